Source: an optimization exercise on an open RTL-to-GDS flow (aim: small area, a short achievable clock period and few clock cycles). Production flows keep margins and buffers that such runs may drop.
RTL that was checked went through simulation tests only; none was proved equivalent to the original.
The runs stand in the order in which they began. Some may have run side by side, so a run need not build on the results above it, and the first need not be the original design.
Some runs may be left out. An edit can pass the tests and still lose a function that they never use.
The RTL of runs 1, 3 to 8, 10, 14, 15, 19, 24, 26, 27, 30, 33 and 34 was laid out without a check of its function.
Power figures rest on the tool's default switching activity, not on a simulated workload.

**design/flow/constraint.sdc**
```tcl
create_clock -name core_clock -period 10.0 [get_ports {clk}]
set_input_delay 2.0000 -clock core_clock [delete_from_list [all_inputs] [get_ports {clk}]]
set_output_delay 2.0000 -clock core_clock [all_outputs]
set_load 0.01 [all_outputs]
```
**design/flow/design.v**
```verilog
module encrpytion        
    # (parameter k = 32)(
    input clk,               
    input rst,               
    input en,                
    input [k-1:0]a,          
    input [2*k-1:0]n,        
    input [k:0]e,            
    output reg [k-1:0]cipher,        
    output reg ready_flag            
    );
reg [2*k-1:0]   a1;          
reg [2*k-1:0]   n1;          
reg [2*k-1:0]   c;           
reg [2*k-1:0]   b;           
reg [2*k-1:0]   x;           
reg [2*k-1:0]   y;           
reg [k:0]       i;
reg [3:0]       p_state, n_state;
reg [1:0]       counter;
reg             update_flag;      
always @(posedge clk or posedge rst)	
begin
    if(rst) begin            
        ready_flag = 1'b0;
        c = 0;
        a1 = 0;
        n1 = 0;
        x = 0;
        y = 0;
        b = 0;
        i = 0;
        n_state <= 3'b000;
    end
    else if(en) begin
        if(update_flag) begin
            case(p_state)
                3'b000: begin			     
                        a1 = a;
                        n1 = n;
                        y = a1;	 
                        b = a1;
                        i = ((e-1)/2);
                        n_state <= 3'b001;
                        end
                3'b001: begin                
                            if(b > 0) begin
                                n_state <= 3'b011;
                            end
                            else begin   
                                if(i==0) begin
                                    n_state <= 3'b100;         
                                end
                                else begin
                                    i = i-1;
                                    n_state <= 3'b010;
                                end
                            end
                        end
                3'b010: begin	              
                        if(i==0) begin
                            a1=y;
                            b=c;
                            n_state <= 3'b001;
                        end
                        else begin
                            if(i == (((e-1)/2)-1)) begin
                                x=c;
                                a1=c;
                                b=c;
                                n_state <= 3'b001;
                            end
                            else begin
                                a1=x;
                                b=c;
                                n_state <= 3'b001;
                            end
                        end	
                        c = 0;
                        end
                3'b011: begin 			        
                        if((b & 1)!=0) begin				
                            c = c + a1;
                            if(c >= n1) begin
                                c = c - n1;
                            end 		
                        end
                        a1 = a1 << 1;
                        if(a1 >= n1) begin
                            a1 = a1 - n1;
                        end
                        b = b >> 1; 
                        n_state <= 3'b001;					
                        end	
                3'b100: begin                    
                        cipher = c;  
                        ready_flag = 1'b1;
                        end
                default: n_state <= 3'b000;
            endcase
        end
    end
    else begin           
        ready_flag = 1'b0;
        c = 0;
        a1 = 0;
        n1 = 0;
        x = 0;
        y = 0;
        b = 0;
        i = 0;
        n_state <= 3'b000;
    end
end
always @(posedge clk or posedge rst)
begin
	if(rst) begin
	   p_state <= 3'b000;
	   counter <= 0;
	   update_flag <= 1'b0;
	end
	else begin
        if(counter == 1) begin
            p_state <= n_state;
            counter <= 0;
            update_flag <= 1'b1;         
        end
        else begin
            counter <= counter + 1;
            update_flag <= 1'b0;         
        end
    end
end			
endmodule
```
**design/flow/config.mk**
```make
export PLATFORM = sky130hd
export DESIGN_NAME = encrpytion
export DESIGN_NICKNAME = encrpytion
export VERILOG_FILES = /design/flow/design.v
export SDC_FILE = /design/flow/constraint.sdc
export NUM_CORES = 4
export LEC_CHECK = 0
export CAP_MARGIN = 20
export CORE_MARGIN = 2
export CORE_UTILIZATION = 40
export PLACE_DENSITY = 0.6
export SLEW_MARGIN = 20
```
**design/flow/run.sh**
```bash
#!/bin/bash
# synth_recipe.tcl (not shown) runs the flow's synth.tcl, then flattens the netlist and writes it again
# the make line also repeats each setting of config.mk as NAME=value (left out here)
make -C /OpenROAD-flow-scripts/flow DESIGN_CONFIG=/design/flow/config.mk WORK_HOME=/design/flow/orfs CLKGATE_MAP_FILE= SYNTH_SCRIPT=/design/flow/synth_recipe.tcl finish
```
==> summary.txt, run 1 <==
----------------------------------------------------
[Place]
  Pre-CTS WS ... 1.417 ns
  Placed wire-length estimate after detailed placement ... 88300 microns
  Number of cells after detailed placement ... 5264
  Placer congestion estimate ... approximately 0.98
  Post-placement cell area ... 36730 sq um
  Total of buffers placed on input and output ports ... 164

[Min path]
  Worst-case hold path end point ... counter[0]
  Cell depth of the worst hold path ... 1
  Classification of the worst-slack hold path ... flip-flop to flip-flop
  Startpoint of the worst hold path ... counter[0]

[Die]
  Count of boundary I/O pins ... 165
  DIE WIDTH ... around 300 microns
  Total die area ... about 88000 sq um
  Total core area ... between 80000 and 90000 sq um
  Die Y-Extent ... 296.9 microns
  # rows ... 107
  Starting Density ... between 40% and 50%

[Final layout]
  Layout cell share with drive strength beyond 1 ... 4.813%
  Final std cells w/o fill ... 5363
  Net total in the final layout ... ~4500
  Post-synthesis to final-layout area growth ... 12.70%
  Cell area after layout ... 38660 sq um

[Worst setup path]
  Count of buffer and inverter cells on the critical path ... 4
  Data arrival time of the critical path ... 8.57 ns
  Source of the worst register-to-register timing path ... c[19]
  Cells along the critical path ... clkdlybuf4s50_1 -> inv_1 -> ha_1 -> nor4b_2 -> nand4_1 -> xnor2_1 -> or4_4 -> or3_1 -> or4_1 -> o21ai_1 -> o221a_2 -> o211a_1 -> buf_4 -> nand4_4 -> buf_12 -> mux2i_1 -> nor2_1
  Largest delay share family, worst path ... simple AND/OR/NAND/NOR gates
  Required time at the worst-slack endpoint ... around 10 ns
  CP max stage cell ... sky130_fd_sc_hd__nand4_4
  Reg2Reg Depth ... 23
  Capture point of the worst reg-to-reg path ... c[48]
  Crit Path Max Fanout ... 34
  R2R Setup Slk ... around 2.1 ns
  Longest individual stage delay on the worst path ... between 0.8 and 0.9 ns
  Type of the worst setup path ... input port to flip-flop
  Nature of the critical path startpoint ... input port
  Nature of the critical path endpoint ... flip-flop

[STA]
  Number of failing setup endpoints in the final timing report ... 0
  Count of final hold-check violations ... 0
  Post-route worst setup slack ... around 1.9 ns
  Setup TNS ... 0 ns
  Pin slew with the least headroom to its limit ... approximately 1.2 ns
  Final period util ... 80.93%
  Maximum clock frequency ... 123.6 MHz
  Relative slew margins ... 16.57%
  Worst-case clock skew ... 0.04034 ns
  Unrepaired setup endpoints after global routing ... false
  Max-slew violation count ... 0
  Final min period ... 8.093 ns

[Pwr]
  Power Dens Cells ... 161.1 nW/um^2
  Peak supply drop ... 0.1519 mV
  Leakage power ... 0.01714 uW

[CTS]
  Worst-Skew Late Latency ... about 0.64 ns
  Clock transition at the register clock pins on the worst setup and hold paths after CTS ... 0.06 ns
  CTS tree ... built
  Post-CTS Setup Inserts ... 0
  Post-CTS sizing ... 0
  # H-tree levels ... 2
  Maximum root-to-sink buffer count ... 3
  Sinks on the clock net ... 427
  Root Buffer ... sky130_fd_sc_hd__clkbuf_16
  Number of buffers inserted during clock tree synthesis ... 54
  Hold-fix buffers, CTS ... 0

[Global route]
  Maximum number of pins on one net before global-route repair ... 159
  Number of global-route vias before repair ... 30370
  Total track usage ... 26.37%
  Wire length of the first global-routing pass ... 185000 microns
  Antenna violations before repair ... 3
  Sum of overflow across all layers after global routing ... 0

[Yosys]
  Biggest area contributors in the synthesized netlist ... sky130_fd_sc_hd__dfrtp_1 29%, sky130_fd_sc_hd__ha_1 7.1%, sky130_fd_sc_hd__mux2i_1 6.7%
  Mean instance size in the synthesized netlist ... 8.229 sq um
  Warning count from the yosys run ... 1
  Dominant cell by count in the synthesized netlist ... sky130_fd_sc_hd__nand2_1
  Flop and latch count out of synthesis ... 427
  Post-synth EDFFs ... 32
  Post-synthesis sequential area ratio ... 31.61%
  Mapped Cells ... around 4200
  Area of the mapped netlist ... 34310 sq um
  Fraction of synthesized cell area taken by the top area cell type ... ~29%
  Distinct cell type count after synthesis ... 89
  Ranking of synthesized cells by instance count ... 480 x sky130_fd_sc_hd__nand2_1, 424 x sky130_fd_sc_hd__a21oi_1, 395 x sky130_fd_sc_hd__dfrtp_1
  Synthesized netlist net count ... about 4500
  Biggest area consumer among synthesized cells ... sky130_fd_sc_hd__dfrtp_1
  Synth Flop Type ... sky130_fd_sc_hd__dfrtp_1
  Asr flop ratio synth ... 92.51%

[Detailed routing]
  Iteration-0 DRC Markers ... around 2700
  DR DRC count ... 0
  Vias per cell ... 5.984
  Routed length per placed instance ... roughly 22 microns
  Residual antenna-violating net count after detailed routing ... 0
  First-pass iteration count of the detailed router ... 7
  Final wirelength ... 120000 microns
  Via count ... 32090

[Job]
  Max-Cap Viols ... 0

[Run status]
  Outcome ... finished clean

----------------------------------------------------
through the flow:
| stage | util [%] | hold WS, ns | power, uW |
|---|---|---|---|
| 2_1_floorplan | - | 0.4024 | 3451 |
| 3_3_place_gp | 43.20 | 0.4093 | 4076 |
| 3_5_place_dp | 43.21 | 0.4176 | 4075 |
| 4_1_cts | 45.48 | 0.4331 | 6227 |
| 5_1_grt | 45.48 | 0.4671 | 6544 |
| 6_report | 45.48 | 0.4340 | 6230 |
cell families after synthesis:
kind of cell	Yosys count	synth area share, %
AO/OA/AOI/OAI	1359	24.88
XOR/XNOR	248	6.419
adder cells (fa/ha/maj)	197	7.251
buffers and inverters	397	4.873
flip-flops	427	31.61
multiplexers	242	7.105
AND/OR/NAND/NOR	1299	17.86
worst max path at each step:
stage               slack, ns  cells after the start  endpoint  startpoint
finish                   1.91                     17     x[50]        e[0]
global route             1.59                     17     x[59]        e[0]
CTS                      2.05                     17     x[50]        e[0]
detailed placement       1.42                     17     x[28]        e[0]
global placement         1.53                     17     x[27]        e[0]
floorplan                2.68                      1     a1[0]         rst
sequential cells by signal, summed over array words and instances, names as in the netlist:
name         flops
n_state          3
y               32
x               64
n1              64
update_flag      1
ready_flag       1
b               64
i               33
c               64
a1              64
p_state          3
cipher          32
counter          2
report_power, final:
group          internal, uW  switching, uW  total (uW)
sequential             1820            112        1930
combinational           830           1340        2170
clock                  1290            847        2130
cell type report:
cell class | instances | area (sq um)
Clock buffer | 78 | 1593
Antenna cell | 1 | 2.502
Fill cell | 8541 | 46350
Clock inverter | 20 | 335.3
Tap cell | 1144 | 1431
Multi-Input combinational cell | 3345 | 21900
Timing Repair Buffer | 210 | 2019
Sequential cell | 427 | 10850
Inverter | 138 | 526.8
cell usage in the layout, fill, tap and decap left out, drive strengths merged, types with 21 or more instances in the layout:
| cell type | n |
|---|---|
| a211oi | 25 |
| a21o | 127 |
| a21oi | 424 |
| a22o | 60 |
| a31oi | 50 |
| and2 | 21 |
| and3 | 24 |
| buf | 47 |
| clkbuf | 78 |
| clkdlybuf4s50 | 163 |
| dfrtp | 395 |
| edfxtp | 32 |
| ha | 194 |
| inv | 137 |
| mux2i | 230 |
| nand2 | 481 |
| nand2b | 36 |
| nand3 | 78 |
| nand4 | 83 |
| nor2 | 329 |
| nor2b | 47 |
| nor3 | 72 |
| nor4 | 42 |
| o211ai | 26 |
| o21a | 34 |
| o21ai | 351 |
| o21bai | 29 |
| o31ai | 70 |
| or3 | 24 |
| xnor2 | 151 |
| xor2 | 95 |
layer usage:
| layer | wire length (microns) | vias up | track usage (%) |
|---|---|---|---|
| met3 | 7628 | 167 | 4.001 |
| met1 | 55160 | 15660 | 37.12 |
| met5 | 0 | - | 0 |
| met2 | 54250 | 1019 | 42.31 |
| met4 | 2972 | 0 | 6.614 |
| li1 | - | 15240 | - |
==> inputs of run 2 (changes only) <==
==> design/flow/design.v (replaced) <==
module encrpytion        
    # (parameter k = 32)(
    input clk,               
    input rst,               
    input en,                
    input [k-1:0]a,          
    input [2*k-1:0]n,        
    input [k:0]e,            
    output [k-1:0]cipher,    
    output reg ready_flag    
    );
reg  [k-1:0] R;          
reg  [k-1:0] P;          
reg  [k-1:0] Ni;         
reg          bq;         
reg  [4:0]   cnt;        
reg  [4:0]   idx;        
reg          ebit;       
reg          sq;         
reg          run;        
assign cipher = R;
reg  [4:0] idx0;
integer i;
always @(*) begin
    idx0 = 5'd0;
    for (i = 1; i <= k; i = i + 1)
        if (e[i]) idx0 = i - 1;
end
wire [k+2:0] x  = {2'b00, P, 1'b0};
wire [k+2:0] y  = {3'b000, bq ? R : {k{1'b0}}};
wire [k+2:0] z1 = {3'b111, Ni};           
wire [k+2:0] z2 = {2'b11, Ni, 1'b1};      
wire [k+2:0] s1 = x ^ y ^ z1;
wire [k+2:0] c1 = (x & y) | (x & z1) | (y & z1);
wire [k+2:0] s2 = x ^ y ^ z2;
wire [k+2:0] c2 = (x & y) | (x & z2) | (y & z2);
wire [k+2:0] t0 = x + y;
wire [k+2:0] t1 = s1 + {c1[k+1:0], 1'b1};    
wire [k+2:0] t2 = s2 + {c2[k+1:0], 1'b1};    
wire [k-1:0] res = !t2[k+2] ? t2[k-1:0] : !t1[k+2] ? t1[k-1:0] : t0[k-1:0];
wire last   = (cnt == 5'd31);
wire domul  = sq & ebit;
wire finish = last & ~domul & (idx == 5'd0);
wire load   = en & ~run & ~ready_flag;
always @(posedge clk or posedge rst) begin
    if (rst) begin
        run <= 1'b0;
        ready_flag <= 1'b0;
    end else if (!en) begin
        run <= 1'b0;
        ready_flag <= 1'b0;
    end else if (load) begin
        run <= 1'b1;
    end else if (run && finish) begin
        run <= 1'b0;
        ready_flag <= 1'b1;
    end
end
always @(posedge clk) begin
    ebit <= e[idx];
    if (load) begin
        R   <= a;
        Ni  <= ~n[k-1:0];
        P   <= {k{1'b0}};
        bq  <= a[k-1];
        cnt <= 5'd30;
        idx <= idx0;
        sq  <= 1'b1;
    end else if (run) begin
        cnt <= cnt - 5'd1;
        if (last) begin
            R <= res;
            P <= {k{1'b0}};
            if (domul) begin
                sq <= 1'b0;
                bq <= a[k-1];
            end else begin
                sq  <= 1'b1;
                bq  <= res[k-1];
                idx <= idx - 5'd1;
            end
        end else begin
            P  <= res;
            bq <= sq ? R[cnt] : a[cnt];
        end
    end
end
endmodule
==> run 2 against run 1 <==
Net effect: synthesized cell count shrank 69%; global-route usage shrank 2.5 points; highest routed layer unchanged; critical path depth shrank 3; final cell count shrank 67%; sequential share of layout area shrank 7.2 points.
==> summary.txt, run 2 <==
----------------------------------------------------
[Run status]
  Outcome ... finished clean

[Yosys]
  Mean instance size in the synthesized netlist ... 9.387 sq um (+14%)
  Complex-gate fraction of the synthesized area ... 21.85% (-3.0 points)
  Warning count from the yosys run ... 1 (unchanged)
  Asr flop ratio synth ... 1.802% (-91 points)
  Flop and latch count out of synthesis ... 111 (-74%)
  Area share of and/or/nand/nor cells after synthesis ... 13.81% (-4.0 points)
  Area of the mapped netlist ... 12020 sq um (-65%)
  Synth Flop Type ... sky130_fd_sc_hd__edfxtp_1
  Biggest area contributors in the synthesized netlist ... sky130_fd_sc_hd__edfxtp_1 17%, sky130_fd_sc_hd__fa_1 11%, sky130_fd_sc_hd__ha_1 10%
  Distinct cell type count after synthesis ... 93 (+4.5%)
  Dominant cell by count in the synthesized netlist ... sky130_fd_sc_hd__a21oi_1
  Combinational family with the most area after synthesis ... compound AO/OA/AOI/OAI gates
  Biggest area consumer among synthesized cells ... sky130_fd_sc_hd__edfxtp_1
  Post-synthesis sequential area ratio ... 24.41% (-7.2 points)
  Fraction of the mapped netlist area in adder cells ... 21.24% (+14 points)
  Synthesized netlist net count ... 1577 (-65%)
  Share of cell area taken by muxes after synthesis ... 8.435% (+1.3 points)
  Synth Area in XOR/XNOR ... 6.123% (-0.30 points)
  Fraction of synthesized cell area taken by the top area cell type ... 17.49% (-11 points)
  Mapped Cells ... 1280 (-69%)
  Ranking of synthesized cells by instance count ... 111 x sky130_fd_sc_hd__a21oi_1, 101 x sky130_fd_sc_hd__nand2_1, 100 x sky130_fd_sc_hd__ha_1
  Post-synth EDFFs ... 70 (+120%)

[Die]
  DIE WIDTH ... 177.3 microns (-40%)
  Count of boundary I/O pins ... 165 (unchanged)
  Total die area ... 31440 sq um (-64%)
  Total core area ... 29640 sq um (-65%)
  # rows ... 63 (-41%)
  Die Y-Extent ... 177.3 microns (-40%)
  Starting Density ... 40.54% (+0.19 points)

[Worst setup path]
  CP Launch Point ... bq
  Capture point of the critical path ... R[20]
  Cell depth of the worst setup path ... 14 (-3)
  Count of buffer and inverter cells on the critical path ... 2 (-2)
  Type of the worst setup path ... flip-flop to flip-flop
  Nature of the critical path startpoint ... flip-flop
  Cells along the critical path ... buf_4 -> and2_1 -> fa_1 -> ha_1 -> and3_2 -> a21boi_0 -> o22ai_1 -> o21ai_1 -> or3_1 -> nand2_1 -> o31ai_4 -> buf_4 -> o21ai_0 -> mux2_2
  Longest individual stage delay on the worst path ... 0.92 ns (+0.08 ns)
  Crit Path Max Fanout ... 43 (+26%)
  Capture point of the worst reg-to-reg path ... R[20]
  Largest delay share family, worst path ... compound AO/OA/AOI/OAI gates
  Reg2Reg Depth ... 14 (-39%)
  Cell repeated most along the worst path ... sky130_fd_sc_hd__buf_4
  R2R Setup Slk ... 3.70 ns (+1.63 ns)
  Data arrival time of the critical path ... 6.43 ns (-2.14 ns)
  Required time at the worst-slack endpoint ... 10.13 ns (-0.34 ns)
  Source of the worst register-to-register timing path ... bq
  CP max stage cell ... sky130_fd_sc_hd__o31ai_4
  Nature of the critical path endpoint ... flip-flop

[Final layout]
  Registers with the most flip-flops ... Ni (32), P (32), R (32)
  Most common cell after layout, fill and taps aside ... sky130_fd_sc_hd__clkdlybuf4s50_1
  Fill count ... 2869 (-66%)
  Most used cells in the layout excluding fill and tap cells ... 132 x sky130_fd_sc_hd__clkdlybuf4s50_1, 111 x sky130_fd_sc_hd__a21oi_1, 101 x sky130_fd_sc_hd__nand2_1, 100 x sky130_fd_sc_hd__ha_1, 88 x sky130_fd_sc_hd__o21ai_0
  Layout cell share with drive strength beyond 1 ... 7.897% (+3.1 points)
  Post-synthesis to final-layout area growth ... 17.06%
  Net total in the final layout ... 1685 (-63%)

[Detailed routing]
  First-pass iteration count of the detailed router ... 5 (-2)
  Iteration-0 DRC Markers ... 746 (-72%)
  Residual antenna-violating net count after detailed routing ... 0 (unchanged)
  Routed length per placed instance ... 20.68 microns (-7.6%)
  DR DRC count ... 0 (unchanged)
  Via count ... 10350 (-68%)
  Final wirelength ... 36910 microns (-69%)
  Vias per cell ... 5.798 (-3.1%)

[CTS]
  # H-tree levels ... 3 (+1)
  Post-CTS sizing ... 0 (unchanged)
  Post-CTS Setup Inserts ... 0 (unchanged)
  Number of buffers inserted during clock tree synthesis ... 9 (-83%)
  Hold-fix buffers, CTS ... 0 (unchanged)
  Root Buffer ... sky130_fd_sc_hd__clkbuf_16
  Sinks on the clock net ... 111 (-74%)
  Worst-Skew Late Latency ... 0.38 ns (-0.26 ns)
  Maximum root-to-sink buffer count ... 2 (-1)
  Clock transition at the register clock pins on the worst setup and hold paths after CTS ... 0.08 ns (+0.02 ns)
  CTS tree ... built

[STA]
  Setup TNS ... 0 ns (unchanged)
  Worst-case clock skew ... 0.01191 ns (-0.02842 ns)
  Pin slew with the least headroom to its limit ... 1.037 ns (-0.2060 ns)
  Final period util ... 62.99% (-18 points)
  Max-slew violation count ... 0 (unchanged)
  Relative slew margins ... 30.86% (+14 points)
  Maximum clock frequency ... 158.8 MHz (+28%)
  Unrepaired setup endpoints after global routing ... false
  Final min period ... 6.299 ns (-1.794 ns)
  Number of failing setup endpoints in the final timing report ... 0 (unchanged)
  Post-route worst setup slack ... 3.701 ns (+1.794 ns)
  Count of final hold-check violations ... 0 (unchanged)

[Place]
  Placer congestion estimate ... 0.8838 (-10%)
  Pre-CTS WS ... 3.769 ns (+2.352 ns)
  Placed wire-length estimate after detailed placement ... 29190 microns (-67%)
  Total of buffers placed on input and output ports ... 132 (-20%)

[Min path]
  Classification of the worst-slack hold path ... flip-flop to flip-flop
  Startpoint of the worst hold path ... ready_flag

[Global route]
  Number of global-route vias before repair ... 10210 (-66%)
  Total track usage ... 23.88% (-2.5 points)
  Sum of overflow across all layers after global routing ... 0 (unchanged)
  Maximum number of pins on one net before global-route repair ... 47 (-70%)
  Wire length of the first global-routing pass ... 57750 microns (-69%)
  Antenna violations before repair ... 2 (-1)

[Job]
  Max-Cap Viols ... 0 (unchanged)

----------------------------------------------------
## run 2: cell types whose count changed after synthesis, sizes merged, moves of 224 or more
cell / delta
dfrtp: -393
nand2: -379
a21oi: -313
o21ai: -258
nor2: -250
mux2i: -224
## run 2: stage by stage
step / cell area, sq um / std cells / hold WS [ns] / util (%)
after floorplan: 12020 / 1280 / 0.4795 / -
after global placement: 13730 / 1766 / 0.4943 / 46.31
after detailed placement: 13750 / 1767 / 0.5011 / 46.40
after CTS: 14060 / 1783 / 0.5184 / 47.44
after global routing: 14060 / 1785 / 0.5506 / 47.45
final: 14060 / 1785 / 0.5132 / 47.45
## run 2: worst min-delay path by stage
stage                       to  slack, ns  depth (start not counted)
finish              ready_flag       0.51                          1
floorplan                P[30]       0.48                          1
detailed placement  ready_flag       0.50                          1
CTS                 ready_flag       0.52                          1
global route        ready_flag       0.55                          1
global placement    ready_flag       0.49                          1
## run 2: worst register-to-register path, cell delays in order, from the launching register on
cell and delay (ns):
sky130_fd_sc_hd__edfxtp_1 0.63, sky130_fd_sc_hd__buf_4 0.35, sky130_fd_sc_hd__and2_1 0.27, sky130_fd_sc_hd__fa_1 0.45, sky130_fd_sc_hd__ha_1 0.36, sky130_fd_sc_hd__and3_2 0.24, sky130_fd_sc_hd__a21boi_0 0.32, sky130_fd_sc_hd__o22ai_1 0.26
sky130_fd_sc_hd__o21ai_1 0.55, sky130_fd_sc_hd__or3_1 0.30, sky130_fd_sc_hd__nand2_1 0.14, sky130_fd_sc_hd__o31ai_4 0.92, sky130_fd_sc_hd__buf_4 0.58, sky130_fd_sc_hd__o21ai_0 0.35, sky130_fd_sc_hd__mux2_2 0.34
## run 2: cell families (layout without fill, tap and decap cells)
logic type	Yosys count	count (layout)
AO/OA/AOI/OAI	398	398
AND/OR/NAND/NOR	335	335
adder cells (fa/ha/maj)	165	165
buffers and inverters	128	241
flip-flops	111	111
XOR/XNOR	84	84
multiplexers	59	59
other	0	2
## run 2: area by class of cell
type / count / area (sq um) / area share (%)
inverters: 83 / 311.5 / 2.215
flip-flops and latches: 111 / 2933 / 20.85
well taps: 390 / 488.0 / 3.469
multi-input cells: 1041 / 8605 / 61.18
diodes: 2 / 5.005 / 0.03558
repair buffers: 142 / 1416 / 10.07
clock inverters: 4 / 70.07 / 0.4982
clock buffers: 12 / 236.5 / 1.681
## run 2: per-layer routing
layer | share of wire, % | track usage, % | wire length (microns) | vias to the layer above
li1 | - | - | - | 4963
met5 | 0 | 0 | 0 | -
met1 | 46 | 33.78 | 17040 | 5033
met4 | 2.5 | 8.128 | 935 | 0
met3 | 5.2 | 3.192 | 1906 | 50
met2 | 46 | 37.61 | 17030 | 304
Testbench counts for the RTL of run 2, summed over its fixed seeds: cycles 6,240.
Power of run 2 is not shown: the default activity estimate is doubtful for this run.
==> inputs of run 3 (changes only) <==
--- a/design/flow/design.v
+++ b/design/flow/design.v
@@ -41,24 +41,19 @@
 wire last   = (cnt == 5'd31);
 wire domul  = sq & ebit;
 wire finish = last & ~domul & (idx == 5'd0);
-wire load   = en & ~run & ~ready_flag;
+wire idle   = ~run & ~ready_flag;
 always @(posedge clk or posedge rst) begin
     if (rst) begin
         run <= 1'b0;
         ready_flag <= 1'b0;
-    end else if (!en) begin
-        run <= 1'b0;
-        ready_flag <= 1'b0;
-    end else if (load) begin
-        run <= 1'b1;
-    end else if (run && finish) begin
-        run <= 1'b0;
-        ready_flag <= 1'b1;
+    end else begin
+        run <= en & (idle | (run & ~finish));
+        ready_flag <= en & (ready_flag | (run & finish));
     end
 end
 always @(posedge clk) begin
     ebit <= e[idx];
-    if (load) begin
+    if (idle) begin
         R   <= a;
         Ni  <= ~n[k-1:0];
         P   <= {k{1'b0}};
--- a/design/flow/config.mk
+++ b/design/flow/config.mk
@@ -7,6 +7,7 @@
 export LEC_CHECK = 0
 export CAP_MARGIN = 20
 export CORE_MARGIN = 2
-export CORE_UTILIZATION = 40
-export PLACE_DENSITY = 0.6
+export CORE_UTILIZATION = 55
+export PLACE_DENSITY = 0.7
+export SETUP_SLACK_MARGIN = 5
 export SLEW_MARGIN = 20
==> run 3 against run 2 <==
Net effect: still clean on timing, DRC and antenna; global-route usage increased by 8.6 points; synthesized cell count increased by 9.4%; clock-buffer cell count is 3 lower; die area shrank 24%; register-to-register slack improved by 1.4 ns; critical path type unchanged; critical endpoint is now R[31].
==> summary.txt, run 3 <==
----------------------------------------------------
[Yosys]
  Mean instance size in the synthesized netlist ... 8.950 sq um (-4.7%)
  Dominant cell by count in the synthesized netlist ... sky130_fd_sc_hd__a21oi_1
  Mapped Cells ... 1400 (+9.4%)
  Area share of and/or/nand/nor cells after synthesis ... 16.12% (+2.3 points)
  Asr flop ratio synth ... 1.802% (unchanged)
  Distinct cell type count after synthesis ... 84 (-9.7%)
  Synth Area in XOR/XNOR ... 5.033% (-1.1 points)
  Fraction of the mapped netlist area in adder cells ... 20.37% (-0.87 points)
  Synth Flop Type ... sky130_fd_sc_hd__edfxtp_1
  Area of the mapped netlist ... 12530 sq um (+4.3%)
  Warning count from the yosys run ... 1 (unchanged)
  Fraction of synthesized cell area taken by the top area cell type ... 16.78% (-0.72 points)
  Biggest area consumer among synthesized cells ... sky130_fd_sc_hd__edfxtp_1
  Synthesized netlist net count ... 1697 (+7.6%)
  Post-synthesis sequential area ratio ... 23.41% (-1.0 points)
  Biggest area contributors in the synthesized netlist ... sky130_fd_sc_hd__edfxtp_1 17%, sky130_fd_sc_hd__fa_1 10%, sky130_fd_sc_hd__ha_1 10%
  Ranking of synthesized cells by instance count ... 114 x sky130_fd_sc_hd__a21oi_1, 102 x sky130_fd_sc_hd__nand2_1, 100 x sky130_fd_sc_hd__ha_1
  Flop and latch count out of synthesis ... 111 (unchanged)
  Complex-gate fraction of the synthesized area ... 24.04% (+2.2 points)
  Share of cell area taken by muxes after synthesis ... 6.161% (-2.3 points)
  Combinational family with the most area after synthesis ... compound AO/OA/AOI/OAI gates
  Post-synth EDFFs ... 70 (unchanged)

[Detailed routing]
  DR DRC count ... 0 (unchanged)
  Residual antenna-violating net count after detailed routing ... 0 (unchanged)
  Final wirelength ... 38970 microns (+5.6%)
  Via count ... 11610 (+12%)
  Iteration-0 DRC Markers ... 1135 (+52%)
  First-pass iteration count of the detailed router ... 5 (unchanged)
  Routed length per placed instance ... 21.89 microns (+5.9%)
  Vias per cell ... 6.520 (+12%)

[CTS]
  Maximum root-to-sink buffer count ... 2 (unchanged)
  Worst-Skew Late Latency ... 0.37 ns (about the same)
  Sinks on the clock net ... 111 (unchanged)
  Root Buffer ... sky130_fd_sc_hd__clkbuf_16
  Hold-fix buffers, CTS ... 0 (unchanged)
  Number of buffers inserted during clock tree synthesis ... 9 (unchanged)
  # H-tree levels ... 3 (unchanged)
  Clock transition at the register clock pins on the worst setup and hold paths after CTS ... 0.08 ns (about the same)
  CTS tree ... built

[Final layout]
  Most common cell after layout, fill and taps aside ... sky130_fd_sc_hd__clkdlybuf4s50_1
  Post-synthesis to final-layout area growth ... 15.36%
  Combined area of the multi-input logic cells ... 9020 sq um (+4.8%)
  Storage cell area ... 2933 sq um (unchanged)
  Diodes inserted ... 0 (-2)
  Net total in the final layout ... 1787 (+6.1%)
  Most used cells in the layout excluding fill and tap cells ... 132 x sky130_fd_sc_hd__clkdlybuf4s50_1, 112 x sky130_fd_sc_hd__a21oi_1, 102 x sky130_fd_sc_hd__nand2_1, 100 x sky130_fd_sc_hd__ha_1, 93 x sky130_fd_sc_hd__nor2_1
  Layout cell share with drive strength beyond 1 ... 6.087% (-1.8 points)
  Fill count ... 1923 (-33%)
  Registers with the most flip-flops ... Ni (32), P (32), R (32)
  Final core occ ... 64.23% (+17 points)

[Place]
  Pre-CTS WS ... 4.317 ns (+0.5486 ns)
  Placer congestion estimate ... 1.019 (+15%)
  Total of buffers placed on input and output ports ... 132 (unchanged)
  Placed wire-length estimate after detailed placement ... 29350 microns (+0.56%)

[Min path]
  Classification of the worst-slack hold path ... flip-flop to flip-flop
  Startpoint of the worst hold path ... P[30]
  Worst-case hold path end point ... P[30]
  Cell depth of the worst hold path ... 2 (+1)

[Global route]
  Number of global-route vias before repair ... 11120 (+8.9%)
  Sum of overflow across all layers after global routing ... 0 (unchanged)
  Maximum number of pins on one net before global-route repair ... 65 (+38%)
  Wire length of the first global-routing pass ... 60910 microns (+5.5%)
  Total track usage ... 32.46% (+8.6 points)
  Antenna violations before repair ... 0 (-2)

[STA]
  Count of final hold-check violations ... 0 (unchanged)
  Relative slew margins ... 24.50% (-6.4 points)
  Maximum clock frequency ... 205.1 MHz (+29%)
  Unrepaired setup endpoints after global routing ... true
  Number of failing setup endpoints in the final timing report ... 0 (unchanged)
  Setup TNS ... 0 ns (unchanged)
  Final period util ... 48.76% (-14 points)
  Post-route worst setup slack ... 5.124 ns (+1.422 ns)
  Worst-case clock skew ... 0.01119 ns (-0.0007282 ns)
  Pin slew with the least headroom to its limit ... 1.132 ns (+0.09540 ns)
  Final min period ... 4.876 ns (-1.422 ns)
  Max-slew violation count ... 0 (unchanged)

[Worst setup path]
  Required time at the worst-slack endpoint ... 10.23 ns (+0.10 ns)
  Type of the worst setup path ... flip-flop to flip-flop
  Largest delay share family, worst path ... compound AO/OA/AOI/OAI gates
  Cells along the critical path ... buf_4 -> buf_6 -> and2_1 -> fa_1 -> ha_1 -> a21o_1 -> a21o_1 -> a21oi_1 -> nor2_1 -> nor2_1 -> buf_4 -> nand2_1 -> a311oi_1 -> mux2_2
  Capture point of the worst reg-to-reg path ... R[31]
  Crit Path Max Fanout ... 18 (-58%)
  Reg2Reg Depth ... 14 (unchanged)
  Longest individual stage delay on the worst path ... 0.73 ns (-0.19 ns)
  Count of buffer and inverter cells on the critical path ... 3 (+1)
  Nature of the critical path startpoint ... flip-flop
  Source of the worst register-to-register timing path ... bq
  Data arrival time of the critical path ... 5.11 ns (-1.32 ns)
  CP max stage cell ... sky130_fd_sc_hd__a311oi_1
  R2R Setup Slk ... 5.12 ns (+1.42 ns)
  Nature of the critical path endpoint ... flip-flop

[Die]
  Die Y-Extent ... 154.9 microns (-13%)
  DIE WIDTH ... 154.9 microns (-13%)
  Total core area ... 22500 sq um (-24%)
  Count of boundary I/O pins ... 165 (unchanged)
  # rows ... 55 (-13%)
  Total die area ... 24000 sq um (-24%)
  Starting Density ... 55.68% (+15 points)

[Run status]
  Outcome ... finished clean

[Job]
  Max-Cap Viols ... 0 (unchanged)

----------------------------------------------------
run 3: layout make-up:
type	count	area share [%]
Timing Repair Buffer	147	10.11
Multi-Input combinational cell	1131	62.40
Sequential cell	111	20.29
Clock buffer	9	1.558
Tap cell	285	2.467
Clock inverter	7	0.8310
Inverter	90	2.337
run 3: per-layer routing:
layer  wire length (microns)  up-vias  track usage (%)
met5                       0        -                0
met4                    1325        0            11.16
met3                    3739       83            5.265
met2                   17270      603            51.51
met1                   16640     5522            45.35
li1                        -     5398                -
run 3: kinds of logic after synthesis:
group	count (synthesis)
AO/OA/AOI/OAI	447
multiplexers	39
buffers and inverters	158
flip-flops	111
AND/OR/NAND/NOR	408
XOR/XNOR	72
adder cells (fa/ha/maj)	165
run 3: through the flow:
stage	hold WS (ns)	area (sq um)	instances
detailed placement	0.5047	14010	1758
CTS	0.5247	14410	1778
floorplan	0.4646	12530	1400
finish	0.5288	14450	1780
global route	0.5503	14450	1780
global placement	0.4883	14010	1758
run 3: how the worst max path moves through the flow:
stage               slack [ns]   from    end  cells after the start
floorplan                 6.05  a[30]     bq                      7
global placement          4.38     bq  R[31]                     12
detailed placement        4.32     bq  R[31]                     12
CTS                       5.11     bq  R[17]                     13
global route              4.97     bq     bq                     14
finish                    5.12     bq  R[31]                     14
run 3: tightest hold or removal path: stages (launching register included):
cell                      delay, ns
sky130_fd_sc_hd__dfxtp_1       0.37
sky130_fd_sc_hd__a32oi_1       0.07
sky130_fd_sc_hd__o31ai_1       0.06
run 3: timing repair:
item	in CTS	in global routing
resized for setup	3	3
setup buffers	4	1
setup endpoints to repair	65	13
pin swaps	0	1
Power of run 3 is not shown: the default activity estimate is doubtful for this run.
==> inputs of run 4 (changes only) <==
==> design/flow/design.v (replaced) <==
module encrpytion        
    # (parameter k = 32)(
    input clk,               
    input rst,               
    input en,                
    input [k-1:0]a,          
    input [2*k-1:0]n,        
    input [k:0]e,            
    output [k-1:0]cipher,    
    output reg ready_flag    
    );
localparam KS = 2;                   
localparam W  = 35;                  
localparam NW = (33 + KS - 1) / KS;  
localparam D  = NW * KS;             
localparam JW = 5;                   
localparam ST_MUL  = 3'd0;           
localparam ST_CONV = 3'd1;           
localparam ST_NORM = 3'd2;           
localparam ST_FIX  = 3'd3;           
localparam ST_UNA  = 3'd4;           
localparam ST_UNB  = 3'd5;           
reg  [W-1:0]  S, C;       
reg  [32:0]   R;          
reg  [31:0]   N;          
reg  [4:0]    sh;         
reg  [KS-1:0] dq;         
reg           first;      
reg           lastc;      
reg  [JW-1:0] j;          
reg  [4:0]    idx;        
reg           ebit;       
reg           sq;         
reg  [2:0]    st;
reg           run;
assign cipher = R[31:0];
reg  [4:0] idx0;
integer i;
always @(*) begin
    idx0 = 5'd0;
    for (i = 1; i <= k; i = i + 1)
        if (e[i]) idx0 = i - 1;
end
wire [W-1:0] Y  = {{(W-33){R[32]}}, R};
wire [W-1:0] Nx = {{(W-32){1'b0}}, N};
wire [W-1:0] N2 = {{(W-33){1'b0}}, N, 1'b0};
wire [7:0] H1 = {4'd0, N[31:28]};
wire [7:0] H3 = {4'd0, N[31:28]} + {3'd0, N[31:27]};
reg [W-1:0] vs [0:KS];
reg [W-1:0] vc [0:KS];
reg [W-1:0] z, s1, c1, z2;
reg [7:0]   u2;
reg         neg, nz, qp, qn, q2;
integer     t;
always @(*) begin
    vs[0] = S;
    vc[0] = C;
    for (t = 0; t < KS; t = t + 1) begin
        nz  = dq[KS-1-t];
        neg = first & (t == 0) & nz;        
        z   = nz ? (Y ^ {W{neg}}) : {W{1'b0}};
        s1  = {vs[t][W-2:0], 1'b0} ^ {vc[t][W-2:0], 1'b0} ^ z;
        c1  = {(({vs[t][W-3:0], 1'b0} & {vc[t][W-3:0], 1'b0}) |
                ({vs[t][W-3:0], 1'b0} & z[W-2:0]) |
                ({vc[t][W-3:0], 1'b0} & z[W-2:0])), neg};
        u2  = {s1[W-1:28] + c1[W-1:28], 1'b0} + 8'd2;
        qp  = !u2[7] && (u2 >= H1);
        q2  = (!u2[7] && (u2 >= H3)) || (u2[7] && ((-u2) > H3));
        qn  = u2[7] && ((-u2) > H1);
        z2  = (qp | qn) ? ((q2 ? N2 : Nx) ^ {W{qp}}) : {W{1'b0}};
        vs[t+1] = s1 ^ c1 ^ z2;
        vc[t+1] = {((s1[W-2:0] & c1[W-2:0]) | (s1[W-2:0] & z2[W-2:0]) |
                    (c1[W-2:0] & z2[W-2:0])), qp};
    end
end
wire        cpa_conv = (st == ST_CONV);
wire [32:0] opA = cpa_conv ? S[32:0] : R;
wire [32:0] opB = cpa_conv ? C[32:0] : ((st == ST_FIX) ? {1'b0, N} : ~{1'b0, N});
wire [32:0] sum = opA + opB + {32'd0, st == ST_UNB};
wire [D-1:0] Xs = {{(D-33){R[32]}}, R};
wire [D-1:0] Xn = {{(D-33){sum[32]}}, sum};
wire [D-1:0] Xa = {{(D-32){1'b0}}, a};
wire [KS-1:0] wsq  = Xs[KS*j +: KS];
wire [KS-1:0] wmul = Xa[KS*j +: KS];
wire idle   = ~run & ~ready_flag;
wire domul  = sq & ebit;
wire conv_done = ~domul & (idx == 5'd0);
wire fin    = ((st == ST_FIX) | (st == ST_UNB)) & (sh == 5'd0);
always @(posedge clk or posedge rst) begin
    if (rst) begin
        run <= 1'b0;
        ready_flag <= 1'b0;
    end else begin
        run <= en & (idle | (run & ~fin));
        ready_flag <= en & (ready_flag | (run & fin));
    end
end
always @(posedge clk) begin
    ebit <= e[idx];
    if (idle) begin
        R     <= {1'b0, a};
        N     <= n[31:0];
        sh    <= 5'd0;
        idx   <= idx0;
        sq    <= 1'b1;
        S     <= {W{1'b0}};
        C     <= {W{1'b0}};
        dq    <= Xa[D-1 -: KS];
        first <= 1'b1;
        lastc <= 1'b0;
        j     <= NW - 2;
        st    <= n[31] ? ST_MUL : ST_NORM;
    end else if (run) begin
        case (st)
        ST_NORM: begin
            N  <= {N[30:0], 1'b0};
            sh <= sh + 5'd1;
            if (N[30]) st <= ST_MUL;
        end
        ST_MUL: begin
            S     <= vs[KS];
            C     <= vc[KS];
            first <= 1'b0;
            dq    <= sq ? wsq : wmul;
            lastc <= (j == 0);
            j     <= j - 1'b1;
            if (lastc) st <= ST_CONV;
        end
        ST_CONV: begin
            R     <= sum;
            S     <= {W{1'b0}};
            C     <= {W{1'b0}};
            first <= 1'b1;
            lastc <= 1'b0;
            j     <= NW - 2;
            if (domul) begin
                sq <= 1'b0;
                dq <= Xa[D-1 -: KS];
                st <= ST_MUL;
            end else if (idx == 5'd0) begin
                st <= ST_FIX;
            end else begin
                sq  <= 1'b1;
                idx <= idx - 5'd1;
                dq  <= Xn[D-1 -: KS];
                st  <= ST_MUL;
            end
        end
        ST_FIX: begin
            if (R[32]) R <= sum;
            st <= ST_UNA;
        end
        ST_UNA: begin
            N  <= {1'b0, N[31:1]};
            sh <= sh - 5'd1;
            st <= ST_UNB;
        end
        ST_UNB: begin
            if (!sum[32]) R <= sum;
            st <= ST_UNA;
        end
        default: st <= ST_MUL;
        endcase
    end
end
endmodule
==> run 4 against run 3 <==
Net effect: clock-buffer cell count rose by 11; via count rose by 47%; fmax fell by 50%; final cell count rose by 53%; register-to-register slack got worse by 5.0 ns; final area rose by 58%; still clean; die area rose by 48%; utilization rose by 3.9 points.
==> summary.txt, run 4 <==
----------------------------------------------------
[Run status]
  Outcome ... finished clean

[Global route]
  Maximum number of pins on one net before global-route repair ... 97 (+49%)
  Antenna violations before repair ... 0 (unchanged)
  Sum of overflow across all layers after global routing ... 0 (unchanged)
  Wire length of the first global-routing pass ... 89160 microns (+46%)
  Total track usage ... 31.61% (-0.85 points)
  Number of global-route vias before repair ... 16530 (+49%)

[Place]
  Placed wire-length estimate after detailed placement ... 39610 microns (+35%)
  Total of buffers placed on input and output ports ... 132 (unchanged)
  Placer congestion estimate ... 0.8996 (-12%)

[STA]
  Count of final hold-check violations ... 0 (unchanged)
  Maximum clock frequency ... 101.8 MHz (-50%)
  Unrepaired setup endpoints after global routing ... true
  Final min period ... 9.827 ns (+4.951 ns)
  Number of failing setup endpoints in the final timing report ... 0 (unchanged)
  Relative slew margins ... 29.23% (+4.7 points)
  Max-slew violation count ... 0 (unchanged)
  Hold Worst Slack ... 0.4638 ns (-0.06506 ns)
  Pin slew with the least headroom to its limit ... 1.062 ns (-0.07096 ns)
  Final period util ... 98.27% (+50 points)
  Worst-case clock skew ... 0.01250 ns (+0.001312 ns)

[CTS]
  Worst-Skew Late Latency ... 0.46 ns (+0.09 ns)
  Clock transition at the register clock pins on the worst setup and hold paths after CTS ... 0.07 ns (about the same)
  CTS tree ... built
  # H-tree levels ... 4 (+1)
  Sinks on the clock net ... 159 (+43%)
  Number of buffers inserted during clock tree synthesis ... 17 (+8)
  Hold-fix buffers, CTS ... 0 (unchanged)
  Root Buffer ... sky130_fd_sc_hd__clkbuf_16
  Maximum root-to-sink buffer count ... 2 (unchanged)

[Worst setup path]
  Required time at the worst-slack endpoint ... 10.31 ns (+0.08 ns)
  CP Launch Point ... R[28]
  Nature of the critical path endpoint ... flip-flop
  Data arrival time of the critical path ... 10.14 ns (+5.03 ns)
  Nature of the critical path startpoint ... flip-flop
  Crit Path Max Fanout ... 8 (-10)
  Source of the worst register-to-register timing path ... R[28]
  Cell repeated most along the worst path ... sky130_fd_sc_hd__inv_2
  Type of the worst setup path ... flip-flop to flip-flop
  Longest individual stage delay on the worst path ... 0.57 ns (-0.16 ns)
  CP max stage cell ... sky130_fd_sc_hd__fa_2

[Die]
  Starting Density ... 55.92% (+0.24 points)
  Count of boundary I/O pins ... 165 (unchanged)
  # rows ... 67 (+22%)
  Die Y-Extent ... 188.6 microns (+22%)
  Total core area ... 33530 sq um (+49%)
  DIE WIDTH ... 188.6 microns (+22%)
  Total die area ... 35590 sq um (+48%)

[Final layout]
  Diodes inserted ... 0 (unchanged)
  Net total in the final layout ... 2627 (+47%)
  Post-synthesis to final-layout area growth ... 21.88%
  Layout cell share with drive strength beyond 1 ... 19.41% (+13 points)
  Registers with the most flip-flops ... C (34), S (34), R (33)
  Most common cell after layout, fill and taps aside ... sky130_fd_sc_hd__inv_1
  Most used cells in the layout excluding fill and tap cells ... 221 x sky130_fd_sc_hd__inv_1, 158 x sky130_fd_sc_hd__a21oi_1, 132 x sky130_fd_sc_hd__nor2_1, 132 x sky130_fd_sc_hd__clkdlybuf4s50_1, 128 x sky130_fd_sc_hd__nand2_1
  Fill count ... 2641 (+37%)

[Yosys]
  Fraction of synthesized cell area taken by the top area cell type ... 14.31% (-2.5 points)
  Synth Flop Type ... sky130_fd_sc_hd__dfxtp_1
  Mean instance size in the synthesized netlist ... 8.551 sq um (-4.5%)
  Asr flop ratio synth ... 1.258% (-0.54 points)
  Post-synth EDFFs ... 72 (+2.9%)
  Warning count from the yosys run ... 3 (+2)
  Synthesized netlist net count ... 2551 (+50%)
  Dominant cell by count in the synthesized netlist ... sky130_fd_sc_hd__inv_1
  Biggest area contributors in the synthesized netlist ... sky130_fd_sc_hd__fa_1 14%, sky130_fd_sc_hd__edfxtp_1 12%, sky130_fd_sc_hd__dfxtp_1 9.1%
  Flop and latch count out of synthesis ... 159 (+43%)
  Biggest area consumer among synthesized cells ... sky130_fd_sc_hd__fa_1
  Post-synthesis sequential area ratio ... 20.87% (-2.5 points)
  Area of the mapped netlist ... 18750 sq um (+50%)
  Distinct cell type count after synthesis ... 88 (+4.8%)
  Ranking of synthesized cells by instance count ... 226 x sky130_fd_sc_hd__inv_1, 171 x sky130_fd_sc_hd__a21oi_1, 162 x sky130_fd_sc_hd__nor2_1
  Mapped Cells ... 2193 (+57%)

[Job]
  Max-Cap Viols ... 0 (unchanged)

[Detailed routing]
  Routed length per placed instance ... 21.54 microns (-1.6%)
  Final wirelength ... 58790 microns (+51%)
  Residual antenna-violating net count after detailed routing ... 0 (unchanged)
  Iteration-0 DRC Markers ... 1408 (+24%)
  Via count ... 17060 (+47%)
  DR DRC count ... 0 (unchanged)
  Vias per cell ... 6.250 (-4.1%)
  First-pass iteration count of the detailed router ... 12 (+7)

[Min path]
  Startpoint of the worst hold path ... C[0]
  Classification of the worst-slack hold path ... flip-flop to flip-flop

----------------------------------------------------
-- run 4: worst paths after layout --
check,to,slack [ns],cells after the start
worst max-delay path,S[2],0.17,45
worst min-delay path,C[0],0.46,2
worst max register to register,S[2],0.17,45
worst min register to register,C[0],0.46,2
max in group asynchronous,ready_flag,8.18,2
min in group asynchronous,run,1.70,2
-- run 4: cell type report --
| cell class | count | area, sq um | area share (%) |
|---|---|---|---|
| Clock buffer | 20 | 456.7 | 1.998 |
| Sequential cell | 159 | 3918 | 17.14 |
| Multi-Input combinational cell | 1640 | 14500 | 63.44 |
| Timing Repair Buffer | 224 | 2385 | 10.43 |
| Clock inverter | 12 | 183.9 | 0.8048 |
| Tap cell | 448 | 560.5 | 2.453 |
| Inverter | 227 | 852.1 | 3.728 |
-- run 4: what timing repair did --
item / CTS / global route
gates resized for setup: 24 / 230
pin swaps: 13 / 110
setup endpoints to repair: 121 / 126
cloned: 2 / 9
setup buffers: 12 / 19
-- run 4: per-layer routing --
layer / vias up / global-route usage [%] / wire (microns)
met4: 0 / 10.37 / 1760
met3: 121 / 5.960 / 5180
met1: 8355 / 42.27 / 24450
met2: 812 / 51.74 / 27400
met5: - / 0 / 0
li1: 7775 / - / -
-- run 4: kinds of logic (layout without fill, tap and decap cells) --
group,count (synthesis),in the layout,synth area share [%]
buffers and inverters,394,483,8.861
flip-flops,159,159,20.87
adder cells (fa/ha/maj),226,226,20.44
AND/OR/NAND/NOR,592,592,15.63
multiplexers,164,164,10.62
XOR/XNOR,93,93,4.344
AO/OA/AOI/OAI,565,565,19.23
-- run 4: critical path, delay by kind of cell, from the launching register on --
family / cells / cell delay (ns)
buffers and inverters: 10 / 1.11
adder cells (fa/ha/maj): 11 / 4.24
flip-flops: 1 / 0.47
XOR/XNOR: 4 / 0.55
AND/OR/NAND/NOR: 11 / 1.61
multiplexers: 3 / 0.75
AO/OA/AOI/OAI: 6 / 0.94
-- run 4: metrics by stage --
stage               TNS [ns]  worst slack [ns]  area (sq um)  util [%]  cells
floorplan                  0            0.7980         18980         -   2193
global placement           0           0.05793         20520     61.20   2655
detailed placement  -0.03200          -0.02514         20520     61.20   2655
CTS                        0            0.2376         21430     63.90   2701
global route          -3.738           -0.2025         22850     68.16   2730
finish                     0            0.1727         22850     68.16   2730
Power of run 4 is not shown: default switching activity piles up to over one toggle a cycle in this logic, so the estimate is an artifact.
==> inputs of run 5 (changes only) <==
--- a/design/flow/design.v
+++ b/design/flow/design.v
@@ -9,7 +9,7 @@
     output [k-1:0]cipher,    
     output reg ready_flag    
     );
-localparam KS = 2;                   
+localparam KS = 1;                   
 localparam W  = 35;                  
 localparam NW = (33 + KS - 1) / KS;  
 localparam D  = NW * KS;             
==> run 5 against run 4 <==
Net effect: still clean on timing, DRC and antenna; final cell count is 24% lower; setup slack better by 4.2 ns; worst hold slack got worse by 0.0022 ns; global-route usage decreased by 0.79 points; die area is 22% lower; first-iteration DRC count is 13% lower; critical endpoint is now S[32].
==> summary.txt, run 5 <==
----------------------------------------------------
[Place]
  Placer congestion estimate ... 0.8859 (-1.5%)
  Placed wire-length estimate after detailed placement ... 28740 microns (-27%)
  Total of buffers placed on input and output ports ... 132 (unchanged)

[Worst setup path]
  CP max stage cell ... sky130_fd_sc_hd__fa_2
  Nature of the critical path endpoint ... flip-flop
  Type of the worst setup path ... flip-flop to flip-flop
  Required time at the worst-slack endpoint ... 10.38 ns (+0.07 ns)
  R2R Setup Slk ... 4.35 ns (+4.17 ns)
  Capture point of the worst reg-to-reg path ... S[32]
  Nature of the critical path startpoint ... flip-flop
  Longest individual stage delay on the worst path ... 0.57 ns (about the same)
  Source of the worst register-to-register timing path ... R[28]
  Cell repeated most along the worst path ... sky130_fd_sc_hd__o21a_1
  Reg2Reg Depth ... 27 (-40%)
  Data arrival time of the critical path ... 6.03 ns (-4.11 ns)
  Crit Path Max Fanout ... 6 (-2)

[Yosys]
  Biggest area consumer among synthesized cells ... sky130_fd_sc_hd__edfxtp_1
  Area of the mapped netlist ... 14520 sq um (-23%)
  Share of cell area taken by muxes after synthesis ... 14.00% (+3.4 points)
  Post-synthesis sequential area ratio ... 26.82% (+5.9 points)
  Mean instance size in the synthesized netlist ... 8.886 sq um (+3.9%)
  Flop and latch count out of synthesis ... 158 (-0.63%)
  Warning count from the yosys run ... 3 (unchanged)
  Area share of and/or/nand/nor cells after synthesis ... 14.39% (-1.2 points)
  Synth Area in XOR/XNOR ... 4.998% (+0.65 points)
  Biggest area contributors in the synthesized netlist ... sky130_fd_sc_hd__edfxtp_1 15%, sky130_fd_sc_hd__dfxtp_1 12%, sky130_fd_sc_hd__fa_1 9.5%
  Fraction of synthesized cell area taken by the top area cell type ... 14.89% (+0.59 points)
  Fraction of the mapped netlist area in adder cells ... 15.37% (-5.1 points)
  Mapped Cells ... 1634 (-25%)
  Asr flop ratio synth ... 1.266% (+0.0080 points)
  Post-synth EDFFs ... 72 (unchanged)
  Distinct cell type count after synthesis ... 83 (-5.7%)
  Combinational family with the most area after synthesis ... compound AO/OA/AOI/OAI gates
  Dominant cell by count in the synthesized netlist ... sky130_fd_sc_hd__nand2_1
  Synthesized netlist net count ... 1903 (-25%)
  Complex-gate fraction of the synthesized area ... 17.27% (-2.0 points)
  Synth Flop Type ... sky130_fd_sc_hd__dfxtp_1
  Ranking of synthesized cells by instance count ... 163 x sky130_fd_sc_hd__nand2_1, 140 x sky130_fd_sc_hd__a21oi_1, 118 x sky130_fd_sc_hd__nor2_1

[Detailed routing]
  Via count ... 13050 (-23%)
  Routed length per placed instance ... 21.27 microns (-1.3%)
  Vias per cell ... 6.279 (+0.46%)
  First-pass iteration count of the detailed router ... 5 (-7)
  DR DRC count ... 0 (unchanged)
  Iteration-0 DRC Markers ... 1225 (-13%)
  Final wirelength ... 44210 microns (-25%)
  Residual antenna-violating net count after detailed routing ... 0 (unchanged)

[STA]
  Final period util ... 56.53% (-42 points)
  Worst-case clock skew ... 0.01681 ns (+0.004311 ns)
  Final min period ... 5.653 ns (-4.174 ns)
  Relative slew margins ... 17.94% (-11 points)
  Setup TNS ... 0 ns (unchanged)
  Max-slew violation count ... 0 (unchanged)
  Maximum clock frequency ... 176.9 MHz (+74%)
  Unrepaired setup endpoints after global routing ... true
  Count of final hold-check violations ... 0 (unchanged)
  Pin slew with the least headroom to its limit ... 1.229 ns (+0.1676 ns)
  Number of failing setup endpoints in the final timing report ... 0 (unchanged)

[Min path]
  Cell depth of the worst hold path ... 2 (unchanged)
  Classification of the worst-slack hold path ... flip-flop to flip-flop
  Worst-case hold path end point ... lastc
  Startpoint of the worst hold path ... lastc

[Final layout]
  Net total in the final layout ... 2000 (-24%)
  Layout cell share with drive strength beyond 1 ... 17.14% (-2.3 points)
  Registers with the most flip-flops ... C (34), S (34), R (33)
  Most common cell after layout, fill and taps aside ... sky130_fd_sc_hd__nand2_1
  Most used cells in the layout excluding fill and tap cells ... 161 x sky130_fd_sc_hd__nand2_1, 137 x sky130_fd_sc_hd__a21oi_1, 132 x sky130_fd_sc_hd__clkdlybuf4s50_1, 112 x sky130_fd_sc_hd__nor2_1, 98 x sky130_fd_sc_hd__inv_1
  Post-synthesis to final-layout area growth ... 21.09%
  Final core occ ... 67.66% (-0.50 points)
  Diodes inserted ... 0 (unchanged)

[CTS]
  Root Buffer ... sky130_fd_sc_hd__clkbuf_16
  # H-tree levels ... 4 (unchanged)
  Worst-Skew Late Latency ... 0.45 ns (about the same)
  Maximum root-to-sink buffer count ... 2 (unchanged)
  Clock transition at the register clock pins on the worst setup and hold paths after CTS ... 0.07 ns (about the same)
  Sinks on the clock net ... 158 (-0.63%)
  Hold-fix buffers, CTS ... 0 (unchanged)
  CTS tree ... built
  Number of buffers inserted during clock tree synthesis ... 17 (unchanged)

[Die]
  DIE WIDTH ... 166.5 microns (-12%)
  Total die area ... 27710 sq um (-22%)
  Count of boundary I/O pins ... 165 (unchanged)
  Total core area ... 25980 sq um (-23%)
  Die Y-Extent ... 166.5 microns (-12%)
  Starting Density ... 55.87% (about the same)
  # rows ... 59 (-12%)

[Global route]
  Number of global-route vias before repair ... 12690 (-23%)
  Total track usage ... 30.82% (-0.79 points)
  Wire length of the first global-routing pass ... 67950 microns (-24%)
  Antenna violations before repair ... 0 (unchanged)
  Sum of overflow across all layers after global routing ... 0 (unchanged)
  Maximum number of pins on one net before global-route repair ... 98 (+1.0%)

[Run status]
  Outcome ... finished clean

[Job]
  Max-Cap Viols ... 0 (unchanged)

----------------------------------------------------
==> run 5: area by class of cell <==
class	instances	area [sq um]
Clock buffer	17	425.4
Clock inverter	15	131.4
Fill cell	2140	8404
Inverter	107	410.4
Multi-Input combinational cell	1237	10150
Sequential cell	158	3899
Tap cell	335	419.2
Timing Repair Buffer	210	2145
==> run 5: cell families (layout without fill, tap and decap cells) <==
logic type               after synthesis  count (layout)
AND/OR/NAND/NOR                      463             464
AO/OA/AOI/OAI                        393             393
buffers and inverters                240             349
multiplexers                         161             161
flip-flops                           158             158
adder cells (fa/ha/maj)              137             137
XOR/XNOR                              82              82
==> run 5: worst max path at each step <==
stage / startpoint / endpoint / slack, ns
after floorplan: dq / S[31] / 4.68
after global placement: first / S[31] / 3.39
after detailed placement: first / S[31] / 3.30
after CTS: R[28] / S[31] / 4.53
after global routing: R[28] / S[6] / 4.15
final: R[28] / S[32] / 4.35
==> run 5: metrics by stage <==
step	hold WS [ns]	instance area [sq um]	setup slack, ns	cells
after global placement	0.4481	15890	3.387	1988
final	0.4616	17580	4.347	2079
after detailed placement	0.4550	15890	3.302	1988
after global routing	0.4845	17580	4.151	2079
after floorplan	0.4323	14670	4.683	1634
after CTS	0.4625	17100	4.530	2062
==> run 5: metal layers <==
| layer | routed length [microns] | GRT usage (%) | share of wire [%] | up-vias |
|---|---|---|---|---|
| li1 | - | - | - | 5999 |
| met1 | 17850 | 40.03 | 40 | 6408 |
| met2 | 21860 | 53.00 | 49 | 540 |
| met3 | 3115 | 4.325 | 7.0 | 107 |
| met4 | 1386 | 10.57 | 3.1 | 0 |
| met5 | 0 | 0 | 0 | - |
==> run 5: timing repair <==
action | in CTS | in global routing
gates resized for setup | 64 | 70
gates cloned | 4 | 3
endpoints found under the setup margin | 116 | 99
buffers inserted | 38 | 14
hold endpoints to repair | 0 | 0
pin swaps | 77 | 33
==> run 5: critical path, delay by kind of cell, from the launching register on <==
family / cells / cell delay, ns
and+or+nand+nor: 4 / 0.47
AOI/OAI and AO/OA: 6 / 0.88
DFF: 1 / 0.47
muxes: 1 / 0.23
xor gates and xnor gates: 2 / 0.36
adders and majority gates: 6 / 2.24
buffers and inverters: 8 / 0.91
Power of run 5 is left out for the same reason.
==> inputs of run 6 (changes only) <==
--- a/design/flow/design.v
+++ b/design/flow/design.v
@@ -9,10 +9,9 @@
     output [k-1:0]cipher,    
     output reg ready_flag    
     );
-localparam KS = 1;                   
+localparam KS = 2;                   
 localparam W  = 35;                  
-localparam NW = (33 + KS - 1) / KS;  
-localparam D  = NW * KS;             
+localparam NW = 32 / KS;             
 localparam JW = 5;                   
 localparam ST_MUL  = 3'd0;           
 localparam ST_CONV = 3'd1;           
@@ -25,7 +24,6 @@
 reg  [31:0]   N;          
 reg  [4:0]    sh;         
 reg  [KS-1:0] dq;         
-reg           first;      
 reg           lastc;      
 reg  [JW-1:0] j;          
 reg  [4:0]    idx;        
@@ -44,29 +42,58 @@
 wire [W-1:0] Y  = {{(W-33){R[32]}}, R};
 wire [W-1:0] Nx = {{(W-32){1'b0}}, N};
 wire [W-1:0] N2 = {{(W-33){1'b0}}, N, 1'b0};
-wire [7:0] H1 = {4'd0, N[31:28]};
-wire [7:0] H3 = {4'd0, N[31:28]} + {3'd0, N[31:27]};
+reg [27:0] thr;
+always @(*) begin
+    case (N[30:27])
+        4'd0: thr = {7'd125, 7'd117, 7'd5, 7'd13};
+        4'd1: thr = {7'd125, 7'd116, 7'd5, 7'd13};
+        4'd2: thr = {7'd124, 7'd115, 7'd5, 7'd14};
+        4'd3: thr = {7'd124, 7'd115, 7'd5, 7'd15};
+        4'd4: thr = {7'd124, 7'd114, 7'd6, 7'd16};
+        4'd5: thr = {7'd124, 7'd113, 7'd6, 7'd16};
+        4'd6: thr = {7'd123, 7'd112, 7'd6, 7'd17};
+        4'd7: thr = {7'd123, 7'd112, 7'd6, 7'd18};
+        4'd8: thr = {7'd123, 7'd111, 7'd7, 7'd19};
+        4'd9: thr = {7'd123, 7'd110, 7'd7, 7'd19};
+        4'd10: thr = {7'd122, 7'd109, 7'd7, 7'd20};
+        4'd11: thr = {7'd122, 7'd109, 7'd7, 7'd21};
+        4'd12: thr = {7'd122, 7'd108, 7'd8, 7'd22};
+        4'd13: thr = {7'd122, 7'd107, 7'd8, 7'd22};
+        4'd14: thr = {7'd121, 7'd106, 7'd8, 7'd23};
+        4'd15: thr = {7'd121, 7'd106, 7'd8, 7'd24};
+        default: thr = 28'd0;
+    endcase
+end
+wire [6:0] nA1 = thr[27:21], nA3 = thr[20:14], nB1 = thr[13:7], nB3 = thr[6:0];
+function ge7;    
+    input [6:0] x, y, nt;
+    reg [6:0] ps, pc;
+    reg [6:0] r;
+    begin
+        ps = x ^ y ^ nt;
+        pc = {((x[5:0] & y[5:0]) | (x[5:0] & nt[5:0]) | (y[5:0] & nt[5:0])), 1'b0};
+        r  = ps + pc;
+        ge7 = ~r[6];
+    end
+endfunction
 reg [W-1:0] vs [0:KS];
 reg [W-1:0] vc [0:KS];
 reg [W-1:0] z, s1, c1, z2;
-reg [7:0]   u2;
-reg         neg, nz, qp, qn, q2;
+reg         nz, qp, qn, q2;
 integer     t;
 always @(*) begin
     vs[0] = S;
     vc[0] = C;
     for (t = 0; t < KS; t = t + 1) begin
         nz  = dq[KS-1-t];
-        neg = first & (t == 0) & nz;        
-        z   = nz ? (Y ^ {W{neg}}) : {W{1'b0}};
+        z   = nz ? Y : {W{1'b0}};
         s1  = {vs[t][W-2:0], 1'b0} ^ {vc[t][W-2:0], 1'b0} ^ z;
         c1  = {(({vs[t][W-3:0], 1'b0} & {vc[t][W-3:0], 1'b0}) |
                 ({vs[t][W-3:0], 1'b0} & z[W-2:0]) |
-                ({vc[t][W-3:0], 1'b0} & z[W-2:0])), neg};
-        u2  = {s1[W-1:28] + c1[W-1:28], 1'b0} + 8'd2;
-        qp  = !u2[7] && (u2 >= H1);
-        q2  = (!u2[7] && (u2 >= H3)) || (u2[7] && ((-u2) > H3));
-        qn  = u2[7] && ((-u2) > H1);
+                ({vc[t][W-3:0], 1'b0} & z[W-2:0])), 1'b0};
+        qp  = ge7(s1[34:28], c1[34:28], nA1);
+        q2  = ge7(s1[34:28], c1[34:28], nA3) | ~ge7(s1[34:28], c1[34:28], nB3);
+        qn  = ~ge7(s1[34:28], c1[34:28], nB1);
         z2  = (qp | qn) ? ((q2 ? N2 : Nx) ^ {W{qp}}) : {W{1'b0}};
         vs[t+1] = s1 ^ c1 ^ z2;
         vc[t+1] = {((s1[W-2:0] & c1[W-2:0]) | (s1[W-2:0] & z2[W-2:0]) |
@@ -77,11 +104,8 @@
 wire [32:0] opA = cpa_conv ? S[32:0] : R;
 wire [32:0] opB = cpa_conv ? C[32:0] : ((st == ST_FIX) ? {1'b0, N} : ~{1'b0, N});
 wire [32:0] sum = opA + opB + {32'd0, st == ST_UNB};
-wire [D-1:0] Xs = {{(D-33){R[32]}}, R};
-wire [D-1:0] Xn = {{(D-33){sum[32]}}, sum};
-wire [D-1:0] Xa = {{(D-32){1'b0}}, a};
-wire [KS-1:0] wsq  = Xs[KS*j +: KS];
-wire [KS-1:0] wmul = Xa[KS*j +: KS];
+wire [KS-1:0] wsq  = R[KS*j +: KS];
+wire [KS-1:0] wmul = a[KS*j +: KS];
 wire idle   = ~run & ~ready_flag;
 wire domul  = sq & ebit;
 wire conv_done = ~domul & (idx == 5'd0);
@@ -105,8 +129,7 @@
         sq    <= 1'b1;
         S     <= {W{1'b0}};
         C     <= {W{1'b0}};
-        dq    <= Xa[D-1 -: KS];
-        first <= 1'b1;
+        dq    <= a[31 -: KS];
         lastc <= 1'b0;
         j     <= NW - 2;
         st    <= n[31] ? ST_MUL : ST_NORM;
@@ -120,7 +143,6 @@
         ST_MUL: begin
             S     <= vs[KS];
             C     <= vc[KS];
-            first <= 1'b0;
             dq    <= sq ? wsq : wmul;
             lastc <= (j == 0);
             j     <= j - 1'b1;
@@ -130,19 +152,20 @@
             R     <= sum;
             S     <= {W{1'b0}};
             C     <= {W{1'b0}};
-            first <= 1'b1;
             lastc <= 1'b0;
             j     <= NW - 2;
             if (domul) begin
                 sq <= 1'b0;
-                dq <= Xa[D-1 -: KS];
+                dq <= a[31 -: KS];
                 st <= ST_MUL;
             end else if (idx == 5'd0) begin
                 st <= ST_FIX;
             end else begin
                 sq  <= 1'b1;
                 idx <= idx - 5'd1;
-                dq  <= Xn[D-1 -: KS];
+                dq  <= sum[31 -: KS];
+                S   <= {{(W-33){~sum[32]}}, ~sum} & {W{sum[32]}};
+                C   <= {{(W-1){1'b0}}, sum[32]};
                 st  <= ST_MUL;
             end
         end
==> run 6 against run 5 <==
Net effect: still clean on timing, DRC and antenna; setup slack worse by 3.1 ns; critical path depth increased by 11; die area rose by 27%; synthesized cell count rose by 20%; final cell count grew 20%; first-iteration DRC count increased by 24%; wire length rose by 30%; utilization down 1.9 points; clock-buffer cell count grew 4; fmax is 35% lower; global-route usage grew 2.5 points; non-clock buffer count is 20 higher.
==> summary.txt, run 6 <==
----------------------------------------------------
[Run status]
  Outcome ... finished clean

[Detailed routing]
  Vias per cell ... 6.215 (-1.0%)
  First-pass iteration count of the detailed router ... 5 (unchanged)
  DR DRC count ... 0 (unchanged)
  Via count ... 15540 (+19%)
  Iteration-0 DRC Markers ... 1525 (+24%)
  Final wirelength ... 57420 microns (+30%)
  Routed length per placed instance ... 22.97 microns (+8.0%)
  Residual antenna-violating net count after detailed routing ... 0 (unchanged)

[Global route]
  Sum of overflow across all layers after global routing ... 0 (unchanged)
  Antenna violations before repair ... 0 (unchanged)
  Total track usage ... 33.29% (+2.5 points)
  Maximum number of pins on one net before global-route repair ... 77 (-21%)
  Number of global-route vias before repair ... 15860 (+25%)
  Wire length of the first global-routing pass ... 90450 microns (+33%)

[Yosys]
  Mapped Cells ... 1954 (+20%)
  Post-synthesis sequential area ratio ... 23.03% (-3.8 points)
  Warning count from the yosys run ... 3 (unchanged)
  Synth Flop Type ... sky130_fd_sc_hd__dfxtp_1
  Dominant cell by count in the synthesized netlist ... sky130_fd_sc_hd__inv_1
  Biggest area consumer among synthesized cells ... sky130_fd_sc_hd__fa_1
  Area of the mapped netlist ... 18470 sq um (+27%)
  Fraction of synthesized cell area taken by the top area cell type ... 17.01% (+2.1 points)
  Asr flop ratio synth ... 1.143% (-0.12 points)
  Post-synth EDFFs ... 74 (+2.8%)
  Mean instance size in the synthesized netlist ... 9.454 sq um (+6.4%)
  Ranking of synthesized cells by instance count ... 218 x sky130_fd_sc_hd__inv_1, 158 x sky130_fd_sc_hd__mux2i_1, 157 x sky130_fd_sc_hd__fa_1
  Distinct cell type count after synthesis ... 76 (-8.4%)
  Synthesized netlist net count ... 2335 (+23%)
  Flop and latch count out of synthesis ... 175 (+11%)
  Biggest area contributors in the synthesized netlist ... sky130_fd_sc_hd__fa_1 17%, sky130_fd_sc_hd__edfxtp_1 12%, sky130_fd_sc_hd__dfxtp_1 11%

[Die]
  Total core area ... 33280 sq um (+28%)
  Total die area ... 35070 sq um (+27%)
  Count of boundary I/O pins ... 165 (unchanged)
  DIE WIDTH ... 187.3 microns (+12%)
  # rows ... 67 (+14%)
  Starting Density ... 55.51% (-0.37 points)
  Die Y-Extent ... 187.3 microns (+12%)

[Place]
  Placer congestion estimate ... 0.8705 (-1.7%)
  Number of cells after detailed placement ... 2395 (+20%)
  Post-placement cell area ... 20070 sq um (+26%)
  Placed wire-length estimate after detailed placement ... 37270 microns (+30%)
  Total of buffers placed on input and output ports ... 132 (unchanged)

[Worst setup path]
  Crit Path Max Fanout ... 7 (+1)
  Type of the worst setup path ... flip-flop to flip-flop
  Longest individual stage delay on the worst path ... 0.50 ns (-0.07 ns)
  Required time at the worst-slack endpoint ... 10.31 ns (-0.07 ns)
  Count of buffer and inverter cells on the critical path ... 11 (+3)
  Largest delay share family, worst path ... adder cells
  CP max stage cell ... sky130_fd_sc_hd__fa_2
  Nature of the critical path startpoint ... flip-flop
  Data arrival time of the critical path ... 9.08 ns (+3.05 ns)
  Nature of the critical path endpoint ... flip-flop

[Final layout]
  Registers with the most flip-flops ... C (34), S (34), R (33)
  Fill count ... 2716 (+27%)
  Layout cell share with drive strength beyond 1 ... 15.59% (-1.5 points)
  Diodes inserted ... 0 (unchanged)
  Most used cells in the layout excluding fill and tap cells ... 210 x sky130_fd_sc_hd__inv_1, 145 x sky130_fd_sc_hd__a21oi_1, 141 x sky130_fd_sc_hd__mux2i_1, 132 x sky130_fd_sc_hd__clkdlybuf4s50_1, 115 x sky130_fd_sc_hd__fa_1
  Final std cells w/o fill ... 2500 (+20%)
  Net total in the final layout ... 2420 (+21%)
  Most common cell after layout, fill and taps aside ... sky130_fd_sc_hd__inv_1
  Combined area of the multi-input logic cells ... 13240 sq um (+30%)
  Storage cell area ... 4258 sq um (+9.2%)
  Cell area after layout ... 21890 sq um (+25%)
  Post-synthesis to final-layout area growth ... 18.50%

[STA]
  Maximum clock frequency ... 114.1 MHz (-35%)
  Unrepaired setup endpoints after global routing ... true
  Worst-case clock skew ... 0.01267 ns (-0.004139 ns)
  Pin slew with the least headroom to its limit ... 1.162 ns (-0.06736 ns)
  Final period util ... 87.64% (+31 points)
  Relative slew margins ... 22.44% (+4.5 points)
  Hold Worst Slack ... 0.4759 ns (+0.01430 ns)
  Max-slew violation count ... 0 (unchanged)
  Number of failing setup endpoints in the final timing report ... 0 (unchanged)
  Count of final hold-check violations ... 0 (unchanged)
  Final min period ... 8.764 ns (+3.111 ns)
  Setup TNS ... 0 ns (unchanged)

[Job]
  Max-Cap Viols ... 0 (unchanged)

[CTS]
  Sinks on the clock net ... 175 (+11%)
  Root Buffer ... sky130_fd_sc_hd__clkbuf_16
  Maximum root-to-sink buffer count ... 2 (unchanged)
  Worst-Skew Late Latency ... 0.46 ns (about the same)
  Number of buffers inserted during clock tree synthesis ... 17 (unchanged)
  CTS tree ... built
  # H-tree levels ... 4 (unchanged)
  Clock transition at the register clock pins on the worst setup and hold paths after CTS ... 0.07 ns (about the same)

[Min path]
  Classification of the worst-slack hold path ... flip-flop to flip-flop

----------------------------------------------------
-- run 6: logic make-up (layout without fill, tap and decap cells) --
kind of cell,count (synthesis),after routing,synth area share [%]
adder cells (fa/ha/maj),249,249,23.25
AO/OA/AOI/OAI,427,427,15.00
buffers and inverters,387,482,8.697
flip-flops,175,175,23.03
XOR/XNOR,57,57,3.089
AND/OR/NAND/NOR,431,434,12.23
multiplexers,228,228,14.72
-- run 6: worst paths after layout --
| check | from | end | slack [ns] | cells past startpoint |
|---|---|---|---|---|
| hold / removal | S[33] | S[33] | 0.48 | 2 |
| min in group asynchronous | rst | ready_flag | 1.70 | 2 |
| setup / recovery | dq[1] | S[1] | 1.24 | 38 |
| max in group asynchronous | rst | run | 8.18 | 2 |
| setup reg to reg | dq[1] | S[1] | 1.24 | 38 |
| hold reg to reg | S[33] | S[33] | 0.48 | 2 |
-- run 6: cell type report --
cell class | count | share of cell area, %
multi-input combinational | 1395 | 60.49
clock inverter | 11 | 0.2286
tap | 448 | 2.561
inverter | 220 | 3.807
sequential | 175 | 19.45
timing repair buffer | 230 | 11.45
clock buffer | 21 | 2.012
-- run 6: worst min-delay path, delay by kind of cell (launching register included) --
kind             cells  cell delay [ns]
AO/OA/AOI/OAI        1             0.06
AND/OR/NAND/NOR      1             0.05
flip-flops           1             0.32
-- run 6: per-layer routing --
layer	vias to the layer above	global-route usage (%)	part of all wire, %
met3	158	5.947	8.5
met5	-	0	0
met1	7664	42.88	39
met4	0	15.45	5.0
li1	6907	-	-
met2	809	54.70	47
-- run 6: timing repair --
item | 4_1_cts | 5_1_grt
pin swaps | 43 | 24
setup endpoints to repair | 105 | 100
setup buffers | 51 | 10
gates resized for setup | 91 | 33
hold buffers | 0 | 0
cloned | 12 | 0
-- run 6: metrics by stage --
step | worst slack (ns) | util (%)
6_report | 1.236 | 65.77
5_1_grt | 0.9158 | 65.77
4_1_cts | 1.276 | 65.02
3_5_place_dp | 0.6233 | 60.30
3_3_place_gp | 0.7531 | 60.30
2_1_floorplan | 1.722 | -
Power of run 6 is left out for the same reason.
==> inputs of run 7 (changes only) <==
--- a/design/flow/design.v
+++ b/design/flow/design.v
@@ -9,7 +9,7 @@
     output [k-1:0]cipher,    
     output reg ready_flag    
     );
-localparam KS = 2;                   
+localparam KS = 1;                   
 localparam W  = 35;                  
 localparam NW = 32 / KS;             
 localparam JW = 5;                   
==> run 7 against run 6 <==
Net effect: sequential share of layout area rose by 5.1 points; first-iteration DRC count is 21% lower; worst hold slack lost 0.014 ns; global-route usage decreased by 2.3 points; setup slack improved by 3.8 ns; flip-flop and latch count fell by 1; wire length decreased by 24%; largest cell class unchanged; fmax increased by 75%; still clean; clock-buffer cell count decreased by 2; via count fell by 19%; highest routed layer is now met5; final area decreased by 22%.
==> summary.txt, run 7 <==
----------------------------------------------------
[Run status]
  Outcome ... finished clean

[Min path]
  Cell depth of the worst hold path ... 2 (unchanged)
  Classification of the worst-slack hold path ... flip-flop to flip-flop
  Worst-case hold path end point ... S[33]
  Startpoint of the worst hold path ... S[33]

[CTS]
  Maximum root-to-sink buffer count ... 2 (unchanged)
  Clock transition at the register clock pins on the worst setup and hold paths after CTS ... 0.07 ns (about the same)
  # H-tree levels ... 4 (unchanged)
  Number of buffers inserted during clock tree synthesis ... 17 (unchanged)
  Hold-fix buffers, CTS ... 0 (unchanged)
  Root Buffer ... sky130_fd_sc_hd__clkbuf_16
  Worst-Skew Late Latency ... 0.45 ns (about the same)
  CTS tree ... built
  Sinks on the clock net ... 174 (-0.57%)

[Place]
  Placed wire-length estimate after detailed placement ... 29250 microns (-22%)
  Placer congestion estimate ... 0.8948 (+2.8%)
  Total of buffers placed on input and output ports ... 132 (unchanged)
  Pre-CTS WS ... 4.218 ns (+3.595 ns)

[Die]
  Starting Density ... 55.47% (about the same)
  Die Y-Extent ... 167.9 microns (-10%)
  Total core area ... 26650 sq um (-20%)
  DIE WIDTH ... 167.9 microns (-10%)
  Count of boundary I/O pins ... 165 (unchanged)
  # rows ... 60 (-10%)
  Total die area ... 28210 sq um (-20%)

[Global route]
  Wire length of the first global-routing pass ... 68760 microns (-24%)
  Maximum number of pins on one net before global-route repair ... 75 (-2.6%)
  Antenna violations before repair ... 1 (+1)
  Total track usage ... 30.98% (-2.3 points)
  Number of global-route vias before repair ... 12430 (-22%)
  Sum of overflow across all layers after global routing ... 0 (unchanged)

[Detailed routing]
  DR DRC count ... 0 (unchanged)
  Via count ... 12560 (-19%)
  Routed length per placed instance ... 22.49 microns (-2.1%)
  Residual antenna-violating net count after detailed routing ... 0 (unchanged)
  First-pass iteration count of the detailed router ... 7 (+2)
  Met1 wire length ... 18120 microns (-20%)
  Met3 wirelength from detailed routing ... 3558 microns (-27%)
  Iteration-0 DRC Markers ... 1212 (-21%)
  Final wirelength ... 43740 microns (-24%)
  Met2 wire len ... 20630 microns (-24%)
  Vias per cell ... 6.460 (+3.9%)
  Highest metal used ... met5

[STA]
  Unrepaired setup endpoints after global routing ... true
  Maximum clock frequency ... 199.8 MHz (+75%)
  Relative slew margins ... 25.13% (+2.7 points)
  Max-slew violation count ... 0 (unchanged)
  Count of final hold-check violations ... 0 (unchanged)
  Final min period ... 5.006 ns (-3.758 ns)
  Number of failing setup endpoints in the final timing report ... 0 (unchanged)
  Final period util ... 50.06% (-38 points)
  Post-route worst setup slack ... 4.994 ns (+3.758 ns)
  Pin slew with the least headroom to its limit ... 1.117 ns (-0.04480 ns)
  Setup TNS ... 0 ns (unchanged)
  Worst-case clock skew ... 0.01773 ns (+0.005065 ns)

[Yosys]
  Warning count from the yosys run ... 3 (unchanged)
  Ranking of synthesized cells by instance count ... 102 x sky130_fd_sc_hd__nand2_1, 102 x sky130_fd_sc_hd__o21ai_0, 101 x sky130_fd_sc_hd__a21oi_1
  Post-synth EDFFs ... 73 (-1.4%)
  Synthesized netlist net count ... 1806 (-23%)
  Mapped Cells ... 1527 (-22%)
  Biggest area consumer among synthesized cells ... sky130_fd_sc_hd__edfxtp_1
  Synth Flop Type ... sky130_fd_sc_hd__dfxtp_1
  Distinct cell type count after synthesis ... 74 (-2.6%)
  Post-synthesis sequential area ratio ... 28.57% (+5.5 points)
  Area of the mapped netlist ... 14780 sq um (-20%)
  Mean instance size in the synthesized netlist ... 9.681 sq um (+2.4%)
  Flop and latch count out of synthesis ... 174 (-0.57%)
  Asr flop ratio synth ... 1.149% (+0.0066 points)
  Biggest area contributors in the synthesized netlist ... sky130_fd_sc_hd__edfxtp_1 15%, sky130_fd_sc_hd__dfxtp_1 13%, sky130_fd_sc_hd__fa_1 11%
  Fraction of synthesized cell area taken by the top area cell type ... 14.83% (-2.2 points)

[Worst setup path]
  Nature of the critical path endpoint ... flip-flop
  CP max stage cell ... sky130_fd_sc_hd__fa_2
  Count of buffer and inverter cells on the critical path ... 3 (-8)
  Longest individual stage delay on the worst path ... 0.63 ns (+0.13 ns)
  Nature of the critical path startpoint ... flip-flop
  Data arrival time of the critical path ... 5.34 ns (-3.74 ns)
  Cells along the critical path ... buf_4 -> and2_1 -> fa_2 -> fa_1 -> ha_1 -> o21a_1 -> o211a_1 -> or3_4 -> nand2_4 -> o21a_4 -> buf_12 -> buf_4 -> mux2i_1 -> mux2_2 -> fa_1 -> o21ai_0 -> a21oi_1 -> nor2_1
  Crit Path Max Fanout ... 7 (unchanged)
  Required time at the worst-slack endpoint ... 10.33 ns (+0.02 ns)
  Capture point of the worst reg-to-reg path ... S[30]
  Largest delay share family, worst path ... adder cells
  Type of the worst setup path ... flip-flop to flip-flop
  Reg2Reg Depth ... 18 (-53%)
  Source of the worst register-to-register timing path ... dq
  R2R Setup Slk ... 4.99 ns (+3.76 ns)

[Final layout]
  Net total in the final layout ... 1870 (-23%)
  Fill count ... 2189 (-19%)
  Registers with the most flip-flops ... C (34), S (34), R (33)
  Most used cells in the layout excluding fill and tap cells ... 132 x sky130_fd_sc_hd__clkdlybuf4s50_1, 100 x sky130_fd_sc_hd__nand2_1, 100 x sky130_fd_sc_hd__o21ai_0, 99 x sky130_fd_sc_hd__dfxtp_1, 97 x sky130_fd_sc_hd__a21oi_1
  Most common cell after layout, fill and taps aside ... sky130_fd_sc_hd__clkdlybuf4s50_1
  Diodes inserted ... 0 (unchanged)
  Layout cell share with drive strength beyond 1 ... 12.78% (-2.8 points)
  Post-synthesis to final-layout area growth ... 16.17%

[Job]
  Max-Cap Viols ... 0 (unchanged)

----------------------------------------------------
==> run 7: changes by cell type in the layout (fill, tap and decap cells not counted), moves of 29 or more <==
cell and change:
sky130_fd_sc_hd__a21oi_1 -48, sky130_fd_sc_hd__nor3b_1 -30, sky130_fd_sc_hd__o21ai_0 +32, sky130_fd_sc_hd__fa_1 -41
sky130_fd_sc_hd__nor3_1 +29, sky130_fd_sc_hd__fa_2 -36, sky130_fd_sc_hd__mux2i_1 -60, sky130_fd_sc_hd__buf_4 -33
sky130_fd_sc_hd__inv_1 -164
==> run 7: worst reg2reg max path: stages, from the launching register on <==
cell and delay, ns:
sky130_fd_sc_hd__edfxtp_1 0.46, sky130_fd_sc_hd__buf_4 0.21, sky130_fd_sc_hd__and2_1 0.16, sky130_fd_sc_hd__fa_2 0.63, sky130_fd_sc_hd__fa_1 0.45, sky130_fd_sc_hd__ha_1 0.30
sky130_fd_sc_hd__o21a_1 0.14, sky130_fd_sc_hd__o211a_1 0.26, sky130_fd_sc_hd__or3_4 0.39, sky130_fd_sc_hd__nand2_4 0.07, sky130_fd_sc_hd__o21a_4 0.15, sky130_fd_sc_hd__buf_12 0.14
sky130_fd_sc_hd__buf_4 0.14, sky130_fd_sc_hd__mux2i_1 0.22, sky130_fd_sc_hd__mux2_2 0.38, sky130_fd_sc_hd__fa_1 0.53, sky130_fd_sc_hd__o21ai_0 0.08, sky130_fd_sc_hd__a21oi_1 0.14
sky130_fd_sc_hd__nor2_1 0.06
==> run 7: how the worst max path moves through the flow <==
stage               start    end  slack [ns]  cells past startpoint
finish                 dq  S[30]        4.99                     18
global route           dq  S[30]        4.85                     20
CTS                    dq  S[29]        4.98                     20
detailed placement     dq  S[29]        4.22                     18
global placement       dq  S[29]        4.31                     18
floorplan              dq  S[31]        5.14                     20
==> run 7: area by class of cell <==
type                    instances  area (sq um)  share of cell area, %
clock buffers                  19         432.9                  2.521
clock inverters                13         155.1                 0.9035
inverters                      53         200.2                  1.166
multi-input cells            1172          9977                  58.10
flip-flops and latches        174          4224                  24.60
well taps                     341         426.7                  2.485
repair buffers                173          1757                  10.23
==> run 7: layer usage <==
metal | track usage, % | up-vias
li1 | - | 5745
met1 | 41.27 | 6136
met2 | 50.90 | 577
met3 | 6.135 | 104
met4 | 10.28 | 2
met5 | 0 | -
==> run 7: cell families (layout without fill, tap and decap cells) <==
logic type	count (synthesis)	in the layout	synth area share, %
AOI/OAI and AO/OA	454	454	20.57
and+or+nand+nor	361	362	11.76
buffers and inverters	182	258	5.696
DFF	174	174	28.57
muxes	165	165	14.14
adders and majority gates	147	147	16.50
xor gates and xnor gates	44	44	2.759
==> run 7: repair_timing <==
action	4_1_cts	5_1_grt
setup buffers	11	7
gates resized for setup	16	51
gates cloned	2	2
pin swaps	2	38
endpoints found under the setup margin	93	64
==> run 7: through the flow <==
| step | cell area, sq um | hold slack [ns] | instances | utilization [%] |
|---|---|---|---|---|
| global route | 17170 | 0.4810 | 1945 | 64.44 |
| global placement | 16100 | 0.4445 | 1891 | 60.40 |
| CTS | 16870 | 0.4598 | 1936 | 63.32 |
| floorplan | 14790 | 0.4380 | 1527 | - |
| detailed placement | 16100 | 0.4500 | 1891 | 60.40 |
| finish | 17170 | 0.4615 | 1945 | 64.44 |
Power of run 7 is left out for the same reason.
==> inputs of run 8 (changes only) <==
==> design/flow/design.v (replaced) <==
module encrpytion        
    # (parameter k = 32)(
    input clk,               
    input rst,               
    input en,                
    input [k-1:0]a,          
    input [2*k-1:0]n,        
    input [k:0]e,            
    output [k-1:0]cipher,    
    output reg ready_flag    
    );
reg  [k-1:0] R;          
reg  [k-1:0] P;          
reg  [k-1:0] Ni;         
reg          bq;         
reg  [4:0]   cnt;        
reg  [4:0]   idx;        
reg          ebit;       
reg          sq;         
reg          run;        
assign cipher = R;
reg  [4:0] idx0;
integer i;
always @(*) begin
    idx0 = 5'd0;
    for (i = 1; i <= k; i = i + 1)
        if (e[i]) idx0 = i - 1;
end
wire [k+2:0] x  = {2'b00, P, 1'b0};
wire [k+2:0] y  = {3'b000, bq ? R : {k{1'b0}}};
wire [k+2:0] z1 = {3'b111, Ni};           
wire [k+2:0] z2 = {2'b11, Ni, 1'b1};      
wire [k+2:0] s1 = x ^ y ^ z1;
wire [k+2:0] c1 = (x & y) | (x & z1) | (y & z1);
wire [k+2:0] s2 = x ^ y ^ z2;
wire [k+2:0] c2 = (x & y) | (x & z2) | (y & z2);
wire [34:0] ad0_p0 = x ^ y;
wire [34:0] ad0_g0 = x & y;
wire [34:0] ad0_G0 = {ad0_g0[34:1], ad0_g0[0] | (ad0_p0[0] & 1'b0)};
wire [34:0] ad0_P0 = ad0_p0;
wire ad0_g1_1 = ad0_G0[1] | (ad0_P0[1] & ad0_G0[0]);
wire ad0_p1_1 = ad0_P0[1] & ad0_P0[0];
wire ad0_g1_2 = ad0_G0[2] | (ad0_P0[2] & ad0_G0[1]);
wire ad0_p1_2 = ad0_P0[2] & ad0_P0[1];
wire ad0_g1_3 = ad0_G0[3] | (ad0_P0[3] & ad0_G0[2]);
wire ad0_p1_3 = ad0_P0[3] & ad0_P0[2];
wire ad0_g1_4 = ad0_G0[4] | (ad0_P0[4] & ad0_G0[3]);
wire ad0_p1_4 = ad0_P0[4] & ad0_P0[3];
wire ad0_g1_5 = ad0_G0[5] | (ad0_P0[5] & ad0_G0[4]);
wire ad0_p1_5 = ad0_P0[5] & ad0_P0[4];
wire ad0_g1_6 = ad0_G0[6] | (ad0_P0[6] & ad0_G0[5]);
wire ad0_p1_6 = ad0_P0[6] & ad0_P0[5];
wire ad0_g1_7 = ad0_G0[7] | (ad0_P0[7] & ad0_G0[6]);
wire ad0_p1_7 = ad0_P0[7] & ad0_P0[6];
wire ad0_g1_8 = ad0_G0[8] | (ad0_P0[8] & ad0_G0[7]);
wire ad0_p1_8 = ad0_P0[8] & ad0_P0[7];
wire ad0_g1_9 = ad0_G0[9] | (ad0_P0[9] & ad0_G0[8]);
wire ad0_p1_9 = ad0_P0[9] & ad0_P0[8];
wire ad0_g1_10 = ad0_G0[10] | (ad0_P0[10] & ad0_G0[9]);
wire ad0_p1_10 = ad0_P0[10] & ad0_P0[9];
wire ad0_g1_11 = ad0_G0[11] | (ad0_P0[11] & ad0_G0[10]);
wire ad0_p1_11 = ad0_P0[11] & ad0_P0[10];
wire ad0_g1_12 = ad0_G0[12] | (ad0_P0[12] & ad0_G0[11]);
wire ad0_p1_12 = ad0_P0[12] & ad0_P0[11];
wire ad0_g1_13 = ad0_G0[13] | (ad0_P0[13] & ad0_G0[12]);
wire ad0_p1_13 = ad0_P0[13] & ad0_P0[12];
wire ad0_g1_14 = ad0_G0[14] | (ad0_P0[14] & ad0_G0[13]);
wire ad0_p1_14 = ad0_P0[14] & ad0_P0[13];
wire ad0_g1_15 = ad0_G0[15] | (ad0_P0[15] & ad0_G0[14]);
wire ad0_p1_15 = ad0_P0[15] & ad0_P0[14];
wire ad0_g1_16 = ad0_G0[16] | (ad0_P0[16] & ad0_G0[15]);
wire ad0_p1_16 = ad0_P0[16] & ad0_P0[15];
wire ad0_g1_17 = ad0_G0[17] | (ad0_P0[17] & ad0_G0[16]);
wire ad0_p1_17 = ad0_P0[17] & ad0_P0[16];
wire ad0_g1_18 = ad0_G0[18] | (ad0_P0[18] & ad0_G0[17]);
wire ad0_p1_18 = ad0_P0[18] & ad0_P0[17];
wire ad0_g1_19 = ad0_G0[19] | (ad0_P0[19] & ad0_G0[18]);
wire ad0_p1_19 = ad0_P0[19] & ad0_P0[18];
wire ad0_g1_20 = ad0_G0[20] | (ad0_P0[20] & ad0_G0[19]);
wire ad0_p1_20 = ad0_P0[20] & ad0_P0[19];
wire ad0_g1_21 = ad0_G0[21] | (ad0_P0[21] & ad0_G0[20]);
wire ad0_p1_21 = ad0_P0[21] & ad0_P0[20];
wire ad0_g1_22 = ad0_G0[22] | (ad0_P0[22] & ad0_G0[21]);
wire ad0_p1_22 = ad0_P0[22] & ad0_P0[21];
wire ad0_g1_23 = ad0_G0[23] | (ad0_P0[23] & ad0_G0[22]);
wire ad0_p1_23 = ad0_P0[23] & ad0_P0[22];
wire ad0_g1_24 = ad0_G0[24] | (ad0_P0[24] & ad0_G0[23]);
wire ad0_p1_24 = ad0_P0[24] & ad0_P0[23];
wire ad0_g1_25 = ad0_G0[25] | (ad0_P0[25] & ad0_G0[24]);
wire ad0_p1_25 = ad0_P0[25] & ad0_P0[24];
wire ad0_g1_26 = ad0_G0[26] | (ad0_P0[26] & ad0_G0[25]);
wire ad0_p1_26 = ad0_P0[26] & ad0_P0[25];
wire ad0_g1_27 = ad0_G0[27] | (ad0_P0[27] & ad0_G0[26]);
wire ad0_p1_27 = ad0_P0[27] & ad0_P0[26];
wire ad0_g1_28 = ad0_G0[28] | (ad0_P0[28] & ad0_G0[27]);
wire ad0_p1_28 = ad0_P0[28] & ad0_P0[27];
wire ad0_g1_29 = ad0_G0[29] | (ad0_P0[29] & ad0_G0[28]);
wire ad0_p1_29 = ad0_P0[29] & ad0_P0[28];
wire ad0_g1_30 = ad0_G0[30] | (ad0_P0[30] & ad0_G0[29]);
wire ad0_p1_30 = ad0_P0[30] & ad0_P0[29];
wire ad0_g1_31 = ad0_G0[31] | (ad0_P0[31] & ad0_G0[30]);
wire ad0_p1_31 = ad0_P0[31] & ad0_P0[30];
wire ad0_g1_32 = ad0_G0[32] | (ad0_P0[32] & ad0_G0[31]);
wire ad0_p1_32 = ad0_P0[32] & ad0_P0[31];
wire ad0_g1_33 = ad0_G0[33] | (ad0_P0[33] & ad0_G0[32]);
wire ad0_p1_33 = ad0_P0[33] & ad0_P0[32];
wire ad0_g1_34 = ad0_G0[34] | (ad0_P0[34] & ad0_G0[33]);
wire ad0_p1_34 = ad0_P0[34] & ad0_P0[33];
wire ad0_g2_2 = ad0_g1_2 | (ad0_p1_2 & ad0_G0[0]);
wire ad0_p2_2 = ad0_p1_2 & ad0_P0[0];
wire ad0_g2_3 = ad0_g1_3 | (ad0_p1_3 & ad0_g1_1);
wire ad0_p2_3 = ad0_p1_3 & ad0_p1_1;
wire ad0_g2_4 = ad0_g1_4 | (ad0_p1_4 & ad0_g1_2);
wire ad0_p2_4 = ad0_p1_4 & ad0_p1_2;
wire ad0_g2_5 = ad0_g1_5 | (ad0_p1_5 & ad0_g1_3);
wire ad0_p2_5 = ad0_p1_5 & ad0_p1_3;
wire ad0_g2_6 = ad0_g1_6 | (ad0_p1_6 & ad0_g1_4);
wire ad0_p2_6 = ad0_p1_6 & ad0_p1_4;
wire ad0_g2_7 = ad0_g1_7 | (ad0_p1_7 & ad0_g1_5);
wire ad0_p2_7 = ad0_p1_7 & ad0_p1_5;
wire ad0_g2_8 = ad0_g1_8 | (ad0_p1_8 & ad0_g1_6);
wire ad0_p2_8 = ad0_p1_8 & ad0_p1_6;
wire ad0_g2_9 = ad0_g1_9 | (ad0_p1_9 & ad0_g1_7);
wire ad0_p2_9 = ad0_p1_9 & ad0_p1_7;
wire ad0_g2_10 = ad0_g1_10 | (ad0_p1_10 & ad0_g1_8);
wire ad0_p2_10 = ad0_p1_10 & ad0_p1_8;
wire ad0_g2_11 = ad0_g1_11 | (ad0_p1_11 & ad0_g1_9);
wire ad0_p2_11 = ad0_p1_11 & ad0_p1_9;
wire ad0_g2_12 = ad0_g1_12 | (ad0_p1_12 & ad0_g1_10);
wire ad0_p2_12 = ad0_p1_12 & ad0_p1_10;
wire ad0_g2_13 = ad0_g1_13 | (ad0_p1_13 & ad0_g1_11);
wire ad0_p2_13 = ad0_p1_13 & ad0_p1_11;
wire ad0_g2_14 = ad0_g1_14 | (ad0_p1_14 & ad0_g1_12);
wire ad0_p2_14 = ad0_p1_14 & ad0_p1_12;
wire ad0_g2_15 = ad0_g1_15 | (ad0_p1_15 & ad0_g1_13);
wire ad0_p2_15 = ad0_p1_15 & ad0_p1_13;
wire ad0_g2_16 = ad0_g1_16 | (ad0_p1_16 & ad0_g1_14);
wire ad0_p2_16 = ad0_p1_16 & ad0_p1_14;
wire ad0_g2_17 = ad0_g1_17 | (ad0_p1_17 & ad0_g1_15);
wire ad0_p2_17 = ad0_p1_17 & ad0_p1_15;
wire ad0_g2_18 = ad0_g1_18 | (ad0_p1_18 & ad0_g1_16);
wire ad0_p2_18 = ad0_p1_18 & ad0_p1_16;
wire ad0_g2_19 = ad0_g1_19 | (ad0_p1_19 & ad0_g1_17);
wire ad0_p2_19 = ad0_p1_19 & ad0_p1_17;
wire ad0_g2_20 = ad0_g1_20 | (ad0_p1_20 & ad0_g1_18);
wire ad0_p2_20 = ad0_p1_20 & ad0_p1_18;
wire ad0_g2_21 = ad0_g1_21 | (ad0_p1_21 & ad0_g1_19);
wire ad0_p2_21 = ad0_p1_21 & ad0_p1_19;
wire ad0_g2_22 = ad0_g1_22 | (ad0_p1_22 & ad0_g1_20);
wire ad0_p2_22 = ad0_p1_22 & ad0_p1_20;
wire ad0_g2_23 = ad0_g1_23 | (ad0_p1_23 & ad0_g1_21);
wire ad0_p2_23 = ad0_p1_23 & ad0_p1_21;
wire ad0_g2_24 = ad0_g1_24 | (ad0_p1_24 & ad0_g1_22);
wire ad0_p2_24 = ad0_p1_24 & ad0_p1_22;
wire ad0_g2_25 = ad0_g1_25 | (ad0_p1_25 & ad0_g1_23);
wire ad0_p2_25 = ad0_p1_25 & ad0_p1_23;
wire ad0_g2_26 = ad0_g1_26 | (ad0_p1_26 & ad0_g1_24);
wire ad0_p2_26 = ad0_p1_26 & ad0_p1_24;
wire ad0_g2_27 = ad0_g1_27 | (ad0_p1_27 & ad0_g1_25);
wire ad0_p2_27 = ad0_p1_27 & ad0_p1_25;
wire ad0_g2_28 = ad0_g1_28 | (ad0_p1_28 & ad0_g1_26);
wire ad0_p2_28 = ad0_p1_28 & ad0_p1_26;
wire ad0_g2_29 = ad0_g1_29 | (ad0_p1_29 & ad0_g1_27);
wire ad0_p2_29 = ad0_p1_29 & ad0_p1_27;
wire ad0_g2_30 = ad0_g1_30 | (ad0_p1_30 & ad0_g1_28);
wire ad0_p2_30 = ad0_p1_30 & ad0_p1_28;
wire ad0_g2_31 = ad0_g1_31 | (ad0_p1_31 & ad0_g1_29);
wire ad0_p2_31 = ad0_p1_31 & ad0_p1_29;
wire ad0_g2_32 = ad0_g1_32 | (ad0_p1_32 & ad0_g1_30);
wire ad0_p2_32 = ad0_p1_32 & ad0_p1_30;
wire ad0_g2_33 = ad0_g1_33 | (ad0_p1_33 & ad0_g1_31);
wire ad0_p2_33 = ad0_p1_33 & ad0_p1_31;
wire ad0_g2_34 = ad0_g1_34 | (ad0_p1_34 & ad0_g1_32);
wire ad0_p2_34 = ad0_p1_34 & ad0_p1_32;
wire ad0_g3_4 = ad0_g2_4 | (ad0_p2_4 & ad0_G0[0]);
wire ad0_p3_4 = ad0_p2_4 & ad0_P0[0];
wire ad0_g3_5 = ad0_g2_5 | (ad0_p2_5 & ad0_g1_1);
wire ad0_p3_5 = ad0_p2_5 & ad0_p1_1;
wire ad0_g3_6 = ad0_g2_6 | (ad0_p2_6 & ad0_g2_2);
wire ad0_p3_6 = ad0_p2_6 & ad0_p2_2;
wire ad0_g3_7 = ad0_g2_7 | (ad0_p2_7 & ad0_g2_3);
wire ad0_p3_7 = ad0_p2_7 & ad0_p2_3;
wire ad0_g3_8 = ad0_g2_8 | (ad0_p2_8 & ad0_g2_4);
wire ad0_p3_8 = ad0_p2_8 & ad0_p2_4;
wire ad0_g3_9 = ad0_g2_9 | (ad0_p2_9 & ad0_g2_5);
wire ad0_p3_9 = ad0_p2_9 & ad0_p2_5;
wire ad0_g3_10 = ad0_g2_10 | (ad0_p2_10 & ad0_g2_6);
wire ad0_p3_10 = ad0_p2_10 & ad0_p2_6;
wire ad0_g3_11 = ad0_g2_11 | (ad0_p2_11 & ad0_g2_7);
wire ad0_p3_11 = ad0_p2_11 & ad0_p2_7;
wire ad0_g3_12 = ad0_g2_12 | (ad0_p2_12 & ad0_g2_8);
wire ad0_p3_12 = ad0_p2_12 & ad0_p2_8;
wire ad0_g3_13 = ad0_g2_13 | (ad0_p2_13 & ad0_g2_9);
wire ad0_p3_13 = ad0_p2_13 & ad0_p2_9;
wire ad0_g3_14 = ad0_g2_14 | (ad0_p2_14 & ad0_g2_10);
wire ad0_p3_14 = ad0_p2_14 & ad0_p2_10;
wire ad0_g3_15 = ad0_g2_15 | (ad0_p2_15 & ad0_g2_11);
wire ad0_p3_15 = ad0_p2_15 & ad0_p2_11;
wire ad0_g3_16 = ad0_g2_16 | (ad0_p2_16 & ad0_g2_12);
wire ad0_p3_16 = ad0_p2_16 & ad0_p2_12;
wire ad0_g3_17 = ad0_g2_17 | (ad0_p2_17 & ad0_g2_13);
wire ad0_p3_17 = ad0_p2_17 & ad0_p2_13;
wire ad0_g3_18 = ad0_g2_18 | (ad0_p2_18 & ad0_g2_14);
wire ad0_p3_18 = ad0_p2_18 & ad0_p2_14;
wire ad0_g3_19 = ad0_g2_19 | (ad0_p2_19 & ad0_g2_15);
wire ad0_p3_19 = ad0_p2_19 & ad0_p2_15;
wire ad0_g3_20 = ad0_g2_20 | (ad0_p2_20 & ad0_g2_16);
wire ad0_p3_20 = ad0_p2_20 & ad0_p2_16;
wire ad0_g3_21 = ad0_g2_21 | (ad0_p2_21 & ad0_g2_17);
wire ad0_p3_21 = ad0_p2_21 & ad0_p2_17;
wire ad0_g3_22 = ad0_g2_22 | (ad0_p2_22 & ad0_g2_18);
wire ad0_p3_22 = ad0_p2_22 & ad0_p2_18;
wire ad0_g3_23 = ad0_g2_23 | (ad0_p2_23 & ad0_g2_19);
wire ad0_p3_23 = ad0_p2_23 & ad0_p2_19;
wire ad0_g3_24 = ad0_g2_24 | (ad0_p2_24 & ad0_g2_20);
wire ad0_p3_24 = ad0_p2_24 & ad0_p2_20;
wire ad0_g3_25 = ad0_g2_25 | (ad0_p2_25 & ad0_g2_21);
wire ad0_p3_25 = ad0_p2_25 & ad0_p2_21;
wire ad0_g3_26 = ad0_g2_26 | (ad0_p2_26 & ad0_g2_22);
wire ad0_p3_26 = ad0_p2_26 & ad0_p2_22;
wire ad0_g3_27 = ad0_g2_27 | (ad0_p2_27 & ad0_g2_23);
wire ad0_p3_27 = ad0_p2_27 & ad0_p2_23;
wire ad0_g3_28 = ad0_g2_28 | (ad0_p2_28 & ad0_g2_24);
wire ad0_p3_28 = ad0_p2_28 & ad0_p2_24;
wire ad0_g3_29 = ad0_g2_29 | (ad0_p2_29 & ad0_g2_25);
wire ad0_p3_29 = ad0_p2_29 & ad0_p2_25;
wire ad0_g3_30 = ad0_g2_30 | (ad0_p2_30 & ad0_g2_26);
wire ad0_p3_30 = ad0_p2_30 & ad0_p2_26;
wire ad0_g3_31 = ad0_g2_31 | (ad0_p2_31 & ad0_g2_27);
wire ad0_p3_31 = ad0_p2_31 & ad0_p2_27;
wire ad0_g3_32 = ad0_g2_32 | (ad0_p2_32 & ad0_g2_28);
wire ad0_p3_32 = ad0_p2_32 & ad0_p2_28;
wire ad0_g3_33 = ad0_g2_33 | (ad0_p2_33 & ad0_g2_29);
wire ad0_p3_33 = ad0_p2_33 & ad0_p2_29;
wire ad0_g3_34 = ad0_g2_34 | (ad0_p2_34 & ad0_g2_30);
wire ad0_p3_34 = ad0_p2_34 & ad0_p2_30;
wire ad0_g4_8 = ad0_g3_8 | (ad0_p3_8 & ad0_G0[0]);
wire ad0_p4_8 = ad0_p3_8 & ad0_P0[0];
wire ad0_g4_9 = ad0_g3_9 | (ad0_p3_9 & ad0_g1_1);
wire ad0_p4_9 = ad0_p3_9 & ad0_p1_1;
wire ad0_g4_10 = ad0_g3_10 | (ad0_p3_10 & ad0_g2_2);
wire ad0_p4_10 = ad0_p3_10 & ad0_p2_2;
wire ad0_g4_11 = ad0_g3_11 | (ad0_p3_11 & ad0_g2_3);
wire ad0_p4_11 = ad0_p3_11 & ad0_p2_3;
wire ad0_g4_12 = ad0_g3_12 | (ad0_p3_12 & ad0_g3_4);
wire ad0_p4_12 = ad0_p3_12 & ad0_p3_4;
wire ad0_g4_13 = ad0_g3_13 | (ad0_p3_13 & ad0_g3_5);
wire ad0_p4_13 = ad0_p3_13 & ad0_p3_5;
wire ad0_g4_14 = ad0_g3_14 | (ad0_p3_14 & ad0_g3_6);
wire ad0_p4_14 = ad0_p3_14 & ad0_p3_6;
wire ad0_g4_15 = ad0_g3_15 | (ad0_p3_15 & ad0_g3_7);
wire ad0_p4_15 = ad0_p3_15 & ad0_p3_7;
wire ad0_g4_16 = ad0_g3_16 | (ad0_p3_16 & ad0_g3_8);
wire ad0_p4_16 = ad0_p3_16 & ad0_p3_8;
wire ad0_g4_17 = ad0_g3_17 | (ad0_p3_17 & ad0_g3_9);
wire ad0_p4_17 = ad0_p3_17 & ad0_p3_9;
wire ad0_g4_18 = ad0_g3_18 | (ad0_p3_18 & ad0_g3_10);
wire ad0_p4_18 = ad0_p3_18 & ad0_p3_10;
wire ad0_g4_19 = ad0_g3_19 | (ad0_p3_19 & ad0_g3_11);
wire ad0_p4_19 = ad0_p3_19 & ad0_p3_11;
wire ad0_g4_20 = ad0_g3_20 | (ad0_p3_20 & ad0_g3_12);
wire ad0_p4_20 = ad0_p3_20 & ad0_p3_12;
wire ad0_g4_21 = ad0_g3_21 | (ad0_p3_21 & ad0_g3_13);
wire ad0_p4_21 = ad0_p3_21 & ad0_p3_13;
wire ad0_g4_22 = ad0_g3_22 | (ad0_p3_22 & ad0_g3_14);
wire ad0_p4_22 = ad0_p3_22 & ad0_p3_14;
wire ad0_g4_23 = ad0_g3_23 | (ad0_p3_23 & ad0_g3_15);
wire ad0_p4_23 = ad0_p3_23 & ad0_p3_15;
wire ad0_g4_24 = ad0_g3_24 | (ad0_p3_24 & ad0_g3_16);
wire ad0_p4_24 = ad0_p3_24 & ad0_p3_16;
wire ad0_g4_25 = ad0_g3_25 | (ad0_p3_25 & ad0_g3_17);
wire ad0_p4_25 = ad0_p3_25 & ad0_p3_17;
wire ad0_g4_26 = ad0_g3_26 | (ad0_p3_26 & ad0_g3_18);
wire ad0_p4_26 = ad0_p3_26 & ad0_p3_18;
wire ad0_g4_27 = ad0_g3_27 | (ad0_p3_27 & ad0_g3_19);
wire ad0_p4_27 = ad0_p3_27 & ad0_p3_19;
wire ad0_g4_28 = ad0_g3_28 | (ad0_p3_28 & ad0_g3_20);
wire ad0_p4_28 = ad0_p3_28 & ad0_p3_20;
wire ad0_g4_29 = ad0_g3_29 | (ad0_p3_29 & ad0_g3_21);
wire ad0_p4_29 = ad0_p3_29 & ad0_p3_21;
wire ad0_g4_30 = ad0_g3_30 | (ad0_p3_30 & ad0_g3_22);
wire ad0_p4_30 = ad0_p3_30 & ad0_p3_22;
wire ad0_g4_31 = ad0_g3_31 | (ad0_p3_31 & ad0_g3_23);
wire ad0_p4_31 = ad0_p3_31 & ad0_p3_23;
wire ad0_g4_32 = ad0_g3_32 | (ad0_p3_32 & ad0_g3_24);
wire ad0_p4_32 = ad0_p3_32 & ad0_p3_24;
wire ad0_g4_33 = ad0_g3_33 | (ad0_p3_33 & ad0_g3_25);
wire ad0_p4_33 = ad0_p3_33 & ad0_p3_25;
wire ad0_g4_34 = ad0_g3_34 | (ad0_p3_34 & ad0_g3_26);
wire ad0_p4_34 = ad0_p3_34 & ad0_p3_26;
wire ad0_g5_16 = ad0_g4_16 | (ad0_p4_16 & ad0_G0[0]);
wire ad0_p5_16 = ad0_p4_16 & ad0_P0[0];
wire ad0_g5_17 = ad0_g4_17 | (ad0_p4_17 & ad0_g1_1);
wire ad0_p5_17 = ad0_p4_17 & ad0_p1_1;
wire ad0_g5_18 = ad0_g4_18 | (ad0_p4_18 & ad0_g2_2);
wire ad0_p5_18 = ad0_p4_18 & ad0_p2_2;
wire ad0_g5_19 = ad0_g4_19 | (ad0_p4_19 & ad0_g2_3);
wire ad0_p5_19 = ad0_p4_19 & ad0_p2_3;
wire ad0_g5_20 = ad0_g4_20 | (ad0_p4_20 & ad0_g3_4);
wire ad0_p5_20 = ad0_p4_20 & ad0_p3_4;
wire ad0_g5_21 = ad0_g4_21 | (ad0_p4_21 & ad0_g3_5);
wire ad0_p5_21 = ad0_p4_21 & ad0_p3_5;
wire ad0_g5_22 = ad0_g4_22 | (ad0_p4_22 & ad0_g3_6);
wire ad0_p5_22 = ad0_p4_22 & ad0_p3_6;
wire ad0_g5_23 = ad0_g4_23 | (ad0_p4_23 & ad0_g3_7);
wire ad0_p5_23 = ad0_p4_23 & ad0_p3_7;
wire ad0_g5_24 = ad0_g4_24 | (ad0_p4_24 & ad0_g4_8);
wire ad0_p5_24 = ad0_p4_24 & ad0_p4_8;
wire ad0_g5_25 = ad0_g4_25 | (ad0_p4_25 & ad0_g4_9);
wire ad0_p5_25 = ad0_p4_25 & ad0_p4_9;
wire ad0_g5_26 = ad0_g4_26 | (ad0_p4_26 & ad0_g4_10);
wire ad0_p5_26 = ad0_p4_26 & ad0_p4_10;
wire ad0_g5_27 = ad0_g4_27 | (ad0_p4_27 & ad0_g4_11);
wire ad0_p5_27 = ad0_p4_27 & ad0_p4_11;
wire ad0_g5_28 = ad0_g4_28 | (ad0_p4_28 & ad0_g4_12);
wire ad0_p5_28 = ad0_p4_28 & ad0_p4_12;
wire ad0_g5_29 = ad0_g4_29 | (ad0_p4_29 & ad0_g4_13);
wire ad0_p5_29 = ad0_p4_29 & ad0_p4_13;
wire ad0_g5_30 = ad0_g4_30 | (ad0_p4_30 & ad0_g4_14);
wire ad0_p5_30 = ad0_p4_30 & ad0_p4_14;
wire ad0_g5_31 = ad0_g4_31 | (ad0_p4_31 & ad0_g4_15);
wire ad0_p5_31 = ad0_p4_31 & ad0_p4_15;
wire ad0_g5_32 = ad0_g4_32 | (ad0_p4_32 & ad0_g4_16);
wire ad0_p5_32 = ad0_p4_32 & ad0_p4_16;
wire ad0_g5_33 = ad0_g4_33 | (ad0_p4_33 & ad0_g4_17);
wire ad0_p5_33 = ad0_p4_33 & ad0_p4_17;
wire ad0_g5_34 = ad0_g4_34 | (ad0_p4_34 & ad0_g4_18);
wire ad0_p5_34 = ad0_p4_34 & ad0_p4_18;
wire ad0_g6_32 = ad0_g5_32 | (ad0_p5_32 & ad0_G0[0]);
wire ad0_p6_32 = ad0_p5_32 & ad0_P0[0];
wire ad0_g6_33 = ad0_g5_33 | (ad0_p5_33 & ad0_g1_1);
wire ad0_p6_33 = ad0_p5_33 & ad0_p1_1;
wire ad0_g6_34 = ad0_g5_34 | (ad0_p5_34 & ad0_g2_2);
wire ad0_p6_34 = ad0_p5_34 & ad0_p2_2;
wire [34:0] t0 = ad0_p0 ^ {ad0_g6_33, ad0_g6_32, ad0_g5_31, ad0_g5_30, ad0_g5_29, ad0_g5_28, ad0_g5_27, ad0_g5_26, ad0_g5_25, ad0_g5_24, ad0_g5_23, ad0_g5_22, ad0_g5_21, ad0_g5_20, ad0_g5_19, ad0_g5_18, ad0_g5_17, ad0_g5_16, ad0_g4_15, ad0_g4_14, ad0_g4_13, ad0_g4_12, ad0_g4_11, ad0_g4_10, ad0_g4_9, ad0_g4_8, ad0_g3_7, ad0_g3_6, ad0_g3_5, ad0_g3_4, ad0_g2_3, ad0_g2_2, ad0_g1_1, ad0_G0[0], 1'b0};
wire [34:0] ad1_p0 = s1 ^ {c1[k+1:0], 1'b0};
wire [34:0] ad1_g0 = s1 & {c1[k+1:0], 1'b0};
wire [34:0] ad1_G0 = {ad1_g0[34:1], ad1_g0[0] | (ad1_p0[0] & 1'b1)};
wire [34:0] ad1_P0 = ad1_p0;
wire ad1_g1_1 = ad1_G0[1] | (ad1_P0[1] & ad1_G0[0]);
wire ad1_p1_1 = ad1_P0[1] & ad1_P0[0];
wire ad1_g1_2 = ad1_G0[2] | (ad1_P0[2] & ad1_G0[1]);
wire ad1_p1_2 = ad1_P0[2] & ad1_P0[1];
wire ad1_g1_3 = ad1_G0[3] | (ad1_P0[3] & ad1_G0[2]);
wire ad1_p1_3 = ad1_P0[3] & ad1_P0[2];
wire ad1_g1_4 = ad1_G0[4] | (ad1_P0[4] & ad1_G0[3]);
wire ad1_p1_4 = ad1_P0[4] & ad1_P0[3];
wire ad1_g1_5 = ad1_G0[5] | (ad1_P0[5] & ad1_G0[4]);
wire ad1_p1_5 = ad1_P0[5] & ad1_P0[4];
wire ad1_g1_6 = ad1_G0[6] | (ad1_P0[6] & ad1_G0[5]);
wire ad1_p1_6 = ad1_P0[6] & ad1_P0[5];
wire ad1_g1_7 = ad1_G0[7] | (ad1_P0[7] & ad1_G0[6]);
wire ad1_p1_7 = ad1_P0[7] & ad1_P0[6];
wire ad1_g1_8 = ad1_G0[8] | (ad1_P0[8] & ad1_G0[7]);
wire ad1_p1_8 = ad1_P0[8] & ad1_P0[7];
wire ad1_g1_9 = ad1_G0[9] | (ad1_P0[9] & ad1_G0[8]);
wire ad1_p1_9 = ad1_P0[9] & ad1_P0[8];
wire ad1_g1_10 = ad1_G0[10] | (ad1_P0[10] & ad1_G0[9]);
wire ad1_p1_10 = ad1_P0[10] & ad1_P0[9];
wire ad1_g1_11 = ad1_G0[11] | (ad1_P0[11] & ad1_G0[10]);
wire ad1_p1_11 = ad1_P0[11] & ad1_P0[10];
wire ad1_g1_12 = ad1_G0[12] | (ad1_P0[12] & ad1_G0[11]);
wire ad1_p1_12 = ad1_P0[12] & ad1_P0[11];
wire ad1_g1_13 = ad1_G0[13] | (ad1_P0[13] & ad1_G0[12]);
wire ad1_p1_13 = ad1_P0[13] & ad1_P0[12];
wire ad1_g1_14 = ad1_G0[14] | (ad1_P0[14] & ad1_G0[13]);
wire ad1_p1_14 = ad1_P0[14] & ad1_P0[13];
wire ad1_g1_15 = ad1_G0[15] | (ad1_P0[15] & ad1_G0[14]);
wire ad1_p1_15 = ad1_P0[15] & ad1_P0[14];
wire ad1_g1_16 = ad1_G0[16] | (ad1_P0[16] & ad1_G0[15]);
wire ad1_p1_16 = ad1_P0[16] & ad1_P0[15];
wire ad1_g1_17 = ad1_G0[17] | (ad1_P0[17] & ad1_G0[16]);
wire ad1_p1_17 = ad1_P0[17] & ad1_P0[16];
wire ad1_g1_18 = ad1_G0[18] | (ad1_P0[18] & ad1_G0[17]);
wire ad1_p1_18 = ad1_P0[18] & ad1_P0[17];
wire ad1_g1_19 = ad1_G0[19] | (ad1_P0[19] & ad1_G0[18]);
wire ad1_p1_19 = ad1_P0[19] & ad1_P0[18];
wire ad1_g1_20 = ad1_G0[20] | (ad1_P0[20] & ad1_G0[19]);
wire ad1_p1_20 = ad1_P0[20] & ad1_P0[19];
wire ad1_g1_21 = ad1_G0[21] | (ad1_P0[21] & ad1_G0[20]);
wire ad1_p1_21 = ad1_P0[21] & ad1_P0[20];
wire ad1_g1_22 = ad1_G0[22] | (ad1_P0[22] & ad1_G0[21]);
wire ad1_p1_22 = ad1_P0[22] & ad1_P0[21];
wire ad1_g1_23 = ad1_G0[23] | (ad1_P0[23] & ad1_G0[22]);
wire ad1_p1_23 = ad1_P0[23] & ad1_P0[22];
wire ad1_g1_24 = ad1_G0[24] | (ad1_P0[24] & ad1_G0[23]);
wire ad1_p1_24 = ad1_P0[24] & ad1_P0[23];
wire ad1_g1_25 = ad1_G0[25] | (ad1_P0[25] & ad1_G0[24]);
wire ad1_p1_25 = ad1_P0[25] & ad1_P0[24];
wire ad1_g1_26 = ad1_G0[26] | (ad1_P0[26] & ad1_G0[25]);
wire ad1_p1_26 = ad1_P0[26] & ad1_P0[25];
wire ad1_g1_27 = ad1_G0[27] | (ad1_P0[27] & ad1_G0[26]);
wire ad1_p1_27 = ad1_P0[27] & ad1_P0[26];
wire ad1_g1_28 = ad1_G0[28] | (ad1_P0[28] & ad1_G0[27]);
wire ad1_p1_28 = ad1_P0[28] & ad1_P0[27];
wire ad1_g1_29 = ad1_G0[29] | (ad1_P0[29] & ad1_G0[28]);
wire ad1_p1_29 = ad1_P0[29] & ad1_P0[28];
wire ad1_g1_30 = ad1_G0[30] | (ad1_P0[30] & ad1_G0[29]);
wire ad1_p1_30 = ad1_P0[30] & ad1_P0[29];
wire ad1_g1_31 = ad1_G0[31] | (ad1_P0[31] & ad1_G0[30]);
wire ad1_p1_31 = ad1_P0[31] & ad1_P0[30];
wire ad1_g1_32 = ad1_G0[32] | (ad1_P0[32] & ad1_G0[31]);
wire ad1_p1_32 = ad1_P0[32] & ad1_P0[31];
wire ad1_g1_33 = ad1_G0[33] | (ad1_P0[33] & ad1_G0[32]);
wire ad1_p1_33 = ad1_P0[33] & ad1_P0[32];
wire ad1_g1_34 = ad1_G0[34] | (ad1_P0[34] & ad1_G0[33]);
wire ad1_p1_34 = ad1_P0[34] & ad1_P0[33];
wire ad1_g2_2 = ad1_g1_2 | (ad1_p1_2 & ad1_G0[0]);
wire ad1_p2_2 = ad1_p1_2 & ad1_P0[0];
wire ad1_g2_3 = ad1_g1_3 | (ad1_p1_3 & ad1_g1_1);
wire ad1_p2_3 = ad1_p1_3 & ad1_p1_1;
wire ad1_g2_4 = ad1_g1_4 | (ad1_p1_4 & ad1_g1_2);
wire ad1_p2_4 = ad1_p1_4 & ad1_p1_2;
wire ad1_g2_5 = ad1_g1_5 | (ad1_p1_5 & ad1_g1_3);
wire ad1_p2_5 = ad1_p1_5 & ad1_p1_3;
wire ad1_g2_6 = ad1_g1_6 | (ad1_p1_6 & ad1_g1_4);
wire ad1_p2_6 = ad1_p1_6 & ad1_p1_4;
wire ad1_g2_7 = ad1_g1_7 | (ad1_p1_7 & ad1_g1_5);
wire ad1_p2_7 = ad1_p1_7 & ad1_p1_5;
wire ad1_g2_8 = ad1_g1_8 | (ad1_p1_8 & ad1_g1_6);
wire ad1_p2_8 = ad1_p1_8 & ad1_p1_6;
wire ad1_g2_9 = ad1_g1_9 | (ad1_p1_9 & ad1_g1_7);
wire ad1_p2_9 = ad1_p1_9 & ad1_p1_7;
wire ad1_g2_10 = ad1_g1_10 | (ad1_p1_10 & ad1_g1_8);
wire ad1_p2_10 = ad1_p1_10 & ad1_p1_8;
wire ad1_g2_11 = ad1_g1_11 | (ad1_p1_11 & ad1_g1_9);
wire ad1_p2_11 = ad1_p1_11 & ad1_p1_9;
wire ad1_g2_12 = ad1_g1_12 | (ad1_p1_12 & ad1_g1_10);
wire ad1_p2_12 = ad1_p1_12 & ad1_p1_10;
wire ad1_g2_13 = ad1_g1_13 | (ad1_p1_13 & ad1_g1_11);
wire ad1_p2_13 = ad1_p1_13 & ad1_p1_11;
wire ad1_g2_14 = ad1_g1_14 | (ad1_p1_14 & ad1_g1_12);
wire ad1_p2_14 = ad1_p1_14 & ad1_p1_12;
wire ad1_g2_15 = ad1_g1_15 | (ad1_p1_15 & ad1_g1_13);
wire ad1_p2_15 = ad1_p1_15 & ad1_p1_13;
wire ad1_g2_16 = ad1_g1_16 | (ad1_p1_16 & ad1_g1_14);
wire ad1_p2_16 = ad1_p1_16 & ad1_p1_14;
wire ad1_g2_17 = ad1_g1_17 | (ad1_p1_17 & ad1_g1_15);
wire ad1_p2_17 = ad1_p1_17 & ad1_p1_15;
wire ad1_g2_18 = ad1_g1_18 | (ad1_p1_18 & ad1_g1_16);
wire ad1_p2_18 = ad1_p1_18 & ad1_p1_16;
wire ad1_g2_19 = ad1_g1_19 | (ad1_p1_19 & ad1_g1_17);
wire ad1_p2_19 = ad1_p1_19 & ad1_p1_17;
wire ad1_g2_20 = ad1_g1_20 | (ad1_p1_20 & ad1_g1_18);
wire ad1_p2_20 = ad1_p1_20 & ad1_p1_18;
wire ad1_g2_21 = ad1_g1_21 | (ad1_p1_21 & ad1_g1_19);
wire ad1_p2_21 = ad1_p1_21 & ad1_p1_19;
wire ad1_g2_22 = ad1_g1_22 | (ad1_p1_22 & ad1_g1_20);
wire ad1_p2_22 = ad1_p1_22 & ad1_p1_20;
wire ad1_g2_23 = ad1_g1_23 | (ad1_p1_23 & ad1_g1_21);
wire ad1_p2_23 = ad1_p1_23 & ad1_p1_21;
wire ad1_g2_24 = ad1_g1_24 | (ad1_p1_24 & ad1_g1_22);
wire ad1_p2_24 = ad1_p1_24 & ad1_p1_22;
wire ad1_g2_25 = ad1_g1_25 | (ad1_p1_25 & ad1_g1_23);
wire ad1_p2_25 = ad1_p1_25 & ad1_p1_23;
wire ad1_g2_26 = ad1_g1_26 | (ad1_p1_26 & ad1_g1_24);
wire ad1_p2_26 = ad1_p1_26 & ad1_p1_24;
wire ad1_g2_27 = ad1_g1_27 | (ad1_p1_27 & ad1_g1_25);
wire ad1_p2_27 = ad1_p1_27 & ad1_p1_25;
wire ad1_g2_28 = ad1_g1_28 | (ad1_p1_28 & ad1_g1_26);
wire ad1_p2_28 = ad1_p1_28 & ad1_p1_26;
wire ad1_g2_29 = ad1_g1_29 | (ad1_p1_29 & ad1_g1_27);
wire ad1_p2_29 = ad1_p1_29 & ad1_p1_27;
wire ad1_g2_30 = ad1_g1_30 | (ad1_p1_30 & ad1_g1_28);
wire ad1_p2_30 = ad1_p1_30 & ad1_p1_28;
wire ad1_g2_31 = ad1_g1_31 | (ad1_p1_31 & ad1_g1_29);
wire ad1_p2_31 = ad1_p1_31 & ad1_p1_29;
wire ad1_g2_32 = ad1_g1_32 | (ad1_p1_32 & ad1_g1_30);
wire ad1_p2_32 = ad1_p1_32 & ad1_p1_30;
wire ad1_g2_33 = ad1_g1_33 | (ad1_p1_33 & ad1_g1_31);
wire ad1_p2_33 = ad1_p1_33 & ad1_p1_31;
wire ad1_g2_34 = ad1_g1_34 | (ad1_p1_34 & ad1_g1_32);
wire ad1_p2_34 = ad1_p1_34 & ad1_p1_32;
wire ad1_g3_4 = ad1_g2_4 | (ad1_p2_4 & ad1_G0[0]);
wire ad1_p3_4 = ad1_p2_4 & ad1_P0[0];
wire ad1_g3_5 = ad1_g2_5 | (ad1_p2_5 & ad1_g1_1);
wire ad1_p3_5 = ad1_p2_5 & ad1_p1_1;
wire ad1_g3_6 = ad1_g2_6 | (ad1_p2_6 & ad1_g2_2);
wire ad1_p3_6 = ad1_p2_6 & ad1_p2_2;
wire ad1_g3_7 = ad1_g2_7 | (ad1_p2_7 & ad1_g2_3);
wire ad1_p3_7 = ad1_p2_7 & ad1_p2_3;
wire ad1_g3_8 = ad1_g2_8 | (ad1_p2_8 & ad1_g2_4);
wire ad1_p3_8 = ad1_p2_8 & ad1_p2_4;
wire ad1_g3_9 = ad1_g2_9 | (ad1_p2_9 & ad1_g2_5);
wire ad1_p3_9 = ad1_p2_9 & ad1_p2_5;
wire ad1_g3_10 = ad1_g2_10 | (ad1_p2_10 & ad1_g2_6);
wire ad1_p3_10 = ad1_p2_10 & ad1_p2_6;
wire ad1_g3_11 = ad1_g2_11 | (ad1_p2_11 & ad1_g2_7);
wire ad1_p3_11 = ad1_p2_11 & ad1_p2_7;
wire ad1_g3_12 = ad1_g2_12 | (ad1_p2_12 & ad1_g2_8);
wire ad1_p3_12 = ad1_p2_12 & ad1_p2_8;
wire ad1_g3_13 = ad1_g2_13 | (ad1_p2_13 & ad1_g2_9);
wire ad1_p3_13 = ad1_p2_13 & ad1_p2_9;
wire ad1_g3_14 = ad1_g2_14 | (ad1_p2_14 & ad1_g2_10);
wire ad1_p3_14 = ad1_p2_14 & ad1_p2_10;
wire ad1_g3_15 = ad1_g2_15 | (ad1_p2_15 & ad1_g2_11);
wire ad1_p3_15 = ad1_p2_15 & ad1_p2_11;
wire ad1_g3_16 = ad1_g2_16 | (ad1_p2_16 & ad1_g2_12);
wire ad1_p3_16 = ad1_p2_16 & ad1_p2_12;
wire ad1_g3_17 = ad1_g2_17 | (ad1_p2_17 & ad1_g2_13);
wire ad1_p3_17 = ad1_p2_17 & ad1_p2_13;
wire ad1_g3_18 = ad1_g2_18 | (ad1_p2_18 & ad1_g2_14);
wire ad1_p3_18 = ad1_p2_18 & ad1_p2_14;
wire ad1_g3_19 = ad1_g2_19 | (ad1_p2_19 & ad1_g2_15);
wire ad1_p3_19 = ad1_p2_19 & ad1_p2_15;
wire ad1_g3_20 = ad1_g2_20 | (ad1_p2_20 & ad1_g2_16);
wire ad1_p3_20 = ad1_p2_20 & ad1_p2_16;
wire ad1_g3_21 = ad1_g2_21 | (ad1_p2_21 & ad1_g2_17);
wire ad1_p3_21 = ad1_p2_21 & ad1_p2_17;
wire ad1_g3_22 = ad1_g2_22 | (ad1_p2_22 & ad1_g2_18);
wire ad1_p3_22 = ad1_p2_22 & ad1_p2_18;
wire ad1_g3_23 = ad1_g2_23 | (ad1_p2_23 & ad1_g2_19);
wire ad1_p3_23 = ad1_p2_23 & ad1_p2_19;
wire ad1_g3_24 = ad1_g2_24 | (ad1_p2_24 & ad1_g2_20);
wire ad1_p3_24 = ad1_p2_24 & ad1_p2_20;
wire ad1_g3_25 = ad1_g2_25 | (ad1_p2_25 & ad1_g2_21);
wire ad1_p3_25 = ad1_p2_25 & ad1_p2_21;
wire ad1_g3_26 = ad1_g2_26 | (ad1_p2_26 & ad1_g2_22);
wire ad1_p3_26 = ad1_p2_26 & ad1_p2_22;
wire ad1_g3_27 = ad1_g2_27 | (ad1_p2_27 & ad1_g2_23);
wire ad1_p3_27 = ad1_p2_27 & ad1_p2_23;
wire ad1_g3_28 = ad1_g2_28 | (ad1_p2_28 & ad1_g2_24);
wire ad1_p3_28 = ad1_p2_28 & ad1_p2_24;
wire ad1_g3_29 = ad1_g2_29 | (ad1_p2_29 & ad1_g2_25);
wire ad1_p3_29 = ad1_p2_29 & ad1_p2_25;
wire ad1_g3_30 = ad1_g2_30 | (ad1_p2_30 & ad1_g2_26);
wire ad1_p3_30 = ad1_p2_30 & ad1_p2_26;
wire ad1_g3_31 = ad1_g2_31 | (ad1_p2_31 & ad1_g2_27);
wire ad1_p3_31 = ad1_p2_31 & ad1_p2_27;
wire ad1_g3_32 = ad1_g2_32 | (ad1_p2_32 & ad1_g2_28);
wire ad1_p3_32 = ad1_p2_32 & ad1_p2_28;
wire ad1_g3_33 = ad1_g2_33 | (ad1_p2_33 & ad1_g2_29);
wire ad1_p3_33 = ad1_p2_33 & ad1_p2_29;
wire ad1_g3_34 = ad1_g2_34 | (ad1_p2_34 & ad1_g2_30);
wire ad1_p3_34 = ad1_p2_34 & ad1_p2_30;
wire ad1_g4_8 = ad1_g3_8 | (ad1_p3_8 & ad1_G0[0]);
wire ad1_p4_8 = ad1_p3_8 & ad1_P0[0];
wire ad1_g4_9 = ad1_g3_9 | (ad1_p3_9 & ad1_g1_1);
wire ad1_p4_9 = ad1_p3_9 & ad1_p1_1;
wire ad1_g4_10 = ad1_g3_10 | (ad1_p3_10 & ad1_g2_2);
wire ad1_p4_10 = ad1_p3_10 & ad1_p2_2;
wire ad1_g4_11 = ad1_g3_11 | (ad1_p3_11 & ad1_g2_3);
wire ad1_p4_11 = ad1_p3_11 & ad1_p2_3;
wire ad1_g4_12 = ad1_g3_12 | (ad1_p3_12 & ad1_g3_4);
wire ad1_p4_12 = ad1_p3_12 & ad1_p3_4;
wire ad1_g4_13 = ad1_g3_13 | (ad1_p3_13 & ad1_g3_5);
wire ad1_p4_13 = ad1_p3_13 & ad1_p3_5;
wire ad1_g4_14 = ad1_g3_14 | (ad1_p3_14 & ad1_g3_6);
wire ad1_p4_14 = ad1_p3_14 & ad1_p3_6;
wire ad1_g4_15 = ad1_g3_15 | (ad1_p3_15 & ad1_g3_7);
wire ad1_p4_15 = ad1_p3_15 & ad1_p3_7;
wire ad1_g4_16 = ad1_g3_16 | (ad1_p3_16 & ad1_g3_8);
wire ad1_p4_16 = ad1_p3_16 & ad1_p3_8;
wire ad1_g4_17 = ad1_g3_17 | (ad1_p3_17 & ad1_g3_9);
wire ad1_p4_17 = ad1_p3_17 & ad1_p3_9;
wire ad1_g4_18 = ad1_g3_18 | (ad1_p3_18 & ad1_g3_10);
wire ad1_p4_18 = ad1_p3_18 & ad1_p3_10;
wire ad1_g4_19 = ad1_g3_19 | (ad1_p3_19 & ad1_g3_11);
wire ad1_p4_19 = ad1_p3_19 & ad1_p3_11;
wire ad1_g4_20 = ad1_g3_20 | (ad1_p3_20 & ad1_g3_12);
wire ad1_p4_20 = ad1_p3_20 & ad1_p3_12;
wire ad1_g4_21 = ad1_g3_21 | (ad1_p3_21 & ad1_g3_13);
wire ad1_p4_21 = ad1_p3_21 & ad1_p3_13;
wire ad1_g4_22 = ad1_g3_22 | (ad1_p3_22 & ad1_g3_14);
wire ad1_p4_22 = ad1_p3_22 & ad1_p3_14;
wire ad1_g4_23 = ad1_g3_23 | (ad1_p3_23 & ad1_g3_15);
wire ad1_p4_23 = ad1_p3_23 & ad1_p3_15;
wire ad1_g4_24 = ad1_g3_24 | (ad1_p3_24 & ad1_g3_16);
wire ad1_p4_24 = ad1_p3_24 & ad1_p3_16;
wire ad1_g4_25 = ad1_g3_25 | (ad1_p3_25 & ad1_g3_17);
wire ad1_p4_25 = ad1_p3_25 & ad1_p3_17;
wire ad1_g4_26 = ad1_g3_26 | (ad1_p3_26 & ad1_g3_18);
wire ad1_p4_26 = ad1_p3_26 & ad1_p3_18;
wire ad1_g4_27 = ad1_g3_27 | (ad1_p3_27 & ad1_g3_19);
wire ad1_p4_27 = ad1_p3_27 & ad1_p3_19;
wire ad1_g4_28 = ad1_g3_28 | (ad1_p3_28 & ad1_g3_20);
wire ad1_p4_28 = ad1_p3_28 & ad1_p3_20;
wire ad1_g4_29 = ad1_g3_29 | (ad1_p3_29 & ad1_g3_21);
wire ad1_p4_29 = ad1_p3_29 & ad1_p3_21;
wire ad1_g4_30 = ad1_g3_30 | (ad1_p3_30 & ad1_g3_22);
wire ad1_p4_30 = ad1_p3_30 & ad1_p3_22;
wire ad1_g4_31 = ad1_g3_31 | (ad1_p3_31 & ad1_g3_23);
wire ad1_p4_31 = ad1_p3_31 & ad1_p3_23;
wire ad1_g4_32 = ad1_g3_32 | (ad1_p3_32 & ad1_g3_24);
wire ad1_p4_32 = ad1_p3_32 & ad1_p3_24;
wire ad1_g4_33 = ad1_g3_33 | (ad1_p3_33 & ad1_g3_25);
wire ad1_p4_33 = ad1_p3_33 & ad1_p3_25;
wire ad1_g4_34 = ad1_g3_34 | (ad1_p3_34 & ad1_g3_26);
wire ad1_p4_34 = ad1_p3_34 & ad1_p3_26;
wire ad1_g5_16 = ad1_g4_16 | (ad1_p4_16 & ad1_G0[0]);
wire ad1_p5_16 = ad1_p4_16 & ad1_P0[0];
wire ad1_g5_17 = ad1_g4_17 | (ad1_p4_17 & ad1_g1_1);
wire ad1_p5_17 = ad1_p4_17 & ad1_p1_1;
wire ad1_g5_18 = ad1_g4_18 | (ad1_p4_18 & ad1_g2_2);
wire ad1_p5_18 = ad1_p4_18 & ad1_p2_2;
wire ad1_g5_19 = ad1_g4_19 | (ad1_p4_19 & ad1_g2_3);
wire ad1_p5_19 = ad1_p4_19 & ad1_p2_3;
wire ad1_g5_20 = ad1_g4_20 | (ad1_p4_20 & ad1_g3_4);
wire ad1_p5_20 = ad1_p4_20 & ad1_p3_4;
wire ad1_g5_21 = ad1_g4_21 | (ad1_p4_21 & ad1_g3_5);
wire ad1_p5_21 = ad1_p4_21 & ad1_p3_5;
wire ad1_g5_22 = ad1_g4_22 | (ad1_p4_22 & ad1_g3_6);
wire ad1_p5_22 = ad1_p4_22 & ad1_p3_6;
wire ad1_g5_23 = ad1_g4_23 | (ad1_p4_23 & ad1_g3_7);
wire ad1_p5_23 = ad1_p4_23 & ad1_p3_7;
wire ad1_g5_24 = ad1_g4_24 | (ad1_p4_24 & ad1_g4_8);
wire ad1_p5_24 = ad1_p4_24 & ad1_p4_8;
wire ad1_g5_25 = ad1_g4_25 | (ad1_p4_25 & ad1_g4_9);
wire ad1_p5_25 = ad1_p4_25 & ad1_p4_9;
wire ad1_g5_26 = ad1_g4_26 | (ad1_p4_26 & ad1_g4_10);
wire ad1_p5_26 = ad1_p4_26 & ad1_p4_10;
wire ad1_g5_27 = ad1_g4_27 | (ad1_p4_27 & ad1_g4_11);
wire ad1_p5_27 = ad1_p4_27 & ad1_p4_11;
wire ad1_g5_28 = ad1_g4_28 | (ad1_p4_28 & ad1_g4_12);
wire ad1_p5_28 = ad1_p4_28 & ad1_p4_12;
wire ad1_g5_29 = ad1_g4_29 | (ad1_p4_29 & ad1_g4_13);
wire ad1_p5_29 = ad1_p4_29 & ad1_p4_13;
wire ad1_g5_30 = ad1_g4_30 | (ad1_p4_30 & ad1_g4_14);
wire ad1_p5_30 = ad1_p4_30 & ad1_p4_14;
wire ad1_g5_31 = ad1_g4_31 | (ad1_p4_31 & ad1_g4_15);
wire ad1_p5_31 = ad1_p4_31 & ad1_p4_15;
wire ad1_g5_32 = ad1_g4_32 | (ad1_p4_32 & ad1_g4_16);
wire ad1_p5_32 = ad1_p4_32 & ad1_p4_16;
wire ad1_g5_33 = ad1_g4_33 | (ad1_p4_33 & ad1_g4_17);
wire ad1_p5_33 = ad1_p4_33 & ad1_p4_17;
wire ad1_g5_34 = ad1_g4_34 | (ad1_p4_34 & ad1_g4_18);
wire ad1_p5_34 = ad1_p4_34 & ad1_p4_18;
wire ad1_g6_32 = ad1_g5_32 | (ad1_p5_32 & ad1_G0[0]);
wire ad1_p6_32 = ad1_p5_32 & ad1_P0[0];
wire ad1_g6_33 = ad1_g5_33 | (ad1_p5_33 & ad1_g1_1);
wire ad1_p6_33 = ad1_p5_33 & ad1_p1_1;
wire ad1_g6_34 = ad1_g5_34 | (ad1_p5_34 & ad1_g2_2);
wire ad1_p6_34 = ad1_p5_34 & ad1_p2_2;
wire [34:0] t1 = ad1_p0 ^ {ad1_g6_33, ad1_g6_32, ad1_g5_31, ad1_g5_30, ad1_g5_29, ad1_g5_28, ad1_g5_27, ad1_g5_26, ad1_g5_25, ad1_g5_24, ad1_g5_23, ad1_g5_22, ad1_g5_21, ad1_g5_20, ad1_g5_19, ad1_g5_18, ad1_g5_17, ad1_g5_16, ad1_g4_15, ad1_g4_14, ad1_g4_13, ad1_g4_12, ad1_g4_11, ad1_g4_10, ad1_g4_9, ad1_g4_8, ad1_g3_7, ad1_g3_6, ad1_g3_5, ad1_g3_4, ad1_g2_3, ad1_g2_2, ad1_g1_1, ad1_G0[0], 1'b1};
wire [34:0] ad2_p0 = s2 ^ {c2[k+1:0], 1'b0};
wire [34:0] ad2_g0 = s2 & {c2[k+1:0], 1'b0};
wire [34:0] ad2_G0 = {ad2_g0[34:1], ad2_g0[0] | (ad2_p0[0] & 1'b1)};
wire [34:0] ad2_P0 = ad2_p0;
wire ad2_g1_1 = ad2_G0[1] | (ad2_P0[1] & ad2_G0[0]);
wire ad2_p1_1 = ad2_P0[1] & ad2_P0[0];
wire ad2_g1_2 = ad2_G0[2] | (ad2_P0[2] & ad2_G0[1]);
wire ad2_p1_2 = ad2_P0[2] & ad2_P0[1];
wire ad2_g1_3 = ad2_G0[3] | (ad2_P0[3] & ad2_G0[2]);
wire ad2_p1_3 = ad2_P0[3] & ad2_P0[2];
wire ad2_g1_4 = ad2_G0[4] | (ad2_P0[4] & ad2_G0[3]);
wire ad2_p1_4 = ad2_P0[4] & ad2_P0[3];
wire ad2_g1_5 = ad2_G0[5] | (ad2_P0[5] & ad2_G0[4]);
wire ad2_p1_5 = ad2_P0[5] & ad2_P0[4];
wire ad2_g1_6 = ad2_G0[6] | (ad2_P0[6] & ad2_G0[5]);
wire ad2_p1_6 = ad2_P0[6] & ad2_P0[5];
wire ad2_g1_7 = ad2_G0[7] | (ad2_P0[7] & ad2_G0[6]);
wire ad2_p1_7 = ad2_P0[7] & ad2_P0[6];
wire ad2_g1_8 = ad2_G0[8] | (ad2_P0[8] & ad2_G0[7]);
wire ad2_p1_8 = ad2_P0[8] & ad2_P0[7];
wire ad2_g1_9 = ad2_G0[9] | (ad2_P0[9] & ad2_G0[8]);
wire ad2_p1_9 = ad2_P0[9] & ad2_P0[8];
wire ad2_g1_10 = ad2_G0[10] | (ad2_P0[10] & ad2_G0[9]);
wire ad2_p1_10 = ad2_P0[10] & ad2_P0[9];
wire ad2_g1_11 = ad2_G0[11] | (ad2_P0[11] & ad2_G0[10]);
wire ad2_p1_11 = ad2_P0[11] & ad2_P0[10];
wire ad2_g1_12 = ad2_G0[12] | (ad2_P0[12] & ad2_G0[11]);
wire ad2_p1_12 = ad2_P0[12] & ad2_P0[11];
wire ad2_g1_13 = ad2_G0[13] | (ad2_P0[13] & ad2_G0[12]);
wire ad2_p1_13 = ad2_P0[13] & ad2_P0[12];
wire ad2_g1_14 = ad2_G0[14] | (ad2_P0[14] & ad2_G0[13]);
wire ad2_p1_14 = ad2_P0[14] & ad2_P0[13];
wire ad2_g1_15 = ad2_G0[15] | (ad2_P0[15] & ad2_G0[14]);
wire ad2_p1_15 = ad2_P0[15] & ad2_P0[14];
wire ad2_g1_16 = ad2_G0[16] | (ad2_P0[16] & ad2_G0[15]);
wire ad2_p1_16 = ad2_P0[16] & ad2_P0[15];
wire ad2_g1_17 = ad2_G0[17] | (ad2_P0[17] & ad2_G0[16]);
wire ad2_p1_17 = ad2_P0[17] & ad2_P0[16];
wire ad2_g1_18 = ad2_G0[18] | (ad2_P0[18] & ad2_G0[17]);
wire ad2_p1_18 = ad2_P0[18] & ad2_P0[17];
wire ad2_g1_19 = ad2_G0[19] | (ad2_P0[19] & ad2_G0[18]);
wire ad2_p1_19 = ad2_P0[19] & ad2_P0[18];
wire ad2_g1_20 = ad2_G0[20] | (ad2_P0[20] & ad2_G0[19]);
wire ad2_p1_20 = ad2_P0[20] & ad2_P0[19];
wire ad2_g1_21 = ad2_G0[21] | (ad2_P0[21] & ad2_G0[20]);
wire ad2_p1_21 = ad2_P0[21] & ad2_P0[20];
wire ad2_g1_22 = ad2_G0[22] | (ad2_P0[22] & ad2_G0[21]);
wire ad2_p1_22 = ad2_P0[22] & ad2_P0[21];
wire ad2_g1_23 = ad2_G0[23] | (ad2_P0[23] & ad2_G0[22]);
wire ad2_p1_23 = ad2_P0[23] & ad2_P0[22];
wire ad2_g1_24 = ad2_G0[24] | (ad2_P0[24] & ad2_G0[23]);
wire ad2_p1_24 = ad2_P0[24] & ad2_P0[23];
wire ad2_g1_25 = ad2_G0[25] | (ad2_P0[25] & ad2_G0[24]);
wire ad2_p1_25 = ad2_P0[25] & ad2_P0[24];
wire ad2_g1_26 = ad2_G0[26] | (ad2_P0[26] & ad2_G0[25]);
wire ad2_p1_26 = ad2_P0[26] & ad2_P0[25];
wire ad2_g1_27 = ad2_G0[27] | (ad2_P0[27] & ad2_G0[26]);
wire ad2_p1_27 = ad2_P0[27] & ad2_P0[26];
wire ad2_g1_28 = ad2_G0[28] | (ad2_P0[28] & ad2_G0[27]);
wire ad2_p1_28 = ad2_P0[28] & ad2_P0[27];
wire ad2_g1_29 = ad2_G0[29] | (ad2_P0[29] & ad2_G0[28]);
wire ad2_p1_29 = ad2_P0[29] & ad2_P0[28];
wire ad2_g1_30 = ad2_G0[30] | (ad2_P0[30] & ad2_G0[29]);
wire ad2_p1_30 = ad2_P0[30] & ad2_P0[29];
wire ad2_g1_31 = ad2_G0[31] | (ad2_P0[31] & ad2_G0[30]);
wire ad2_p1_31 = ad2_P0[31] & ad2_P0[30];
wire ad2_g1_32 = ad2_G0[32] | (ad2_P0[32] & ad2_G0[31]);
wire ad2_p1_32 = ad2_P0[32] & ad2_P0[31];
wire ad2_g1_33 = ad2_G0[33] | (ad2_P0[33] & ad2_G0[32]);
wire ad2_p1_33 = ad2_P0[33] & ad2_P0[32];
wire ad2_g1_34 = ad2_G0[34] | (ad2_P0[34] & ad2_G0[33]);
wire ad2_p1_34 = ad2_P0[34] & ad2_P0[33];
wire ad2_g2_2 = ad2_g1_2 | (ad2_p1_2 & ad2_G0[0]);
wire ad2_p2_2 = ad2_p1_2 & ad2_P0[0];
wire ad2_g2_3 = ad2_g1_3 | (ad2_p1_3 & ad2_g1_1);
wire ad2_p2_3 = ad2_p1_3 & ad2_p1_1;
wire ad2_g2_4 = ad2_g1_4 | (ad2_p1_4 & ad2_g1_2);
wire ad2_p2_4 = ad2_p1_4 & ad2_p1_2;
wire ad2_g2_5 = ad2_g1_5 | (ad2_p1_5 & ad2_g1_3);
wire ad2_p2_5 = ad2_p1_5 & ad2_p1_3;
wire ad2_g2_6 = ad2_g1_6 | (ad2_p1_6 & ad2_g1_4);
wire ad2_p2_6 = ad2_p1_6 & ad2_p1_4;
wire ad2_g2_7 = ad2_g1_7 | (ad2_p1_7 & ad2_g1_5);
wire ad2_p2_7 = ad2_p1_7 & ad2_p1_5;
wire ad2_g2_8 = ad2_g1_8 | (ad2_p1_8 & ad2_g1_6);
wire ad2_p2_8 = ad2_p1_8 & ad2_p1_6;
wire ad2_g2_9 = ad2_g1_9 | (ad2_p1_9 & ad2_g1_7);
wire ad2_p2_9 = ad2_p1_9 & ad2_p1_7;
wire ad2_g2_10 = ad2_g1_10 | (ad2_p1_10 & ad2_g1_8);
wire ad2_p2_10 = ad2_p1_10 & ad2_p1_8;
wire ad2_g2_11 = ad2_g1_11 | (ad2_p1_11 & ad2_g1_9);
wire ad2_p2_11 = ad2_p1_11 & ad2_p1_9;
wire ad2_g2_12 = ad2_g1_12 | (ad2_p1_12 & ad2_g1_10);
wire ad2_p2_12 = ad2_p1_12 & ad2_p1_10;
wire ad2_g2_13 = ad2_g1_13 | (ad2_p1_13 & ad2_g1_11);
wire ad2_p2_13 = ad2_p1_13 & ad2_p1_11;
wire ad2_g2_14 = ad2_g1_14 | (ad2_p1_14 & ad2_g1_12);
wire ad2_p2_14 = ad2_p1_14 & ad2_p1_12;
wire ad2_g2_15 = ad2_g1_15 | (ad2_p1_15 & ad2_g1_13);
wire ad2_p2_15 = ad2_p1_15 & ad2_p1_13;
wire ad2_g2_16 = ad2_g1_16 | (ad2_p1_16 & ad2_g1_14);
wire ad2_p2_16 = ad2_p1_16 & ad2_p1_14;
wire ad2_g2_17 = ad2_g1_17 | (ad2_p1_17 & ad2_g1_15);
wire ad2_p2_17 = ad2_p1_17 & ad2_p1_15;
wire ad2_g2_18 = ad2_g1_18 | (ad2_p1_18 & ad2_g1_16);
wire ad2_p2_18 = ad2_p1_18 & ad2_p1_16;
wire ad2_g2_19 = ad2_g1_19 | (ad2_p1_19 & ad2_g1_17);
wire ad2_p2_19 = ad2_p1_19 & ad2_p1_17;
wire ad2_g2_20 = ad2_g1_20 | (ad2_p1_20 & ad2_g1_18);
wire ad2_p2_20 = ad2_p1_20 & ad2_p1_18;
wire ad2_g2_21 = ad2_g1_21 | (ad2_p1_21 & ad2_g1_19);
wire ad2_p2_21 = ad2_p1_21 & ad2_p1_19;
wire ad2_g2_22 = ad2_g1_22 | (ad2_p1_22 & ad2_g1_20);
wire ad2_p2_22 = ad2_p1_22 & ad2_p1_20;
wire ad2_g2_23 = ad2_g1_23 | (ad2_p1_23 & ad2_g1_21);
wire ad2_p2_23 = ad2_p1_23 & ad2_p1_21;
wire ad2_g2_24 = ad2_g1_24 | (ad2_p1_24 & ad2_g1_22);
wire ad2_p2_24 = ad2_p1_24 & ad2_p1_22;
wire ad2_g2_25 = ad2_g1_25 | (ad2_p1_25 & ad2_g1_23);
wire ad2_p2_25 = ad2_p1_25 & ad2_p1_23;
wire ad2_g2_26 = ad2_g1_26 | (ad2_p1_26 & ad2_g1_24);
wire ad2_p2_26 = ad2_p1_26 & ad2_p1_24;
wire ad2_g2_27 = ad2_g1_27 | (ad2_p1_27 & ad2_g1_25);
wire ad2_p2_27 = ad2_p1_27 & ad2_p1_25;
wire ad2_g2_28 = ad2_g1_28 | (ad2_p1_28 & ad2_g1_26);
wire ad2_p2_28 = ad2_p1_28 & ad2_p1_26;
wire ad2_g2_29 = ad2_g1_29 | (ad2_p1_29 & ad2_g1_27);
wire ad2_p2_29 = ad2_p1_29 & ad2_p1_27;
wire ad2_g2_30 = ad2_g1_30 | (ad2_p1_30 & ad2_g1_28);
wire ad2_p2_30 = ad2_p1_30 & ad2_p1_28;
wire ad2_g2_31 = ad2_g1_31 | (ad2_p1_31 & ad2_g1_29);
wire ad2_p2_31 = ad2_p1_31 & ad2_p1_29;
wire ad2_g2_32 = ad2_g1_32 | (ad2_p1_32 & ad2_g1_30);
wire ad2_p2_32 = ad2_p1_32 & ad2_p1_30;
wire ad2_g2_33 = ad2_g1_33 | (ad2_p1_33 & ad2_g1_31);
wire ad2_p2_33 = ad2_p1_33 & ad2_p1_31;
wire ad2_g2_34 = ad2_g1_34 | (ad2_p1_34 & ad2_g1_32);
wire ad2_p2_34 = ad2_p1_34 & ad2_p1_32;
wire ad2_g3_4 = ad2_g2_4 | (ad2_p2_4 & ad2_G0[0]);
wire ad2_p3_4 = ad2_p2_4 & ad2_P0[0];
wire ad2_g3_5 = ad2_g2_5 | (ad2_p2_5 & ad2_g1_1);
wire ad2_p3_5 = ad2_p2_5 & ad2_p1_1;
wire ad2_g3_6 = ad2_g2_6 | (ad2_p2_6 & ad2_g2_2);
wire ad2_p3_6 = ad2_p2_6 & ad2_p2_2;
wire ad2_g3_7 = ad2_g2_7 | (ad2_p2_7 & ad2_g2_3);
wire ad2_p3_7 = ad2_p2_7 & ad2_p2_3;
wire ad2_g3_8 = ad2_g2_8 | (ad2_p2_8 & ad2_g2_4);
wire ad2_p3_8 = ad2_p2_8 & ad2_p2_4;
wire ad2_g3_9 = ad2_g2_9 | (ad2_p2_9 & ad2_g2_5);
wire ad2_p3_9 = ad2_p2_9 & ad2_p2_5;
wire ad2_g3_10 = ad2_g2_10 | (ad2_p2_10 & ad2_g2_6);
wire ad2_p3_10 = ad2_p2_10 & ad2_p2_6;
wire ad2_g3_11 = ad2_g2_11 | (ad2_p2_11 & ad2_g2_7);
wire ad2_p3_11 = ad2_p2_11 & ad2_p2_7;
wire ad2_g3_12 = ad2_g2_12 | (ad2_p2_12 & ad2_g2_8);
wire ad2_p3_12 = ad2_p2_12 & ad2_p2_8;
wire ad2_g3_13 = ad2_g2_13 | (ad2_p2_13 & ad2_g2_9);
wire ad2_p3_13 = ad2_p2_13 & ad2_p2_9;
wire ad2_g3_14 = ad2_g2_14 | (ad2_p2_14 & ad2_g2_10);
wire ad2_p3_14 = ad2_p2_14 & ad2_p2_10;
wire ad2_g3_15 = ad2_g2_15 | (ad2_p2_15 & ad2_g2_11);
wire ad2_p3_15 = ad2_p2_15 & ad2_p2_11;
wire ad2_g3_16 = ad2_g2_16 | (ad2_p2_16 & ad2_g2_12);
wire ad2_p3_16 = ad2_p2_16 & ad2_p2_12;
wire ad2_g3_17 = ad2_g2_17 | (ad2_p2_17 & ad2_g2_13);
wire ad2_p3_17 = ad2_p2_17 & ad2_p2_13;
wire ad2_g3_18 = ad2_g2_18 | (ad2_p2_18 & ad2_g2_14);
wire ad2_p3_18 = ad2_p2_18 & ad2_p2_14;
wire ad2_g3_19 = ad2_g2_19 | (ad2_p2_19 & ad2_g2_15);
wire ad2_p3_19 = ad2_p2_19 & ad2_p2_15;
wire ad2_g3_20 = ad2_g2_20 | (ad2_p2_20 & ad2_g2_16);
wire ad2_p3_20 = ad2_p2_20 & ad2_p2_16;
wire ad2_g3_21 = ad2_g2_21 | (ad2_p2_21 & ad2_g2_17);
wire ad2_p3_21 = ad2_p2_21 & ad2_p2_17;
wire ad2_g3_22 = ad2_g2_22 | (ad2_p2_22 & ad2_g2_18);
wire ad2_p3_22 = ad2_p2_22 & ad2_p2_18;
wire ad2_g3_23 = ad2_g2_23 | (ad2_p2_23 & ad2_g2_19);
wire ad2_p3_23 = ad2_p2_23 & ad2_p2_19;
wire ad2_g3_24 = ad2_g2_24 | (ad2_p2_24 & ad2_g2_20);
wire ad2_p3_24 = ad2_p2_24 & ad2_p2_20;
wire ad2_g3_25 = ad2_g2_25 | (ad2_p2_25 & ad2_g2_21);
wire ad2_p3_25 = ad2_p2_25 & ad2_p2_21;
wire ad2_g3_26 = ad2_g2_26 | (ad2_p2_26 & ad2_g2_22);
wire ad2_p3_26 = ad2_p2_26 & ad2_p2_22;
wire ad2_g3_27 = ad2_g2_27 | (ad2_p2_27 & ad2_g2_23);
wire ad2_p3_27 = ad2_p2_27 & ad2_p2_23;
wire ad2_g3_28 = ad2_g2_28 | (ad2_p2_28 & ad2_g2_24);
wire ad2_p3_28 = ad2_p2_28 & ad2_p2_24;
wire ad2_g3_29 = ad2_g2_29 | (ad2_p2_29 & ad2_g2_25);
wire ad2_p3_29 = ad2_p2_29 & ad2_p2_25;
wire ad2_g3_30 = ad2_g2_30 | (ad2_p2_30 & ad2_g2_26);
wire ad2_p3_30 = ad2_p2_30 & ad2_p2_26;
wire ad2_g3_31 = ad2_g2_31 | (ad2_p2_31 & ad2_g2_27);
wire ad2_p3_31 = ad2_p2_31 & ad2_p2_27;
wire ad2_g3_32 = ad2_g2_32 | (ad2_p2_32 & ad2_g2_28);
wire ad2_p3_32 = ad2_p2_32 & ad2_p2_28;
wire ad2_g3_33 = ad2_g2_33 | (ad2_p2_33 & ad2_g2_29);
wire ad2_p3_33 = ad2_p2_33 & ad2_p2_29;
wire ad2_g3_34 = ad2_g2_34 | (ad2_p2_34 & ad2_g2_30);
wire ad2_p3_34 = ad2_p2_34 & ad2_p2_30;
wire ad2_g4_8 = ad2_g3_8 | (ad2_p3_8 & ad2_G0[0]);
wire ad2_p4_8 = ad2_p3_8 & ad2_P0[0];
wire ad2_g4_9 = ad2_g3_9 | (ad2_p3_9 & ad2_g1_1);
wire ad2_p4_9 = ad2_p3_9 & ad2_p1_1;
wire ad2_g4_10 = ad2_g3_10 | (ad2_p3_10 & ad2_g2_2);
wire ad2_p4_10 = ad2_p3_10 & ad2_p2_2;
wire ad2_g4_11 = ad2_g3_11 | (ad2_p3_11 & ad2_g2_3);
wire ad2_p4_11 = ad2_p3_11 & ad2_p2_3;
wire ad2_g4_12 = ad2_g3_12 | (ad2_p3_12 & ad2_g3_4);
wire ad2_p4_12 = ad2_p3_12 & ad2_p3_4;
wire ad2_g4_13 = ad2_g3_13 | (ad2_p3_13 & ad2_g3_5);
wire ad2_p4_13 = ad2_p3_13 & ad2_p3_5;
wire ad2_g4_14 = ad2_g3_14 | (ad2_p3_14 & ad2_g3_6);
wire ad2_p4_14 = ad2_p3_14 & ad2_p3_6;
wire ad2_g4_15 = ad2_g3_15 | (ad2_p3_15 & ad2_g3_7);
wire ad2_p4_15 = ad2_p3_15 & ad2_p3_7;
wire ad2_g4_16 = ad2_g3_16 | (ad2_p3_16 & ad2_g3_8);
wire ad2_p4_16 = ad2_p3_16 & ad2_p3_8;
wire ad2_g4_17 = ad2_g3_17 | (ad2_p3_17 & ad2_g3_9);
wire ad2_p4_17 = ad2_p3_17 & ad2_p3_9;
wire ad2_g4_18 = ad2_g3_18 | (ad2_p3_18 & ad2_g3_10);
wire ad2_p4_18 = ad2_p3_18 & ad2_p3_10;
wire ad2_g4_19 = ad2_g3_19 | (ad2_p3_19 & ad2_g3_11);
wire ad2_p4_19 = ad2_p3_19 & ad2_p3_11;
wire ad2_g4_20 = ad2_g3_20 | (ad2_p3_20 & ad2_g3_12);
wire ad2_p4_20 = ad2_p3_20 & ad2_p3_12;
wire ad2_g4_21 = ad2_g3_21 | (ad2_p3_21 & ad2_g3_13);
wire ad2_p4_21 = ad2_p3_21 & ad2_p3_13;
wire ad2_g4_22 = ad2_g3_22 | (ad2_p3_22 & ad2_g3_14);
wire ad2_p4_22 = ad2_p3_22 & ad2_p3_14;
wire ad2_g4_23 = ad2_g3_23 | (ad2_p3_23 & ad2_g3_15);
wire ad2_p4_23 = ad2_p3_23 & ad2_p3_15;
wire ad2_g4_24 = ad2_g3_24 | (ad2_p3_24 & ad2_g3_16);
wire ad2_p4_24 = ad2_p3_24 & ad2_p3_16;
wire ad2_g4_25 = ad2_g3_25 | (ad2_p3_25 & ad2_g3_17);
wire ad2_p4_25 = ad2_p3_25 & ad2_p3_17;
wire ad2_g4_26 = ad2_g3_26 | (ad2_p3_26 & ad2_g3_18);
wire ad2_p4_26 = ad2_p3_26 & ad2_p3_18;
wire ad2_g4_27 = ad2_g3_27 | (ad2_p3_27 & ad2_g3_19);
wire ad2_p4_27 = ad2_p3_27 & ad2_p3_19;
wire ad2_g4_28 = ad2_g3_28 | (ad2_p3_28 & ad2_g3_20);
wire ad2_p4_28 = ad2_p3_28 & ad2_p3_20;
wire ad2_g4_29 = ad2_g3_29 | (ad2_p3_29 & ad2_g3_21);
wire ad2_p4_29 = ad2_p3_29 & ad2_p3_21;
wire ad2_g4_30 = ad2_g3_30 | (ad2_p3_30 & ad2_g3_22);
wire ad2_p4_30 = ad2_p3_30 & ad2_p3_22;
wire ad2_g4_31 = ad2_g3_31 | (ad2_p3_31 & ad2_g3_23);
wire ad2_p4_31 = ad2_p3_31 & ad2_p3_23;
wire ad2_g4_32 = ad2_g3_32 | (ad2_p3_32 & ad2_g3_24);
wire ad2_p4_32 = ad2_p3_32 & ad2_p3_24;
wire ad2_g4_33 = ad2_g3_33 | (ad2_p3_33 & ad2_g3_25);
wire ad2_p4_33 = ad2_p3_33 & ad2_p3_25;
wire ad2_g4_34 = ad2_g3_34 | (ad2_p3_34 & ad2_g3_26);
wire ad2_p4_34 = ad2_p3_34 & ad2_p3_26;
wire ad2_g5_16 = ad2_g4_16 | (ad2_p4_16 & ad2_G0[0]);
wire ad2_p5_16 = ad2_p4_16 & ad2_P0[0];
wire ad2_g5_17 = ad2_g4_17 | (ad2_p4_17 & ad2_g1_1);
wire ad2_p5_17 = ad2_p4_17 & ad2_p1_1;
wire ad2_g5_18 = ad2_g4_18 | (ad2_p4_18 & ad2_g2_2);
wire ad2_p5_18 = ad2_p4_18 & ad2_p2_2;
wire ad2_g5_19 = ad2_g4_19 | (ad2_p4_19 & ad2_g2_3);
wire ad2_p5_19 = ad2_p4_19 & ad2_p2_3;
wire ad2_g5_20 = ad2_g4_20 | (ad2_p4_20 & ad2_g3_4);
wire ad2_p5_20 = ad2_p4_20 & ad2_p3_4;
wire ad2_g5_21 = ad2_g4_21 | (ad2_p4_21 & ad2_g3_5);
wire ad2_p5_21 = ad2_p4_21 & ad2_p3_5;
wire ad2_g5_22 = ad2_g4_22 | (ad2_p4_22 & ad2_g3_6);
wire ad2_p5_22 = ad2_p4_22 & ad2_p3_6;
wire ad2_g5_23 = ad2_g4_23 | (ad2_p4_23 & ad2_g3_7);
wire ad2_p5_23 = ad2_p4_23 & ad2_p3_7;
wire ad2_g5_24 = ad2_g4_24 | (ad2_p4_24 & ad2_g4_8);
wire ad2_p5_24 = ad2_p4_24 & ad2_p4_8;
wire ad2_g5_25 = ad2_g4_25 | (ad2_p4_25 & ad2_g4_9);
wire ad2_p5_25 = ad2_p4_25 & ad2_p4_9;
wire ad2_g5_26 = ad2_g4_26 | (ad2_p4_26 & ad2_g4_10);
wire ad2_p5_26 = ad2_p4_26 & ad2_p4_10;
wire ad2_g5_27 = ad2_g4_27 | (ad2_p4_27 & ad2_g4_11);
wire ad2_p5_27 = ad2_p4_27 & ad2_p4_11;
wire ad2_g5_28 = ad2_g4_28 | (ad2_p4_28 & ad2_g4_12);
wire ad2_p5_28 = ad2_p4_28 & ad2_p4_12;
wire ad2_g5_29 = ad2_g4_29 | (ad2_p4_29 & ad2_g4_13);
wire ad2_p5_29 = ad2_p4_29 & ad2_p4_13;
wire ad2_g5_30 = ad2_g4_30 | (ad2_p4_30 & ad2_g4_14);
wire ad2_p5_30 = ad2_p4_30 & ad2_p4_14;
wire ad2_g5_31 = ad2_g4_31 | (ad2_p4_31 & ad2_g4_15);
wire ad2_p5_31 = ad2_p4_31 & ad2_p4_15;
wire ad2_g5_32 = ad2_g4_32 | (ad2_p4_32 & ad2_g4_16);
wire ad2_p5_32 = ad2_p4_32 & ad2_p4_16;
wire ad2_g5_33 = ad2_g4_33 | (ad2_p4_33 & ad2_g4_17);
wire ad2_p5_33 = ad2_p4_33 & ad2_p4_17;
wire ad2_g5_34 = ad2_g4_34 | (ad2_p4_34 & ad2_g4_18);
wire ad2_p5_34 = ad2_p4_34 & ad2_p4_18;
wire ad2_g6_32 = ad2_g5_32 | (ad2_p5_32 & ad2_G0[0]);
wire ad2_p6_32 = ad2_p5_32 & ad2_P0[0];
wire ad2_g6_33 = ad2_g5_33 | (ad2_p5_33 & ad2_g1_1);
wire ad2_p6_33 = ad2_p5_33 & ad2_p1_1;
wire ad2_g6_34 = ad2_g5_34 | (ad2_p5_34 & ad2_g2_2);
wire ad2_p6_34 = ad2_p5_34 & ad2_p2_2;
wire [34:0] t2 = ad2_p0 ^ {ad2_g6_33, ad2_g6_32, ad2_g5_31, ad2_g5_30, ad2_g5_29, ad2_g5_28, ad2_g5_27, ad2_g5_26, ad2_g5_25, ad2_g5_24, ad2_g5_23, ad2_g5_22, ad2_g5_21, ad2_g5_20, ad2_g5_19, ad2_g5_18, ad2_g5_17, ad2_g5_16, ad2_g4_15, ad2_g4_14, ad2_g4_13, ad2_g4_12, ad2_g4_11, ad2_g4_10, ad2_g4_9, ad2_g4_8, ad2_g3_7, ad2_g3_6, ad2_g3_5, ad2_g3_4, ad2_g2_3, ad2_g2_2, ad2_g1_1, ad2_G0[0], 1'b1};
wire [k-1:0] res = !t2[k+2] ? t2[k-1:0] : !t1[k+2] ? t1[k-1:0] : t0[k-1:0];
wire last   = (cnt == 5'd31);
wire domul  = sq & ebit;
wire finish = last & ~domul & (idx == 5'd0);
wire idle   = ~run & ~ready_flag;
always @(posedge clk or posedge rst) begin
    if (rst) begin
        run <= 1'b0;
        ready_flag <= 1'b0;
    end else begin
        run <= en & (idle | (run & ~finish));
        ready_flag <= en & (ready_flag | (run & finish));
    end
end
always @(posedge clk) begin
    ebit <= e[idx];
    if (idle) begin
        R   <= a;
        Ni  <= ~n[k-1:0];
        P   <= {k{1'b0}};
        bq  <= a[k-1];
        cnt <= 5'd30;
        idx <= idx0;
        sq  <= 1'b1;
    end else if (run) begin
        cnt <= cnt - 5'd1;
        if (last) begin
            R <= res;
            P <= {k{1'b0}};
            if (domul) begin
                sq <= 1'b0;
                bq <= a[k-1];
            end else begin
                sq  <= 1'b1;
                bq  <= res[k-1];
                idx <= idx - 5'd1;
            end
        end else begin
            P  <= res;
            bq <= sq ? R[cnt] : a[cnt];
        end
    end
end
endmodule
==> run 8 against run 7 <==
Net effect: flip-flop and latch count shrank 63; sequential share of layout area down 3.4 points; fmax rose by 3.1%; still clean; setup slack better by 0.15 ns; worst hold slack better by 0.081 ns; die area is 19% lower; area after synthesis is 20% lower; non-clock buffer count is 25 lower; first-iteration DRC count shrank 33%; clock-buffer cell count down 10; wire length shrank 17%.
==> summary.txt, run 8 <==
----------------------------------------------------
[Run status]
  Outcome ... finished clean

[STA]
  Maximum clock frequency ... 206.0 MHz (+3.1%)
  Setup TNS ... 0 ns (unchanged)
  Max-slew violation count ... 0 (unchanged)
  Relative slew margins ... 36.44% (+11 points)
  Count of final hold-check violations ... 0 (unchanged)
  Final min period ... 4.855 ns (-0.1510 ns)
  Final period util ... 48.55% (-1.5 points)
  Unrepaired setup endpoints after global routing ... true
  Worst-case clock skew ... 0.009199 ns (-0.008536 ns)
  Pin slew with the least headroom to its limit ... 0.9435 ns (-0.1735 ns)
  Number of failing setup endpoints in the final timing report ... 0 (unchanged)

[Yosys]
  Biggest area contributors in the synthesized netlist ... sky130_fd_sc_hd__edfxtp_1 18%, sky130_fd_sc_hd__fa_1 11%, sky130_fd_sc_hd__ha_1 10%
  Dominant cell by count in the synthesized netlist ... sky130_fd_sc_hd__nand2_1
  Ranking of synthesized cells by instance count ... 122 x sky130_fd_sc_hd__nand2_1, 118 x sky130_fd_sc_hd__a21oi_1, 99 x sky130_fd_sc_hd__ha_1
  Fraction of synthesized cell area taken by the top area cell type ... 17.72% (+2.9 points)
  Mean instance size in the synthesized netlist ... 9.166 sq um (-5.3%)
  Flop and latch count out of synthesis ... 111 (-36%)
  Asr flop ratio synth ... 1.802% (+0.65 points)
  Area of the mapped netlist ... 11860 sq um (-20%)
  Warning count from the yosys run ... 1 (-2)
  Distinct cell type count after synthesis ... 77 (+4.1%)
  Mapped Cells ... 1294 (-15%)
  Post-synthesis sequential area ratio ... 24.73% (-3.8 points)
  Synth Flop Type ... sky130_fd_sc_hd__edfxtp_1
  Biggest area consumer among synthesized cells ... sky130_fd_sc_hd__edfxtp_1
  Post-synth EDFFs ... 70 (-4.1%)
  Synthesized netlist net count ... 1590 (-12%)

[CTS]
  Root Buffer ... sky130_fd_sc_hd__clkbuf_16
  Maximum root-to-sink buffer count ... 2 (unchanged)
  CTS tree ... built
  Clock transition at the register clock pins on the worst setup and hold paths after CTS ... 0.08 ns (about the same)
  Number of buffers inserted during clock tree synthesis ... 9 (-8)
  Worst-Skew Late Latency ... 0.37 ns (-0.08 ns)
  # H-tree levels ... 3 (-1)
  Sinks on the clock net ... 111 (-36%)

[Detailed routing]
  DR DRC count ... 0 (unchanged)
  Via count ... 10710 (-15%)
  Routed length per placed instance ... 21.50 microns (-4.4%)
  Vias per cell ... 6.335 (-1.9%)
  Residual antenna-violating net count after detailed routing ... 0 (unchanged)
  Iteration-0 DRC Markers ... 812 (-33%)
  Final wirelength ... 36360 microns (-17%)
  First-pass iteration count of the detailed router ... 5 (-2)

[Worst setup path]
  Required time at the worst-slack endpoint ... 10.24 ns (-0.09 ns)
  Cell repeated most along the worst path ... sky130_fd_sc_hd__buf_4
  Cells along the critical path ... buf_4 -> and2_1 -> fa_1 -> ha_1 -> a21o_1 -> a21oi_1 -> a2111oi_4 -> nor4_4 -> buf_4 -> o41ai_4 -> o211ai_1 -> a22o_4 -> buf_8 -> nand2_1 -> o221ai_2 -> a41o_1
  Crit Path Max Fanout ... 32 (+25)
  R2R Setup Slk ... 5.14 ns (+0.15 ns)
  Longest individual stage delay on the worst path ... 0.51 ns (-0.12 ns)
  Capture point of the worst reg-to-reg path ... bq
  CP max stage cell ... sky130_fd_sc_hd__edfxtp_1
  Source of the worst register-to-register timing path ... bq
  Data arrival time of the critical path ... 5.09 ns (-0.25 ns)
  Type of the worst setup path ... flip-flop to flip-flop
  Nature of the critical path endpoint ... flip-flop
  Reg2Reg Depth ... 16 (-2)
  Nature of the critical path startpoint ... flip-flop

[Global route]
  Maximum number of pins on one net before global-route repair ... 43 (-43%)
  Sum of overflow across all layers after global routing ... 0 (unchanged)
  Antenna violations before repair ... 0 (-1)
  Wire length of the first global-routing pass ... 57430 microns (-16%)
  Number of global-route vias before repair ... 10660 (-14%)
  Total track usage ... 33.00% (+2.0 points)

[Final layout]
  Registers with the most flip-flops ... Ni (32), P (32), R (32)
  Most used cells in the layout excluding fill and tap cells ... 132 x sky130_fd_sc_hd__clkdlybuf4s50_1, 121 x sky130_fd_sc_hd__nand2_1, 118 x sky130_fd_sc_hd__a21oi_1, 99 x sky130_fd_sc_hd__ha_1, 83 x sky130_fd_sc_hd__nor2_1
  Combined area of the multi-input logic cells ... 8526 sq um (-15%)
  Diodes inserted ... 0 (unchanged)
  Layout cell share with drive strength beyond 1 ... 6.003% (-6.8 points)
  Storage cell area ... 2933 sq um (-31%)
  Post-synthesis to final-layout area growth ... 16.84%
  Fill count ... 1778 (-19%)
  Final std cells w/o fill ... 1691 (-13%)
  Most common cell after layout, fill and taps aside ... sky130_fd_sc_hd__clkdlybuf4s50_1
  Net total in the final layout ... 1707 (-8.7%)

[Min path]
  Worst-case hold path end point ... P[21]
  Cell depth of the worst hold path ... 2 (unchanged)
  Classification of the worst-slack hold path ... flip-flop to flip-flop
  Startpoint of the worst hold path ... P[21]

[Job]
  Max-Cap Viols ... 0 (unchanged)

[Die]
  Count of boundary I/O pins ... 165 (unchanged)
  DIE WIDTH ... 150.9 microns (-10%)
  Die Y-Extent ... 150.9 microns (-10%)
  Total die area ... 22760 sq um (-19%)
  Total core area ... 21090 sq um (-21%)
  Starting Density ... 56.25% (+0.78 points)
  # rows ... 53 (-12%)

[Place]
  Placer congestion estimate ... 0.9003 (+0.61%)
  Number of cells after detailed placement ... 1669 (-12%)
  Placed wire-length estimate after detailed placement ... 28140 microns (-3.8%)
  Total of buffers placed on input and output ports ... 132 (unchanged)

----------------------------------------------------
run 8: cell types whose count changed after synthesis, sizes merged, moves of 23 or more:
cell / delta
clkbuf: -43
a211oi: -28
dfxtp: -60
mux2i: -80
nor2b: -23
mux2: -32
inv: +24
buf: -44
a22o: -45
ha: +32
run 8: how the worst max path moves through the flow:
stage	from	to	slack, ns	cells past startpoint
after global placement	bq	bq	4.17	14
after floorplan	bq	R[31]	5.99	15
after CTS	bq	R[24]	5.02	14
after global routing	bq	R[24]	4.96	14
final	bq	bq	5.14	16
after detailed placement	bq	bq	4.08	14
run 8: kinds of logic after synthesis:
family	share of synthesized area [%]
AND/OR/NAND/NOR	14.62
AO/OA/AOI/OAI	22.43
XOR/XNOR	5.316
flip-flops	24.73
adder cells (fa/ha/maj)	21.41
buffers and inverters	3.850
multiplexers	7.648
run 8: layout make-up:
class | instances | share of cell area, %
multi-input combinational | 1067 | 61.52
sequential | 111 | 21.16
timing repair buffer | 148 | 10.48
tap | 275 | 2.483
inverter | 74 | 2.004
clock buffer | 9 | 1.625
clock inverter | 7 | 0.7223
run 8: worst max-delay path: cells and delay by family (launching register included):
family	cells	cell delay, ns
AO/OA/AOI/OAI	8	2.09
adder cells (fa/ha/maj)	2	0.79
buffers and inverters	3	0.70
AND/OR/NAND/NOR	3	0.62
flip-flops	1	0.51
run 8: layer usage:
| layer | wire length (microns) | global-route usage [%] | up-vias | part of all wire (%) |
|---|---|---|---|---|
| met5 | 0 | 0 | - | 0 |
| met4 | 1262 | 11.73 | 0 | 3.5 |
| met3 | 2789 | 5.361 | 70 | 7.7 |
| met2 | 16640 | 53.73 | 470 | 46 |
| met1 | 15660 | 44.77 | 5134 | 43 |
| li1 | - | - | 5038 | - |
run 8: per-stage QoR:
stage | utilization (%) | worst slack [ns] | hold slack [ns] | cell area (sq um)
final | 65.72 | 5.145 | 0.5421 | 13860
after CTS | 65.63 | 5.021 | 0.5407 | 13840
after global routing | 65.72 | 4.955 | 0.5718 | 13860
after floorplan | - | 5.990 | 0.5033 | 11860
after global placement | 63.71 | 4.174 | 0.5215 | 13440
after detailed placement | 63.71 | 4.077 | 0.5299 | 13440
run 8: timing repair:
item / 4_1_cts / 5_1_grt
buffers inserted: 6 / 0
pin swaps: 4 / 3
gates resized for setup: 9 / 4
endpoints found under the setup margin: 59 / 14
hold buffers: 0 / 0
Power of run 8 is not shown: the default activity estimate is doubtful for this run.
## Run 9: large edit since run 8, in outline
design/flow/design.v: 977 -> 605 lines; modules unchanged: 0
  encrpytion: edited, 977 -> 605 lines, shown in part
==> module encrpytion as of run 9, first 53 of 605 lines <==
module encrpytion        
    # (parameter k = 32)(
    input clk,               
    input rst,               
    input en,                
    input [k-1:0]a,          
    input [2*k-1:0]n,        
    input [k:0]e,            
    output [k-1:0]cipher,    
    output reg ready_flag    
    );
reg  [k-1:0] R;          
reg  [k-1:0] P;          
reg  [k-1:0] Ni;         
reg          bq;         
reg  [4:0]   cnt;        
reg  [4:0]   idx;        
reg          ebit;       
reg          sq;         
reg          run;        
assign cipher = R;
reg  [4:0] idx0;
integer i;
always @(*) begin
    idx0 = 5'd0;
    for (i = 1; i <= k; i = i + 1)
        if (e[i]) idx0 = i - 1;
end
wire [k+2:0] x  = {2'b00, P, 1'b0};
wire [k+2:0] y  = {3'b000, bq ? R : {k{1'b0}}};
wire [k+2:0] z1 = {3'b111, Ni};           
wire [k+2:0] z2 = {2'b11, Ni, 1'b1};      
wire [k+2:0] s1 = x ^ y ^ z1;
wire [k+2:0] c1 = (x & y) | (x & z1) | (y & z1);
wire [k+2:0] s2 = x ^ y ^ z2;
wire [k+2:0] c2 = (x & y) | (x & z2) | (y & z2);
wire [34:0] ad0_p0 = x ^ y;
wire [34:0] ad0_g0 = x & y;
wire [34:0] ad0_G0 = {ad0_g0[34:1], ad0_g0[0] | (ad0_p0[0] & 1'b0)};
wire [34:0] ad0_P0 = ad0_p0;
wire ad0_g1_1 = ad0_G0[1] | (ad0_P0[1] & ad0_G0[0]);
wire ad0_p1_1 = ad0_P0[1] & ad0_P0[0];
wire ad0_g1_3 = ad0_G0[3] | (ad0_P0[3] & ad0_G0[2]);
wire ad0_p1_3 = ad0_P0[3] & ad0_P0[2];
wire ad0_g1_5 = ad0_G0[5] | (ad0_P0[5] & ad0_G0[4]);
wire ad0_p1_5 = ad0_P0[5] & ad0_P0[4];
wire ad0_g1_7 = ad0_G0[7] | (ad0_P0[7] & ad0_G0[6]);
wire ad0_p1_7 = ad0_P0[7] & ad0_P0[6];
wire ad0_g1_9 = ad0_G0[9] | (ad0_P0[9] & ad0_G0[8]);
wire ad0_p1_9 = ad0_P0[9] & ad0_P0[8];
wire ad0_g1_11 = ad0_G0[11] | (ad0_P0[11] & ad0_G0[10]);
wire ad0_p1_11 = ad0_P0[11] & ad0_P0[10];
wire ad0_g1_13 = ad0_G0[13] | (ad0_P0[13] & ad0_G0[12]);
==> run 9 against run 8 <==
Net effect: sequential share of layout area increased by 1.0 points; area after synthesis decreased by 5.0%; highest routed layer unchanged; still clean on timing, DRC and antenna; wire length decreased by 13%; fmax increased by 2.3%; first-iteration DRC count decreased by 23%; critical path depth increased by 1; flip-flop and latch count unchanged.
==> summary.txt, run 9 <==
----------------------------------------------------
[Yosys]
  Distinct cell type count after synthesis ... 72 (-6.5%)
  Flop and latch count out of synthesis ... 111 (unchanged)
  Fraction of the mapped netlist area in adder cells ... 24.27% (+2.9 points)
  Complex-gate fraction of the synthesized area ... 17.03% (-5.4 points)
  Biggest area contributors in the synthesized netlist ... sky130_fd_sc_hd__edfxtp_1 19%, sky130_fd_sc_hd__fa_1 13%, sky130_fd_sc_hd__ha_1 11%
  Synth Flop Type ... sky130_fd_sc_hd__edfxtp_1
  Area share of and/or/nand/nor cells after synthesis ... 11.98% (-2.6 points)
  Post-synthesis sequential area ratio ... 26.02% (+1.3 points)
  Dominant cell by count in the synthesized netlist ... sky130_fd_sc_hd__ha_1
  Synthesized netlist net count ... 1440 (-9.4%)
  Combinational family with the most area after synthesis ... adder cells
  Mean instance size in the synthesized netlist ... 9.930 sq um (+8.3%)
  Asr flop ratio synth ... 1.802% (unchanged)
  Post-synth EDFFs ... 70 (unchanged)
  Mapped Cells ... 1135 (-12%)
  Area of the mapped netlist ... 11270 sq um (-5.0%)
  Share of cell area taken by muxes after synthesis ... 10.37% (+2.7 points)
  Fraction of synthesized cell area taken by the top area cell type ... 18.65% (+0.93 points)
  Ranking of synthesized cells by instance count ... 97 x sky130_fd_sc_hd__ha_1, 89 x sky130_fd_sc_hd__inv_1, 87 x sky130_fd_sc_hd__a21oi_1
  Warning count from the yosys run ... 1 (unchanged)
  Synth Area in XOR/XNOR ... 5.906% (+0.59 points)
  Biggest area consumer among synthesized cells ... sky130_fd_sc_hd__edfxtp_1

[Place]
  Pre-CTS WS ... 4.002 ns (-0.07423 ns)
  Placer congestion estimate ... 0.9069 (+0.73%)
  Placed wire-length estimate after detailed placement ... 24180 microns (-14%)
  Total of buffers placed on input and output ports ... 132 (unchanged)

[CTS]
  Maximum root-to-sink buffer count ... 2 (unchanged)
  Sinks on the clock net ... 111 (unchanged)
  # H-tree levels ... 3 (unchanged)
  Worst-Skew Late Latency ... 0.37 ns (about the same)
  CTS tree ... built
  Root Buffer ... sky130_fd_sc_hd__clkbuf_16
  Hold-fix buffers, CTS ... 0 (unchanged)
  Clock transition at the register clock pins on the worst setup and hold paths after CTS ... 0.08 ns (about the same)
  Number of buffers inserted during clock tree synthesis ... 9 (unchanged)

[Die]
  Total die area ... 21650 sq um (-4.9%)
  Total core area ... 20170 sq um (-4.4%)
  # rows ... 52 (-1.9%)
  Count of boundary I/O pins ... 165 (unchanged)
  Starting Density ... 55.88% (-0.37 points)
  Die Y-Extent ... 147.2 microns (-2.5%)
  DIE WIDTH ... 147.2 microns (-2.5%)

[STA]
  Max-slew violation count ... 0 (unchanged)
  Relative slew margins ... 43.63% (+7.2 points)
  Setup TNS ... 0 ns (unchanged)
  Number of failing setup endpoints in the final timing report ... 0 (unchanged)
  Worst-case clock skew ... 0.01264 ns (+0.003442 ns)
  Final min period ... 4.745 ns (-0.1098 ns)
  Maximum clock frequency ... 210.7 MHz (+2.3%)
  Final period util ... 47.45% (-1.1 points)
  Pin slew with the least headroom to its limit ... 0.8404 ns (-0.1031 ns)
  Count of final hold-check violations ... 0 (unchanged)
  Post-route worst setup slack ... 5.255 ns (+0.1098 ns)
  Unrepaired setup endpoints after global routing ... false

[Global route]
  Sum of overflow across all layers after global routing ... 0 (unchanged)
  Antenna violations before repair ... 0 (unchanged)
  Maximum number of pins on one net before global-route repair ... 46 (+7.0%)
  Total track usage ... 29.78% (-3.2 points)
  Wire length of the first global-routing pass ... 50510 microns (-12%)
  Number of global-route vias before repair ... 9527 (-11%)

[Detailed routing]
  Iteration-0 DRC Markers ... 626 (-23%)
  DR DRC count ... 0 (unchanged)
  Residual antenna-violating net count after detailed routing ... 0 (unchanged)
  Via count ... 9381 (-12%)
  Vias per cell ... 6.107 (-3.6%)
  Routed length per placed instance ... 20.51 microns (-4.6%)
  Final wirelength ... 31510 microns (-13%)
  First-pass iteration count of the detailed router ... 8 (+3)

[Worst setup path]
  CP max stage cell ... sky130_fd_sc_hd__fa_1
  Count of buffer and inverter cells on the critical path ... 5 (+2)
  Data arrival time of the critical path ... 4.84 ns (-0.25 ns)
  Reg2Reg Depth ... 17 (+1)
  R2R Setup Slk ... 5.25 ns (+0.11 ns)
  CP Launch Point ... bq
  Source of the worst register-to-register timing path ... bq
  Capture point of the worst reg-to-reg path ... R[16]
  Largest delay share family, worst path ... compound AO/OA/AOI/OAI gates
  Crit Path Max Fanout ... 16 (-50%)
  Longest individual stage delay on the worst path ... 0.47 ns (-0.04 ns)
  Required time at the worst-slack endpoint ... 10.09 ns (-0.15 ns)
  Cell repeated most along the worst path ... sky130_fd_sc_hd__buf_4
  Nature of the critical path endpoint ... flip-flop
  Type of the worst setup path ... flip-flop to flip-flop
  Nature of the critical path startpoint ... flip-flop
  Cells along the critical path ... buf_4 -> nand2_1 -> inv_1 -> fa_1 -> inv_1 -> fa_1 -> nand2b_1 -> a211oi_2 -> o211ai_1 -> buf_4 -> o211ai_4 -> a31oi_2 -> o21ai_4 -> buf_4 -> mux2_2 -> mux2i_1 -> o21ai_0

[Final layout]
  Storage cell area ... 2933 sq um (unchanged)
  Net total in the final layout ... 1566 (-8.3%)
  Post-synthesis to final-layout area growth ... 17.20%
  Combined area of the multi-input logic cells ... 7878 sq um (-7.6%)
  Most used cells in the layout excluding fill and tap cells ... 132 x sky130_fd_sc_hd__clkdlybuf4s50_1, 97 x sky130_fd_sc_hd__ha_1, 88 x sky130_fd_sc_hd__inv_1, 87 x sky130_fd_sc_hd__a21oi_1, 78 x sky130_fd_sc_hd__nand2_1
  Most common cell after layout, fill and taps aside ... sky130_fd_sc_hd__clkdlybuf4s50_1
  Fill count ... 1712 (-3.7%)
  Diodes inserted ... 0 (unchanged)
  Registers with the most flip-flops ... Ni (32), P (32), R (32)
  Layout cell share with drive strength beyond 1 ... 7.267% (+1.3 points)

[Min path]
  Startpoint of the worst hold path ... P[16]
  Classification of the worst-slack hold path ... flip-flop to flip-flop
  Cell depth of the worst hold path ... 2 (unchanged)
  Worst-case hold path end point ... P[16]

[Pwr]
  Power Dens Cells ... between 300 and 400 nW/um^2
  Leakage power ... 0.005477 uW
  Peak supply drop ... 0.1493 mV

[Run status]
  Outcome ... finished clean

[Job]
  Max-Cap Viols ... 0 (unchanged)

----------------------------------------------------
run 9: layer usage:
layer	vias up	GRT usage, %	part of all wire [%]
li1	4397	-	-
met1	4569	40.69	43
met2	365	49.04	47
met3	50	4.907	7.0
met4	0	9.038	2.6
met5	-	0	0
run 9: report_power, final:
group	switching, uW	leakage (uW)	internal, uW
Clock	185	0.000130	168
Combinational	1900	0.00431	1520
Sequential	151	0.00104	658
run 9: kinds of logic after synthesis:
group                    Yosys count
AO/OA/AOI/OAI                    295
XOR/XNOR                          76
adder cells (fa/ha/maj)          173
buffers and inverters            125
flip-flops                       111
multiplexers                      77
AND/OR/NAND/NOR                  278
run 9: timing repair:
| item | in CTS | in global routing |
|---|---|---|
| endpoints found under the hold margin | 0 | 0 |
| gates resized for setup | 2 | 4 |
| setup buffers | 3 | 4 |
| setup endpoints to repair | 65 | 35 |
| pin swaps | 1 | 2 |
run 9: per-stage QoR:
stage               instance area, sq um  util (%)  cells  hold WS (ns)  power [uW]
floorplan                          11270         -   1135        0.5065        3227
global placement                   12860     63.78   1513        0.5278        4065
detailed placement                 12860     63.78   1513        0.5377        4122
CTS                                13160     65.24   1532        0.5495        4514
global route                       13210     65.49   1536        0.5859        4961
finish                             13210     65.49   1536        0.5533        4575
run 9: final cells by class:
cell class              count  area share [%]
clock buffers               9           1.705
inverters                  89           2.529
clock inverters             7          0.2842
multi-input cells         899           59.64
repair buffers            151           11.08
flip-flops and latches    111           22.20
well taps                 270           2.558
run 9: worst max-delay path by stage:
| stage | depth (start not counted) | end |
|---|---|---|
| CTS | 14 | R[19] |
| floorplan | 16 | R[2] |
| finish | 17 | R[16] |
| global placement | 16 | R[16] |
| global route | 17 | R[16] |
| detailed placement | 16 | R[16] |
run 9: worst min-delay path, cell delays in order (launching register included):
cell and delay (ns):
sky130_fd_sc_hd__dfxtp_1 0.38, sky130_fd_sc_hd__nand2_1 0.08, sky130_fd_sc_hd__o21ai_1 0.05
Testbench counts for the RTL of run 9, summed over its fixed seeds: cycles 6,240.
==> inputs of run 10 (changes only) <==
==> design/flow/design.v (replaced) <==
module encrpytion        
    # (parameter k = 32)(
    input clk,               
    input rst,               
    input en,                
    input [k-1:0]a,          
    input [2*k-1:0]n,        
    input [k:0]e,            
    output [k-1:0]cipher,    
    output reg ready_flag    
    );
reg  [32:0]  P;          
reg  [31:0]  R;          
reg  [31:0]  Ni;         
reg          bq;         
reg  [4:0]   cnt;        
reg  [4:0]   idx;        
reg          ebit;       
reg          sq;         
reg          conv;       
reg          run;        
assign cipher = R;
reg  [4:0] idx0;
integer i;
always @(*) begin
    idx0 = 5'd0;
    for (i = 1; i <= k; i = i + 1)
        if (e[i]) idx0 = i - 1;
end
wire        f    = P[32];
wire [34:0] x2   = {P[32], P, 1'b0};                           
wire [34:0] y    = conv ? ~{P[32], P[32], P} : {3'b000, bq ? R : 32'd0};
wire [34:0] cAv  = f ? {3'b000, ~Ni} : (conv ? 35'd0 : {3'b111, Ni});
wire        cinA = ~f & ~conv;
wire [34:0] cBv  = f ? 35'd0 : {2'b11, Ni, 1'b1};
wire        cinB = ~f;
wire [34:0] sA   = x2 ^ y ^ cAv;
wire [34:0] cA   = (x2 & y) | (x2 & cAv) | (y & cAv);
wire [34:0] sB   = x2 ^ y ^ cBv;
wire [34:0] cB   = (x2 & y) | (x2 & cBv) | (y & cBv);
wire [34:0] adA_p0 = sA ^ {cA[33:0], conv};
wire [34:0] adA_g0 = sA & {cA[33:0], conv};
wire [34:0] adA_G0 = {adA_g0[34:1], adA_g0[0] | (adA_p0[0] & cinA)};
wire [34:0] adA_P0 = adA_p0;
wire adA_g1_1 = adA_G0[1] | (adA_P0[1] & adA_G0[0]);
wire adA_p1_1 = adA_P0[1] & adA_P0[0];
wire adA_g1_3 = adA_G0[3] | (adA_P0[3] & adA_G0[2]);
wire adA_p1_3 = adA_P0[3] & adA_P0[2];
wire adA_g1_5 = adA_G0[5] | (adA_P0[5] & adA_G0[4]);
wire adA_p1_5 = adA_P0[5] & adA_P0[4];
wire adA_g1_7 = adA_G0[7] | (adA_P0[7] & adA_G0[6]);
wire adA_p1_7 = adA_P0[7] & adA_P0[6];
wire adA_g1_9 = adA_G0[9] | (adA_P0[9] & adA_G0[8]);
wire adA_p1_9 = adA_P0[9] & adA_P0[8];
wire adA_g1_11 = adA_G0[11] | (adA_P0[11] & adA_G0[10]);
wire adA_p1_11 = adA_P0[11] & adA_P0[10];
wire adA_g1_13 = adA_G0[13] | (adA_P0[13] & adA_G0[12]);
wire adA_p1_13 = adA_P0[13] & adA_P0[12];
wire adA_g1_15 = adA_G0[15] | (adA_P0[15] & adA_G0[14]);
wire adA_p1_15 = adA_P0[15] & adA_P0[14];
wire adA_g1_17 = adA_G0[17] | (adA_P0[17] & adA_G0[16]);
wire adA_p1_17 = adA_P0[17] & adA_P0[16];
wire adA_g1_19 = adA_G0[19] | (adA_P0[19] & adA_G0[18]);
wire adA_p1_19 = adA_P0[19] & adA_P0[18];
wire adA_g1_21 = adA_G0[21] | (adA_P0[21] & adA_G0[20]);
wire adA_p1_21 = adA_P0[21] & adA_P0[20];
wire adA_g1_23 = adA_G0[23] | (adA_P0[23] & adA_G0[22]);
wire adA_p1_23 = adA_P0[23] & adA_P0[22];
wire adA_g1_25 = adA_G0[25] | (adA_P0[25] & adA_G0[24]);
wire adA_p1_25 = adA_P0[25] & adA_P0[24];
wire adA_g1_27 = adA_G0[27] | (adA_P0[27] & adA_G0[26]);
wire adA_p1_27 = adA_P0[27] & adA_P0[26];
wire adA_g1_29 = adA_G0[29] | (adA_P0[29] & adA_G0[28]);
wire adA_p1_29 = adA_P0[29] & adA_P0[28];
wire adA_g1_31 = adA_G0[31] | (adA_P0[31] & adA_G0[30]);
wire adA_p1_31 = adA_P0[31] & adA_P0[30];
wire adA_g1_33 = adA_G0[33] | (adA_P0[33] & adA_G0[32]);
wire adA_p1_33 = adA_P0[33] & adA_P0[32];
wire adA_g2_2 = adA_G0[2] | (adA_P0[2] & adA_g1_1);
wire adA_p2_2 = adA_P0[2] & adA_p1_1;
wire adA_g2_3 = adA_g1_3 | (adA_p1_3 & adA_g1_1);
wire adA_p2_3 = adA_p1_3 & adA_p1_1;
wire adA_g2_6 = adA_G0[6] | (adA_P0[6] & adA_g1_5);
wire adA_p2_6 = adA_P0[6] & adA_p1_5;
wire adA_g2_7 = adA_g1_7 | (adA_p1_7 & adA_g1_5);
wire adA_p2_7 = adA_p1_7 & adA_p1_5;
wire adA_g2_10 = adA_G0[10] | (adA_P0[10] & adA_g1_9);
wire adA_p2_10 = adA_P0[10] & adA_p1_9;
wire adA_g2_11 = adA_g1_11 | (adA_p1_11 & adA_g1_9);
wire adA_p2_11 = adA_p1_11 & adA_p1_9;
wire adA_g2_14 = adA_G0[14] | (adA_P0[14] & adA_g1_13);
wire adA_p2_14 = adA_P0[14] & adA_p1_13;
wire adA_g2_15 = adA_g1_15 | (adA_p1_15 & adA_g1_13);
wire adA_p2_15 = adA_p1_15 & adA_p1_13;
wire adA_g2_18 = adA_G0[18] | (adA_P0[18] & adA_g1_17);
wire adA_p2_18 = adA_P0[18] & adA_p1_17;
wire adA_g2_19 = adA_g1_19 | (adA_p1_19 & adA_g1_17);
wire adA_p2_19 = adA_p1_19 & adA_p1_17;
wire adA_g2_22 = adA_G0[22] | (adA_P0[22] & adA_g1_21);
wire adA_p2_22 = adA_P0[22] & adA_p1_21;
wire adA_g2_23 = adA_g1_23 | (adA_p1_23 & adA_g1_21);
wire adA_p2_23 = adA_p1_23 & adA_p1_21;
wire adA_g2_26 = adA_G0[26] | (adA_P0[26] & adA_g1_25);
wire adA_p2_26 = adA_P0[26] & adA_p1_25;
wire adA_g2_27 = adA_g1_27 | (adA_p1_27 & adA_g1_25);
wire adA_p2_27 = adA_p1_27 & adA_p1_25;
wire adA_g2_30 = adA_G0[30] | (adA_P0[30] & adA_g1_29);
wire adA_p2_30 = adA_P0[30] & adA_p1_29;
wire adA_g2_31 = adA_g1_31 | (adA_p1_31 & adA_g1_29);
wire adA_p2_31 = adA_p1_31 & adA_p1_29;
wire adA_g2_34 = adA_G0[34] | (adA_P0[34] & adA_g1_33);
wire adA_p2_34 = adA_P0[34] & adA_p1_33;
wire adA_g3_4 = adA_G0[4] | (adA_P0[4] & adA_g2_3);
wire adA_p3_4 = adA_P0[4] & adA_p2_3;
wire adA_g3_5 = adA_g1_5 | (adA_p1_5 & adA_g2_3);
wire adA_p3_5 = adA_p1_5 & adA_p2_3;
wire adA_g3_6 = adA_g2_6 | (adA_p2_6 & adA_g2_3);
wire adA_p3_6 = adA_p2_6 & adA_p2_3;
wire adA_g3_7 = adA_g2_7 | (adA_p2_7 & adA_g2_3);
wire adA_p3_7 = adA_p2_7 & adA_p2_3;
wire adA_g3_12 = adA_G0[12] | (adA_P0[12] & adA_g2_11);
wire adA_p3_12 = adA_P0[12] & adA_p2_11;
wire adA_g3_13 = adA_g1_13 | (adA_p1_13 & adA_g2_11);
wire adA_p3_13 = adA_p1_13 & adA_p2_11;
wire adA_g3_14 = adA_g2_14 | (adA_p2_14 & adA_g2_11);
wire adA_p3_14 = adA_p2_14 & adA_p2_11;
wire adA_g3_15 = adA_g2_15 | (adA_p2_15 & adA_g2_11);
wire adA_p3_15 = adA_p2_15 & adA_p2_11;
wire adA_g3_20 = adA_G0[20] | (adA_P0[20] & adA_g2_19);
wire adA_p3_20 = adA_P0[20] & adA_p2_19;
wire adA_g3_21 = adA_g1_21 | (adA_p1_21 & adA_g2_19);
wire adA_p3_21 = adA_p1_21 & adA_p2_19;
wire adA_g3_22 = adA_g2_22 | (adA_p2_22 & adA_g2_19);
wire adA_p3_22 = adA_p2_22 & adA_p2_19;
wire adA_g3_23 = adA_g2_23 | (adA_p2_23 & adA_g2_19);
wire adA_p3_23 = adA_p2_23 & adA_p2_19;
wire adA_g3_28 = adA_G0[28] | (adA_P0[28] & adA_g2_27);
wire adA_p3_28 = adA_P0[28] & adA_p2_27;
wire adA_g3_29 = adA_g1_29 | (adA_p1_29 & adA_g2_27);
wire adA_p3_29 = adA_p1_29 & adA_p2_27;
wire adA_g3_30 = adA_g2_30 | (adA_p2_30 & adA_g2_27);
wire adA_p3_30 = adA_p2_30 & adA_p2_27;
wire adA_g3_31 = adA_g2_31 | (adA_p2_31 & adA_g2_27);
wire adA_p3_31 = adA_p2_31 & adA_p2_27;
wire adA_g4_8 = adA_G0[8] | (adA_P0[8] & adA_g3_7);
wire adA_p4_8 = adA_P0[8] & adA_p3_7;
wire adA_g4_9 = adA_g1_9 | (adA_p1_9 & adA_g3_7);
wire adA_p4_9 = adA_p1_9 & adA_p3_7;
wire adA_g4_10 = adA_g2_10 | (adA_p2_10 & adA_g3_7);
wire adA_p4_10 = adA_p2_10 & adA_p3_7;
wire adA_g4_11 = adA_g2_11 | (adA_p2_11 & adA_g3_7);
wire adA_p4_11 = adA_p2_11 & adA_p3_7;
wire adA_g4_12 = adA_g3_12 | (adA_p3_12 & adA_g3_7);
wire adA_p4_12 = adA_p3_12 & adA_p3_7;
wire adA_g4_13 = adA_g3_13 | (adA_p3_13 & adA_g3_7);
wire adA_p4_13 = adA_p3_13 & adA_p3_7;
wire adA_g4_14 = adA_g3_14 | (adA_p3_14 & adA_g3_7);
wire adA_p4_14 = adA_p3_14 & adA_p3_7;
wire adA_g4_15 = adA_g3_15 | (adA_p3_15 & adA_g3_7);
wire adA_p4_15 = adA_p3_15 & adA_p3_7;
wire adA_g4_24 = adA_G0[24] | (adA_P0[24] & adA_g3_23);
wire adA_p4_24 = adA_P0[24] & adA_p3_23;
wire adA_g4_25 = adA_g1_25 | (adA_p1_25 & adA_g3_23);
wire adA_p4_25 = adA_p1_25 & adA_p3_23;
wire adA_g4_26 = adA_g2_26 | (adA_p2_26 & adA_g3_23);
wire adA_p4_26 = adA_p2_26 & adA_p3_23;
wire adA_g4_27 = adA_g2_27 | (adA_p2_27 & adA_g3_23);
wire adA_p4_27 = adA_p2_27 & adA_p3_23;
wire adA_g4_28 = adA_g3_28 | (adA_p3_28 & adA_g3_23);
wire adA_p4_28 = adA_p3_28 & adA_p3_23;
wire adA_g4_29 = adA_g3_29 | (adA_p3_29 & adA_g3_23);
wire adA_p4_29 = adA_p3_29 & adA_p3_23;
wire adA_g4_30 = adA_g3_30 | (adA_p3_30 & adA_g3_23);
wire adA_p4_30 = adA_p3_30 & adA_p3_23;
wire adA_g4_31 = adA_g3_31 | (adA_p3_31 & adA_g3_23);
wire adA_p4_31 = adA_p3_31 & adA_p3_23;
wire adA_g5_16 = adA_G0[16] | (adA_P0[16] & adA_g4_15);
wire adA_p5_16 = adA_P0[16] & adA_p4_15;
wire adA_g5_17 = adA_g1_17 | (adA_p1_17 & adA_g4_15);
wire adA_p5_17 = adA_p1_17 & adA_p4_15;
wire adA_g5_18 = adA_g2_18 | (adA_p2_18 & adA_g4_15);
wire adA_p5_18 = adA_p2_18 & adA_p4_15;
wire adA_g5_19 = adA_g2_19 | (adA_p2_19 & adA_g4_15);
wire adA_p5_19 = adA_p2_19 & adA_p4_15;
wire adA_g5_20 = adA_g3_20 | (adA_p3_20 & adA_g4_15);
wire adA_p5_20 = adA_p3_20 & adA_p4_15;
wire adA_g5_21 = adA_g3_21 | (adA_p3_21 & adA_g4_15);
wire adA_p5_21 = adA_p3_21 & adA_p4_15;
wire adA_g5_22 = adA_g3_22 | (adA_p3_22 & adA_g4_15);
wire adA_p5_22 = adA_p3_22 & adA_p4_15;
wire adA_g5_23 = adA_g3_23 | (adA_p3_23 & adA_g4_15);
wire adA_p5_23 = adA_p3_23 & adA_p4_15;
wire adA_g5_24 = adA_g4_24 | (adA_p4_24 & adA_g4_15);
wire adA_p5_24 = adA_p4_24 & adA_p4_15;
wire adA_g5_25 = adA_g4_25 | (adA_p4_25 & adA_g4_15);
wire adA_p5_25 = adA_p4_25 & adA_p4_15;
wire adA_g5_26 = adA_g4_26 | (adA_p4_26 & adA_g4_15);
wire adA_p5_26 = adA_p4_26 & adA_p4_15;
wire adA_g5_27 = adA_g4_27 | (adA_p4_27 & adA_g4_15);
wire adA_p5_27 = adA_p4_27 & adA_p4_15;
wire adA_g5_28 = adA_g4_28 | (adA_p4_28 & adA_g4_15);
wire adA_p5_28 = adA_p4_28 & adA_p4_15;
wire adA_g5_29 = adA_g4_29 | (adA_p4_29 & adA_g4_15);
wire adA_p5_29 = adA_p4_29 & adA_p4_15;
wire adA_g5_30 = adA_g4_30 | (adA_p4_30 & adA_g4_15);
wire adA_p5_30 = adA_p4_30 & adA_p4_15;
wire adA_g5_31 = adA_g4_31 | (adA_p4_31 & adA_g4_15);
wire adA_p5_31 = adA_p4_31 & adA_p4_15;
wire adA_g6_32 = adA_G0[32] | (adA_P0[32] & adA_g5_31);
wire adA_p6_32 = adA_P0[32] & adA_p5_31;
wire adA_g6_33 = adA_g1_33 | (adA_p1_33 & adA_g5_31);
wire adA_p6_33 = adA_p1_33 & adA_p5_31;
wire adA_g6_34 = adA_g2_34 | (adA_p2_34 & adA_g5_31);
wire adA_p6_34 = adA_p2_34 & adA_p5_31;
wire [34:0] tA = adA_p0 ^ {adA_g6_33, adA_g6_32, adA_g5_31, adA_g5_30, adA_g5_29, adA_g5_28, adA_g5_27, adA_g5_26, adA_g5_25, adA_g5_24, adA_g5_23, adA_g5_22, adA_g5_21, adA_g5_20, adA_g5_19, adA_g5_18, adA_g5_17, adA_g5_16, adA_g4_15, adA_g4_14, adA_g4_13, adA_g4_12, adA_g4_11, adA_g4_10, adA_g4_9, adA_g4_8, adA_g3_7, adA_g3_6, adA_g3_5, adA_g3_4, adA_g2_3, adA_g2_2, adA_g1_1, adA_G0[0], cinA};
wire [34:0] adB_p0 = sB ^ {cB[33:0], 1'b0};
wire [34:0] adB_g0 = sB & {cB[33:0], 1'b0};
wire [34:0] adB_G0 = {adB_g0[34:1], adB_g0[0] | (adB_p0[0] & cinB)};
wire [34:0] adB_P0 = adB_p0;
wire adB_g1_1 = adB_G0[1] | (adB_P0[1] & adB_G0[0]);
wire adB_p1_1 = adB_P0[1] & adB_P0[0];
wire adB_g1_3 = adB_G0[3] | (adB_P0[3] & adB_G0[2]);
wire adB_p1_3 = adB_P0[3] & adB_P0[2];
wire adB_g1_5 = adB_G0[5] | (adB_P0[5] & adB_G0[4]);
wire adB_p1_5 = adB_P0[5] & adB_P0[4];
wire adB_g1_7 = adB_G0[7] | (adB_P0[7] & adB_G0[6]);
wire adB_p1_7 = adB_P0[7] & adB_P0[6];
wire adB_g1_9 = adB_G0[9] | (adB_P0[9] & adB_G0[8]);
wire adB_p1_9 = adB_P0[9] & adB_P0[8];
wire adB_g1_11 = adB_G0[11] | (adB_P0[11] & adB_G0[10]);
wire adB_p1_11 = adB_P0[11] & adB_P0[10];
wire adB_g1_13 = adB_G0[13] | (adB_P0[13] & adB_G0[12]);
wire adB_p1_13 = adB_P0[13] & adB_P0[12];
wire adB_g1_15 = adB_G0[15] | (adB_P0[15] & adB_G0[14]);
wire adB_p1_15 = adB_P0[15] & adB_P0[14];
wire adB_g1_17 = adB_G0[17] | (adB_P0[17] & adB_G0[16]);
wire adB_p1_17 = adB_P0[17] & adB_P0[16];
wire adB_g1_19 = adB_G0[19] | (adB_P0[19] & adB_G0[18]);
wire adB_p1_19 = adB_P0[19] & adB_P0[18];
wire adB_g1_21 = adB_G0[21] | (adB_P0[21] & adB_G0[20]);
wire adB_p1_21 = adB_P0[21] & adB_P0[20];
wire adB_g1_23 = adB_G0[23] | (adB_P0[23] & adB_G0[22]);
wire adB_p1_23 = adB_P0[23] & adB_P0[22];
wire adB_g1_25 = adB_G0[25] | (adB_P0[25] & adB_G0[24]);
wire adB_p1_25 = adB_P0[25] & adB_P0[24];
wire adB_g1_27 = adB_G0[27] | (adB_P0[27] & adB_G0[26]);
wire adB_p1_27 = adB_P0[27] & adB_P0[26];
wire adB_g1_29 = adB_G0[29] | (adB_P0[29] & adB_G0[28]);
wire adB_p1_29 = adB_P0[29] & adB_P0[28];
wire adB_g1_31 = adB_G0[31] | (adB_P0[31] & adB_G0[30]);
wire adB_p1_31 = adB_P0[31] & adB_P0[30];
wire adB_g1_33 = adB_G0[33] | (adB_P0[33] & adB_G0[32]);
wire adB_p1_33 = adB_P0[33] & adB_P0[32];
wire adB_g2_2 = adB_G0[2] | (adB_P0[2] & adB_g1_1);
wire adB_p2_2 = adB_P0[2] & adB_p1_1;
wire adB_g2_3 = adB_g1_3 | (adB_p1_3 & adB_g1_1);
wire adB_p2_3 = adB_p1_3 & adB_p1_1;
wire adB_g2_6 = adB_G0[6] | (adB_P0[6] & adB_g1_5);
wire adB_p2_6 = adB_P0[6] & adB_p1_5;
wire adB_g2_7 = adB_g1_7 | (adB_p1_7 & adB_g1_5);
wire adB_p2_7 = adB_p1_7 & adB_p1_5;
wire adB_g2_10 = adB_G0[10] | (adB_P0[10] & adB_g1_9);
wire adB_p2_10 = adB_P0[10] & adB_p1_9;
wire adB_g2_11 = adB_g1_11 | (adB_p1_11 & adB_g1_9);
wire adB_p2_11 = adB_p1_11 & adB_p1_9;
wire adB_g2_14 = adB_G0[14] | (adB_P0[14] & adB_g1_13);
wire adB_p2_14 = adB_P0[14] & adB_p1_13;
wire adB_g2_15 = adB_g1_15 | (adB_p1_15 & adB_g1_13);
wire adB_p2_15 = adB_p1_15 & adB_p1_13;
wire adB_g2_18 = adB_G0[18] | (adB_P0[18] & adB_g1_17);
wire adB_p2_18 = adB_P0[18] & adB_p1_17;
wire adB_g2_19 = adB_g1_19 | (adB_p1_19 & adB_g1_17);
wire adB_p2_19 = adB_p1_19 & adB_p1_17;
wire adB_g2_22 = adB_G0[22] | (adB_P0[22] & adB_g1_21);
wire adB_p2_22 = adB_P0[22] & adB_p1_21;
wire adB_g2_23 = adB_g1_23 | (adB_p1_23 & adB_g1_21);
wire adB_p2_23 = adB_p1_23 & adB_p1_21;
wire adB_g2_26 = adB_G0[26] | (adB_P0[26] & adB_g1_25);
wire adB_p2_26 = adB_P0[26] & adB_p1_25;
wire adB_g2_27 = adB_g1_27 | (adB_p1_27 & adB_g1_25);
wire adB_p2_27 = adB_p1_27 & adB_p1_25;
wire adB_g2_30 = adB_G0[30] | (adB_P0[30] & adB_g1_29);
wire adB_p2_30 = adB_P0[30] & adB_p1_29;
wire adB_g2_31 = adB_g1_31 | (adB_p1_31 & adB_g1_29);
wire adB_p2_31 = adB_p1_31 & adB_p1_29;
wire adB_g2_34 = adB_G0[34] | (adB_P0[34] & adB_g1_33);
wire adB_p2_34 = adB_P0[34] & adB_p1_33;
wire adB_g3_4 = adB_G0[4] | (adB_P0[4] & adB_g2_3);
wire adB_p3_4 = adB_P0[4] & adB_p2_3;
wire adB_g3_5 = adB_g1_5 | (adB_p1_5 & adB_g2_3);
wire adB_p3_5 = adB_p1_5 & adB_p2_3;
wire adB_g3_6 = adB_g2_6 | (adB_p2_6 & adB_g2_3);
wire adB_p3_6 = adB_p2_6 & adB_p2_3;
wire adB_g3_7 = adB_g2_7 | (adB_p2_7 & adB_g2_3);
wire adB_p3_7 = adB_p2_7 & adB_p2_3;
wire adB_g3_12 = adB_G0[12] | (adB_P0[12] & adB_g2_11);
wire adB_p3_12 = adB_P0[12] & adB_p2_11;
wire adB_g3_13 = adB_g1_13 | (adB_p1_13 & adB_g2_11);
wire adB_p3_13 = adB_p1_13 & adB_p2_11;
wire adB_g3_14 = adB_g2_14 | (adB_p2_14 & adB_g2_11);
wire adB_p3_14 = adB_p2_14 & adB_p2_11;
wire adB_g3_15 = adB_g2_15 | (adB_p2_15 & adB_g2_11);
wire adB_p3_15 = adB_p2_15 & adB_p2_11;
wire adB_g3_20 = adB_G0[20] | (adB_P0[20] & adB_g2_19);
wire adB_p3_20 = adB_P0[20] & adB_p2_19;
wire adB_g3_21 = adB_g1_21 | (adB_p1_21 & adB_g2_19);
wire adB_p3_21 = adB_p1_21 & adB_p2_19;
wire adB_g3_22 = adB_g2_22 | (adB_p2_22 & adB_g2_19);
wire adB_p3_22 = adB_p2_22 & adB_p2_19;
wire adB_g3_23 = adB_g2_23 | (adB_p2_23 & adB_g2_19);
wire adB_p3_23 = adB_p2_23 & adB_p2_19;
wire adB_g3_28 = adB_G0[28] | (adB_P0[28] & adB_g2_27);
wire adB_p3_28 = adB_P0[28] & adB_p2_27;
wire adB_g3_29 = adB_g1_29 | (adB_p1_29 & adB_g2_27);
wire adB_p3_29 = adB_p1_29 & adB_p2_27;
wire adB_g3_30 = adB_g2_30 | (adB_p2_30 & adB_g2_27);
wire adB_p3_30 = adB_p2_30 & adB_p2_27;
wire adB_g3_31 = adB_g2_31 | (adB_p2_31 & adB_g2_27);
wire adB_p3_31 = adB_p2_31 & adB_p2_27;
wire adB_g4_8 = adB_G0[8] | (adB_P0[8] & adB_g3_7);
wire adB_p4_8 = adB_P0[8] & adB_p3_7;
wire adB_g4_9 = adB_g1_9 | (adB_p1_9 & adB_g3_7);
wire adB_p4_9 = adB_p1_9 & adB_p3_7;
wire adB_g4_10 = adB_g2_10 | (adB_p2_10 & adB_g3_7);
wire adB_p4_10 = adB_p2_10 & adB_p3_7;
wire adB_g4_11 = adB_g2_11 | (adB_p2_11 & adB_g3_7);
wire adB_p4_11 = adB_p2_11 & adB_p3_7;
wire adB_g4_12 = adB_g3_12 | (adB_p3_12 & adB_g3_7);
wire adB_p4_12 = adB_p3_12 & adB_p3_7;
wire adB_g4_13 = adB_g3_13 | (adB_p3_13 & adB_g3_7);
wire adB_p4_13 = adB_p3_13 & adB_p3_7;
wire adB_g4_14 = adB_g3_14 | (adB_p3_14 & adB_g3_7);
wire adB_p4_14 = adB_p3_14 & adB_p3_7;
wire adB_g4_15 = adB_g3_15 | (adB_p3_15 & adB_g3_7);
wire adB_p4_15 = adB_p3_15 & adB_p3_7;
wire adB_g4_24 = adB_G0[24] | (adB_P0[24] & adB_g3_23);
wire adB_p4_24 = adB_P0[24] & adB_p3_23;
wire adB_g4_25 = adB_g1_25 | (adB_p1_25 & adB_g3_23);
wire adB_p4_25 = adB_p1_25 & adB_p3_23;
wire adB_g4_26 = adB_g2_26 | (adB_p2_26 & adB_g3_23);
wire adB_p4_26 = adB_p2_26 & adB_p3_23;
wire adB_g4_27 = adB_g2_27 | (adB_p2_27 & adB_g3_23);
wire adB_p4_27 = adB_p2_27 & adB_p3_23;
wire adB_g4_28 = adB_g3_28 | (adB_p3_28 & adB_g3_23);
wire adB_p4_28 = adB_p3_28 & adB_p3_23;
wire adB_g4_29 = adB_g3_29 | (adB_p3_29 & adB_g3_23);
wire adB_p4_29 = adB_p3_29 & adB_p3_23;
wire adB_g4_30 = adB_g3_30 | (adB_p3_30 & adB_g3_23);
wire adB_p4_30 = adB_p3_30 & adB_p3_23;
wire adB_g4_31 = adB_g3_31 | (adB_p3_31 & adB_g3_23);
wire adB_p4_31 = adB_p3_31 & adB_p3_23;
wire adB_g5_16 = adB_G0[16] | (adB_P0[16] & adB_g4_15);
wire adB_p5_16 = adB_P0[16] & adB_p4_15;
wire adB_g5_17 = adB_g1_17 | (adB_p1_17 & adB_g4_15);
wire adB_p5_17 = adB_p1_17 & adB_p4_15;
wire adB_g5_18 = adB_g2_18 | (adB_p2_18 & adB_g4_15);
wire adB_p5_18 = adB_p2_18 & adB_p4_15;
wire adB_g5_19 = adB_g2_19 | (adB_p2_19 & adB_g4_15);
wire adB_p5_19 = adB_p2_19 & adB_p4_15;
wire adB_g5_20 = adB_g3_20 | (adB_p3_20 & adB_g4_15);
wire adB_p5_20 = adB_p3_20 & adB_p4_15;
wire adB_g5_21 = adB_g3_21 | (adB_p3_21 & adB_g4_15);
wire adB_p5_21 = adB_p3_21 & adB_p4_15;
wire adB_g5_22 = adB_g3_22 | (adB_p3_22 & adB_g4_15);
wire adB_p5_22 = adB_p3_22 & adB_p4_15;
wire adB_g5_23 = adB_g3_23 | (adB_p3_23 & adB_g4_15);
wire adB_p5_23 = adB_p3_23 & adB_p4_15;
wire adB_g5_24 = adB_g4_24 | (adB_p4_24 & adB_g4_15);
wire adB_p5_24 = adB_p4_24 & adB_p4_15;
wire adB_g5_25 = adB_g4_25 | (adB_p4_25 & adB_g4_15);
wire adB_p5_25 = adB_p4_25 & adB_p4_15;
wire adB_g5_26 = adB_g4_26 | (adB_p4_26 & adB_g4_15);
wire adB_p5_26 = adB_p4_26 & adB_p4_15;
wire adB_g5_27 = adB_g4_27 | (adB_p4_27 & adB_g4_15);
wire adB_p5_27 = adB_p4_27 & adB_p4_15;
wire adB_g5_28 = adB_g4_28 | (adB_p4_28 & adB_g4_15);
wire adB_p5_28 = adB_p4_28 & adB_p4_15;
wire adB_g5_29 = adB_g4_29 | (adB_p4_29 & adB_g4_15);
wire adB_p5_29 = adB_p4_29 & adB_p4_15;
wire adB_g5_30 = adB_g4_30 | (adB_p4_30 & adB_g4_15);
wire adB_p5_30 = adB_p4_30 & adB_p4_15;
wire adB_g5_31 = adB_g4_31 | (adB_p4_31 & adB_g4_15);
wire adB_p5_31 = adB_p4_31 & adB_p4_15;
wire adB_g6_32 = adB_G0[32] | (adB_P0[32] & adB_g5_31);
wire adB_p6_32 = adB_P0[32] & adB_p5_31;
wire adB_g6_33 = adB_g1_33 | (adB_p1_33 & adB_g5_31);
wire adB_p6_33 = adB_p1_33 & adB_p5_31;
wire adB_g6_34 = adB_g2_34 | (adB_p2_34 & adB_g5_31);
wire adB_p6_34 = adB_p2_34 & adB_p5_31;
wire [34:0] tB = adB_p0 ^ {adB_g6_33, adB_g6_32, adB_g5_31, adB_g5_30, adB_g5_29, adB_g5_28, adB_g5_27, adB_g5_26, adB_g5_25, adB_g5_24, adB_g5_23, adB_g5_22, adB_g5_21, adB_g5_20, adB_g5_19, adB_g5_18, adB_g5_17, adB_g5_16, adB_g4_15, adB_g4_14, adB_g4_13, adB_g4_12, adB_g4_11, adB_g4_10, adB_g4_9, adB_g4_8, adB_g3_7, adB_g3_6, adB_g3_5, adB_g3_4, adB_g2_3, adB_g2_2, adB_g1_1, adB_G0[0], cinB};
wire [32:0] pn   = tB[34] ? tA[32:0] : tB[32:0];
wire last   = (cnt == 5'd31) & ~conv;
wire domul  = sq & ebit;
wire finish = conv & ~domul & (idx == 5'd0);
wire idle   = ~run & ~ready_flag;
always @(posedge clk or posedge rst) begin
    if (rst) begin
        run <= 1'b0;
        ready_flag <= 1'b0;
    end else begin
        run <= en & (idle | (run & ~finish));
        ready_flag <= en & (ready_flag | (run & finish));
    end
end
always @(posedge clk) begin
    ebit <= e[idx];
    if (idle) begin
        R    <= a;
        Ni   <= ~n[k-1:0];
        P    <= 33'd0;
        bq   <= a[k-1];
        cnt  <= 5'd30;
        idx  <= idx0;
        sq   <= 1'b1;
        conv <= 1'b0;
    end else if (run) begin
        if (conv) begin
            R    <= tA[31:0];
            P    <= 33'd0;
            conv <= 1'b0;
            cnt  <= 5'd30;
            if (domul) begin
                sq <= 1'b0;
                bq <= a[k-1];
            end else begin
                sq  <= 1'b1;
                bq  <= tA[31];
                idx <= idx - 5'd1;
            end
        end else begin
            P    <= pn;
            cnt  <= cnt - 5'd1;
            bq   <= sq ? R[cnt] : a[cnt];
            conv <= last;
        end
    end
end
endmodule
==> run 10 against run 9 <==
Net effect: still clean on timing, DRC and antenna; worst hold slack got worse by 0.012 ns; flip-flop and latch count up 2; sequential share of layout area increased by 0.75 points; die area fell by 4.6%; critical endpoint is now P[24]; highest routed layer unchanged.
==> summary.txt, run 10 <==
----------------------------------------------------
[Yosys]
  Synth Flop Type ... sky130_fd_sc_hd__edfxtp_1
  Mean instance size in the synthesized netlist ... 9.397 sq um (-5.4%)
  Biggest area consumer among synthesized cells ... sky130_fd_sc_hd__edfxtp_1
  Synthesized netlist net count ... 1417 (-1.6%)
  Post-synthesis sequential area ratio ... 27.68% (+1.7 points)
  Fraction of synthesized cell area taken by the top area cell type ... 19.57% (+0.92 points)
  Dominant cell by count in the synthesized netlist ... sky130_fd_sc_hd__inv_1
  Distinct cell type count after synthesis ... 71 (-1.4%)
  Flop and latch count out of synthesis ... 113 (+1.8%)
  Biggest area contributors in the synthesized netlist ... sky130_fd_sc_hd__edfxtp_1 20%, sky130_fd_sc_hd__fa_1 14%, sky130_fd_sc_hd__ha_1 8.0%
  Warning count from the yosys run ... 1 (unchanged)
  Asr flop ratio synth ... 1.770% (-0.032 points)
  Area of the mapped netlist ... 10740 sq um (-4.7%)
  Post-synth EDFFs ... 70 (unchanged)
  Mapped Cells ... 1143 (+0.70%)
  Ranking of synthesized cells by instance count ... 189 x sky130_fd_sc_hd__inv_1, 107 x sky130_fd_sc_hd__nand2_1, 73 x sky130_fd_sc_hd__fa_1

[Die]
  Total core area ... 19330 sq um (-4.1%)
  DIE WIDTH ... 143.7 microns (-2.3%)
  # rows ... 51 (-1.9%)
  Count of boundary I/O pins ... 165 (unchanged)
  Total die area ... 20660 sq um (-4.6%)
  Die Y-Extent ... 143.7 microns (-2.3%)
  Starting Density ... 55.55% (-0.33 points)

[STA]
  Worst-case clock skew ... 0.01127 ns (-0.001372 ns)
  Relative slew margins ... 36.71% (-6.9 points)
  Max-slew violation count ... 0 (unchanged)
  Unrepaired setup endpoints after global routing ... true
  Final min period ... 4.737 ns (-0.008180 ns)
  Count of final hold-check violations ... 0 (unchanged)
  Final period util ... 47.37% (-0.082 points)
  Maximum clock frequency ... 211.1 MHz (+0.17%)
  Number of failing setup endpoints in the final timing report ... 0 (unchanged)
  Setup TNS ... 0 ns (unchanged)
  Pin slew with the least headroom to its limit ... 0.9493 ns (+0.1089 ns)

[Worst setup path]
  Reg2Reg Depth ... 17 (unchanged)
  Required time at the worst-slack endpoint ... 10.37 ns (+0.28 ns)
  Largest delay share family, worst path ... compound AO/OA/AOI/OAI gates
  Type of the worst setup path ... flip-flop to flip-flop
  Source of the worst register-to-register timing path ... conv
  Cells along the critical path ... buf_8 -> inv_1 -> and3_1 -> a21oi_1 -> inv_1 -> fa_1 -> ha_1 -> and3_1 -> a221oi_2 -> o2111a_1 -> o21ai_2 -> a32oi_2 -> o21ai_4 -> buf_4 -> o311ai_0 -> a21oi_1 -> a21o_1
  R2R Setup Slk ... 5.26 ns (about the same)
  Count of buffer and inverter cells on the critical path ... 4 (-1)
  Longest individual stage delay on the worst path ... 0.48 ns (about the same)
  CP max stage cell ... sky130_fd_sc_hd__buf_4
  Data arrival time of the critical path ... 5.10 ns (+0.26 ns)
  Capture point of the worst reg-to-reg path ... P[24]
  Nature of the critical path startpoint ... flip-flop
  CP Launch Point ... conv
  Cell depth of the worst setup path ... 17 (unchanged)
  Nature of the critical path endpoint ... flip-flop
  Capture point of the critical path ... P[24]
  Crit Path Max Fanout ... 37 (+21)

[Min path]
  Classification of the worst-slack hold path ... flip-flop to flip-flop

[Final layout]
  Layout cell share with drive strength beyond 1 ... 6.986% (-0.28 points)
  Most common cell after layout, fill and taps aside ... sky130_fd_sc_hd__inv_1
  Storage cell area ... 2974 sq um (+1.4%)
  Combined area of the multi-input logic cells ... 6920 sq um (-12%)
  Fill count ... 1605 (-6.3%)
  Largest reg by FF count ... P
  Diodes inserted ... 0 (unchanged)
  Most used cells in the layout excluding fill and tap cells ... 188 x sky130_fd_sc_hd__inv_1, 132 x sky130_fd_sc_hd__clkdlybuf4s50_1, 107 x sky130_fd_sc_hd__nand2_1, 73 x sky130_fd_sc_hd__fa_1, 70 x sky130_fd_sc_hd__edfxtp_1
  Net total in the final layout ... 1535 (-2.0%)
  Max FFs per register ... 33
  Cell area after layout ... 12960 sq um (-1.9%)
  Registers with the most flip-flops ... P (33), Ni (32), R (32)
  Post-synthesis to final-layout area growth ... 20.65%
  Final std cells w/o fill ... 1539 (+0.20%)

[Place]
  Placer congestion estimate ... 0.8797 (-3.0%)
  Number of cells after detailed placement ... 1506 (-0.46%)
  Placed wire-length estimate after detailed placement ... 21010 microns (-13%)
  Post-placement cell area ... 12310 sq um (-4.3%)
  Total of buffers placed on input and output ports ... 132 (unchanged)

[CTS]
  Hold-fix buffers, CTS ... 0 (unchanged)
  Root Buffer ... sky130_fd_sc_hd__clkbuf_16
  Maximum root-to-sink buffer count ... 2 (unchanged)
  Number of buffers inserted during clock tree synthesis ... 17 (+8)
  Worst-Skew Late Latency ... 0.42 ns (+0.05 ns)
  Sinks on the clock net ... 113 (+1.8%)
  CTS tree ... built
  Clock transition at the register clock pins on the worst setup and hold paths after CTS ... 0.06 ns (-0.02 ns)
  # H-tree levels ... 4 (+1)

[Global route]
  Wire length of the first global-routing pass ... 46370 microns (-8.2%)
  Antenna violations before repair ... 0 (unchanged)
  Number of global-route vias before repair ... 8921 (-6.4%)
  Maximum number of pins on one net before global-route repair ... 66 (+43%)
  Total track usage ... 29.24% (-0.54 points)
  Sum of overflow across all layers after global routing ... 0 (unchanged)

[Detailed routing]
  First-pass iteration count of the detailed router ... 5 (-3)
  Routed length per placed instance ... 18.89 microns (-7.9%)
  Via count ... 8815 (-6.0%)
  Final wirelength ... 29070 microns (-7.7%)
  DR DRC count ... 0 (unchanged)
  Iteration-0 DRC Markers ... 616 (-1.6%)
  Residual antenna-violating net count after detailed routing ... 0 (unchanged)
  Vias per cell ... 5.728 (-6.2%)

[Run status]
  Outcome ... finished clean

[Job]
  Max-Cap Viols ... 0 (unchanged)

----------------------------------------------------
[run 10: cell count changes in the layout (fill, tap and decap cells not counted), moves of 22 or more]
cell,previous run,this run
sky130_fd_sc_hd__inv_1,88,188
sky130_fd_sc_hd__nand2_1,78,107
sky130_fd_sc_hd__a22oi_1,3,32
sky130_fd_sc_hd__o21ai_0,62,30
sky130_fd_sc_hd__ha_1,97,69
sky130_fd_sc_hd__nor2b_1,6,38
sky130_fd_sc_hd__and2_1,41,1
sky130_fd_sc_hd__a21oi_1,87,65
[run 10: how the worst min path moves through the flow]
stage          cells past startpoint   start  slack [ns]     to
3_3_place_gp                       2   P[30]        0.52  P[30]
2_1_floorplan                      1   P[24]        0.49  P[24]
4_1_cts                            2  cnt[4]        0.54   conv
5_1_grt                            2  cnt[4]        0.57   conv
3_5_place_dp                       2   P[30]        0.52  P[30]
6_report                           2  cnt[4]        0.54   conv
[run 10: stage by stage]
step	worst slack, ns	hold slack, ns	util [%]
global route	4.995	0.5700	67.02
finish	5.263	0.5415	67.02
global placement	4.837	0.5191	63.66
CTS	4.959	0.5408	66.81
floorplan	5.822	0.4908	-
detailed placement	4.752	0.5230	63.66
[run 10: final cells by class]
cell class / instances / area share, %
Inverter: 189 / 5.475
Tap cell: 265 / 2.559
Clock buffer: 21 / 3.476
Sequential cell: 113 / 22.95
Clock inverter: 11 / 1.062
Multi-Input combinational cell: 796 / 53.40
Timing Repair Buffer: 144 / 11.07
[run 10: per-layer routing]
metal,GRT usage (%),part of all wire (%),wire length (microns),vias up
li1,-,-,-,4212
met1,40.16,45,13060,4270
met2,48.85,48,13950,301
met3,5.432,5.9,1702,32
met4,5.573,1.3,366,0
met5,0,0,0,-
[run 10: worst register-to-register path, cell delays in order (launching register included)]
cell and delay (ns):
sky130_fd_sc_hd__dfxtp_1 0.40, sky130_fd_sc_hd__buf_8 0.33, sky130_fd_sc_hd__inv_1 0.25, sky130_fd_sc_hd__and3_1 0.24, sky130_fd_sc_hd__a21oi_1 0.22, sky130_fd_sc_hd__inv_1 0.09
sky130_fd_sc_hd__fa_1 0.44, sky130_fd_sc_hd__ha_1 0.34, sky130_fd_sc_hd__and3_1 0.23, sky130_fd_sc_hd__a221oi_2 0.09, sky130_fd_sc_hd__o2111a_1 0.27, sky130_fd_sc_hd__o21ai_2 0.15
sky130_fd_sc_hd__a32oi_2 0.24, sky130_fd_sc_hd__o21ai_4 0.35, sky130_fd_sc_hd__buf_4 0.48, sky130_fd_sc_hd__o311ai_0 0.27, sky130_fd_sc_hd__a21oi_1 0.21, sky130_fd_sc_hd__a21o_1 0.10
[run 10: logic make-up after synthesis]
| family | synth area share (%) |
|---|---|
| buffers and inverters | 8.294 |
| and+or+nand+nor | 11.34 |
| adders and majority gates | 21.64 |
| muxes | 10.27 |
| xor gates and xnor gates | 4.485 |
| AOI/OAI and AO/OA | 16.29 |
| DFF | 27.68 |
[run 10: timing repair]
| item | 4_1_cts | 5_1_grt |
|---|---|---|
| endpoints found under the setup margin | 14 | 33 |
| gates resized for setup | 5 | 10 |
| setup buffers | 0 | 1 |
| pin swaps | 0 | 0 |
Power of run 10 is not shown: the default activity estimate is doubtful for this run.
==> run 11: too many edits to list; what changed since run 10 <==
design/flow/design.v: 438 -> 604 lines; modules unchanged: 0
  encrpytion: edited, 438 -> 604 lines, shown in part
==> module encrpytion as of run 11, first 53 of 604 lines <==
module encrpytion        
    # (parameter k = 32)(
    input clk,               
    input rst,               
    input en,                
    input [k-1:0]a,          
    input [2*k-1:0]n,        
    input [k:0]e,            
    output [k-1:0]cipher,    
    output reg ready_flag    
    );
reg  [k-1:0] R;          
reg  [k-1:0] P;          
reg  [k-1:0] Ni;         
reg          bq;         
reg  [4:0]   cnt;        
reg  [4:0]   idx;        
reg          ebit;       
reg          sq;         
reg          run;        
assign cipher = R;
reg  [4:0] idx0;
integer i;
always @(*) begin
    idx0 = 5'd0;
    for (i = 1; i <= k; i = i + 1)
        if (e[i]) idx0 = i - 1;
end
wire [k+2:0] x  = {2'b00, P, 1'b0};
wire [k+2:0] y  = {3'b000, bq ? R : {k{1'b0}}};
wire [k+2:0] z1 = {3'b111, Ni};           
wire [k+2:0] z2 = {2'b11, Ni, 1'b1};      
wire [k+2:0] s1 = x ^ y ^ z1;
wire [k+2:0] c1 = (x & y) | (x & z1) | (y & z1);
wire [k+2:0] s2 = x ^ y ^ z2;
wire [k+2:0] c2 = (x & y) | (x & z2) | (y & z2);
wire [34:0] ad0_p0 = x ^ y;
wire [34:0] ad0_g0 = x & y;
wire [34:0] ad0_G0 = {ad0_g0[34:1], ad0_g0[0] | (ad0_p0[0] & 1'b0)};
wire [34:0] ad0_P0 = ad0_p0;
wire ad0_g1_1 = ad0_G0[1] | (ad0_P0[1] & ad0_G0[0]);
wire ad0_p1_1 = ad0_P0[1] & ad0_P0[0];
wire ad0_g1_3 = ad0_G0[3] | (ad0_P0[3] & ad0_G0[2]);
wire ad0_p1_3 = ad0_P0[3] & ad0_P0[2];
wire ad0_g1_5 = ad0_G0[5] | (ad0_P0[5] & ad0_G0[4]);
wire ad0_p1_5 = ad0_P0[5] & ad0_P0[4];
wire ad0_g1_7 = ad0_G0[7] | (ad0_P0[7] & ad0_G0[6]);
wire ad0_p1_7 = ad0_P0[7] & ad0_P0[6];
wire ad0_g1_9 = ad0_G0[9] | (ad0_P0[9] & ad0_G0[8]);
wire ad0_p1_9 = ad0_P0[9] & ad0_P0[8];
wire ad0_g1_11 = ad0_G0[11] | (ad0_P0[11] & ad0_G0[10]);
wire ad0_p1_11 = ad0_P0[11] & ad0_P0[10];
wire ad0_g1_13 = ad0_G0[13] | (ad0_P0[13] & ad0_G0[12]);
--- a/design/flow/config.mk
+++ b/design/flow/config.mk
@@ -7,7 +7,7 @@
 export LEC_CHECK = 0
 export CAP_MARGIN = 20
 export CORE_MARGIN = 2
-export CORE_UTILIZATION = 55
-export PLACE_DENSITY = 0.7
+export CORE_UTILIZATION = 70
+export PLACE_DENSITY = 0.8
 export SETUP_SLACK_MARGIN = 5
 export SLEW_MARGIN = 20
==> run 11 against run 10 <==
Net effect: largest cell class unchanged; critical path depth fell by 2; final cell count down 9.7%; still clean; utilization rose by 17 points; clock-buffer cell count decreased by 12; first-iteration DRC count is 27% higher; setup slack got worse by 0.13 ns.
==> summary.txt, run 11 <==
----------------------------------------------------
[Die]
  Starting Density ... 72.14% (+17 points)
  Die Y-Extent ... 126.8 microns (-12%)
  Count of boundary I/O pins ... 165 (unchanged)
  DIE WIDTH ... 126.8 microns (-12%)
  # rows ... 44 (-14%)
  Total die area ... 16090 sq um (-22%)
  Total core area ... 14640 sq um (-24%)

[Global route]
  Number of global-route vias before repair ... 9194 (+3.1%)
  Wire length of the first global-routing pass ... 45650 microns (-1.6%)
  Antenna violations before repair ... 0 (unchanged)
  Maximum number of pins on one net before global-route repair ... 59 (-11%)
  Total track usage ... 36.22% (+7.0 points)
  Sum of overflow across all layers after global routing ... 0 (unchanged)

[Yosys]
  Fraction of synthesized cell area taken by the top area cell type ... 14.40% (-5.2 points)
  Mean instance size in the synthesized netlist ... 9.763 sq um (+3.9%)
  Area of the mapped netlist ... 10560 sq um (-1.6%)
  Post-synth EDFFs ... 38 (-46%)
  Synth Flop Type ... sky130_fd_sc_hd__dfxtp_1
  Post-synthesis sequential area ratio ... 24.73% (-2.9 points)
  Mapped Cells ... 1082 (-5.3%)
  Dominant cell by count in the synthesized netlist ... sky130_fd_sc_hd__ha_1
  Flop and latch count out of synthesis ... 111 (-1.8%)
  Biggest area consumer among synthesized cells ... sky130_fd_sc_hd__fa_1
  Distinct cell type count after synthesis ... 77 (+8.5%)
  Warning count from the yosys run ... 1 (unchanged)
  Biggest area contributors in the synthesized netlist ... sky130_fd_sc_hd__fa_1 14%, sky130_fd_sc_hd__dfxtp_1 13%, sky130_fd_sc_hd__ha_1 11%
  Ranking of synthesized cells by instance count ... 97 x sky130_fd_sc_hd__ha_1, 81 x sky130_fd_sc_hd__nor2_1, 79 x sky130_fd_sc_hd__nand2_1
  Asr flop ratio synth ... 1.802% (+0.032 points)
  Synthesized netlist net count ... 1387 (-2.1%)

[Final layout]
  Registers with the most flip-flops ... Ni (32), P (32), R (32)
  Most common cell after layout, fill and taps aside ... sky130_fd_sc_hd__clkdlybuf4s50_1
  Storage cell area ... 2613 sq um (-12%)
  Fill count ... 882 (-45%)
  Post-synthesis to final-layout area growth ... 16.78%
  Layout cell share with drive strength beyond 1 ... 7.137% (+0.15 points)
  Combined area of the multi-input logic cells ... 7503 sq um (+8.4%)
  Diodes inserted ... 0 (unchanged)
  Most used cells in the layout excluding fill and tap cells ... 132 x sky130_fd_sc_hd__clkdlybuf4s50_1, 97 x sky130_fd_sc_hd__ha_1, 80 x sky130_fd_sc_hd__nor2_1, 79 x sky130_fd_sc_hd__nand2_1, 78 x sky130_fd_sc_hd__inv_1
  Net total in the final layout ... 1505 (-2.0%)

[CTS]
  # H-tree levels ... 3 (-1)
  Hold-fix buffers, CTS ... 0 (unchanged)
  Worst-Skew Late Latency ... 0.37 ns (-0.05 ns)
  Number of buffers inserted during clock tree synthesis ... 9 (-8)
  CTS tree ... built
  Clock transition at the register clock pins on the worst setup and hold paths after CTS ... 0.08 ns (+0.02 ns)
  Maximum root-to-sink buffer count ... 2 (unchanged)
  Sinks on the clock net ... 111 (-1.8%)
  Root Buffer ... sky130_fd_sc_hd__clkbuf_16

[Detailed routing]
  Residual antenna-violating net count after detailed routing ... 0 (unchanged)
  Via count ... 9071 (+2.9%)
  Iteration-0 DRC Markers ... 785 (+27%)
  Vias per cell ... 6.531 (+14%)
  Final wirelength ... 28080 microns (-3.4%)
  First-pass iteration count of the detailed router ... 5 (unchanged)
  Routed length per placed instance ... 20.22 microns (+7.0%)
  DR DRC count ... 0 (unchanged)

[Worst setup path]
  CP max stage cell ... sky130_fd_sc_hd__fa_1
  Cells along the critical path ... buf_4 -> and2_1 -> fa_1 -> ha_1 -> a21oi_1 -> o21bai_1 -> a211o_1 -> o22ai_2 -> o21ai_2 -> a221oi_4 -> buf_4 -> o21ai_0 -> o211ai_1 -> o31ai_1 -> mux2_2
  Required time at the worst-slack endpoint ... 10.13 ns (-0.24 ns)
  CP Launch Point ... bq
  Type of the worst setup path ... flip-flop to flip-flop
  Data arrival time of the critical path ... 5.00 ns (-0.10 ns)
  Nature of the critical path endpoint ... flip-flop
  Cell repeated most along the worst path ... sky130_fd_sc_hd__buf_4
  Longest individual stage delay on the worst path ... 0.45 ns (-0.03 ns)
  Source of the worst register-to-register timing path ... bq
  Crit Path Max Fanout ... 33 (-11%)
  Nature of the critical path startpoint ... flip-flop

[STA]
  Worst-case clock skew ... 0.009541 ns (-0.001728 ns)
  Number of failing setup endpoints in the final timing report ... 0 (unchanged)
  Unrepaired setup endpoints after global routing ... false
  Final min period ... 4.870 ns (+0.1326 ns)
  Maximum clock frequency ... 205.3 MHz (-2.7%)
  Setup TNS ... 0 ns (unchanged)
  Pin slew with the least headroom to its limit ... 1.005 ns (+0.05553 ns)
  Count of final hold-check violations ... 0 (unchanged)
  Final period util ... 48.70% (+1.3 points)
  Max-slew violation count ... 0 (unchanged)
  Relative slew margins ... 33.01% (-3.7 points)

[Place]
  Placer congestion estimate ... 0.9338 (+6.1%)
  Total of buffers placed on input and output ports ... 132 (unchanged)
  Placed wire-length estimate after detailed placement ... 21450 microns (+2.1%)

[Min path]
  Classification of the worst-slack hold path ... flip-flop to flip-flop
  Startpoint of the worst hold path ... cnt[4]

[Job]
  Max-Cap Viols ... 0 (unchanged)

[Run status]
  Outcome ... finished clean

----------------------------------------------------
==> run 11: final timing paths <==
check	slack, ns	endpoint	depth (start not counted)
hold / removal	0.58	cnt[4]	2
setup / recovery	5.13	R[12]	15
hold reg to reg	0.58	cnt[4]	2
min in group asynchronous	1.77	run	2
setup reg to reg	5.13	R[12]	15
max in group asynchronous	8.12	ready_flag	2
==> run 11: metrics by stage <==
| step | std cells | worst slack [ns] | cell area (sq um) | hold WS [ns] | utilization (%) |
|---|---|---|---|---|---|
| finish | 1389 | 5.130 | 12340 | 0.5822 | 84.24 |
| global route | 1389 | 5.022 | 12340 | 0.6197 | 84.24 |
| CTS | 1389 | 5.214 | 12330 | 0.5829 | 84.18 |
| detailed placement | 1371 | 4.663 | 12000 | 0.5579 | 81.95 |
| global placement | 1371 | 4.749 | 12000 | 0.5270 | 81.95 |
| floorplan | 1082 | 6.059 | 10560 | 0.5117 | - |
==> run 11: routing by layer <==
layer | track usage (%) | routed length, microns | vias up
li1 | - | - | 4130
met1 | 46.96 | 11290 | 4349
met2 | 58.19 | 12950 | 500
met3 | 9.110 | 2709 | 92
met4 | 15.71 | 1127 | 0
met5 | 0 | 0 | -
==> run 11: what timing repair did <==
action	CTS	global route
setup buffers	2	0
gates resized for setup	2	1
endpoints found under the setup margin	50	2
pin swaps	0	0
==> run 11: critical path: cells and delay by family (launching register included) <==
| kind | cells | cell delay [ns] |
|---|---|---|
| fa+ha+maj | 2 | 0.82 |
| flops | 1 | 0.37 |
| compound gates | 9 | 2.17 |
| mux | 1 | 0.29 |
| buf+inv | 2 | 0.71 |
| simple gates | 1 | 0.25 |
==> run 11: cell type report <==
type | instances | share of cell area (%)
clock inverter | 7 | 0.6491
tap | 184 | 1.866
clock buffer | 9 | 1.826
multi-input combinational | 859 | 60.82
sequential | 111 | 21.18
timing repair buffer | 141 | 11.29
inverter | 78 | 2.373
==> run 11: cell families after synthesis <==
logic type | synth area share (%)
flip-flops | 24.73
AO/OA/AOI/OAI | 17.39
AND/OR/NAND/NOR | 13.54
adder cells (fa/ha/maj) | 25.89
buffers and inverters | 4.370
XOR/XNOR | 5.555
multiplexers | 8.528
Testbench counts for the RTL of run 11, summed over its fixed seeds: cycles 6,240.
Power of run 11 is not shown: the default activity estimate is doubtful for this run.
==> inputs of run 12 (changes only) <==
--- a/design/flow/config.mk
+++ b/design/flow/config.mk
@@ -7,7 +7,7 @@
 export LEC_CHECK = 0
 export CAP_MARGIN = 20
 export CORE_MARGIN = 2
-export CORE_UTILIZATION = 70
-export PLACE_DENSITY = 0.8
+export CORE_UTILIZATION = 55
+export PLACE_DENSITY = 0.7
 export SETUP_SLACK_MARGIN = 5
 export SLEW_MARGIN = 20
==> run 12 against run 11 <==
Net effect: clock-buffer cell count stayed put; utilization is 18 points lower; die area is 26% higher; via count is 4.8% lower; fmax is 1.7% higher; synthesized cell count stayed put; wire length is 3.3% lower; final cell count is 3.7% higher; sequential share of layout area is 0.15 points lower; setup slack better by 0.082 ns; register-to-register slack better by 0.08 ns; area after synthesis stayed put.
==> summary.txt, run 12 <==
----------------------------------------------------
[Detailed routing]
  Final wirelength ... 27150 microns (-3.3%)
  Via count ... 8632 (-4.8%)
  DR DRC count ... 0 (unchanged)
  Residual antenna-violating net count after detailed routing ... 0 (unchanged)
  Iteration-0 DRC Markers ... 553 (-30%)
  Routed length per placed instance ... 18.84 microns (-6.8%)
  First-pass iteration count of the detailed router ... 5 (unchanged)
  Vias per cell ... 5.990 (-8.3%)

[STA]
  Setup TNS ... 0 ns (unchanged)
  Final period util ... 47.87% (-0.82 points)
  Unrepaired setup endpoints after global routing ... false
  Relative slew margins ... 33.75% (+0.74 points)
  Maximum clock frequency ... 208.9 MHz (+1.7%)
  Count of final hold-check violations ... 0 (unchanged)
  Max-slew violation count ... 0 (unchanged)
  Number of failing setup endpoints in the final timing report ... 0 (unchanged)
  Pin slew with the least headroom to its limit ... 0.9937 ns (-0.01109 ns)
  Post-route worst setup slack ... 5.213 ns (+0.08244 ns)
  Final min period ... 4.787 ns (-0.08244 ns)
  Worst-case clock skew ... 0.009950 ns (+0.0004084 ns)

[Min path]
  Cell depth of the worst hold path ... 2 (unchanged)
  Worst-case hold path end point ... cnt[4]
  Classification of the worst-slack hold path ... flip-flop to flip-flop
  Startpoint of the worst hold path ... cnt[4]

[Final layout]
  Layout cell share with drive strength beyond 1 ... 7.125% (-0.012 points)
  Final std cells w/o fill ... 1441 (+3.7%)
  Post-synthesis to final-layout area growth ... 17.62%
  Cell area after layout ... 12430 sq um (+0.72%)
  Most used cells in the layout excluding fill and tap cells ... 132 x sky130_fd_sc_hd__clkdlybuf4s50_1, 97 x sky130_fd_sc_hd__ha_1, 80 x sky130_fd_sc_hd__nor2_1, 78 x sky130_fd_sc_hd__inv_1, 78 x sky130_fd_sc_hd__nand2_1
  Registers with the most flip-flops ... Ni (32), P (32), R (32)
  Fill count ... 1549 (+76%)
  Net total in the final layout ... 1507 (+0.13%)
  Diodes inserted ... 0 (unchanged)
  Most common cell after layout, fill and taps aside ... sky130_fd_sc_hd__clkdlybuf4s50_1

[Yosys]
  Post-synthesis sequential area ratio ... 24.73% (unchanged)
  Combinational family with the most area after synthesis ... adder cells
  Biggest area contributors in the synthesized netlist ... sky130_fd_sc_hd__fa_1 14%, sky130_fd_sc_hd__dfxtp_1 13%, sky130_fd_sc_hd__ha_1 11%
  Flop and latch count out of synthesis ... 111 (unchanged)
  Area of the mapped netlist ... 10560 sq um (unchanged)
  Area share of and/or/nand/nor cells after synthesis ... 13.54% (unchanged)
  Mean instance size in the synthesized netlist ... 9.763 sq um (unchanged)
  Ranking of synthesized cells by instance count ... 97 x sky130_fd_sc_hd__ha_1, 81 x sky130_fd_sc_hd__nor2_1, 79 x sky130_fd_sc_hd__nand2_1
  Synthesized netlist net count ... 1387 (unchanged)
  Dominant cell by count in the synthesized netlist ... sky130_fd_sc_hd__ha_1
  Complex-gate fraction of the synthesized area ... 17.39% (unchanged)
  Distinct cell type count after synthesis ... 77 (unchanged)
  Warning count from the yosys run ... 1 (unchanged)
  Synth Flop Type ... sky130_fd_sc_hd__dfxtp_1
  Mapped Cells ... 1082 (unchanged)
  Biggest area consumer among synthesized cells ... sky130_fd_sc_hd__fa_1
  Synth Area in XOR/XNOR ... 5.555% (unchanged)
  Share of cell area taken by muxes after synthesis ... 8.528% (unchanged)
  Fraction of synthesized cell area taken by the top area cell type ... 14.40% (unchanged)
  Fraction of the mapped netlist area in adder cells ... 25.89% (unchanged)
  Asr flop ratio synth ... 1.802% (unchanged)
  Post-synth EDFFs ... 38 (unchanged)

[Die]
  # rows ... 50 (+14%)
  Die Y-Extent ... 142.6 microns (+12%)
  Total die area ... 20330 sq um (+26%)
  DIE WIDTH ... 142.6 microns (+12%)
  Total core area ... 18770 sq um (+28%)
  Starting Density ... 56.29% (-16 points)
  Count of boundary I/O pins ... 165 (unchanged)

[Run status]
  Outcome ... finished clean

[CTS]
  Root Buffer ... sky130_fd_sc_hd__clkbuf_16
  # H-tree levels ... 3 (unchanged)
  Hold-fix buffers, CTS ... 0 (unchanged)
  Clock transition at the register clock pins on the worst setup and hold paths after CTS ... 0.08 ns (about the same)
  CTS tree ... built
  Number of buffers inserted during clock tree synthesis ... 9 (unchanged)
  Sinks on the clock net ... 111 (unchanged)
  Maximum root-to-sink buffer count ... 2 (unchanged)
  Worst-Skew Late Latency ... 0.36 ns (about the same)

[Worst setup path]
  Required time at the worst-slack endpoint ... 10.12 ns (about the same)
  Type of the worst setup path ... flip-flop to flip-flop
  Data arrival time of the critical path ... 4.91 ns (-0.09 ns)
  Crit Path Max Fanout ... 58 (+76%)
  Nature of the critical path endpoint ... flip-flop
  Longest individual stage delay on the worst path ... 0.55 ns (+0.10 ns)
  Reg2Reg Depth ... 14 (-1)
  Cells along the critical path ... buf_12 -> and2_1 -> fa_1 -> ha_1 -> o21ai_0 -> o21ai_2 -> a2111oi_4 -> or4_1 -> o21ai_2 -> a211o_4 -> a21oi_4 -> clkbuf_8 -> mux2_2 -> mux2_2
  Source of the worst register-to-register timing path ... bq
  Largest delay share family, worst path ... compound AO/OA/AOI/OAI gates
  Capture point of the worst reg-to-reg path ... R[14]
  Nature of the critical path startpoint ... flip-flop
  Count of buffer and inverter cells on the critical path ... 2 (unchanged)
  R2R Setup Slk ... 5.21 ns (+0.08 ns)
  CP max stage cell ... sky130_fd_sc_hd__a2111oi_4

[Place]
  Placed wire-length estimate after detailed placement ... 20890 microns (-2.6%)
  Placer congestion estimate ... 0.9099 (-2.6%)
  Number of cells after detailed placement ... 1421 (+3.6%)
  Pre-CTS WS ... 4.406 ns (-0.2573 ns)
  Total of buffers placed on input and output ports ... 132 (unchanged)
  Post-placement cell area ... 12060 sq um (+0.52%)

[Global route]
  Sum of overflow across all layers after global routing ... 0 (unchanged)
  Maximum number of pins on one net before global-route repair ... 59 (unchanged)
  Number of global-route vias before repair ... 8626 (-6.2%)
  Total track usage ... 28.07% (-8.2 points)
  Wire length of the first global-routing pass ... 44460 microns (-2.6%)
  Antenna violations before repair ... 0 (unchanged)

[Job]
  Max-Cap Viols ... 0 (unchanged)

----------------------------------------------------
-- run 12: kinds of logic after synthesis --
logic type      Yosys count
simple gates            296
flops                   111
mux                      50
buf+inv                 112
xor+xnor                 67
fa+ha+maj               173
compound gates          273
-- run 12: worst max-delay path by stage --
stage | startpoint | depth (start not counted) | to
2_1_floorplan | bq | 15 | R[22]
3_3_place_gp | bq | 13 | R[22]
3_5_place_dp | bq | 13 | R[22]
4_1_cts | bq | 16 | R[29]
5_1_grt | bq | 15 | R[14]
6_report | bq | 14 | R[14]
-- run 12: cell type report --
class / count / area (sq um) / area share, %
clock inverter: 7 / 62.56 / 0.5035
clock buffer: 9 / 225.2 / 1.813
sequential: 111 / 2613 / 21.03
tap: 234 / 292.8 / 2.356
timing repair buffer: 143 / 1426 / 11.48
multi-input combinational: 859 / 7513 / 60.47
inverter: 78 / 292.8 / 2.356
-- run 12: what timing repair did --
action / CTS / global route
setup endpoints to repair: 65 / 36
pin swaps: 0 / 1
endpoints found under the hold margin: 0 / 0
resized for setup: 1 / 4
setup buffers: 3 / 1
-- run 12: worst reg2reg max path, cell delays in order, from the launching register on --
cell and delay (ns):
sky130_fd_sc_hd__edfxtp_1 0.44, sky130_fd_sc_hd__buf_12 0.18, sky130_fd_sc_hd__and2_1 0.20, sky130_fd_sc_hd__fa_1 0.44, sky130_fd_sc_hd__ha_1 0.32, sky130_fd_sc_hd__o21ai_0 0.32, sky130_fd_sc_hd__o21ai_2 0.16, sky130_fd_sc_hd__a2111oi_4 0.55
sky130_fd_sc_hd__or4_1 0.21, sky130_fd_sc_hd__o21ai_2 0.08, sky130_fd_sc_hd__a211o_4 0.40, sky130_fd_sc_hd__a21oi_4 0.13, sky130_fd_sc_hd__clkbuf_8 0.40, sky130_fd_sc_hd__mux2_2 0.47, sky130_fd_sc_hd__mux2_2 0.26
-- run 12: layer usage --
metal / vias up / track usage [%] / part of all wire, % / wire [microns]
li1: 4134 / - / - / -
met1: 4190 / 38.66 / 46 / 12370
met2: 269 / 45.47 / 46 / 12360
met3: 39 / 5.485 / 6.6 / 1796
met4: 0 / 7.660 / 2.3 / 626
met5: - / 0 / 0 / 0
-- run 12: metrics by stage --
stage	utilization, %	hold WS [ns]
after global routing	66.21	0.6035
after floorplan	-	0.5117
after global placement	64.28	0.5237
after detailed placement	64.28	0.5399
final	66.21	0.5647
after CTS	66.03	0.5591
Power of run 12 is not shown: the default activity estimate is doubtful for this run.
==> inputs of run 13 (changes only) <==
--- a/design/flow/config.mk
+++ b/design/flow/config.mk
@@ -5,6 +5,7 @@
 export SDC_FILE = /design/flow/constraint.sdc
 export NUM_CORES = 4
 export LEC_CHECK = 0
+export ABC_AREA = 1
 export CAP_MARGIN = 20
 export CORE_MARGIN = 2
 export CORE_UTILIZATION = 55
==> run 13 against run 12 <==
Net effect: wire length increased by 8.6%; critical path type unchanged; clock skew fell by 0.00056 ns; critical endpoint is now R[19]; via count rose by 12%; register-to-register slack gained 0.10 ns; die area up 0.58%.
==> summary.txt, run 13 <==
----------------------------------------------------
[STA]
  Maximum clock frequency ... 213.5 MHz (+2.2%)
  Unrepaired setup endpoints after global routing ... false
  Worst-case clock skew ... 0.009390 ns (-0.0005594 ns)
  Setup TNS ... 0 ns (unchanged)
  Final min period ... 4.684 ns (-0.1037 ns)
  Pin slew with the least headroom to its limit ... 0.9686 ns (-0.02517 ns)
  Number of failing setup endpoints in the final timing report ... 0 (unchanged)
  Relative slew margins ... 35.03% (+1.3 points)
  Count of final hold-check violations ... 0 (unchanged)
  Final period util ... 46.84% (-1.0 points)
  Max-slew violation count ... 0 (unchanged)

[Pwr]
  Part of the total power dissipated in the clock network ... 9.0%
  Total internal power ... between 2000 and 2500 uW
  Switching pwr ... around 2200 uW
  Total power draw ... 4271 uW
  Relative contribution of sequential cells to total power ... 18.2%
  Comb pwr share ... 72.7%
  Power Dens Cells ... between 300 and 400 nW/um^2
  Peak supply drop ... roughly 0.17 mV
  Leakage power ... 0.006023 uW
  Switching power as a share of total power ... about half

[Detailed routing]
  Met3 wirelength from detailed routing ... 2240 microns (+25%)
  Residual antenna-violating net count after detailed routing ... 0 (unchanged)
  DR DRC count ... 0 (unchanged)
  Routed length per placed instance ... 16.81 microns (-11%)
  Final wirelength ... 29490 microns (+8.6%)
  Iteration-0 DRC Markers ... 768 (+39%)
  Met2 wire len ... 13490 microns (+9.2%)
  Highest metal used ... met4
  Met1 wire length ... 13020 microns (+5.3%)
  Via count ... 9695 (+12%)
  First-pass iteration count of the detailed router ... 5 (unchanged)
  Vias per cell ... 5.527 (-7.7%)

[CTS]
  Maximum root-to-sink buffer count ... 2 (unchanged)
  # H-tree levels ... 3 (unchanged)
  Clock transition at the register clock pins on the worst setup and hold paths after CTS ... 0.08 ns (about the same)
  Number of buffers inserted during clock tree synthesis ... 9 (unchanged)
  Worst-Skew Late Latency ... 0.37 ns (about the same)
  Sinks on the clock net ... 111 (unchanged)
  Hold-fix buffers, CTS ... 0 (unchanged)
  Root Buffer ... sky130_fd_sc_hd__clkbuf_16
  CTS tree ... built

[Die]
  # rows ... 50 (unchanged)
  Total die area ... 20450 sq um (+0.58%)
  Starting Density ... 56.43% (+0.15 points)
  Total core area ... 18830 sq um (+0.33%)
  Count of boundary I/O pins ... 165 (unchanged)
  DIE WIDTH ... 143 microns (+0.29%)
  Die Y-Extent ... 143 microns (+0.29%)

[Final layout]
  Registers with the most flip-flops ... Ni (32), P (32), R (32)
  Diodes inserted ... 0 (unchanged)
  Final std cells w/o fill ... 1754 (+22%)
  Net total in the final layout ... 1794 (+19%)
  Layout cell share with drive strength beyond 1 ... 5.355% (-1.8 points)
  Most common cell after layout, fill and taps aside ... sky130_fd_sc_hd__nand2_1
  Post-synthesis to final-layout area growth ... 17.23%
  Final core occ ... 66.15% (about the same)
  Most used cells in the layout excluding fill and tap cells ... 246 x sky130_fd_sc_hd__nand2_1, 198 x sky130_fd_sc_hd__inv_1, 154 x sky130_fd_sc_hd__nor2_1, 132 x sky130_fd_sc_hd__clkdlybuf4s50_1, 98 x sky130_fd_sc_hd__o21ai_0

[Run status]
  Outcome ... finished clean

[Yosys]
  Post-synthesis sequential area ratio ... 24.58% (-0.15 points)
  Mean instance size in the synthesized netlist ... 7.717 sq um (-21%)
  Mapped Cells ... 1377 (+27%)
  Biggest area consumer among synthesized cells ... sky130_fd_sc_hd__fa_1
  Post-synth EDFFs ... 38 (unchanged)
  Biggest area contributors in the synthesized netlist ... sky130_fd_sc_hd__fa_1 14%, sky130_fd_sc_hd__dfxtp_1 13%, sky130_fd_sc_hd__ha_1 11%
  Area of the mapped netlist ... 10630 sq um (+0.59%)
  Fraction of synthesized cell area taken by the top area cell type ... 14.32% (-0.085 points)
  Warning count from the yosys run ... 1 (unchanged)
  Synthesized netlist net count ... 1682 (+21%)
  Synth Flop Type ... sky130_fd_sc_hd__dfxtp_1
  Distinct cell type count after synthesis ... 55 (-29%)
  Ranking of synthesized cells by instance count ... 246 x sky130_fd_sc_hd__nand2_1, 198 x sky130_fd_sc_hd__inv_1, 155 x sky130_fd_sc_hd__nor2_1
  Dominant cell by count in the synthesized netlist ... sky130_fd_sc_hd__nand2_1
  Asr flop ratio synth ... 1.802% (unchanged)
  Flop and latch count out of synthesis ... 111 (unchanged)

[Place]
  Total of buffers placed on input and output ports ... 132 (unchanged)
  Placed wire-length estimate after detailed placement ... 22140 microns (+6.0%)
  Placer congestion estimate ... 0.8636 (-5.1%)
  Number of cells after detailed placement ... 1736 (+22%)

[Worst setup path]
  Required time at the worst-slack endpoint ... 10.10 ns (-0.02 ns)
  Type of the worst setup path ... flip-flop to flip-flop
  Data arrival time of the critical path ... 4.79 ns (-0.12 ns)
  Nature of the critical path startpoint ... flip-flop
  Crit Path Max Fanout ... 31 (-47%)
  Nature of the critical path endpoint ... flip-flop
  Reg2Reg Depth ... 26 (+12)

[Global route]
  Total track usage ... 29.76% (+1.7 points)
  Sum of overflow across all layers after global routing ... 0 (unchanged)
  Maximum number of pins on one net before global-route repair ... 35 (-41%)
  Antenna violations before repair ... 0 (unchanged)
  Number of global-route vias before repair ... 9380 (+8.7%)
  Wire length of the first global-routing pass ... 47290 microns (+6.4%)

[Min path]
  Classification of the worst-slack hold path ... flip-flop to flip-flop
  Cell depth of the worst hold path ... 2 (unchanged)

[Job]
  Max-Cap Viols ... 0 (unchanged)

----------------------------------------------------
==> run 13: final cells by class <==
cell class / count / area (sq um)
multi-input cells: 1023 / 7053
fillers: 1660 / 6374
flip-flops and latches: 111 / 2613
repair buffers: 140 / 1381
inverters: 204 / 780.7
well taps: 260 / 325.3
clock buffers: 9 / 225.2
clock inverters: 7 / 78.83
==> run 13: logic make-up (layout without fill, tap and decap cells) <==
group / after synthesis / in the layout / synth area share (%)
buf+inv: 244 / 360 / 9.290
xor+xnor: 50 / 50 / 4.121
fa+ha+maj: 173 / 173 / 25.74
compound gates: 286 / 286 / 15.95
flops: 111 / 111 / 24.58
simple gates: 513 / 514 / 20.31
==> run 13: final timing paths <==
kind	startpoint	to	slack, ns
worst max-delay path	bq	R[19]	5.32
worst max register to register	bq	R[19]	5.32
max in group asynchronous	rst	ready_flag	8.08
min in group asynchronous	rst	run	1.80
worst min register to register	idx[4]	ebit	0.56
worst min-delay path	idx[4]	ebit	0.56
==> run 13: critical path: stages (launching register included) <==
cell and delay, ns:
sky130_fd_sc_hd__edfxtp_1 0.41, sky130_fd_sc_hd__buf_4 0.23, sky130_fd_sc_hd__nand2_1 0.08, sky130_fd_sc_hd__inv_1 0.08
sky130_fd_sc_hd__fa_1 0.50, sky130_fd_sc_hd__inv_1 0.05, sky130_fd_sc_hd__fa_1 0.36, sky130_fd_sc_hd__inv_1 0.12
sky130_fd_sc_hd__nand3_1 0.08, sky130_fd_sc_hd__nand2_1 0.14, sky130_fd_sc_hd__nand2_1 0.09, sky130_fd_sc_hd__nand2_2 0.10
sky130_fd_sc_hd__nand3_2 0.09, sky130_fd_sc_hd__nand2_4 0.10, sky130_fd_sc_hd__a21oi_4 0.08, sky130_fd_sc_hd__inv_2 0.08
sky130_fd_sc_hd__nand2_1 0.06, sky130_fd_sc_hd__nand2_2 0.10, sky130_fd_sc_hd__inv_2 0.08, sky130_fd_sc_hd__o21ai_4 0.21
sky130_fd_sc_hd__nand2_4 0.10, sky130_fd_sc_hd__o21ai_4 0.17, sky130_fd_sc_hd__nand2_2 0.11, sky130_fd_sc_hd__nand3_4 0.24
sky130_fd_sc_hd__inv_4 0.24, sky130_fd_sc_hd__o21ai_0 0.38, sky130_fd_sc_hd__a31oi_1 0.14
==> run 13: power groups by stage <==
| stage | clock (uW) | combinational (uW) | sequential, uW |
|---|---|---|---|
| after global placement | 0 | 2940 | 795 |
| after CTS | 394 | 3050 | 780 |
| after global routing | 407 | 3490 | 801 |
| after detailed placement | 0 | 3010 | 797 |
| final | 386 | 3110 | 778 |
| after floorplan | 0 | 2280 | 779 |
==> run 13: metrics by stage <==
stage	hold slack [ns]	worst slack (ns)	instance area, sq um
3_3_place_gp	0.5045	4.518	12110
6_report	0.5589	5.316	12460
2_1_floorplan	0.4766	6.162	10630
4_1_cts	0.5527	5.109	12430
5_1_grt	0.5893	5.018	12460
3_5_place_dp	0.5314	4.514	12110
==> run 13: routing by layer <==
| metal | vias to the layer above | GRT usage [%] |
|---|---|---|
| met5 | - | 0 |
| met3 | 62 | 4.091 |
| met1 | 4541 | 41.28 |
| met4 | 0 | 8.911 |
| li1 | 4725 | - |
| met2 | 367 | 48.53 |
==> run 13: repair_timing <==
| action | 4_1_cts | 5_1_grt |
|---|---|---|
| setup buffers | 1 | 0 |
| endpoints found under the setup margin | 61 | 49 |
| gates cloned | 0 | 1 |
| resized for setup | 1 | 4 |
| pin swaps | 0 | 0 |
==> inputs of run 14 (changes only) <==
==> design/flow/design.v (replaced) <==
module encrpytion        
    # (parameter k = 32)(
    input clk,               
    input rst,               
    input en,                
    input [k-1:0]a,          
    input [2*k-1:0]n,        
    input [k:0]e,            
    output [k-1:0]cipher,    
    output reg ready_flag    
    );
reg  [k-1:0] R;          
reg  [k-1:0] P;          
reg  [k-1:0] Ni;         
reg          bq;         
reg  [4:0]   cnt;        
reg  [4:0]   idx;        
reg          ebit;       
reg          sq;         
reg          run;        
assign cipher = R;
reg  [4:0] idx0;
integer i;
always @(*) begin
    idx0 = 5'd0;
    for (i = 1; i <= k; i = i + 1)
        if (e[i]) idx0 = i - 1;
end
wire [k+2:0] x  = {2'b00, P, 1'b0};
wire [k+2:0] y  = {3'b000, bq ? R : {k{1'b0}}};
wire [k+2:0] z1 = {3'b111, Ni};           
wire [k+2:0] z2 = {2'b11, Ni, 1'b1};      
wire [k+2:0] s1 = x ^ y ^ z1;
wire [k+2:0] c1 = (x & y) | (x & z1) | (y & z1);
wire [k+2:0] s2 = x ^ y ^ z2;
wire [k+2:0] c2 = (x & y) | (x & z2) | (y & z2);
wire [34:0] ad0_p0 = x ^ y;
wire [34:0] ad0_g0 = x & y;
wire [34:0] ad0_G0 = {ad0_g0[34:1], ad0_g0[0] | (ad0_p0[0] & 1'b0)};
wire [34:0] ad0_P0 = ad0_p0;
wire ad0_g1_1 = ad0_G0[1] | (ad0_P0[1] & ad0_G0[0]);
wire ad0_p1_1 = ad0_P0[1] & ad0_P0[0];
wire ad0_g1_3 = ad0_G0[3] | (ad0_P0[3] & ad0_G0[2]);
wire ad0_p1_3 = ad0_P0[3] & ad0_P0[2];
wire ad0_g1_5 = ad0_G0[5] | (ad0_P0[5] & ad0_G0[4]);
wire ad0_p1_5 = ad0_P0[5] & ad0_P0[4];
wire ad0_g1_7 = ad0_G0[7] | (ad0_P0[7] & ad0_G0[6]);
wire ad0_p1_7 = ad0_P0[7] & ad0_P0[6];
wire ad0_g1_9 = ad0_G0[9] | (ad0_P0[9] & ad0_G0[8]);
wire ad0_p1_9 = ad0_P0[9] & ad0_P0[8];
wire ad0_g1_11 = ad0_G0[11] | (ad0_P0[11] & ad0_G0[10]);
wire ad0_p1_11 = ad0_P0[11] & ad0_P0[10];
wire ad0_g1_13 = ad0_G0[13] | (ad0_P0[13] & ad0_G0[12]);
wire ad0_p1_13 = ad0_P0[13] & ad0_P0[12];
wire ad0_g1_15 = ad0_G0[15] | (ad0_P0[15] & ad0_G0[14]);
wire ad0_p1_15 = ad0_P0[15] & ad0_P0[14];
wire ad0_g1_17 = ad0_G0[17] | (ad0_P0[17] & ad0_G0[16]);
wire ad0_p1_17 = ad0_P0[17] & ad0_P0[16];
wire ad0_g1_19 = ad0_G0[19] | (ad0_P0[19] & ad0_G0[18]);
wire ad0_p1_19 = ad0_P0[19] & ad0_P0[18];
wire ad0_g1_21 = ad0_G0[21] | (ad0_P0[21] & ad0_G0[20]);
wire ad0_p1_21 = ad0_P0[21] & ad0_P0[20];
wire ad0_g1_23 = ad0_G0[23] | (ad0_P0[23] & ad0_G0[22]);
wire ad0_p1_23 = ad0_P0[23] & ad0_P0[22];
wire ad0_g1_25 = ad0_G0[25] | (ad0_P0[25] & ad0_G0[24]);
wire ad0_p1_25 = ad0_P0[25] & ad0_P0[24];
wire ad0_g1_27 = ad0_G0[27] | (ad0_P0[27] & ad0_G0[26]);
wire ad0_p1_27 = ad0_P0[27] & ad0_P0[26];
wire ad0_g1_29 = ad0_G0[29] | (ad0_P0[29] & ad0_G0[28]);
wire ad0_p1_29 = ad0_P0[29] & ad0_P0[28];
wire ad0_g1_31 = ad0_G0[31] | (ad0_P0[31] & ad0_G0[30]);
wire ad0_p1_31 = ad0_P0[31] & ad0_P0[30];
wire ad0_g1_33 = ad0_G0[33] | (ad0_P0[33] & ad0_G0[32]);
wire ad0_p1_33 = ad0_P0[33] & ad0_P0[32];
wire ad0_g2_3 = ad0_g1_3 | (ad0_p1_3 & ad0_g1_1);
wire ad0_p2_3 = ad0_p1_3 & ad0_p1_1;
wire ad0_g2_7 = ad0_g1_7 | (ad0_p1_7 & ad0_g1_5);
wire ad0_p2_7 = ad0_p1_7 & ad0_p1_5;
wire ad0_g2_11 = ad0_g1_11 | (ad0_p1_11 & ad0_g1_9);
wire ad0_p2_11 = ad0_p1_11 & ad0_p1_9;
wire ad0_g2_15 = ad0_g1_15 | (ad0_p1_15 & ad0_g1_13);
wire ad0_p2_15 = ad0_p1_15 & ad0_p1_13;
wire ad0_g2_19 = ad0_g1_19 | (ad0_p1_19 & ad0_g1_17);
wire ad0_p2_19 = ad0_p1_19 & ad0_p1_17;
wire ad0_g2_23 = ad0_g1_23 | (ad0_p1_23 & ad0_g1_21);
wire ad0_p2_23 = ad0_p1_23 & ad0_p1_21;
wire ad0_g2_27 = ad0_g1_27 | (ad0_p1_27 & ad0_g1_25);
wire ad0_p2_27 = ad0_p1_27 & ad0_p1_25;
wire ad0_g2_31 = ad0_g1_31 | (ad0_p1_31 & ad0_g1_29);
wire ad0_p2_31 = ad0_p1_31 & ad0_p1_29;
wire ad0_g3_7 = ad0_g2_7 | (ad0_p2_7 & ad0_g2_3);
wire ad0_p3_7 = ad0_p2_7 & ad0_p2_3;
wire ad0_g3_15 = ad0_g2_15 | (ad0_p2_15 & ad0_g2_11);
wire ad0_p3_15 = ad0_p2_15 & ad0_p2_11;
wire ad0_g3_23 = ad0_g2_23 | (ad0_p2_23 & ad0_g2_19);
wire ad0_p3_23 = ad0_p2_23 & ad0_p2_19;
wire ad0_g3_31 = ad0_g2_31 | (ad0_p2_31 & ad0_g2_27);
wire ad0_p3_31 = ad0_p2_31 & ad0_p2_27;
wire ad0_g4_15 = ad0_g3_15 | (ad0_p3_15 & ad0_g3_7);
wire ad0_p4_15 = ad0_p3_15 & ad0_p3_7;
wire ad0_g4_31 = ad0_g3_31 | (ad0_p3_31 & ad0_g3_23);
wire ad0_p4_31 = ad0_p3_31 & ad0_p3_23;
wire ad0_g5_31 = ad0_g4_31 | (ad0_p4_31 & ad0_g4_15);
wire ad0_p5_31 = ad0_p4_31 & ad0_p4_15;
wire ad0_g9_23 = ad0_g3_23 | (ad0_p3_23 & ad0_g4_15);
wire ad0_p9_23 = ad0_p3_23 & ad0_p4_15;
wire ad0_g10_11 = ad0_g2_11 | (ad0_p2_11 & ad0_g3_7);
wire ad0_p10_11 = ad0_p2_11 & ad0_p3_7;
wire ad0_g10_19 = ad0_g2_19 | (ad0_p2_19 & ad0_g4_15);
wire ad0_p10_19 = ad0_p2_19 & ad0_p4_15;
wire ad0_g10_27 = ad0_g2_27 | (ad0_p2_27 & ad0_g9_23);
wire ad0_p10_27 = ad0_p2_27 & ad0_p9_23;
wire ad0_g11_5 = ad0_g1_5 | (ad0_p1_5 & ad0_g2_3);
wire ad0_p11_5 = ad0_p1_5 & ad0_p2_3;
wire ad0_g11_9 = ad0_g1_9 | (ad0_p1_9 & ad0_g3_7);
wire ad0_p11_9 = ad0_p1_9 & ad0_p3_7;
wire ad0_g11_13 = ad0_g1_13 | (ad0_p1_13 & ad0_g10_11);
wire ad0_p11_13 = ad0_p1_13 & ad0_p10_11;
wire ad0_g11_17 = ad0_g1_17 | (ad0_p1_17 & ad0_g4_15);
wire ad0_p11_17 = ad0_p1_17 & ad0_p4_15;
wire ad0_g11_21 = ad0_g1_21 | (ad0_p1_21 & ad0_g10_19);
wire ad0_p11_21 = ad0_p1_21 & ad0_p10_19;
wire ad0_g11_25 = ad0_g1_25 | (ad0_p1_25 & ad0_g9_23);
wire ad0_p11_25 = ad0_p1_25 & ad0_p9_23;
wire ad0_g11_29 = ad0_g1_29 | (ad0_p1_29 & ad0_g10_27);
wire ad0_p11_29 = ad0_p1_29 & ad0_p10_27;
wire ad0_g11_33 = ad0_g1_33 | (ad0_p1_33 & ad0_g5_31);
wire ad0_p11_33 = ad0_p1_33 & ad0_p5_31;
wire ad0_g12_2 = ad0_G0[2] | (ad0_P0[2] & ad0_g1_1);
wire ad0_p12_2 = ad0_P0[2] & ad0_p1_1;
wire ad0_g12_4 = ad0_G0[4] | (ad0_P0[4] & ad0_g2_3);
wire ad0_p12_4 = ad0_P0[4] & ad0_p2_3;
wire ad0_g12_6 = ad0_G0[6] | (ad0_P0[6] & ad0_g11_5);
wire ad0_p12_6 = ad0_P0[6] & ad0_p11_5;
wire ad0_g12_8 = ad0_G0[8] | (ad0_P0[8] & ad0_g3_7);
wire ad0_p12_8 = ad0_P0[8] & ad0_p3_7;
wire ad0_g12_10 = ad0_G0[10] | (ad0_P0[10] & ad0_g11_9);
wire ad0_p12_10 = ad0_P0[10] & ad0_p11_9;
wire ad0_g12_12 = ad0_G0[12] | (ad0_P0[12] & ad0_g10_11);
wire ad0_p12_12 = ad0_P0[12] & ad0_p10_11;
wire ad0_g12_14 = ad0_G0[14] | (ad0_P0[14] & ad0_g11_13);
wire ad0_p12_14 = ad0_P0[14] & ad0_p11_13;
wire ad0_g12_16 = ad0_G0[16] | (ad0_P0[16] & ad0_g4_15);
wire ad0_p12_16 = ad0_P0[16] & ad0_p4_15;
wire ad0_g12_18 = ad0_G0[18] | (ad0_P0[18] & ad0_g11_17);
wire ad0_p12_18 = ad0_P0[18] & ad0_p11_17;
wire ad0_g12_20 = ad0_G0[20] | (ad0_P0[20] & ad0_g10_19);
wire ad0_p12_20 = ad0_P0[20] & ad0_p10_19;
wire ad0_g12_22 = ad0_G0[22] | (ad0_P0[22] & ad0_g11_21);
wire ad0_p12_22 = ad0_P0[22] & ad0_p11_21;
wire ad0_g12_24 = ad0_G0[24] | (ad0_P0[24] & ad0_g9_23);
wire ad0_p12_24 = ad0_P0[24] & ad0_p9_23;
wire ad0_g12_26 = ad0_G0[26] | (ad0_P0[26] & ad0_g11_25);
wire ad0_p12_26 = ad0_P0[26] & ad0_p11_25;
wire ad0_g12_28 = ad0_G0[28] | (ad0_P0[28] & ad0_g10_27);
wire ad0_p12_28 = ad0_P0[28] & ad0_p10_27;
wire ad0_g12_30 = ad0_G0[30] | (ad0_P0[30] & ad0_g11_29);
wire ad0_p12_30 = ad0_P0[30] & ad0_p11_29;
wire ad0_g12_32 = ad0_G0[32] | (ad0_P0[32] & ad0_g5_31);
wire ad0_p12_32 = ad0_P0[32] & ad0_p5_31;
wire ad0_g12_34 = ad0_G0[34] | (ad0_P0[34] & ad0_g11_33);
wire ad0_p12_34 = ad0_P0[34] & ad0_p11_33;
wire [34:0] t0 = ad0_p0 ^ {ad0_g11_33, ad0_g12_32, ad0_g5_31, ad0_g12_30, ad0_g11_29, ad0_g12_28, ad0_g10_27, ad0_g12_26, ad0_g11_25, ad0_g12_24, ad0_g9_23, ad0_g12_22, ad0_g11_21, ad0_g12_20, ad0_g10_19, ad0_g12_18, ad0_g11_17, ad0_g12_16, ad0_g4_15, ad0_g12_14, ad0_g11_13, ad0_g12_12, ad0_g10_11, ad0_g12_10, ad0_g11_9, ad0_g12_8, ad0_g3_7, ad0_g12_6, ad0_g11_5, ad0_g12_4, ad0_g2_3, ad0_g12_2, ad0_g1_1, ad0_G0[0], 1'b0};
wire [34:0] ad1_p0 = s1 ^ {c1[k+1:0], 1'b0};
wire [34:0] ad1_g0 = s1 & {c1[k+1:0], 1'b0};
wire [34:0] ad1_G0 = {ad1_g0[34:1], ad1_g0[0] | (ad1_p0[0] & 1'b1)};
wire [34:0] ad1_P0 = ad1_p0;
wire ad1_g1_1 = ad1_G0[1] | (ad1_P0[1] & ad1_G0[0]);
wire ad1_p1_1 = ad1_P0[1] & ad1_P0[0];
wire ad1_g1_3 = ad1_G0[3] | (ad1_P0[3] & ad1_G0[2]);
wire ad1_p1_3 = ad1_P0[3] & ad1_P0[2];
wire ad1_g1_5 = ad1_G0[5] | (ad1_P0[5] & ad1_G0[4]);
wire ad1_p1_5 = ad1_P0[5] & ad1_P0[4];
wire ad1_g1_7 = ad1_G0[7] | (ad1_P0[7] & ad1_G0[6]);
wire ad1_p1_7 = ad1_P0[7] & ad1_P0[6];
wire ad1_g1_9 = ad1_G0[9] | (ad1_P0[9] & ad1_G0[8]);
wire ad1_p1_9 = ad1_P0[9] & ad1_P0[8];
wire ad1_g1_11 = ad1_G0[11] | (ad1_P0[11] & ad1_G0[10]);
wire ad1_p1_11 = ad1_P0[11] & ad1_P0[10];
wire ad1_g1_13 = ad1_G0[13] | (ad1_P0[13] & ad1_G0[12]);
wire ad1_p1_13 = ad1_P0[13] & ad1_P0[12];
wire ad1_g1_15 = ad1_G0[15] | (ad1_P0[15] & ad1_G0[14]);
wire ad1_p1_15 = ad1_P0[15] & ad1_P0[14];
wire ad1_g1_17 = ad1_G0[17] | (ad1_P0[17] & ad1_G0[16]);
wire ad1_p1_17 = ad1_P0[17] & ad1_P0[16];
wire ad1_g1_19 = ad1_G0[19] | (ad1_P0[19] & ad1_G0[18]);
wire ad1_p1_19 = ad1_P0[19] & ad1_P0[18];
wire ad1_g1_21 = ad1_G0[21] | (ad1_P0[21] & ad1_G0[20]);
wire ad1_p1_21 = ad1_P0[21] & ad1_P0[20];
wire ad1_g1_23 = ad1_G0[23] | (ad1_P0[23] & ad1_G0[22]);
wire ad1_p1_23 = ad1_P0[23] & ad1_P0[22];
wire ad1_g1_25 = ad1_G0[25] | (ad1_P0[25] & ad1_G0[24]);
wire ad1_p1_25 = ad1_P0[25] & ad1_P0[24];
wire ad1_g1_27 = ad1_G0[27] | (ad1_P0[27] & ad1_G0[26]);
wire ad1_p1_27 = ad1_P0[27] & ad1_P0[26];
wire ad1_g1_29 = ad1_G0[29] | (ad1_P0[29] & ad1_G0[28]);
wire ad1_p1_29 = ad1_P0[29] & ad1_P0[28];
wire ad1_g1_31 = ad1_G0[31] | (ad1_P0[31] & ad1_G0[30]);
wire ad1_p1_31 = ad1_P0[31] & ad1_P0[30];
wire ad1_g1_33 = ad1_G0[33] | (ad1_P0[33] & ad1_G0[32]);
wire ad1_p1_33 = ad1_P0[33] & ad1_P0[32];
wire ad1_g2_3 = ad1_g1_3 | (ad1_p1_3 & ad1_g1_1);
wire ad1_p2_3 = ad1_p1_3 & ad1_p1_1;
wire ad1_g2_7 = ad1_g1_7 | (ad1_p1_7 & ad1_g1_5);
wire ad1_p2_7 = ad1_p1_7 & ad1_p1_5;
wire ad1_g2_11 = ad1_g1_11 | (ad1_p1_11 & ad1_g1_9);
wire ad1_p2_11 = ad1_p1_11 & ad1_p1_9;
wire ad1_g2_15 = ad1_g1_15 | (ad1_p1_15 & ad1_g1_13);
wire ad1_p2_15 = ad1_p1_15 & ad1_p1_13;
wire ad1_g2_19 = ad1_g1_19 | (ad1_p1_19 & ad1_g1_17);
wire ad1_p2_19 = ad1_p1_19 & ad1_p1_17;
wire ad1_g2_23 = ad1_g1_23 | (ad1_p1_23 & ad1_g1_21);
wire ad1_p2_23 = ad1_p1_23 & ad1_p1_21;
wire ad1_g2_27 = ad1_g1_27 | (ad1_p1_27 & ad1_g1_25);
wire ad1_p2_27 = ad1_p1_27 & ad1_p1_25;
wire ad1_g2_31 = ad1_g1_31 | (ad1_p1_31 & ad1_g1_29);
wire ad1_p2_31 = ad1_p1_31 & ad1_p1_29;
wire ad1_g3_7 = ad1_g2_7 | (ad1_p2_7 & ad1_g2_3);
wire ad1_p3_7 = ad1_p2_7 & ad1_p2_3;
wire ad1_g3_15 = ad1_g2_15 | (ad1_p2_15 & ad1_g2_11);
wire ad1_p3_15 = ad1_p2_15 & ad1_p2_11;
wire ad1_g3_23 = ad1_g2_23 | (ad1_p2_23 & ad1_g2_19);
wire ad1_p3_23 = ad1_p2_23 & ad1_p2_19;
wire ad1_g3_31 = ad1_g2_31 | (ad1_p2_31 & ad1_g2_27);
wire ad1_p3_31 = ad1_p2_31 & ad1_p2_27;
wire ad1_g4_15 = ad1_g3_15 | (ad1_p3_15 & ad1_g3_7);
wire ad1_p4_15 = ad1_p3_15 & ad1_p3_7;
wire ad1_g4_31 = ad1_g3_31 | (ad1_p3_31 & ad1_g3_23);
wire ad1_p4_31 = ad1_p3_31 & ad1_p3_23;
wire ad1_g5_31 = ad1_g4_31 | (ad1_p4_31 & ad1_g4_15);
wire ad1_p5_31 = ad1_p4_31 & ad1_p4_15;
wire ad1_g9_23 = ad1_g3_23 | (ad1_p3_23 & ad1_g4_15);
wire ad1_p9_23 = ad1_p3_23 & ad1_p4_15;
wire ad1_g10_11 = ad1_g2_11 | (ad1_p2_11 & ad1_g3_7);
wire ad1_p10_11 = ad1_p2_11 & ad1_p3_7;
wire ad1_g10_19 = ad1_g2_19 | (ad1_p2_19 & ad1_g4_15);
wire ad1_p10_19 = ad1_p2_19 & ad1_p4_15;
wire ad1_g10_27 = ad1_g2_27 | (ad1_p2_27 & ad1_g9_23);
wire ad1_p10_27 = ad1_p2_27 & ad1_p9_23;
wire ad1_g11_5 = ad1_g1_5 | (ad1_p1_5 & ad1_g2_3);
wire ad1_p11_5 = ad1_p1_5 & ad1_p2_3;
wire ad1_g11_9 = ad1_g1_9 | (ad1_p1_9 & ad1_g3_7);
wire ad1_p11_9 = ad1_p1_9 & ad1_p3_7;
wire ad1_g11_13 = ad1_g1_13 | (ad1_p1_13 & ad1_g10_11);
wire ad1_p11_13 = ad1_p1_13 & ad1_p10_11;
wire ad1_g11_17 = ad1_g1_17 | (ad1_p1_17 & ad1_g4_15);
wire ad1_p11_17 = ad1_p1_17 & ad1_p4_15;
wire ad1_g11_21 = ad1_g1_21 | (ad1_p1_21 & ad1_g10_19);
wire ad1_p11_21 = ad1_p1_21 & ad1_p10_19;
wire ad1_g11_25 = ad1_g1_25 | (ad1_p1_25 & ad1_g9_23);
wire ad1_p11_25 = ad1_p1_25 & ad1_p9_23;
wire ad1_g11_29 = ad1_g1_29 | (ad1_p1_29 & ad1_g10_27);
wire ad1_p11_29 = ad1_p1_29 & ad1_p10_27;
wire ad1_g11_33 = ad1_g1_33 | (ad1_p1_33 & ad1_g5_31);
wire ad1_p11_33 = ad1_p1_33 & ad1_p5_31;
wire ad1_g12_2 = ad1_G0[2] | (ad1_P0[2] & ad1_g1_1);
wire ad1_p12_2 = ad1_P0[2] & ad1_p1_1;
wire ad1_g12_4 = ad1_G0[4] | (ad1_P0[4] & ad1_g2_3);
wire ad1_p12_4 = ad1_P0[4] & ad1_p2_3;
wire ad1_g12_6 = ad1_G0[6] | (ad1_P0[6] & ad1_g11_5);
wire ad1_p12_6 = ad1_P0[6] & ad1_p11_5;
wire ad1_g12_8 = ad1_G0[8] | (ad1_P0[8] & ad1_g3_7);
wire ad1_p12_8 = ad1_P0[8] & ad1_p3_7;
wire ad1_g12_10 = ad1_G0[10] | (ad1_P0[10] & ad1_g11_9);
wire ad1_p12_10 = ad1_P0[10] & ad1_p11_9;
wire ad1_g12_12 = ad1_G0[12] | (ad1_P0[12] & ad1_g10_11);
wire ad1_p12_12 = ad1_P0[12] & ad1_p10_11;
wire ad1_g12_14 = ad1_G0[14] | (ad1_P0[14] & ad1_g11_13);
wire ad1_p12_14 = ad1_P0[14] & ad1_p11_13;
wire ad1_g12_16 = ad1_G0[16] | (ad1_P0[16] & ad1_g4_15);
wire ad1_p12_16 = ad1_P0[16] & ad1_p4_15;
wire ad1_g12_18 = ad1_G0[18] | (ad1_P0[18] & ad1_g11_17);
wire ad1_p12_18 = ad1_P0[18] & ad1_p11_17;
wire ad1_g12_20 = ad1_G0[20] | (ad1_P0[20] & ad1_g10_19);
wire ad1_p12_20 = ad1_P0[20] & ad1_p10_19;
wire ad1_g12_22 = ad1_G0[22] | (ad1_P0[22] & ad1_g11_21);
wire ad1_p12_22 = ad1_P0[22] & ad1_p11_21;
wire ad1_g12_24 = ad1_G0[24] | (ad1_P0[24] & ad1_g9_23);
wire ad1_p12_24 = ad1_P0[24] & ad1_p9_23;
wire ad1_g12_26 = ad1_G0[26] | (ad1_P0[26] & ad1_g11_25);
wire ad1_p12_26 = ad1_P0[26] & ad1_p11_25;
wire ad1_g12_28 = ad1_G0[28] | (ad1_P0[28] & ad1_g10_27);
wire ad1_p12_28 = ad1_P0[28] & ad1_p10_27;
wire ad1_g12_30 = ad1_G0[30] | (ad1_P0[30] & ad1_g11_29);
wire ad1_p12_30 = ad1_P0[30] & ad1_p11_29;
wire ad1_g12_32 = ad1_G0[32] | (ad1_P0[32] & ad1_g5_31);
wire ad1_p12_32 = ad1_P0[32] & ad1_p5_31;
wire ad1_g12_34 = ad1_G0[34] | (ad1_P0[34] & ad1_g11_33);
wire ad1_p12_34 = ad1_P0[34] & ad1_p11_33;
wire [34:0] t1 = ad1_p0 ^ {ad1_g11_33, ad1_g12_32, ad1_g5_31, ad1_g12_30, ad1_g11_29, ad1_g12_28, ad1_g10_27, ad1_g12_26, ad1_g11_25, ad1_g12_24, ad1_g9_23, ad1_g12_22, ad1_g11_21, ad1_g12_20, ad1_g10_19, ad1_g12_18, ad1_g11_17, ad1_g12_16, ad1_g4_15, ad1_g12_14, ad1_g11_13, ad1_g12_12, ad1_g10_11, ad1_g12_10, ad1_g11_9, ad1_g12_8, ad1_g3_7, ad1_g12_6, ad1_g11_5, ad1_g12_4, ad1_g2_3, ad1_g12_2, ad1_g1_1, ad1_G0[0], 1'b1};
wire [34:0] ad2_p0 = s2 ^ {c2[k+1:0], 1'b0};
wire [34:0] ad2_g0 = s2 & {c2[k+1:0], 1'b0};
wire [34:0] ad2_G0 = {ad2_g0[34:1], ad2_g0[0] | (ad2_p0[0] & 1'b1)};
wire [34:0] ad2_P0 = ad2_p0;
wire ad2_g1_1 = ad2_G0[1] | (ad2_P0[1] & ad2_G0[0]);
wire ad2_p1_1 = ad2_P0[1] & ad2_P0[0];
wire ad2_g1_3 = ad2_G0[3] | (ad2_P0[3] & ad2_G0[2]);
wire ad2_p1_3 = ad2_P0[3] & ad2_P0[2];
wire ad2_g1_5 = ad2_G0[5] | (ad2_P0[5] & ad2_G0[4]);
wire ad2_p1_5 = ad2_P0[5] & ad2_P0[4];
wire ad2_g1_7 = ad2_G0[7] | (ad2_P0[7] & ad2_G0[6]);
wire ad2_p1_7 = ad2_P0[7] & ad2_P0[6];
wire ad2_g1_9 = ad2_G0[9] | (ad2_P0[9] & ad2_G0[8]);
wire ad2_p1_9 = ad2_P0[9] & ad2_P0[8];
wire ad2_g1_11 = ad2_G0[11] | (ad2_P0[11] & ad2_G0[10]);
wire ad2_p1_11 = ad2_P0[11] & ad2_P0[10];
wire ad2_g1_13 = ad2_G0[13] | (ad2_P0[13] & ad2_G0[12]);
wire ad2_p1_13 = ad2_P0[13] & ad2_P0[12];
wire ad2_g1_15 = ad2_G0[15] | (ad2_P0[15] & ad2_G0[14]);
wire ad2_p1_15 = ad2_P0[15] & ad2_P0[14];
wire ad2_g1_17 = ad2_G0[17] | (ad2_P0[17] & ad2_G0[16]);
wire ad2_p1_17 = ad2_P0[17] & ad2_P0[16];
wire ad2_g1_19 = ad2_G0[19] | (ad2_P0[19] & ad2_G0[18]);
wire ad2_p1_19 = ad2_P0[19] & ad2_P0[18];
wire ad2_g1_21 = ad2_G0[21] | (ad2_P0[21] & ad2_G0[20]);
wire ad2_p1_21 = ad2_P0[21] & ad2_P0[20];
wire ad2_g1_23 = ad2_G0[23] | (ad2_P0[23] & ad2_G0[22]);
wire ad2_p1_23 = ad2_P0[23] & ad2_P0[22];
wire ad2_g1_25 = ad2_G0[25] | (ad2_P0[25] & ad2_G0[24]);
wire ad2_p1_25 = ad2_P0[25] & ad2_P0[24];
wire ad2_g1_27 = ad2_G0[27] | (ad2_P0[27] & ad2_G0[26]);
wire ad2_p1_27 = ad2_P0[27] & ad2_P0[26];
wire ad2_g1_29 = ad2_G0[29] | (ad2_P0[29] & ad2_G0[28]);
wire ad2_p1_29 = ad2_P0[29] & ad2_P0[28];
wire ad2_g1_31 = ad2_G0[31] | (ad2_P0[31] & ad2_G0[30]);
wire ad2_p1_31 = ad2_P0[31] & ad2_P0[30];
wire ad2_g1_33 = ad2_G0[33] | (ad2_P0[33] & ad2_G0[32]);
wire ad2_p1_33 = ad2_P0[33] & ad2_P0[32];
wire ad2_g2_3 = ad2_g1_3 | (ad2_p1_3 & ad2_g1_1);
wire ad2_p2_3 = ad2_p1_3 & ad2_p1_1;
wire ad2_g2_7 = ad2_g1_7 | (ad2_p1_7 & ad2_g1_5);
wire ad2_p2_7 = ad2_p1_7 & ad2_p1_5;
wire ad2_g2_11 = ad2_g1_11 | (ad2_p1_11 & ad2_g1_9);
wire ad2_p2_11 = ad2_p1_11 & ad2_p1_9;
wire ad2_g2_15 = ad2_g1_15 | (ad2_p1_15 & ad2_g1_13);
wire ad2_p2_15 = ad2_p1_15 & ad2_p1_13;
wire ad2_g2_19 = ad2_g1_19 | (ad2_p1_19 & ad2_g1_17);
wire ad2_p2_19 = ad2_p1_19 & ad2_p1_17;
wire ad2_g2_23 = ad2_g1_23 | (ad2_p1_23 & ad2_g1_21);
wire ad2_p2_23 = ad2_p1_23 & ad2_p1_21;
wire ad2_g2_27 = ad2_g1_27 | (ad2_p1_27 & ad2_g1_25);
wire ad2_p2_27 = ad2_p1_27 & ad2_p1_25;
wire ad2_g2_31 = ad2_g1_31 | (ad2_p1_31 & ad2_g1_29);
wire ad2_p2_31 = ad2_p1_31 & ad2_p1_29;
wire ad2_g3_7 = ad2_g2_7 | (ad2_p2_7 & ad2_g2_3);
wire ad2_p3_7 = ad2_p2_7 & ad2_p2_3;
wire ad2_g3_15 = ad2_g2_15 | (ad2_p2_15 & ad2_g2_11);
wire ad2_p3_15 = ad2_p2_15 & ad2_p2_11;
wire ad2_g3_23 = ad2_g2_23 | (ad2_p2_23 & ad2_g2_19);
wire ad2_p3_23 = ad2_p2_23 & ad2_p2_19;
wire ad2_g3_31 = ad2_g2_31 | (ad2_p2_31 & ad2_g2_27);
wire ad2_p3_31 = ad2_p2_31 & ad2_p2_27;
wire ad2_g4_15 = ad2_g3_15 | (ad2_p3_15 & ad2_g3_7);
wire ad2_p4_15 = ad2_p3_15 & ad2_p3_7;
wire ad2_g4_31 = ad2_g3_31 | (ad2_p3_31 & ad2_g3_23);
wire ad2_p4_31 = ad2_p3_31 & ad2_p3_23;
wire ad2_g5_31 = ad2_g4_31 | (ad2_p4_31 & ad2_g4_15);
wire ad2_p5_31 = ad2_p4_31 & ad2_p4_15;
wire ad2_g9_23 = ad2_g3_23 | (ad2_p3_23 & ad2_g4_15);
wire ad2_p9_23 = ad2_p3_23 & ad2_p4_15;
wire ad2_g10_11 = ad2_g2_11 | (ad2_p2_11 & ad2_g3_7);
wire ad2_p10_11 = ad2_p2_11 & ad2_p3_7;
wire ad2_g10_19 = ad2_g2_19 | (ad2_p2_19 & ad2_g4_15);
wire ad2_p10_19 = ad2_p2_19 & ad2_p4_15;
wire ad2_g10_27 = ad2_g2_27 | (ad2_p2_27 & ad2_g9_23);
wire ad2_p10_27 = ad2_p2_27 & ad2_p9_23;
wire ad2_g11_5 = ad2_g1_5 | (ad2_p1_5 & ad2_g2_3);
wire ad2_p11_5 = ad2_p1_5 & ad2_p2_3;
wire ad2_g11_9 = ad2_g1_9 | (ad2_p1_9 & ad2_g3_7);
wire ad2_p11_9 = ad2_p1_9 & ad2_p3_7;
wire ad2_g11_13 = ad2_g1_13 | (ad2_p1_13 & ad2_g10_11);
wire ad2_p11_13 = ad2_p1_13 & ad2_p10_11;
wire ad2_g11_17 = ad2_g1_17 | (ad2_p1_17 & ad2_g4_15);
wire ad2_p11_17 = ad2_p1_17 & ad2_p4_15;
wire ad2_g11_21 = ad2_g1_21 | (ad2_p1_21 & ad2_g10_19);
wire ad2_p11_21 = ad2_p1_21 & ad2_p10_19;
wire ad2_g11_25 = ad2_g1_25 | (ad2_p1_25 & ad2_g9_23);
wire ad2_p11_25 = ad2_p1_25 & ad2_p9_23;
wire ad2_g11_29 = ad2_g1_29 | (ad2_p1_29 & ad2_g10_27);
wire ad2_p11_29 = ad2_p1_29 & ad2_p10_27;
wire ad2_g11_33 = ad2_g1_33 | (ad2_p1_33 & ad2_g5_31);
wire ad2_p11_33 = ad2_p1_33 & ad2_p5_31;
wire ad2_g12_2 = ad2_G0[2] | (ad2_P0[2] & ad2_g1_1);
wire ad2_p12_2 = ad2_P0[2] & ad2_p1_1;
wire ad2_g12_4 = ad2_G0[4] | (ad2_P0[4] & ad2_g2_3);
wire ad2_p12_4 = ad2_P0[4] & ad2_p2_3;
wire ad2_g12_6 = ad2_G0[6] | (ad2_P0[6] & ad2_g11_5);
wire ad2_p12_6 = ad2_P0[6] & ad2_p11_5;
wire ad2_g12_8 = ad2_G0[8] | (ad2_P0[8] & ad2_g3_7);
wire ad2_p12_8 = ad2_P0[8] & ad2_p3_7;
wire ad2_g12_10 = ad2_G0[10] | (ad2_P0[10] & ad2_g11_9);
wire ad2_p12_10 = ad2_P0[10] & ad2_p11_9;
wire ad2_g12_12 = ad2_G0[12] | (ad2_P0[12] & ad2_g10_11);
wire ad2_p12_12 = ad2_P0[12] & ad2_p10_11;
wire ad2_g12_14 = ad2_G0[14] | (ad2_P0[14] & ad2_g11_13);
wire ad2_p12_14 = ad2_P0[14] & ad2_p11_13;
wire ad2_g12_16 = ad2_G0[16] | (ad2_P0[16] & ad2_g4_15);
wire ad2_p12_16 = ad2_P0[16] & ad2_p4_15;
wire ad2_g12_18 = ad2_G0[18] | (ad2_P0[18] & ad2_g11_17);
wire ad2_p12_18 = ad2_P0[18] & ad2_p11_17;
wire ad2_g12_20 = ad2_G0[20] | (ad2_P0[20] & ad2_g10_19);
wire ad2_p12_20 = ad2_P0[20] & ad2_p10_19;
wire ad2_g12_22 = ad2_G0[22] | (ad2_P0[22] & ad2_g11_21);
wire ad2_p12_22 = ad2_P0[22] & ad2_p11_21;
wire ad2_g12_24 = ad2_G0[24] | (ad2_P0[24] & ad2_g9_23);
wire ad2_p12_24 = ad2_P0[24] & ad2_p9_23;
wire ad2_g12_26 = ad2_G0[26] | (ad2_P0[26] & ad2_g11_25);
wire ad2_p12_26 = ad2_P0[26] & ad2_p11_25;
wire ad2_g12_28 = ad2_G0[28] | (ad2_P0[28] & ad2_g10_27);
wire ad2_p12_28 = ad2_P0[28] & ad2_p10_27;
wire ad2_g12_30 = ad2_G0[30] | (ad2_P0[30] & ad2_g11_29);
wire ad2_p12_30 = ad2_P0[30] & ad2_p11_29;
wire ad2_g12_32 = ad2_G0[32] | (ad2_P0[32] & ad2_g5_31);
wire ad2_p12_32 = ad2_P0[32] & ad2_p5_31;
wire ad2_g12_34 = ad2_G0[34] | (ad2_P0[34] & ad2_g11_33);
wire ad2_p12_34 = ad2_P0[34] & ad2_p11_33;
wire [34:0] t2 = ad2_p0 ^ {ad2_g11_33, ad2_g12_32, ad2_g5_31, ad2_g12_30, ad2_g11_29, ad2_g12_28, ad2_g10_27, ad2_g12_26, ad2_g11_25, ad2_g12_24, ad2_g9_23, ad2_g12_22, ad2_g11_21, ad2_g12_20, ad2_g10_19, ad2_g12_18, ad2_g11_17, ad2_g12_16, ad2_g4_15, ad2_g12_14, ad2_g11_13, ad2_g12_12, ad2_g10_11, ad2_g12_10, ad2_g11_9, ad2_g12_8, ad2_g3_7, ad2_g12_6, ad2_g11_5, ad2_g12_4, ad2_g2_3, ad2_g12_2, ad2_g1_1, ad2_G0[0], 1'b1};
wire [k-1:0] res = !t2[k+2] ? t2[k-1:0] : !t1[k+2] ? t1[k-1:0] : t0[k-1:0];
wire last   = (cnt == 5'd31);
wire domul  = sq & ebit;
wire finish = last & ~domul & (idx == 5'd0);
wire idle   = ~run & ~ready_flag;
always @(posedge clk or posedge rst) begin
    if (rst) begin
        run <= 1'b0;
        ready_flag <= 1'b0;
    end else begin
        run <= en & (idle | (run & ~finish));
        ready_flag <= en & (ready_flag | (run & finish));
    end
end
always @(posedge clk)
    Ni <= ~n[k-1:0];
always @(posedge clk) begin
    ebit <= e[idx];
    P <= (idle | last) ? {k{1'b0}} : res;
    if (idle) begin
        R   <= a;
        bq  <= a[k-1];
        cnt <= 5'd30;
        idx <= idx0;
        sq  <= 1'b1;
    end else if (run) begin
        cnt <= cnt - 5'd1;
        if (last) begin
            R <= res;
            if (domul) begin
                sq <= 1'b0;
                bq <= a[k-1];
            end else begin
                sq  <= 1'b1;
                bq  <= res[k-1];
                idx <= idx - 5'd1;
            end
        end else begin
            bq <= sq ? R[cnt] : a[cnt];
        end
    end
end
endmodule
==> run 14 against run 13 <==
Net effect: wire length is 2.7% lower; area after synthesis fell by 0.27%; clock skew up 0.0019 ns; sequential share of layout area is 0.36 points lower; register-to-register slack got worse by 0.06 ns; clock-buffer cell count unchanged; die area is 0.27% lower; still clean on timing, DRC and antenna.
==> summary.txt, run 14 <==
----------------------------------------------------
[STA]
  Number of failing setup endpoints in the final timing report ... 0 (unchanged)
  Relative slew margins ... 48.46% (+13 points)
  Count of final hold-check violations ... 0 (unchanged)
  Unrepaired setup endpoints after global routing ... true
  Max-slew violation count ... 0 (unchanged)
  Maximum clock frequency ... 210.6 MHz (-1.4%)
  Final period util ... 47.49% (+0.65 points)
  Setup TNS ... 0 ns (unchanged)
  Worst-case clock skew ... 0.01130 ns (+0.001909 ns)
  Post-route worst setup slack ... 5.251 ns (-0.06498 ns)
  Pin slew with the least headroom to its limit ... 0.7719 ns (-0.1966 ns)
  Final min period ... 4.749 ns (+0.06498 ns)

[Min path]
  Classification of the worst-slack hold path ... flip-flop to flip-flop

[Worst setup path]
  Crit Path Max Fanout ... 10 (-68%)
  Required time at the worst-slack endpoint ... 10.10 ns (about the same)
  Nature of the critical path startpoint ... flip-flop
  Type of the worst setup path ... flip-flop to flip-flop
  Nature of the critical path endpoint ... flip-flop
  Cell repeated most along the worst path ... sky130_fd_sc_hd__nand2_1
  CP max stage cell ... sky130_fd_sc_hd__fa_1
  Longest individual stage delay on the worst path ... 0.49 ns (about the same)
  Data arrival time of the critical path ... 4.85 ns (+0.06 ns)

[Yosys]
  Mapped Cells ... 1285 (-6.7%)
  Warning count from the yosys run ... 1 (unchanged)
  Biggest area consumer among synthesized cells ... sky130_fd_sc_hd__fa_1
  Area share of and/or/nand/nor cells after synthesis ... 18.58% (-1.7 points)
  Flop and latch count out of synthesis ... 111 (unchanged)
  Synth Flop Type ... sky130_fd_sc_hd__dfxtp_1
  Post-synth EDFFs ... 38 (unchanged)
  Dominant cell by count in the synthesized netlist ... sky130_fd_sc_hd__nand2_1
  Area of the mapped netlist ... 10600 sq um (-0.27%)
  Complex-gate fraction of the synthesized area ... 13.36% (-2.6 points)
  Fraction of synthesized cell area taken by the top area cell type ... 20.59% (+6.3 points)
  Asr flop ratio synth ... 1.802% (unchanged)
  Distinct cell type count after synthesis ... 46 (-16%)
  Ranking of synthesized cells by instance count ... 287 x sky130_fd_sc_hd__nand2_1, 162 x sky130_fd_sc_hd__inv_1, 109 x sky130_fd_sc_hd__fa_1, 109 x sky130_fd_sc_hd__nor2_1, 97 x sky130_fd_sc_hd__o21ai_0
  Biggest area contributors in the synthesized netlist ... sky130_fd_sc_hd__fa_1 21%, sky130_fd_sc_hd__dfxtp_1 13%, sky130_fd_sc_hd__ha_1 11%
  Share of cell area taken by muxes after synthesis ... 0% (unchanged)
  Combinational family with the most area after synthesis ... adder cells
  Mean instance size in the synthesized netlist ... 8.247 sq um (+6.9%)
  Synth Area in XOR/XNOR ... 3.802% (-0.32 points)
  Synthesized netlist net count ... 1622 (-3.6%)
  Post-synthesis sequential area ratio ... 24.65% (+0.067 points)
  Fraction of the mapped netlist area in adder cells ... 31.92% (+6.2 points)

[Die]
  DIE WIDTH ... 142.8 microns (-0.13%)
  Die Y-Extent ... 142.8 microns (-0.13%)
  Total core area ... 18830 sq um (unchanged)
  # rows ... 50 (unchanged)
  Total die area ... 20390 sq um (-0.27%)
  Starting Density ... 56.28% (-0.15 points)
  Count of boundary I/O pins ... 165 (unchanged)

[Global route]
  Total track usage ... 28.93% (-0.83 points)
  Number of global-route vias before repair ... 9159 (-2.4%)
  Maximum number of pins on one net before global-route repair ... 47 (+34%)
  Most used routing layer in global routing ... met2
  Met3 GRT Util ... 5.030% (+0.94 points)
  Met2 track demand over resource in global routing ... 49.65% (+1.1 points)
  Sum of overflow across all layers after global routing ... 0 (unchanged)
  Antenna violations before repair ... 0 (unchanged)
  Global Route met1 Usage ... 38.03% (-3.3 points)
  Wire length of the first global-routing pass ... 45990 microns (-2.8%)

[CTS]
  Worst-Skew Late Latency ... 0.37 ns (about the same)
  Sinks on the clock net ... 111 (unchanged)
  Clock transition at the register clock pins on the worst setup and hold paths after CTS ... 0.08 ns (about the same)
  Number of buffers inserted during clock tree synthesis ... 9 (unchanged)
  Maximum root-to-sink buffer count ... 2 (unchanged)
  Root Buffer ... sky130_fd_sc_hd__clkbuf_16
  # H-tree levels ... 3 (unchanged)
  CTS tree ... built

[Job]
  Max-Cap Viols ... 0 (unchanged)

[Detailed routing]
  First-pass iteration count of the detailed router ... 5 (unchanged)
  Final wirelength ... 28700 microns (-2.7%)
  Routed length per placed instance ... 17.08 microns (+1.6%)
  Vias per cell ... 5.482 (-0.83%)
  Via count ... 9209 (-5.0%)
  DR DRC count ... 0 (unchanged)
  Residual antenna-violating net count after detailed routing ... 0 (unchanged)
  Iteration-0 DRC Markers ... 591 (-23%)

[Place]
  Pre-CTS WS ... 4.159 ns (-0.3554 ns)
  Placer congestion estimate ... 0.8943 (+3.6%)
  Placed wire-length estimate after detailed placement ... 21200 microns (-4.3%)
  Total of buffers placed on input and output ports ... 132 (unchanged)

[Final layout]
  Diodes inserted ... 0 (unchanged)
  Net total in the final layout ... 1752 (-2.3%)
  Post-synthesis to final-layout area growth ... 19.58%
  Most used cells in the layout excluding fill and tap cells ... 282 x sky130_fd_sc_hd__nand2_1, 161 x sky130_fd_sc_hd__inv_1, 132 x sky130_fd_sc_hd__clkdlybuf4s50_1, 109 x sky130_fd_sc_hd__fa_1, 107 x sky130_fd_sc_hd__nor2_1
  Layout cell share with drive strength beyond 1 ... 5.986% (+0.63 points)
  Most common cell after layout, fill and taps aside ... sky130_fd_sc_hd__nand2_1
  Registers with the most flip-flops ... Ni (32), P (32), R (32)

[Run status]
  Outcome ... finished clean

----------------------------------------------------
run 14: cells by family after synthesis:
family,count (synthesis)
AND/OR/NAND/NOR,483
flip-flops,111
adder cells (fa/ha/maj),205
AO/OA/AOI/OAI,237
XOR/XNOR,46
buffers and inverters,203
run 14: metrics by stage:
step                hold WS, ns  cell area, sq um  std cells  utilization (%)
CTS                      0.5309             12490       1667            66.31
global route             0.5619             12670       1680            67.30
detailed placement       0.5094             12130       1649            64.43
floorplan                0.4763             10600       1285                -
finish                   0.5418             12670       1680            67.30
global placement         0.4962             12130       1649            64.43
run 14: layout make-up:
type	count	area [sq um]
fillers	1632	6158
clock buffers	9	225.2
clock inverters	7	76.32
flip-flops and latches	111	2613
well taps	260	325.3
inverters	165	624.3
repair buffers	156	1531
multi-input cells	972	7277
run 14: repair_timing:
action,in CTS,in global routing
setup buffers,2,11
hold buffers,0,0
setup endpoints to repair,65,36
gates cloned,0,2
pin swaps,1,4
gates resized for setup,10,20
run 14: worst max-delay path: cells and delay by family (launching register included):
family                   cells  cell delay, ns
flip-flops                   1            0.46
AO/OA/AOI/OAI                5            0.87
AND/OR/NAND/NOR             16            1.47
buffers and inverters        4            0.42
adder cells (fa/ha/maj)      3            1.25
run 14: routing by layer:
| metal | wire length [microns] | vias up |
|---|---|---|
| li1 | - | 4464 |
| met1 | 12030 | 4380 |
| met2 | 13940 | 318 |
| met3 | 2170 | 47 |
| met4 | 556 | 0 |
| met5 | 0 | - |
run 14: worst paths after layout:
| check | startpoint | end | slack [ns] | cells past startpoint |
|---|---|---|---|---|
| min in group asynchronous | rst | ready_flag | 1.80 | 2 |
| setup / recovery | bq | R[30] | 5.25 | 28 |
| hold reg to reg | cnt[3] | cnt[3] | 0.54 | 1 |
| setup reg to reg | bq | R[30] | 5.25 | 28 |
| max in group asynchronous | rst | run | 8.07 | 2 |
| hold / removal | cnt[3] | cnt[3] | 0.54 | 1 |
Power of run 14 is not shown: the default activity estimate is doubtful for this run.
## Run 15: large edit since run 14, in outline
design/flow/design.v: 460 -> 622 lines; modules unchanged: 0
  encrpytion: edited, 460 -> 622 lines, shown in part
==> module encrpytion, changes in run 15, first 39 of 621 lines <==
@@ -74,93 +74,147 @@
 wire ad0_p1_33 = ad0_P0[33] & ad0_P0[32];
 wire ad0_g2_3 = ad0_g1_3 | (ad0_p1_3 & ad0_g1_1);
 wire ad0_p2_3 = ad0_p1_3 & ad0_p1_1;
+wire ad0_g2_5 = ad0_g1_5 | (ad0_p1_5 & ad0_g1_3);
+wire ad0_p2_5 = ad0_p1_5 & ad0_p1_3;
 wire ad0_g2_7 = ad0_g1_7 | (ad0_p1_7 & ad0_g1_5);
 wire ad0_p2_7 = ad0_p1_7 & ad0_p1_5;
+wire ad0_g2_9 = ad0_g1_9 | (ad0_p1_9 & ad0_g1_7);
+wire ad0_p2_9 = ad0_p1_9 & ad0_p1_7;
 wire ad0_g2_11 = ad0_g1_11 | (ad0_p1_11 & ad0_g1_9);
 wire ad0_p2_11 = ad0_p1_11 & ad0_p1_9;
+wire ad0_g2_13 = ad0_g1_13 | (ad0_p1_13 & ad0_g1_11);
+wire ad0_p2_13 = ad0_p1_13 & ad0_p1_11;
 wire ad0_g2_15 = ad0_g1_15 | (ad0_p1_15 & ad0_g1_13);
 wire ad0_p2_15 = ad0_p1_15 & ad0_p1_13;
+wire ad0_g2_17 = ad0_g1_17 | (ad0_p1_17 & ad0_g1_15);
+wire ad0_p2_17 = ad0_p1_17 & ad0_p1_15;
 wire ad0_g2_19 = ad0_g1_19 | (ad0_p1_19 & ad0_g1_17);
 wire ad0_p2_19 = ad0_p1_19 & ad0_p1_17;
+wire ad0_g2_21 = ad0_g1_21 | (ad0_p1_21 & ad0_g1_19);
+wire ad0_p2_21 = ad0_p1_21 & ad0_p1_19;
 wire ad0_g2_23 = ad0_g1_23 | (ad0_p1_23 & ad0_g1_21);
 wire ad0_p2_23 = ad0_p1_23 & ad0_p1_21;
+wire ad0_g2_25 = ad0_g1_25 | (ad0_p1_25 & ad0_g1_23);
+wire ad0_p2_25 = ad0_p1_25 & ad0_p1_23;
 wire ad0_g2_27 = ad0_g1_27 | (ad0_p1_27 & ad0_g1_25);
 wire ad0_p2_27 = ad0_p1_27 & ad0_p1_25;
+wire ad0_g2_29 = ad0_g1_29 | (ad0_p1_29 & ad0_g1_27);
+wire ad0_p2_29 = ad0_p1_29 & ad0_p1_27;
 wire ad0_g2_31 = ad0_g1_31 | (ad0_p1_31 & ad0_g1_29);
 wire ad0_p2_31 = ad0_p1_31 & ad0_p1_29;
+wire ad0_g2_33 = ad0_g1_33 | (ad0_p1_33 & ad0_g1_31);
+wire ad0_p2_33 = ad0_p1_33 & ad0_p1_31;
+wire ad0_g3_5 = ad0_g2_5 | (ad0_p2_5 & ad0_g1_1);
+wire ad0_p3_5 = ad0_p2_5 & ad0_p1_1;
 wire ad0_g3_7 = ad0_g2_7 | (ad0_p2_7 & ad0_g2_3);
 wire ad0_p3_7 = ad0_p2_7 & ad0_p2_3;
+wire ad0_g3_9 = ad0_g2_9 | (ad0_p2_9 & ad0_g2_5);
==> run 15 against run 14 <==
Net effect: sequential share of layout area about the same; wire length grew 0.35%; first-iteration DRC count increased by 9.1%; die area down 0.13%; non-clock buffer count is 2 lower; fmax shrank 1.8%; area after synthesis decreased by 0.13%; critical path depth shrank 2; critical endpoint is now bq; highest routed layer unchanged.
==> summary.txt, run 15 <==
----------------------------------------------------
[Run status]
  Outcome ... finished clean

[Worst setup path]
  Crit Path Max Fanout ... 5 (-5)
  Source of the worst register-to-register timing path ... bq
  Data arrival time of the critical path ... 4.93 ns (+0.08 ns)
  CP Launch Point ... bq
  Nature of the critical path startpoint ... flip-flop
  Capture point of the worst reg-to-reg path ... bq
  R2R Setup Slk ... 5.16 ns (-0.09 ns)
  Nature of the critical path endpoint ... flip-flop
  Required time at the worst-slack endpoint ... 10.09 ns (about the same)
  Reg2Reg Depth ... 26 (-7.1%)
  Type of the worst setup path ... flip-flop to flip-flop

[Yosys]
  Biggest area contributors in the synthesized netlist ... sky130_fd_sc_hd__fa_1 21%, sky130_fd_sc_hd__dfxtp_1 13%, sky130_fd_sc_hd__ha_1 11%
  Area of the mapped netlist ... 10580 sq um (-0.13%)
  Distinct cell type count after synthesis ... 50 (+8.7%)
  Share of cell area taken by muxes after synthesis ... 2.908% (+2.9 points)
  Complex-gate fraction of the synthesized area ... 14.12% (+0.75 points)
  Ranking of synthesized cells by instance count ... 227 x sky130_fd_sc_hd__nand2_1, 149 x sky130_fd_sc_hd__inv_1, 118 x sky130_fd_sc_hd__nor2_1
  Synthesized netlist net count ... 1590 (-2.0%)
  Asr flop ratio synth ... 1.802% (unchanged)
  Combinational family with the most area after synthesis ... adder cells
  Post-synth EDFFs ... 38 (unchanged)
  Mapped Cells ... 1253 (-2.5%)
  Area share of and/or/nand/nor cells after synthesis ... 15.65% (-2.9 points)
  Dominant cell by count in the synthesized netlist ... sky130_fd_sc_hd__nand2_1
  Fraction of synthesized cell area taken by the top area cell type ... 20.62% (+0.027 points)
  Warning count from the yosys run ... 1 (unchanged)
  Biggest area consumer among synthesized cells ... sky130_fd_sc_hd__fa_1
  Fraction of the mapped netlist area in adder cells ... 31.97% (+0.042 points)
  Synth Area in XOR/XNOR ... 3.807% (+0.0049 points)
  Mean instance size in the synthesized netlist ... 8.447 sq um (+2.4%)
  Post-synthesis sequential area ratio ... 24.68% (+0.032 points)
  Synth Flop Type ... sky130_fd_sc_hd__dfxtp_1
  Flop and latch count out of synthesis ... 111 (unchanged)

[Final layout]
  Fill count ... 1609 (-1.4%)
  Storage cell area ... 2613 sq um (unchanged)
  Final std cells w/o fill ... 1621 (-3.5%)
  Combined area of the multi-input logic cells ... 7383 sq um (+1.5%)
  Net total in the final layout ... 1719 (-1.9%)
  Diodes inserted ... 0 (unchanged)
  Post-synthesis to final-layout area growth ... 19.66% (about the same)
  Final core occ ... 67.48% (+0.18 points)
  Most used cells in the layout excluding fill and tap cells ... 226 x sky130_fd_sc_hd__nand2_1, 145 x sky130_fd_sc_hd__inv_1, 132 x sky130_fd_sc_hd__clkdlybuf4s50_1, 116 x sky130_fd_sc_hd__nor2_1, 112 x sky130_fd_sc_hd__o21ai_0
  Layout cell share with drive strength beyond 1 ... 6.921% (+0.94 points)
  Registers with the most flip-flops ... Ni (32), P (32), R (32)
  Most common cell after layout, fill and taps aside ... sky130_fd_sc_hd__nand2_1

[STA]
  Worst-case clock skew ... 0.008467 ns (-0.002832 ns)
  Final period util ... 48.37% (+0.88 points)
  Count of final hold-check violations ... 0 (unchanged)
  Number of failing setup endpoints in the final timing report ... 0 (unchanged)
  Unrepaired setup endpoints after global routing ... true
  Pin slew with the least headroom to its limit ... 0.9760 ns (+0.2041 ns)
  Final min period ... 4.837 ns (+0.08794 ns)
  Maximum clock frequency ... 206.8 MHz (-1.8%)
  Setup TNS ... 0 ns (unchanged)
  Relative slew margins ... 34.77% (-14 points)
  Max-slew violation count ... 0 (unchanged)

[Min path]
  Cell depth of the worst hold path ... 1 (unchanged)
  Classification of the worst-slack hold path ... flip-flop to flip-flop
  Startpoint of the worst hold path ... cnt[4]
  Worst-case hold path end point ... cnt[4]

[CTS]
  Maximum root-to-sink buffer count ... 2 (unchanged)
  Sinks on the clock net ... 111 (unchanged)
  Hold-fix buffers, CTS ... 0 (unchanged)
  Root Buffer ... sky130_fd_sc_hd__clkbuf_16
  # H-tree levels ... 3 (unchanged)
  CTS tree ... built
  Clock transition at the register clock pins on the worst setup and hold paths after CTS ... 0.08 ns (about the same)
  Number of buffers inserted during clock tree synthesis ... 9 (unchanged)
  Worst-Skew Late Latency ... 0.37 ns (about the same)

[Die]
  Total die area ... 20370 sq um (-0.13%)
  DIE WIDTH ... 142.7 microns (about the same)
  Die Y-Extent ... 142.7 microns (about the same)
  Starting Density ... 56.39% (+0.11 points)
  Count of boundary I/O pins ... 165 (unchanged)
  Total core area ... 18770 sq um (-0.33%)
  # rows ... 50 (unchanged)

[Detailed routing]
  Via count ... 9054 (-1.7%)
  Final wirelength ... 28800 microns (+0.35%)
  Routed length per placed instance ... 17.77 microns (+4.0%)
  First-pass iteration count of the detailed router ... 5 (unchanged)
  Vias per cell ... 5.585 (+1.9%)
  Residual antenna-violating net count after detailed routing ... 0 (unchanged)
  Iteration-0 DRC Markers ... 645 (+9.1%)
  DR DRC count ... 0 (unchanged)

[Pwr]
  Power Dens Cells ... 332.6 nW/um^2
  Relative contribution of sequential cells to total power ... a little under a fifth
  Switching power as a share of total power ... between 40% and 50%
  Total internal power ... 2147 uW
  Comb pwr share ... 72.3%
  Part of the total power dissipated in the clock network ... 8.7%
  Total power draw ... 4212 uW
  Switching pwr ... just over 2000 uW
  Leakage power ... 0.006045 uW
  Peak supply drop ... 0.1673 mV

[Global route]
  Number of global-route vias before repair ... 9071 (-0.96%)
  Maximum number of pins on one net before global-route repair ... 67 (+43%)
  Total track usage ... 29.41% (+0.48 points)
  Antenna violations before repair ... 0 (unchanged)
  Wire length of the first global-routing pass ... 46130 microns (+0.30%)
  Sum of overflow across all layers after global routing ... 0 (unchanged)

[Place]
  Placer congestion estimate ... 0.9152 (+2.3%)
  Total of buffers placed on input and output ports ... 132 (unchanged)
  Placed wire-length estimate after detailed placement ... 21890 microns (+3.2%)
  Number of cells after detailed placement ... 1590 (-3.6%)

[Job]
  Max-Cap Viols ... 0 (unchanged)

----------------------------------------------------
-- run 15: cell count changes in the layout (fill, tap and decap cells not counted), moves of 9 or more --
cell / delta
sky130_fd_sc_hd__xnor2_1: -15
sky130_fd_sc_hd__o21ai_0: +20
sky130_fd_sc_hd__nand2_1: -56
sky130_fd_sc_hd__and2_1: -13
sky130_fd_sc_hd__nand3_1: -17
sky130_fd_sc_hd__inv_1: -16
sky130_fd_sc_hd__xor2_1: +14
sky130_fd_sc_hd__nor2_1: +9
sky130_fd_sc_hd__mux2_2: +14
sky130_fd_sc_hd__a21oi_1: +18
sky130_fd_sc_hd__mux2i_1: +14
-- run 15: cell families (layout without fill, tap and decap cells) --
family / Yosys count / count (layout)
simple gates: 406 / 406
compound gates: 266 / 267
fa+ha+maj: 205 / 205
buf+inv: 190 / 323
flops: 111 / 111
xor+xnor: 46 / 46
mux: 29 / 29
-- run 15: cell type report --
type	count	area share [%]
timing repair buffer	154	11.94
multi-input combinational	953	58.30
inverter	153	4.535
sequential	111	20.63
clock buffer	10	1.887
clock inverter	6	0.3952
tap	234	2.312
-- run 15: critical path, stage by stage, from the launching register on --
cell and delay [ns]:
sky130_fd_sc_hd__edfxtp_1 0.50, sky130_fd_sc_hd__buf_6 0.18, sky130_fd_sc_hd__nand2_1 0.06, sky130_fd_sc_hd__inv_2 0.06, sky130_fd_sc_hd__fa_2 0.60, sky130_fd_sc_hd__ha_4 0.22, sky130_fd_sc_hd__a21oi_2 0.13, sky130_fd_sc_hd__o21ai_2 0.08
sky130_fd_sc_hd__nand2_1 0.06, sky130_fd_sc_hd__o211ai_1 0.10, sky130_fd_sc_hd__a31oi_1 0.22, sky130_fd_sc_hd__inv_1 0.12, sky130_fd_sc_hd__a21oi_4 0.19, sky130_fd_sc_hd__o21ai_4 0.08, sky130_fd_sc_hd__nand2_1 0.09, sky130_fd_sc_hd__o211ai_1 0.15
sky130_fd_sc_hd__a21o_1 0.25, sky130_fd_sc_hd__nand3_2 0.09, sky130_fd_sc_hd__a21oi_1 0.06, sky130_fd_sc_hd__or2_1 0.25, sky130_fd_sc_hd__fa_2 0.36, sky130_fd_sc_hd__xnor2_2 0.14, sky130_fd_sc_hd__nand2_1 0.07, sky130_fd_sc_hd__o211ai_1 0.10
sky130_fd_sc_hd__o21ai_1 0.12, sky130_fd_sc_hd__o21ai_1 0.15, sky130_fd_sc_hd__o211ai_1 0.09
-- run 15: routing by layer --
| metal | vias to the layer above | wire length (microns) | GRT usage (%) |
|---|---|---|---|
| li1 | 4401 | - | - |
| met3 | 42 | 1932 | 4.292 |
| met4 | 0 | 599 | 8.442 |
| met1 | 4299 | 12640 | 40.57 |
| met2 | 312 | 13630 | 48.51 |
| met5 | - | 0 | 0 |
-- run 15: timing repair --
| action | CTS | global route |
|---|---|---|
| setup buffers | 8 | 5 |
| pin swaps | 3 | 14 |
| endpoints found under the setup margin | 17 | 16 |
| hold endpoints to repair | 0 | 0 |
| resized for setup | 4 | 26 |
| gates cloned | 0 | 1 |
-- run 15: power by group through the flow --
stage               Sequential (uW)  Combinational (uW)  Clock [uW]
floorplan                       789                2030           0
global placement                815                2770           0
detailed placement              818                2850           0
CTS                             801                2910         370
global route                    825                3440         388
finish                          801                3050         366
-- run 15: through the flow --
| stage | area [sq um] | hold WS, ns | setup WS, ns |
|---|---|---|---|
| final | 12660 | 0.5242 | 5.163 |
| after detailed placement | 12140 | 0.5174 | 4.332 |
| after global routing | 12660 | 0.5434 | 4.885 |
| after floorplan | 10580 | 0.4796 | 5.439 |
| after global placement | 12120 | 0.4995 | 4.420 |
| after CTS | 12510 | 0.5237 | 5.016 |
-- run 15: how the worst max path moves through the flow --
stage / endpoint / slack (ns) / depth (start not counted)
floorplan: bq / 5.44 / 26
global placement: bq / 4.42 / 25
detailed placement: bq / 4.33 / 25
CTS: bq / 5.02 / 26
global route: bq / 4.89 / 26
finish: bq / 5.16 / 26
==> inputs of run 16 (changes only) <==
==> design/flow/design.v: back to that of run 11 <==
==> design/flow/flow/run.sh (new file) <==
#!/bin/bash
# Standard ORFS layout (standard.sh, unchanged synthesis) with
# ORFS's power/area recovery step enabled after global-route timing repair.
set -euo pipefail
export RECOVER_POWER=100
bash standard.sh > standard.log 2>&1
==> design/flow/standard.sh (new file) <==
#!/bin/bash
# synth_recipe.tcl (not shown) runs the flow's synth.tcl, then flattens the netlist and writes it again
# the make line also repeats each setting of config.mk as NAME=value (left out here)
make -C /OpenROAD-flow-scripts/flow DESIGN_CONFIG=/design/flow/config.mk WORK_HOME=/design/flow/orfs CLKGATE_MAP_FILE= SYNTH_SCRIPT=/design/flow/synth_recipe.tcl "${@:-finish}"
removed: design/flow/run.sh
==> run 16 against run 15 <==
Net effect: the layout now fails its checks (max-capacitance violations, max-slew violations); flip-flop and latch count unchanged; global-route usage up 0.35 points; final area down 2.5%; non-clock buffer count down 14; clock power up 5.7%; clock-buffer cell count down 1; sequential share of layout area up 0.53 points; utilization down 1.9 points; wire length up 2.3%; final cell count up 8.2%; synthesized cell count up 9.9%; first-iteration DRC count up 14%; highest routed layer unchanged.
==> summary.txt, run 16 <==
----------------------------------------------------
[CTS]
  Root Buffer ... sky130_fd_sc_hd__clkbuf_16
  CTS tree ... built
  Worst-Skew Late Latency ... 0.37 ns (about the same)
  Hold-fix buffers, CTS ... 0 (unchanged)
  # H-tree levels ... 3 (unchanged)
  Clock transition at the register clock pins on the worst setup and hold paths after CTS ... 0.08 ns (about the same)
  Maximum root-to-sink buffer count ... 2 (unchanged)
  Sinks on the clock net ... 111 (unchanged)
  Number of buffers inserted during clock tree synthesis ... 9 (unchanged)

[Yosys]
  Ranking of synthesized cells by instance count ... 246 x sky130_fd_sc_hd__nand2_1, 198 x sky130_fd_sc_hd__inv_1, 155 x sky130_fd_sc_hd__nor2_1
  Distinct cell type count after synthesis ... 55 (+10%)
  Asr flop ratio synth ... 1.802% (unchanged)
  Mapped Cells ... 1377 (+9.9%)
  Synth Flop Type ... sky130_fd_sc_hd__dfxtp_1
  Flop and latch count out of synthesis ... 111 (unchanged)
  Biggest area contributors in the synthesized netlist ... sky130_fd_sc_hd__fa_1 14%, sky130_fd_sc_hd__dfxtp_1 13%, sky130_fd_sc_hd__ha_1 11%
  Share of cell area taken by muxes after synthesis ... 0% (-2.9 points)
  Synth Area in XOR/XNOR ... 4.121% (+0.31 points)
  Post-synth EDFFs ... 38 (unchanged)
  Synthesized netlist net count ... 1682 (+5.8%)
  Combinational family with the most area after synthesis ... adder cells
  Complex-gate fraction of the synthesized area ... 15.95% (+1.8 points)
  Fraction of the mapped netlist area in adder cells ... 25.74% (-6.2 points)
  Fraction of synthesized cell area taken by the top area cell type ... 14.32% (-6.3 points)
  Dominant cell by count in the synthesized netlist ... sky130_fd_sc_hd__nand2_1
  Area of the mapped netlist ... 10630 sq um (+0.40%)
  Area share of and/or/nand/nor cells after synthesis ... 20.31% (+4.7 points)
  Post-synthesis sequential area ratio ... 24.58% (-0.099 points)
  Mean instance size in the synthesized netlist ... 7.717 sq um (-8.6%)
  Biggest area consumer among synthesized cells ... sky130_fd_sc_hd__fa_1
  Warning count from the yosys run ... 1 (unchanged)

[Pwr]
  Switching power as a share of total power ... 51.20% (+2.2 points)
  Leakage power ... 0.006004 uW (-0.68%)
  Power Dens Cells ... 335.6 nW/um^2 (+0.90%)
  Comb pwr share ... 71.9% (-0.4 points)
  Part of the total power dissipated in the clock network ... 9.3% (+0.6 points)
  Total internal power ... 2022 uW (-5.8%)
  Switching pwr ... 2121 uW (+2.7%)
  Relative contribution of sequential cells to total power ... 18.7% (-0.3 points)
  Peak supply drop ... 0.1569 mV (-6.3%)
  Total power draw ... 4143 uW (-1.6%)

[Job]
  Max-Cap Viols ... 1 (+1)

[Final layout]
  Final std cells w/o fill ... 1754 (+8.2%)
  Post-synthesis to final-layout area growth ... 16.18%
  Final core occ ... 65.56% (-1.9 points)
  Diodes inserted ... 0 (unchanged)
  Net total in the final layout ... 1794 (+4.4%)
  Registers with the most flip-flops ... Ni (32), P (32), R (32)
  Layout cell share with drive strength beyond 1 ... 3.949% (-3.0 points)
  Most common cell after layout, fill and taps aside ... sky130_fd_sc_hd__nand2_1
  Most used cells in the layout excluding fill and tap cells ... 249 x sky130_fd_sc_hd__nand2_1, 199 x sky130_fd_sc_hd__inv_1, 154 x sky130_fd_sc_hd__nor2_1, 125 x sky130_fd_sc_hd__o21ai_0, 97 x sky130_fd_sc_hd__ha_1

[STA]
  Relative slew margins ... -20.60% (-55 points)
  Number of failing setup endpoints in the final timing report ... 0 (unchanged)
  Post-route worst setup slack ... 3.165 ns (-1.999 ns)
  Count of final hold-check violations ... 0 (unchanged)
  Unrepaired setup endpoints after global routing ... false
  Setup TNS ... 0 ns (unchanged)
  Maximum clock frequency ... 146.3 MHz (-29%)
  Final min period ... 6.835 ns (+1.999 ns)
  Max-slew violation count ... 23 (+23)
  Worst-case clock skew ... 0.008841 ns (+0.0003740 ns)
  Pin slew with the least headroom to its limit ... 1.809 ns (+0.8330 ns)
  Final period util ... 68.35% (+20 points)

[Die]
  Die Y-Extent ... 143 microns (+0.20%)
  Starting Density ... 56.43% (about the same)
  Total core area ... 18830 sq um (+0.33%)
  Total die area ... 20450 sq um (+0.39%)
  # rows ... 50 (unchanged)
  DIE WIDTH ... 143 microns (+0.20%)
  Count of boundary I/O pins ... 165 (unchanged)

[Worst setup path]
  Crit Path Max Fanout ... 31 (+26)
  Nature of the critical path startpoint ... flip-flop
  Nature of the critical path endpoint ... flip-flop
  Type of the worst setup path ... flip-flop to flip-flop
  Required time at the worst-slack endpoint ... 10.11 ns (+0.02 ns)
  Data arrival time of the critical path ... 6.94 ns (+2.01 ns)

[Detailed routing]
  Via count ... 9722 (+7.4%)
  First-pass iteration count of the detailed router ... 6 (+1)
  Final wirelength ... 29450 microns (+2.3%)
  Residual antenna-violating net count after detailed routing ... 0 (unchanged)
  Routed length per placed instance ... 16.79 microns (-5.5%)
  Vias per cell ... 5.543 (-0.76%)
  DR DRC count ... 0 (unchanged)
  Iteration-0 DRC Markers ... 733 (+14%)

[Place]
  Total of buffers placed on input and output ports ... 132 (unchanged)
  Placer congestion estimate ... 0.8636 (-5.6%)
  Number of cells after detailed placement ... 1736 (+9.2%)
  Pre-CTS WS ... 4.514 ns (+0.1819 ns)
  Placed wire-length estimate after detailed placement ... 22140 microns (+1.2%)

[Global route]
  Sum of overflow across all layers after global routing ... 0 (unchanged)
  Number of global-route vias before repair ... 9380 (+3.4%)
  Total track usage ... 29.76% (+0.35 points)
  Antenna violations before repair ... 0 (unchanged)
  Maximum number of pins on one net before global-route repair ... 35 (-48%)
  Wire length of the first global-routing pass ... 47290 microns (+2.5%)

[Run status]
  Outcome ... finished with violations
  Layout Check Fail Reasons ... max-capacitance violations, max-slew violations

[Min path]
  Classification of the worst-slack hold path ... flip-flop to flip-flop

----------------------------------------------------
[run 16: metal layers]
| metal | up-vias | track usage [%] | part of all wire, % |
|---|---|---|---|
| met5 | - | 0 | 0 |
| met4 | 0 | 8.911 | 2.5 |
| met3 | 57 | 4.091 | 8.2 |
| met2 | 400 | 48.53 | 45 |
| met1 | 4543 | 41.28 | 44 |
| li1 | 4722 | - | - |
[run 16: cell type report]
cell class              instances  area (sq um)
multi-input cells            1023          6953
fillers                      1683          6485
flip-flops and latches        111          2613
repair buffers                140          1370
inverters                     204         780.7
well taps                     260         325.3
clock buffers                   9         225.2
clock inverters                 7         78.83
[run 16: worst max-delay path, stage by stage (launching register included)]
cell and delay, ns:
sky130_fd_sc_hd__edfxtp_1 0.37, sky130_fd_sc_hd__clkbuf_1 0.76, sky130_fd_sc_hd__nand2_1 0.23, sky130_fd_sc_hd__inv_1 0.20, sky130_fd_sc_hd__fa_1 0.48, sky130_fd_sc_hd__ha_1 0.30
sky130_fd_sc_hd__nand3_1 0.07, sky130_fd_sc_hd__nand2_1 0.14, sky130_fd_sc_hd__nand2_1 0.07, sky130_fd_sc_hd__nand2_1 0.12, sky130_fd_sc_hd__nand3_1 0.09, sky130_fd_sc_hd__nand2_1 0.14
sky130_fd_sc_hd__a21oi_1 0.17, sky130_fd_sc_hd__clkinv_1 0.11, sky130_fd_sc_hd__nand2_1 0.05, sky130_fd_sc_hd__nand2_1 0.12, sky130_fd_sc_hd__inv_1 0.11, sky130_fd_sc_hd__o21ai_0 0.63
sky130_fd_sc_hd__nand2_4 0.10, sky130_fd_sc_hd__o21ai_0 0.42, sky130_fd_sc_hd__nand2_2 0.12, sky130_fd_sc_hd__nand3_1 0.71, sky130_fd_sc_hd__inv_4 0.37, sky130_fd_sc_hd__nand2_1 0.15
sky130_fd_sc_hd__o21ai_0 0.09, sky130_fd_sc_hd__o21ai_0 0.31, sky130_fd_sc_hd__o21ai_0 0.14
[run 16: kinds of logic (layout without fill, tap and decap cells)]
group | count (synthesis) | count (layout)
compound gates | 286 | 286
xor+xnor | 50 | 50
simple gates | 513 | 514
flops | 111 | 111
fa+ha+maj | 173 | 173
buf+inv | 244 | 360
[run 16: final timing paths]
| check | from | endpoint | slack [ns] | cells after the start |
|---|---|---|---|---|
| hold / removal | idx[4] | ebit | 0.56 | 2 |
| setup / recovery | bq | R[6] | 3.16 | 26 |
| hold reg to reg | idx[4] | ebit | 0.56 | 2 |
| setup reg to reg | bq | R[6] | 3.16 | 26 |
| max in group asynchronous | rst | ready_flag | 7.94 | 2 |
| min in group asynchronous | rst | run | 1.94 | 2 |
[run 16: timing repair]
| action | in CTS | in global routing |
|---|---|---|
| resized for setup | 1 | 4 |
| pin swaps | 0 | 0 |
| setup buffers | 1 | 0 |
| cloned | 0 | 1 |
| hold endpoints to repair | 0 | 0 |
| endpoints found under the setup margin | 61 | 49 |
[run 16: power groups by stage]
stage | Combinational (uW) | Sequential (uW) | Clock, uW
final | 2980 | 775 | 387
after global routing | 3370 | 799 | 407
after CTS | 3050 | 780 | 394
after detailed placement | 3010 | 797 | 0
after global placement | 2940 | 795 | 0
after floorplan | 2280 | 779 | 0
[run 16: per-stage QoR]
| step | hold WS [ns] | cell area [sq um] |
|---|---|---|
| after floorplan | 0.4766 | 10630 |
| after global placement | 0.5045 | 12110 |
| after detailed placement | 0.5314 | 12110 |
| after CTS | 0.5527 | 12430 |
| after global routing | 0.5893 | 12350 |
| final | 0.5600 | 12350 |
Testbench counts for the RTL of run 16, summed over its fixed seeds: cycles 6,240.
==> inputs of run 17 (changes only) <==
==> design/flow/flow/run.sh (replaced) <==
#!/bin/bash
set -euo pipefail
export BUFFER_PORTS_ARGS="-buffer_cell sky130_fd_sc_hd__buf_1"
export SETUP_SLACK_MARGIN=6
bash standard.sh > standard.log 2>&1
--- a/design/flow/config.mk
+++ b/design/flow/config.mk
@@ -10,5 +10,4 @@
 export CORE_MARGIN = 2
 export CORE_UTILIZATION = 55
 export PLACE_DENSITY = 0.7
-export SETUP_SLACK_MARGIN = 5
 export SLEW_MARGIN = 20
==> run 17 against run 16 <==
Net effect: the run now finishes clean; register-to-register slack improved by 2.8 ns; area after synthesis did not move; critical path depth did not move; non-clock buffer count rose by 78; final area rose by 6.6%; global-route usage rose by 1.1 points; synthesized cell count did not move; flip-flop and latch count did not move; worst hold slack got worse by 0.018 ns; die area did not move; sequential share of layout area fell by 1.3 points; wire length rose by 12%.
==> summary.txt, run 17 <==
----------------------------------------------------
[Yosys]
  Post-synth EDFFs ... 38 (unchanged)
  Biggest area consumer among synthesized cells ... sky130_fd_sc_hd__fa_1
  Post-synthesis sequential area ratio ... 24.58% (unchanged)
  Dominant cell by count in the synthesized netlist ... sky130_fd_sc_hd__nand2_1
  Synthesized netlist net count ... 1682 (unchanged)
  Synth Flop Type ... sky130_fd_sc_hd__dfxtp_1
  Flop and latch count out of synthesis ... 111 (unchanged)
  Mean instance size in the synthesized netlist ... 7.717 sq um (unchanged)
  Distinct cell type count after synthesis ... 55 (unchanged)
  Ranking of synthesized cells by instance count ... 246 x sky130_fd_sc_hd__nand2_1, 198 x sky130_fd_sc_hd__inv_1, 155 x sky130_fd_sc_hd__nor2_1
  Warning count from the yosys run ... 1 (unchanged)
  Asr flop ratio synth ... 1.802% (unchanged)
  Mapped Cells ... 1377 (unchanged)
  Biggest area contributors in the synthesized netlist ... sky130_fd_sc_hd__fa_1 14%, sky130_fd_sc_hd__dfxtp_1 13%, sky130_fd_sc_hd__ha_1 11%
  Fraction of synthesized cell area taken by the top area cell type ... 14.32% (unchanged)
  Area of the mapped netlist ... 10630 sq um (unchanged)

[CTS]
  Maximum root-to-sink buffer count ... 2 (unchanged)
  Sinks on the clock net ... 111 (unchanged)
  Root Buffer ... sky130_fd_sc_hd__clkbuf_16
  CTS tree ... built
  Worst-Skew Late Latency ... 0.38 ns (about the same)
  Clock transition at the register clock pins on the worst setup and hold paths after CTS ... 0.08 ns (about the same)
  Number of buffers inserted during clock tree synthesis ... 9 (unchanged)
  # H-tree levels ... 3 (unchanged)
  Hold-fix buffers, CTS ... 0 (unchanged)

[STA]
  Count of final hold-check violations ... 0 (unchanged)
  Max-slew violation count ... 0 (-100%)
  Relative slew margins ... 34.73% (+55 points)
  Final min period ... 4.082 ns (-2.753 ns)
  Setup TNS ... 0 ns (unchanged)
  Unrepaired setup endpoints after global routing ... true
  Maximum clock frequency ... 245.0 MHz (+67%)
  Worst-case clock skew ... 0.01336 ns (+0.004522 ns)
  Number of failing setup endpoints in the final timing report ... 0 (unchanged)
  Final period util ... 40.82% (-28 points)
  Hold Worst Slack ... 0.5424 ns (-0.01758 ns)
  Pin slew with the least headroom to its limit ... 0.9780 ns (-0.8310 ns)

[Worst setup path]
  CP max stage cell ... sky130_fd_sc_hd__fa_2
  R2R Setup Slk ... 5.92 ns (+2.75 ns)
  Nature of the critical path endpoint ... flip-flop
  Data arrival time of the critical path ... 4.20 ns (-2.74 ns)
  Longest individual stage delay on the worst path ... 0.57 ns (-0.19 ns)
  Nature of the critical path startpoint ... flip-flop
  Source of the worst register-to-register timing path ... bq
  Type of the worst setup path ... flip-flop to flip-flop
  Cell repeated most along the worst path ... sky130_fd_sc_hd__nand2_2
  Reg2Reg Depth ... 26 (unchanged)
  Crit Path Max Fanout ... 8 (-74%)
  Required time at the worst-slack endpoint ... 10.12 ns (about the same)
  Capture point of the worst reg-to-reg path ... R[20]

[Min path]
  Startpoint of the worst hold path ... cnt[4]
  Worst-case hold path end point ... cnt[4]
  Classification of the worst-slack hold path ... flip-flop to flip-flop
  Cell depth of the worst hold path ... 1 (-1)

[Final layout]
  Diodes inserted ... 0 (unchanged)
  Most used cells in the layout excluding fill and tap cells ... 227 x sky130_fd_sc_hd__nand2_1, 190 x sky130_fd_sc_hd__inv_1, 146 x sky130_fd_sc_hd__nor2_1, 132 x sky130_fd_sc_hd__buf_1, 88 x sky130_fd_sc_hd__ha_1
  Net total in the final layout ... 1883 (+5.0%)
  Post-synthesis to final-layout area growth ... 23.87%
  Cell area after layout ... 13160 sq um (+6.6%)
  Layout cell share with drive strength beyond 1 ... 16.42% (+12 points)
  Most common cell after layout, fill and taps aside ... sky130_fd_sc_hd__nand2_1
  Registers with the most flip-flops ... Ni (32), P (32), R (32)

[Detailed routing]
  Vias per cell ... 5.609 (+1.2%)
  Iteration-0 DRC Markers ... 831 (+13%)
  Routed length per placed instance ... 17.89 microns (+6.6%)
  Final wirelength ... 32980 microns (+12%)
  Via count ... 10340 (+6.3%)
  Residual antenna-violating net count after detailed routing ... 0 (unchanged)
  First-pass iteration count of the detailed router ... 5 (-1)
  DR DRC count ... 0 (unchanged)

[Place]
  Total of buffers placed on input and output ports ... 132 (unchanged)
  Placer congestion estimate ... 0.8912 (+3.2%)
  Placed wire-length estimate after detailed placement ... 21490 microns (-3.0%)
  Post-placement cell area ... 11290 sq um (-6.8%)

[Global route]
  Maximum number of pins on one net before global-route repair ... 42 (+20%)
  Number of global-route vias before repair ... 9661 (+3.0%)
  Antenna violations before repair ... 0 (unchanged)
  Sum of overflow across all layers after global routing ... 0 (unchanged)
  Total track usage ... 30.85% (+1.1 points)
  Wire length of the first global-routing pass ... 48670 microns (+2.9%)

[Die]
  Die Y-Extent ... 143 microns (unchanged)
  Total core area ... 18830 sq um (unchanged)
  Total die area ... 20450 sq um (unchanged)
  Starting Density ... 56.43% (unchanged)
  # rows ... 50 (unchanged)
  Count of boundary I/O pins ... 165 (unchanged)
  DIE WIDTH ... 143 microns (unchanged)

[Job]
  Max-Cap Viols ... 0 (-1)

[Run status]
  Outcome ... finished clean

----------------------------------------------------
run 17: changes by cell type in the layout (fill, tap and decap cells not counted), moves of 12 or more:
cell and change:
sky130_fd_sc_hd__nand2_1 -22, sky130_fd_sc_hd__a21oi_1 -12, sky130_fd_sc_hd__o21ai_1 +30, sky130_fd_sc_hd__nand3_1 -19, sky130_fd_sc_hd__o21ai_0 -52, sky130_fd_sc_hd__nand3_2 +15, sky130_fd_sc_hd__buf_4 +55, sky130_fd_sc_hd__o21ai_2 +13
sky130_fd_sc_hd__clkdlybuf4s50_1 -62, sky130_fd_sc_hd__buf_1 +132, sky130_fd_sc_hd__dlygate4sd3_1 -70, sky130_fd_sc_hd__buf_6 +15, sky130_fd_sc_hd__nand2_2 +13
run 17: cells by family (layout without fill, tap and decap cells):
group                      after synthesis  after routing  share of synthesized area, %
AOI/OAI and AO/OA                      286            286                         15.95
xor gates and xnor gates                50             50                         4.121
adders and majority gates              173            173                         25.74
buffers and inverters                  244            444                         9.290
DFF                                    111            111                         24.58
and+or+nand+nor                        513            519                         20.31
run 17: worst max path at each step:
stage	from	endpoint	slack, ns
6_report	bq	R[20]	5.92
3_5_place_dp	bq	bq	4.78
3_3_place_gp	bq	bq	4.80
5_1_grt	bq	R[12]	5.77
4_1_cts	bq	R[0]	5.95
2_1_floorplan	bq	bq	6.16
run 17: area by class of cell:
class / instances / area, sq um
clock inverter: 1 / 30.03
tap: 260 / 325.3
clock buffer: 15 / 257.7
timing repair buffer: 218 / 1330
timing repair inverter: 6 / 102.6
sequential: 111 / 2613
fill: 1507 / 5668
multi-input combinational: 1028 / 7697
inverter: 204 / 807.0
run 17: per-stage QoR:
stage	std cells	setup slack [ns]	util [%]
finish	1843	5.918	69.90
CTS	1804	5.954	65.20
floorplan	1377	6.162	-
global placement	1736	4.796	59.95
detailed placement	1736	4.781	59.95
global route	1843	5.771	69.90
run 17: routing by layer:
metal / vias up / global-route usage [%] / part of all wire (%) / routed length (microns)
met3: 107 / 5.600 / 8.3 / 2736
met1: 4832 / 41.33 / 41 / 13640
met4: 0 / 11.62 / 3.8 / 1240
met2: 485 / 49.89 / 47 / 15360
met5: - / 0 / 0 / 0
li1: 4914 / - / - / -
run 17: worst max-delay path: cells and delay by family, from the launching register on:
family	cells	cell delay [ns]
simple gates	12	1.02
compound gates	6	0.84
fa+ha+maj	2	0.79
buf+inv	6	0.77
flops	1	0.38
run 17: what timing repair did:
action                                  in CTS  in global routing
resized for setup                           78                111
buffers inserted                            47                 32
gates cloned                                 5                  7
pin swaps                                   36                 52
endpoints found under the setup margin      65                 65
Power of run 17 is not shown: the default activity estimate is doubtful for this run.
==> inputs of run 18 (changes only) <==
==> design/flow/flow/run.sh (replaced) <==
#!/bin/bash
# Standard ORFS layout (standard.sh, unchanged synthesis); every
# input and output port still gets its own buffer, but a plain buf_1
# instead of the delay buffer buffer_ports picks by itself.
set -euo pipefail
export BUFFER_PORTS_ARGS="-buffer_cell sky130_fd_sc_hd__buf_1"
bash standard.sh > standard.log 2>&1
--- a/design/flow/config.mk
+++ b/design/flow/config.mk
@@ -10,4 +10,5 @@
 export CORE_MARGIN = 2
 export CORE_UTILIZATION = 55
 export PLACE_DENSITY = 0.7
+export SETUP_SLACK_MARGIN = 5
 export SLEW_MARGIN = 20
==> run 18 against run 17 <==
Net effect: wire length shrank 14%; setup slack lost 0.62 ns; still clean on timing, DRC and antenna; flip-flop and latch count stayed put; critical path type unchanged.
==> summary.txt, run 18 <==
----------------------------------------------------
[Final layout]
  Registers with the most flip-flops ... Ni (32), P (32), R (32)
  Layout cell share with drive strength beyond 1 ... 5.084% (-11 points)
  Most used cells in the layout excluding fill and tap cells ... 246 x sky130_fd_sc_hd__nand2_1, 198 x sky130_fd_sc_hd__inv_1, 154 x sky130_fd_sc_hd__nor2_1, 132 x sky130_fd_sc_hd__buf_1, 98 x sky130_fd_sc_hd__o21ai_0
  Post-synthesis to final-layout area growth ... 9.219%
  Most common cell after layout, fill and taps aside ... sky130_fd_sc_hd__nand2_1
  Net total in the final layout ... 1795 (-4.7%)
  Diodes inserted ... 0 (unchanged)
  Final core occ ... 61.63% (-8.3 points)
  Final std cells w/o fill ... 1755 (-4.8%)

[Yosys]
  Synth Flop Type ... sky130_fd_sc_hd__dfxtp_1
  Biggest area contributors in the synthesized netlist ... sky130_fd_sc_hd__fa_1 14%, sky130_fd_sc_hd__dfxtp_1 13%, sky130_fd_sc_hd__ha_1 11%
  Flop and latch count out of synthesis ... 111 (unchanged)
  Post-synth EDFFs ... 38 (unchanged)
  Asr flop ratio synth ... 1.802% (unchanged)
  Synthesized netlist net count ... 1682 (unchanged)
  Mean instance size in the synthesized netlist ... 7.717 sq um (unchanged)
  Ranking of synthesized cells by instance count ... 246 x sky130_fd_sc_hd__nand2_1, 198 x sky130_fd_sc_hd__inv_1, 155 x sky130_fd_sc_hd__nor2_1
  Dominant cell by count in the synthesized netlist ... sky130_fd_sc_hd__nand2_1
  Area of the mapped netlist ... 10630 sq um (unchanged)
  Mapped Cells ... 1377 (unchanged)
  Warning count from the yosys run ... 1 (unchanged)
  Distinct cell type count after synthesis ... 55 (unchanged)
  Post-synthesis sequential area ratio ... 24.58% (unchanged)
  Fraction of synthesized cell area taken by the top area cell type ... 14.32% (unchanged)
  Biggest area consumer among synthesized cells ... sky130_fd_sc_hd__fa_1

[STA]
  Maximum clock frequency ... 212.6 MHz (-13%)
  Setup TNS ... 0 ns (unchanged)
  Worst-case clock skew ... 0.01239 ns (-0.0009694 ns)
  Unrepaired setup endpoints after global routing ... true
  Relative slew margins ... 39.88% (+5.2 points)
  Count of final hold-check violations ... 0 (unchanged)
  Final period util ... 47.05% (+6.2 points)
  Max-slew violation count ... 0 (unchanged)
  Pin slew with the least headroom to its limit ... 0.9008 ns (-0.07725 ns)
  Number of failing setup endpoints in the final timing report ... 0 (unchanged)
  Final min period ... 4.705 ns (+0.6223 ns)

[Min path]
  Worst-case hold path end point ... cnt[4]
  Startpoint of the worst hold path ... cnt[4]
  Cell depth of the worst hold path ... 1 (unchanged)
  Classification of the worst-slack hold path ... flip-flop to flip-flop

[Place]
  Placed wire-length estimate after detailed placement ... 21490 microns (unchanged)
  Total of buffers placed on input and output ports ... 132 (unchanged)
  Number of cells after detailed placement ... 1736 (unchanged)
  Placer congestion estimate ... 0.8912 (unchanged)

[Run status]
  Outcome ... finished clean

[Worst setup path]
  Cell repeated most along the worst path ... sky130_fd_sc_hd__nand2_2
  Data arrival time of the critical path ... 4.80 ns (+0.60 ns)
  Nature of the critical path endpoint ... flip-flop
  Crit Path Max Fanout ... 33 (+25)
  Cells along the critical path ... buf_4 -> nand2_1 -> inv_1 -> fa_1 -> ha_1 -> a21oi_1 -> nand2_2 -> nand2_2 -> nand2_2 -> nand2_2 -> nand2_2 -> a21oi_2 -> o21a_4 -> o21ai_4 -> inv_2 -> o21ai_2 -> nand2_1 -> nand2_1 -> nand2_2 -> nand2_4 -> inv_6 -> nand3_1 -> o21ai_1 -> o21ai_1
  Nature of the critical path startpoint ... flip-flop
  Source of the worst register-to-register timing path ... bq
  Type of the worst setup path ... flip-flop to flip-flop
  CP max stage cell ... sky130_fd_sc_hd__edfxtp_1
  Capture point of the worst reg-to-reg path ... R[28]
  Longest individual stage delay on the worst path ... 0.56 ns (about the same)
  R2R Setup Slk ... 5.30 ns (-0.62 ns)
  Required time at the worst-slack endpoint ... 10.10 ns (-0.02 ns)
  Reg2Reg Depth ... 24 (-7.7%)

[Global route]
  Number of global-route vias before repair ... 9120 (-5.6%)
  Total track usage ... 28.46% (-2.4 points)
  Antenna violations before repair ... 0 (unchanged)
  Sum of overflow across all layers after global routing ... 0 (unchanged)
  Maximum number of pins on one net before global-route repair ... 42 (unchanged)
  Wire length of the first global-routing pass ... 45340 microns (-6.8%)

[Die]
  # rows ... 50 (unchanged)
  Total core area ... 18830 sq um (unchanged)
  DIE WIDTH ... 143 microns (unchanged)
  Count of boundary I/O pins ... 165 (unchanged)
  Total die area ... 20450 sq um (unchanged)
  Starting Density ... 56.43% (unchanged)
  Die Y-Extent ... 143 microns (unchanged)

[CTS]
  Number of buffers inserted during clock tree synthesis ... 9 (unchanged)
  Maximum root-to-sink buffer count ... 2 (unchanged)
  Hold-fix buffers, CTS ... 0 (unchanged)
  Clock transition at the register clock pins on the worst setup and hold paths after CTS ... 0.08 ns (about the same)
  # H-tree levels ... 3 (unchanged)
  CTS tree ... built
  Worst-Skew Late Latency ... 0.37 ns (about the same)
  Root Buffer ... sky130_fd_sc_hd__clkbuf_16
  Sinks on the clock net ... 111 (unchanged)

[Detailed routing]
  Iteration-0 DRC Markers ... 615 (-26%)
  Via count ... 9538 (-7.7%)
  Routed length per placed instance ... 16.21 microns (-9.4%)
  DR DRC count ... 0 (unchanged)
  First-pass iteration count of the detailed router ... 5 (unchanged)
  Vias per cell ... 5.435 (-3.1%)
  Final wirelength ... 28440 microns (-14%)
  Residual antenna-violating net count after detailed routing ... 0 (unchanged)

[Job]
  Max-Cap Viols ... 0 (unchanged)

----------------------------------------------------
==> run 18: cell counts after synthesis <==
No cell type changed its count.
==> run 18: layout make-up <==
type | instances | area [sq um]
clock buffer | 15 | 257.7
clock inverter | 1 | 30.03
fill | 1756 | 7224
inverter | 204 | 773.2
multi-input combinational | 1023 | 7044
sequential | 111 | 2613
tap | 260 | 325.3
timing repair buffer | 141 | 563.0
==> run 18: cell families after synthesis <==
kind of cell / share of synthesized area, %
AOI/OAI and AO/OA: 15.95
xor gates and xnor gates: 4.121
adders and majority gates: 25.74
buffers and inverters: 9.290
DFF: 24.58
and+or+nand+nor: 20.31
==> run 18: worst max-delay path by stage <==
stage	start	end	slack (ns)	cells after the start
2_1_floorplan	bq	bq	6.16	31
3_3_place_gp	bq	bq	4.80	26
3_5_place_dp	bq	bq	4.78	26
4_1_cts	bq	R[19]	5.26	26
5_1_grt	bq	R[21]	4.97	28
6_report	bq	R[28]	5.30	24
==> run 18: timing repair <==
action / 4_1_cts / 5_1_grt
pin swaps: 0 / 0
endpoints found under the setup margin: 44 / 33
setup buffers: 2 / 0
cloned: 0 / 1
resized for setup: 1 / 1
==> run 18: worst max-delay path: cells and delay by family, from the launching register on <==
kind | cells | cell delay [ns]
flops | 1 | 0.56
buf+inv | 4 | 0.88
fa+ha+maj | 2 | 0.79
compound gates | 7 | 1.13
simple gates | 11 | 1.02
==> run 18: per-stage QoR <==
stage / instance area, sq um / worst slack [ns] / hold WS (ns)
finish: 11610 / 5.295 / 0.5469
global route: 11610 / 4.969 / 0.5859
CTS: 11590 / 5.258 / 0.5344
detailed placement: 11290 / 4.781 / 0.5198
global placement: 11290 / 4.796 / 0.5024
floorplan: 10630 / 6.162 / 0.4766
==> run 18: layer usage <==
metal	GRT usage [%]	routed length, microns	vias to the layer above
met5	0	0	-
met4	9.224	733	0
met3	4.695	2037	57
met2	46.31	13000	344
met1	38.78	12670	4412
li1	-	-	4725
Power of run 18 is not shown: the default activity estimate is doubtful for this run.
==> inputs of run 19 (changes only) <==
--- a/design/flow/design.v
+++ b/design/flow/design.v
@@ -18,14 +18,8 @@
 reg          ebit;       
 reg          sq;         
 reg          run;        
+reg          srch;       
 assign cipher = R;
-reg  [4:0] idx0;
-integer i;
-always @(*) begin
-    idx0 = 5'd0;
-    for (i = 1; i <= k; i = i + 1)
-        if (e[i]) idx0 = i - 1;
-end
 wire [k+2:0] x  = {2'b00, P, 1'b0};
 wire [k+2:0] y  = {3'b000, bq ? R : {k{1'b0}}};
 wire [k+2:0] z1 = {3'b111, Ni};           
@@ -579,13 +573,18 @@
     ebit <= e[idx];
     P <= (idle | last) ? {k{1'b0}} : res;
     if (idle) begin
-        R   <= a;
-        bq  <= a[k-1];
-        cnt <= 5'd30;
-        idx <= idx0;
-        sq  <= 1'b1;
+        R    <= a;
+        bq   <= a[k-1];
+        cnt  <= 5'd30;
+        idx  <= e[k] ? 5'd31 : 5'd30;
+        srch <= ~e[k] & ~e[k-1];
+        sq   <= 1'b1;
     end else if (run) begin
         cnt <= cnt - 5'd1;
+        if (srch) begin
+            idx  <= idx - 5'd1;
+            srch <= ~e[idx];
+        end
         if (last) begin
             R <= res;
             if (domul) begin
==> run 19 against run 18 <==
Net effect: largest cell class unchanged; final area is 9.9% higher; sequential share of layout area is 1.8 points lower; clock skew grew 0.00061 ns; fmax rose by 0.92%; first-iteration DRC count is 50% higher; non-clock buffer count increased by 1; global-route usage grew 1.5 points; wire length is 14% higher; via count increased by 17%; worst hold slack got worse by 0.011 ns.
==> summary.txt, run 19 <==
----------------------------------------------------
[Run status]
  Outcome ... finished clean

[Pwr]
  Power Dens Cells ... about 330 nW/um^2
  Peak supply drop ... 0.1248 mV
  Leakage power ... 0.006840 uW

[Final layout]
  Layout cell share with drive strength beyond 1 ... 3.716% (-1.4 points)
  Diodes inserted ... 0 (unchanged)
  Most used cells in the layout excluding fill and tap cells ... 438 x sky130_fd_sc_hd__nand2_1, 301 x sky130_fd_sc_hd__inv_1, 132 x sky130_fd_sc_hd__buf_1, 128 x sky130_fd_sc_hd__nand3_1, 127 x sky130_fd_sc_hd__nor2_1
  Post-synthesis to final-layout area growth ... 8.738%
  Registers with the most flip-flops ... Ni (32), P (32), R (32)
  Most common cell after layout, fill and taps aside ... sky130_fd_sc_hd__nand2_1
  Final core occ ... 60.86% (-0.78 points)
  Net total in the final layout ... 2097 (+17%)

[Place]
  Total of buffers placed on input and output ports ... 132 (unchanged)
  Placer congestion estimate ... 0.8816 (-1.1%)
  Placed wire-length estimate after detailed placement ... 24930 microns (+16%)

[STA]
  Worst-case clock skew ... 0.01300 ns (+0.0006092 ns)
  Max-slew violation count ... 0 (unchanged)
  Final min period ... 4.662 ns (-0.04271 ns)
  Relative slew margins ... 26.78% (-13 points)
  Pin slew with the least headroom to its limit ... 1.096 ns (+0.1951 ns)
  Maximum clock frequency ... 214.5 MHz (+0.92%)
  Count of final hold-check violations ... 0 (unchanged)
  Unrepaired setup endpoints after global routing ... false
  Final period util ... 46.62% (-0.43 points)
  Hold Worst Slack ... 0.5363 ns (-0.01059 ns)
  Number of failing setup endpoints in the final timing report ... 0 (unchanged)
  Setup TNS ... 0 ns (unchanged)

[Global route]
  Total track usage ... 29.93% (+1.5 points)
  Maximum number of pins on one net before global-route repair ... 48 (+14%)
  Global Route met1 Usage ... 41.36% (+2.6 points)
  Met3 GRT Util ... 5.671% (+0.98 points)
  Sum of overflow across all layers after global routing ... 0 (unchanged)
  Antenna violations before repair ... 0 (unchanged)
  Most used routing layer in global routing ... met2
  Met2 track demand over resource in global routing ... 47.56% (+1.2 points)
  Wire length of the first global-routing pass ... 52970 microns (+17%)
  Number of global-route vias before repair ... 10620 (+16%)

[Die]
  # rows ... 53 (+6.0%)
  Die Y-Extent ... 150.0 microns (+4.9%)
  Count of boundary I/O pins ... 165 (unchanged)
  Starting Density ... 55.96% (-0.47 points)
  Total core area ... 20960 sq um (+11%)
  DIE WIDTH ... 150.0 microns (+4.9%)
  Total die area ... 22510 sq um (+10%)

[Yosys]
  Area of the mapped netlist ... 11730 sq um (+10%)
  Distinct cell type count after synthesis ... 47 (-15%)
  Mapped Cells ... 1692 (+23%)
  Warning count from the yosys run ... 1 (unchanged)
  Ranking of synthesized cells by instance count ... 438 x sky130_fd_sc_hd__nand2_1, 301 x sky130_fd_sc_hd__inv_1, 128 x sky130_fd_sc_hd__nand3_1, 128 x sky130_fd_sc_hd__nor2_1, 98 x sky130_fd_sc_hd__a21oi_1
  Dominant cell by count in the synthesized netlist ... sky130_fd_sc_hd__nand2_1
  Biggest area contributors in the synthesized netlist ... sky130_fd_sc_hd__nand2_1 14%, sky130_fd_sc_hd__fa_1 12%, sky130_fd_sc_hd__dfxtp_1 12%
  Flop and latch count out of synthesis ... 112 (+0.90%)
  Synthesized netlist net count ... 1991 (+18%)
  Biggest area consumer among synthesized cells ... sky130_fd_sc_hd__nand2_1
  Post-synth EDFFs ... 39 (+2.6%)
  Synth Flop Type ... sky130_fd_sc_hd__dfxtp_1
  Post-synthesis sequential area ratio ... 22.53% (-2.1 points)
  Mean instance size in the synthesized netlist ... 6.931 sq um (-10%)
  Fraction of synthesized cell area taken by the top area cell type ... 14.02% (-0.30 points)
  Asr flop ratio synth ... 1.786% (-0.016 points)

[Worst setup path]
  Crit Path Max Fanout ... 30 (-9.1%)
  Longest individual stage delay on the worst path ... 0.85 ns (+0.29 ns)
  R2R Setup Slk ... 5.34 ns (+0.04 ns)
  Capture point of the worst reg-to-reg path ... R[18]
  Capture point of the critical path ... R[18]
  Largest delay share family, worst path ... compound AO/OA/AOI/OAI gates
  Cell repeated most along the worst path ... sky130_fd_sc_hd__nand2_1
  Cell depth of the worst setup path ... 16 (-33%)
  Source of the worst register-to-register timing path ... bq
  Nature of the critical path endpoint ... flip-flop
  Data arrival time of the critical path ... 4.78 ns (-0.02 ns)
  CP Launch Point ... bq
  CP max stage cell ... sky130_fd_sc_hd__a21oi_4
  Nature of the critical path startpoint ... flip-flop
  Required time at the worst-slack endpoint ... 10.12 ns (+0.02 ns)
  Reg2Reg Depth ... 16 (-33%)
  Count of buffer and inverter cells on the critical path ... 3 (-1)
  Type of the worst setup path ... flip-flop to flip-flop
  Cells along the critical path ... buf_4 -> buf_4 -> nand2_1 -> fa_1 -> inv_1 -> ha_1 -> a21oi_2 -> o21ai_1 -> a21oi_1 -> nand2_1 -> a21oi_2 -> nand2_4 -> a21oi_4 -> nand3_1 -> nand3_1 -> nand2_1

[Detailed routing]
  Routed length per placed instance ... 15.55 microns (-4.0%)
  First-pass iteration count of the detailed router ... 5 (unchanged)
  Final wirelength ... 32320 microns (+14%)
  Residual antenna-violating net count after detailed routing ... 0 (unchanged)
  Via count ... 11120 (+17%)
  DR DRC count ... 0 (unchanged)
  Iteration-0 DRC Markers ... 922 (+50%)
  Vias per cell ... 5.350 (-1.6%)

[CTS]
  Sinks on the clock net ... 112 (+0.90%)
  Worst-Skew Late Latency ... 0.37 ns (about the same)
  Root Buffer ... sky130_fd_sc_hd__clkbuf_16
  Hold-fix buffers, CTS ... 0 (unchanged)
  # H-tree levels ... 3 (unchanged)
  CTS tree ... built
  Clock transition at the register clock pins on the worst setup and hold paths after CTS ... 0.09 ns (about the same)
  Number of buffers inserted during clock tree synthesis ... 9 (unchanged)
  Maximum root-to-sink buffer count ... 2 (unchanged)

[Job]
  Max-Cap Viols ... 0 (unchanged)

[Min path]
  Classification of the worst-slack hold path ... flip-flop to flip-flop

----------------------------------------------------
run 19: cell families after synthesis:
kind of cell | share of synthesized area (%)
XOR/XNOR | 2.016
AO/OA/AOI/OAI | 13.27
adder cells (fa/ha/maj) | 22.43
AND/OR/NAND/NOR | 28.02
buffers and inverters | 11.74
flip-flops | 22.53
run 19: repair_timing:
| item | CTS | global route |
|---|---|---|
| gates resized for setup | 2 | 1 |
| setup buffers | 3 | 0 |
| gates cloned | 0 | 0 |
| endpoints found under the setup margin | 58 | 14 |
run 19: worst reg2reg max path, stage by stage (launching register included):
cell and delay [ns]:
sky130_fd_sc_hd__edfxtp_1 0.36, sky130_fd_sc_hd__buf_4 0.14, sky130_fd_sc_hd__buf_4 0.29, sky130_fd_sc_hd__nand2_1 0.19, sky130_fd_sc_hd__fa_1 0.51, sky130_fd_sc_hd__inv_1 0.04
sky130_fd_sc_hd__ha_1 0.33, sky130_fd_sc_hd__a21oi_2 0.19, sky130_fd_sc_hd__o21ai_1 0.20, sky130_fd_sc_hd__a21oi_1 0.19, sky130_fd_sc_hd__nand2_1 0.26, sky130_fd_sc_hd__a21oi_2 0.29
sky130_fd_sc_hd__nand2_4 0.09, sky130_fd_sc_hd__a21oi_4 0.85, sky130_fd_sc_hd__nand3_1 0.25, sky130_fd_sc_hd__nand3_1 0.18, sky130_fd_sc_hd__nand2_1 0.06
run 19: worst min path at each step:
stage          startpoint     end  slack, ns  cells past startpoint
6_report           cnt[4]  cnt[4]       0.54                      2
5_1_grt            cnt[4]  cnt[4]       0.55                      2
4_1_cts            cnt[4]  cnt[4]       0.53                      2
3_5_place_dp       cnt[4]  cnt[4]       0.51                      2
3_3_place_gp       cnt[4]  cnt[4]       0.51                      2
2_1_floorplan      cnt[4]  cnt[4]       0.48                      2
run 19: power by group:
part,switching (uW),internal (uW),total [uW]
clock,197,201,398
sequential,118,621,739
combinational,1990,1100,3090
total,2300,1930,4230
run 19: area by class of cell:
cell class	count	area, sq um
Tap cell	275	344.1
Sequential cell	112	2643
Clock inverter	7	86.33
Clock buffer	9	225.2
Multi-Input combinational cell	1229	7725
Fill cell	2036	8203
Timing Repair Buffer	142	583.1
Inverter	304	1146
run 19: per-stage QoR:
stage	cell area, sq um	worst slack (ns)	std cells	power [uW]
CTS	12740	5.328	2078	4207
finish	12750	5.338	2078	4230
global placement	12390	4.549	2059	3708
floorplan	11730	6.253	1692	3091
detailed placement	12390	4.571	2059	3771
global route	12750	5.113	2078	4713
run 19: per-layer routing:
layer,share of wire (%),vias up
met5,0,-
met4,2.8,0
met3,8.9,60
met2,44,447
met1,44,5000
li1,-,5610
==> inputs of run 20 (changes only) <==
--- a/design/flow/design.v
+++ b/design/flow/design.v
@@ -18,8 +18,14 @@
 reg          ebit;       
 reg          sq;         
 reg          run;        
-reg          srch;       
 assign cipher = R;
+reg  [4:0] idx0;
+integer i;
+always @(*) begin
+    idx0 = 5'd0;
+    for (i = 1; i <= k; i = i + 1)
+        if (e[i]) idx0 = i - 1;
+end
 wire [k+2:0] x  = {2'b00, P, 1'b0};
 wire [k+2:0] y  = {3'b000, bq ? R : {k{1'b0}}};
 wire [k+2:0] z1 = {3'b111, Ni};           
@@ -573,18 +579,13 @@
     ebit <= e[idx];
     P <= (idle | last) ? {k{1'b0}} : res;
     if (idle) begin
-        R    <= a;
-        bq   <= a[k-1];
-        cnt  <= 5'd30;
-        idx  <= e[k] ? 5'd31 : 5'd30;
-        srch <= ~e[k] & ~e[k-1];
-        sq   <= 1'b1;
+        R   <= a;
+        bq  <= a[k-1];
+        cnt <= 5'd30;
+        idx <= idx0;
+        sq  <= 1'b1;
     end else if (run) begin
         cnt <= cnt - 5'd1;
-        if (srch) begin
-            idx  <= idx - 5'd1;
-            srch <= ~e[idx];
-        end
         if (last) begin
             R <= res;
             if (domul) begin
--- a/design/flow/config.mk
+++ b/design/flow/config.mk
@@ -9,6 +9,8 @@
 export CAP_MARGIN = 20
 export CORE_MARGIN = 2
 export CORE_UTILIZATION = 55
+export CTS_BUF_LIST = sky130_fd_sc_hd__clkbuf_8
+export CTS_CLUSTER_SIZE = 30
 export PLACE_DENSITY = 0.7
 export SETUP_SLACK_MARGIN = 5
 export SLEW_MARGIN = 20
==> run 20 against run 19 <==
Net effect: sequential share of layout area increased by 2.0 points; fmax decreased by 1.2%; via count decreased by 14%; wire length decreased by 12%; area after synthesis decreased by 9.4%; final cell count decreased by 16%; register-to-register slack got worse by 0.06 ns; die area decreased by 9.1%.
==> summary.txt, run 20 <==
----------------------------------------------------
[Final layout]
  Net total in the final layout ... 1795 (-14%)
  Post-synthesis to final-layout area growth ... 8.266%
  Fill count ... 1762 (-13%)
  Most common cell after layout, fill and taps aside ... sky130_fd_sc_hd__nand2_1
  Most used cells in the layout excluding fill and tap cells ... 246 x sky130_fd_sc_hd__nand2_1, 203 x sky130_fd_sc_hd__inv_1, 154 x sky130_fd_sc_hd__nor2_1, 132 x sky130_fd_sc_hd__buf_1, 98 x sky130_fd_sc_hd__o21ai_0
  Diodes inserted ... 0 (unchanged)
  Layout cell share with drive strength beyond 1 ... 5.084% (+1.4 points)
  Registers with the most flip-flops ... Ni (32), P (32), R (32)

[STA]
  Setup TNS ... 0 ns (unchanged)
  Relative slew margins ... 41.19% (+14 points)
  Final period util ... 47.18% (+0.56 points)
  Number of failing setup endpoints in the final timing report ... 0 (unchanged)
  Pin slew with the least headroom to its limit ... 0.8812 ns (-0.2147 ns)
  Max-slew violation count ... 0 (unchanged)
  Worst-case clock skew ... 0.02085 ns (+0.007844 ns)
  Count of final hold-check violations ... 0 (unchanged)
  Unrepaired setup endpoints after global routing ... true
  Final min period ... 4.718 ns (+0.05568 ns)
  Maximum clock frequency ... 212.0 MHz (-1.2%)

[CTS]
  # H-tree levels ... 3 (unchanged)
  Clock transition at the register clock pins on the worst setup and hold paths after CTS ... 0.12 ns (+0.03 ns)
  Worst-Skew Late Latency ... 0.41 ns (+0.04 ns)
  Number of buffers inserted during clock tree synthesis ... 9 (unchanged)
  Root Buffer ... sky130_fd_sc_hd__clkbuf_8
  Hold-fix buffers, CTS ... 0 (unchanged)
  Maximum root-to-sink buffer count ... 2 (unchanged)
  CTS tree ... built
  Sinks on the clock net ... 111 (-0.89%)

[Worst setup path]
  Count of buffer and inverter cells on the critical path ... 4 (+1)
  Cell repeated most along the worst path ... sky130_fd_sc_hd__nand2_2
  Data arrival time of the critical path ... 4.86 ns (+0.08 ns)
  Type of the worst setup path ... flip-flop to flip-flop
  Longest individual stage delay on the worst path ... 0.56 ns (-0.29 ns)
  Required time at the worst-slack endpoint ... 10.14 ns (+0.02 ns)
  Crit Path Max Fanout ... 33 (+10%)
  Nature of the critical path endpoint ... flip-flop
  Nature of the critical path startpoint ... flip-flop
  Cells along the critical path ... buf_4 -> nand2_1 -> inv_1 -> fa_1 -> ha_1 -> a21oi_1 -> nand2_2 -> nand2_2 -> nand2_2 -> nand2_2 -> nand2_2 -> a21oi_2 -> o21a_4 -> o21ai_4 -> inv_2 -> o21ai_2 -> nand2_1 -> nand2_1 -> nand2_2 -> nand2_4 -> inv_6 -> nand3_1 -> o21ai_1 -> o21ai_1
  Largest delay share family, worst path ... compound AO/OA/AOI/OAI gates
  CP max stage cell ... sky130_fd_sc_hd__edfxtp_1

[Global route]
  Antenna violations before repair ... 0 (unchanged)
  Number of global-route vias before repair ... 9095 (-14%)
  Wire length of the first global-routing pass ... 45180 microns (-15%)
  Maximum number of pins on one net before global-route repair ... 42 (-13%)
  Total track usage ... 28.31% (-1.6 points)
  Sum of overflow across all layers after global routing ... 0 (unchanged)

[Place]
  Placed wire-length estimate after detailed placement ... 21490 microns (-14%)
  Total of buffers placed on input and output ports ... 132 (unchanged)
  Placer congestion estimate ... 0.8912 (+1.1%)

[Yosys]
  Area of the mapped netlist ... 10630 sq um (-9.4%)
  Asr flop ratio synth ... 1.802% (+0.016 points)
  Synth Flop Type ... sky130_fd_sc_hd__dfxtp_1
  Flop and latch count out of synthesis ... 111 (-0.89%)
  Dominant cell by count in the synthesized netlist ... sky130_fd_sc_hd__nand2_1
  Mean instance size in the synthesized netlist ... 7.717 sq um (+11%)
  Biggest area consumer among synthesized cells ... sky130_fd_sc_hd__fa_1
  Fraction of synthesized cell area taken by the top area cell type ... 14.32% (+0.30 points)
  Distinct cell type count after synthesis ... 55 (+17%)
  Warning count from the yosys run ... 1 (unchanged)
  Post-synth EDFFs ... 38 (-2.6%)
  Post-synthesis sequential area ratio ... 24.58% (+2.1 points)
  Biggest area contributors in the synthesized netlist ... sky130_fd_sc_hd__fa_1 14%, sky130_fd_sc_hd__dfxtp_1 13%, sky130_fd_sc_hd__ha_1 11%
  Ranking of synthesized cells by instance count ... 246 x sky130_fd_sc_hd__nand2_1, 198 x sky130_fd_sc_hd__inv_1, 155 x sky130_fd_sc_hd__nor2_1
  Mapped Cells ... 1377 (-19%)
  Synthesized netlist net count ... 1682 (-16%)

[Die]
  DIE WIDTH ... 143 microns (-4.7%)
  Total die area ... 20450 sq um (-9.1%)
  Count of boundary I/O pins ... 165 (unchanged)
  Total core area ... 18830 sq um (-10%)
  Die Y-Extent ... 143 microns (-4.7%)
  Starting Density ... 56.43% (+0.47 points)
  # rows ... 50 (-5.7%)

[Run status]
  Outcome ... finished clean

[Min path]
  Classification of the worst-slack hold path ... flip-flop to flip-flop

[Detailed routing]
  Final wirelength ... 28290 microns (-12%)
  Via count ... 9518 (-14%)
  First-pass iteration count of the detailed router ... 5 (unchanged)
  Routed length per placed instance ... 16.12 microns (+3.6%)
  DR DRC count ... 0 (unchanged)
  Iteration-0 DRC Markers ... 566 (-39%)
  Vias per cell ... 5.423 (+1.4%)
  Residual antenna-violating net count after detailed routing ... 0 (unchanged)

[Job]
  Max-Cap Viols ... 0 (unchanged)

----------------------------------------------------
## run 20: per-stage QoR
| stage | instances | instance area (sq um) | utilization (%) | setup WS, ns | hold WS (ns) |
|---|---|---|---|---|---|
| 2_1_floorplan | 1377 | 10630 | - | 6.162 | 0.4766 |
| 3_3_place_gp | 1736 | 11290 | 59.95 | 4.796 | 0.5024 |
| 3_5_place_dp | 1736 | 11290 | 59.95 | 4.781 | 0.5198 |
| 4_1_cts | 1754 | 11490 | 61.03 | 5.267 | 0.5390 |
| 5_1_grt | 1755 | 11500 | 61.10 | 4.984 | 0.5910 |
| 6_report | 1755 | 11500 | 61.10 | 5.282 | 0.5422 |
## run 20: worst paths after layout
check	start	endpoint	cells after the start	slack, ns
setup / recovery	bq	R[28]	24	5.28
hold / removal	cnt[4]	cnt[4]	1	0.54
setup reg to reg	bq	R[28]	24	5.28
hold reg to reg	cnt[4]	cnt[4]	1	0.54
max in group asynchronous	rst	run	2	8.48
min in group asynchronous	rst	ready_flag	2	1.40
## run 20: cell families after synthesis
kind of cell,synth area share (%)
AOI/OAI and AO/OA,15.95
adders and majority gates,25.74
and+or+nand+nor,20.31
xor gates and xnor gates,4.121
DFF,24.58
buffers and inverters,9.290
## run 20: per-layer routing
layer	GRT usage, %	part of all wire (%)	wire (microns)
met4	8.546	2.4	683
met2	46.01	46	12980
met1	38.89	45	12670
met5	0	0	0
met3	4.695	6.9	1958
## run 20: timing repair
action	CTS	global route
setup buffers	2	0
resized for setup	1	1
gates cloned	0	1
setup endpoints to repair	42	31
## run 20: layout make-up
cell class | count | area (sq um) | area share [%]
inverters | 204 | 773.2 | 6.721
multi-input cells | 1023 | 7044 | 61.23
clock buffers | 10 | 137.6 | 1.196
flip-flops and latches | 111 | 2613 | 22.71
well taps | 260 | 325.3 | 2.828
clock inverters | 6 | 48.80 | 0.4241
repair buffers | 141 | 563.0 | 4.894
## run 20: worst register-to-register path, cell delays in order (launching register included)
cell and delay, ns:
sky130_fd_sc_hd__edfxtp_1 0.56, sky130_fd_sc_hd__buf_4 0.22, sky130_fd_sc_hd__nand2_1 0.05, sky130_fd_sc_hd__inv_1 0.12
sky130_fd_sc_hd__fa_1 0.45, sky130_fd_sc_hd__ha_1 0.34, sky130_fd_sc_hd__a21oi_1 0.17, sky130_fd_sc_hd__nand2_2 0.10
sky130_fd_sc_hd__nand2_2 0.07, sky130_fd_sc_hd__nand2_2 0.06, sky130_fd_sc_hd__nand2_2 0.06, sky130_fd_sc_hd__nand2_2 0.08
sky130_fd_sc_hd__a21oi_2 0.30, sky130_fd_sc_hd__o21a_4 0.25, sky130_fd_sc_hd__o21ai_4 0.11, sky130_fd_sc_hd__inv_2 0.11
sky130_fd_sc_hd__o21ai_2 0.07, sky130_fd_sc_hd__nand2_1 0.08, sky130_fd_sc_hd__nand2_1 0.06, sky130_fd_sc_hd__nand2_2 0.07
sky130_fd_sc_hd__nand2_4 0.28, sky130_fd_sc_hd__inv_6 0.43, sky130_fd_sc_hd__nand3_1 0.14, sky130_fd_sc_hd__o21ai_1 0.17
sky130_fd_sc_hd__o21ai_1 0.09
Testbench counts for the RTL of run 20, summed over its fixed seeds: cycles 6,240.
Power of run 20 is not shown: the default activity estimate is doubtful for this run.
==> inputs of run 21 (changes only) <==
==> design/flow/flow/run.sh (replaced) <==
#!/bin/bash
# Standard ORFS layout (standard.sh, unchanged synthesis), same clock
# and constraints, with:
#  - every port buffered with a plain buf_1 (instead of a delay buffer);
#  - a timing-oriented restructure of the long paths after floorplan,
#    mapped onto the platform's cells less those it marks don't-use.
set -euo pipefail
export BUFFER_PORTS_ARGS="-buffer_cell sky130_fd_sc_hd__buf_1"
export POST_FLOORPLAN_TCL=$PWD/flow/restructure.tcl
mkdir -p orfs/objects/sky130hd/encrpytion/base/rmp
python3 flow/filter_lib.py $FLOW_HOME/platforms/sky130hd/lib/sky130_fd_sc_hd__tt_025C_1v80.lib \
  orfs/objects/sky130hd/encrpytion/base/rmp/hd_no_dont_use.lib > filter_lib.log 2>&1
bash standard.sh > standard.log 2>&1
==> design/flow/flow/filter_lib.py (new file) <==
#!/usr/bin/env python3
# Copy a liberty file without the cells the platform marks don't-use
# (lpflow_* and probe cells), for restructure's ABC mapping.
import re, sys
src, dst = sys.argv[1], sys.argv[2]
txt = open(src).read()
out = []
pos = 0
pat = re.compile(r'\n\s*cell\s*\(\s*"?([A-Za-z0-9_]+)"?\s*\)\s*\{')
removed = 0
for m in pat.finditer(txt):
    if m.start() < pos:
        continue
    name = m.group(1)
    if 'lpflow' not in name and 'probe' not in name:
        continue
    # find the matching closing brace of this cell group
    depth = 0
    i = m.end() - 1
    while True:
        c = txt[i]
        if c == '{':
            depth += 1
        elif c == '}':
            depth -= 1
            if depth == 0:
                break
        i += 1
    out.append(txt[pos:m.start()])
    pos = i + 1
    removed += 1
out.append(txt[pos:])
open(dst, 'w').write(''.join(out))
print("removed %d cells" % removed)
==> design/flow/flow/restructure.tcl (new file) <==
# After floorplan: resynthesise the logic on long paths for timing with
# OpenROAD's restructure (registers are left as they are). Timing repair in
# the later stages recovers the clock period.
set lib $::env(OBJECTS_DIR)/rmp/hd_no_dont_use.lib
puts "restructure: area before"
report_design_area
restructure -target timing -slack_threshold 5.5 -liberty_file $lib \
  -tielo_port sky130_fd_sc_hd__conb_1/LO -tiehi_port sky130_fd_sc_hd__conb_1/HI \
  -work_dir $::env(OBJECTS_DIR)/rmp -abc_logfile $::env(LOG_DIR)/2_1_rmp_abc.log
puts "restructure: area after"
report_design_area
--- a/design/flow/config.mk
+++ b/design/flow/config.mk
@@ -9,8 +9,6 @@
 export CAP_MARGIN = 20
 export CORE_MARGIN = 2
 export CORE_UTILIZATION = 55
-export CTS_BUF_LIST = sky130_fd_sc_hd__clkbuf_8
-export CTS_CLUSTER_SIZE = 30
 export PLACE_DENSITY = 0.7
 export SETUP_SLACK_MARGIN = 5
 export SLEW_MARGIN = 20
==> run 21 against run 20 <==
Net effect: final area is 0.88% higher; area after synthesis stayed put; critical endpoint unchanged; clock-buffer cell count is 5 higher; synthesized cell count stayed put; via count is 0.21% higher; worst hold slack better by 0.0047 ns; global-route usage is 0.15 points higher; clock skew is 0.0085 ns lower; setup slack better by 0.013 ns; first-iteration DRC count is 8.7% higher; fmax is 0.28% higher; sequential share of layout area is 0.20 points lower.
==> summary.txt, run 21 <==
----------------------------------------------------
[CTS]
  # H-tree levels ... 3 (unchanged)
  Root Buffer ... sky130_fd_sc_hd__clkbuf_16
  Number of buffers inserted during clock tree synthesis ... 9 (unchanged)
  Worst-Skew Late Latency ... 0.37 ns (-0.04 ns)
  Maximum root-to-sink buffer count ... 2 (unchanged)
  Clock transition at the register clock pins on the worst setup and hold paths after CTS ... 0.08 ns (-0.04 ns)
  Hold-fix buffers, CTS ... 0 (unchanged)
  CTS tree ... built
  Sinks on the clock net ... 111 (unchanged)

[Final layout]
  Final std cells w/o fill ... 1755 (unchanged)
  Combined area of the multi-input logic cells ... 7044 sq um (unchanged)
  Most common cell after layout, fill and taps aside ... sky130_fd_sc_hd__nand2_1
  Post-synthesis to final-layout area growth ... 9.219%
  Layout cell share with drive strength beyond 1 ... 5.084% (unchanged)
  Fill count ... 1756 (-0.34%)
  Diodes inserted ... 0 (unchanged)
  Storage cell area ... 2613 sq um (unchanged)
  Registers with the most flip-flops ... Ni (32), P (32), R (32)
  Most used cells in the layout excluding fill and tap cells ... 246 x sky130_fd_sc_hd__nand2_1, 198 x sky130_fd_sc_hd__inv_1, 154 x sky130_fd_sc_hd__nor2_1, 132 x sky130_fd_sc_hd__buf_1, 98 x sky130_fd_sc_hd__o21ai_0
  Net total in the final layout ... 1795 (unchanged)

[STA]
  Maximum clock frequency ... 212.6 MHz (+0.28%)
  Count of final hold-check violations ... 0 (unchanged)
  Setup TNS ... 0 ns (unchanged)
  Final min period ... 4.705 ns (-0.01297 ns)
  Max-slew violation count ... 0 (unchanged)
  Worst-case clock skew ... 0.01239 ns (-0.008453 ns)
  Pin slew with the least headroom to its limit ... 0.9008 ns (+0.01956 ns)
  Number of failing setup endpoints in the final timing report ... 0 (unchanged)
  Unrepaired setup endpoints after global routing ... true
  Relative slew margins ... 39.88% (-1.3 points)
  Final period util ... 47.05% (-0.13 points)

[Job]
  Max-Cap Viols ... 0 (unchanged)

[Die]
  DIE WIDTH ... 143 microns (unchanged)
  Die Y-Extent ... 143 microns (unchanged)
  Starting Density ... 56.43% (unchanged)
  Count of boundary I/O pins ... 165 (unchanged)
  # rows ... 50 (unchanged)
  Total core area ... 18830 sq um (unchanged)
  Total die area ... 20450 sq um (unchanged)

[Detailed routing]
  Residual antenna-violating net count after detailed routing ... 0 (unchanged)
  Routed length per placed instance ... 16.21 microns (+0.55%)
  Vias per cell ... 5.435 (+0.21%)
  Final wirelength ... 28440 microns (+0.55%)
  DR DRC count ... 0 (unchanged)
  First-pass iteration count of the detailed router ... 5 (unchanged)
  Iteration-0 DRC Markers ... 615 (+8.7%)
  Via count ... 9538 (+0.21%)

[Global route]
  Number of global-route vias before repair ... 9120 (+0.27%)
  Antenna violations before repair ... 0 (unchanged)
  Total track usage ... 28.46% (+0.15 points)
  Maximum number of pins on one net before global-route repair ... 42 (unchanged)
  Sum of overflow across all layers after global routing ... 0 (unchanged)
  Wire length of the first global-routing pass ... 45340 microns (+0.35%)

[Yosys]
  Post-synthesis sequential area ratio ... 24.58% (unchanged)
  Post-synth EDFFs ... 38 (unchanged)
  Ranking of synthesized cells by instance count ... 246 x sky130_fd_sc_hd__nand2_1, 198 x sky130_fd_sc_hd__inv_1, 155 x sky130_fd_sc_hd__nor2_1
  Flop and latch count out of synthesis ... 111 (unchanged)
  Dominant cell by count in the synthesized netlist ... sky130_fd_sc_hd__nand2_1
  Mean instance size in the synthesized netlist ... 7.717 sq um (unchanged)
  Synth Flop Type ... sky130_fd_sc_hd__dfxtp_1
  Fraction of synthesized cell area taken by the top area cell type ... 14.32% (unchanged)
  Distinct cell type count after synthesis ... 55 (unchanged)
  Area of the mapped netlist ... 10630 sq um (unchanged)
  Asr flop ratio synth ... 1.802% (unchanged)
  Synthesized netlist net count ... 1682 (unchanged)
  Mapped Cells ... 1377 (unchanged)
  Biggest area contributors in the synthesized netlist ... sky130_fd_sc_hd__fa_1 14%, sky130_fd_sc_hd__dfxtp_1 13%, sky130_fd_sc_hd__ha_1 11%
  Warning count from the yosys run ... 1 (unchanged)
  Biggest area consumer among synthesized cells ... sky130_fd_sc_hd__fa_1

[Place]
  Placed wire-length estimate after detailed placement ... 21490 microns (unchanged)
  Placer congestion estimate ... 0.8912 (unchanged)
  Total of buffers placed on input and output ports ... 132 (unchanged)
  Number of cells after detailed placement ... 1736 (unchanged)

[Worst setup path]
  Nature of the critical path startpoint ... flip-flop
  Crit Path Max Fanout ... 33 (unchanged)
  Nature of the critical path endpoint ... flip-flop
  Type of the worst setup path ... flip-flop to flip-flop
  Data arrival time of the critical path ... 4.80 ns (-0.06 ns)
  Required time at the worst-slack endpoint ... 10.10 ns (-0.04 ns)

[Min path]
  Classification of the worst-slack hold path ... flip-flop to flip-flop

[Run status]
  Outcome ... finished clean

----------------------------------------------------
[run 21: worst max-delay path, cell delays in order (launching register included)]
cell	delay, ns
sky130_fd_sc_hd__edfxtp_1	0.56
sky130_fd_sc_hd__buf_4	0.22
sky130_fd_sc_hd__nand2_1	0.05
sky130_fd_sc_hd__inv_1	0.13
sky130_fd_sc_hd__fa_1	0.45
sky130_fd_sc_hd__ha_1	0.34
sky130_fd_sc_hd__a21oi_1	0.17
sky130_fd_sc_hd__nand2_2	0.10
sky130_fd_sc_hd__nand2_2	0.06
sky130_fd_sc_hd__nand2_2	0.06
sky130_fd_sc_hd__nand2_2	0.06
sky130_fd_sc_hd__nand2_2	0.08
sky130_fd_sc_hd__a21oi_2	0.29
sky130_fd_sc_hd__o21a_4	0.25
sky130_fd_sc_hd__o21ai_4	0.10
sky130_fd_sc_hd__inv_2	0.11
sky130_fd_sc_hd__o21ai_2	0.07
sky130_fd_sc_hd__nand2_1	0.08
sky130_fd_sc_hd__nand2_1	0.06
sky130_fd_sc_hd__nand2_2	0.07
sky130_fd_sc_hd__nand2_4	0.28
sky130_fd_sc_hd__inv_6	0.42
sky130_fd_sc_hd__nand3_1	0.12
sky130_fd_sc_hd__o21ai_1	0.16
sky130_fd_sc_hd__o21ai_1	0.09
[run 21: final timing paths]
| kind | start | endpoint | slack (ns) | depth (start not counted) |
|---|---|---|---|---|
| min in group asynchronous | rst | ready_flag | 1.45 | 2 |
| worst min register to register | cnt[4] | cnt[4] | 0.55 | 1 |
| worst max-delay path | bq | R[28] | 5.30 | 24 |
| worst max register to register | bq | R[28] | 5.30 | 24 |
| max in group asynchronous | rst | run | 8.44 | 2 |
| worst min-delay path | cnt[4] | cnt[4] | 0.55 | 1 |
[run 21: metal layers]
metal	up-vias	wire, microns	track usage (%)
met5	-	0	0
met4	0	733	9.224
met3	57	2037	4.695
met2	344	13000	46.31
met1	4412	12670	38.78
li1	4725	-	-
[run 21: timing repair]
item	CTS	global route
cloned	0	1
resized for setup	1	1
buffers inserted	2	0
setup endpoints to repair	44	33
pin swaps	0	0
[run 21: logic make-up after synthesis]
| family | count (synthesis) | share of synthesized area, % |
|---|---|---|
| AO/OA/AOI/OAI | 286 | 15.95 |
| XOR/XNOR | 50 | 4.121 |
| adder cells (fa/ha/maj) | 173 | 25.74 |
| buffers and inverters | 244 | 9.290 |
| flip-flops | 111 | 24.58 |
| AND/OR/NAND/NOR | 513 | 20.31 |
[run 21: final cells by class]
| type | count | area share, % |
|---|---|---|
| Clock buffer | 15 | 2.221 |
| Timing Repair Buffer | 141 | 4.851 |
| Inverter | 204 | 6.662 |
| Sequential cell | 111 | 22.51 |
| Multi-Input combinational cell | 1023 | 60.69 |
| Clock inverter | 1 | 0.2587 |
| Tap cell | 260 | 2.803 |
[run 21: through the flow]
step	worst slack, ns	util [%]	instance area (sq um)	hold slack (ns)
after global routing	4.969	61.63	11610	0.5859
final	5.295	61.63	11610	0.5469
after CTS	5.258	61.57	11590	0.5344
after floorplan	6.162	-	10630	0.4766
after detailed placement	4.781	59.95	11290	0.5198
after global placement	4.796	59.95	11290	0.5024
Power of run 21 is not shown: the default activity estimate is doubtful for this run.
==> inputs of run 22 (changes only) <==
==> design/flow/flow/run.sh (replaced) <==
#!/bin/bash
# Standard ORFS layout (standard.sh, unchanged synthesis); every
# input and output port still gets its own buffer, but a plain buf_1
# instead of the delay buffer buffer_ports picks by itself.
set -euo pipefail
export BUFFER_PORTS_ARGS="-buffer_cell sky130_fd_sc_hd__buf_1"
bash standard.sh > standard.log 2>&1
--- a/design/flow/config.mk
+++ b/design/flow/config.mk
@@ -9,6 +9,7 @@
 export CAP_MARGIN = 20
 export CORE_MARGIN = 2
 export CORE_UTILIZATION = 55
+export CTS_BUF_LIST = sky130_fd_sc_hd__clkbuf_8
 export PLACE_DENSITY = 0.7
 export SETUP_SLACK_MARGIN = 5
 export SLEW_MARGIN = 20
removed: design/flow/flow/filter_lib.py
removed: design/flow/flow/restructure.tcl
==> run 22 against run 21 <==
Net effect: register-to-register slack barely moved; synthesized cell count did not move; clock skew grew 0.0085 ns; final area is 0.87% lower; wire length fell by 0.54%; critical path depth did not move; clock-buffer cell count fell by 5; fmax down 0.28%; sequential share of layout area grew 0.20 points; worst hold slack got worse by 0.0047 ns; critical path type unchanged; highest routed layer unchanged.
==> summary.txt, run 22 <==
----------------------------------------------------
[Run status]
  Outcome ... finished clean

[STA]
  Unrepaired setup endpoints after global routing ... true
  Hold Worst Slack ... 0.5422 ns (-0.004700 ns)
  Maximum clock frequency ... 212.0 MHz (-0.28%)
  Max-slew violation count ... 0 (unchanged)
  Final period util ... 47.18% (+0.13 points)
  Relative slew margins ... 41.19% (+1.3 points)
  Final min period ... 4.718 ns (+0.01297 ns)
  Setup TNS ... 0 ns (unchanged)
  Pin slew with the least headroom to its limit ... 0.8812 ns (-0.01956 ns)
  Worst-case clock skew ... 0.02085 ns (+0.008453 ns)
  Count of final hold-check violations ... 0 (unchanged)
  Number of failing setup endpoints in the final timing report ... 0 (unchanged)
  Post-route worst setup slack ... 5.282 ns (-0.01297 ns)

[CTS]
  Worst-Skew Late Latency ... 0.41 ns (+0.04 ns)
  CTS tree ... built
  Root Buffer ... sky130_fd_sc_hd__clkbuf_8
  Number of buffers inserted during clock tree synthesis ... 9 (unchanged)
  Sinks on the clock net ... 111 (unchanged)
  # H-tree levels ... 3 (unchanged)
  Clock transition at the register clock pins on the worst setup and hold paths after CTS ... 0.12 ns (+0.04 ns)
  Maximum root-to-sink buffer count ... 2 (unchanged)

[Die]
  DIE WIDTH ... 143 microns (unchanged)
  Die Y-Extent ... 143 microns (unchanged)
  Total die area ... 20450 sq um (unchanged)
  Starting Density ... 56.43% (unchanged)
  # rows ... 50 (unchanged)
  Count of boundary I/O pins ... 165 (unchanged)
  Total core area ... 18830 sq um (unchanged)

[Detailed routing]
  Routed length per placed instance ... 16.12 microns (-0.54%)
  Final wirelength ... 28290 microns (-0.54%)
  DR DRC count ... 0 (unchanged)
  Vias per cell ... 5.423 (-0.21%)
  Residual antenna-violating net count after detailed routing ... 0 (unchanged)
  First-pass iteration count of the detailed router ... 5 (unchanged)
  Iteration-0 DRC Markers ... 566 (-8.0%)
  Via count ... 9518 (-0.21%)

[Worst setup path]
  Crit Path Max Fanout ... 33 (unchanged)
  Type of the worst setup path ... flip-flop to flip-flop
  Data arrival time of the critical path ... 4.86 ns (+0.06 ns)
  Nature of the critical path startpoint ... flip-flop
  Nature of the critical path endpoint ... flip-flop
  Required time at the worst-slack endpoint ... 10.14 ns (+0.04 ns)
  Reg2Reg Depth ... 24 (unchanged)

[Yosys]
  Fraction of synthesized cell area taken by the top area cell type ... 14.32% (unchanged)
  Synth Flop Type ... sky130_fd_sc_hd__dfxtp_1
  Distinct cell type count after synthesis ... 55 (unchanged)
  Mapped Cells ... 1377 (unchanged)
  Biggest area consumer among synthesized cells ... sky130_fd_sc_hd__fa_1
  Synthesized netlist net count ... 1682 (unchanged)
  Ranking of synthesized cells by instance count ... 246 x sky130_fd_sc_hd__nand2_1, 198 x sky130_fd_sc_hd__inv_1, 155 x sky130_fd_sc_hd__nor2_1
  Post-synthesis sequential area ratio ... 24.58% (unchanged)
  Area of the mapped netlist ... 10630 sq um (unchanged)
  Flop and latch count out of synthesis ... 111 (unchanged)
  Asr flop ratio synth ... 1.802% (unchanged)
  Biggest area contributors in the synthesized netlist ... sky130_fd_sc_hd__fa_1 14%, sky130_fd_sc_hd__dfxtp_1 13%, sky130_fd_sc_hd__ha_1 11%
  Mean instance size in the synthesized netlist ... 7.717 sq um (unchanged)
  Warning count from the yosys run ... 1 (unchanged)
  Dominant cell by count in the synthesized netlist ... sky130_fd_sc_hd__nand2_1
  Post-synth EDFFs ... 38 (unchanged)

[Place]
  Total of buffers placed on input and output ports ... 132 (unchanged)
  Pre-CTS WS ... 4.781 ns (unchanged)
  Placed wire-length estimate after detailed placement ... 21490 microns (unchanged)
  Placer congestion estimate ... 0.8912 (unchanged)
  Post-placement cell area ... 11290 sq um (unchanged)

[Final layout]
  Most common cell after layout, fill and taps aside ... sky130_fd_sc_hd__nand2_1
  Layout cell share with drive strength beyond 1 ... 5.084% (unchanged)
  Diodes inserted ... 0 (unchanged)
  Most used cells in the layout excluding fill and tap cells ... 246 x sky130_fd_sc_hd__nand2_1, 203 x sky130_fd_sc_hd__inv_1, 154 x sky130_fd_sc_hd__nor2_1, 132 x sky130_fd_sc_hd__buf_1, 98 x sky130_fd_sc_hd__o21ai_0
  Post-synthesis to final-layout area growth ... 8.266%
  Net total in the final layout ... 1795 (unchanged)
  Cell area after layout ... 11500 sq um (-0.87%)
  Registers with the most flip-flops ... Ni (32), P (32), R (32)
  Fill count ... 1762 (+0.34%)

[Job]
  Max-Cap Viols ... 0 (unchanged)

[Global route]
  Number of global-route vias before repair ... 9095 (-0.27%)
  Sum of overflow across all layers after global routing ... 0 (unchanged)
  Maximum number of pins on one net before global-route repair ... 42 (unchanged)
  Wire length of the first global-routing pass ... 45180 microns (-0.35%)
  Antenna violations before repair ... 0 (unchanged)
  Total track usage ... 28.31% (-0.15 points)

[Min path]
  Cell depth of the worst hold path ... 1 (unchanged)
  Classification of the worst-slack hold path ... flip-flop to flip-flop

----------------------------------------------------
run 22: cell counts after synthesis:
Identical to the previous run, type by type.
run 22: cell families (layout without fill, tap and decap cells):
family / after synthesis / count (layout) / synth area share, %
xor+xnor: 50 / 50 / 4.121
fa+ha+maj: 173 / 173 / 25.74
buf+inv: 244 / 361 / 9.290
compound gates: 286 / 286 / 15.95
simple gates: 513 / 514 / 20.31
flops: 111 / 111 / 24.58
run 22: critical path, stage by stage, from the launching register on:
cell	delay, ns
sky130_fd_sc_hd__edfxtp_1	0.56
sky130_fd_sc_hd__buf_4	0.22
sky130_fd_sc_hd__nand2_1	0.05
sky130_fd_sc_hd__inv_1	0.12
sky130_fd_sc_hd__fa_1	0.45
sky130_fd_sc_hd__ha_1	0.34
sky130_fd_sc_hd__a21oi_1	0.17
sky130_fd_sc_hd__nand2_2	0.10
sky130_fd_sc_hd__nand2_2	0.07
sky130_fd_sc_hd__nand2_2	0.06
sky130_fd_sc_hd__nand2_2	0.06
sky130_fd_sc_hd__nand2_2	0.08
sky130_fd_sc_hd__a21oi_2	0.30
sky130_fd_sc_hd__o21a_4	0.25
sky130_fd_sc_hd__o21ai_4	0.10
sky130_fd_sc_hd__inv_2	0.11
sky130_fd_sc_hd__o21ai_2	0.07
sky130_fd_sc_hd__nand2_1	0.08
sky130_fd_sc_hd__nand2_1	0.06
sky130_fd_sc_hd__nand2_2	0.07
sky130_fd_sc_hd__nand2_4	0.28
sky130_fd_sc_hd__inv_6	0.42
sky130_fd_sc_hd__nand3_1	0.12
sky130_fd_sc_hd__o21ai_1	0.17
sky130_fd_sc_hd__o21ai_1	0.09
run 22: stage by stage:
stage                     utilization [%]  instances
after floorplan                         -       1377
after global placement              59.95       1736
after detailed placement            59.95       1736
after CTS                           61.03       1754
after global routing                61.10       1755
final                               61.10       1755
run 22: final cells by class:
| cell class | instances | area [sq um] | area share (%) |
|---|---|---|---|
| Clock inverter | 6 | 48.80 | 0.4241 |
| Inverter | 204 | 773.2 | 6.721 |
| Tap cell | 260 | 325.3 | 2.828 |
| Sequential cell | 111 | 2613 | 22.71 |
| Timing Repair Buffer | 141 | 563.0 | 4.894 |
| Clock buffer | 10 | 137.6 | 1.196 |
| Multi-Input combinational cell | 1023 | 7044 | 61.23 |
run 22: worst paths after layout:
path	from	to	slack, ns
min in group asynchronous	rst	ready_flag	1.40
hold reg to reg	cnt[4]	cnt[4]	0.54
setup reg to reg	bq	R[28]	5.28
setup / recovery	bq	R[28]	5.28
hold / removal	cnt[4]	cnt[4]	0.54
max in group asynchronous	rst	run	8.48
run 22: repair_timing:
action,in CTS,in global routing
hold buffers,0,0
resized for setup,1,1
pin swaps,0,0
endpoints found under the setup margin,42,31
cloned,0,1
buffers inserted,2,0
run 22: metal layers:
layer / wire [microns] / vias to the layer above / track usage, %
met3: 1958 / 50 / 4.695
met4: 683 / 0 / 8.546
li1: - / 4719 / -
met2: 12980 / 324 / 46.01
met1: 12670 / 4425 / 38.89
met5: 0 / - / 0
Power of run 22 is not shown: the default activity estimate is doubtful for this run.
==> inputs of run 23 (changes only) <==
==> design/flow/flow/run.sh (replaced) <==
#!/bin/bash
# Standard ORFS layout (standard.sh, unchanged synthesis), same clock
# and constraints, with:
#  - every port buffered with a plain buf_1 (instead of a delay buffer);
#  - a timing-oriented restructure of the long paths after floorplan,
#    mapped onto the platform's cells less those it marks don't-use.
set -euo pipefail
export BUFFER_PORTS_ARGS="-buffer_cell sky130_fd_sc_hd__buf_1"
export POST_FLOORPLAN_TCL=$PWD/flow/restructure.tcl
mkdir -p orfs/objects/sky130hd/encrpytion/base/rmp
python3 flow/filter_lib.py $FLOW_HOME/platforms/sky130hd/lib/sky130_fd_sc_hd__tt_025C_1v80.lib \
  orfs/objects/sky130hd/encrpytion/base/rmp/hd_no_dont_use.lib > filter_lib.log 2>&1
bash standard.sh > standard.log 2>&1
==> design/flow/flow/filter_lib.py (new file) <==
#!/usr/bin/env python3
# Copy a liberty file without the cells the platform marks don't-use
# (lpflow_* and probe cells), for restructure's ABC mapping.
import re, sys
src, dst = sys.argv[1], sys.argv[2]
txt = open(src).read()
out = []
pos = 0
pat = re.compile(r'\n\s*cell\s*\(\s*"?([A-Za-z0-9_]+)"?\s*\)\s*\{')
removed = 0
for m in pat.finditer(txt):
    if m.start() < pos:
        continue
    name = m.group(1)
    if 'lpflow' not in name and 'probe' not in name:
        continue
    # find the matching closing brace of this cell group
    depth = 0
    i = m.end() - 1
    while True:
        c = txt[i]
        if c == '{':
            depth += 1
        elif c == '}':
            depth -= 1
            if depth == 0:
                break
        i += 1
    out.append(txt[pos:m.start()])
    pos = i + 1
    removed += 1
out.append(txt[pos:])
open(dst, 'w').write(''.join(out))
print("removed %d cells" % removed)
==> design/flow/flow/restructure.tcl (new file) <==
# After floorplan: resynthesise the logic on long paths for timing with
# OpenROAD's restructure (registers are left as they are). Timing repair in
# the later stages recovers the clock period.
set lib $::env(OBJECTS_DIR)/rmp/hd_no_dont_use.lib
puts "restructure: area before"
report_design_area
restructure -target timing -slack_threshold 9 -liberty_file $lib \
  -tielo_port sky130_fd_sc_hd__conb_1/LO -tiehi_port sky130_fd_sc_hd__conb_1/HI \
  -work_dir $::env(OBJECTS_DIR)/rmp -abc_logfile $::env(LOG_DIR)/2_1_rmp_abc.log
puts "restructure: area after"
report_design_area
--- a/design/flow/config.mk
+++ b/design/flow/config.mk
@@ -9,7 +9,6 @@
 export CAP_MARGIN = 20
 export CORE_MARGIN = 2
 export CORE_UTILIZATION = 55
-export CTS_BUF_LIST = sky130_fd_sc_hd__clkbuf_8
 export PLACE_DENSITY = 0.7
 export SETUP_SLACK_MARGIN = 5
 export SLEW_MARGIN = 20
==> run 23 against run 22 <==
Net effect: still clean on timing, DRC and antenna; fmax grew 0.28%; synthesized cell count is the same; first-iteration DRC count grew 8.7%; critical path type unchanged.
==> summary.txt, run 23 <==
----------------------------------------------------
[Die]
  # rows ... 50 (unchanged)
  Total die area ... 20450 sq um (unchanged)
  Total core area ... 18830 sq um (unchanged)
  Die Y-Extent ... 143 microns (unchanged)
  Count of boundary I/O pins ... 165 (unchanged)
  DIE WIDTH ... 143 microns (unchanged)
  Starting Density ... 56.43% (unchanged)

[Final layout]
  Post-synthesis to final-layout area growth ... 9.219%
  Most common cell after layout, fill and taps aside ... sky130_fd_sc_hd__nand2_1
  Most used cells in the layout excluding fill and tap cells ... 246 x sky130_fd_sc_hd__nand2_1, 198 x sky130_fd_sc_hd__inv_1, 154 x sky130_fd_sc_hd__nor2_1, 132 x sky130_fd_sc_hd__buf_1, 98 x sky130_fd_sc_hd__o21ai_0
  Registers with the most flip-flops ... Ni (32), P (32), R (32)
  Final std cells w/o fill ... 1755 (unchanged)
  Diodes inserted ... 0 (unchanged)
  Net total in the final layout ... 1795 (unchanged)
  Layout cell share with drive strength beyond 1 ... 5.084% (unchanged)

[STA]
  Count of final hold-check violations ... 0 (unchanged)
  Final min period ... 4.705 ns (-0.01297 ns)
  Worst-case clock skew ... 0.01239 ns (-0.008453 ns)
  Final period util ... 47.05% (-0.13 points)
  Relative slew margins ... 39.88% (-1.3 points)
  Unrepaired setup endpoints after global routing ... true
  Setup TNS ... 0 ns (unchanged)
  Pin slew with the least headroom to its limit ... 0.9008 ns (+0.01956 ns)
  Maximum clock frequency ... 212.6 MHz (+0.28%)
  Number of failing setup endpoints in the final timing report ... 0 (unchanged)
  Max-slew violation count ... 0 (unchanged)

[Worst setup path]
  Crit Path Max Fanout ... 33 (unchanged)
  Required time at the worst-slack endpoint ... 10.10 ns (-0.04 ns)
  Nature of the critical path endpoint ... flip-flop
  Nature of the critical path startpoint ... flip-flop
  Source of the worst register-to-register timing path ... bq
  Data arrival time of the critical path ... 4.80 ns (-0.06 ns)
  Reg2Reg Depth ... 24 (unchanged)
  R2R Setup Slk ... 5.30 ns (about the same)
  Capture point of the worst reg-to-reg path ... R[28]
  CP Launch Point ... bq
  Type of the worst setup path ... flip-flop to flip-flop

[Detailed routing]
  DR DRC count ... 0 (unchanged)
  Residual antenna-violating net count after detailed routing ... 0 (unchanged)
  Vias per cell ... 5.435 (+0.21%)
  First-pass iteration count of the detailed router ... 5 (unchanged)
  Iteration-0 DRC Markers ... 615 (+8.7%)
  Routed length per placed instance ... 16.21 microns (+0.55%)
  Final wirelength ... 28440 microns (+0.55%)
  Via count ... 9538 (+0.21%)

[Global route]
  Maximum number of pins on one net before global-route repair ... 42 (unchanged)
  Total track usage ... 28.46% (+0.15 points)
  Antenna violations before repair ... 0 (unchanged)
  Sum of overflow across all layers after global routing ... 0 (unchanged)
  Wire length of the first global-routing pass ... 45340 microns (+0.35%)
  Number of global-route vias before repair ... 9120 (+0.27%)

[Yosys]
  Post-synthesis sequential area ratio ... 24.58% (unchanged)
  Distinct cell type count after synthesis ... 55 (unchanged)
  Fraction of synthesized cell area taken by the top area cell type ... 14.32% (unchanged)
  Mapped Cells ... 1377 (unchanged)
  Asr flop ratio synth ... 1.802% (unchanged)
  Area of the mapped netlist ... 10630 sq um (unchanged)
  Post-synth EDFFs ... 38 (unchanged)
  Ranking of synthesized cells by instance count ... 246 x sky130_fd_sc_hd__nand2_1, 198 x sky130_fd_sc_hd__inv_1, 155 x sky130_fd_sc_hd__nor2_1
  Biggest area contributors in the synthesized netlist ... sky130_fd_sc_hd__fa_1 14%, sky130_fd_sc_hd__dfxtp_1 13%, sky130_fd_sc_hd__ha_1 11%
  Biggest area consumer among synthesized cells ... sky130_fd_sc_hd__fa_1
  Dominant cell by count in the synthesized netlist ... sky130_fd_sc_hd__nand2_1
  Synth Flop Type ... sky130_fd_sc_hd__dfxtp_1
  Warning count from the yosys run ... 1 (unchanged)
  Flop and latch count out of synthesis ... 111 (unchanged)
  Synthesized netlist net count ... 1682 (unchanged)
  Mean instance size in the synthesized netlist ... 7.717 sq um (unchanged)

[Place]
  Total of buffers placed on input and output ports ... 132 (unchanged)
  Placer congestion estimate ... 0.8912 (unchanged)
  Placed wire-length estimate after detailed placement ... 21490 microns (unchanged)
  Number of cells after detailed placement ... 1736 (unchanged)

[CTS]
  Maximum root-to-sink buffer count ... 2 (unchanged)
  Root Buffer ... sky130_fd_sc_hd__clkbuf_16
  Worst-Skew Late Latency ... 0.37 ns (-0.04 ns)
  # H-tree levels ... 3 (unchanged)
  Number of buffers inserted during clock tree synthesis ... 9 (unchanged)
  Clock transition at the register clock pins on the worst setup and hold paths after CTS ... 0.08 ns (-0.04 ns)
  CTS tree ... built
  Hold-fix buffers, CTS ... 0 (unchanged)
  Sinks on the clock net ... 111 (unchanged)

[Min path]
  Cell depth of the worst hold path ... 1 (unchanged)
  Classification of the worst-slack hold path ... flip-flop to flip-flop
  Worst-case hold path end point ... cnt[4]
  Startpoint of the worst hold path ... cnt[4]

[Job]
  Max-Cap Viols ... 0 (unchanged)

[Run status]
  Outcome ... finished clean

----------------------------------------------------
## run 23: cell counts after synthesis
Identical to the previous run, type by type.
## run 23: cells by family after synthesis
logic type / Yosys count / share of synthesized area [%]
fa+ha+maj: 173 / 25.74
simple gates: 513 / 20.31
compound gates: 286 / 15.95
flops: 111 / 24.58
buf+inv: 244 / 9.290
xor+xnor: 50 / 4.121
## run 23: cell type report
class / instances / area (sq um)
fill: 1756 / 7224
multi-input combinational: 1023 / 7044
sequential: 111 / 2613
inverter: 204 / 773.2
timing repair buffer: 141 / 563.0
tap: 260 / 325.3
clock buffer: 15 / 257.7
clock inverter: 1 / 30.03
## run 23: how the worst max path moves through the flow
stage,end,slack (ns),cells past startpoint
2_1_floorplan,bq,6.16,31
3_3_place_gp,bq,4.80,26
3_5_place_dp,bq,4.78,26
4_1_cts,R[19],5.26,26
5_1_grt,R[21],4.97,28
6_report,R[28],5.30,24
## run 23: through the flow
step	utilization, %	cell area, sq um	setup slack (ns)	hold slack [ns]
global placement	59.95	11290	4.796	0.5024
finish	61.63	11610	5.295	0.5469
detailed placement	59.95	11290	4.781	0.5198
global route	61.63	11610	4.969	0.5859
floorplan	-	10630	6.162	0.4766
CTS	61.57	11590	5.258	0.5344
## run 23: what timing repair did
action	in CTS	in global routing
buffers inserted	2	0
cloned	0	1
resized for setup	1	1
setup endpoints to repair	44	33
## run 23: layer usage
metal / GRT usage [%] / share of wire, % / up-vias
met4: 9.224 / 2.6 / 0
met2: 46.31 / 46 / 344
li1: - / - / 4725
met5: 0 / 0 / -
met1: 38.78 / 45 / 4412
met3: 4.695 / 7.2 / 57
## run 23: critical path: stages (launching register included)
cell,delay [ns]
sky130_fd_sc_hd__edfxtp_1,0.56
sky130_fd_sc_hd__buf_4,0.22
sky130_fd_sc_hd__nand2_1,0.05
sky130_fd_sc_hd__inv_1,0.13
sky130_fd_sc_hd__fa_1,0.45
sky130_fd_sc_hd__ha_1,0.34
sky130_fd_sc_hd__a21oi_1,0.17
sky130_fd_sc_hd__nand2_2,0.10
sky130_fd_sc_hd__nand2_2,0.06
sky130_fd_sc_hd__nand2_2,0.06
sky130_fd_sc_hd__nand2_2,0.06
sky130_fd_sc_hd__nand2_2,0.08
sky130_fd_sc_hd__a21oi_2,0.29
sky130_fd_sc_hd__o21a_4,0.25
sky130_fd_sc_hd__o21ai_4,0.10
sky130_fd_sc_hd__inv_2,0.11
sky130_fd_sc_hd__o21ai_2,0.07
sky130_fd_sc_hd__nand2_1,0.08
sky130_fd_sc_hd__nand2_1,0.06
sky130_fd_sc_hd__nand2_2,0.07
sky130_fd_sc_hd__nand2_4,0.28
sky130_fd_sc_hd__inv_6,0.42
sky130_fd_sc_hd__nand3_1,0.12
sky130_fd_sc_hd__o21ai_1,0.16
sky130_fd_sc_hd__o21ai_1,0.09
Power of run 23 is not shown: the default activity estimate is doubtful for this run.
==> inputs of run 24 (changes only) <==
--- a/design/flow/design.v
+++ b/design/flow/design.v
@@ -18,6 +18,7 @@
 reg          ebit;       
 reg          sq;         
 reg          run;        
+reg          zp;         
 assign cipher = R;
 reg  [4:0] idx0;
 integer i;
@@ -26,7 +27,7 @@
     for (i = 1; i <= k; i = i + 1)
         if (e[i]) idx0 = i - 1;
 end
-wire [k+2:0] x  = {2'b00, P, 1'b0};
+wire [k+2:0] x  = {2'b00, P & {k{~zp}}, 1'b0};
 wire [k+2:0] y  = {3'b000, bq ? R : {k{1'b0}}};
 wire [k+2:0] z1 = {3'b111, Ni};           
 wire [k+2:0] z2 = {2'b11, Ni, 1'b1};      
@@ -575,13 +576,33 @@
 end
 always @(posedge clk)
     Ni <= ~n[k-1:0];
+function [5:0] first_bit;      
+    input [2:0] top;           
+    begin
+        if (top[2])      first_bit = {1'b1, 5'd30};
+        else if (top[1]) first_bit = {1'b1, 5'd29};
+        else             first_bit = {top[0], 5'd28};
+    end
+endfunction
+function [5:0] next_bit;       
+    input [3:0] top;           
+    begin
+        if (top[3])      next_bit = {top[2], 5'd29};
+        else if (top[2]) next_bit = {top[1], 5'd28};
+        else             next_bit = {top[0], 5'd27};
+    end
+endfunction
+wire [5:0] fa = first_bit(a[k-1:k-3]);
+wire [5:0] na = next_bit(a[k-1:k-4]);
+wire [5:0] nr = next_bit(res[k-1:k-4]);
 always @(posedge clk) begin
     ebit <= e[idx];
-    P <= (idle | last) ? {k{1'b0}} : res;
+    P    <= res;
+    zp   <= 1'b0;
     if (idle) begin
         R   <= a;
-        bq  <= a[k-1];
-        cnt <= 5'd30;
+        zp  <= 1'b1;
+        {bq, cnt} <= fa;
         idx <= idx0;
         sq  <= 1'b1;
     end else if (run) begin
@@ -590,10 +611,12 @@
             R <= res;
             if (domul) begin
                 sq <= 1'b0;
-                bq <= a[k-1];
+                zp <= ~|a[k-1:k-3];
+                {bq, cnt} <= na;
             end else begin
                 sq  <= 1'b1;
-                bq  <= res[k-1];
+                zp  <= ~|res[k-1:k-3];
+                {bq, cnt} <= nr;
                 idx <= idx - 5'd1;
             end
         end else begin
==> design/flow/flow/run.sh (replaced) <==
#!/bin/bash
# Standard ORFS layout (standard.sh, unchanged synthesis); every
# input and output port still gets its own buffer, but a plain buf_1
# instead of the delay buffer buffer_ports picks by itself.
set -euo pipefail
export BUFFER_PORTS_ARGS="-buffer_cell sky130_fd_sc_hd__buf_1"
bash standard.sh > standard.log 2>&1
removed: design/flow/flow/filter_lib.py
removed: design/flow/flow/restructure.tcl
==> run 24 against run 23 <==
Net effect: still clean on timing, DRC and antenna; clock skew barely moved; synthesized cell count rose by 10%; setup slack got worse by 0.097 ns; fmax fell by 2.0%.
==> summary.txt, run 24 <==
----------------------------------------------------
[Worst setup path]
  Type of the worst setup path ... flip-flop to flip-flop
  Longest individual stage delay on the worst path ... 0.55 ns (about the same)
  Cells along the critical path ... buf_4 -> nand2_1 -> fa_1 -> inv_1 -> ha_1 -> a21oi_1 -> nor2_1 -> nor2_2 -> nor2_1 -> nor2_2 -> o21a_1 -> inv_2 -> a21oi_2 -> nor2_1 -> nor2_1 -> nand3_1 -> nand2_1 -> nand2_8 -> inv_6 -> nand3_2 -> nand2_4 -> nand3_1 -> o211ai_1 -> nand3_1
  R2R Setup Slk ... 5.20 ns (-0.10 ns)
  Cell repeated most along the worst path ... sky130_fd_sc_hd__nor2_1
  Reg2Reg Depth ... 24 (unchanged)
  Capture point of the worst reg-to-reg path ... cnt[2]
  Nature of the critical path endpoint ... flip-flop
  Required time at the worst-slack endpoint ... 10.09 ns (about the same)
  Crit Path Max Fanout ... 35 (+6.1%)
  Source of the worst register-to-register timing path ... bq
  Nature of the critical path startpoint ... flip-flop
  CP max stage cell ... sky130_fd_sc_hd__fa_1
  Data arrival time of the critical path ... 4.89 ns (+0.09 ns)

[Yosys]
  Synth Flop Type ... sky130_fd_sc_hd__dfxtp_1
  Asr flop ratio synth ... 1.786% (-0.016 points)
  Post-synth EDFFs ... 43 (+13%)
  Area of the mapped netlist ... 11250 sq um (+5.9%)
  Distinct cell type count after synthesis ... 60 (+9.1%)
  Fraction of synthesized cell area taken by the top area cell type ... 13.53% (-0.79 points)
  Ranking of synthesized cells by instance count ... 293 x sky130_fd_sc_hd__nand2_1, 259 x sky130_fd_sc_hd__inv_1, 160 x sky130_fd_sc_hd__nor2_1
  Mapped Cells ... 1515 (+10%)
  Biggest area contributors in the synthesized netlist ... sky130_fd_sc_hd__fa_1 14%, sky130_fd_sc_hd__dfxtp_1 12%, sky130_fd_sc_hd__edfxtp_1 11%
  Synthesized netlist net count ... 1820 (+8.2%)
  Warning count from the yosys run ... 1 (unchanged)
  Mean instance size in the synthesized netlist ... 7.425 sq um (-3.8%)
  Flop and latch count out of synthesis ... 112 (+0.90%)
  Post-synthesis sequential area ratio ... 23.85% (-0.74 points)
  Dominant cell by count in the synthesized netlist ... sky130_fd_sc_hd__nand2_1
  Biggest area consumer among synthesized cells ... sky130_fd_sc_hd__fa_1

[STA]
  Final min period ... 4.802 ns (+0.09700 ns)
  Setup TNS ... 0 ns (unchanged)
  Pin slew with the least headroom to its limit ... 0.9217 ns (+0.02095 ns)
  Hold Worst Slack ... 0.5975 ns (+0.05062 ns)
  Max-slew violation count ... 0 (unchanged)
  Count of final hold-check violations ... 0 (unchanged)
  Unrepaired setup endpoints after global routing ... false
  Worst-case clock skew ... 0.01258 ns (+0.0001832 ns)
  Final period util ... 48.02% (+0.97 points)
  Maximum clock frequency ... 208.3 MHz (-2.0%)
  Relative slew margins ... 38.46% (-1.4 points)
  Number of failing setup endpoints in the final timing report ... 0 (unchanged)

[Min path]
  Startpoint of the worst hold path ... ebit
  Cell depth of the worst hold path ... 2 (+1)
  Classification of the worst-slack hold path ... flip-flop to flip-flop
  Worst-case hold path end point ... zp

[Final layout]
  Most used cells in the layout excluding fill and tap cells ... 293 x sky130_fd_sc_hd__nand2_1, 259 x sky130_fd_sc_hd__inv_1, 159 x sky130_fd_sc_hd__nor2_1, 132 x sky130_fd_sc_hd__buf_1, 97 x sky130_fd_sc_hd__ha_1
  Net total in the final layout ... 1930 (+7.5%)
  Cell area after layout ... 12290 sq um (+5.9%)
  Diodes inserted ... 0 (unchanged)
  Post-synthesis to final-layout area growth ... 9.266% (about the same)
  Registers with the most flip-flops ... Ni (32), P (32), R (32)
  Most common cell after layout, fill and taps aside ... sky130_fd_sc_hd__nand2_1
  Layout cell share with drive strength beyond 1 ... 5.153% (+0.070 points)

[Place]
  Total of buffers placed on input and output ports ... 132 (unchanged)
  Placer congestion estimate ... 0.9145 (+2.6%)
  Post-placement cell area ... 11940 sq um (+5.8%)
  Placed wire-length estimate after detailed placement ... 22420 microns (+4.3%)

[Detailed routing]
  Via count ... 10220 (+7.1%)
  Routed length per placed instance ... 15.59 microns (-3.8%)
  First-pass iteration count of the detailed router ... 5 (unchanged)
  Final wirelength ... 29610 microns (+4.1%)
  Vias per cell ... 5.377 (-1.1%)
  Iteration-0 DRC Markers ... 636 (+3.4%)
  DR DRC count ... 0 (unchanged)
  Residual antenna-violating net count after detailed routing ... 0 (unchanged)

[Global route]
  Total track usage ... 28.02% (-0.44 points)
  Maximum number of pins on one net before global-route repair ... 46 (+9.5%)
  Sum of overflow across all layers after global routing ... 0 (unchanged)
  Number of global-route vias before repair ... 10030 (+10%)
  Antenna violations before repair ... 0 (unchanged)
  Wire length of the first global-routing pass ... 48400 microns (+6.8%)

[CTS]
  CTS tree ... built
  Hold-fix buffers, CTS ... 0 (unchanged)
  Maximum root-to-sink buffer count ... 2 (unchanged)
  Number of buffers inserted during clock tree synthesis ... 9 (unchanged)
  Root Buffer ... sky130_fd_sc_hd__clkbuf_16
  Post-CTS Setup Inserts ... 0 (-2)
  Worst-Skew Late Latency ... 0.37 ns (about the same)
  Clock transition at the register clock pins on the worst setup and hold paths after CTS ... 0.09 ns (about the same)
  Sinks on the clock net ... 112 (+0.90%)
  # H-tree levels ... 3 (unchanged)

[Die]
  Total core area ... 20170 sq um (+7.1%)
  Die Y-Extent ... 147.0 microns (+2.8%)
  DIE WIDTH ... 147.0 microns (+2.8%)
  # rows ... 52 (+4.0%)
  Count of boundary I/O pins ... 165 (unchanged)
  Starting Density ... 55.77% (-0.66 points)
  Total die area ... 21610 sq um (+5.7%)

[Job]
  Max-Cap Viols ... 0 (unchanged)

[Run status]
  Outcome ... finished clean

----------------------------------------------------
-- run 24: cell count changes after synthesis, moves of 7 or more --
cell | previous run | this run
sky130_fd_sc_hd__inv_1 | 198 | 259
sky130_fd_sc_hd__o21bai_1 | 3 | 16
sky130_fd_sc_hd__or2_2 | 13 | 5
sky130_fd_sc_hd__nor3_1 | 14 | 7
sky130_fd_sc_hd__nand2_1 | 246 | 293
sky130_fd_sc_hd__o22ai_1 | 10 | 21
-- run 24: kinds of logic (layout without fill, tap and decap cells) --
| family | Yosys count | count (layout) | share of synthesized area, % |
|---|---|---|---|
| AOI/OAI and AO/OA | 300 | 300 | 15.72 |
| xor gates and xnor gates | 51 | 51 | 3.971 |
| adders and majority gates | 173 | 173 | 24.32 |
| buffers and inverters | 312 | 427 | 10.87 |
| DFF | 112 | 112 | 23.85 |
| muxes | 2 | 2 | 0.1780 |
| and+or+nand+nor | 565 | 565 | 21.10 |
-- run 24: per-stage QoR --
| stage | util, % | setup WS (ns) | std cells |
|---|---|---|---|
| after floorplan | - | 6.294 | 1515 |
| after global placement | 59.19 | 4.718 | 1884 |
| after detailed placement | 59.19 | 4.677 | 1884 |
| after CTS | 60.87 | 5.152 | 1900 |
| after global routing | 60.94 | 5.010 | 1900 |
| final | 60.94 | 5.198 | 1900 |
-- run 24: worst max-delay path: cells and delay by family, from the launching register on --
family                   cells  cell delay [ns]
adder cells (fa/ha/maj)      2             0.74
buffers and inverters        4             0.84
AND/OR/NAND/NOR             14             1.91
flip-flops                   1             0.33
AO/OA/AOI/OAI                4             0.67
-- run 24: routing by layer --
metal / wire length [microns] / part of all wire, % / GRT usage [%]
met2: 13600 / 46 / 46.78
met1: 13160 / 44 / 37.14
met3: 2078 / 7.0 / 4.317
met5: 0 / 0 / 0
met4: 779 / 2.6 / 10.19
-- run 24: worst max-delay path by stage --
stage	cells past startpoint	endpoint	slack [ns]	start
2_1_floorplan	30	bq	6.29	bq
3_3_place_gp	25	cnt[2]	4.72	zp
3_5_place_dp	25	cnt[2]	4.68	zp
4_1_cts	24	cnt[2]	5.15	bq
5_1_grt	26	R[12]	5.01	bq
6_report	24	cnt[2]	5.20	bq
-- run 24: cell type report --
type | count | area, sq um
Fill cell | 1918 | 7879
Multi-Input combinational cell | 1091 | 7365
Sequential cell | 112 | 2683
Inverter | 273 | 1036
Timing Repair Buffer | 138 | 540.5
Tap cell | 270 | 337.8
Clock buffer | 9 | 225.2
Clock inverter | 7 | 103.9
-- run 24: repair_timing --
action / 4_1_cts / 5_1_grt
resized for setup: 3 / 3
hold endpoints to repair: 0 / 0
endpoints found under the setup margin: 24 / 10
Power of run 24 is not shown: default switching activity piles up to over one toggle a cycle in this logic, so the estimate is an artifact.
==> inputs of run 25 (changes only) <==
--- a/design/flow/design.v
+++ b/design/flow/design.v
@@ -18,7 +18,6 @@
 reg          ebit;       
 reg          sq;         
 reg          run;        
-reg          zp;         
 assign cipher = R;
 reg  [4:0] idx0;
 integer i;
@@ -27,7 +26,7 @@
     for (i = 1; i <= k; i = i + 1)
         if (e[i]) idx0 = i - 1;
 end
-wire [k+2:0] x  = {2'b00, P & {k{~zp}}, 1'b0};
+wire [k+2:0] x  = {2'b00, P, 1'b0};
 wire [k+2:0] y  = {3'b000, bq ? R : {k{1'b0}}};
 wire [k+2:0] z1 = {3'b111, Ni};           
 wire [k+2:0] z2 = {2'b11, Ni, 1'b1};      
@@ -584,24 +583,13 @@
         else             first_bit = {top[0], 5'd28};
     end
 endfunction
-function [5:0] next_bit;       
-    input [3:0] top;           
-    begin
-        if (top[3])      next_bit = {top[2], 5'd29};
-        else if (top[2]) next_bit = {top[1], 5'd28};
-        else             next_bit = {top[0], 5'd27};
-    end
-endfunction
 wire [5:0] fa = first_bit(a[k-1:k-3]);
-wire [5:0] na = next_bit(a[k-1:k-4]);
-wire [5:0] nr = next_bit(res[k-1:k-4]);
+wire [5:0] fr = first_bit(res[k-1:k-3]);
 always @(posedge clk) begin
     ebit <= e[idx];
-    P    <= res;
-    zp   <= 1'b0;
+    P <= (idle | last) ? {k{1'b0}} : res;
     if (idle) begin
         R   <= a;
-        zp  <= 1'b1;
         {bq, cnt} <= fa;
         idx <= idx0;
         sq  <= 1'b1;
@@ -611,12 +599,10 @@
             R <= res;
             if (domul) begin
                 sq <= 1'b0;
-                zp <= ~|a[k-1:k-3];
-                {bq, cnt} <= na;
+                {bq, cnt} <= fa;
             end else begin
                 sq  <= 1'b1;
-                zp  <= ~|res[k-1:k-3];
-                {bq, cnt} <= nr;
+                {bq, cnt} <= fr;
                 idx <= idx - 5'd1;
             end
         end else begin
==> run 25 against run 24 <==
Net effect: still clean; worst hold slack lost 0.057 ns; area after synthesis shrank 4.6%; global-route usage grew 0.55 points; non-clock buffer count shrank 1; critical path depth shrank 3; first-iteration DRC count grew 11%; register-to-register slack gained 0.14 ns; final cell count shrank 7.2%; clock skew shrank 0.0023 ns; synthesized cell count shrank 8.4%; sequential share of layout area grew 0.87 points; critical path type unchanged; highest routed layer unchanged.
==> summary.txt, run 25 <==
----------------------------------------------------
[Die]
  Count of boundary I/O pins ... 165 (unchanged)
  DIE WIDTH ... 143.7 microns (-2.3%)
  Starting Density ... 55.66% (-0.11 points)
  Total core area ... 19270 sq um (-4.5%)
  # rows ... 51 (-1.9%)
  Die Y-Extent ... 143.7 microns (-2.3%)
  Total die area ... 20640 sq um (-4.5%)

[Yosys]
  Biggest area contributors in the synthesized netlist ... sky130_fd_sc_hd__fa_1 14%, sky130_fd_sc_hd__dfxtp_1 12%, sky130_fd_sc_hd__edfxtp_1 12%
  Asr flop ratio synth ... 1.802% (+0.016 points)
  Fraction of synthesized cell area taken by the top area cell type ... 14.18% (+0.66 points)
  Synthesized netlist net count ... 1692 (-7.0%)
  Post-synth EDFFs ... 43 (unchanged)
  Area of the mapped netlist ... 10730 sq um (-4.6%)
  Post-synthesis sequential area ratio ... 24.82% (+0.97 points)
  Mean instance size in the synthesized netlist ... 7.734 sq um (+4.2%)
  Distinct cell type count after synthesis ... 54 (-10%)
  Ranking of synthesized cells by instance count ... 247 x sky130_fd_sc_hd__nand2_1, 198 x sky130_fd_sc_hd__inv_1, 156 x sky130_fd_sc_hd__nor2_1
  Mapped Cells ... 1387 (-8.4%)
  Warning count from the yosys run ... 1 (unchanged)
  Dominant cell by count in the synthesized netlist ... sky130_fd_sc_hd__nand2_1
  Flop and latch count out of synthesis ... 111 (-0.89%)
  Biggest area consumer among synthesized cells ... sky130_fd_sc_hd__fa_1
  Synth Flop Type ... sky130_fd_sc_hd__dfxtp_1

[Detailed routing]
  Vias per cell ... 5.484 (+2.0%)
  Via count ... 9674 (-5.3%)
  Routed length per placed instance ... 16.19 microns (+3.9%)
  DR DRC count ... 0 (unchanged)
  First-pass iteration count of the detailed router ... 5 (unchanged)
  Iteration-0 DRC Markers ... 708 (+11%)
  Final wirelength ... 28560 microns (-3.6%)
  Residual antenna-violating net count after detailed routing ... 0 (unchanged)

[Job]
  Max-Cap Viols ... 0 (unchanged)

[STA]
  Max-slew violation count ... 0 (unchanged)
  Relative slew margins ... 24.04% (-14 points)
  Unrepaired setup endpoints after global routing ... false
  Setup TNS ... 0 ns (unchanged)
  Pin slew with the least headroom to its limit ... 1.132 ns (+0.2106 ns)
  Maximum clock frequency ... 214.6 MHz (+3.1%)
  Final min period ... 4.659 ns (-0.1425 ns)
  Count of final hold-check violations ... 0 (unchanged)
  Number of failing setup endpoints in the final timing report ... 0 (unchanged)
  Worst-case clock skew ... 0.01023 ns (-0.002345 ns)
  Final period util ... 46.59% (-1.4 points)

[Final layout]
  Registers with the most flip-flops ... Ni (32), P (32), R (32)
  Layout cell share with drive strength beyond 1 ... 3.135% (-2.0 points)
  Net total in the final layout ... 1799 (-6.8%)
  Post-synthesis to final-layout area growth ... 9.343% (about the same)
  Most common cell after layout, fill and taps aside ... sky130_fd_sc_hd__nand2_1
  Most used cells in the layout excluding fill and tap cells ... 247 x sky130_fd_sc_hd__nand2_1, 198 x sky130_fd_sc_hd__inv_1, 155 x sky130_fd_sc_hd__nor2_1, 132 x sky130_fd_sc_hd__buf_1, 97 x sky130_fd_sc_hd__ha_1
  Diodes inserted ... 0 (unchanged)
  Fill count ... 1865 (-2.8%)
  Final std cells w/o fill ... 1764 (-7.2%)

[Place]
  Placer congestion estimate ... 0.9091 (-0.59%)
  Placed wire-length estimate after detailed placement ... 21750 microns (-3.0%)
  Number of cells after detailed placement ... 1747 (-7.3%)
  Total of buffers placed on input and output ports ... 132 (unchanged)

[CTS]
  Maximum root-to-sink buffer count ... 2 (unchanged)
  Number of buffers inserted during clock tree synthesis ... 9 (unchanged)
  Root Buffer ... sky130_fd_sc_hd__clkbuf_16
  Worst-Skew Late Latency ... 0.37 ns (about the same)
  Sinks on the clock net ... 111 (-0.89%)
  Hold-fix buffers, CTS ... 0 (unchanged)
  CTS tree ... built
  # H-tree levels ... 3 (unchanged)
  Clock transition at the register clock pins on the worst setup and hold paths after CTS ... 0.08 ns (about the same)

[Worst setup path]
  Source of the worst register-to-register timing path ... bq
  Crit Path Max Fanout ... 33 (-5.7%)
  Type of the worst setup path ... flip-flop to flip-flop
  Nature of the critical path startpoint ... flip-flop
  Capture point of the worst reg-to-reg path ... bq
  Reg2Reg Depth ... 21 (-13%)
  Data arrival time of the critical path ... 4.91 ns (+0.02 ns)
  R2R Setup Slk ... 5.34 ns (+0.14 ns)
  Required time at the worst-slack endpoint ... 10.25 ns (+0.16 ns)
  Nature of the critical path endpoint ... flip-flop

[Global route]
  Total track usage ... 28.56% (+0.55 points)
  Antenna violations before repair ... 0 (unchanged)
  Wire length of the first global-routing pass ... 46140 microns (-4.7%)
  Sum of overflow across all layers after global routing ... 0 (unchanged)
  Maximum number of pins on one net before global-route repair ... 49 (+6.5%)
  Number of global-route vias before repair ... 9494 (-5.4%)

[Min path]
  Startpoint of the worst hold path ... idx[4]
  Worst-case hold path end point ... ebit
  Cell depth of the worst hold path ... 2 (unchanged)
  Classification of the worst-slack hold path ... flip-flop to flip-flop

[Run status]
  Outcome ... finished clean

----------------------------------------------------
-- run 25: cell types whose count changed after synthesis, moves of 5 or more --
cell                       delta
sky130_fd_sc_hd__o22ai_1     -14
sky130_fd_sc_hd__nand3_1     -18
sky130_fd_sc_hd__nand2_2     -11
sky130_fd_sc_hd__inv_2        -7
sky130_fd_sc_hd__inv_1       -61
sky130_fd_sc_hd__o21ai_1     +16
sky130_fd_sc_hd__o211ai_1     +6
sky130_fd_sc_hd__xnor2_1      -5
sky130_fd_sc_hd__nand2_1     -46
sky130_fd_sc_hd__o221ai_1     +7
sky130_fd_sc_hd__xor2_1      +14
sky130_fd_sc_hd__o21ai_0      -5
-- run 25: cell type report --
class                   instances  area [sq um]  area share [%]
well taps                     265         331.6           2.827
clock inverters                 6         35.03          0.2987
repair buffers                137         533.0           4.545
flip-flops and latches        111          2663           22.70
inverters                     203         777.0           6.625
multi-input cells            1032          7151           60.97
clock buffers                  10         239.0           2.038
-- run 25: cells by family after synthesis --
logic type	after synthesis	share of synthesized area (%)
AND/OR/NAND/NOR	480	18.13
AO/OA/AOI/OAI	313	17.26
buffers and inverters	245	8.912
adder cells (fa/ha/maj)	173	25.50
flip-flops	111	24.82
XOR/XNOR	60	4.899
multiplexers	5	0.4783
-- run 25: repair_timing --
item,CTS,global route
pin swaps,0,1
setup buffers,0,0
gates resized for setup,5,5
cloned,0,1
endpoints found under the setup margin,46,38
-- run 25: through the flow --
step	hold WS, ns	worst slack (ns)	area [sq um]	utilization, %
2_1_floorplan	0.4801	6.253	10730	-
3_3_place_gp	0.5069	4.790	11400	59.18
3_5_place_dp	0.5165	4.728	11400	59.18
4_1_cts	0.5391	5.023	11690	60.68
5_1_grt	0.5846	5.083	11730	60.86
6_report	0.5410	5.341	11730	60.86
-- run 25: per-layer routing --
metal | part of all wire (%) | vias up | global-route usage (%)
met5 | 0 | - | 0
met3 | 7.0 | 35 | 3.399
li1 | - | 4776 | -
met4 | 1.5 | 0 | 7.534
met1 | 45 | 4515 | 39.10
met2 | 47 | 348 | 48.17
-- run 25: worst max path at each step --
| stage | startpoint | end | slack, ns |
|---|---|---|---|
| final | bq | bq | 5.34 |
| after global routing | bq | cnt[0] | 5.08 |
| after CTS | bq | bq | 5.02 |
| after detailed placement | bq | cnt[0] | 4.73 |
| after global placement | bq | bq | 4.79 |
| after floorplan | bq | R[17] | 6.25 |
-- run 25: critical path, stage by stage (launching register included) --
cell and delay (ns):
sky130_fd_sc_hd__edfxtp_1 0.57, sky130_fd_sc_hd__buf_4 0.40, sky130_fd_sc_hd__nand2_1 0.09, sky130_fd_sc_hd__inv_1 0.14
sky130_fd_sc_hd__fa_1 0.43, sky130_fd_sc_hd__ha_1 0.36, sky130_fd_sc_hd__a21oi_1 0.25, sky130_fd_sc_hd__o21bai_1 0.09
sky130_fd_sc_hd__a21oi_1 0.12, sky130_fd_sc_hd__inv_1 0.09, sky130_fd_sc_hd__a221o_1 0.33, sky130_fd_sc_hd__a21oi_4 0.28
sky130_fd_sc_hd__o21ai_2 0.10, sky130_fd_sc_hd__nand2_1 0.18, sky130_fd_sc_hd__nand2_8 0.23, sky130_fd_sc_hd__inv_8 0.28
sky130_fd_sc_hd__nand3_1 0.11, sky130_fd_sc_hd__nand2_1 0.15, sky130_fd_sc_hd__inv_1 0.07, sky130_fd_sc_hd__nand3_1 0.10
sky130_fd_sc_hd__nand2_1 0.06, sky130_fd_sc_hd__nand2_1 0.06
Testbench counts for the RTL of run 25, summed over its fixed seeds: cycles 6,039.
Power of run 25 is not shown: the default activity estimate is doubtful for this run.
==> inputs of run 26 (changes only) <==
--- a/design/flow/design.v
+++ b/design/flow/design.v
@@ -18,6 +18,7 @@
 reg          ebit;       
 reg          sq;         
 reg          run;        
+reg          clr;        
 assign cipher = R;
 reg  [4:0] idx0;
 integer i;
@@ -583,26 +584,38 @@
         else             first_bit = {top[0], 5'd28};
     end
 endfunction
+function [5:0] next_bit;       
+    input [3:0] top;           
+    begin
+        if (top[3])      next_bit = {top[2], 5'd29};
+        else if (top[2]) next_bit = {top[1], 5'd28};
+        else             next_bit = {top[0], 5'd27};
+    end
+endfunction
 wire [5:0] fa = first_bit(a[k-1:k-3]);
-wire [5:0] fr = first_bit(res[k-1:k-3]);
+wire [5:0] na = next_bit(a[k-1:k-4]);
+wire [5:0] nr = next_bit(res[k-1:k-4]);
 always @(posedge clk) begin
     ebit <= e[idx];
-    P <= (idle | last) ? {k{1'b0}} : res;
+    P    <= (idle | clr) ? {k{1'b0}} : res;
+    clr  <= 1'b0;
     if (idle) begin
         R   <= a;
         {bq, cnt} <= fa;
         idx <= idx0;
         sq  <= 1'b1;
-    end else if (run) begin
+    end else if (run & ~clr) begin
         cnt <= cnt - 5'd1;
         if (last) begin
             R <= res;
             if (domul) begin
-                sq <= 1'b0;
-                {bq, cnt} <= fa;
+                sq  <= 1'b0;
+                clr <= ~|a[k-1:k-3];
+                {bq, cnt} <= na;
             end else begin
                 sq  <= 1'b1;
-                {bq, cnt} <= fr;
+                clr <= ~|res[k-1:k-3];
+                {bq, cnt} <= nr;
                 idx <= idx - 5'd1;
             end
         end else begin
==> run 26 against run 25 <==
Net effect: utilization rose by 0.60 points; synthesized cell count rose by 3.4%; final cell count rose by 2.8%; global-route usage fell by 0.17 points; fmax fell by 0.43%; sequential share of layout area fell by 0.42 points; flip-flop and latch count rose by 1; die area rose by 2.6%; register-to-register slack got worse by 0.02 ns; critical path depth did not move; area after synthesis rose by 2.7%; setup slack got worse by 0.020 ns.
==> summary.txt, run 26 <==
----------------------------------------------------
[Worst setup path]
  Capture point of the critical path ... bq
  Type of the worst setup path ... flip-flop to flip-flop
  R2R Setup Slk ... 5.32 ns (-0.02 ns)
  Data arrival time of the critical path ... 4.82 ns (-0.09 ns)
  Source of the worst register-to-register timing path ... bq
  CP Launch Point ... bq
  Nature of the critical path endpoint ... flip-flop
  Required time at the worst-slack endpoint ... 10.14 ns (-0.11 ns)
  Nature of the critical path startpoint ... flip-flop
  Reg2Reg Depth ... 21 (unchanged)
  Crit Path Max Fanout ... 40 (+21%)
  Capture point of the worst reg-to-reg path ... bq

[CTS]
  Sinks on the clock net ... 112 (+0.90%)
  Worst-Skew Late Latency ... 0.38 ns (about the same)
  # H-tree levels ... 3 (unchanged)
  Root Buffer ... sky130_fd_sc_hd__clkbuf_16
  Clock transition at the register clock pins on the worst setup and hold paths after CTS ... 0.08 ns (about the same)
  Maximum root-to-sink buffer count ... 2 (unchanged)
  CTS tree ... built
  Number of buffers inserted during clock tree synthesis ... 9 (unchanged)

[Global route]
  Wire length of the first global-routing pass ... 48240 microns (+4.5%)
  Sum of overflow across all layers after global routing ... 0 (unchanged)
  Number of global-route vias before repair ... 9717 (+2.3%)
  Maximum number of pins on one net before global-route repair ... 54 (+10%)
  Total track usage ... 28.39% (-0.17 points)
  Antenna violations before repair ... 1 (+1)

[STA]
  Final period util ... 46.79% (+0.20 points)
  Worst-case clock skew ... 0.01311 ns (+0.002882 ns)
  Maximum clock frequency ... 213.7 MHz (-0.43%)
  Pin slew with the least headroom to its limit ... 0.9043 ns (-0.2281 ns)
  Unrepaired setup endpoints after global routing ... false
  Setup TNS ... 0 ns (unchanged)
  Final min period ... 4.679 ns (+0.02017 ns)
  Post-route worst setup slack ... 5.321 ns (-0.02017 ns)
  Max-slew violation count ... 0 (unchanged)
  Number of failing setup endpoints in the final timing report ... 0 (unchanged)
  Relative slew margins ... 39.08% (+15 points)
  Count of final hold-check violations ... 0 (unchanged)

[Yosys]
  Dominant cell by count in the synthesized netlist ... sky130_fd_sc_hd__nand2_1
  Warning count from the yosys run ... 1 (unchanged)
  Post-synth EDFFs ... 43 (unchanged)
  Mean instance size in the synthesized netlist ... 7.683 sq um (-0.66%)
  Synthesized netlist net count ... 1739 (+2.8%)
  Biggest area consumer among synthesized cells ... sky130_fd_sc_hd__fa_1
  Ranking of synthesized cells by instance count ... 277 x sky130_fd_sc_hd__nand2_1, 194 x sky130_fd_sc_hd__inv_1, 150 x sky130_fd_sc_hd__nor2_1
  Fraction of synthesized cell area taken by the top area cell type ... 13.81% (-0.37 points)
  Area of the mapped netlist ... 11020 sq um (+2.7%)
  Synth Flop Type ... sky130_fd_sc_hd__dfxtp_1
  Distinct cell type count after synthesis ... 59 (+9.3%)
  Mapped Cells ... 1434 (+3.4%)
  Post-synthesis sequential area ratio ... 24.35% (-0.47 points)
  Asr flop ratio synth ... 1.786% (-0.016 points)
  Flop and latch count out of synthesis ... 112 (+0.90%)
  Biggest area contributors in the synthesized netlist ... sky130_fd_sc_hd__fa_1 14%, sky130_fd_sc_hd__dfxtp_1 12%, sky130_fd_sc_hd__edfxtp_1 12%

[Die]
  Die Y-Extent ... 145.5 microns (+1.3%)
  Total core area ... 19590 sq um (+1.7%)
  Total die area ... 21180 sq um (+2.6%)
  Starting Density ... 56.24% (+0.58 points)
  DIE WIDTH ... 145.5 microns (+1.3%)
  Count of boundary I/O pins ... 165 (unchanged)
  # rows ... 51 (unchanged)

[Place]
  Post-placement cell area ... 11690 sq um (+2.5%)
  Pre-CTS WS ... 4.504 ns (-0.2245 ns)
  Placed wire-length estimate after detailed placement ... 22380 microns (+2.9%)
  Total of buffers placed on input and output ports ... 132 (unchanged)
  Placer congestion estimate ... 0.8903 (-2.1%)

[Detailed routing]
  Residual antenna-violating net count after detailed routing ... 0 (unchanged)
  Routed length per placed instance ... 16.33 microns (+0.89%)
  Final wirelength ... 29630 microns (+3.7%)
  Via count ... 10020 (+3.6%)
  Iteration-0 DRC Markers ... 627 (-11%)
  Vias per cell ... 5.525 (+0.75%)
  First-pass iteration count of the detailed router ... 5 (unchanged)
  DR DRC count ... 0 (unchanged)

[Final layout]
  Cell area after layout ... 12040 sq um (+2.7%)
  Layout cell share with drive strength beyond 1 ... 4.842% (+1.7 points)
  Registers with the most flip-flops ... Ni (32), P (32), R (32)
  Fill count ... 1833 (-1.7%)
  Net total in the final layout ... 1849 (+2.8%)
  Post-synthesis to final-layout area growth ... 9.290% (about the same)
  Most common cell after layout, fill and taps aside ... sky130_fd_sc_hd__nand2_1
  Diodes inserted ... 0 (unchanged)
  Most used cells in the layout excluding fill and tap cells ... 277 x sky130_fd_sc_hd__nand2_1, 194 x sky130_fd_sc_hd__inv_1, 149 x sky130_fd_sc_hd__nor2_1, 132 x sky130_fd_sc_hd__buf_1

[Min path]
  Cell depth of the worst hold path ... 2 (unchanged)
  Classification of the worst-slack hold path ... flip-flop to flip-flop

[Run status]
  Outcome ... finished clean

[Job]
  Max-Cap Viols ... 0 (unchanged)

----------------------------------------------------
==> run 26: cell count changes after synthesis, moves of 7 or more <==
cell / previous run / this run
sky130_fd_sc_hd__a211oi_1: 1 / 8
sky130_fd_sc_hd__a21oi_1: 87 / 97
sky130_fd_sc_hd__a31oi_1: 18 / 7
sky130_fd_sc_hd__nand2_1: 247 / 277
sky130_fd_sc_hd__nand3_1: 39 / 69
sky130_fd_sc_hd__o21ai_0: 88 / 95
sky130_fd_sc_hd__o21ai_1: 44 / 19
sky130_fd_sc_hd__o21bai_1: 18 / 9
==> run 26: kinds of logic (layout without fill, tap and decap cells) <==
family          Yosys count  count (layout)  share of synthesized area (%)
fa+ha+maj               173             173                          24.83
buf+inv                 246             361                          8.904
mux                       1               1                        0.09086
compound gates          304             304                          16.81
simple gates            542             542                          20.57
flops                   112             112                          24.35
xor+xnor                 56              56                          4.452
==> run 26: stage by stage <==
| stage | util, % | hold slack, ns | std cells |
|---|---|---|---|
| finish | 61.46 | 0.5443 | 1814 |
| global route | 61.46 | 0.5612 | 1814 |
| CTS | 61.40 | 0.5374 | 1814 |
| detailed placement | 59.67 | 0.5264 | 1796 |
| global placement | 59.67 | 0.5122 | 1796 |
| floorplan | - | 0.4818 | 1434 |
==> run 26: repair_timing <==
action,CTS,global route
hold buffers,0,0
buffers inserted,2,0
gates cloned,0,0
endpoints found under the setup margin,61,6
gates resized for setup,3,3
==> run 26: layout make-up <==
cell class                 instances  area (sq um)  area share, %
clock buffer                      11         252.7          2.099
multi-input combinational       1076          7368          61.20
tap                              265         331.6          2.754
clock inverter                     5         63.81         0.5300
timing repair buffer             141         563.0          4.676
sequential                       112          2683          22.28
inverter                         204         778.2          6.464
==> run 26: worst min path at each step <==
stage          startpoint    to  slack, ns
3_5_place_dp           sq    sq       0.53
2_1_floorplan      idx[4]  ebit       0.48
4_1_cts                sq    sq       0.54
3_3_place_gp           sq    sq       0.51
5_1_grt                sq    sq       0.56
6_report               sq    sq       0.54
==> run 26: routing by layer <==
metal,part of all wire (%),vias to the layer above,GRT usage [%]
met5,0.044,-,0
met4,2.5,2,9.461
met3,8.0,53,5.611
met2,46,376,46.82
met1,43,4649,37.61
li1,-,4943,-
==> run 26: worst max-delay path, stage by stage (launching register included) <==
cell and delay (ns):
sky130_fd_sc_hd__edfxtp_1 0.39, sky130_fd_sc_hd__buf_4 0.28, sky130_fd_sc_hd__nand2_1 0.08, sky130_fd_sc_hd__inv_1 0.13, sky130_fd_sc_hd__fa_1 0.44, sky130_fd_sc_hd__ha_1 0.33
sky130_fd_sc_hd__a21oi_1 0.26, sky130_fd_sc_hd__o21bai_1 0.10, sky130_fd_sc_hd__a21oi_1 0.20, sky130_fd_sc_hd__o21ai_0 0.30, sky130_fd_sc_hd__a211oi_1 0.32, sky130_fd_sc_hd__nand2_1 0.10
sky130_fd_sc_hd__nand2_1 0.10, sky130_fd_sc_hd__nand2_4 0.24, sky130_fd_sc_hd__inv_6 0.42, sky130_fd_sc_hd__nand3_1 0.14, sky130_fd_sc_hd__nand2_1 0.20, sky130_fd_sc_hd__nand2_1 0.09
sky130_fd_sc_hd__nand2_1 0.07, sky130_fd_sc_hd__nand3_1 0.09, sky130_fd_sc_hd__nand2_1 0.08, sky130_fd_sc_hd__nand2_1 0.05
Power of run 26 is not shown: the default activity estimate is doubtful for this run.
==> inputs of run 27 (changes only) <==
--- a/design/flow/design.v
+++ b/design/flow/design.v
@@ -18,7 +18,6 @@
 reg          ebit;       
 reg          sq;         
 reg          run;        
-reg          clr;        
 assign cipher = R;
 reg  [4:0] idx0;
 integer i;
@@ -584,38 +583,27 @@
         else             first_bit = {top[0], 5'd28};
     end
 endfunction
-function [5:0] next_bit;       
-    input [3:0] top;           
-    begin
-        if (top[3])      next_bit = {top[2], 5'd29};
-        else if (top[2]) next_bit = {top[1], 5'd28};
-        else             next_bit = {top[0], 5'd27};
-    end
-endfunction
 wire [5:0] fa = first_bit(a[k-1:k-3]);
-wire [5:0] na = next_bit(a[k-1:k-4]);
-wire [5:0] nr = next_bit(res[k-1:k-4]);
+wire       fr_d = !t2[k+2] ? |t2[k-1:k-3] : !t1[k+2] ? |t1[k-1:k-3] : |t0[k-1:k-3];
+wire [5:0] fr = {fr_d, 3'b111, res[k-1], ~res[k-1] & res[k-2]};
 always @(posedge clk) begin
     ebit <= e[idx];
-    P    <= (idle | clr) ? {k{1'b0}} : res;
-    clr  <= 1'b0;
+    P <= (idle | last) ? {k{1'b0}} : res;
     if (idle) begin
         R   <= a;
         {bq, cnt} <= fa;
         idx <= idx0;
         sq  <= 1'b1;
-    end else if (run & ~clr) begin
+    end else if (run) begin
         cnt <= cnt - 5'd1;
         if (last) begin
             R <= res;
             if (domul) begin
-                sq  <= 1'b0;
-                clr <= ~|a[k-1:k-3];
-                {bq, cnt} <= na;
+                sq <= 1'b0;
+                {bq, cnt} <= fa;
             end else begin
                 sq  <= 1'b1;
-                clr <= ~|res[k-1:k-3];
-                {bq, cnt} <= nr;
+                {bq, cnt} <= fr;
                 idx <= idx - 5'd1;
             end
         end else begin
==> design/flow/flow/run.sh (replaced) <==
#!/bin/bash
set -euo pipefail
export BUFFER_PORTS_ARGS="-buffer_cell sky130_fd_sc_hd__buf_1"
export SETUP_SLACK_MARGIN=6
bash standard.sh > standard.log 2>&1
--- a/design/flow/config.mk
+++ b/design/flow/config.mk
@@ -10,5 +10,4 @@
 export CORE_MARGIN = 2
 export CORE_UTILIZATION = 55
 export PLACE_DENSITY = 0.7
-export SETUP_SLACK_MARGIN = 5
 export SLEW_MARGIN = 20
==> run 27 against run 26 <==
Net effect: register-to-register slack gained 0.54 ns; first-iteration DRC count grew 15%; area after synthesis shrank 2.6%; critical path type unchanged; global-route usage grew 3.4 points; final cell count grew 0.61%; non-clock buffer count grew 65; clock skew shrank 0.0053 ns; sequential share of layout area shrank 2.0 points; die area shrank 2.6%; via count grew 1.5%; flip-flop and latch count shrank 1.
==> summary.txt, run 27 <==
----------------------------------------------------
[STA]
  Max-slew violation count ... 0 (unchanged)
  Relative slew margins ... 24.45% (-15 points)
  Setup TNS ... 0 ns (unchanged)
  Final min period ... 4.140 ns (-0.5388 ns)
  Number of failing setup endpoints in the final timing report ... 0 (unchanged)
  Final period util ... 41.40% (-5.4 points)
  Maximum clock frequency ... 241.5 MHz (+13%)
  Pin slew with the least headroom to its limit ... 1.129 ns (+0.2248 ns)
  Count of final hold-check violations ... 0 (unchanged)
  Unrepaired setup endpoints after global routing ... true
  Worst-case clock skew ... 0.007829 ns (-0.005285 ns)

[Yosys]
  Warning count from the yosys run ... 1 (unchanged)
  Area of the mapped netlist ... 10730 sq um (-2.6%)
  Biggest area contributors in the synthesized netlist ... sky130_fd_sc_hd__fa_1 14%, sky130_fd_sc_hd__dfxtp_1 12%, sky130_fd_sc_hd__edfxtp_1 12%
  Synth Flop Type ... sky130_fd_sc_hd__dfxtp_1
  Fraction of synthesized cell area taken by the top area cell type ... 14.19% (+0.38 points)
  Biggest area consumer among synthesized cells ... sky130_fd_sc_hd__fa_1
  Mean instance size in the synthesized netlist ... 7.829 sq um (+1.9%)
  Post-synthesis sequential area ratio ... 24.83% (+0.48 points)
  Dominant cell by count in the synthesized netlist ... sky130_fd_sc_hd__nand2_1
  Distinct cell type count after synthesis ... 59 (unchanged)
  Synthesized netlist net count ... 1675 (-3.7%)
  Post-synth EDFFs ... 43 (unchanged)
  Mapped Cells ... 1370 (-4.5%)
  Flop and latch count out of synthesis ... 111 (-0.89%)
  Asr flop ratio synth ... 1.802% (+0.016 points)
  Ranking of synthesized cells by instance count ... 231 x sky130_fd_sc_hd__nand2_1, 210 x sky130_fd_sc_hd__inv_1, 159 x sky130_fd_sc_hd__nor2_1

[Worst setup path]
  Data arrival time of the critical path ... 4.25 ns (-0.57 ns)
  Nature of the critical path endpoint ... flip-flop
  CP Launch Point ... bq
  Count of buffer and inverter cells on the critical path ... 7 (+4)
  Longest individual stage delay on the worst path ... 0.56 ns (+0.12 ns)
  Largest delay share family, worst path ... simple AND/OR/NAND/NOR gates
  Cell repeated most along the worst path ... sky130_fd_sc_hd__nand2_2
  Crit Path Max Fanout ... 8 (-80%)
  Required time at the worst-slack endpoint ... 10.11 ns (-0.03 ns)
  Nature of the critical path startpoint ... flip-flop
  Source of the worst register-to-register timing path ... bq
  CP max stage cell ... sky130_fd_sc_hd__fa_2
  Type of the worst setup path ... flip-flop to flip-flop

[Detailed routing]
  First-pass iteration count of the detailed router ... 5 (unchanged)
  Final wirelength ... 32530 microns (+9.8%)
  Iteration-0 DRC Markers ... 719 (+15%)
  DR DRC count ... 0 (unchanged)
  Routed length per placed instance ... 17.83 microns (+9.1%)
  Residual antenna-violating net count after detailed routing ... 0 (unchanged)
  Vias per cell ... 5.576 (+0.92%)
  Via count ... 10180 (+1.5%)

[Global route]
  Total track usage ... 31.76% (+3.4 points)
  Most used routing layer in global routing ... met2
  Antenna violations before repair ... 0 (-1)
  Wire length of the first global-routing pass ... 49960 microns (+3.6%)
  Met3 GRT Util ... 5.032% (-0.58 points)
  Number of global-route vias before repair ... 9788 (+0.73%)
  Met2 track demand over resource in global routing ... 51.73% (+4.9 points)
  Maximum number of pins on one net before global-route repair ... 47 (-13%)
  Sum of overflow across all layers after global routing ... 0 (unchanged)
  Global Route met1 Usage ... 41.78% (+4.2 points)

[CTS]
  Number of buffers inserted during clock tree synthesis ... 9 (unchanged)
  Hold-fix buffers, CTS ... 0 (unchanged)
  Clock transition at the register clock pins on the worst setup and hold paths after CTS ... 0.08 ns (about the same)
  Sinks on the clock net ... 111 (-0.89%)
  CTS tree ... built
  # H-tree levels ... 3 (unchanged)
  Worst-Skew Late Latency ... 0.37 ns (about the same)
  Root Buffer ... sky130_fd_sc_hd__clkbuf_16
  Maximum root-to-sink buffer count ... 2 (unchanged)

[Final layout]
  Post-synthesis to final-layout area growth ... 22.22%
  Final std cells w/o fill ... 1825 (+0.61%)
  Combined area of the multi-input logic cells ... 7641 sq um (+3.7%)
  Most used cells in the layout excluding fill and tap cells ... 211 x sky130_fd_sc_hd__nand2_1, 201 x sky130_fd_sc_hd__inv_1, 151 x sky130_fd_sc_hd__nor2_1, 132 x sky130_fd_sc_hd__buf_1, 84 x sky130_fd_sc_hd__ha_1
  Storage cell area ... 2663 sq um (-0.75%)
  Diodes inserted ... 0 (unchanged)
  Final core occ ... 68.02% (+6.6 points)
  Layout cell share with drive strength beyond 1 ... 15.71% (+11 points)
  Net total in the final layout ... 1860 (+0.59%)
  Fill count ... 1648 (-10%)
  Registers with the most flip-flops ... Ni (32), P (32), R (32)
  Most common cell after layout, fill and taps aside ... sky130_fd_sc_hd__nand2_1

[Place]
  Number of cells after detailed placement ... 1738 (-3.2%)
  Placer congestion estimate ... 0.8968 (+0.73%)
  Total of buffers placed on input and output ports ... 132 (unchanged)
  Placed wire-length estimate after detailed placement ... 22190 microns (-0.83%)

[Die]
  Count of boundary I/O pins ... 165 (unchanged)
  Starting Density ... 55.66% (-0.58 points)
  Die Y-Extent ... 143.6 microns (-1.3%)
  Total die area ... 20630 sq um (-2.6%)
  DIE WIDTH ... 143.6 microns (-1.3%)
  # rows ... 51 (unchanged)
  Total core area ... 19270 sq um (-1.6%)

[Run status]
  Outcome ... finished clean

[Min path]
  Startpoint of the worst hold path ... idx[4]
  Classification of the worst-slack hold path ... flip-flop to flip-flop

[Job]
  Max-Cap Viols ... 0 (unchanged)

----------------------------------------------------
run 27: cell types whose count changed after synthesis, moves of 8 or more:
cell	delta
sky130_fd_sc_hd__a21oi_1	-13
sky130_fd_sc_hd__nand3_1	-32
sky130_fd_sc_hd__nand2_1	-46
sky130_fd_sc_hd__nor2_1	+9
sky130_fd_sc_hd__inv_1	+16
sky130_fd_sc_hd__xnor2_1	+11
sky130_fd_sc_hd__o221ai_1	+8
sky130_fd_sc_hd__xor2_1	-8
run 27: final timing paths:
kind / endpoint / slack, ns / cells after the start
worst max-delay path: R[29] / 5.86 / 28
min in group asynchronous: run / 1.44 / 2
worst max register to register: R[29] / 5.86 / 28
worst min register to register: ebit / 0.57 / 2
worst min-delay path: ebit / 0.57 / 2
max in group asynchronous: ready_flag / 8.45 / 2
run 27: cell type report:
| class | count | share of cell area (%) |
|---|---|---|
| multi-input cells | 1003 | 58.29 |
| flip-flops and latches | 111 | 20.31 |
| repair buffers | 206 | 9.192 |
| inverters | 222 | 6.863 |
| well taps | 265 | 2.529 |
| clock buffers | 11 | 2.014 |
| clock inverters | 5 | 0.6490 |
| repair inverters | 2 | 0.1527 |
run 27: cells by family (layout without fill, tap and decap cells):
logic type                 count (synthesis)  after routing  synth area share (%)
and+or+nand+nor                          481            482                 18.84
AOI/OAI and AO/OA                        288            288                 16.46
buffers and inverters                    257            446                 9.461
adders and majority gates                173            173                 25.50
DFF                                      111            111                 24.83
xor gates and xnor gates                  59             59                 4.818
muxes                                      1              1               0.09333
run 27: worst reg2reg max path: cells and delay by family, from the launching register on:
kind / cells / cell delay, ns
DFF: 1 / 0.46
and+or+nand+nor: 14 / 1.12
AOI/OAI and AO/OA: 5 / 0.78
buffers and inverters: 7 / 0.78
adders and majority gates: 2 / 0.78
run 27: routing by layer:
| metal | up-vias | share of wire (%) |
|---|---|---|
| met3 | 105 | 7.7 |
| li1 | 4864 | - |
| met4 | 0 | 4.9 |
| met5 | - | 0 |
| met2 | 444 | 46 |
| met1 | 4764 | 41 |
run 27: through the flow:
stage	setup slack, ns	area [sq um]	hold slack, ns
after floorplan	6.184	10730	0.5000
after global routing	5.734	13110	0.6290
final	5.860	13110	0.5746
after detailed placement	4.682	11440	0.5644
after global placement	4.805	11440	0.5855
after CTS	5.929	12630	0.5832
run 27: repair_timing:
action,in CTS,in global routing
pin swaps,27,52
setup endpoints to repair,67,66
gates cloned,5,0
resized for setup,76,91
buffers inserted,52,14
Power of run 27 is not shown: the default activity estimate is doubtful for this run.
==> inputs of run 28 (changes only) <==
--- a/design/flow/design.v
+++ b/design/flow/design.v
@@ -584,8 +584,7 @@
     end
 endfunction
 wire [5:0] fa = first_bit(a[k-1:k-3]);
-wire       fr_d = !t2[k+2] ? |t2[k-1:k-3] : !t1[k+2] ? |t1[k-1:k-3] : |t0[k-1:k-3];
-wire [5:0] fr = {fr_d, 3'b111, res[k-1], ~res[k-1] & res[k-2]};
+wire [5:0] fr = first_bit(res[k-1:k-3]);
 always @(posedge clk) begin
     ebit <= e[idx];
     P <= (idle | last) ? {k{1'b0}} : res;
==> design/flow/flow/run.sh (replaced) <==
#!/bin/bash
set -euo pipefail
export BUFFER_PORTS_ARGS="-buffer_cell sky130_fd_sc_hd__buf_1"
export SETUP_SLACK_MARGIN=7
bash standard.sh > standard.log 2>&1
==> run 28 against run 27 <==
Net effect: still clean on timing, DRC and antenna; first-iteration DRC count grew 24%; clock-buffer cell count shrank 2; die area is essentially flat; synthesized cell count grew 1.2%; wire length grew 0.72%; flip-flop and latch count is the same; clock skew grew 0.0063 ns; fmax grew 6.3%; global-route usage shrank 0.86 points; critical path depth shrank 6; register-to-register slack gained 0.24 ns; non-clock buffer count grew 14; critical endpoint is now bq; largest cell class unchanged.
==> summary.txt, run 28 <==
----------------------------------------------------
[Yosys]
  Post-synth EDFFs ... 43 (unchanged)
  Distinct cell type count after synthesis ... 54 (-8.5%)
  Synth Flop Type ... sky130_fd_sc_hd__dfxtp_1
  Area of the mapped netlist ... 10730 sq um (about the same)
  Post-synthesis sequential area ratio ... 24.82% (about the same)
  Flop and latch count out of synthesis ... 111 (unchanged)
  Mapped Cells ... 1387 (+1.2%)
  Biggest area contributors in the synthesized netlist ... sky130_fd_sc_hd__fa_1 14%, sky130_fd_sc_hd__dfxtp_1 12%, sky130_fd_sc_hd__edfxtp_1 12%
  Biggest area consumer among synthesized cells ... sky130_fd_sc_hd__fa_1
  Synthesized netlist net count ... 1692 (+1.0%)
  Warning count from the yosys run ... 1 (unchanged)
  Asr flop ratio synth ... 1.802% (unchanged)
  Fraction of synthesized cell area taken by the top area cell type ... 14.18% (about the same)
  Dominant cell by count in the synthesized netlist ... sky130_fd_sc_hd__nand2_1
  Ranking of synthesized cells by instance count ... 247 x sky130_fd_sc_hd__nand2_1, 198 x sky130_fd_sc_hd__inv_1, 156 x sky130_fd_sc_hd__nor2_1
  Mean instance size in the synthesized netlist ... 7.734 sq um (-1.2%)

[Worst setup path]
  Crit Path Max Fanout ... 7 (-1)
  Nature of the critical path endpoint ... flip-flop
  Data arrival time of the critical path ... 4.03 ns (-0.22 ns)
  Cells along the critical path ... buf_6 -> nand2_1 -> inv_1 -> fa_1 -> ha_1 -> a21oi_1 -> nand2_2 -> nand3_2 -> nand2_4 -> a21oi_4 -> o21ai_4 -> a21oi_4 -> o21ai_2 -> nand2_4 -> buf_6 -> nand2_8 -> nand2_4 -> nand2_4 -> nor2_4 -> nand3_2 -> nand2_1 -> nand2_1
  Cell depth of the worst setup path ... 22 (-21%)
  Reg2Reg Depth ... 22 (-21%)
  Required time at the worst-slack endpoint ... 10.13 ns (+0.02 ns)
  Count of buffer and inverter cells on the critical path ... 3 (-4)
  Nature of the critical path startpoint ... flip-flop
  Largest delay share family, worst path ... simple AND/OR/NAND/NOR gates
  Cell repeated most along the worst path ... sky130_fd_sc_hd__nand2_4
  Longest individual stage delay on the worst path ... 0.44 ns (-0.12 ns)
  Type of the worst setup path ... flip-flop to flip-flop
  CP max stage cell ... sky130_fd_sc_hd__edfxtp_1

[CTS]
  Worst-Skew Late Latency ... 0.37 ns (about the same)
  # H-tree levels ... 3 (unchanged)
  CTS tree ... built
  Number of buffers inserted during clock tree synthesis ... 9 (unchanged)
  Sinks on the clock net ... 111 (unchanged)
  Clock transition at the register clock pins on the worst setup and hold paths after CTS ... 0.08 ns (about the same)
  Maximum root-to-sink buffer count ... 2 (unchanged)
  Root Buffer ... sky130_fd_sc_hd__clkbuf_16

[Global route]
  Maximum number of pins on one net before global-route repair ... 49 (+4.3%)
  Sum of overflow across all layers after global routing ... 0 (unchanged)
  Total track usage ... 30.90% (-0.86 points)
  Number of global-route vias before repair ... 9985 (+2.0%)
  Wire length of the first global-routing pass ... 49600 microns (-0.72%)
  Antenna violations before repair ... 0 (unchanged)

[Place]
  Placer congestion estimate ... 0.9072 (+1.2%)
  Total of buffers placed on input and output ports ... 132 (unchanged)
  Placed wire-length estimate after detailed placement ... 21390 microns (-3.6%)

[Die]
  Total die area ... 20640 sq um (about the same)
  Count of boundary I/O pins ... 165 (unchanged)
  Starting Density ... 55.66% (about the same)
  Die Y-Extent ... 143.7 microns (about the same)
  # rows ... 51 (unchanged)
  DIE WIDTH ... 143.7 microns (about the same)
  Total core area ... 19270 sq um (unchanged)

[Detailed routing]
  Via count ... 10390 (+2.1%)
  Residual antenna-violating net count after detailed routing ... 0 (unchanged)
  DR DRC count ... 0 (unchanged)
  Vias per cell ... 5.606 (+0.53%)
  Final wirelength ... 32770 microns (+0.72%)
  Iteration-0 DRC Markers ... 893 (+24%)
  Routed length per placed instance ... 17.67 microns (-0.85%)
  First-pass iteration count of the detailed router ... 7 (+2)

[Job]
  Max-Cap Viols ... 0 (unchanged)

[STA]
  Final min period ... 3.896 ns (-0.2442 ns)
  Maximum clock frequency ... 256.7 MHz (+6.3%)
  Pin slew with the least headroom to its limit ... 1.037 ns (-0.09187 ns)
  Relative slew margins ... 30.77% (+6.3 points)
  Max-slew violation count ... 0 (unchanged)
  Final period util ... 38.96% (-2.4 points)
  Count of final hold-check violations ... 0 (unchanged)
  Number of failing setup endpoints in the final timing report ... 0 (unchanged)
  Unrepaired setup endpoints after global routing ... true
  Worst-case clock skew ... 0.01413 ns (+0.006302 ns)
  Setup TNS ... 0 ns (unchanged)

[Final layout]
  Most used cells in the layout excluding fill and tap cells ... 224 x sky130_fd_sc_hd__nand2_1, 189 x sky130_fd_sc_hd__inv_1, 141 x sky130_fd_sc_hd__nor2_1, 125 x sky130_fd_sc_hd__buf_1, 90 x sky130_fd_sc_hd__ha_1
  Net total in the final layout ... 1889 (+1.6%)
  Layout cell share with drive strength beyond 1 ... 17.37% (+1.7 points)
  Diodes inserted ... 0 (unchanged)
  Most common cell after layout, fill and taps aside ... sky130_fd_sc_hd__nand2_1
  Registers with the most flip-flops ... Ni (32), P (32), R (32)
  Post-synthesis to final-layout area growth ... 25.72%

[Min path]
  Cell depth of the worst hold path ... 2 (unchanged)
  Classification of the worst-slack hold path ... flip-flop to flip-flop

[Run status]
  Outcome ... finished clean

----------------------------------------------------
[run 28: cell types whose count changed in the layout (fill, tap and decap cells not counted), moves of 7 or more]
cell / change
sky130_fd_sc_hd__inv_1: -12
sky130_fd_sc_hd__nor2_1: -10
sky130_fd_sc_hd__nand2_1: +13
sky130_fd_sc_hd__o21ai_2: +14
sky130_fd_sc_hd__o21bai_1: +9
sky130_fd_sc_hd__buf_1: -7
sky130_fd_sc_hd__o21ai_1: +8
sky130_fd_sc_hd__buf_6: +20
sky130_fd_sc_hd__xor2_1: +8
[run 28: worst paths after layout]
path                            startpoint    endpoint  slack, ns
worst max-delay path                    bq          bq       6.10
worst min-delay path                idx[4]        ebit       0.54
worst max register to register          bq          bq       6.10
worst min register to register      idx[4]        ebit       0.54
max in group asynchronous              rst  ready_flag       8.46
min in group asynchronous              rst  ready_flag       1.43
[run 28: cell families after synthesis]
logic type	count (synthesis)	share of synthesized area [%]
AO/OA/AOI/OAI	313	17.26
XOR/XNOR	60	4.899
adder cells (fa/ha/maj)	173	25.50
buffers and inverters	245	8.912
flip-flops	111	24.82
multiplexers	5	0.4783
AND/OR/NAND/NOR	480	18.13
[run 28: area by class of cell]
| type | count | area, sq um |
|---|---|---|
| multi-input combinational | 1035 | 7938 |
| clock buffer | 9 | 225.2 |
| timing repair buffer | 220 | 1396 |
| timing repair inverter | 4 | 56.30 |
| sequential | 111 | 2663 |
| tap | 265 | 331.6 |
| clock inverter | 7 | 78.83 |
| inverter | 203 | 797.0 |
| fill | 1538 | 5786 |
[run 28: repair_timing]
action	in CTS	in global routing
hold buffers	0	0
gates cloned	6	3
gates resized for setup	95	130
buffers inserted	52	30
pin swaps	23	34
setup endpoints to repair	72	108
[run 28: layer usage]
layer  wire [microns]  track usage, %  vias up
met5                0               0        -
met4             1180           10.73        0
met3             3338           6.131      102
met2            14960           50.18      512
met1            13280           41.31     4807
li1                 -               -     4973
[run 28: worst register-to-register path, cell delays in order (launching register included)]
cell,delay (ns)
sky130_fd_sc_hd__edfxtp_1,0.44
sky130_fd_sc_hd__buf_6,0.18
sky130_fd_sc_hd__nand2_1,0.06
sky130_fd_sc_hd__inv_1,0.13
sky130_fd_sc_hd__fa_1,0.44
sky130_fd_sc_hd__ha_1,0.33
sky130_fd_sc_hd__a21oi_1,0.21
sky130_fd_sc_hd__nand2_2,0.10
sky130_fd_sc_hd__nand3_2,0.09
sky130_fd_sc_hd__nand2_4,0.07
sky130_fd_sc_hd__a21oi_4,0.20
sky130_fd_sc_hd__o21ai_4,0.13
sky130_fd_sc_hd__a21oi_4,0.27
sky130_fd_sc_hd__o21ai_2,0.11
sky130_fd_sc_hd__nand2_4,0.13
sky130_fd_sc_hd__buf_6,0.14
sky130_fd_sc_hd__nand2_8,0.08
sky130_fd_sc_hd__nand2_4,0.14
sky130_fd_sc_hd__nand2_4,0.07
sky130_fd_sc_hd__nor2_4,0.12
sky130_fd_sc_hd__nand3_2,0.10
sky130_fd_sc_hd__nand2_1,0.08
sky130_fd_sc_hd__nand2_1,0.05
[run 28: per-stage QoR]
stage / hold WS, ns / worst slack [ns] / cells / instance area (sq um) / utilization, %
global placement: 0.5137 / 4.659 / 1747 / 11480 / 59.60
finish: 0.5402 / 6.104 / 1854 / 13490 / 69.98
floorplan: 0.4801 / 6.490 / 1387 / 10840 / -
CTS: 0.5407 / 6.127 / 1821 / 12690 / 65.86
detailed placement: 0.5211 / 4.698 / 1747 / 11480 / 59.60
global route: 0.5949 / 5.937 / 1854 / 13490 / 69.98
Testbench counts for the RTL of run 28, summed over its fixed seeds: cycles 6,039.
Power of run 28 is left out: the tool's default activity adds up to more than one toggle a clock period on the data nets, which glitch-free logic cannot reach.
==> inputs of run 29 (changes only) <==
==> design/flow/flow/run.sh (replaced) <==
#!/bin/bash
set -euo pipefail
export BUFFER_PORTS_ARGS="-buffer_cell sky130_fd_sc_hd__buf_1"
export SETUP_SLACK_MARGIN=6
bash standard.sh > standard.log 2>&1
==> run 29 against run 28 <==
Net effect: still clean; fmax fell by 2.8%; wire length fell by 4.3%; clock-buffer cell count up 1; setup slack worse by 0.11 ns; die area did not move; utilization is 4.6 points lower; clock skew shrank 0.0061 ns; synthesized cell count stayed put; register-to-register slack worse by 0.11 ns; final area decreased by 6.6%; worst hold slack hardly changed; critical path type unchanged.
==> summary.txt, run 29 <==
----------------------------------------------------
[Detailed routing]
  Met3 wirelength from detailed routing ... 2666 microns (-20%)
  Met1 wire length ... 13170 microns (-0.88%)
  Final wirelength ... 31370 microns (-4.3%)
  Routed length per placed instance ... 17.29 microns (-2.2%)
  Iteration-0 DRC Markers ... 738 (-17%)
  First-pass iteration count of the detailed router ... 6 (-1)
  Highest metal used ... met4
  Vias per cell ... 5.569 (-0.66%)
  Residual antenna-violating net count after detailed routing ... 0 (unchanged)
  DR DRC count ... 0 (unchanged)
  Via count ... 10110 (-2.8%)
  Met2 wire len ... 14790 microns (-1.2%)

[CTS]
  Worst-Skew Late Latency ... 0.37 ns (about the same)
  Number of buffers inserted during clock tree synthesis ... 9 (unchanged)
  CTS tree ... built
  Maximum root-to-sink buffer count ... 2 (unchanged)
  Root Buffer ... sky130_fd_sc_hd__clkbuf_16
  # H-tree levels ... 3 (unchanged)
  Hold-fix buffers, CTS ... 0 (unchanged)
  Clock transition at the register clock pins on the worst setup and hold paths after CTS ... 0.08 ns (about the same)
  Sinks on the clock net ... 111 (unchanged)

[STA]
  Final period util ... 40.08% (+1.1 points)
  Max-slew violation count ... 0 (unchanged)
  Maximum clock frequency ... 249.5 MHz (-2.8%)
  Unrepaired setup endpoints after global routing ... true
  Final min period ... 4.008 ns (+0.1116 ns)
  Post-route worst setup slack ... 5.992 ns (-0.1116 ns)
  Setup TNS ... 0 ns (unchanged)
  Pin slew with the least headroom to its limit ... 1.186 ns (+0.1486 ns)
  Relative slew margins ... 20.46% (-10 points)
  Worst-case clock skew ... 0.008026 ns (-0.006105 ns)
  Count of final hold-check violations ... 0 (unchanged)
  Number of failing setup endpoints in the final timing report ... 0 (unchanged)

[Final layout]
  Final std cells w/o fill ... 1815 (-2.1%)
  Registers with the most flip-flops ... Ni (32), P (32), R (32)
  Fill count ... 1741 (+13%)
  Combined area of the multi-input logic cells ... 7462 sq um (-6.0%)
  Net total in the final layout ... 1850 (-2.1%)
  Diodes inserted ... 0 (unchanged)
  Most common cell after layout, fill and taps aside ... sky130_fd_sc_hd__nand2_1
  Most used cells in the layout excluding fill and tap cells ... 235 x sky130_fd_sc_hd__nand2_1, 191 x sky130_fd_sc_hd__inv_1, 151 x sky130_fd_sc_hd__nor2_1, 132 x sky130_fd_sc_hd__buf_1, 92 x sky130_fd_sc_hd__ha_1
  Post-synthesis to final-layout area growth ... 17.46%
  Storage cell area ... 2663 sq um (unchanged)
  Layout cell share with drive strength beyond 1 ... 10.06% (-7.3 points)

[Global route]
  Number of global-route vias before repair ... 9665 (-3.2%)
  Total track usage ... 29.73% (-1.2 points)
  Wire length of the first global-routing pass ... 47730 microns (-3.8%)
  Antenna violations before repair ... 0 (unchanged)
  Maximum number of pins on one net before global-route repair ... 49 (unchanged)
  Sum of overflow across all layers after global routing ... 0 (unchanged)

[Yosys]
  Biggest area consumer among synthesized cells ... sky130_fd_sc_hd__fa_1
  Warning count from the yosys run ... 1 (unchanged)
  Synthesized netlist net count ... 1692 (unchanged)
  Distinct cell type count after synthesis ... 54 (unchanged)
  Synth Flop Type ... sky130_fd_sc_hd__dfxtp_1
  Area of the mapped netlist ... 10730 sq um (unchanged)
  Flop and latch count out of synthesis ... 111 (unchanged)
  Mean instance size in the synthesized netlist ... 7.734 sq um (unchanged)
  Post-synthesis sequential area ratio ... 24.82% (unchanged)
  Asr flop ratio synth ... 1.802% (unchanged)
  Biggest area contributors in the synthesized netlist ... sky130_fd_sc_hd__fa_1 14%, sky130_fd_sc_hd__dfxtp_1 12%, sky130_fd_sc_hd__edfxtp_1 12%
  Fraction of synthesized cell area taken by the top area cell type ... 14.18% (unchanged)
  Post-synth EDFFs ... 43 (unchanged)
  Dominant cell by count in the synthesized netlist ... sky130_fd_sc_hd__nand2_1
  Ranking of synthesized cells by instance count ... 247 x sky130_fd_sc_hd__nand2_1, 198 x sky130_fd_sc_hd__inv_1, 156 x sky130_fd_sc_hd__nor2_1
  Mapped Cells ... 1387 (unchanged)

[Min path]
  Classification of the worst-slack hold path ... flip-flop to flip-flop

[Die]
  Starting Density ... 55.66% (unchanged)
  DIE WIDTH ... 143.7 microns (unchanged)
  Total core area ... 19270 sq um (unchanged)
  Die Y-Extent ... 143.7 microns (unchanged)
  Count of boundary I/O pins ... 165 (unchanged)
  # rows ... 51 (unchanged)
  Total die area ... 20640 sq um (unchanged)

[Place]
  Number of cells after detailed placement ... 1747 (unchanged)
  Placer congestion estimate ... 0.9091 (+0.21%)
  Total of buffers placed on input and output ports ... 132 (unchanged)
  Placed wire-length estimate after detailed placement ... 21750 microns (+1.7%)
  Pre-CTS WS ... 4.728 ns (+0.03016 ns)

[Worst setup path]
  Longest individual stage delay on the worst path ... 0.48 ns (+0.04 ns)
  Nature of the critical path startpoint ... flip-flop
  Crit Path Max Fanout ... 6 (-1)
  Nature of the critical path endpoint ... flip-flop
  Cells along the critical path ... buf_6 -> buf_6 -> nand2_1 -> inv_1 -> fa_1 -> ha_1 -> a21oi_1 -> nand2_4 -> nand3_2 -> nand2_2 -> a21oi_4 -> o21ai_4 -> nand3_4 -> nand3_4 -> buf_6 -> buf_6 -> buf_6 -> nor2_2 -> nor2_1 -> o21ai_1 -> o21ai_1 -> inv_1 -> o21ai_1
  Cell repeated most along the worst path ... sky130_fd_sc_hd__buf_6
  Largest delay share family, worst path ... buffers and inverters
  Type of the worst setup path ... flip-flop to flip-flop
  Count of buffer and inverter cells on the critical path ... 7 (+4)
  Data arrival time of the critical path ... 4.12 ns (+0.09 ns)
  CP max stage cell ... sky130_fd_sc_hd__edfxtp_1
  Required time at the worst-slack endpoint ... 10.11 ns (-0.02 ns)

[Run status]
  Outcome ... finished clean

[Job]
  Max-Cap Viols ... 0 (unchanged)

----------------------------------------------------
## run 29: final timing paths
| check | from | to | slack (ns) | depth (start not counted) |
|---|---|---|---|---|
| min in group asynchronous | rst | run | 1.44 | 2 |
| hold reg to reg | idx[4] | ebit | 0.54 | 2 |
| setup reg to reg | bq | R[13] | 5.99 | 23 |
| hold / removal | idx[4] | ebit | 0.54 | 2 |
| max in group asynchronous | rst | ready_flag | 8.45 | 2 |
| setup / recovery | bq | R[13] | 5.99 | 23 |
## run 29: layout make-up
| cell class | count | area share, % |
|---|---|---|
| clock buffers | 10 | 1.897 |
| well taps | 265 | 2.632 |
| repair buffers | 185 | 8.282 |
| clock inverters | 6 | 0.2781 |
| repair inverters | 2 | 0.1986 |
| multi-input cells | 1033 | 59.23 |
| inverters | 203 | 6.356 |
| flip-flops and latches | 111 | 21.13 |
## run 29: logic make-up after synthesis
logic type      count (synthesis)  share of synthesized area, %
xor+xnor                       60                         4.899
buf+inv                       245                         8.912
simple gates                  480                         18.13
compound gates                313                         17.26
flops                         111                         24.82
mux                             5                        0.4783
fa+ha+maj                     173                         25.50
## run 29: per-layer routing
metal	vias to the layer above	global-route usage (%)
met1	4711	40.81
met4	0	8.978
met2	455	49.35
met5	-	0
li1	4881	-
met3	61	3.665
## run 29: timing repair
action,4_1_cts,5_1_grt
endpoints found under the setup margin,67,66
pin swaps,9,36
cloned,2,3
gates resized for setup,35,71
endpoints found under the hold margin,0,0
setup buffers,17,30
## run 29: stage by stage
step / area [sq um] / utilization, % / hold WS (ns)
global placement: 11400 / 59.18 / 0.5069
detailed placement: 11400 / 59.18 / 0.5165
finish: 12600 / 65.38 / 0.5398
floorplan: 10730 / - / 0.4801
global route: 12600 / 65.38 / 0.5846
CTS: 11990 / 62.20 / 0.5391
## run 29: worst register-to-register path: stages (launching register included)
cell                       delay (ns)
sky130_fd_sc_hd__edfxtp_1        0.48
sky130_fd_sc_hd__buf_6           0.17
sky130_fd_sc_hd__buf_6           0.12
sky130_fd_sc_hd__nand2_1         0.05
sky130_fd_sc_hd__inv_1           0.08
sky130_fd_sc_hd__fa_1            0.47
sky130_fd_sc_hd__ha_1            0.34
sky130_fd_sc_hd__a21oi_1         0.25
sky130_fd_sc_hd__nand2_4         0.10
sky130_fd_sc_hd__nand3_2         0.08
sky130_fd_sc_hd__nand2_2         0.07
sky130_fd_sc_hd__a21oi_4         0.21
sky130_fd_sc_hd__o21ai_4         0.13
sky130_fd_sc_hd__nand3_4         0.14
sky130_fd_sc_hd__nand3_4         0.19
sky130_fd_sc_hd__buf_6           0.21
sky130_fd_sc_hd__buf_6           0.11
sky130_fd_sc_hd__buf_6           0.10
sky130_fd_sc_hd__nor2_2          0.09
sky130_fd_sc_hd__nor2_1          0.04
sky130_fd_sc_hd__o21ai_1         0.08
sky130_fd_sc_hd__o21ai_1         0.08
sky130_fd_sc_hd__inv_1           0.10
sky130_fd_sc_hd__o21ai_1         0.06
Power of run 29 is not shown: the default activity estimate is doubtful for this run.
==> inputs of run 30 (changes only) <==
--- a/design/flow/design.v
+++ b/design/flow/design.v
@@ -18,6 +18,7 @@
 reg          ebit;       
 reg          sq;         
 reg          run;        
+reg          clr;        
 assign cipher = R;
 reg  [4:0] idx0;
 integer i;
@@ -583,26 +584,38 @@
         else             first_bit = {top[0], 5'd28};
     end
 endfunction
+function [5:0] next_bit;       
+    input [3:0] top;           
+    begin
+        if (top[3])      next_bit = {top[2], 5'd29};
+        else if (top[2]) next_bit = {top[1], 5'd28};
+        else             next_bit = {top[0], 5'd27};
+    end
+endfunction
 wire [5:0] fa = first_bit(a[k-1:k-3]);
-wire [5:0] fr = first_bit(res[k-1:k-3]);
+wire [5:0] na = next_bit(a[k-1:k-4]);
+wire [5:0] nr = next_bit(res[k-1:k-4]);
 always @(posedge clk) begin
     ebit <= e[idx];
-    P <= (idle | last) ? {k{1'b0}} : res;
+    P    <= (idle | clr) ? {k{1'b0}} : res;
+    clr  <= 1'b0;
     if (idle) begin
         R   <= a;
         {bq, cnt} <= fa;
         idx <= idx0;
         sq  <= 1'b1;
-    end else if (run) begin
+    end else if (run & ~clr) begin
         cnt <= cnt - 5'd1;
         if (last) begin
             R <= res;
             if (domul) begin
-                sq <= 1'b0;
-                {bq, cnt} <= fa;
+                sq  <= 1'b0;
+                clr <= ~|a[k-1:k-3];
+                {bq, cnt} <= na;
             end else begin
                 sq  <= 1'b1;
-                {bq, cnt} <= fr;
+                clr <= ~|res[k-1:k-3];
+                {bq, cnt} <= nr;
                 idx <= idx - 5'd1;
             end
         end else begin
==> run 30 against run 29 <==
Net effect: still clean; global-route usage rose by 0.29 points; non-clock buffer count rose by 2; fmax rose by 0.90%; clock-buffer cell count rose by 1; critical path depth fell by 2; first-iteration DRC count rose by 28%; area after synthesis rose by 2.7%; via count rose by 3.8%; wire length rose by 5.8%; synthesized cell count rose by 3.4%; largest cell class unchanged.
==> summary.txt, run 30 <==
----------------------------------------------------
[Run status]
  Outcome ... finished clean

[CTS]
  Worst-Skew Late Latency ... 0.37 ns (about the same)
  Root Buffer ... sky130_fd_sc_hd__clkbuf_16
  Number of buffers inserted during clock tree synthesis ... 9 (unchanged)
  CTS tree ... built
  Clock transition at the register clock pins on the worst setup and hold paths after CTS ... 0.09 ns (about the same)
  Maximum root-to-sink buffer count ... 2 (unchanged)
  Sinks on the clock net ... 112 (+0.90%)
  Hold-fix buffers, CTS ... 0 (unchanged)
  # H-tree levels ... 3 (unchanged)

[STA]
  Post-route worst setup slack ... 6.028 ns (+0.03578 ns)
  Unrepaired setup endpoints after global routing ... true
  Relative slew margins ... 38.00% (+18 points)
  Count of final hold-check violations ... 0 (unchanged)
  Worst-case clock skew ... 0.01477 ns (+0.006741 ns)
  Setup TNS ... 0 ns (unchanged)
  Final min period ... 3.972 ns (-0.03578 ns)
  Hold Worst Slack ... 0.5404 ns (+0.0005710 ns)
  Final period util ... 39.72% (-0.36 points)
  Number of failing setup endpoints in the final timing report ... 0 (unchanged)
  Maximum clock frequency ... 251.8 MHz (+0.90%)
  Pin slew with the least headroom to its limit ... 0.9203 ns (-0.2655 ns)
  Max-slew violation count ... 0 (unchanged)

[Min path]
  Classification of the worst-slack hold path ... flip-flop to flip-flop

[Die]
  Die Y-Extent ... 145.5 microns (+1.3%)
  # rows ... 51 (unchanged)
  Total core area ... 19590 sq um (+1.7%)
  Total die area ... 21180 sq um (+2.6%)
  Starting Density ... 56.24% (+0.58 points)
  DIE WIDTH ... 145.5 microns (+1.3%)
  Count of boundary I/O pins ... 165 (unchanged)

[Worst setup path]
  Nature of the critical path endpoint ... flip-flop
  Data arrival time of the critical path ... 4.11 ns (about the same)
  Largest delay share family, worst path ... compound AO/OA/AOI/OAI gates
  Count of buffer and inverter cells on the critical path ... 3 (-4)
  CP max stage cell ... sky130_fd_sc_hd__edfxtp_1
  Cells along the critical path ... buf_12 -> nand2_1 -> inv_1 -> fa_1 -> ha_1 -> a21o_1 -> a21oi_1 -> o21bai_2 -> a21oi_2 -> o21bai_4 -> a21oi_2 -> nand3_4 -> buf_8 -> nand3_1 -> nand3_2 -> nand2_2 -> nand2_2 -> nand2_2 -> nand3_2 -> nand2_1 -> nand2_1
  Type of the worst setup path ... flip-flop to flip-flop
  Longest individual stage delay on the worst path ... 0.48 ns (about the same)
  Crit Path Max Fanout ... 18 (+12)
  Nature of the critical path startpoint ... flip-flop
  Required time at the worst-slack endpoint ... 10.14 ns (+0.03 ns)

[Place]
  Placed wire-length estimate after detailed placement ... 22380 microns (+2.9%)
  Placer congestion estimate ... 0.8903 (-2.1%)
  Total of buffers placed on input and output ports ... 132 (unchanged)
  Pre-CTS WS ... 4.504 ns (-0.2245 ns)

[Final layout]
  Net total in the final layout ... 1901 (+2.8%)
  Most used cells in the layout excluding fill and tap cells ... 259 x sky130_fd_sc_hd__nand2_1, 184 x sky130_fd_sc_hd__inv_1, 148 x sky130_fd_sc_hd__nor2_1, 132 x sky130_fd_sc_hd__buf_1, 89 x sky130_fd_sc_hd__ha_1
  Fill count ... 1693 (-2.8%)
  Most common cell after layout, fill and taps aside ... sky130_fd_sc_hd__nand2_1
  Post-synthesis to final-layout area growth ... 18.22%
  Diodes inserted ... 0 (unchanged)
  Layout cell share with drive strength beyond 1 ... 12.68% (+2.6 points)
  Registers with the most flip-flops ... Ni (32), P (32), R (32)

[Yosys]
  Mapped Cells ... 1434 (+3.4%)
  Flop and latch count out of synthesis ... 112 (+0.90%)
  Warning count from the yosys run ... 1 (unchanged)
  Ranking of synthesized cells by instance count ... 277 x sky130_fd_sc_hd__nand2_1, 194 x sky130_fd_sc_hd__inv_1, 150 x sky130_fd_sc_hd__nor2_1
  Biggest area consumer among synthesized cells ... sky130_fd_sc_hd__fa_1
  Mean instance size in the synthesized netlist ... 7.683 sq um (-0.66%)
  Distinct cell type count after synthesis ... 59 (+9.3%)
  Biggest area contributors in the synthesized netlist ... sky130_fd_sc_hd__fa_1 14%, sky130_fd_sc_hd__dfxtp_1 12%, sky130_fd_sc_hd__edfxtp_1 12%
  Post-synthesis sequential area ratio ... 24.35% (-0.47 points)
  Synthesized netlist net count ... 1739 (+2.8%)
  Fraction of synthesized cell area taken by the top area cell type ... 13.81% (-0.37 points)
  Post-synth EDFFs ... 43 (unchanged)
  Area of the mapped netlist ... 11020 sq um (+2.7%)
  Synth Flop Type ... sky130_fd_sc_hd__dfxtp_1
  Dominant cell by count in the synthesized netlist ... sky130_fd_sc_hd__nand2_1
  Asr flop ratio synth ... 1.786% (-0.016 points)

[Detailed routing]
  Vias per cell ... 5.625 (+1.0%)
  Via count ... 10500 (+3.8%)
  Final wirelength ... 33190 microns (+5.8%)
  DR DRC count ... 0 (unchanged)
  Iteration-0 DRC Markers ... 944 (+28%)
  Residual antenna-violating net count after detailed routing ... 0 (unchanged)
  First-pass iteration count of the detailed router ... 6 (unchanged)
  Routed length per placed instance ... 17.79 microns (+2.9%)

[Job]
  Max-Cap Viols ... 0 (unchanged)

[Global route]
  Sum of overflow across all layers after global routing ... 0 (unchanged)
  Total track usage ... 30.02% (+0.29 points)
  Maximum number of pins on one net before global-route repair ... 54 (+10%)
  Antenna violations before repair ... 1 (+1)
  Number of global-route vias before repair ... 10000 (+3.5%)
  Wire length of the first global-routing pass ... 50430 microns (+5.7%)

----------------------------------------------------
==> run 30: through the flow <==
step	area (sq um)	cells	util [%]
after floorplan	11020	1434	-
after global placement	11690	1796	59.67
after global routing	13020	1866	66.48
after detailed placement	11690	1796	59.67
final	13020	1866	66.48
after CTS	12350	1836	63.02
==> run 30: cell families after synthesis <==
family,count (synthesis),share of synthesized area [%]
AND/OR/NAND/NOR,542,20.57
buffers and inverters,246,8.904
adder cells (fa/ha/maj),173,24.83
XOR/XNOR,56,4.452
flip-flops,112,24.35
AO/OA/AOI/OAI,304,16.81
multiplexers,1,0.09086
==> run 30: final cells by class <==
type	instances	area (sq um)	share of cell area, %
Timing Repair Buffer	187	1017	7.811
Tap cell	265	331.6	2.546
Sequential cell	112	2683	20.60
Inverter	204	810.8	6.225
Multi-Input combinational cell	1078	7823	60.06
Clock inverter	5	63.81	0.4900
Clock buffer	11	252.7	1.941
Timing Repair inverter	4	42.54	0.3266
==> run 30: path summary, 6_finish.rpt <==
path,start,endpoint,depth (start not counted),slack [ns]
worst max-delay path,bq,bq,21,6.03
worst min-delay path,sq,sq,2,0.54
worst max register to register,bq,bq,21,6.03
worst min register to register,sq,sq,2,0.54
max in group asynchronous,rst,ready_flag,2,8.45
min in group asynchronous,rst,run,2,1.44
==> run 30: tightest hold or removal path, stage by stage, from the launching register on <==
cell	delay, ns
sky130_fd_sc_hd__dfxtp_1	0.32
sky130_fd_sc_hd__inv_1	0.08
sky130_fd_sc_hd__o211ai_1	0.09
==> run 30: what timing repair did <==
item | in CTS | in global routing
endpoints found under the setup margin | 69 | 62
resized for setup | 34 | 96
gates cloned | 4 | 2
buffers inserted | 20 | 28
pin swaps | 10 | 38
hold endpoints to repair | 0 | 0
==> run 30: layer usage <==
layer | up-vias | share of wire (%) | wire length, microns | track usage, %
li1 | 5057 | - | - | -
met1 | 4831 | 40 | 13310 | 39.54
met2 | 503 | 46 | 15180 | 48.29
met3 | 104 | 10 | 3305 | 6.646
met4 | 2 | 4.2 | 1381 | 11.96
met5 | - | 0.039 | 13 | 0
Power of run 30 is not shown: the default activity estimate is doubtful for this run.
==> inputs of run 31 (changes only) <==
--- a/design/flow/design.v
+++ b/design/flow/design.v
@@ -18,7 +18,6 @@
 reg          ebit;       
 reg          sq;         
 reg          run;        
-reg          clr;        
 assign cipher = R;
 reg  [4:0] idx0;
 integer i;
@@ -584,38 +583,26 @@
         else             first_bit = {top[0], 5'd28};
     end
 endfunction
-function [5:0] next_bit;       
-    input [3:0] top;           
-    begin
-        if (top[3])      next_bit = {top[2], 5'd29};
-        else if (top[2]) next_bit = {top[1], 5'd28};
-        else             next_bit = {top[0], 5'd27};
-    end
-endfunction
 wire [5:0] fa = first_bit(a[k-1:k-3]);
-wire [5:0] na = next_bit(a[k-1:k-4]);
-wire [5:0] nr = next_bit(res[k-1:k-4]);
+wire [5:0] fr = first_bit(res[k-1:k-3]);
 always @(posedge clk) begin
     ebit <= e[idx];
-    P    <= (idle | clr) ? {k{1'b0}} : res;
-    clr  <= 1'b0;
+    P <= (idle | last) ? {k{1'b0}} : res;
     if (idle) begin
         R   <= a;
         {bq, cnt} <= fa;
         idx <= idx0;
         sq  <= 1'b1;
-    end else if (run & ~clr) begin
+    end else if (run) begin
         cnt <= cnt - 5'd1;
         if (last) begin
             R <= res;
             if (domul) begin
-                sq  <= 1'b0;
-                clr <= ~|a[k-1:k-3];
-                {bq, cnt} <= na;
+                sq <= 1'b0;
+                {bq, cnt} <= fa;
             end else begin
                 sq  <= 1'b1;
-                clr <= ~|res[k-1:k-3];
-                {bq, cnt} <= nr;
+                {bq, cnt} <= fr;
                 idx <= idx - 5'd1;
             end
         end else begin
--- a/design/flow/config.mk
+++ b/design/flow/config.mk
@@ -8,6 +8,6 @@
 export ABC_AREA = 1
 export CAP_MARGIN = 20
 export CORE_MARGIN = 2
-export CORE_UTILIZATION = 55
-export PLACE_DENSITY = 0.7
+export CORE_UTILIZATION = 45
+export PLACE_DENSITY = 0.6
 export SLEW_MARGIN = 20
==> run 31 against run 30 <==
Net effect: clock skew decreased by 0.0056 ns; first-iteration DRC count down 9.7%; non-clock buffer count up 9; fmax is 0.81% higher; via count down 4.4%; final area decreased by 1.4%; register-to-register slack better by 0.03 ns; wire length fell by 1.8%; die area rose by 18%; synthesized cell count is 3.3% lower; largest cell class unchanged; highest routed layer is now met4.
==> summary.txt, run 31 <==
----------------------------------------------------
[Yosys]
  Warning count from the yosys run ... 1 (unchanged)
  Ranking of synthesized cells by instance count ... 247 x sky130_fd_sc_hd__nand2_1, 198 x sky130_fd_sc_hd__inv_1, 156 x sky130_fd_sc_hd__nor2_1
  Dominant cell by count in the synthesized netlist ... sky130_fd_sc_hd__nand2_1
  Biggest area contributors in the synthesized netlist ... sky130_fd_sc_hd__fa_1 14%, sky130_fd_sc_hd__dfxtp_1 12%, sky130_fd_sc_hd__edfxtp_1 12%
  Synth Flop Type ... sky130_fd_sc_hd__dfxtp_1
  Biggest area consumer among synthesized cells ... sky130_fd_sc_hd__fa_1
  Mean instance size in the synthesized netlist ... 7.734 sq um (+0.66%)
  Mapped Cells ... 1387 (-3.3%)
  Post-synthesis sequential area ratio ... 24.82% (+0.47 points)
  Synthesized netlist net count ... 1692 (-2.7%)
  Asr flop ratio synth ... 1.802% (+0.016 points)
  Fraction of synthesized cell area taken by the top area cell type ... 14.18% (+0.37 points)
  Area of the mapped netlist ... 10730 sq um (-2.6%)
  Flop and latch count out of synthesis ... 111 (-0.89%)
  Post-synth EDFFs ... 43 (unchanged)
  Distinct cell type count after synthesis ... 54 (-8.5%)

[STA]
  Maximum clock frequency ... 253.8 MHz (+0.81%)
  Number of failing setup endpoints in the final timing report ... 0 (unchanged)
  Setup TNS ... 0 ns (unchanged)
  Max-slew violation count ... 0 (unchanged)
  Final min period ... 3.940 ns (-0.03204 ns)
  Final period util ... 39.40% (-0.32 points)
  Unrepaired setup endpoints after global routing ... true
  Worst-case clock skew ... 0.009177 ns (-0.005590 ns)
  Pin slew with the least headroom to its limit ... 0.9768 ns (+0.05650 ns)
  Count of final hold-check violations ... 0 (unchanged)
  Relative slew margins ... 34.81% (-3.2 points)

[Final layout]
  Most used cells in the layout excluding fill and tap cells ... 234 x sky130_fd_sc_hd__nand2_1, 189 x sky130_fd_sc_hd__inv_1, 149 x sky130_fd_sc_hd__nor2_1, 132 x sky130_fd_sc_hd__buf_1, 91 x sky130_fd_sc_hd__ha_1
  Final core occ ... 54.89% (-12 points)
  Post-synthesis to final-layout area growth ... 19.76%
  Most common cell after layout, fill and taps aside ... sky130_fd_sc_hd__nand2_1
  Net total in the final layout ... 1864 (-1.9%)
  Layout cell share with drive strength beyond 1 ... 11.57% (-1.1 points)
  Registers with the most flip-flops ... Ni (32), P (32), R (32)
  Diodes inserted ... 0 (unchanged)

[CTS]
  CTS tree ... built
  Hold-fix buffers, CTS ... 0 (unchanged)
  Worst-Skew Late Latency ... 0.36 ns (about the same)
  Number of buffers inserted during clock tree synthesis ... 9 (unchanged)
  Sinks on the clock net ... 111 (-0.89%)
  # H-tree levels ... 3 (unchanged)
  Maximum root-to-sink buffer count ... 2 (unchanged)
  Clock transition at the register clock pins on the worst setup and hold paths after CTS ... 0.08 ns (about the same)
  Root Buffer ... sky130_fd_sc_hd__clkbuf_16

[Place]
  Placed wire-length estimate after detailed placement ... 22710 microns (+1.5%)
  Placer congestion estimate ... 0.8482 (-4.7%)
  Total of buffers placed on input and output ports ... 132 (unchanged)

[Detailed routing]
  Iteration-0 DRC Markers ... 852 (-9.7%)
  Vias per cell ... 5.332 (-5.2%)
  Routed length per placed instance ... 17.31 microns (-2.7%)
  Residual antenna-violating net count after detailed routing ... 0 (unchanged)
  First-pass iteration count of the detailed router ... 5 (-1)
  Final wirelength ... 32600 microns (-1.8%)
  DR DRC count ... 0 (unchanged)
  Via count ... 10040 (-4.4%)

[Global route]
  Antenna violations before repair ... 0 (-1)
  Number of global-route vias before repair ... 9587 (-4.2%)
  Total track usage ... 25.75% (-4.3 points)
  Maximum number of pins on one net before global-route repair ... 49 (-9.3%)
  Sum of overflow across all layers after global routing ... 0 (unchanged)
  Wire length of the first global-routing pass ... 49760 microns (-1.3%)

[Die]
  Total die area ... 25090 sq um (+18%)
  DIE WIDTH ... 158.4 microns (+8.8%)
  # rows ... 56 (+9.8%)
  Starting Density ... 45.84% (-10 points)
  Total core area ... 23400 sq um (+19%)
  Count of boundary I/O pins ... 165 (unchanged)
  Die Y-Extent ... 158.4 microns (+8.8%)

[Worst setup path]
  Required time at the worst-slack endpoint ... 10.23 ns (+0.09 ns)
  Nature of the critical path endpoint ... flip-flop
  Type of the worst setup path ... flip-flop to flip-flop
  Crit Path Max Fanout ... 8 (-10)
  Data arrival time of the critical path ... 4.17 ns (+0.06 ns)
  Nature of the critical path startpoint ... flip-flop

[Min path]
  Classification of the worst-slack hold path ... flip-flop to flip-flop

[Job]
  Max-Cap Viols ... 0 (unchanged)

[Run status]
  Outcome ... finished clean

----------------------------------------------------
run 31: changes by cell type in the layout (fill, tap and decap cells not counted), moves of 8 or more:
| cell | before | now |
|---|---|---|
| sky130_fd_sc_hd__o21ai_2 | 4 | 13 |
| sky130_fd_sc_hd__a31oi_1 | 7 | 16 |
| sky130_fd_sc_hd__nand3_1 | 60 | 33 |
| sky130_fd_sc_hd__nand2_1 | 259 | 234 |
| sky130_fd_sc_hd__o21ai_1 | 26 | 34 |
| sky130_fd_sc_hd__o21bai_1 | 7 | 16 |
run 31: stage by stage:
step / area [sq um] / hold slack (ns) / setup slack, ns / std cells
after floorplan: 10730 / 0.4801 / 6.253 / 1387
after global placement: 11460 / 0.5153 / 4.653 / 1800
after detailed placement: 11490 / 0.5250 / 4.593 / 1801
after CTS: 12080 / 0.5449 / 5.966 / 1841
after global routing: 12850 / 0.5841 / 5.887 / 1883
final: 12850 / 0.5381 / 6.060 / 1883
run 31: routing by layer:
| metal | global-route usage [%] | vias up | wire, microns |
|---|---|---|---|
| met5 | 0 | - | 0 |
| met4 | 5.363 | 0 | 573 |
| met3 | 4.273 | 35 | 2154 |
| met2 | 44.02 | 334 | 15490 |
| met1 | 34.46 | 4761 | 14390 |
| li1 | - | 4910 | - |
run 31: cells by family after synthesis:
family                   share of synthesized area, %
adder cells (fa/ha/maj)                         25.50
AND/OR/NAND/NOR                                 18.13
multiplexers                                   0.4783
AO/OA/AOI/OAI                                   17.26
flip-flops                                      24.82
buffers and inverters                           8.912
XOR/XNOR                                        4.899
run 31: repair_timing:
action	4_1_cts	5_1_grt
endpoints found under the setup margin	67	67
resized for setup	31	91
gates cloned	5	4
buffers inserted	19	38
pin swaps	10	41
run 31: worst paths after layout:
check,from,end,slack (ns),cells after the start
worst max-delay path,bq,P[14],6.06,21
worst min-delay path,idx[4],ebit,0.54,2
worst max register to register,bq,P[14],6.06,21
worst min register to register,idx[4],ebit,0.54,2
max in group asynchronous,rst,run,8.44,2
min in group asynchronous,rst,ready_flag,1.45,2
run 31: final cells by class:
type | instances | area [sq um]
Inverter | 203 | 793.3
Timing Repair Buffer | 196 | 1110
Tap cell | 319 | 399.1
Multi-Input combinational cell | 1034 | 7542
Sequential cell | 111 | 2664
Clock buffer | 11 | 232.7
Fill cell | 2247 | 10560
Timing Repair inverter | 4 | 71.32
Clock inverter | 5 | 33.78
run 31: worst max-delay path, stage by stage (launching register included):
cell and delay, ns:
sky130_fd_sc_hd__edfxtp_1 0.44, sky130_fd_sc_hd__buf_6 0.17, sky130_fd_sc_hd__buf_12 0.15, sky130_fd_sc_hd__nand2_4 0.06, sky130_fd_sc_hd__inv_4 0.04, sky130_fd_sc_hd__fa_1 0.56, sky130_fd_sc_hd__ha_4 0.23, sky130_fd_sc_hd__a21oi_4 0.13
sky130_fd_sc_hd__o21bai_1 0.09, sky130_fd_sc_hd__a21oi_1 0.18, sky130_fd_sc_hd__inv_1 0.09, sky130_fd_sc_hd__a221o_1 0.36, sky130_fd_sc_hd__a21oi_4 0.23, sky130_fd_sc_hd__o21ai_2 0.11, sky130_fd_sc_hd__nand2_4 0.13, sky130_fd_sc_hd__nand2_8 0.14
sky130_fd_sc_hd__buf_6 0.21, sky130_fd_sc_hd__clkinv_8 0.07, sky130_fd_sc_hd__nand3_2 0.06, sky130_fd_sc_hd__o211ai_1 0.13, sky130_fd_sc_hd__buf_4 0.17, sky130_fd_sc_hd__nor2_1 0.03
Testbench counts for the RTL of run 31, summed over its fixed seeds: cycles 6,039.
Power of run 31 is not shown: the default activity estimate is doubtful for this run.
==> inputs of run 32 (changes only) <==
--- a/design/flow/config.mk
+++ b/design/flow/config.mk
@@ -8,6 +8,6 @@
 export ABC_AREA = 1
 export CAP_MARGIN = 20
 export CORE_MARGIN = 2
-export CORE_UTILIZATION = 45
-export PLACE_DENSITY = 0.6
+export CORE_UTILIZATION = 65
+export PLACE_DENSITY = 0.75
 export SLEW_MARGIN = 20
==> run 32 against run 31 <==
Net effect: clock skew is 0.0050 ns higher; still clean on timing, DRC and antenna; critical path type unchanged; wire length down 1.5%; synthesized cell count did not move; critical path depth stayed put.
==> summary.txt, run 32 <==
----------------------------------------------------
[Run status]
  Outcome ... finished clean

[Yosys]
  Post-synthesis sequential area ratio ... 24.82% (unchanged)
  Biggest area consumer among synthesized cells ... sky130_fd_sc_hd__fa_1
  Flop and latch count out of synthesis ... 111 (unchanged)
  Dominant cell by count in the synthesized netlist ... sky130_fd_sc_hd__nand2_1
  Warning count from the yosys run ... 1 (unchanged)
  Fraction of synthesized cell area taken by the top area cell type ... 14.18% (unchanged)
  Post-synth EDFFs ... 43 (unchanged)
  Biggest area contributors in the synthesized netlist ... sky130_fd_sc_hd__fa_1 14%, sky130_fd_sc_hd__dfxtp_1 12%, sky130_fd_sc_hd__edfxtp_1 12%
  Ranking of synthesized cells by instance count ... 247 x sky130_fd_sc_hd__nand2_1, 198 x sky130_fd_sc_hd__inv_1, 156 x sky130_fd_sc_hd__nor2_1
  Distinct cell type count after synthesis ... 54 (unchanged)
  Mean instance size in the synthesized netlist ... 7.734 sq um (unchanged)
  Synth Flop Type ... sky130_fd_sc_hd__dfxtp_1
  Asr flop ratio synth ... 1.802% (unchanged)
  Mapped Cells ... 1387 (unchanged)
  Area of the mapped netlist ... 10730 sq um (unchanged)
  Synthesized netlist net count ... 1692 (unchanged)

[Die]
  Starting Density ... 67.04% (+21 points)
  # rows ... 46 (-18%)
  Total core area ... 16000 sq um (-32%)
  DIE WIDTH ... 132.5 microns (-16%)
  Die Y-Extent ... 132.5 microns (-16%)
  Total die area ... 17550 sq um (-30%)
  Count of boundary I/O pins ... 165 (unchanged)

[Worst setup path]
  R2R Setup Slk ... 5.94 ns (-0.12 ns)
  Type of the worst setup path ... flip-flop to flip-flop
  Source of the worst register-to-register timing path ... bq
  CP Launch Point ... bq
  Nature of the critical path endpoint ... flip-flop
  Crit Path Max Fanout ... 6 (-2)
  Required time at the worst-slack endpoint ... 10.10 ns (-0.13 ns)
  Nature of the critical path startpoint ... flip-flop
  Data arrival time of the critical path ... 4.16 ns (about the same)

[Place]
  Total of buffers placed on input and output ports ... 132 (unchanged)
  Placed wire-length estimate after detailed placement ... 21240 microns (-6.4%)
  Post-placement cell area ... 11350 sq um (-1.2%)
  Pre-CTS WS ... 4.739 ns (+0.1461 ns)
  Placer congestion estimate ... 0.9377 (+11%)

[STA]
  Unrepaired setup endpoints after global routing ... true
  Count of final hold-check violations ... 0 (unchanged)
  Maximum clock frequency ... 246.2 MHz (-3.0%)
  Number of failing setup endpoints in the final timing report ... 0 (unchanged)
  Final min period ... 4.062 ns (+0.1223 ns)
  Pin slew with the least headroom to its limit ... 1.066 ns (+0.08936 ns)
  Post-route worst setup slack ... 5.938 ns (-0.1223 ns)
  Max-slew violation count ... 0 (unchanged)
  Worst-case clock skew ... 0.01418 ns (+0.004999 ns)
  Hold Worst Slack ... 0.5200 ns (-0.01812 ns)
  Relative slew margins ... 28.85% (-6.0 points)
  Setup TNS ... 0 ns (unchanged)
  Final period util ... 40.62% (+1.2 points)

[Global route]
  Wire length of the first global-routing pass ... 47850 microns (-3.8%)
  Sum of overflow across all layers after global routing ... 0 (unchanged)
  Antenna violations before repair ... 0 (unchanged)
  Number of global-route vias before repair ... 9880 (+3.1%)
  Total track usage ... 34.15% (+8.4 points)
  Maximum number of pins on one net before global-route repair ... 49 (unchanged)

[Final layout]
  Diodes inserted ... 0 (unchanged)
  Cell area after layout ... 12840 sq um (about the same)
  Registers with the most flip-flops ... Ni (32), P (32), R (32)
  Net total in the final layout ... 1857 (-0.38%)
  Layout cell share with drive strength beyond 1 ... 12.40% (+0.82 points)
  Most used cells in the layout excluding fill and tap cells ... 234 x sky130_fd_sc_hd__nand2_1, 190 x sky130_fd_sc_hd__inv_1, 144 x sky130_fd_sc_hd__nor2_1, 132 x sky130_fd_sc_hd__buf_1, 92 x sky130_fd_sc_hd__ha_1
  Most common cell after layout, fill and taps aside ... sky130_fd_sc_hd__nand2_1
  Post-synthesis to final-layout area growth ... 19.72% (about the same)

[Min path]
  Classification of the worst-slack hold path ... flip-flop to flip-flop
  Startpoint of the worst hold path ... idx[4]

[CTS]
  Clock transition at the register clock pins on the worst setup and hold paths after CTS ... 0.08 ns (about the same)
  Worst-Skew Late Latency ... 0.37 ns (about the same)
  Hold-fix buffers, CTS ... 0 (unchanged)
  CTS tree ... built
  Root Buffer ... sky130_fd_sc_hd__clkbuf_16
  # H-tree levels ... 3 (unchanged)
  Number of buffers inserted during clock tree synthesis ... 9 (unchanged)
  Maximum root-to-sink buffer count ... 2 (unchanged)
  Sinks on the clock net ... 111 (unchanged)

[Detailed routing]
  Residual antenna-violating net count after detailed routing ... 0 (unchanged)
  DR DRC count ... 0 (unchanged)
  Vias per cell ... 5.916 (+11%)
  Iteration-0 DRC Markers ... 1084 (+27%)
  Routed length per placed instance ... 18.11 microns (+4.6%)
  Via count ... 10490 (+4.5%)
  First-pass iteration count of the detailed router ... 7 (+2)
  Final wirelength ... 32110 microns (-1.5%)

[Job]
  Max-Cap Viols ... 0 (unchanged)

----------------------------------------------------
[run 32: cell counts after synthesis]
Identical to the previous run, type by type.
[run 32: area by class of cell]
class | count | area, sq um
clock buffers | 9 | 225.2
inverters | 203 | 798.3
clock inverters | 7 | 118.9
well taps | 216 | 270.3
repair inverters | 2 | 27.53
fillers | 1152 | 3158
flip-flops and latches | 111 | 2663
multi-input cells | 1032 | 7586
repair buffers | 193 | 1154
[run 32: cells by family after synthesis]
| kind of cell | synth area share (%) |
|---|---|
| AND/OR/NAND/NOR | 18.13 |
| AO/OA/AOI/OAI | 17.26 |
| adder cells (fa/ha/maj) | 25.50 |
| multiplexers | 0.4783 |
| flip-flops | 24.82 |
| XOR/XNOR | 4.899 |
| buffers and inverters | 8.912 |
[run 32: worst paths after layout]
| check | to | cells past startpoint |
|---|---|---|
| worst min-delay path | ebit | 2 |
| worst max register to register | R[17] | 21 |
| min in group asynchronous | ready_flag | 2 |
| worst max-delay path | R[17] | 21 |
| worst min register to register | ebit | 2 |
| max in group asynchronous | run | 2 |
[run 32: per-layer routing]
| layer | global-route usage, % | routed length [microns] | vias to the layer above |
|---|---|---|---|
| met4 | 12.49 | 1340 | 0 |
| met1 | 44.86 | 12200 | 4837 |
| met2 | 55.53 | 14970 | 628 |
| li1 | - | - | 4905 |
| met3 | 7.778 | 3593 | 119 |
| met5 | 0 | 0 | - |
[run 32: timing repair]
action / in CTS / in global routing
setup buffers: 21 / 30
pin swaps: 9 / 48
gates resized for setup: 32 / 111
endpoints found under the setup margin: 67 / 67
cloned: 2 / 4
[run 32: worst max-delay path, cell delays in order, from the launching register on]
cell and delay (ns):
sky130_fd_sc_hd__edfxtp_1 0.39, sky130_fd_sc_hd__buf_6 0.17, sky130_fd_sc_hd__buf_6 0.13, sky130_fd_sc_hd__nand2_4 0.06, sky130_fd_sc_hd__inv_4 0.05, sky130_fd_sc_hd__fa_1 0.49
sky130_fd_sc_hd__ha_4 0.32, sky130_fd_sc_hd__nand3_2 0.09, sky130_fd_sc_hd__nand2_2 0.11, sky130_fd_sc_hd__nand2_2 0.06, sky130_fd_sc_hd__nand2_2 0.08, sky130_fd_sc_hd__nand3_2 0.09
sky130_fd_sc_hd__nand2_4 0.11, sky130_fd_sc_hd__a21oi_4 0.09, sky130_fd_sc_hd__o21ai_4 0.24, sky130_fd_sc_hd__buf_4 0.16, sky130_fd_sc_hd__buf_4 0.13, sky130_fd_sc_hd__inv_1 0.07
sky130_fd_sc_hd__fa_1 0.45, sky130_fd_sc_hd__xnor2_1 0.17, sky130_fd_sc_hd__mux2i_1 0.22, sky130_fd_sc_hd__o21ai_0 0.11
[run 32: per-stage QoR]
stage / instances / util, %
2_1_floorplan: 1387 / -
3_3_place_gp: 1699 / 70.94
3_5_place_dp: 1699 / 70.94
4_1_cts: 1738 / 75.34
5_1_grt: 1773 / 80.26
6_report: 1773 / 80.26
Power of run 32 is left out: the tool's default activity adds up to more than one toggle a clock period on the data nets, which glitch-free logic cannot reach.
==> inputs of run 33 (changes only) <==
--- a/design/flow/design.v
+++ b/design/flow/design.v
@@ -12,7 +12,8 @@
 reg  [k-1:0] R;          
 reg  [k-1:0] P;          
 reg  [k-1:0] Ni;         
-reg          bq;         
+reg  [k-1:0] Y;          
+reg          clr;        
 reg  [4:0]   cnt;        
 reg  [4:0]   idx;        
 reg          ebit;       
@@ -27,7 +28,7 @@
         if (e[i]) idx0 = i - 1;
 end
 wire [k+2:0] x  = {2'b00, P, 1'b0};
-wire [k+2:0] y  = {3'b000, bq ? R : {k{1'b0}}};
+wire [k+2:0] y  = {3'b000, Y};
 wire [k+2:0] z1 = {3'b111, Ni};           
 wire [k+2:0] z2 = {2'b11, Ni, 1'b1};      
 wire [k+2:0] s1 = x ^ y ^ z1;
@@ -578,35 +579,39 @@
 function [5:0] first_bit;      
     input [2:0] top;           
     begin
-        if (top[2])      first_bit = {1'b1, 5'd30};
-        else if (top[1]) first_bit = {1'b1, 5'd29};
-        else             first_bit = {top[0], 5'd28};
+        if (top[2])      first_bit = {1'b0, 5'd30};
+        else if (top[1]) first_bit = {1'b0, 5'd29};
+        else             first_bit = {~top[0], 5'd28};
     end
 endfunction
 wire [5:0] fa = first_bit(a[k-1:k-3]);
 wire [5:0] fr = first_bit(res[k-1:k-3]);
+wire       xb = sq ? R[cnt] : a[cnt];        
 always @(posedge clk) begin
     ebit <= e[idx];
-    P <= (idle | last) ? {k{1'b0}} : res;
+    P   <= (idle | last | clr) ? {k{1'b0}} : res;
+    clr <= 1'b0;
     if (idle) begin
         R   <= a;
-        {bq, cnt} <= fa;
+        Y   <= a;
+        {clr, cnt} <= fa;
         idx <= idx0;
         sq  <= 1'b1;
     end else if (run) begin
         cnt <= cnt - 5'd1;
         if (last) begin
             R <= res;
+            Y <= res;
             if (domul) begin
                 sq <= 1'b0;
-                {bq, cnt} <= fa;
+                {clr, cnt} <= fa;
             end else begin
                 sq  <= 1'b1;
-                {bq, cnt} <= fr;
+                {clr, cnt} <= fr;
                 idx <= idx - 5'd1;
             end
         end else begin
-            bq <= sq ? R[cnt] : a[cnt];
+            Y <= xb ? R : {k{1'b0}};
         end
     end
 end
--- a/design/flow/config.mk
+++ b/design/flow/config.mk
@@ -8,6 +8,6 @@
 export ABC_AREA = 1
 export CAP_MARGIN = 20
 export CORE_MARGIN = 2
-export CORE_UTILIZATION = 65
-export PLACE_DENSITY = 0.75
+export CORE_UTILIZATION = 55
+export PLACE_DENSITY = 0.7
 export SLEW_MARGIN = 20
==> run 33 against run 32 <==
Net effect: still clean; critical path depth decreased by 5; clock skew decreased by 0.0035 ns; synthesized cell count increased by 7.9%; clock-buffer cell count increased by 11; utilization decreased by 17 points; non-clock buffer count decreased by 34; final area increased by 8.6%.
==> summary.txt, run 33 <==
----------------------------------------------------
[Yosys]
  Fraction of synthesized cell area taken by the top area cell type ... 18.01% (+3.8 points)
  Distinct cell type count after synthesis ... 54 (unchanged)
  Post-synth EDFFs ... 74 (+72%)
  Post-synthesis sequential area ratio ... 29.29% (+4.5 points)
  Flop and latch count out of synthesis ... 143 (+29%)
  Mapped Cells ... 1497 (+7.9%)
  Synth Flop Type ... sky130_fd_sc_hd__edfxtp_1
  Biggest area contributors in the synthesized netlist ... sky130_fd_sc_hd__edfxtp_1 18%, sky130_fd_sc_hd__fa_1 12%, sky130_fd_sc_hd__dfxtp_1 11%
  Dominant cell by count in the synthesized netlist ... sky130_fd_sc_hd__nand2_1
  Mean instance size in the synthesized netlist ... 8.240 sq um (+6.6%)
  Synthesized netlist net count ... 1804 (+6.6%)
  Asr flop ratio synth ... 1.399% (-0.40 points)
  Area of the mapped netlist ... 12340 sq um (+15%)
  Ranking of synthesized cells by instance count ... 217 x sky130_fd_sc_hd__nand2_1, 196 x sky130_fd_sc_hd__inv_1, 149 x sky130_fd_sc_hd__nor2_1
  Warning count from the yosys run ... 1 (unchanged)
  Biggest area consumer among synthesized cells ... sky130_fd_sc_hd__edfxtp_1

[Global route]
  Antenna violations before repair ... 1 (+1)
  Total track usage ... 29.10% (-5.0 points)
  Wire length of the first global-routing pass ... 54470 microns (+14%)
  Maximum number of pins on one net before global-route repair ... 51 (+4.1%)
  Number of global-route vias before repair ... 10610 (+7.4%)
  Sum of overflow across all layers after global routing ... 0 (unchanged)

[Worst setup path]
  Reg2Reg Depth ... 16 (-24%)
  Type of the worst setup path ... flip-flop to flip-flop
  Data arrival time of the critical path ... 4.00 ns (-0.16 ns)
  Crit Path Max Fanout ... 6 (unchanged)
  Nature of the critical path startpoint ... flip-flop
  CP Launch Point ... Y[17]
  Capture point of the critical path ... R[13]
  Source of the worst register-to-register timing path ... Y[17]
  Capture point of the worst reg-to-reg path ... R[13]
  R2R Setup Slk ... 6.18 ns (+0.24 ns)
  Nature of the critical path endpoint ... flip-flop
  Required time at the worst-slack endpoint ... 10.17 ns (+0.07 ns)

[Final layout]
  Cell area after layout ... 13950 sq um (+8.6%)
  Most common cell after layout, fill and taps aside ... sky130_fd_sc_hd__nand2_1
  Fill count ... 1936 (+68%)
  Net total in the final layout ... 1936 (+4.3%)
  Final core occ ... 63.73% (-17 points)
  Layout cell share with drive strength beyond 1 ... 8.283% (-4.1 points)
  Diodes inserted ... 0 (unchanged)
  Post-synthesis to final-layout area growth ... 13.09%
  Most used cells in the layout excluding fill and tap cells ... 214 x sky130_fd_sc_hd__nand2_1, 194 x sky130_fd_sc_hd__inv_1, 146 x sky130_fd_sc_hd__nor2_1, 132 x sky130_fd_sc_hd__buf_1, 100 x sky130_fd_sc_hd__a21oi_1

[Place]
  Post-placement cell area ... 12990 sq um (+14%)
  Total of buffers placed on input and output ports ... 132 (unchanged)
  Placed wire-length estimate after detailed placement ... 24380 microns (+15%)
  Placer congestion estimate ... 0.9095 (-3.0%)

[Detailed routing]
  Routed length per placed instance ... 17.79 microns (-1.7%)
  First-pass iteration count of the detailed router ... 5 (-2)
  Via count ... 10980 (+4.7%)
  Vias per cell ... 5.711 (-3.5%)
  Iteration-0 DRC Markers ... 1045 (-3.6%)
  Final wirelength ... 34200 microns (+6.5%)
  Residual antenna-violating net count after detailed routing ... 0 (unchanged)
  DR DRC count ... 0 (unchanged)

[STA]
  Number of failing setup endpoints in the final timing report ... 0 (unchanged)
  Pin slew with the least headroom to its limit ... 1.014 ns (-0.05191 ns)
  Unrepaired setup endpoints after global routing ... false
  Maximum clock frequency ... 261.5 MHz (+6.2%)
  Relative slew margins ... 32.31% (+3.5 points)
  Worst-case clock skew ... 0.01064 ns (-0.003541 ns)
  Setup TNS ... 0 ns (unchanged)
  Hold Worst Slack ... 0.5300 ns (+0.009996 ns)
  Final min period ... 3.824 ns (-0.2381 ns)
  Final period util ... 38.24% (-2.4 points)
  Count of final hold-check violations ... 0 (unchanged)
  Max-slew violation count ... 0 (unchanged)

[Min path]
  Startpoint of the worst hold path ... idx[4]
  Classification of the worst-slack hold path ... flip-flop to flip-flop

[CTS]
  Clock transition at the register clock pins on the worst setup and hold paths after CTS ... 0.06 ns (-0.02 ns)
  Sinks on the clock net ... 143 (+29%)
  Worst-Skew Late Latency ... 0.43 ns (+0.06 ns)
  Number of buffers inserted during clock tree synthesis ... 17 (+8)
  Maximum root-to-sink buffer count ... 2 (unchanged)
  Root Buffer ... sky130_fd_sc_hd__clkbuf_16
  # H-tree levels ... 4 (+1)
  Hold-fix buffers, CTS ... 0 (unchanged)
  CTS tree ... built

[Die]
  Die Y-Extent ... 153.8 microns (+16%)
  Total core area ... 21890 sq um (+37%)
  # rows ... 54 (+17%)
  Count of boundary I/O pins ... 165 (unchanged)
  Total die area ... 23640 sq um (+35%)
  DIE WIDTH ... 153.8 microns (+16%)
  Starting Density ... 56.35% (-11 points)

[Job]
  Max-Cap Viols ... 0 (unchanged)

[Run status]
  Outcome ... finished clean

----------------------------------------------------
run 33: worst min path at each step:
stage	to	slack, ns	depth (start not counted)
4_1_cts	ebit	0.54	2
6_report	ebit	0.53	2
5_1_grt	ebit	0.58	2
3_3_place_gp	ebit	0.52	2
2_1_floorplan	ebit	0.49	2
3_5_place_dp	ebit	0.52	2
run 33: cell type report:
class | count | area [sq um] | share of cell area (%)
Multi-Input combinational cell | 1101 | 7856 | 56.31
Sequential cell | 143 | 3613 | 25.90
Clock inverter | 12 | 132.6 | 0.9507
Tap cell | 280 | 350.3 | 2.511
Clock buffer | 20 | 457.9 | 3.283
Timing Repair Buffer | 159 | 742.0 | 5.318
Inverter | 207 | 798.3 | 5.722
run 33: critical path, stage by stage (launching register included):
cell and delay, ns:
sky130_fd_sc_hd__edfxtp_1 0.47, sky130_fd_sc_hd__fa_1 0.49, sky130_fd_sc_hd__ha_1 0.34, sky130_fd_sc_hd__a21o_1 0.21, sky130_fd_sc_hd__a21oi_1 0.13, sky130_fd_sc_hd__o21bai_1 0.15
sky130_fd_sc_hd__a31oi_1 0.21, sky130_fd_sc_hd__o21ai_2 0.18, sky130_fd_sc_hd__a21oi_4 0.21, sky130_fd_sc_hd__nand3_4 0.16, sky130_fd_sc_hd__buf_8 0.21, sky130_fd_sc_hd__buf_4 0.13
sky130_fd_sc_hd__o21ai_2 0.11, sky130_fd_sc_hd__a21oi_1 0.07, sky130_fd_sc_hd__a21oi_2 0.17, sky130_fd_sc_hd__nor2_1 0.08, sky130_fd_sc_hd__or2_1 0.23
run 33: logic make-up (layout without fill, tap and decap cells):
kind of cell    after synthesis  count (layout)  share of synthesized area (%)
compound gates              379             379                          19.02
xor+xnor                     52              52                          3.692
fa+ha+maj                   175             175                          22.38
buf+inv                     255             398                          8.439
flops                       143             143                          29.29
simple gates                493             495                          17.18
run 33: timing repair:
item	4_1_cts	5_1_grt
gates resized for setup	14	28
setup buffers	12	9
pin swaps	8	15
cloned	1	1
setup endpoints to repair	92	66
run 33: per-layer routing:
metal  up-vias  wire, microns  GRT usage [%]
met5         -             13              0
met4         2            921          9.480
met3        62           2828          5.214
met2       444          15710          47.17
met1      5123          14730          39.74
li1       5346              -              -
run 33: per-stage QoR:
stage,cells,setup slack (ns)
after floorplan,1497,6.478
after global placement,1867,5.509
after detailed placement,1867,5.435
after CTS,1912,5.962
after global routing,1922,5.997
final,1922,6.176
Power of run 33 is not shown: the default activity estimate is doubtful for this run.
==> inputs of run 34 (changes only) <==
==> design/flow/flow/run.sh (replaced) <==
#!/bin/bash
# Standard ORFS layout (standard.sh, unchanged synthesis); every
# input and output port still gets its own buffer, but a plain buf_1
# instead of the delay buffer buffer_ports picks by itself.
set -euo pipefail
export BUFFER_PORTS_ARGS="-buffer_cell sky130_fd_sc_hd__buf_1"
bash standard.sh > standard.log 2>&1
--- a/design/flow/config.mk
+++ b/design/flow/config.mk
@@ -10,4 +10,5 @@
 export CORE_MARGIN = 2
 export CORE_UTILIZATION = 55
 export PLACE_DENSITY = 0.7
+export SETUP_SLACK_MARGIN = 5
 export SLEW_MARGIN = 20
==> run 34 against run 33 <==
Net effect: highest routed layer unchanged; flip-flop and latch count stayed put; worst hold slack improved by 0.0016 ns; via count decreased by 1.7%; synthesized cell count unchanged; sequential share of layout area rose by 0.70 points; critical endpoint is now Y[29]; setup slack got worse by 0.76 ns.
==> summary.txt, run 34 <==
----------------------------------------------------
[Final layout]
  Most used cells in the layout excluding fill and tap cells ... 217 x sky130_fd_sc_hd__nand2_1, 196 x sky130_fd_sc_hd__inv_1, 147 x sky130_fd_sc_hd__nor2_1, 132 x sky130_fd_sc_hd__buf_1, 102 x sky130_fd_sc_hd__a21oi_1
  Net total in the final layout ... 1913 (-1.2%)
  Diodes inserted ... 0 (unchanged)
  Most common cell after layout, fill and taps aside ... sky130_fd_sc_hd__nand2_1
  Layout cell share with drive strength beyond 1 ... 5.868% (-2.4 points)
  Post-synthesis to final-layout area growth ... 10.10%

[CTS]
  Root Buffer ... sky130_fd_sc_hd__clkbuf_16
  Sinks on the clock net ... 143 (unchanged)
  Number of buffers inserted during clock tree synthesis ... 17 (unchanged)
  CTS tree ... built
  # H-tree levels ... 4 (unchanged)
  Post-CTS sizing ... 0 (-14)
  Worst-Skew Late Latency ... 0.43 ns (about the same)
  Maximum root-to-sink buffer count ... 2 (unchanged)
  Post-CTS Setup Inserts ... 0 (-12)
  Hold-fix buffers, CTS ... 0 (unchanged)
  Clock transition at the register clock pins on the worst setup and hold paths after CTS ... 0.06 ns (about the same)

[STA]
  Max-slew violation count ... 0 (unchanged)
  Setup TNS ... 0 ns (unchanged)
  Count of final hold-check violations ... 0 (unchanged)
  Maximum clock frequency ... 218.3 MHz (-17%)
  Unrepaired setup endpoints after global routing ... false
  Number of failing setup endpoints in the final timing report ... 0 (unchanged)
  Final period util ... 45.81% (+7.6 points)
  Worst-case clock skew ... 0.01156 ns (+0.0009233 ns)
  Pin slew with the least headroom to its limit ... 0.9785 ns (-0.03575 ns)
  Relative slew margins ... 34.70% (+2.4 points)
  Final min period ... 4.581 ns (+0.7569 ns)

[Global route]
  Sum of overflow across all layers after global routing ... 0 (unchanged)
  Total track usage ... 28.31% (-0.79 points)
  Maximum number of pins on one net before global-route repair ... 51 (unchanged)
  Wire length of the first global-routing pass ... 53390 microns (-2.0%)
  Number of global-route vias before repair ... 10580 (-0.28%)
  Antenna violations before repair ... 1 (unchanged)

[Place]
  Total of buffers placed on input and output ports ... 132 (unchanged)
  Placed wire-length estimate after detailed placement ... 24380 microns (unchanged)
  Placer congestion estimate ... 0.9095 (unchanged)

[Die]
  # rows ... 54 (unchanged)
  Count of boundary I/O pins ... 165 (unchanged)
  Starting Density ... 56.35% (unchanged)
  DIE WIDTH ... 153.8 microns (unchanged)
  Total core area ... 21890 sq um (unchanged)
  Die Y-Extent ... 153.8 microns (unchanged)
  Total die area ... 23640 sq um (unchanged)

[Yosys]
  Synthesized netlist net count ... 1804 (unchanged)
  Dominant cell by count in the synthesized netlist ... sky130_fd_sc_hd__nand2_1
  Mapped Cells ... 1497 (unchanged)
  Mean instance size in the synthesized netlist ... 8.240 sq um (unchanged)
  Ranking of synthesized cells by instance count ... 217 x sky130_fd_sc_hd__nand2_1, 196 x sky130_fd_sc_hd__inv_1, 149 x sky130_fd_sc_hd__nor2_1
  Biggest area contributors in the synthesized netlist ... sky130_fd_sc_hd__edfxtp_1 18%, sky130_fd_sc_hd__fa_1 12%, sky130_fd_sc_hd__dfxtp_1 11%
  Asr flop ratio synth ... 1.399% (unchanged)
  Synth Flop Type ... sky130_fd_sc_hd__edfxtp_1
  Fraction of synthesized cell area taken by the top area cell type ... 18.01% (unchanged)
  Post-synthesis sequential area ratio ... 29.29% (unchanged)
  Warning count from the yosys run ... 1 (unchanged)
  Post-synth EDFFs ... 74 (unchanged)
  Area of the mapped netlist ... 12340 sq um (unchanged)
  Distinct cell type count after synthesis ... 54 (unchanged)
  Flop and latch count out of synthesis ... 143 (unchanged)
  Biggest area consumer among synthesized cells ... sky130_fd_sc_hd__edfxtp_1

[Worst setup path]
  Source of the worst register-to-register timing path ... Y[1]
  R2R Setup Slk ... 5.42 ns (-0.76 ns)
  Data arrival time of the critical path ... 4.73 ns (+0.73 ns)
  Nature of the critical path endpoint ... flip-flop
  Type of the worst setup path ... flip-flop to flip-flop
  Capture point of the worst reg-to-reg path ... Y[29]
  CP Launch Point ... Y[1]
  Reg2Reg Depth ... 21 (+5)
  Crit Path Max Fanout ... 33 (+27)
  Nature of the critical path startpoint ... flip-flop
  Required time at the worst-slack endpoint ... 10.15 ns (-0.02 ns)

[Detailed routing]
  Met2 wire len ... 15130 microns (-3.7%)
  Final wirelength ... 32730 microns (-4.3%)
  DR DRC count ... 0 (unchanged)
  Vias per cell ... 5.685 (-0.47%)
  Via count ... 10800 (-1.7%)
  Highest metal used ... met5
  Residual antenna-violating net count after detailed routing ... 0 (unchanged)
  Routed length per placed instance ... 17.24 microns (-3.1%)
  First-pass iteration count of the detailed router ... 6 (+1)
  Iteration-0 DRC Markers ... 979 (-6.3%)
  Met3 wirelength from detailed routing ... 2557 microns (-9.6%)
  Met1 wire length ... 14350 microns (-2.6%)

[Min path]
  Worst-case hold path end point ... ebit
  Startpoint of the worst hold path ... idx[4]
  Classification of the worst-slack hold path ... flip-flop to flip-flop
  Cell depth of the worst hold path ... 2 (unchanged)

[Job]
  Max-Cap Viols ... 0 (unchanged)

[Run status]
  Outcome ... finished clean

----------------------------------------------------
## run 34: changes by cell type in the layout (fill, tap and decap cells not counted), sizes merged
cell,change
nand3,-1
buf,-21
nand2,-1
inv,+1
clkinvlp,-1
## run 34: layout make-up
class | instances | area [sq um]
clock buffers | 20 | 457.9
clock inverters | 12 | 132.6
fillers | 1966 | 8309
inverters | 207 | 782.0
multi-input cells | 1099 | 7705
flip-flops and latches | 143 | 3613
well taps | 280 | 350.3
repair buffers | 138 | 540.5
## run 34: cell families after synthesis
| logic type | count (synthesis) | share of synthesized area (%) |
|---|---|---|
| AOI/OAI and AO/OA | 379 | 19.02 |
| xor gates and xnor gates | 52 | 3.692 |
| adders and majority gates | 175 | 22.38 |
| buffers and inverters | 255 | 8.439 |
| DFF | 143 | 29.29 |
| and+or+nand+nor | 493 | 17.18 |
## run 34: stage by stage
step | hold slack [ns] | setup slack (ns) | cell area [sq um] | util [%] | instances
finish | 0.5316 | 5.419 | 13580 | 62.04 | 1899
global route | 0.5770 | 5.126 | 13580 | 62.04 | 1899
CTS | 0.5392 | 5.406 | 13580 | 62.04 | 1899
detailed placement | 0.5241 | 5.435 | 12990 | 59.35 | 1867
global placement | 0.5206 | 5.509 | 12990 | 59.35 | 1867
floorplan | 0.4855 | 6.478 | 12340 | - | 1497
## run 34: how the worst max path moves through the flow
stage / slack (ns) / end
after floorplan: 6.48 / R[17]
final: 5.42 / Y[29]
after detailed placement: 5.44 / Y[29]
after global placement: 5.51 / Y[29]
after global routing: 5.13 / R[29]
after CTS: 5.41 / Y[29]
## run 34: critical path, stage by stage, from the launching register on
cell,delay (ns)
sky130_fd_sc_hd__edfxtp_1,0.47
sky130_fd_sc_hd__fa_1,0.55
sky130_fd_sc_hd__inv_1,0.05
sky130_fd_sc_hd__fa_1,0.35
sky130_fd_sc_hd__inv_1,0.10
sky130_fd_sc_hd__nand3_1,0.09
sky130_fd_sc_hd__nand2_2,0.11
sky130_fd_sc_hd__nand2_2,0.07
sky130_fd_sc_hd__nand2_4,0.08
sky130_fd_sc_hd__nand2_4,0.06
sky130_fd_sc_hd__a21oi_4,0.23
sky130_fd_sc_hd__a21oi_4,0.12
sky130_fd_sc_hd__o21ai_4,0.40
sky130_fd_sc_hd__nand3_2,0.15
sky130_fd_sc_hd__nand3_4,0.41
sky130_fd_sc_hd__inv_4,0.34
sky130_fd_sc_hd__nand3_1,0.18
sky130_fd_sc_hd__o21ai_0,0.12
sky130_fd_sc_hd__nand2_1,0.10
sky130_fd_sc_hd__nand2_1,0.09
sky130_fd_sc_hd__nand2_1,0.08
sky130_fd_sc_hd__o21ai_0,0.08
## run 34: layer usage
metal  track usage [%]  vias up
met1             38.57     5004
met5                 0        -
met4             8.170        2
met3             4.848       46
li1                  -     5293
met2             46.67      450
Power of run 34 is not shown: the default activity estimate is doubtful for this run.

## static timing again, ports no longer ideal
How much do the figures lean on ideal ports? The routed layouts below were timed once more, with nothing changed but the port constraints. Step 1, drivers: a clkbuf_16 drives clk and a buf_2 each remaining input, both assumed. Step 2 adds t to the input delays and takes it off the output delays; t is the mean of the earliest and latest rising clock arrival at the registers after step 1. Input paths then give back, and output paths get back, about the clock's delay inside the block. Slacks: ideal ports / drivers / drivers and shift; pairs: ideal ports / drivers.
run	t, ns	slack for setup (ns)	hold WS [ns]	worst setup path at the end	slew at the worst register clock pin (ns)
run 1	0.685	1.907 / 1.950 / 1.265	0.434 / 0.434 / 0.434	input to register	0.07 / 0.07
run 2	0.418	3.701 / 3.701 / 3.701	0.513 / 0.513 / 0.513	register to register	0.08 / 0.08
run 3	0.407	5.124 / 5.124 / 5.124	0.529 / 0.529 / 0.529	register to register	0.09 / 0.09
run 4	0.512	0.173 / 0.173 / 0.173	0.464 / 0.464 / 0.464	register to register	0.07 / 0.07
run 5	0.492	4.347 / 4.347 / 4.347	0.462 / 0.462 / 0.462	register to register	0.08 / 0.08
run 6	0.508	1.236 / 1.236 / 1.236	0.476 / 0.476 / 0.476	register to register	0.07 / 0.07
run 7	0.486	4.994 / 4.994 / 4.994	0.461 / 0.462 / 0.462	register to register	0.08 / 0.08
run 8	0.412	5.145 / 5.145 / 5.145	0.542 / 0.542 / 0.542	register to register	0.09 / 0.09
run 9	0.407	5.255 / 5.255 / 5.255	0.553 / 0.553 / 0.553	register to register	0.08 / 0.08
run 10	0.467	5.263 / 5.263 / 5.263	0.542 / 0.542 / 0.542	register to register	0.06 / 0.06
run 11	0.411	5.130 / 5.130 / 5.130	0.582 / 0.582 / 0.582	register to register	0.08 / 0.08
run 12	0.408	5.213 / 5.213 / 5.213	0.565 / 0.565 / 0.565	register to register	0.08 / 0.08
run 13	0.410	5.316 / 5.316 / 5.316	0.559 / 0.559 / 0.559	register to register	0.08 / 0.08
run 14	0.411	5.251 / 5.251 / 5.251	0.542 / 0.542 / 0.542	register to register	0.08 / 0.08
run 15	0.410	5.163 / 5.163 / 5.163	0.524 / 0.524 / 0.524	register to register	0.08 / 0.08
run 16	0.410	3.165 / 3.165 / 3.165	0.560 / 0.560 / 0.560	register to register	0.08 / 0.08
run 17	0.412	5.918 / 5.918 / 5.918	0.542 / 0.542 / 0.542	register to register	0.08 / 0.08
run 18	0.409	5.295 / 5.295 / 5.295	0.547 / 0.547 / 0.547	register to register	0.08 / 0.08
run 19	0.414	5.338 / 5.338 / 5.338	0.536 / 0.536 / 0.536	register to register	0.09 / 0.09
run 20	0.444	5.282 / 5.282 / 5.282	0.542 / 0.542 / 0.542	register to register	0.12 / 0.12
run 21	0.409	5.295 / 5.295 / 5.295	0.547 / 0.547 / 0.547	register to register	0.08 / 0.08
run 22	0.444	5.282 / 5.282 / 5.282	0.542 / 0.542 / 0.542	register to register	0.12 / 0.12
run 23	0.409	5.295 / 5.295 / 5.295	0.547 / 0.547 / 0.547	register to register	0.08 / 0.08
run 24	0.413	5.198 / 5.198 / 5.198	0.598 / 0.598 / 0.598	register to register	0.09 / 0.09
run 25	0.415	5.341 / 5.341 / 5.341	0.541 / 0.541 / 0.541	register to register	0.08 / 0.08
run 26	0.415	5.321 / 5.321 / 5.321	0.544 / 0.544 / 0.544	register to register	0.08 / 0.08
run 27	0.414	5.860 / 5.860 / 5.860	0.575 / 0.575 / 0.575	register to register	0.08 / 0.08
run 28	0.417	6.104 / 6.104 / 6.104	0.540 / 0.540 / 0.540	register to register	0.09 / 0.09
run 29	0.418	5.992 / 5.992 / 5.992	0.540 / 0.540 / 0.540	register to register	0.08 / 0.08
run 30	0.414	6.028 / 6.028 / 6.028	0.540 / 0.540 / 0.540	register to register	0.09 / 0.09
run 31	0.407	6.060 / 6.060 / 6.060	0.538 / 0.538 / 0.538	register to register	0.08 / 0.08
run 32	0.411	5.938 / 5.938 / 5.938	0.520 / 0.520 / 0.520	register to register	0.08 / 0.08
run 33	0.472	6.176 / 6.176 / 5.998	0.530 / 0.530 / 0.530	input to register	0.07 / 0.07
run 34	0.473	5.419 / 5.419 / 5.419	0.532 / 0.532 / 0.532	register to register	0.07 / 0.07
For run 1, which loses most, drivers alone change the setup slack by +0.043 ns; drivers and shift together by -0.642 ns.
